This is an optimization exercise on Yosys and OpenROAD, whose aim is small area, a short achievable clock period and few clock cycles, not a production implementation.
At most, simulation tests tie the RTL to the original design; equivalence was not proved.
The runs stand in the order in which they began. Some may have run side by side, so a run need not build on the results above it, and the first need not be the original design.
Some runs may be left out. An edit can pass the tests and still lose a function that they never use.
For runs 2 to 4, only the layout was checked, not whether the RTL still works.
No activity file was given, so power comes from the tool's default toggle rates.

### flow/design.v
module mulDiv(clk, rst_n, valid, ready, mode, in_A, in_B, out);
    input         clk, rst_n;
    input         valid, mode;  
    output        ready;
    input  [31:0] in_A, in_B;
    output [63:0] out;
    parameter IDLE = 2'b00;
    parameter MUL  = 2'b01;
    parameter DIV  = 2'b10;
    parameter OUT  = 2'b11;
    reg  [ 1:0] state, state_nxt;
    reg  [ 4:0] counter, counter_nxt;
    reg  [63:0] shreg, shreg_nxt;
    reg  [31:0] alu_in, alu_in_nxt;
    reg  [32:0] alu_out;
    assign  ready = (state==OUT);
    assign  out = shreg;
    always @(*) begin
        case(state)
            IDLE: begin
                if (valid)
                    state_nxt = (mode==1) ? DIV : MUL;
                else
                    state_nxt = IDLE;
            end
            MUL : state_nxt = (counter==5'b11111) ? OUT : MUL;
            DIV : state_nxt = (counter==5'b11111) ? OUT : DIV;
            OUT : state_nxt = IDLE;       
        endcase
    end
    always @(*) begin
        case(state)
            MUL : counter_nxt = counter + 1'b1;
            DIV : counter_nxt = counter + 1'b1;
            default : counter_nxt = 0;
        endcase
    end
    always @(*) begin
        case(state)
            IDLE: begin
                if (valid) alu_in_nxt = in_B;
                else       alu_in_nxt = 0;
            end
            OUT : alu_in_nxt = 0;
            default: alu_in_nxt = alu_in;
        endcase
    end
    always @(*) begin
        case(state)
            MUL: begin 
                if (shreg[0]==1'b1) alu_out = shreg[63:32] + alu_in;
                else                alu_out = shreg[63:32];
            end
            DIV:begin
                if (shreg[62:31] >= alu_in) alu_out = shreg[62:31] - alu_in;
                else                        alu_out = shreg[62:31];
            end
            default: alu_out = 0;
        endcase
    end
    always @( *) begin
        case(state)
            IDLE: begin
                if (valid)begin
                    shreg_nxt[63:32] = 32'b0;
                    shreg_nxt[31:0] = in_A[31:0];
                end                  
                else
                    shreg_nxt = 0;
            end
            MUL: begin
                shreg_nxt[63:31] = alu_out[32:0];
                shreg_nxt[30:0] = shreg[31:1];
            end
            DIV: begin
                if (shreg[62:31] >= alu_in)begin
                    shreg_nxt[63:32] = alu_out[31:0];
                    shreg_nxt[31:1] = shreg[30:0];
                    shreg_nxt[0] = 1;
                end 
                else begin
                    shreg_nxt[63:32] = alu_out[31:0];
                    shreg_nxt[31:1] = shreg[30:0];
                    shreg_nxt[0] = 0;
                end                        
            end
            default: shreg_nxt = shreg;
        endcase
    end
    always @(posedge clk or negedge rst_n) begin
        if (!rst_n) begin
            state <= IDLE;
            counter <= 0;
            shreg <= 0;
            alu_in <= 0;
        end
        else begin
            state <= state_nxt;
            counter <= counter_nxt;
            shreg <= shreg_nxt;
            alu_in <= alu_in_nxt;
        end
    end
endmodule
### flow/run.sh
#!/bin/bash
# synth_recipe.tcl (not shown) runs the flow's synth.tcl, then flattens the netlist and writes it again
# the make line also repeats each setting of config.mk as NAME=value (left out here)
make -C /OpenROAD-flow-scripts/flow DESIGN_CONFIG=/design/flow/config.mk WORK_HOME=/design/flow/orfs CLKGATE_MAP_FILE= SYNTH_SCRIPT=/design/flow/synth_recipe.tcl finish
### flow/config.mk
export PLATFORM = sky130hd
export DESIGN_NAME = mulDiv
export DESIGN_NICKNAME = mulDiv
export VERILOG_FILES = /design/flow/design.v
export SDC_FILE = /design/flow/constraint.sdc
export NUM_CORES = 8
export LEC_CHECK = 0
export CAP_MARGIN = 20
export CORE_MARGIN = 2
export CORE_UTILIZATION = 40
export PLACE_DENSITY = 0.6
export SLEW_MARGIN = 20
### flow/constraint.sdc
create_clock -name core_clock -period 5.0 [get_ports {clk}]
set_input_delay 1.0000 -clock core_clock [delete_from_list [all_inputs] [get_ports {clk}]]
set_output_delay 1.0000 -clock core_clock [all_outputs]
set_load 0.01 [all_outputs]
==> reports/summary.json, run 1 <==
{
  "run_status": {"value": "finished clean"},
  "maximum_number_of_pins_on_one_net_before_global_route_repair": {"value": 102},
  "worstHoldPathType": {"value": "reg -> reg"},
  "globalRoute.totalOverflow": {"value": 0},
  "ctsHoldBuffers": {"value": 0},
  "clock_latency_on_the_worst_skew_pair": {"value": 0.37, "unit": "ns"},
  "chipWidth": {"value": 154.2, "unit": "microns"},
  "report.final.setup_viol": {"value": 0},
  "synth-edff-count": {"value": 0},
  "post_cts.resized_instances": {"value": 0},
  "worst_slew_margin_relative_to_its_limit": {"value": 25.84, "unit": "%"},
  "std_cell_rows": {"value": 54},
  "syn_area_per_cell": {"value": 8.640, "unit": "sq um"},
  "layout_worst_path_cycle_share": {"value": 74.99, "unit": "%"},
  "hpwl": {"value": 19.37, "unit": "mm"},
  "syn_nets": {"value": 1186},
  "fillers": {"value": 2090},
  "diodes": {"value": 0},
  "yosysUniqueCellTypes": {"value": 76},
  "synth_cells": {"value": 1045},
  "dr_total_vias": {"value": 8356},
  "unrepaired_setup_endpoints_after_global_routing": {"value": "false"},
  "critical_path.max_fanout": {"value": 7},
  "cts_root_buf": {"value": "sky130_fd_sc_hd__clkbuf_16"},
  "pin_count": {"value": 133},
  "design.core.area": {"value": 21960, "unit": "sq um"},
  "drive_gt1_share": {"value": 6.063, "unit": "%"},
  "timing_max_transition_violations_final": {"value": 0},
  "num-nets-final": {"value": 1274},
  "yosysTopAreaCell": {"value": "sky130_fd_sc_hd__dfrtp_1"},
  "required": {"value": 5.27, "unit": "ns"},
  "power_leakage": {"value": 0.004691, "unit": "uW"},
  "initial_antenna_violation_count": {"value": 0},
  "globalplace.congestion": {"value": 0.8940},
  "grtUsageTotal": {"value": 22.86, "unit": "%"},
  "syn_to_final_growth": {"value": 20.05, "unit": "%"},
  "ir_drop": {"value": 166.0, "unit": "uV"},
  "first_iter_violations": {"value": 588},
  "drt_wl_total": {"value": 26.95, "unit": "mm"},
  "placed_area": {"value": 10520, "unit": "sq um"},
  "floorplan_die_area": {"value": 23790, "unit": "sq um"},
  "port_buffers": {"value": 132},
  "transition_time_of_the_tightest_slew_check_pin": {"value": 1.110, "unit": "ns"},
  "synth_warnings": {"value": 1},
  "antenna_left": {"value": 0},
  "via_per_instance_ratio": {"value": 5.893},
  "ys_dominant_reg_cell": {"value": "sky130_fd_sc_hd__dfrtp_1"},
  "synth-seq-cells": {"value": 103},
  "cp-end-kind": {"value": "register"},
  "skew": {"value": 0.007882, "unit": "ns"},
  "hold_viol_final": {"value": 0},
  "synthArstFlopShare": {"value": 100.0, "unit": "%"},
  "initial_core_util": {"value": 41.12, "unit": "%"},
  "synth_seq_area_share": {"value": 28.55, "unit": "%"},
  "critPathKind": {"value": "reg -> reg"},
  "drt-wirelength-per-cell": {"value": 19.01, "unit": "microns"},
  "netlist_top_cells_area": {"value": "sky130_fd_sc_hd__dfrtp_1 29%, sky130_fd_sc_hd__ha_1 9.8%, sky130_fd_sc_hd__a22o_1 6.0%, sky130_fd_sc_hd__a21oi_1 5.3%, sky130_fd_sc_hd__o21ai_0 4.1%"},
  "numClockSinks": {"value": 103},
  "final_design_area_no_fill": {"value": 10840, "unit": "sq um"},
  "drcViolationCount": {"value": 0},
  "critical_path.max_stage_delay": {"value": 0.59, "unit": "ns"},
  "first_global_vias": {"value": 8072},
  "post-cts-setup-buffers": {"value": 0},
  "cts.clk_slew.worst_paths": {"value": 0.08, "unit": "ns"},
  "startpoint_type": {"value": "register"},
  "critical_path.cell_chain": {"value": "ha_1 -> a211oi_1 -> o211ai_1 -> a32oi_1 -> buf_4 -> o31a_1 -> o21ai_1 -> a31o_2 -> o41a_1 -> xor2_1 -> a21oi_1 -> o31ai_1"},
  "syn-cell-area": {"value": 9029, "unit": "sq um"},
  "final_core_util": {"value": 49.36, "unit": "%"},
  "floorplan.die.height": {"value": 154.2, "unit": "microns"},
  "drt_first_pass_iters": {"value": 5},
  "maxClockFrequency": {"value": 266.7, "unit": "MHz"},
  "crit_slowest_cell": {"value": "sky130_fd_sc_hd__a211oi_1"},
  "cts_htree_levels": {"value": 3},
  "layout_min_cycle_time": {"value": 3.750, "unit": "ns"},
  "synth_top_cell_area_share": {"value": 28.55, "unit": "%"},
  "power_density": {"value": 473.9, "unit": "nW/um^2"},
  "cts_buf_count": {"value": 9},
  "cts_tree": {"value": "yes"},
  "clk_path_buf_depth": {"value": 2},
  "global_route_wire_length_before_repair": {"value": 44.19, "unit": "mm"},
  "worst_ep_arrival_time": {"value": 4.02, "unit": "ns"},
  "timing.max_cap.violations": {"value": 0},
  "setup_tns": {"value": 0, "unit": "ns"}
}
## cell families (layout without fill, tap and decap cells)
kind of cell | count (synthesis) | in the layout | synth area share [%]
xor gates and xnor gates | 59 | 59 | 5.723
DFF | 103 | 103 | 28.55
muxes | 50 | 50 | 5.876
adders and majority gates | 73 | 73 | 10.28
AOI/OAI and AO/OA | 422 | 422 | 32.73
buffers and inverters | 121 | 214 | 5.474
and+or+nand+nor | 217 | 217 | 11.36
## cell usage after synthesis (16+ instances only)
master                     number
sky130_fd_sc_hd__o21ai_0       74
sky130_fd_sc_hd__a21o_1        33
sky130_fd_sc_hd__a22o_1        62
sky130_fd_sc_hd__nor2_1        36
sky130_fd_sc_hd__xor2_1        18
sky130_fd_sc_hd__inv_1         54
sky130_fd_sc_hd__dfrtp_1      103
sky130_fd_sc_hd__a22oi_1       32
sky130_fd_sc_hd__clkbuf_1      57
sky130_fd_sc_hd__ha_1          71
sky130_fd_sc_hd__nand2_1       94
sky130_fd_sc_hd__mux2i_1       32
sky130_fd_sc_hd__nor2b_1       16
sky130_fd_sc_hd__xnor2_1       41
sky130_fd_sc_hd__a21oi_1       95
sky130_fd_sc_hd__nand3_1       18
sky130_fd_sc_hd__a211oi_1      19
## path summary, 6_finish.rpt
| path | start | end | slack, ns | cells past startpoint |
|---|---|---|---|---|
| worst max-delay path | shreg[33]$_DFFE_PN0P_ | shreg[62]$_DFFE_PN0P_ | 1.25 | 12 |
| worst min register to register | counter[0]$_DFF_PN0_ | counter[0]$_DFF_PN0_ | 0.47 | 1 |
| min in group asynchronous | rst_n | alu_in[18]$_DFFE_PN0P_ | 0.74 | 1 |
| max in group asynchronous | rst_n | shreg[14]$_DFFE_PN0P_ | 3.17 | 2 |
| worst min-delay path | counter[0]$_DFF_PN0_ | counter[0]$_DFF_PN0_ | 0.47 | 1 |
| worst max register to register | shreg[33]$_DFFE_PN0P_ | shreg[62]$_DFFE_PN0P_ | 1.25 | 12 |
## state kept, by name (all words and copies together) (netlist names)
name and flops:
alu_in 32, shreg 64, counter 5, state 2
## where the power goes
part	switching, uW	internal (uW)	total (uW)
Combinational	1750	1290	3040
Clock	360	442	802
Sequential	253	1040	1290
## through the flow
stage | worst slack [ns] | hold WS (ns) | total power, uW | std cells
2_1_floorplan | 1.843 | 0.4317 | 3469 | 1045
3_3_place_gp | 1.327 | 0.4558 | 4325 | 1402
3_5_place_dp | 1.348 | 0.4560 | 4335 | 1402
4_1_cts | 1.297 | 0.4687 | 5155 | 1418
5_1_grt | 1.137 | 0.4945 | 5536 | 1418
6_report | 1.250 | 0.4655 | 5136 | 1418
## layer usage
layer  share of wire [%]  track usage [%]  up-vias  routed length, microns
met4                 1.0            5.029        0                     276
met5                   0                0        -                       0
met1                  48            32.58     4041                   13000
met2                  46            37.07      214                   12430
met3                 4.6            3.026       16                    1245
li1                    -                -     4085                       -
## worst max-delay path, delay by kind of cell, from the launching register on
| kind | cells | cell delay (ns) |
|---|---|---|
| adders and majority gates | 1 | 0.35 |
| xor gates and xnor gates | 1 | 0.22 |
| DFF | 1 | 0.48 |
| buffers and inverters | 1 | 0.17 |
| AOI/OAI and AO/OA | 9 | 2.45 |
## layout by cell type, fill, tap and decap left out, types with 7 or more instances in the layout
| master | instances |
|---|---|
| sky130_fd_sc_hd__a211oi_1 | 19 |
| sky130_fd_sc_hd__a21o_1 | 33 |
| sky130_fd_sc_hd__a21oi_1 | 95 |
| sky130_fd_sc_hd__a221o_1 | 7 |
| sky130_fd_sc_hd__a22o_1 | 62 |
| sky130_fd_sc_hd__a22oi_1 | 32 |
| sky130_fd_sc_hd__and2_1 | 13 |
| sky130_fd_sc_hd__buf_4 | 12 |
| sky130_fd_sc_hd__clkbuf_16 | 9 |
| sky130_fd_sc_hd__clkdlybuf4s50_1 | 131 |
| sky130_fd_sc_hd__dfrtp_1 | 102 |
| sky130_fd_sc_hd__ha_1 | 67 |
| sky130_fd_sc_hd__inv_1 | 54 |
| sky130_fd_sc_hd__mux2_2 | 15 |
| sky130_fd_sc_hd__mux2i_1 | 32 |
| sky130_fd_sc_hd__nand2_1 | 94 |
| sky130_fd_sc_hd__nand2b_1 | 7 |
| sky130_fd_sc_hd__nand3_1 | 18 |
| sky130_fd_sc_hd__nand4_1 | 9 |
| sky130_fd_sc_hd__nor2_1 | 36 |
| sky130_fd_sc_hd__nor2b_1 | 14 |
| sky130_fd_sc_hd__nor3_1 | 7 |
| sky130_fd_sc_hd__o211ai_1 | 9 |
| sky130_fd_sc_hd__o21a_1 | 13 |
| sky130_fd_sc_hd__o21ai_0 | 74 |
| sky130_fd_sc_hd__o221ai_1 | 15 |
| sky130_fd_sc_hd__xnor2_1 | 41 |
| sky130_fd_sc_hd__xor2_1 | 18 |
## area by class of cell
type	count	area [sq um]	share of cell area, %
Clock buffer	9	225.2	2.078
Clock inverter	7	95.09	0.8773
Inverter	55	206.4	1.905
Multi-Input combinational cell	821	5982	55.19
Sequential cell	103	2579	23.79
Tap cell	280	350.3	3.232
Timing Repair Buffer	143	1401	12.93
Testbench counts, summed over its fixed seeds: cycles 54,400.
==> run 2: changes to the inputs <==
==> flow/design.v (replaced) <==
module mulDiv(clk, rst_n, valid, ready, mode, in_A, in_B, out);
    input         clk, rst_n;
    input         valid, mode;  
    output        ready;
    input  [31:0] in_A, in_B;
    output [63:0] out;
    function [4:0] lzc32;
        input [31:0] x;
        reg   [15:0] x16;
        reg   [7:0]  x8;
        reg   [3:0]  x4;
        reg   [1:0]  x2;
        begin
            lzc32[4] = ~|x[31:16];
            x16      = lzc32[4] ? x[15:0]  : x[31:16];
            lzc32[3] = ~|x16[15:8];
            x8       = lzc32[3] ? x16[7:0] : x16[15:8];
            lzc32[2] = ~|x8[7:4];
            x4       = lzc32[2] ? x8[3:0]  : x8[7:4];
            lzc32[1] = ~|x4[3:2];
            x2       = lzc32[1] ? x4[1:0]  : x4[3:2];
            lzc32[0] = ~x2[1];
        end
    endfunction
    reg         s_norm, s_iter, rdy;
    reg         md;
    reg  [4:0]  cnt;
    reg  [4:0]  lza, lzb;
    reg         za, zb;
    reg  [31:0] X, Y, Z;
    assign ready = rdy;
    assign out   = {X, Y};
    wire        a_short = (lza >= lzb);           
    wire [4:0]  lzm     = a_short ? lza : lzb;
    wire [31:0] mop     = a_short ? X : Z;        
    wire [31:0] nop     = a_short ? Z : X;        
    wire [4:0]  dsh     = lzb - lza;              
    wire [31:0] sh_in   = md ? Z : mop;
    wire [4:0]  sh_amt  = md ? dsh : lzm;
    wire [31:0] sh_out  = sh_in << sh_amt;
    wire        mul_triv = za | zb | (lzm == 5'd31);
    wire        div_triv = zb | (lza > lzb);
    wire [31:0] add_a = md ? X : {Y[30:0], 1'b0};
    wire [31:0] add_b = md ? ~Z : (X[31] ? Z : 32'd0);
    wire [32:0] sum   = {1'b0, add_a} + {1'b0, add_b} + {32'd0, md};
    wire        cy    = sum[32];
    wire [31:0] xinc  = {X[30:0], Y[31]} + {31'd0, cy};
    always @(posedge clk or negedge rst_n) begin
        if (!rst_n) begin
            s_norm <= 1'b0;
            s_iter <= 1'b0;
            rdy    <= 1'b0;
        end else begin
            rdy    <= 1'b0;
            s_norm <= 1'b0;
            if (valid) begin
                s_norm <= 1'b1;
            end
            if (s_norm) begin
                if (md ? div_triv : mul_triv) rdy <= 1'b1;
                else                          s_iter <= 1'b1;
            end
            if (s_iter && cnt == 5'd0) begin
                s_iter <= 1'b0;
                rdy    <= 1'b1;
            end
        end
    end
    always @(posedge clk) begin
        if (valid) begin
            md  <= mode;
            X   <= in_A;
            Z   <= in_B;
            lza <= lzc32(in_A);
            lzb <= lzc32(in_B);
            za  <= ~|in_A;
            zb  <= ~|in_B;
        end
        if (s_norm) begin
            if (md) begin
                cnt <= dsh;
                if (zb) Y <= 32'hFFFFFFFF;
                else    Y <= 32'd0;
                Z <= sh_out;
            end else begin
                cnt <= 5'd30 - lzm;
                if (za | zb) begin
                    X <= 32'd0;
                    Y <= 32'd0;
                end else begin
                    X <= {sh_out[30:0], 1'b0};
                    Y <= nop;
                end
                Z <= nop;
            end
        end
        if (s_iter) begin
            cnt <= cnt - 5'd1;
            if (md) begin
                if (cy) X <= sum[31:0];
                Y <= {Y[30:0], cy};
                Z <= {1'b0, Z[31:1]};
            end else begin
                Y <= sum[31:0];
                X <= xinc;
            end
        end
    end
endmodule
==> run 2 against run 1 <==
Compared with the run above:
- sequential power increased by 86%
- maximum frequency down 21%
- synthesized area up 58%
- synthesized cell count grew 84%
- total power is 130% higher
- non-clock buffer count increased by 115
- global-route usage up 17 points
- die area increased by 56%
- design area is 59% higher
- critical endpoint is now X[23]$_DFF_P_
- largest cell class unchanged
==> reports/summary.json, run 2 <==
{
  "run_status": {"value": "finished clean"},
  "multiInputGateArea": {"value": 10680, "unit": "sq um", "change": "+79%"},
  "layout.cells.most_common": {"value": "sky130_fd_sc_hd__nand2_1"},
  "drt_wl_total": {"value": 75.05, "unit": "mm", "change": "+180%"},
  "ir_drop": {"value": 393.1, "unit": "uV", "change": "+140%"},
  "netlist_top_cells_area": {"value": "sky130_fd_sc_hd__edfxtp_1 11%, sky130_fd_sc_hd__mux2i_1 9.6%, sky130_fd_sc_hd__dfxtp_1 9.0%, sky130_fd_sc_hd__nand2_1 6.1%, sky130_fd_sc_hd__mux2_2 6.0%"},
  "syn-cell-area": {"value": 14240, "unit": "sq um", "change": "+58%"},
  "setup_tns": {"value": 0, "unit": "ns", "change": "unchanged"},
  "first_iter_violations": {"value": 2696, "change": "+360%"},
  "p_sw_share": {"value": 52.53, "unit": "%", "change": "+6.6 points"},
  "cts_buf_count": {"value": 17, "change": "+8"},
  "timing.critical_path.mode_cell": {"value": "sky130_fd_sc_hd__and3_1"},
  "startpoint_type": {"value": "register"},
  "pin_count": {"value": 133, "change": "unchanged"},
  "netlist_top_cells_count": {"value": "233 x sky130_fd_sc_hd__nand2_1, 168 x sky130_fd_sc_hd__a21oi_1, 166 x sky130_fd_sc_hd__nor2_1"},
  "final.setup.worst_slack": {"value": 0.2743, "unit": "ns", "change": "-0.9762 ns"},
  "synthArstFlopShare": {"value": 2.564, "unit": "%", "change": "-97 points"},
  "yosysUniqueCellTypes": {"value": 91, "change": "+20%"},
  "drive_gt1_share": {"value": 14.92, "unit": "%", "change": "+8.9 points"},
  "seq_area": {"value": 2863, "unit": "sq um", "change": "+11%"},
  "place.detailed.instances": {"value": 2461, "change": "+76%"},
  "place_worst_setup_slack": {"value": 0.2528, "unit": "ns", "change": "-1.096 ns"},
  "drt_first_pass_iters": {"value": 6, "change": "+1"},
  "via_per_instance_ratio": {"value": 6.805, "change": "+15%"},
  "required": {"value": 5.30, "unit": "ns", "change": "+0.03 ns"},
  "cts_htree_levels": {"value": 4, "change": "+1"},
  "hpwl": {"value": 56.21, "unit": "mm", "change": "+190%"},
  "power.net_switching": {"value": 6176, "unit": "uW", "change": "+160%"},
  "critPathTopFamily": {"value": "compound AO/OA/AOI/OAI gates"},
  "combPwrFrac": {"value": 68.3, "unit": "%", "change": "+9.1 points"},
  "std_cell_rows": {"value": 69, "change": "+28%"},
  "share_clk_of_total_power": {"value": 11.3, "unit": "%", "change": "-4.3 points"},
  "dr_total_vias": {"value": 17013, "change": "+100%"},
  "clk_path_buf_depth": {"value": 2, "change": "unchanged"},
  "initial_antenna_violation_count": {"value": 0, "change": "unchanged"},
  "first_global_vias": {"value": 15686, "change": "+94%"},
  "report.final.setup_viol": {"value": 0, "change": "unchanged"},
  "hold_viol_final": {"value": 0, "change": "unchanged"},
  "critPathKind": {"value": "reg -> reg"},
  "worst_slew_margin_relative_to_its_limit": {"value": 38.31, "unit": "%", "change": "+12 points"},
  "synth-edff-count": {"value": 50, "change": "+50"},
  "cp.buffers_inverters": {"value": 2, "change": "+1"},
  "drcViolationCount": {"value": 0, "change": "unchanged"},
  "critical_path.max_fanout": {"value": 34, "change": "+27"},
  "design.core.area": {"value": 35310, "unit": "sq um", "change": "+61%"},
  "floorplan.die.height": {"value": 192.7, "unit": "microns", "change": "+25%"},
  "p_int": {"value": 5582, "unit": "uW", "change": "+100%"},
  "syn_to_final_growth": {"value": 20.76, "unit": "%"},
  "power_density": {"value": 683.7, "unit": "nW/um^2", "change": "+44%"},
  "biggestRegsByFlops": {"value": "X: 32 flops, Y: 32 flops, Z: 32 flops"},
  "cts.clk_slew.worst_paths": {"value": 0.06, "unit": "ns", "change": "-0.02 ns"},
  "power_leakage": {"value": 0.006920, "unit": "uW", "change": "+47%"},
  "drt-wirelength-per-cell": {"value": 30.02, "unit": "microns", "change": "+58%"},
  "num-nets-final": {"value": 2138, "change": "+68%"},
  "layoutNonFillerInstCount": {"value": 2500, "change": "+76%"},
  "cts_root_buf": {"value": "sky130_fd_sc_hd__clkbuf_16"},
  "cts_tree": {"value": "yes"},
  "post-synth-top-count-cell": {"value": "sky130_fd_sc_hd__nand2_1"},
  "layout_worst_path_cycle_share": {"value": 94.51, "unit": "%", "change": "+20 points"},
  "numClockSinks": {"value": 117, "change": "+14%"},
  "antenna_left": {"value": 0, "change": "unchanged"},
  "cp-end-kind": {"value": "register"},
  "ys_dominant_reg_cell": {"value": "sky130_fd_sc_hd__dfxtp_1"},
  "syn_area_per_cell": {"value": 7.409, "unit": "sq um", "change": "-14%"},
  "initial_core_util": {"value": 40.33, "unit": "%", "change": "-0.79 points"},
  "floorplan_die_area": {"value": 37130, "unit": "sq um", "change": "+56%"},
  "syn_nets": {"value": 2035, "change": "+72%"},
  "globalRoute.totalOverflow": {"value": 0, "change": "unchanged"},
  "yosysTopAreaCell": {"value": "sky130_fd_sc_hd__edfxtp_1"},
  "clock_latency_on_the_worst_skew_pair": {"value": 0.47, "unit": "ns", "change": "+0.10 ns"},
  "p_seq_share": {"value": 20.4, "unit": "%", "change": "-4.8 points"},
  "synth-seq-cells": {"value": 117, "change": "+14%"},
  "final_core_util": {"value": 48.70, "unit": "%", "change": "-0.66 points"},
  "worst_ep_arrival_time": {"value": 5.02, "unit": "ns", "change": "+1.00 ns"},
  "transition_time_of_the_tightest_slew_check_pin": {"value": 0.9231, "unit": "ns", "change": "-0.1866 ns"},
  "final.hold.worst_slack": {"value": 0.6167, "unit": "ns", "change": "+0.1511 ns"},
  "port_buffers": {"value": 132, "change": "unchanged"},
  "global_route_wire_length_before_repair": {"value": 107.1, "unit": "mm", "change": "+140%"},
  "crit_slowest_cell": {"value": "sky130_fd_sc_hd__edfxtp_1"},
  "worstHoldPathType": {"value": "reg -> reg"},
  "layout.cells.most_common_list": {"value": "230 x sky130_fd_sc_hd__nand2_1, 168 x sky130_fd_sc_hd__a21oi_1, 163 x sky130_fd_sc_hd__nor2_1"},
  "timing_max_transition_violations_final": {"value": 0, "change": "unchanged"},
  "grtUsageTotal": {"value": 39.65, "unit": "%", "change": "+17 points"},
  "skew": {"value": 0.01525, "unit": "ns", "change": "+0.007363 ns"},
  "maxClockFrequency": {"value": 211.6, "unit": "MHz", "change": "-21%"},
  "critical_path.cell_chain": {"value": "clkbuf_16 -> mux2_2 -> ha_1 -> o21ai_0 -> a21oi_1 -> nand3_2 -> a211oi_2 -> o21ai_1 -> a21bo_2 -> clkinv_4 -> ha_4 -> and3_1 -> and2_4 -> nand2_4 -> nor3_1 -> and3_1 -> xnor2_1 -> nor2_1 -> a31oi_1 -> o221ai_1"},
  "maximum_number_of_pins_on_one_net_before_global_route_repair": {"value": 100, "change": "-2.0%"},
  "globalplace.congestion": {"value": 1.033, "change": "+16%"},
  "fillers": {"value": 3529, "change": "+69%"},
  "critical_path.max_stage_delay": {"value": 0.45, "unit": "ns", "change": "-0.14 ns"},
  "synth_cells": {"value": 1922, "change": "+84%"},
  "chipWidth": {"value": 192.7, "unit": "microns", "change": "+25%"},
  "synth_seq_area_share": {"value": 20.07, "unit": "%", "change": "-8.5 points"},
  "synth_top_cell_area_share": {"value": 10.54, "unit": "%", "change": "-18 points"},
  "timing.max_cap.violations": {"value": 0, "change": "unchanged"},
  "synth_warnings": {"value": 1, "change": "unchanged"},
  "layout_min_cycle_time": {"value": 4.726, "unit": "ns", "change": "+0.9762 ns"}
}
[run 2: through the flow]
| stage | total power (uW) | cell area, sq um |
|---|---|---|
| final | 11760 | 17200 |
| after global routing | 12340 | 17190 |
| after global placement | 9986 | 16510 |
| after floorplan | 6955 | 14530 |
| after CTS | 11400 | 17110 |
| after detailed placement | 10030 | 16510 |
[run 2: power groups by stage]
stage | logic, uW | registers, uW | clock network (uW)
final | 8030 | 2400 | 1330
after global placement | 7660 | 2330 | 0
after global routing | 8560 | 2410 | 1360
after floorplan | 5010 | 1950 | 0
after CTS | 7750 | 2320 | 1330
after detailed placement | 7700 | 2330 | 0
[run 2: metal layers]
metal / track usage [%] / vias up / share of wire (%)
met4: 19.91 / 0 / 5.2
met2: 57.80 / 1258 / 42
met5: 0 / - / 0
met3: 8.947 / 211 / 12
li1: - / 7398 / -
met1: 54.46 / 8146 / 40
[run 2: kinds of logic after synthesis]
logic type	count (synthesis)	synth area share, %
xor gates and xnor gates	59	3.629
buffers and inverters	206	6.124
adders and majority gates	45	4.112
AOI/OAI and AO/OA	620	28.89
DFF	117	20.07
muxes	217	16.17
and+or+nand+nor	658	21.01
[run 2: final timing paths]
path | startpoint | end | slack [ns] | depth (start not counted)
max reg2reg | md$_DFFE_PP_ | X[23]$_DFF_P_ | 0.27 | 20
min in group asynchronous | rst_n | rdy$_DFF_PN0_ | 0.72 | 1
min reg2reg | cnt[4]$_DFFE_PP_ | rdy$_DFF_PN0_ | 0.62 | 1
min | cnt[4]$_DFFE_PP_ | rdy$_DFF_PN0_ | 0.62 | 1
max in group asynchronous | rst_n | s_norm$_DFF_PN0_ | 4.11 | 1
max | md$_DFFE_PP_ | X[23]$_DFF_P_ | 0.27 | 20
[run 2: cell type report]
type / instances / area share, %
clock inverters: 10 / 0.5166
clock buffers: 22 / 2.947
inverters: 32 / 0.7421
well taps: 461 / 3.354
multi-input cells: 1599 / 62.12
diodes: 1 / 0.01455
repair buffers: 258 / 13.66
flip-flops and latches: 117 / 16.65
[run 2: what timing repair did]
action | CTS | global route
endpoints found under the setup margin | 0 | 5
resized for setup | 0 | 3
hold buffers | 0 | 0
setup buffers | 0 | 4
==> run 3: changes to the inputs <==
--- a/flow/config.mk
+++ b/flow/config.mk
@@ -9,4 +9,5 @@
 export CORE_MARGIN = 2
 export CORE_UTILIZATION = 40
 export PLACE_DENSITY = 0.6
+export SETUP_SLACK_MARGIN = 1.5
 export SLEW_MARGIN = 20
==> run 3 against run 2 <==
Compared with the run above:
- synthesized cell count did not move
- hold slack worse by 0.066 ns
- critical path type unchanged
- highest routed layer is now met5
- combinational power grew 24%
- clock skew shrank 0.0013 ns
- routed wire length rose by 5.0%
- first-iteration DRC count shrank 14%
- design area increased by 19%
- via count increased by 6.2%
- setup slack better by 0.14 ns
- non-clock buffer count increased by 181
==> reports/summary.json, run 3 <==
{
  "synth_cells": {"value": 1922, "change": "unchanged"},
  "depth_of_the_worst_register_to_register_path": {"value": 24, "change": "+20%"},
  "multiInputGateArea": {"value": 12040, "unit": "sq um", "change": "+13%"},
  "syn_area_per_cell": {"value": 7.409, "unit": "sq um", "change": "unchanged"},
  "initial_antenna_violation_count": {"value": 1, "change": "+1"},
  "cts_tree": {"value": "yes"},
  "worstHoldStart": {"value": "cnt[4]$_DFFE_PP_"},
  "syn_to_final_growth": {"value": 43.82, "unit": "%"},
  "via_per_instance_ratio": {"value": 6.740, "change": "-0.96%"},
  "worst-r2r-setup-slack": {"value": 0.41, "unit": "ns", "change": "+0.14 ns"},
  "cts_buf_count": {"value": 17, "change": "unchanged"},
  "cts.clk_slew.worst_paths": {"value": 0.07, "unit": "ns", "change": "about the same"},
  "place_worst_setup_slack": {"value": 0.1252, "unit": "ns", "change": "-0.1276 ns"},
  "diodes": {"value": 0, "change": "-1"},
  "critical_path.max_fanout": {"value": 15, "change": "-56%"},
  "first_global_vias": {"value": 16327, "change": "+4.1%"},
  "whs_endpoint": {"value": "rdy$_DFF_PN0_"},
  "pin_count": {"value": 133, "change": "unchanged"},
  "netlist_top_cells_area": {"value": "sky130_fd_sc_hd__edfxtp_1 11%, sky130_fd_sc_hd__mux2i_1 9.6%, sky130_fd_sc_hd__dfxtp_1 9.0%, sky130_fd_sc_hd__nand2_1 6.1%, sky130_fd_sc_hd__mux2_2 6.0%"},
  "synthArstFlopShare": {"value": 2.564, "unit": "%", "change": "unchanged"},
  "worstHoldPathType": {"value": "reg -> reg"},
  "yosysUniqueCellTypes": {"value": 91, "change": "unchanged"},
  "floorplan_die_area": {"value": 37130, "unit": "sq um", "change": "unchanged"},
  "layout_min_cycle_time": {"value": 4.585, "unit": "ns", "change": "-0.1406 ns"},
  "worst_slew_margin_relative_to_its_limit": {"value": 34.37, "unit": "%", "change": "-3.9 points"},
  "final.setup.worst_slack": {"value": 0.4149, "unit": "ns", "change": "+0.1406 ns"},
  "min_delay_path_depth": {"value": 1, "change": "unchanged"},
  "layout.cells.most_common_list": {"value": "225 x sky130_fd_sc_hd__buf_4, 223 x sky130_fd_sc_hd__nand2_1, 150 x sky130_fd_sc_hd__a21oi_1, 150 x sky130_fd_sc_hd__nor2_1, 131 x sky130_fd_sc_hd__clkdlybuf4s50_1"},
  "maximum_number_of_pins_on_one_net_before_global_route_repair": {"value": 68, "change": "-32%"},
  "chipWidth": {"value": 192.7, "unit": "microns", "change": "unchanged"},
  "design.core.area": {"value": 35310, "unit": "sq um", "change": "unchanged"},
  "num-nets-final": {"value": 2321, "change": "+8.6%"},
  "antenna_left": {"value": 0, "change": "unchanged"},
  "cts_root_buf": {"value": "sky130_fd_sc_hd__clkbuf_16"},
  "hold_viol_final": {"value": 0, "change": "unchanged"},
  "power_leakage": {"value": 0.008273, "unit": "uW", "change": "+20%"},
  "port_buffers": {"value": 132, "change": "unchanged"},
  "power_density": {"value": 664.7, "unit": "nW/um^2", "change": "-2.8%"},
  "final.hold.worst_slack": {"value": 0.5505, "unit": "ns", "change": "-0.06620 ns"},
  "hpwl": {"value": 55.78, "unit": "mm", "change": "-0.76%"},
  "dr_total_vias": {"value": 18070, "change": "+6.2%"},
  "run_status": {"value": "finished clean"},
  "layout_worst_path_cycle_share": {"value": 91.70, "unit": "%", "change": "-2.8 points"},
  "design_power_total": {"value": 13610, "unit": "uW", "change": "+16%"},
  "netlist_top_cells_count": {"value": "233 x sky130_fd_sc_hd__nand2_1, 168 x sky130_fd_sc_hd__a21oi_1, 166 x sky130_fd_sc_hd__nor2_1"},
  "timing_max_transition_violations_final": {"value": 0, "change": "unchanged"},
  "transition_time_of_the_tightest_slew_check_pin": {"value": 0.9821, "unit": "ns", "change": "+0.05904 ns"},
  "synth_seq_area_share": {"value": 20.07, "unit": "%", "change": "unchanged"},
  "drt-wirelength-per-cell": {"value": 29.40, "unit": "microns", "change": "-2.1%"},
  "timing.max_cap.violations": {"value": 0, "change": "unchanged"},
  "syn-cell-area": {"value": 14240, "unit": "sq um", "change": "unchanged"},
  "ys_dominant_reg_cell": {"value": "sky130_fd_sc_hd__dfxtp_1"},
  "drive_gt1_share": {"value": 29.32, "unit": "%", "change": "+14 points"},
  "clock_latency_on_the_worst_skew_pair": {"value": 0.47, "unit": "ns", "change": "about the same"},
  "global_route_wire_length_before_repair": {"value": 109.0, "unit": "mm", "change": "+1.8%"},
  "syn_nets": {"value": 2035, "change": "unchanged"},
  "drt_wl_total": {"value": 78.82, "unit": "mm", "change": "+5.0%"},
  "synth_warnings": {"value": 1, "change": "unchanged"},
  "synth-seq-cells": {"value": 117, "change": "unchanged"},
  "ir_drop": {"value": 432.8, "unit": "uV", "change": "+10%"},
  "report.final.setup_viol": {"value": 0, "change": "unchanged"},
  "cts_htree_levels": {"value": 4, "change": "unchanged"},
  "globalRoute.totalOverflow": {"value": 0, "change": "unchanged"},
  "drt_first_pass_iters": {"value": 6, "change": "unchanged"},
  "fillers": {"value": 3239, "change": "-8.2%"},
  "numClockSinks": {"value": 117, "change": "unchanged"},
  "globalplace.congestion": {"value": 1.025, "change": "-0.83%"},
  "post-synth-top-count-cell": {"value": "sky130_fd_sc_hd__nand2_1"},
  "synth-edff-count": {"value": 50, "change": "unchanged"},
  "seq_area": {"value": 2863, "unit": "sq um", "change": "unchanged"},
  "layout.cells.most_common": {"value": "sky130_fd_sc_hd__buf_4"},
  "floorplan.die.height": {"value": 192.7, "unit": "microns", "change": "unchanged"},
  "critPathKind": {"value": "reg -> reg"},
  "required": {"value": 5.36, "unit": "ns", "change": "+0.06 ns"},
  "reg2reg_to": {"value": "X[14]$_DFF_P_"},
  "worst_ep_arrival_time": {"value": 4.94, "unit": "ns", "change": "-0.08 ns"},
  "std_cell_rows": {"value": 69, "change": "unchanged"},
  "clk_path_buf_depth": {"value": 2, "change": "unchanged"},
  "setup_tns": {"value": 0, "unit": "ns", "change": "unchanged"},
  "unrepaired_setup_endpoints_after_global_routing": {"value": "true"},
  "startpoint_type": {"value": "register"},
  "worst_r2r_startpoint": {"value": "md$_DFFE_PP_"},
  "first_iter_violations": {"value": 2330, "change": "-14%"},
  "drcViolationCount": {"value": 0, "change": "unchanged"},
  "synth_top_cell_area_share": {"value": 10.54, "unit": "%", "change": "unchanged"},
  "skew": {"value": 0.01390, "unit": "ns", "change": "-0.001345 ns"},
  "cp-end-kind": {"value": "register"},
  "initial_core_util": {"value": 40.33, "unit": "%", "change": "unchanged"},
  "yosysTopAreaCell": {"value": "sky130_fd_sc_hd__edfxtp_1"},
  "grtUsageTotal": {"value": 40.46, "unit": "%", "change": "+0.81 points"},
  "maxClockFrequency": {"value": 218.1, "unit": "MHz", "change": "+3.1%"},
  "biggestRegsByFlops": {"value": "X: 32 flops, Y: 32 flops, Z: 32 flops"}
}
run 3: cell counts after synthesis:
Identical to the previous run, type by type.
run 3: repair_timing:
action | 4_1_cts | 5_1_grt
cloned | 5 | 6
endpoints found under the hold margin | 0 | 0
hold buffers | 0 | 0
gates resized for setup | 156 | 191
endpoints found under the setup margin | 84 | 89
pin swaps | 58 | 74
setup buffers | 82 | 86
run 3: stage by stage:
stage | cells | cell area (sq um) | utilization (%)
3_3_place_gp | 2470 | 16640 | 47.12
2_1_floorplan | 1922 | 14600 | -
6_report | 2681 | 20480 | 58.00
4_1_cts | 2588 | 18760 | 53.14
5_1_grt | 2681 | 20480 | 58.00
3_5_place_dp | 2470 | 16640 | 47.12
run 3: worst max path at each step:
stage                             from       endpoint  slack (ns)  depth (start not counted)
after floorplan           md$_DFFE_PP_  X[31]$_DFF_P_       -0.02                         29
after global placement    md$_DFFE_PP_  X[31]$_DFF_P_        0.17                         23
after detailed placement  md$_DFFE_PP_  X[31]$_DFF_P_        0.13                         23
after CTS                 md$_DFFE_PP_  X[30]$_DFF_P_        0.44                         23
after global routing      md$_DFFE_PP_  X[30]$_DFF_P_        0.27                         22
final                     md$_DFFE_PP_  X[14]$_DFF_P_        0.41                         24
run 3: cells by family after synthesis:
logic type | synth area share [%]
simple gates | 21.01
mux | 16.17
flops | 20.07
xor+xnor | 3.629
buf+inv | 6.124
fa+ha+maj | 4.112
compound gates | 28.89
run 3: report_power, final:
| group | total (uW) | internal (uW) | switching (uW) |
|---|---|---|---|
| Sequential | 2350 | 1530 | 822 |
| Combinational | 9940 | 4400 | 5530 |
| Clock | 1320 | 785 | 535 |
| Total | 13600 | 6720 | 6890 |
run 3: layout make-up:
| type | instances | share of cell area [%] |
|---|---|---|
| tap | 461 | 2.816 |
| inverter | 32 | 0.6476 |
| clock inverter | 5 | 0.1588 |
| multi-input combinational | 1601 | 58.77 |
| sequential | 117 | 13.98 |
| clock buffer | 26 | 2.798 |
| timing repair buffer | 439 | 20.83 |
run 3: metal layers:
metal | up-vias | wire [microns] | track usage [%]
met3 | 287 | 9232 | 10.20
met1 | 8665 | 31440 | 54.42
met2 | 1342 | 32900 | 58.44
met5 | - | 13 | 0
met4 | 2 | 5237 | 22.84
li1 | 7774 | - | -
run 3: worst max-delay path: stages (launching register included):
cell and delay, ns:
sky130_fd_sc_hd__edfxtp_1 0.42, sky130_fd_sc_hd__buf_6 0.16, sky130_fd_sc_hd__buf_12 0.16, sky130_fd_sc_hd__mux2_2 0.35, sky130_fd_sc_hd__ha_1 0.32, sky130_fd_sc_hd__a2111oi_4 0.41, sky130_fd_sc_hd__o21ai_2 0.15, sky130_fd_sc_hd__nand3_4 0.13
sky130_fd_sc_hd__a211oi_4 0.09, sky130_fd_sc_hd__o21ai_2 0.19, sky130_fd_sc_hd__a21bo_2 0.23, sky130_fd_sc_hd__clkinv_4 0.09, sky130_fd_sc_hd__ha_4 0.16, sky130_fd_sc_hd__and3_4 0.14, sky130_fd_sc_hd__buf_4 0.13, sky130_fd_sc_hd__buf_6 0.10
sky130_fd_sc_hd__buf_6 0.10, sky130_fd_sc_hd__buf_6 0.10, sky130_fd_sc_hd__buf_6 0.11, sky130_fd_sc_hd__buf_6 0.10, sky130_fd_sc_hd__and3_4 0.17, sky130_fd_sc_hd__and3_4 0.17, sky130_fd_sc_hd__xnor2_2 0.15, sky130_fd_sc_hd__a221oi_2 0.08
sky130_fd_sc_hd__a31o_2 0.25
==> run 4: changes to the inputs <==
--- a/flow/config.mk
+++ b/flow/config.mk
@@ -5,9 +5,9 @@
 export SDC_FILE = /design/flow/constraint.sdc
 export NUM_CORES = 8
 export LEC_CHECK = 0
+export ABC_CLOCK_PERIOD_IN_PS = 2000
 export CAP_MARGIN = 20
 export CORE_MARGIN = 2
 export CORE_UTILIZATION = 40
 export PLACE_DENSITY = 0.6
-export SETUP_SLACK_MARGIN = 1.5
 export SLEW_MARGIN = 20
==> run 4 against run 3 <==
Compared with the run above:
- still clean
- total power shrank 14%
- synthesized area is the same
- clock skew is 0.0013 ns higher
- critical path type unchanged
- critical endpoint is now X[23]$_DFF_P_
- largest power group unchanged
==> reports/summary.json, run 4 <==
{
  "startpoint_type": {"value": "register"},
  "skew": {"value": 0.01525, "unit": "ns", "change": "+0.001345 ns"},
  "maxClockFrequency": {"value": 211.6, "unit": "MHz", "change": "-3.0%"},
  "design.core.area": {"value": 35310, "unit": "sq um", "change": "unchanged"},
  "dr_total_vias": {"value": 17013, "change": "-5.8%"},
  "synth-edff-count": {"value": 50, "change": "unchanged"},
  "p_seq_share": {"value": 20.4, "unit": "%", "change": "+3.1 points"},
  "clk_path_buf_depth": {"value": 2, "change": "unchanged"},
  "power_leakage": {"value": 0.006920, "unit": "uW", "change": "-16%"},
  "ir_drop": {"value": 393.1, "unit": "uV", "change": "-9.2%"},
  "netlist_top_cells_area": {"value": "sky130_fd_sc_hd__edfxtp_1 11%, sky130_fd_sc_hd__mux2i_1 9.6%, sky130_fd_sc_hd__dfxtp_1 9.0%, sky130_fd_sc_hd__nand2_1 6.1%, sky130_fd_sc_hd__mux2_2 6.0%"},
  "ys_dominant_reg_cell": {"value": "sky130_fd_sc_hd__dfxtp_1"},
  "drt-wirelength-per-cell": {"value": 30.02, "unit": "microns", "change": "+2.1%"},
  "initial_antenna_violation_count": {"value": 0, "change": "-1"},
  "globalRouteMet2Util": {"value": 57.80, "unit": "%", "change": "-0.63 points"},
  "synth_warnings": {"value": 1, "change": "unchanged"},
  "placed_area": {"value": 16510, "unit": "sq um", "change": "-0.77%"},
  "antenna_left": {"value": 0, "change": "unchanged"},
  "std_cell_rows": {"value": 69, "change": "unchanged"},
  "numClockSinks": {"value": 117, "change": "unchanged"},
  "timing_max_transition_violations_final": {"value": 0, "change": "unchanged"},
  "post-synth-top-count-cell": {"value": "sky130_fd_sc_hd__nand2_1"},
  "p_int": {"value": 5582, "unit": "uW", "change": "-17%"},
  "hold_viol_final": {"value": 0, "change": "unchanged"},
  "grt.met3_usage": {"value": 8.947, "unit": "%", "change": "-1.3 points"},
  "synth_seq_area_share": {"value": 20.07, "unit": "%", "change": "unchanged"},
  "cts.clk_slew.worst_paths": {"value": 0.06, "unit": "ns", "change": "about the same"},
  "share_clk_of_total_power": {"value": 11.3, "unit": "%", "change": "+1.6 points"},
  "cts_buf_count": {"value": 17, "change": "unchanged"},
  "design_power_total": {"value": 11760, "unit": "uW", "change": "-14%"},
  "biggestRegsByFlops": {"value": "X: 32 flops, Y: 32 flops, Z: 32 flops"},
  "num-nets-final": {"value": 2138, "change": "-7.9%"},
  "globalRoute.totalOverflow": {"value": 0, "change": "unchanged"},
  "timing.max_cap.violations": {"value": 0, "change": "unchanged"},
  "yosysUniqueCellTypes": {"value": 91, "change": "unchanged"},
  "pin_count": {"value": 133, "change": "unchanged"},
  "timing.critical_path.mode_cell": {"value": "sky130_fd_sc_hd__and3_1"},
  "globalplace.congestion": {"value": 1.033, "change": "+0.84%"},
  "crit_slowest_cell": {"value": "sky130_fd_sc_hd__edfxtp_1"},
  "netlist_top_cells_count": {"value": "233 x sky130_fd_sc_hd__nand2_1, 168 x sky130_fd_sc_hd__a21oi_1, 166 x sky130_fd_sc_hd__nor2_1"},
  "syn_nets": {"value": 2035, "change": "unchanged"},
  "layout_min_cycle_time": {"value": 4.726, "unit": "ns", "change": "+0.1406 ns"},
  "cts_tree": {"value": "yes"},
  "fillers": {"value": 3529, "change": "+9.0%"},
  "drive_gt1_share": {"value": 14.92, "unit": "%", "change": "-14 points"},
  "synth-seq-cells": {"value": 117, "change": "unchanged"},
  "syn_area_per_cell": {"value": 7.409, "unit": "sq um", "change": "unchanged"},
  "clock_latency_on_the_worst_skew_pair": {"value": 0.47, "unit": "ns", "change": "about the same"},
  "initial_core_util": {"value": 40.33, "unit": "%", "change": "unchanged"},
  "layout_worst_path_cycle_share": {"value": 94.51, "unit": "%", "change": "+2.8 points"},
  "layout.cells.most_common": {"value": "sky130_fd_sc_hd__nand2_1"},
  "final_core_util": {"value": 48.70, "unit": "%", "change": "-9.3 points"},
  "hpwl": {"value": 56.21, "unit": "mm", "change": "+0.76%"},
  "cts_root_buf": {"value": "sky130_fd_sc_hd__clkbuf_16"},
  "synthArstFlopShare": {"value": 2.564, "unit": "%", "change": "unchanged"},
  "cp-end-kind": {"value": "register"},
  "report.final.setup_viol": {"value": 0, "change": "unchanged"},
  "maximum_number_of_pins_on_one_net_before_global_route_repair": {"value": 100, "change": "+47%"},
  "drt_wl_total": {"value": 75.05, "unit": "mm", "change": "-4.8%"},
  "final_design_area_no_fill": {"value": 17200, "unit": "sq um", "change": "-16%"},
  "cts_htree_levels": {"value": 4, "change": "unchanged"},
  "run_status": {"value": "finished clean"},
  "combPwrFrac": {"value": 68.3, "unit": "%", "change": "-4.7 points"},
  "worst_ep_arrival_time": {"value": 5.02, "unit": "ns", "change": "+0.08 ns"},
  "drcViolationCount": {"value": 0, "change": "unchanged"},
  "critical_path.max_fanout": {"value": 34, "change": "+19"},
  "critical_path.cell_chain": {"value": "clkbuf_16 -> mux2_2 -> ha_1 -> o21ai_0 -> a21oi_1 -> nand3_2 -> a211oi_2 -> o21ai_1 -> a21bo_2 -> clkinv_4 -> ha_4 -> and3_1 -> and2_4 -> nand2_4 -> nor3_1 -> and3_1 -> xnor2_1 -> nor2_1 -> a31oi_1 -> o221ai_1"},
  "synth_top_cell_area_share": {"value": 10.54, "unit": "%", "change": "unchanged"},
  "global_route_wire_length_before_repair": {"value": 107.1, "unit": "mm", "change": "-1.7%"},
  "setup_tns": {"value": 0, "unit": "ns", "change": "unchanged"},
  "worstHoldPathType": {"value": "reg -> reg"},
  "first_global_vias": {"value": 15686, "change": "-3.9%"},
  "floorplan.die.height": {"value": 192.7, "unit": "microns", "change": "unchanged"},
  "yosysTopAreaCell": {"value": "sky130_fd_sc_hd__edfxtp_1"},
  "p_sw_share": {"value": 52.53, "unit": "%", "change": "+1.9 points"},
  "cp.buffers_inverters": {"value": 2, "change": "-7"},
  "via_per_instance_ratio": {"value": 6.805, "change": "+0.97%"},
  "floorplan_die_area": {"value": 37130, "unit": "sq um", "change": "unchanged"},
  "first_iter_violations": {"value": 2696, "change": "+16%"},
  "layout.cells.most_common_list": {"value": "230 x sky130_fd_sc_hd__nand2_1, 168 x sky130_fd_sc_hd__a21oi_1, 163 x sky130_fd_sc_hd__nor2_1"},
  "synth_cells": {"value": 1922, "change": "unchanged"},
  "port_buffers": {"value": 132, "change": "unchanged"},
  "globalRoute.busiestLayer": {"value": "met2"},
  "power_density": {"value": 683.7, "unit": "nW/um^2", "change": "+2.9%"},
  "required": {"value": 5.30, "unit": "ns", "change": "-0.06 ns"},
  "drt_first_pass_iters": {"value": 6, "change": "unchanged"},
  "transition_time_of_the_tightest_slew_check_pin": {"value": 0.9231, "unit": "ns", "change": "-0.05904 ns"},
  "grtUsageTotal": {"value": 39.65, "unit": "%", "change": "-0.81 points"},
  "chipWidth": {"value": 192.7, "unit": "microns", "change": "unchanged"},
  "critPathKind": {"value": "reg -> reg"},
  "met1_usage": {"value": 54.46, "unit": "%", "change": "about the same"},
  "critPathTopFamily": {"value": "compound AO/OA/AOI/OAI gates"},
  "syn_to_final_growth": {"value": 20.76, "unit": "%"},
  "syn-cell-area": {"value": 14240, "unit": "sq um", "change": "unchanged"},
  "critical_path.max_stage_delay": {"value": 0.45, "unit": "ns", "change": "+0.03 ns"},
  "worst_slew_margin_relative_to_its_limit": {"value": 38.31, "unit": "%", "change": "+3.9 points"},
  "power.net_switching": {"value": 6176, "unit": "uW", "change": "-10%"}
}
[run 4: cell count changes in the layout (fill, tap and decap cells not counted), moves of 11 or more]
cell,delta
sky130_fd_sc_hd__buf_4,-104
sky130_fd_sc_hd__buf_6,-49
sky130_fd_sc_hd__o21ai_0,+27
sky130_fd_sc_hd__o21ai_1,-20
sky130_fd_sc_hd__a21oi_1,+18
sky130_fd_sc_hd__buf_12,-16
sky130_fd_sc_hd__a21oi_2,-13
sky130_fd_sc_hd__nor2_1,+13
sky130_fd_sc_hd__nand3_1,+11
[run 4: logic make-up (layout without fill, tap and decap cells)]
| group | Yosys count | in the layout | share of synthesized area, % |
|---|---|---|---|
| simple gates | 658 | 658 | 21.01 |
| buf+inv | 206 | 322 | 6.124 |
| compound gates | 620 | 620 | 28.89 |
| xor+xnor | 59 | 59 | 3.629 |
| fa+ha+maj | 45 | 45 | 4.112 |
| flops | 117 | 117 | 20.07 |
| other cells | 0 | 1 | 0 |
| mux | 217 | 217 | 16.17 |
[run 4: layout make-up]
cell class | instances | area, sq um | share of cell area, %
Antenna cell | 1 | 2.502 | 0.01455
Clock buffer | 22 | 506.7 | 2.947
Clock inverter | 10 | 88.84 | 0.5166
Inverter | 32 | 127.6 | 0.7421
Multi-Input combinational cell | 1599 | 10680 | 62.12
Sequential cell | 117 | 2863 | 16.65
Tap cell | 461 | 576.8 | 3.354
Timing Repair Buffer | 258 | 2349 | 13.66
[run 4: worst register-to-register path, stage by stage (launching register included)]
cell                        delay [ns]
sky130_fd_sc_hd__edfxtp_1         0.45
sky130_fd_sc_hd__clkbuf_16        0.29
sky130_fd_sc_hd__mux2_2           0.40
sky130_fd_sc_hd__ha_1             0.39
sky130_fd_sc_hd__o21ai_0          0.12
sky130_fd_sc_hd__a21oi_1          0.30
sky130_fd_sc_hd__nand3_2          0.17
sky130_fd_sc_hd__a211oi_2         0.27
sky130_fd_sc_hd__o21ai_1          0.14
sky130_fd_sc_hd__a21bo_2          0.26
sky130_fd_sc_hd__clkinv_4         0.07
sky130_fd_sc_hd__ha_4             0.13
sky130_fd_sc_hd__and3_1           0.16
sky130_fd_sc_hd__and2_4           0.17
sky130_fd_sc_hd__nand2_4          0.08
sky130_fd_sc_hd__nor3_1           0.43
sky130_fd_sc_hd__and3_1           0.25
sky130_fd_sc_hd__xnor2_1          0.12
sky130_fd_sc_hd__nor2_1           0.05
sky130_fd_sc_hd__a31oi_1          0.18
sky130_fd_sc_hd__o221ai_1         0.15
[run 4: metal layers]
metal  routed length, microns  share of wire (%)
met1                    30170                 40
met4                     3886                5.2
met5                        0                  0
met2                    31770                 42
met3                     9222                 12
[run 4: path summary, 6_finish.rpt]
check | start | end | slack (ns) | depth (start not counted)
min in group asynchronous | rst_n | rdy$_DFF_PN0_ | 0.72 | 1
max reg2reg | md$_DFFE_PP_ | X[23]$_DFF_P_ | 0.27 | 20
max | md$_DFFE_PP_ | X[23]$_DFF_P_ | 0.27 | 20
min | cnt[4]$_DFFE_PP_ | rdy$_DFF_PN0_ | 0.62 | 1
max in group asynchronous | rst_n | s_norm$_DFF_PN0_ | 4.11 | 1
min reg2reg | cnt[4]$_DFFE_PP_ | rdy$_DFF_PN0_ | 0.62 | 1
[run 4: power by group through the flow]
stage | combinational [uW] | sequential, uW | clock [uW]
6_report | 8030 | 2400 | 1330
5_1_grt | 8560 | 2410 | 1360
4_1_cts | 7750 | 2320 | 1330
3_5_place_dp | 7700 | 2330 | 0
3_3_place_gp | 7660 | 2330 | 0
2_1_floorplan | 5010 | 1950 | 0
[run 4: through the flow]
step | instances | worst slack [ns] | hold slack (ns)
after floorplan | 1922 | -0.01950 | 0.4913
after CTS | 2493 | 0.2360 | 0.6152
after detailed placement | 2461 | 0.2528 | 0.5915
after global routing | 2499 | -0.0009357 | 0.6342
after global placement | 2461 | 0.2826 | 0.5944
final | 2500 | 0.2743 | 0.6167
[run 4: what timing repair did]
| item | 4_1_cts | 5_1_grt |
|---|---|---|
| hold buffers | 0 | 0 |
| buffers inserted | 0 | 4 |
| resized for setup | 0 | 3 |
| endpoints found under the setup margin | 0 | 5 |
| endpoints found under the hold margin | 0 | 0 |
==> run 5: changes to the inputs <==
==> flow/design.v (replaced) <==
module mulDiv(clk, rst_n, valid, ready, mode, in_A, in_B, out);
    input         clk, rst_n;
    input         valid, mode;  
    output        ready;
    input  [31:0] in_A, in_B;
    output [63:0] out;
    function [4:0] lzc32;
        input [31:0] x;
        reg   [15:0] v1;           
        reg   [15:0] p1;           
        reg   [7:0]  v2;
        reg   [15:0] p2;           
        reg   [3:0]  v3;
        reg   [11:0] p3;           
        reg   [1:0]  v4;
        reg   [7:0]  p4;           
        integer i;
        begin
            for (i = 0; i < 16; i = i + 1) begin
                v1[i] = x[2*i+1] | x[2*i];
                p1[i] = ~x[2*i+1];
            end
            for (i = 0; i < 8; i = i + 1) begin
                v2[i] = v1[2*i+1] | v1[2*i];
                p2[2*i+1]   = ~v1[2*i+1];
                p2[2*i]     = v1[2*i+1] ? p1[2*i+1] : p1[2*i];
            end
            for (i = 0; i < 4; i = i + 1) begin
                v3[i] = v2[2*i+1] | v2[2*i];
                p3[3*i+2]   = ~v2[2*i+1];
                p3[3*i+:2]  = v2[2*i+1] ? p2[2*(2*i+1)+:2] : p2[2*(2*i)+:2];
            end
            for (i = 0; i < 2; i = i + 1) begin
                v4[i] = v3[2*i+1] | v3[2*i];
                p4[4*i+3]   = ~v3[2*i+1];
                p4[4*i+:3]  = v3[2*i+1] ? p3[3*(2*i+1)+:3] : p3[3*(2*i)+:3];
            end
            lzc32[4]   = ~v4[1];
            lzc32[3:0] = v4[1] ? p4[7:4] : p4[3:0];
        end
    endfunction
    function [31:0] below_msb;
        input [31:0] x;
        integer i;
        begin
            below_msb[31] = x[31];
            for (i = 30; i >= 0; i = i - 1)
                below_msb[i] = below_msb[i+1] | x[i];
        end
    endfunction
    function [30:0] inc31;
        input [30:0] x;
        input        ci;
        reg   [30:0] p;
        integer i, l;
        begin
            p = x;
            for (l = 0; l < 5; l = l + 1)
                for (i = 30; i >= 0; i = i - 1)
                    if (i >= (1 << l)) p[i] = p[i] & p[i - (1 << l)];
            inc31[0] = x[0] ^ ci;
            for (i = 1; i < 31; i = i + 1)
                inc31[i] = x[i] ^ (ci & p[i-1]);
        end
    endfunction
    reg         s_norm, s_iter, s_fin, s_fix, rdy;
    reg         md;
    reg  [4:0]  cnt;
    reg         last;      
    reg  [4:0]  lza, lzb;
    reg         zb;
    reg         a_short;   
    reg         en, inv;   
    reg  [31:0] X, Y, Z;
    reg         e;       
    reg         xm;      
    assign ready = rdy;
    assign out   = {X, Y};
    wire [31:0] ma_in  = below_msb(in_A);
    wire [31:0] mb_in  = below_msb(in_B);
    wire        a_lt_b = |(in_B & ~ma_in);    
    wire        a_gt_b = |(in_A & ~mb_in);    
    wire        triv   = mode ? a_lt_b : ~ma_in[0];
    wire [4:0]  lzm     = a_short ? lza : lzb;
    wire [31:0] nop     = a_short ? Z : X;        
    wire [31:0] mop     = a_short ? X : Z;        
    wire [4:0]  dsh     = lzb - lza;
    wire [31:0] sh_in   = md ? Z : mop;
    wire [4:0]  sh_amt  = md ? dsh : lzm;
    wire [31:0] sh_out  = sh_in << sh_amt;
    wire        one     = (lzm == 5'd31);         
    wire [31:0] b    = (Z & {32{en}}) ^ {32{inv}};
    wire [33:0] t    = {1'b0, Y, 1'b1} + {1'b0, b, inv};
    wire [31:0] s    = t[32:1];
    wire        c    = t[33];
    wire        sgn  = e ^ inv ^ c;               
    wire        inc_lo = s_fix ? ~X[0] : X[0];
    wire [30:0] inc_hi = inc31(X[31:1], s_fix ? X[0] : (e & ~md));
    wire [31:0] inc    = {inc_hi, inc_lo};
    wire n_norm = valid & ~triv;
    wire n_iter = (s_norm & ~(md & zb)) | (s_iter & ~last);
    wire n_fin  = (s_norm & md & zb) | (s_iter & last & md);
    wire n_fix  = s_iter & last & ~md & c;
    wire n_rdy  = (valid & triv) | s_fin | s_fix | (s_iter & last & ~md & ~c);
    wire [4:0] n_cnt = s_norm ? (md ? dsh : (one ? 5'd0 : 5'd30 - lzm)) : cnt - 5'd1;
    always @(posedge clk or negedge rst_n) begin
        if (!rst_n) begin
            s_norm <= 1'b0;
            s_iter <= 1'b0;
            s_fin  <= 1'b0;
            s_fix  <= 1'b0;
            rdy    <= 1'b0;
        end else begin
            s_norm <= n_norm;
            s_iter <= n_iter;
            s_fin  <= n_fin;
            s_fix  <= n_fix;
            rdy    <= n_rdy;
        end
    end
    always @(posedge clk) begin
        lza     <= lzc32(in_A);
        lzb     <= lzc32(in_B);
        zb      <= ~mb_in[0];
        a_short <= ~a_gt_b;
        cnt     <= n_cnt;
        last    <= (n_cnt == 5'd0);
        if (valid) md <= mode;
        if (md) begin
            en  <= n_iter | (n_fin & sgn);
            inv <= n_iter & ~(s_iter & sgn);
        end else begin
            en  <= n_iter & (s_norm ? (one ? sh_out[31] : sh_out[30]) : X[31]);
            inv <= 1'b0;
        end
        if (s_norm)      e <= 1'b0;
        else if (md)     e <= sgn;
        else             e <= c;
        xm <= s_norm ? (one ? sh_out[31] : sh_out[30]) : X[31];
        if (valid)
            X <= in_A;
        else if (s_norm)
            X <= md ? {32{zb}} : {sh_out[29:0], 1'b0, nop[31] & ~one};
        else if (s_fin)
            X <= s;
        else if (s_fix | (last & ~md))
            X <= inc;
        else
            X <= {inc[30:0], md ? ~sgn : s[31]};
        if (valid)
            Y <= 32'd0;
        else if (s_norm)
            Y <= md ? X : {nop[30:0] & {31{~one}}, 1'b0};
        else if (s_fin)
            Y <= X;
        else if (md | last | s_fix)
            Y <= s;
        else
            Y <= {s[30:0], 1'b0};
        if (valid)
            Z <= in_B;
        else if (s_norm) begin
            if (md)            Z <= sh_out;
            else if (!a_short) Z <= X;
        end else if (s_iter & md & ~last)
            Z <= {1'b0, Z[31:1]};
    end
endmodule
--- a/flow/config.mk
+++ b/flow/config.mk
@@ -5,9 +5,9 @@
 export SDC_FILE = /design/flow/constraint.sdc
 export NUM_CORES = 8
 export LEC_CHECK = 0
-export ABC_CLOCK_PERIOD_IN_PS = 2000
 export CAP_MARGIN = 20
 export CORE_MARGIN = 2
 export CORE_UTILIZATION = 40
 export PLACE_DENSITY = 0.6
+export SETUP_SLACK_MARGIN = 1.5
 export SLEW_MARGIN = 20
==> run 5 against run 4 <==
Compared with the run above:
- clock power about the same
- die area is 0.51% lower
- sequential power is 29% lower
- count of clock-buffer cells in the layout fell by 2
- design area up 1.7%
- synthesized cell count up 1.6%
- sequential cell count increased by 6
- global-route usage down 2.1 points
- largest power group unchanged
- highest routed layer unchanged
==> reports/summary.json, run 5 <==
{
  "clock_latency_on_the_worst_skew_pair": {"value": 0.44, "unit": "ns", "change": "-0.03 ns"},
  "post-synth-top-count-cell": {"value": "sky130_fd_sc_hd__nand2_1"},
  "hold_viol_final": {"value": 0, "change": "unchanged"},
  "drt-wirelength-per-cell": {"value": 28.28, "unit": "microns", "change": "-5.8%"},
  "ys_dominant_reg_cell": {"value": "sky130_fd_sc_hd__dfxtp_1"},
  "crit_slowest_cell": {"value": "sky130_fd_sc_hd__edfxtp_1"},
  "critical_path.cell_chain": {"value": "buf_12 -> nand2b_1 -> o21ai_0 -> mux2i_1 -> mux2_2 -> mux2_2 -> mux2i_4 -> mux2i_1 -> a221o_1"},
  "layout_worst_path_cycle_share": {"value": 70.10, "unit": "%", "change": "-24 points"},
  "layout.cells.most_common": {"value": "sky130_fd_sc_hd__nand2_1"},
  "chipWidth": {"value": 192.2, "unit": "microns", "change": "-0.25%"},
  "place_worst_setup_slack": {"value": 0.8416, "unit": "ns", "change": "+0.5889 ns"},
  "critical_path.max_fanout": {"value": 30, "change": "-12%"},
  "first_global_vias": {"value": 15312, "change": "-2.4%"},
  "critPathTopFamily": {"value": "multiplexers"},
  "worst_ep_arrival_time": {"value": 3.69, "unit": "ns", "change": "-1.33 ns"},
  "syn_area_per_cell": {"value": 7.257, "unit": "sq um", "change": "-2.0%"},
  "biggestRegsByFlops": {"value": "X: 32 flops, Y: 32 flops, Z: 32 flops"},
  "run_status": {"value": "finished clean"},
  "skew": {"value": 0.01402, "unit": "ns", "change": "-0.001229 ns"},
  "multiInputGateArea": {"value": 10930, "unit": "sq um", "change": "+2.3%"},
  "place.detailed.instances": {"value": 2431, "change": "-1.2%"},
  "cp.buffers_inverters": {"value": 1, "change": "-1"},
  "final_design_area_no_fill": {"value": 17480, "unit": "sq um", "change": "+1.7%"},
  "fillers": {"value": 3443, "change": "-2.4%"},
  "unrepaired_setup_endpoints_after_global_routing": {"value": "true"},
  "grtUsageTotal": {"value": 37.55, "unit": "%", "change": "-2.1 points"},
  "synth-seq-cells": {"value": 123, "change": "+5.1%"},
  "yosysTopAreaCell": {"value": "sky130_fd_sc_hd__dfxtp_1"},
  "cts.clk_slew.worst_paths": {"value": 0.07, "unit": "ns", "change": "about the same"},
  "cts_buf_count": {"value": 17, "change": "unchanged"},
  "clk_path_buf_depth": {"value": 2, "change": "unchanged"},
  "worstHoldPathType": {"value": "reg -> reg"},
  "ctsHoldBuffers": {"value": 0, "change": "unchanged"},
  "synth-edff-count": {"value": 33, "change": "-34%"},
  "first_iter_violations": {"value": 2449, "change": "-9.2%"},
  "antenna_left": {"value": 0, "change": "unchanged"},
  "layout_min_cycle_time": {"value": 3.505, "unit": "ns", "change": "-1.221 ns"},
  "report.final.setup_viol": {"value": 0, "change": "unchanged"},
  "timing.max_cap.violations": {"value": 0, "change": "unchanged"},
  "drcViolationCount": {"value": 0, "change": "unchanged"},
  "syn_nets": {"value": 2060, "change": "+1.2%"},
  "netlist_top_cells_count": {"value": "211 x sky130_fd_sc_hd__nand2_1, 190 x sky130_fd_sc_hd__a21oi_1, 172 x sky130_fd_sc_hd__nor2_1"},
  "drt_first_pass_iters": {"value": 6, "change": "unchanged"},
  "drive_gt1_share": {"value": 13.68, "unit": "%", "change": "-1.2 points"},
  "timing_max_transition_violations_final": {"value": 0, "change": "unchanged"},
  "worst-r2r-setup-slack": {"value": 1.49, "unit": "ns", "change": "+1.22 ns"},
  "yosysUniqueCellTypes": {"value": 89, "change": "-2.2%"},
  "maxClockFrequency": {"value": 285.3, "unit": "MHz", "change": "+35%"},
  "globalplace.congestion": {"value": 1.037, "change": "+0.36%"},
  "syn_to_final_growth": {"value": 23.41, "unit": "%"},
  "startpoint_type": {"value": "register"},
  "global_route_wire_length_before_repair": {"value": 102.5, "unit": "mm", "change": "-4.3%"},
  "globalRoute.totalOverflow": {"value": 0, "change": "unchanged"},
  "worst_slew_margin_relative_to_its_limit": {"value": 40.68, "unit": "%", "change": "+2.4 points"},
  "critical_path.max_stage_delay": {"value": 0.54, "unit": "ns", "change": "+0.09 ns"},
  "via_per_instance_ratio": {"value": 6.724, "change": "-1.2%"},
  "initial_core_util": {"value": 40.81, "unit": "%", "change": "+0.48 points"},
  "floorplan.die.height": {"value": 192.2, "unit": "microns", "change": "-0.25%"},
  "layout.cells.most_common_list": {"value": "209 x sky130_fd_sc_hd__nand2_1, 175 x sky130_fd_sc_hd__a21oi_1, 168 x sky130_fd_sc_hd__nor2_1"},
  "drt_wl_total": {"value": 71.17, "unit": "mm", "change": "-5.2%"},
  "cts_htree_levels": {"value": 4, "change": "unchanged"},
  "design.core.area": {"value": 34710, "unit": "sq um", "change": "-1.7%"},
  "num-nets-final": {"value": 2157, "change": "+0.89%"},
  "synthArstFlopShare": {"value": 4.065, "unit": "%", "change": "+1.5 points"},
  "port_buffers": {"value": 132, "change": "unchanged"},
  "cp-end-kind": {"value": "register"},
  "power_leakage": {"value": 0.006948, "unit": "uW", "change": "+0.42%"},
  "final.setup.worst_slack": {"value": 1.495, "unit": "ns", "change": "+1.221 ns"},
  "synth_cells": {"value": 1952, "change": "+1.6%"},
  "dr_total_vias": {"value": 16924, "change": "-0.52%"},
  "initial_antenna_violation_count": {"value": 0, "change": "unchanged"},
  "final.hold.worst_slack": {"value": 0.4946, "unit": "ns", "change": "-0.1221 ns"},
  "std_cell_rows": {"value": 68, "change": "-1.4%"},
  "maximum_number_of_pins_on_one_net_before_global_route_repair": {"value": 77, "change": "-23%"},
  "seq_area": {"value": 2834, "unit": "sq um", "change": "-1.0%"},
  "ir_drop": {"value": 452.7, "unit": "uV", "change": "+15%"},
  "cts_root_buf": {"value": "sky130_fd_sc_hd__clkbuf_16"},
  "floorplan_die_area": {"value": 36940, "unit": "sq um", "change": "-0.51%"},
  "transition_time_of_the_tightest_slew_check_pin": {"value": 0.8898, "unit": "ns", "change": "-0.03325 ns"},
  "netlist_top_cells_area": {"value": "sky130_fd_sc_hd__dfxtp_1 12%, sky130_fd_sc_hd__mux2i_1 8.6%, sky130_fd_sc_hd__edfxtp_1 7.0%, sky130_fd_sc_hd__a21oi_1 6.7%, sky130_fd_sc_hd__o21ai_0 5.9%"},
  "synth_top_cell_area_share": {"value": 12.01, "unit": "%", "change": "+1.5 points"},
  "hpwl": {"value": 52.25, "unit": "mm", "change": "-7.0%"},
  "syn-cell-area": {"value": 14170, "unit": "sq um", "change": "-0.52%"},
  "numClockSinks": {"value": 123, "change": "+5.1%"},
  "synth_warnings": {"value": 1, "change": "unchanged"},
  "critPathKind": {"value": "reg -> reg"},
  "synth_seq_area_share": {"value": 19.89, "unit": "%", "change": "-0.18 points"},
  "setup_tns": {"value": 0, "unit": "ns", "change": "unchanged"},
  "pin_count": {"value": 133, "change": "unchanged"},
  "power_density": {"value": 547.6, "unit": "nW/um^2", "change": "-20%"},
  "cts_tree": {"value": "yes"},
  "placed_area": {"value": 15800, "unit": "sq um", "change": "-4.3%"},
  "required": {"value": 5.18, "unit": "ns", "change": "-0.12 ns"},
  "layoutNonFillerInstCount": {"value": 2517, "change": "+0.68%"},
  "diodes": {"value": 0, "change": "-1"}
}
-- run 5: cell types whose count changed after synthesis, moves of 22 or more --
cell	before	now
sky130_fd_sc_hd__nand3_1	98	40
sky130_fd_sc_hd__mux2_2	76	31
sky130_fd_sc_hd__inv_1	30	71
sky130_fd_sc_hd__o21ai_0	130	168
sky130_fd_sc_hd__xnor2_1	33	67
sky130_fd_sc_hd__a21oi_1	168	190
sky130_fd_sc_hd__nand2_1	233	211
-- run 5: area by class of cell --
cell class / instances / area share [%]
Clock inverter: 12 / 0.8231
Tap cell: 455 / 3.257
Timing Repair Buffer: 234 / 12.93
Clock buffer: 20 / 2.677
Inverter: 73 / 1.582
Sequential cell: 123 / 16.21
Multi-Input combinational cell: 1600 / 62.53
-- run 5: worst reg2reg max path, cell delays in order (launching register included) --
cell and delay, ns:
sky130_fd_sc_hd__edfxtp_1 0.54, sky130_fd_sc_hd__buf_12 0.25, sky130_fd_sc_hd__nand2b_1 0.42, sky130_fd_sc_hd__o21ai_0 0.55
sky130_fd_sc_hd__mux2i_1 0.19, sky130_fd_sc_hd__mux2_2 0.32, sky130_fd_sc_hd__mux2_2 0.29, sky130_fd_sc_hd__mux2i_4 0.23
sky130_fd_sc_hd__mux2i_1 0.12, sky130_fd_sc_hd__a221o_1 0.33
-- run 5: path summary, 6_finish.rpt --
path                                    end  depth (start not counted)      startpoint
max                         Z[25]$_DFFE_PP_                          9    md$_DFFE_PP_
min                          cnt[0]$_DFF_P_                          1  cnt[0]$_DFF_P_
max reg2reg                 Z[25]$_DFFE_PP_                          9    md$_DFFE_PP_
min reg2reg                  cnt[0]$_DFF_P_                          1  cnt[0]$_DFF_P_
max in group asynchronous  s_norm$_DFF_PN0_                          1           rst_n
min in group asynchronous   s_fix$_DFF_PN0_                          1           rst_n
-- run 5: cell families (layout without fill, tap and decap cells) --
kind of cell / Yosys count / in the layout / share of synthesized area, %
adder cells (fa/ha/maj): 40 / 40 / 3.586
flip-flops: 123 / 123 / 19.89
multiplexers: 162 / 162 / 12.37
buffers and inverters: 229 / 339 / 6.659
XOR/XNOR: 89 / 89 / 5.503
AND/OR/NAND/NOR: 615 / 615 / 20.39
AO/OA/AOI/OAI: 694 / 694 / 31.60
-- run 5: where the power goes --
part | switching [uW] | leakage, uW | internal (uW) | total, uW
Clock | 529 | 0.000292 | 822 | 1350
Combinational | 3850 | 0.00554 | 2670 | 6520
Sequential | 419 | 0.00112 | 1280 | 1700
Total | 4790 | 0.00695 | 4780 | 9570
-- run 5: through the flow --
stage	util, %	power (uW)
global placement	45.51	7213
finish	50.36	9573
global route	50.36	10030
detailed placement	45.52	7233
CTS	48.29	8809
floorplan	-	5311
-- run 5: repair_timing --
item | CTS | global route
gates cloned | 3 | 2
endpoints found under the setup margin | 62 | 59
gates resized for setup | 37 | 79
setup buffers | 11 | 38
pin swaps | 3 | 20
-- run 5: metal layers --
layer  routed length (microns)  vias to the layer above  track usage (%)
met5                         0                        -                0
met4                      3670                        0            16.76
met3                      8340                      194            8.825
met2                     30760                     1172            57.21
met1                     28410                     8124            50.26
li1                          -                     7434                -
Testbench counts for the RTL of run 5, summed over its fixed seeds: cycles 16,045.
==> run 6: changes to the inputs <==
--- a/flow/design.v
+++ b/flow/design.v
@@ -48,32 +48,37 @@
                 below_msb[i] = below_msb[i+1] | x[i];
         end
     endfunction
-    function [30:0] inc31;
-        input [30:0] x;
+    function [31:0] inc32;
+        input [31:0] x;
         input        ci;
-        reg   [30:0] p;
+        input [1:0]  k;
+        reg   [31:0] q;            
+        reg   [31:0] pa;           
+        reg   [31:0] cy;
         integer i, l;
         begin
-            p = x;
+            for (i = 0; i < 32; i = i + 1)
+                q[i] = x[i] | (i < k);
+            pa = q;
             for (l = 0; l < 5; l = l + 1)
-                for (i = 30; i >= 0; i = i - 1)
-                    if (i >= (1 << l)) p[i] = p[i] & p[i - (1 << l)];
-            inc31[0] = x[0] ^ ci;
-            for (i = 1; i < 31; i = i + 1)
-                inc31[i] = x[i] ^ (ci & p[i-1]);
+                for (i = 31; i >= 0; i = i - 1)
+                    if (i >= (1 << l)) pa[i] = pa[i] & pa[i - (1 << l)];
+            cy[0] = ci & (k == 2'd0);
+            for (i = 1; i < 32; i = i + 1)
+                cy[i] = ci & (i >= k) & pa[i-1];
+            inc32 = x ^ cy;
         end
     endfunction
     reg         s_norm, s_iter, s_fin, s_fix, rdy;
     reg         md;
-    reg  [4:0]  cnt;
-    reg         last;      
+    reg  [4:0]  r1;        
     reg  [4:0]  lza, lzb;
     reg         zb;
     reg         a_short;   
     reg         en, inv;   
     reg  [31:0] X, Y, Z;
-    reg         e;       
-    reg         xm;      
+    reg         e;         
+    reg  [1:0]  kp;        
     assign ready = rdy;
     assign out   = {X, Y};
     wire [31:0] ma_in  = below_msb(in_A);
@@ -89,20 +94,39 @@
     wire [4:0]  sh_amt  = md ? dsh : lzm;
     wire [31:0] sh_out  = sh_in << sh_amt;
     wire        one     = (lzm == 5'd31);         
+    reg  [1:0]  zc;        
+    reg  [1:0]  k;         
+    reg         last;      
+    wire [4:0]  r1n  = s_norm ? (md ? dsh : (one ? 5'd0 : 5'd30 - lzm))
+                              : r1 - 5'd1 - {3'd0, zc};
+    reg         xn31, xn30;
+    always @(*) begin
+        if (s_norm) begin
+            xn31 = sh_out[29];
+            xn30 = sh_out[28];
+        end else
+            case (k)
+                2'd1:    begin xn31 = X[30]; xn30 = X[29]; end
+                2'd2:    begin xn31 = X[29]; xn30 = X[28]; end
+                default: begin xn31 = X[28]; xn30 = X[27]; end
+            endcase
+    end
+    wire        z1n   = ~md & (r1n != 5'd0) & ~xn31;
+    wire        z2n   = z1n & (r1n != 5'd1) & ~xn30;
+    wire [1:0]  zcn   = {z2n, z1n & ~z2n};
+    wire        lastn = (r1n == {3'd0, zcn});
+    wire [1:0]  kn    = md ? 2'd1 : (lastn ? zcn : zcn + 2'd1);
     wire [31:0] b    = (Z & {32{en}}) ^ {32{inv}};
     wire [33:0] t    = {1'b0, Y, 1'b1} + {1'b0, b, inv};
     wire [31:0] s    = t[32:1];
     wire        c    = t[33];
     wire        sgn  = e ^ inv ^ c;               
-    wire        inc_lo = s_fix ? ~X[0] : X[0];
-    wire [30:0] inc_hi = inc31(X[31:1], s_fix ? X[0] : (e & ~md));
-    wire [31:0] inc    = {inc_hi, inc_lo};
+    wire [31:0] inc  = inc32(X, e & ~md, kp);
     wire n_norm = valid & ~triv;
     wire n_iter = (s_norm & ~(md & zb)) | (s_iter & ~last);
     wire n_fin  = (s_norm & md & zb) | (s_iter & last & md);
     wire n_fix  = s_iter & last & ~md & c;
     wire n_rdy  = (valid & triv) | s_fin | s_fix | (s_iter & last & ~md & ~c);
-    wire [4:0] n_cnt = s_norm ? (md ? dsh : (one ? 5'd0 : 5'd30 - lzm)) : cnt - 5'd1;
     always @(posedge clk or negedge rst_n) begin
         if (!rst_n) begin
             s_norm <= 1'b0;
@@ -123,40 +147,59 @@
         lzb     <= lzc32(in_B);
         zb      <= ~mb_in[0];
         a_short <= ~a_gt_b;
-        cnt     <= n_cnt;
-        last    <= (n_cnt == 5'd0);
         if (valid) md <= mode;
+        r1   <= r1n;
+        zc   <= zcn;
+        k    <= kn;
+        last <= lastn;
         if (md) begin
             en  <= n_iter | (n_fin & sgn);
             inv <= n_iter & ~(s_iter & sgn);
         end else begin
-            en  <= n_iter & (s_norm ? (one ? sh_out[31] : sh_out[30]) : X[31]);
+            if (s_norm)
+                en <= one ? sh_out[31] : sh_out[30];
+            else
+                case (k)
+                    2'd1:    en <= X[31] & ~last;
+                    2'd2:    en <= X[30] & ~last;
+                    default: en <= X[29] & ~last;
+                endcase
             inv <= 1'b0;
         end
         if (s_norm)      e <= 1'b0;
         else if (md)     e <= sgn;
         else             e <= c;
-        xm <= s_norm ? (one ? sh_out[31] : sh_out[30]) : X[31];
+        kp <= s_norm ? 2'd0 : k;
         if (valid)
             X <= in_A;
         else if (s_norm)
             X <= md ? {32{zb}} : {sh_out[29:0], 1'b0, nop[31] & ~one};
         else if (s_fin)
             X <= s;
-        else if (s_fix | (last & ~md))
+        else if (s_fix)
             X <= inc;
         else
-            X <= {inc[30:0], md ? ~sgn : s[31]};
+            case (k)
+                2'd0: X <= inc;
+                2'd1: X <= {inc[30:0], md ? ~sgn : s[31]};
+                2'd2: X <= {inc[29:0], s[31:30]};
+                2'd3: X <= {inc[28:0], s[31:29]};
+            endcase
         if (valid)
             Y <= 32'd0;
         else if (s_norm)
             Y <= md ? X : {nop[30:0] & {31{~one}}, 1'b0};
         else if (s_fin)
             Y <= X;
-        else if (md | last | s_fix)
+        else if (md | s_fix)
             Y <= s;
         else
-            Y <= {s[30:0], 1'b0};
+            case (k)
+                2'd0: Y <= s;
+                2'd1: Y <= {s[30:0], 1'b0};
+                2'd2: Y <= {s[29:0], 2'b0};
+                2'd3: Y <= {s[28:0], 3'b0};
+            endcase
         if (valid)
             Z <= in_B;
         else if (s_norm) begin
==> run 6 against run 5 <==
Compared with the run above:
- register-to-register slack hardly changed
- utilization shrank 0.60 points
- combinational power increased by about 40%
- die area is 7.5% higher
- clock skew decreased by 0.0057 ns
- total power up 32%
- still clean
- first-iteration DRC count up 13%
- clock power increased by 4%
==> reports/summary.json, run 6 <==
{
  "timing_max_transition_violations_final": {"value": 0, "change": "unchanged"},
  "drt-wirelength-per-cell": {"value": 29.34, "unit": "microns", "change": "+3.8%"},
  "synth_cells": {"value": 2058, "change": "+5.4%"},
  "startpoint": {"value": "lzb[0]$_DFF_P_"},
  "synth-seq-cells": {"value": 129, "change": "+4.9%"},
  "syn-cell-area": {"value": 15250, "unit": "sq um", "change": "+7.7%"},
  "layout.cells.most_common": {"value": "sky130_fd_sc_hd__nand2_1"},
  "worstSetupEndpoint": {"value": "X[29]$_DFF_P_"},
  "transition_time_of_the_tightest_slew_check_pin": {"value": 1.238, "unit": "ns", "change": "+0.3483 ns"},
  "first_global_vias": {"value": 16999, "change": "+11%"},
  "synth_top_cell_area_share": {"value": 11.94, "unit": "%", "change": "-0.069 points"},
  "worst-r2r-setup-slack": {"value": 1.49, "unit": "ns", "change": "about the same"},
  "synthArstFlopShare": {"value": 3.876, "unit": "%", "change": "-0.19 points"},
  "drt_wl_total": {"value": 78.63, "unit": "mm", "change": "+10%"},
  "cts_buf_count": {"value": 17, "change": "unchanged"},
  "clock_latency_on_the_worst_skew_pair": {"value": 0.45, "unit": "ns", "change": "about the same"},
  "ys_dominant_reg_cell": {"value": "sky130_fd_sc_hd__dfxtp_1"},
  "grtUsageTotal": {"value": 38.53, "unit": "%", "change": "+0.97 points"},
  "power_density": {"value": 673.8, "unit": "nW/um^2", "change": "+23%"},
  "synth_seq_area_share": {"value": 19.26, "unit": "%", "change": "-0.63 points"},
  "worstHoldPathType": {"value": "reg -> reg"},
  "antenna_left": {"value": 0, "change": "unchanged"},
  "design.core.area": {"value": 37580, "unit": "sq um", "change": "+8.3%"},
  "startpoint_type": {"value": "register"},
  "via_per_instance_ratio": {"value": 6.944, "change": "+3.3%"},
  "post-synth-top-count-cell": {"value": "sky130_fd_sc_hd__nand2_1"},
  "floorplan_die_area": {"value": 39710, "unit": "sq um", "change": "+7.5%"},
  "layout_worst_path_cycle_share": {"value": 70.11, "unit": "%", "change": "about the same"},
  "initial_core_util": {"value": 40.59, "unit": "%", "change": "-0.22 points"},
  "ir_drop": {"value": 383.1, "unit": "uV", "change": "-15%"},
  "unrepaired_setup_endpoints_after_global_routing": {"value": "true"},
  "reg2reg_to": {"value": "X[29]$_DFF_P_"},
  "num-nets-final": {"value": 2268, "change": "+5.1%"},
  "worst_ep_arrival_time": {"value": 3.89, "unit": "ns", "change": "+0.20 ns"},
  "numClockSinks": {"value": 129, "change": "+4.9%"},
  "worstHoldStart": {"value": "s_iter$_DFF_PN0_"},
  "cts.clk_slew.worst_paths": {"value": 0.07, "unit": "ns", "change": "about the same"},
  "worst_slew_margin_relative_to_its_limit": {"value": 17.15, "unit": "%", "change": "-24 points"},
  "port_buffers": {"value": 132, "change": "unchanged"},
  "chipWidth": {"value": 199.3, "unit": "microns", "change": "+3.7%"},
  "hold_viol_final": {"value": 0, "change": "unchanged"},
  "drt_first_pass_iters": {"value": 9, "change": "+3"},
  "maxClockFrequency": {"value": 285.3, "unit": "MHz", "change": "about the same"},
  "initial_antenna_violation_count": {"value": 4, "change": "+4"},
  "drive_gt1_share": {"value": 13.93, "unit": "%", "change": "+0.25 points"},
  "global_route_wire_length_before_repair": {"value": 112.4, "unit": "mm", "change": "+9.7%"},
  "first_iter_violations": {"value": 2760, "change": "+13%"},
  "worst_r2r_startpoint": {"value": "lzb[0]$_DFF_P_"},
  "yosysTopAreaCell": {"value": "sky130_fd_sc_hd__dfxtp_1"},
  "maximum_number_of_pins_on_one_net_before_global_route_repair": {"value": 67, "change": "-13%"},
  "cts_tree": {"value": "yes"},
  "biggestRegsByFlops": {"value": "X: 32 flops, Y: 32 flops, Z: 32 flops"},
  "hpwl": {"value": 57.92, "unit": "mm", "change": "+11%"},
  "std_cell_rows": {"value": 71, "change": "+4.4%"},
  "synth-edff-count": {"value": 33, "change": "unchanged"},
  "timing.max_cap.violations": {"value": 0, "change": "unchanged"},
  "drcViolationCount": {"value": 0, "change": "unchanged"},
  "layout_min_cycle_time": {"value": 3.505, "unit": "ns", "change": "+0.0004000 ns"},
  "critical_path.max_fanout": {"value": 12, "change": "-60%"},
  "netlist_top_cells_area": {"value": "sky130_fd_sc_hd__dfxtp_1 12%, sky130_fd_sc_hd__mux2i_1 9.6%, sky130_fd_sc_hd__edfxtp_1 6.5%, sky130_fd_sc_hd__a21oi_1 6.3%, sky130_fd_sc_hd__o21ai_0 5.2%"},
  "setup_tns": {"value": 0, "unit": "ns", "change": "unchanged"},
  "depth_of_the_worst_register_to_register_path": {"value": 12, "change": "+3"},
  "netlist_top_cells_count": {"value": "209 x sky130_fd_sc_hd__nand2_1, 192 x sky130_fd_sc_hd__a21oi_1, 163 x sky130_fd_sc_hd__nor2_1"},
  "final.hold.worst_slack": {"value": 0.4921, "unit": "ns", "change": "-0.002508 ns"},
  "critPathKind": {"value": "reg -> reg"},
  "synth_warnings": {"value": 1, "change": "unchanged"},
  "clk_path_buf_depth": {"value": 2, "change": "unchanged"},
  "dr_total_vias": {"value": 18611, "change": "+10%"},
  "globalplace.congestion": {"value": 1.035, "change": "-0.14%"},
  "skew": {"value": 0.008363, "unit": "ns", "change": "-0.005653 ns"},
  "floorplan.die.height": {"value": 199.3, "unit": "microns", "change": "+3.7%"},
  "cp-end-kind": {"value": "register"},
  "run_status": {"value": "finished clean"},
  "required": {"value": 5.39, "unit": "ns", "change": "+0.21 ns"},
  "pin_count": {"value": 133, "change": "unchanged"},
  "cts_htree_levels": {"value": 4, "change": "unchanged"},
  "report.final.setup_viol": {"value": 0, "change": "unchanged"},
  "globalRoute.totalOverflow": {"value": 0, "change": "unchanged"},
  "cts_root_buf": {"value": "sky130_fd_sc_hd__clkbuf_16"},
  "syn_area_per_cell": {"value": 7.412, "unit": "sq um", "change": "+2.1%"},
  "fillers": {"value": 3724, "change": "+8.2%"},
  "yosysUniqueCellTypes": {"value": 88, "change": "-1.1%"},
  "power_leakage": {"value": 0.007365, "unit": "uW", "change": "+6.0%"},
  "syn_to_final_growth": {"value": 22.60, "unit": "%"},
  "syn_nets": {"value": 2171, "change": "+5.4%"},
  "layout.cells.most_common_list": {"value": "207 x sky130_fd_sc_hd__nand2_1, 184 x sky130_fd_sc_hd__a21oi_1, 161 x sky130_fd_sc_hd__nor2_1"}
}
run 6: timing repair:
item	CTS	global route
setup buffers	28	40
resized for setup	48	74
pin swaps	5	24
hold buffers	0	0
endpoints found under the setup margin	84	69
gates cloned	3	1
run 6: worst min-delay path by stage:
stage | endpoint | slack (ns) | cells after the start
floorplan | inv$_SDFF_PN0_ | 0.44 | 1
global placement | inv$_SDFF_PN0_ | 0.47 | 1
detailed placement | inv$_SDFF_PN0_ | 0.47 | 1
CTS | inv$_SDFF_PN0_ | 0.48 | 1
global route | inv$_SDFF_PN0_ | 0.51 | 1
finish | inv$_SDFF_PN0_ | 0.49 | 1
run 6: power by group:
| part | switching, uW | leakage, uW | internal [uW] |
|---|---|---|---|
| Combinational | 5390 | 0.00590 | 3710 |
| Sequential | 696 | 0.00117 | 1410 |
| Clock | 554 | 0.000299 | 844 |
| Total | 6640 | 0.00737 | 5960 |
run 6: cells by family after synthesis:
family,after synthesis,synth area share (%)
AOI/OAI and AO/OA,780,34.64
buffers and inverters,245,6.759
adders and majority gates,45,3.790
xor gates and xnor gates,101,5.849
muxes,180,12.54
DFF,129,19.26
and+or+nand+nor,578,17.16
run 6: metal layers:
| layer | share of wire [%] | GRT usage [%] |
|---|---|---|
| met5 | 0.014 | 0 |
| met4 | 6.7 | 23.38 |
| met3 | 13 | 9.823 |
| met2 | 42 | 56.68 |
| met1 | 39 | 50.40 |
run 6: stage by stage:
stage | cells | utilization, % | worst slack [ns] | instance area (sq um) | power, uW
global placement | 2575 | 44.94 | 0.7820 | 16890 | 9682
detailed placement | 2575 | 44.95 | 0.7577 | 16890 | 9713
global route | 2679 | 49.76 | 1.364 | 18700 | 13180
floorplan | 2058 | - | 1.521 | 15270 | 7129
CTS | 2638 | 47.89 | 1.505 | 17990 | 11510
finish | 2680 | 49.77 | 1.495 | 18700 | 12600
run 6: final cells by class:
class | count | area (sq um) | share of cell area [%]
diodes | 1 | 2.502 | 0.01338
clock buffers | 21 | 450.4 | 2.409
clock inverters | 11 | 160.2 | 0.8564
inverters | 68 | 257.7 | 1.378
multi-input cells | 1687 | 11910 | 63.71
flip-flops and latches | 129 | 2952 | 15.78
well taps | 511 | 639.4 | 3.419
repair buffers | 252 | 2325 | 12.43
run 6: critical path, cell delays in order (launching register included):
cell and delay [ns]:
sky130_fd_sc_hd__dfxtp_2 0.31, sky130_fd_sc_hd__inv_1 0.11, sky130_fd_sc_hd__ha_4 0.15, sky130_fd_sc_hd__inv_1 0.05, sky130_fd_sc_hd__fa_2 0.69, sky130_fd_sc_hd__mux2_4 0.34, sky130_fd_sc_hd__nand3_1 0.13, sky130_fd_sc_hd__a21oi_2 0.31
sky130_fd_sc_hd__inv_1 0.19, sky130_fd_sc_hd__mux2_2 0.34, sky130_fd_sc_hd__and2_1 0.20, sky130_fd_sc_hd__o31ai_2 0.36, sky130_fd_sc_hd__o2111a_1 0.25
Testbench counts for the RTL of run 6, summed over its fixed seeds: cycles 13,418.
==> run 7: changes to the inputs <==
--- a/flow/design.v
+++ b/flow/design.v
@@ -61,8 +61,8 @@
                 q[i] = x[i] | (i < k);
             pa = q;
             for (l = 0; l < 5; l = l + 1)
-                for (i = 31; i >= 0; i = i - 1)
-                    if (i >= (1 << l)) pa[i] = pa[i] & pa[i - (1 << l)];
+                for (i = 0; i < 32; i = i + 1)
+                    if ((i >> l) & 1) pa[i] = pa[i] & pa[((i >> l) << l) - 1];
             cy[0] = ci & (k == 2'd0);
             for (i = 1; i < 32; i = i + 1)
                 cy[i] = ci & (i >= k) & pa[i-1];
==> flow/flow/run.sh (new file) <==
#!/bin/bash
# Own layout flow: the standard ORFS flow (standard.sh, unchanged synthesis
# and steps), except that the input and output ports are buffered with the
# smallest buffer cell (sky130_fd_sc_hd__buf_1) instead of the cell
# buffer_ports picks by default.  Every step's full output goes to a log file
# of its own in this folder (make.log) and in orfs/logs/.
set -euo pipefail
export BUFFER_PORTS_ARGS="-buffer_cell sky130_fd_sc_hd__buf_1"
bash standard.sh > make.log 2>&1
==> flow/standard.sh (new file) <==
#!/bin/bash
# synth_recipe.tcl (not shown) runs the flow's synth.tcl, then flattens the netlist and writes it again
# the make line also repeats each setting of config.mk as NAME=value (left out here)
make -C /OpenROAD-flow-scripts/flow DESIGN_CONFIG=/design/flow/config.mk WORK_HOME=/design/flow/orfs CLKGATE_MAP_FILE= SYNTH_SCRIPT=/design/flow/synth_recipe.tcl "${@:-finish}"
--- a/flow/config.mk
+++ b/flow/config.mk
@@ -7,7 +7,7 @@
 export LEC_CHECK = 0
 export CAP_MARGIN = 20
 export CORE_MARGIN = 2
-export CORE_UTILIZATION = 40
-export PLACE_DENSITY = 0.6
-export SETUP_SLACK_MARGIN = 1.5
+export CORE_UTILIZATION = 60
+export PLACE_DENSITY = 0.75
+export SETUP_SLACK_MARGIN = 1.7
 export SLEW_MARGIN = 20
removed: flow/run.sh
==> run 7 against run 6 <==
Compared with the run above:
- maximum frequency is 1.3% lower
- synthesized cell count shrank 8.4%
- still clean on timing, DRC and antenna
- global-route usage increased by 8.8 points
==> reports/summary.json, run 7 <==
{
  "cts_buf_count": {"value": 17, "change": "unchanged"},
  "clk_path_buf_depth": {"value": 2, "change": "unchanged"},
  "yosysTopAreaCell": {"value": "sky130_fd_sc_hd__dfxtp_1"},
  "yosysUniqueCellTypes": {"value": 80, "change": "-9.1%"},
  "first_global_vias": {"value": 15055, "change": "-11%"},
  "post-synth-top-count-cell": {"value": "sky130_fd_sc_hd__a21oi_1"},
  "unrepaired_setup_endpoints_after_global_routing": {"value": "true"},
  "critical_path.max_fanout": {"value": 5, "change": "-7"},
  "share_clk_of_total_power": {"value": 10.7, "unit": "%", "change": "-0.4 points"},
  "num-nets-final": {"value": 2130, "change": "-6.1%"},
  "cts.clk_slew.worst_paths": {"value": 0.07, "unit": "ns", "change": "about the same"},
  "cts_root_buf": {"value": "sky130_fd_sc_hd__clkbuf_16"},
  "depth_of_the_worst_register_to_register_path": {"value": 14, "change": "+2"},
  "synth-seq-cells": {"value": 129, "change": "unchanged"},
  "cp-end-kind": {"value": "register"},
  "dr_total_vias": {"value": 17295, "change": "-7.1%"},
  "required": {"value": 5.31, "unit": "ns", "change": "-0.08 ns"},
  "port_buffers": {"value": 132, "change": "unchanged"},
  "run_status": {"value": "finished clean"},
  "drcViolationCount": {"value": 0, "change": "unchanged"},
  "synthArstFlopShare": {"value": 3.876, "unit": "%", "change": "unchanged"},
  "syn_nets": {"value": 1998, "change": "-8.0%"},
  "cts_tree": {"value": "yes"},
  "skew": {"value": 0.02200, "unit": "ns", "change": "+0.01364 ns"},
  "synth_warnings": {"value": 1, "change": "unchanged"},
  "p_sw_share": {"value": 52.03, "unit": "%", "change": "-0.70 points"},
  "syn_to_final_growth": {"value": 24.10, "unit": "%"},
  "via_per_instance_ratio": {"value": 7.363, "change": "+6.0%"},
  "layout_min_cycle_time": {"value": 3.552, "unit": "ns", "change": "+0.04638 ns"},
  "setup_tns": {"value": 0, "unit": "ns", "change": "unchanged"},
  "met1_usage": {"value": 60.94, "unit": "%", "change": "+11 points"},
  "globalRouteMet2Util": {"value": 71.12, "unit": "%", "change": "+14 points"},
  "maxClockFrequency": {"value": 281.5, "unit": "MHz", "change": "-1.3%"},
  "globalplace.congestion": {"value": 1.030, "change": "-0.54%"},
  "worst-r2r-setup-slack": {"value": 1.45, "unit": "ns", "change": "-0.05 ns"},
  "initial_antenna_violation_count": {"value": 0, "change": "-4"},
  "floorplan.die.height": {"value": 157.5, "unit": "microns", "change": "-21%"},
  "combPwrFrac": {"value": 73.5, "unit": "%", "change": "+1.3 points"},
  "critPathKind": {"value": "reg -> reg"},
  "diodes": {"value": 0, "change": "-1"},
  "ys_dominant_reg_cell": {"value": "sky130_fd_sc_hd__dfxtp_1"},
  "layout_worst_path_cycle_share": {"value": 71.04, "unit": "%", "change": "+0.93 points"},
  "power.net_switching": {"value": 6490, "unit": "uW", "change": "-2.3%"},
  "synth_seq_area_share": {"value": 20.78, "unit": "%", "change": "+1.5 points"},
  "p_seq_share": {"value": 15.8, "unit": "%", "change": "-0.9 points"},
  "design.core.area": {"value": 23330, "unit": "sq um", "change": "-38%"},
  "syn_area_per_cell": {"value": 7.501, "unit": "sq um", "change": "+1.2%"},
  "place_worst_setup_slack": {"value": 0.8533, "unit": "ns", "change": "+0.09555 ns"},
  "p_int": {"value": 5985, "unit": "uW", "change": "+0.48%"},
  "worstHoldPathType": {"value": "in -> async"},
  "drt_first_pass_iters": {"value": 8, "change": "-1"},
  "chipWidth": {"value": 157.5, "unit": "microns", "change": "-21%"},
  "maximum_number_of_pins_on_one_net_before_global_route_repair": {"value": 65, "change": "-3.0%"},
  "antenna_left": {"value": 0, "change": "unchanged"},
  "worst_ep_arrival_time": {"value": 3.86, "unit": "ns", "change": "-0.03 ns"},
  "hpwl": {"value": 43.44, "unit": "mm", "change": "-25%"},
  "synth-edff-count": {"value": 33, "change": "unchanged"},
  "clock_latency_on_the_worst_skew_pair": {"value": 0.45, "unit": "ns", "change": "about the same"},
  "layout.cells.most_common": {"value": "sky130_fd_sc_hd__a21oi_1"},
  "final.setup.worst_slack": {"value": 1.448, "unit": "ns", "change": "-0.04638 ns"},
  "pin_count": {"value": 133, "change": "unchanged"},
  "initial_core_util": {"value": 60.60, "unit": "%", "change": "+20 points"},
  "globalRoute.totalOverflow": {"value": 0, "change": "unchanged"},
  "std_cell_rows": {"value": 56, "change": "-21%"},
  "synth_top_cell_area_share": {"value": 12.88, "unit": "%", "change": "+0.94 points"},
  "drive_gt1_share": {"value": 19.90, "unit": "%", "change": "+6.0 points"},
  "report.final.setup_viol": {"value": 0, "change": "unchanged"},
  "reg2reg_to": {"value": "X[1]$_DFF_P_"},
  "power_density": {"value": 710.9, "unit": "nW/um^2", "change": "+5.5%"},
  "hold_viol_final": {"value": 0, "change": "unchanged"},
  "cts_htree_levels": {"value": 4, "change": "unchanged"},
  "numClockSinks": {"value": 129, "change": "unchanged"},
  "ir_drop": {"value": 600.6, "unit": "uV", "change": "+57%"},
  "timing.max_cap.violations": {"value": 0, "change": "unchanged"},
  "drt_wl_total": {"value": 63.27, "unit": "mm", "change": "-20%"},
  "grtUsageTotal": {"value": 47.31, "unit": "%", "change": "+8.8 points"},
  "syn-cell-area": {"value": 14140, "unit": "sq um", "change": "-7.3%"},
  "worst_r2r_startpoint": {"value": "Z[5]$_DFFE_PP_"},
  "drt-wirelength-per-cell": {"value": 26.94, "unit": "microns", "change": "-8.2%"},
  "layout.cells.most_common_list": {"value": "181 x sky130_fd_sc_hd__a21oi_1, 178 x sky130_fd_sc_hd__nand2_1, 169 x sky130_fd_sc_hd__nor2_1"},
  "startpoint_type": {"value": "register"},
  "netlist_top_cells_count": {"value": "204 x sky130_fd_sc_hd__a21oi_1, 183 x sky130_fd_sc_hd__nand2_1, 173 x sky130_fd_sc_hd__nor2_1"},
  "biggestRegsByFlops": {"value": "X: 32 flops, Y: 32 flops, Z: 32 flops"},
  "first_iter_violations": {"value": 3033, "change": "+9.9%"},
  "power_leakage": {"value": 0.006938, "unit": "uW", "change": "-5.8%"},
  "global_route_wire_length_before_repair": {"value": 89.13, "unit": "mm", "change": "-21%"},
  "synth_cells": {"value": 1885, "change": "-8.4%"},
  "transition_time_of_the_tightest_slew_check_pin": {"value": 1.214, "unit": "ns", "change": "-0.02398 ns"},
  "grt.met3_usage": {"value": 8.756, "unit": "%", "change": "-1.1 points"},
  "timing_max_transition_violations_final": {"value": 0, "change": "unchanged"},
  "worst_slew_margin_relative_to_its_limit": {"value": 18.62, "unit": "%", "change": "+1.5 points"},
  "globalRoute.busiestLayer": {"value": "met2"},
  "netlist_top_cells_area": {"value": "sky130_fd_sc_hd__dfxtp_1 13%, sky130_fd_sc_hd__mux2i_1 11%, sky130_fd_sc_hd__a21oi_1 7.2%, sky130_fd_sc_hd__edfxtp_1 7.0%, sky130_fd_sc_hd__xnor2_1 5.0%"},
  "floorplan_die_area": {"value": 24810, "unit": "sq um", "change": "-38%"}
}
==> run 7: cell types whose count changed in the layout (fill, tap and decap cells not counted), moves of 17 or more <==
cell,previous run,this run
sky130_fd_sc_hd__mux2i_4,7,24
sky130_fd_sc_hd__a22oi_1,51,25
sky130_fd_sc_hd__o21ai_0,149,121
sky130_fd_sc_hd__clkdlybuf4s50_1,131,0
sky130_fd_sc_hd__buf_1,0,131
sky130_fd_sc_hd__mux2i_2,1,30
sky130_fd_sc_hd__nand2_1,207,178
sky130_fd_sc_hd__inv_1,66,46
sky130_fd_sc_hd__a221oi_1,47,29
sky130_fd_sc_hd__o22ai_1,27,10
sky130_fd_sc_hd__mux2i_1,144,108
sky130_fd_sc_hd__nand3_1,55,34
==> run 7: critical path, cell delays in order, from the launching register on <==
cell and delay, ns:
sky130_fd_sc_hd__edfxtp_1 0.56, sky130_fd_sc_hd__nand2_1 0.12, sky130_fd_sc_hd__xnor2_1 0.14, sky130_fd_sc_hd__ha_1 0.29, sky130_fd_sc_hd__a21o_1 0.20, sky130_fd_sc_hd__a31o_1 0.19
sky130_fd_sc_hd__a21o_1 0.22, sky130_fd_sc_hd__o211ai_1 0.34, sky130_fd_sc_hd__a31oi_2 0.18, sky130_fd_sc_hd__a311oi_2 0.36, sky130_fd_sc_hd__buf_4 0.20, sky130_fd_sc_hd__xnor2_4 0.11
sky130_fd_sc_hd__a221o_1 0.32, sky130_fd_sc_hd__a21oi_1 0.12, sky130_fd_sc_hd__o21ai_1 0.07
==> run 7: kinds of logic (layout without fill, tap and decap cells) <==
group                    Yosys count  count (layout)  synth area share, %
adder cells (fa/ha/maj)           45              45                4.088
XOR/XNOR                         101             101                6.256
multiplexers                     192             192                14.19
buffers and inverters            202             346                5.725
AO/OA/AOI/OAI                    679             680                31.74
flip-flops                       129             129                20.78
AND/OR/NAND/NOR                  537             537                17.22
==> run 7: worst max-delay path by stage <==
| stage | start | end | slack, ns | depth (start not counted) |
|---|---|---|---|---|
| after detailed placement | en$_DFF_P_ | X[24]$_DFF_P_ | 0.85 | 13 |
| after global placement | en$_DFF_P_ | X[24]$_DFF_P_ | 0.93 | 13 |
| after floorplan | en$_DFF_P_ | Y[22]$_SDFF_PP0_ | 1.70 | 15 |
| final | Z[5]$_DFFE_PP_ | X[1]$_DFF_P_ | 1.45 | 14 |
| after global routing | Z[15]$_DFFE_PP_ | Y[31]$_SDFF_PP0_ | 1.30 | 14 |
| after CTS | Z[7]$_DFFE_PP_ | Y[25]$_SDFF_PP0_ | 1.58 | 14 |
==> run 7: metal layers <==
metal  part of all wire [%]  vias to the layer above
met4                    9.1                        0
met2                     43                     1567
li1                       -                     7362
met1                     36                     7954
met3                     12                      412
met5                      0                        -
==> run 7: layout make-up <==
cell class	instances	area (sq um)
clock buffer	20	479.2
clock inverter	12	118.9
fill	1809	5786
inverter	51	207.7
multi-input combinational	1555	11710
sequential	129	2957
tap	319	399.1
timing repair buffer	262	1650
timing repair inverter	1	30.03
==> run 7: what timing repair did <==
action	4_1_cts	5_1_grt
setup buffers	50	40
hold buffers	0	0
endpoints found under the setup margin	88	79
gates cloned	2	0
pin swaps	48	66
gates resized for setup	88	204
hold endpoints to repair	0	0
==> run 7: stage by stage <==
step	cells	hold slack (ns)	cell area [sq um]	total power [uW]	utilization, %
after CTS	2309	0.4628	16210	10690	69.46
after global placement	2225	0.5118	14770	8481	63.30
final	2349	0.4618	17550	12470	75.20
after global routing	2349	0.4769	17550	12960	75.20
after floorplan	1885	0.4339	14160	6717	-
after detailed placement	2225	0.5105	14770	8587	63.30
==> run 7: power by group through the flow <==
stage               combinational [uW]  sequential (uW)  clock [uW]
floorplan                         5000             1720           0
global placement                  6540             1940           0
detailed placement                6640             1950           0
CTS                               7470             1910        1310
global route                      9650             1970        1350
finish                            9170             1970        1340
Testbench counts for the RTL of run 7, summed over its fixed seeds: cycles 13,418.
==> run 8: changes to the inputs <==
--- a/flow/config.mk
+++ b/flow/config.mk
@@ -7,7 +7,7 @@
 export LEC_CHECK = 0
 export CAP_MARGIN = 20
 export CORE_MARGIN = 2
-export CORE_UTILIZATION = 60
-export PLACE_DENSITY = 0.75
+export CORE_UTILIZATION = 50
+export PLACE_DENSITY = 0.7
 export SETUP_SLACK_MARGIN = 1.7
 export SLEW_MARGIN = 20
==> run 8 against run 7 <==
Compared with the run above:
- still clean
- sequential power is essentially flat
- synthesized area is the same
- die area grew 19%
- via count shrank 2.5%
- sequential cell count is the same
- total power grew 1.3%
- design area grew 1.1%
- hold slack gained 0.024 ns
==> reports/summary.json, run 8 <==
{
  "global_route_wire_length_before_repair": {"value": 92.40, "unit": "mm", "change": "+3.7%"},
  "cts_htree_levels": {"value": 4, "change": "unchanged"},
  "globalplace.congestion": {"value": 1.003, "change": "-2.6%"},
  "pin_count": {"value": 133, "change": "unchanged"},
  "syn_nets": {"value": 1998, "change": "unchanged"},
  "clock_latency_on_the_worst_skew_pair": {"value": 0.45, "unit": "ns", "change": "about the same"},
  "cts.clk_slew.worst_paths": {"value": 0.07, "unit": "ns", "change": "about the same"},
  "unrepaired_setup_endpoints_after_global_routing": {"value": "true"},
  "timing_max_transition_violations_final": {"value": 0, "change": "unchanged"},
  "antenna_left": {"value": 0, "change": "unchanged"},
  "first_iter_violations": {"value": 2363, "change": "-22%"},
  "critPathKind": {"value": "reg -> reg"},
  "layout.cells.most_common_list": {"value": "177 x sky130_fd_sc_hd__nand2_1, 177 x sky130_fd_sc_hd__a21oi_1, 168 x sky130_fd_sc_hd__nor2_1"},
  "cp-end-kind": {"value": "register"},
  "setup_tns": {"value": 0, "unit": "ns", "change": "unchanged"},
  "synth_top_cell_area_share": {"value": 12.88, "unit": "%", "change": "unchanged"},
  "synth_warnings": {"value": 1, "change": "unchanged"},
  "worstHoldPathType": {"value": "in -> async"},
  "cts_buf_count": {"value": 17, "change": "unchanged"},
  "syn_area_per_cell": {"value": 7.501, "unit": "sq um", "change": "unchanged"},
  "yosysTopAreaCell": {"value": "sky130_fd_sc_hd__dfxtp_1"},
  "clk_path_buf_depth": {"value": 2, "change": "unchanged"},
  "cts_root_buf": {"value": "sky130_fd_sc_hd__clkbuf_16"},
  "port_buffers": {"value": 132, "change": "unchanged"},
  "globalRoute.totalOverflow": {"value": 0, "change": "unchanged"},
  "crit_slowest_cell": {"value": "sky130_fd_sc_hd__fa_2"},
  "initial_antenna_violation_count": {"value": 0, "change": "unchanged"},
  "final_core_util": {"value": 63.87, "unit": "%", "change": "-11 points"},
  "diodes": {"value": 0, "change": "unchanged"},
  "floorplan_die_area": {"value": 29640, "unit": "sq um", "change": "+19%"},
  "critical_path.max_fanout": {"value": 6, "change": "+1"},
  "timing.max_cap.violations": {"value": 0, "change": "unchanged"},
  "cp.buffers_inverters": {"value": 5, "change": "+4"},
  "ys_dominant_reg_cell": {"value": "sky130_fd_sc_hd__dfxtp_1"},
  "first_global_vias": {"value": 15234, "change": "+1.2%"},
  "grtUsageTotal": {"value": 41.35, "unit": "%", "change": "-6.0 points"},
  "drt_wl_total": {"value": 63.38, "unit": "mm", "change": "+0.16%"},
  "drcViolationCount": {"value": 0, "change": "unchanged"},
  "power_density": {"value": 712.4, "unit": "nW/um^2", "change": "+0.21%"},
  "power_leakage": {"value": 0.007038, "unit": "uW", "change": "+1.4%"},
  "timing.critical_path.mode_cell": {"value": "sky130_fd_sc_hd__mux2i_1"},
  "drt_first_pass_iters": {"value": 14, "change": "+6"},
  "yosysUniqueCellTypes": {"value": 80, "change": "unchanged"},
  "layout_min_cycle_time": {"value": 3.507, "unit": "ns", "change": "-0.04497 ns"},
  "netlist_top_cells_count": {"value": "204 x sky130_fd_sc_hd__a21oi_1, 183 x sky130_fd_sc_hd__nand2_1, 173 x sky130_fd_sc_hd__nor2_1"},
  "syn-cell-area": {"value": 14140, "unit": "sq um", "change": "unchanged"},
  "critical_path.cell_chain": {"value": "inv_2 -> ha_4 -> inv_2 -> fa_2 -> xnor2_4 -> mux2i_4 -> buf_12 -> clkinv_16 -> buf_4 -> mux2i_4 -> mux2i_1 -> mux2i_1 -> mux2_2 -> mux2i_1 -> a211oi_2 -> a21oi_1"},
  "initial_core_util": {"value": 50.90, "unit": "%", "change": "-9.7 points"},
  "num-nets-final": {"value": 2143, "change": "+0.61%"},
  "maxClockFrequency": {"value": 285.2, "unit": "MHz", "change": "+1.3%"},
  "chipWidth": {"value": 172.2, "unit": "microns", "change": "+9.3%"},
  "synth_cells": {"value": 1885, "change": "unchanged"},
  "run_status": {"value": "finished clean"},
  "worst_ep_arrival_time": {"value": 3.83, "unit": "ns", "change": "-0.03 ns"},
  "dr_total_vias": {"value": 16860, "change": "-2.5%"},
  "synth-seq-cells": {"value": 129, "change": "unchanged"},
  "synth_seq_area_share": {"value": 20.78, "unit": "%", "change": "unchanged"},
  "layout_worst_path_cycle_share": {"value": 70.14, "unit": "%", "change": "-0.90 points"},
  "post-synth-top-count-cell": {"value": "sky130_fd_sc_hd__a21oi_1"},
  "std_cell_rows": {"value": 61, "change": "+8.9%"},
  "critical_path.max_stage_delay": {"value": 0.44, "unit": "ns", "change": "-0.12 ns"},
  "via_per_instance_ratio": {"value": 6.964, "change": "-5.4%"},
  "drive_gt1_share": {"value": 20.22, "unit": "%", "change": "+0.31 points"},
  "required": {"value": 5.33, "unit": "ns", "change": "+0.02 ns"},
  "startpoint_type": {"value": "register"},
  "transition_time_of_the_tightest_slew_check_pin": {"value": 1.093, "unit": "ns", "change": "-0.1214 ns"},
  "worst-r2r-setup-slack": {"value": 1.49, "unit": "ns", "change": "+0.04 ns"},
  "ir_drop": {"value": 421.8, "unit": "uV", "change": "-30%"},
  "syn_to_final_growth": {"value": 25.49, "unit": "%"},
  "cts_tree": {"value": "yes"},
  "synth-edff-count": {"value": 33, "change": "unchanged"},
  "design_power_total": {"value": 12640, "unit": "uW", "change": "+1.3%"},
  "report.final.setup_viol": {"value": 0, "change": "unchanged"},
  "hold_viol_final": {"value": 0, "change": "unchanged"},
  "drt-wirelength-per-cell": {"value": 26.18, "unit": "microns", "change": "-2.8%"},
  "biggestRegsByFlops": {"value": "X: 32 flops, Y: 32 flops, Z: 32 flops"},
  "worst_slew_margin_relative_to_its_limit": {"value": 26.88, "unit": "%", "change": "+8.3 points"},
  "design.core.area": {"value": 27780, "unit": "sq um", "change": "+19%"},
  "numClockSinks": {"value": 129, "change": "unchanged"},
  "synthArstFlopShare": {"value": 3.876, "unit": "%", "change": "unchanged"},
  "maximum_number_of_pins_on_one_net_before_global_route_repair": {"value": 57, "change": "-12%"},
  "floorplan.die.height": {"value": 172.2, "unit": "microns", "change": "+9.3%"},
  "netlist_top_cells_area": {"value": "sky130_fd_sc_hd__dfxtp_1 13%, sky130_fd_sc_hd__mux2i_1 11%, sky130_fd_sc_hd__a21oi_1 7.2%, sky130_fd_sc_hd__edfxtp_1 7.0%, sky130_fd_sc_hd__xnor2_1 5.0%"},
  "skew": {"value": 0.01767, "unit": "ns", "change": "-0.004331 ns"},
  "hpwl": {"value": 44.65, "unit": "mm", "change": "+2.8%"},
  "critPathTopFamily": {"value": "multiplexers"}
}
-- run 8: layout make-up --
class,count,area [sq um]
repair buffers,274,1762
clock buffers,19,475.5
multi-input cells,1555,11670
flip-flops and latches,129,2952
clock inverters,13,162.7
inverters,51,220.2
fillers,2481,10040
well taps,378,473.0
repair inverters,2,31.28
-- run 8: per-layer routing --
layer  share of wire (%)  global-route usage, %  wire length [microns]
met1                  38                  54.25                  24030
met4                 7.6                  26.05                   4832
met2                  43                  63.68                  27560
met3                  11                  6.294                   6950
met5                   0                      0                      0
-- run 8: power by group --
group          switching [uW]  internal, uW
clock                     603           814
sequential                535          1400
combinational            5390          3890
total                    6530          6110
-- run 8: metrics by stage --
| step | area [sq um] | std cells | hold slack [ns] | setup slack, ns |
|---|---|---|---|---|
| after floorplan | 14160 | 1885 | 0.4339 | 1.701 |
| after global routing | 17740 | 2421 | 0.4597 | 1.382 |
| after detailed placement | 14850 | 2285 | 0.5037 | 0.8559 |
| after CTS | 16570 | 2372 | 0.4666 | 1.582 |
| final | 17740 | 2421 | 0.4860 | 1.493 |
| after global placement | 14850 | 2285 | 0.5111 | 0.9207 |
-- run 8: repair_timing --
action | in CTS | in global routing
pin swaps | 49 | 69
resized for setup | 122 | 168
hold buffers | 0 | 0
setup buffers | 53 | 48
gates cloned | 2 | 1
endpoints found under the setup margin | 93 | 80
-- run 8: worst paths after layout --
kind,cells past startpoint,endpoint,startpoint
min reg2reg,1,inv$_SDFF_PN0_,s_iter$_DFF_PN0_
max in group asynchronous,1,s_fin$_DFF_PN0_,rst_n
min in group core_clock,1,inv$_SDFF_PN0_,s_iter$_DFF_PN0_
max,16,en$_DFF_P_,lzb[0]$_DFF_P_
min,1,s_norm$_DFF_PN0_,rst_n
max reg2reg,16,en$_DFF_P_,lzb[0]$_DFF_P_
-- run 8: kinds of logic (layout without fill, tap and decap cells) --
group | count (synthesis) | after routing | synth area share (%)
XOR/XNOR | 101 | 101 | 6.256
AND/OR/NAND/NOR | 537 | 537 | 17.22
buffers and inverters | 202 | 359 | 5.725
AO/OA/AOI/OAI | 679 | 680 | 31.74
adder cells (fa/ha/maj) | 45 | 45 | 4.088
flip-flops | 129 | 129 | 20.78
multiplexers | 192 | 192 | 14.19
==> run 9: changes to the inputs <==
--- a/flow/config.mk
+++ b/flow/config.mk
@@ -5,6 +5,7 @@
 export SDC_FILE = /design/flow/constraint.sdc
 export NUM_CORES = 8
 export LEC_CHECK = 0
+export ABC_AREA = 1
 export CAP_MARGIN = 20
 export CORE_MARGIN = 2
 export CORE_UTILIZATION = 50
==> run 9 against run 8 <==
Compared with the run above:
- highest routed layer unchanged
- sequential cell count is the same
- total power fell by 2.9%
- combinational power down 3.2%
- clock power decreased by 4%
- count of clock-buffer cells in the layout increased by 1
- routed wire length rose by 25%
- design area grew 1.4%
- synthesized area up 13%
- hold slack got worse by 0.0017 ns
- first-iteration DRC count grew 62%
==> reports/summary.json, run 9 <==
{
  "run_status": {"value": "finished clean"},
  "layout_min_cycle_time": {"value": 3.269, "unit": "ns", "change": "-0.2379 ns"},
  "critPathTopFamily": {"value": "simple AND/OR/NAND/NOR gates"},
  "critPathKind": {"value": "reg -> reg"},
  "cts_tree": {"value": "yes"},
  "timing_max_transition_violations_final": {"value": 0, "change": "unchanged"},
  "globalplace.congestion": {"value": 1.103, "change": "+10%"},
  "cp.buffers_inverters": {"value": 2, "change": "-3"},
  "drt_first_pass_iters": {"value": 10, "change": "-4"},
  "worst_ep_arrival_time": {"value": 3.61, "unit": "ns", "change": "-0.22 ns"},
  "globalRoute.totalOverflow": {"value": 0, "change": "unchanged"},
  "synthArstFlopShare": {"value": 3.876, "unit": "%", "change": "unchanged"},
  "critical_path.max_fanout": {"value": 4, "change": "-2"},
  "ys_dominant_reg_cell": {"value": "sky130_fd_sc_hd__dfxtp_1"},
  "grtUsageTotal": {"value": 45.74, "unit": "%", "change": "+4.4 points"},
  "worstHoldPathType": {"value": "in -> async"},
  "num-nets-final": {"value": 3016, "change": "+41%"},
  "hpwl": {"value": 61.11, "unit": "mm", "change": "+37%"},
  "timing.critical_path.mode_cell": {"value": "sky130_fd_sc_hd__nand2_1"},
  "worst_slew_margin_relative_to_its_limit": {"value": 29.18, "unit": "%", "change": "+2.3 points"},
  "std_cell_rows": {"value": 65, "change": "+6.6%"},
  "antenna_left": {"value": 0, "change": "unchanged"},
  "maxClockFrequency": {"value": 305.9, "unit": "MHz", "change": "+7.3%"},
  "drcViolationCount": {"value": 0, "change": "unchanged"},
  "fillers": {"value": 3262, "change": "+31%"},
  "first_global_vias": {"value": 19537, "change": "+28%"},
  "cts_htree_levels": {"value": 4, "change": "unchanged"},
  "critical_path.cell_chain": {"value": "nand2_2 -> xor2_2 -> inv_1 -> ha_4 -> nand2_1 -> nor2_2 -> inv_1 -> nor3_4 -> nand2_1 -> nand2_2 -> nand3_2 -> nand2_1 -> nand2_1 -> nand2_2 -> o21ai_1 -> nor2_1 -> nand2_1 -> nand2_1 -> nand2_1 -> nand2_1 -> nand2_1"},
  "cts.clk_slew.worst_paths": {"value": 0.07, "unit": "ns", "change": "about the same"},
  "design_power_total": {"value": 12280, "unit": "uW", "change": "-2.9%"},
  "cts_buf_count": {"value": 17, "change": "unchanged"},
  "syn_area_per_cell": {"value": 5.617, "unit": "sq um", "change": "-25%"},
  "required": {"value": 5.34, "unit": "ns", "change": "about the same"},
  "final_design_area_no_fill": {"value": 18000, "unit": "sq um", "change": "+1.4%"},
  "drt_wl_total": {"value": 79.32, "unit": "mm", "change": "+25%"},
  "synth-seq-cells": {"value": 129, "change": "unchanged"},
  "layout_worst_path_cycle_share": {"value": 65.38, "unit": "%", "change": "-4.8 points"},
  "maximum_number_of_pins_on_one_net_before_global_route_repair": {"value": 73, "change": "+28%"},
  "critical_path.max_stage_delay": {"value": 0.56, "unit": "ns", "change": "+0.12 ns"},
  "design.core.area": {"value": 31470, "unit": "sq um", "change": "+13%"},
  "yosysTopAreaCell": {"value": "sky130_fd_sc_hd__nand2_1"},
  "post-synth-top-count-cell": {"value": "sky130_fd_sc_hd__nand2_1"},
  "timing.max_cap.violations": {"value": 0, "change": "unchanged"},
  "cp-end-kind": {"value": "register"},
  "skew": {"value": 0.01701, "unit": "ns", "change": "-0.0006611 ns"},
  "transition_time_of_the_tightest_slew_check_pin": {"value": 1.056, "unit": "ns", "change": "-0.03687 ns"},
  "floorplan_die_area": {"value": 33390, "unit": "sq um", "change": "+13%"},
  "first_iter_violations": {"value": 3829, "change": "+62%"},
  "syn_to_final_growth": {"value": 12.68, "unit": "%"},
  "final.hold.worst_slack": {"value": 0.4843, "unit": "ns", "change": "-0.001669 ns"},
  "chipWidth": {"value": 182.7, "unit": "microns", "change": "+6.1%"},
  "initial_core_util": {"value": 50.75, "unit": "%", "change": "-0.14 points"},
  "netlist_top_cells_area": {"value": "sky130_fd_sc_hd__nand2_1 18%, sky130_fd_sc_hd__dfxtp_1 11%, sky130_fd_sc_hd__nand3_1 11%, sky130_fd_sc_hd__o21ai_0 7.8%, sky130_fd_sc_hd__inv_1 7.3%"},
  "power_leakage": {"value": 0.008267, "unit": "uW", "change": "+17%"},
  "clock_latency_on_the_worst_skew_pair": {"value": 0.45, "unit": "ns", "change": "about the same"},
  "port_buffers": {"value": 132, "change": "unchanged"},
  "hold_viol_final": {"value": 0, "change": "unchanged"},
  "numClockSinks": {"value": 129, "change": "unchanged"},
  "netlist_top_cells_count": {"value": "761 x sky130_fd_sc_hd__nand2_1, 356 x sky130_fd_sc_hd__nand3_1, 312 x sky130_fd_sc_hd__inv_1"},
  "layout.cells.most_common_list": {"value": "741 x sky130_fd_sc_hd__nand2_1, 347 x sky130_fd_sc_hd__nand3_1, 308 x sky130_fd_sc_hd__inv_1"},
  "crit_slowest_cell": {"value": "sky130_fd_sc_hd__edfxtp_1"},
  "initial_antenna_violation_count": {"value": 0, "change": "unchanged"},
  "placed_area": {"value": 16560, "unit": "sq um", "change": "+12%"},
  "biggestRegsByFlops": {"value": "X: 32 flops, Y: 32 flops, Z: 32 flops"},
  "floorplan.die.height": {"value": 182.7, "unit": "microns", "change": "+6.1%"},
  "synth-edff-count": {"value": 33, "change": "unchanged"},
  "diodes": {"value": 0, "change": "unchanged"},
  "drt-wirelength-per-cell": {"value": 23.91, "unit": "microns", "change": "-8.7%"},
  "synth_warnings": {"value": 1, "change": "unchanged"},
  "setup_tns": {"value": 0, "unit": "ns", "change": "unchanged"},
  "layout.cells.most_common": {"value": "sky130_fd_sc_hd__nand2_1"},
  "pin_count": {"value": 133, "change": "unchanged"},
  "global_route_wire_length_before_repair": {"value": 116.1, "unit": "mm", "change": "+26%"},
  "synth_top_cell_area_share": {"value": 17.88, "unit": "%", "change": "+5.0 points"},
  "startpoint_type": {"value": "register"},
  "syn-cell-area": {"value": 15970, "unit": "sq um", "change": "+13%"},
  "cts_root_buf": {"value": "sky130_fd_sc_hd__clkbuf_16"},
  "report.final.setup_viol": {"value": 0, "change": "unchanged"},
  "syn_nets": {"value": 2957, "change": "+48%"},
  "clk_path_buf_depth": {"value": 2, "change": "unchanged"},
  "yosysUniqueCellTypes": {"value": 63, "change": "-21%"},
  "ctsHoldBuffers": {"value": 0, "change": "unchanged"},
  "power_density": {"value": 682.0, "unit": "nW/um^2", "change": "-4.3%"},
  "drive_gt1_share": {"value": 8.196, "unit": "%", "change": "-12 points"},
  "synth_cells": {"value": 2844, "change": "+51%"},
  "via_per_instance_ratio": {"value": 6.548, "change": "-6.0%"},
  "ir_drop": {"value": 352.3, "unit": "uV", "change": "-16%"},
  "dr_total_vias": {"value": 21726, "change": "+29%"},
  "unrepaired_setup_endpoints_after_global_routing": {"value": "true"},
  "synth_seq_area_share": {"value": 18.39, "unit": "%", "change": "-2.4 points"}
}
[run 9: cell types whose count changed in the layout (fill, tap and decap cells not counted), moves of 24 or more]
| cell | change |
|---|---|
| sky130_fd_sc_hd__xnor2_1 | -64 |
| sky130_fd_sc_hd__mux2i_1 | -122 |
| sky130_fd_sc_hd__inv_1 | +262 |
| sky130_fd_sc_hd__nand3_1 | +315 |
| sky130_fd_sc_hd__nand4_1 | +41 |
| sky130_fd_sc_hd__a21o_1 | -35 |
| sky130_fd_sc_hd__nand2_1 | +564 |
| sky130_fd_sc_hd__a211oi_1 | -26 |
| sky130_fd_sc_hd__xor2_1 | +30 |
| sky130_fd_sc_hd__buf_4 | -59 |
| sky130_fd_sc_hd__a21oi_1 | +45 |
| sky130_fd_sc_hd__o21ai_0 | +114 |
| sky130_fd_sc_hd__a221oi_1 | -24 |
[run 9: final timing paths]
path                                       from               to  slack [ns]  cells past startpoint
worst max-delay path            Z[10]$_DFFE_PP_     X[0]$_DFF_P_        1.73                     21
worst min-delay path                      rst_n    rdy$_DFF_PN0_        0.48                      1
worst max register to register  Z[10]$_DFFE_PP_     X[0]$_DFF_P_        1.73                     21
worst min register to register    r1[4]$_DFF_P_    r1[4]$_DFF_P_        0.61                      3
max in group asynchronous                 rst_n  s_fin$_DFF_PN0_        4.14                      1
min in group core_clock           r1[4]$_DFF_P_    r1[4]$_DFF_P_        0.61                      3
[run 9: layer usage]
metal	vias up	wire length [microns]	global-route usage (%)
met3	355	11010	12.57
li1	9716	-	-
met2	1858	34090	71.00
met1	9797	28600	56.61
met5	-	0	0
met4	0	5622	27.52
[run 9: cell type report]
class / count / area (sq um) / share of cell area (%)
Clock inverter: 12 / 131.4 / 0.7299
Multi-Input combinational cell: 2237 / 11650 / 64.74
Inverter: 322 / 1251 / 6.951
Sequential cell: 129 / 2949 / 16.38
Clock buffer: 20 / 467.9 / 2.600
Tap cell: 402 / 503.0 / 2.794
Timing Repair inverter: 1 / 5.005 / 0.02780
Timing Repair Buffer: 195 / 1039 / 5.770
[run 9: timing repair]
action	in CTS	in global routing
resized for setup	39	113
setup buffers	8	19
gates cloned	1	1
pin swaps	0	17
endpoints found under the setup margin	85	70
[run 9: kinds of logic after synthesis]
kind of cell | share of synthesized area [%]
DFF | 18.39
buffers and inverters | 11.96
and+or+nand+nor | 40.09
AOI/OAI and AO/OA | 23.03
adders and majority gates | 3.619
xor gates and xnor gates | 2.851
muxes | 0.06266
[run 9: through the flow]
stage / instances / worst slack (ns) / utilization [%]
finish: 3318 / 1.731 / 57.19
global placement: 3257 / 0.8899 / 52.61
detailed placement: 3257 / 0.8650 / 52.61
CTS: 3298 / 1.615 / 55.21
floorplan: 2844 / 1.933 / -
global route: 3318 / 1.518 / 57.19
[run 9: worst reg2reg max path, cell delays in order, from the launching register on]
cell and delay [ns]:
sky130_fd_sc_hd__edfxtp_1 0.56, sky130_fd_sc_hd__nand2_2 0.16, sky130_fd_sc_hd__xor2_2 0.14, sky130_fd_sc_hd__inv_1 0.09
sky130_fd_sc_hd__ha_4 0.30, sky130_fd_sc_hd__nand2_1 0.12, sky130_fd_sc_hd__nor2_2 0.16, sky130_fd_sc_hd__inv_1 0.11
sky130_fd_sc_hd__nor3_4 0.14, sky130_fd_sc_hd__nand2_1 0.10, sky130_fd_sc_hd__nand2_2 0.13, sky130_fd_sc_hd__nand3_2 0.15
sky130_fd_sc_hd__nand2_1 0.13, sky130_fd_sc_hd__nand2_1 0.12, sky130_fd_sc_hd__nand2_2 0.10, sky130_fd_sc_hd__o21ai_1 0.10
sky130_fd_sc_hd__nor2_1 0.17, sky130_fd_sc_hd__nand2_1 0.08, sky130_fd_sc_hd__nand2_1 0.08, sky130_fd_sc_hd__nand2_1 0.10
sky130_fd_sc_hd__nand2_1 0.08, sky130_fd_sc_hd__nand2_1 0.05
[run 9: power breakdown]
part           total (uW)  leakage (uW)  switching (uW)  internal [uW]
Sequential           1940       0.00116             510           1430
Clock                1360      0.000282             577            779
Combinational        8980       0.00683            6160           2820
==> run 10: changes to the inputs <==
==> flow/flow/run.sh (replaced) <==
#!/bin/bash
# Own layout flow: the standard ORFS flow (standard.sh: unchanged
# synthesis, floorplan, placement, CTS, routing and finishing steps) with two
# changes:
#  - the input and output ports are buffered with sky130_fd_sc_hd__buf_1
#    instead of the cell buffer_ports picks by default;
#  - the setup-slack margin that timing repair aims for is 1.7 ns up to and
#    including CTS, and 1.2 ns for the repair after global routing, so that
#    the post-route repair only fixes what global-route parasitics break
#    instead of upsizing many paths for a few ps.
# Each make run's full output goes to its own log file in this folder
# (make_cts.log, make_finish.log); ORFS keeps each step's log in orfs/logs/.
set -euo pipefail
export BUFFER_PORTS_ARGS="-buffer_cell sky130_fd_sc_hd__buf_1"
SETUP_SLACK_MARGIN=1.7 bash standard.sh cts > make_cts.log 2>&1
SETUP_SLACK_MARGIN=1.2 bash standard.sh > make_finish.log 2>&1
--- a/flow/config.mk
+++ b/flow/config.mk
@@ -5,10 +5,8 @@
 export SDC_FILE = /design/flow/constraint.sdc
 export NUM_CORES = 8
 export LEC_CHECK = 0
-export ABC_AREA = 1
 export CAP_MARGIN = 20
 export CORE_MARGIN = 2
 export CORE_UTILIZATION = 50
 export PLACE_DENSITY = 0.7
-export SETUP_SLACK_MARGIN = 1.7
 export SLEW_MARGIN = 20
==> run 10 against run 9 <==
Compared with the run above:
- sequential cell count unchanged
- non-clock buffer count increased by 31
- hold slack improved by 0.011 ns
- cell count fell by 29%
==> reports/summary.json, run 10 <==
{
  "required": {"value": 5.33, "unit": "ns", "change": "about the same"},
  "diodes": {"value": 0, "change": "unchanged"},
  "power_leakage": {"value": 0.006660, "unit": "uW", "change": "-19%"},
  "synth_seq_area_share": {"value": 20.78, "unit": "%", "change": "+2.4 points"},
  "p_seq_share": {"value": 16.8, "unit": "%", "change": "+1.0 points"},
  "synthArstFlopShare": {"value": 3.876, "unit": "%", "change": "unchanged"},
  "timing.max_cap.violations": {"value": 0, "change": "unchanged"},
  "skew": {"value": 0.01942, "unit": "ns", "change": "+0.002407 ns"},
  "biggestRegsByFlops": {"value": "X: 32 flops, Y: 32 flops, Z: 32 flops"},
  "critical_path.max_stage_delay": {"value": 0.53, "unit": "ns", "change": "-0.03 ns"},
  "run_status": {"value": "finished clean"},
  "numClockSinks": {"value": 129, "change": "unchanged"},
  "layout_worst_path_cycle_share": {"value": 69.91, "unit": "%", "change": "+4.5 points"},
  "layout.cells.most_common": {"value": "sky130_fd_sc_hd__a21oi_1"},
  "floorplan_die_area": {"value": 29640, "unit": "sq um", "change": "-11%"},
  "cp-end-kind": {"value": "register"},
  "final_core_util": {"value": 59.63, "unit": "%", "change": "+2.4 points"},
  "placed_area": {"value": 14850, "unit": "sq um", "change": "-10%"},
  "syn-cell-area": {"value": 14140, "unit": "sq um", "change": "-11%"},
  "first_global_vias": {"value": 15234, "change": "-22%"},
  "syn_area_per_cell": {"value": 7.501, "unit": "sq um", "change": "+34%"},
  "std_cell_rows": {"value": 61, "change": "-6.2%"},
  "maxClockFrequency": {"value": 286.1, "unit": "MHz", "change": "-6.5%"},
  "clock_latency_on_the_worst_skew_pair": {"value": 0.45, "unit": "ns", "change": "about the same"},
  "critical_path.max_fanout": {"value": 5, "change": "+1"},
  "drt_wl_total": {"value": 61.10, "unit": "mm", "change": "-23%"},
  "critical_path.cell_chain": {"value": "nand2_1 -> xnor2_1 -> ha_1 -> a21o_1 -> a31o_1 -> a21o_1 -> o41a_1 -> a211o_1 -> nand2_4 -> o21bai_4 -> xor2_2 -> buf_6 -> a221oi_2 -> a21oi_1"},
  "depth_of_the_worst_register_to_register_path": {"value": 14, "change": "-33%"},
  "power.net_switching": {"value": 6025, "unit": "uW", "change": "-17%"},
  "syn_nets": {"value": 1998, "change": "-32%"},
  "final.hold.worst_slack": {"value": 0.4958, "unit": "ns", "change": "+0.01145 ns"},
  "syn_to_final_growth": {"value": 17.17, "unit": "%"},
  "port_buffers": {"value": 132, "change": "unchanged"},
  "clk_path_buf_depth": {"value": 2, "change": "unchanged"},
  "synth-edff-count": {"value": 33, "change": "unchanged"},
  "power_density": {"value": 694.6, "unit": "nW/um^2", "change": "+1.9%"},
  "post-synth-top-count-cell": {"value": "sky130_fd_sc_hd__a21oi_1"},
  "final_design_area_no_fill": {"value": 16570, "unit": "sq um", "change": "-8.0%"},
  "drive_gt1_share": {"value": 13.24, "unit": "%", "change": "+5.0 points"},
  "cts_tree": {"value": "yes"},
  "antenna_left": {"value": 0, "change": "unchanged"},
  "crit_cells": {"value": 14, "change": "-33%"},
  "layout.cells.most_common_list": {"value": "193 x sky130_fd_sc_hd__a21oi_1, 181 x sky130_fd_sc_hd__nand2_1, 170 x sky130_fd_sc_hd__nor2_1"},
  "synth-seq-cells": {"value": 129, "change": "unchanged"},
  "netlist_top_cells_area": {"value": "sky130_fd_sc_hd__dfxtp_1 13%, sky130_fd_sc_hd__mux2i_1 11%, sky130_fd_sc_hd__a21oi_1 7.2%, sky130_fd_sc_hd__edfxtp_1 7.0%, sky130_fd_sc_hd__xnor2_1 5.0%"},
  "ys_dominant_reg_cell": {"value": "sky130_fd_sc_hd__dfxtp_1"},
  "crit_slowest_cell": {"value": "sky130_fd_sc_hd__edfxtp_1"},
  "layout_min_cycle_time": {"value": 3.495, "unit": "ns", "change": "+0.2265 ns"},
  "cts_buf_count": {"value": 17, "change": "unchanged"},
  "startpoint_type": {"value": "register"},
  "hold_viol_final": {"value": 0, "change": "unchanged"},
  "synth_warnings": {"value": 1, "change": "unchanged"},
  "globalplace.congestion": {"value": 1.003, "change": "-9.1%"},
  "synth_top_cell_area_share": {"value": 12.88, "unit": "%", "change": "-5.0 points"},
  "via_per_instance_ratio": {"value": 6.883, "change": "+5.1%"},
  "hpwl": {"value": 44.65, "unit": "mm", "change": "-27%"},
  "yosysTopAreaCell": {"value": "sky130_fd_sc_hd__dfxtp_1"},
  "pin_count": {"value": 133, "change": "unchanged"},
  "critPathTopFamily": {"value": "compound AO/OA/AOI/OAI gates"},
  "floorplan.die.height": {"value": 172.2, "unit": "microns", "change": "-5.8%"},
  "first_iter_violations": {"value": 2308, "change": "-40%"},
  "critPathKind": {"value": "reg -> reg"},
  "cts_root_buf": {"value": "sky130_fd_sc_hd__clkbuf_16"},
  "setup_tns": {"value": 0, "unit": "ns", "change": "unchanged"},
  "worst_slew_margin_relative_to_its_limit": {"value": 25.74, "unit": "%", "change": "-3.4 points"},
  "worstHoldPathType": {"value": "in -> async"},
  "design.core.area": {"value": 27780, "unit": "sq um", "change": "-12%"},
  "dr_total_vias": {"value": 16326, "change": "-25%"},
  "initial_antenna_violation_count": {"value": 1, "change": "+1"},
  "cp.buffers_inverters": {"value": 1, "change": "-1"},
  "p_sw_share": {"value": 52.36, "unit": "%", "change": "-6.7 points"},
  "transition_time_of_the_tightest_slew_check_pin": {"value": 1.110, "unit": "ns", "change": "+0.05399 ns"},
  "globalRoute.totalOverflow": {"value": 0, "change": "unchanged"},
  "cts_htree_levels": {"value": 4, "change": "unchanged"},
  "grtUsageTotal": {"value": 41.35, "unit": "%", "change": "-4.4 points"},
  "fillers": {"value": 2597, "change": "-20%"},
  "maximum_number_of_pins_on_one_net_before_global_route_repair": {"value": 57, "change": "-22%"},
  "drt_first_pass_iters": {"value": 8, "change": "-2"},
  "global_route_wire_length_before_repair": {"value": 92.40, "unit": "mm", "change": "-20%"},
  "drt-wirelength-per-cell": {"value": 25.76, "unit": "microns", "change": "+7.8%"},
  "share_clk_of_total_power": {"value": 12.2, "unit": "%", "change": "+1.2 points"},
  "num-nets-final": {"value": 2094, "change": "-31%"},
  "timing_max_transition_violations_final": {"value": 0, "change": "unchanged"},
  "chipWidth": {"value": 172.2, "unit": "microns", "change": "-5.8%"},
  "timing.critical_path.mode_cell": {"value": "sky130_fd_sc_hd__a21o_1"},
  "unrepaired_setup_endpoints_after_global_routing": {"value": "false"},
  "drcViolationCount": {"value": 0, "change": "unchanged"},
  "initial_core_util": {"value": 50.90, "unit": "%", "change": "+0.14 points"},
  "synth_cells": {"value": 1885, "change": "-34%"},
  "p_int": {"value": 5483, "unit": "uW", "change": "+9.1%"},
  "cts.clk_slew.worst_paths": {"value": 0.07, "unit": "ns", "change": "about the same"},
  "report.final.setup_viol": {"value": 0, "change": "unchanged"},
  "netlist_top_cells_count": {"value": "204 x sky130_fd_sc_hd__a21oi_1, 183 x sky130_fd_sc_hd__nand2_1, 173 x sky130_fd_sc_hd__nor2_1"},
  "yosysUniqueCellTypes": {"value": 80, "change": "+27%"},
  "combPwrFrac": {"value": 70.9, "unit": "%", "change": "-2.3 points"},
  "ir_drop": {"value": 453.2, "unit": "uV", "change": "+29%"},
  "worst_ep_arrival_time": {"value": 3.82, "unit": "ns", "change": "+0.21 ns"}
}
run 10: cell count changes in the layout (fill, tap and decap cells not counted), sizes merged, moves of 29 or more:
cell	delta
nand2	-589
nand3	-324
inv	-257
mux2i	+161
o21ai	-128
xnor2	+76
nand4	-41
a21o	+37
nor2	-36
a211oi	+35
a221oi	+33
buf	+32
a21oi	-29
run 10: logic make-up (layout without fill, tap and decap cells):
group           after synthesis  count (layout)  share of synthesized area [%]
mux                         192             192                          14.19
compound gates              679             680                          31.74
fa+ha+maj                    45              45                          4.088
buf+inv                     202             310                          5.725
flops                       129             129                          20.78
xor+xnor                    101             101                          6.256
simple gates                537             537                          17.22
run 10: what timing repair did:
item                                    in CTS  in global routing
pin swaps                                   49                  0
endpoints found under the setup margin      93                  1
hold buffers                                 0                  0
resized for setup                          122                  1
setup buffers                               53                  0
gates cloned                                 2                  0
run 10: power groups by stage:
| stage | clock [uW] | sequential (uW) | combinational, uW |
|---|---|---|---|
| floorplan | 0 | 1720 | 5000 |
| global placement | 0 | 1960 | 6630 |
| detailed placement | 0 | 1960 | 6710 |
| CTS | 1400 | 1910 | 7860 |
| global route | 1450 | 1950 | 8730 |
| finish | 1410 | 1940 | 8160 |
run 10: path summary, 6_finish.rpt:
path                             startpoint          endpoint  slack (ns)
setup / recovery             Z[5]$_DFFE_PP_  Y[25]$_SDFF_PP0_        1.50
hold / removal                        rst_n  s_norm$_DFF_PN0_        0.50
setup reg to reg             Z[5]$_DFFE_PP_  Y[25]$_SDFF_PP0_        1.50
hold reg to reg            s_iter$_DFF_PN0_    inv$_SDFF_PN0_        0.53
max in group asynchronous             rst_n   s_fin$_DFF_PN0_        4.12
min in group core_clock    s_iter$_DFF_PN0_    inv$_SDFF_PN0_        0.53
run 10: cell type report:
class | instances | area, sq um | area share, %
Clock buffer | 19 | 475.5 | 2.870
Clock inverter | 13 | 162.7 | 0.9818
Inverter | 51 | 206.4 | 1.246
Multi-Input combinational cell | 1555 | 10950 | 66.11
Sequential cell | 129 | 2950 | 17.81
Tap cell | 378 | 473.0 | 2.855
Timing Repair Buffer | 226 | 1339 | 8.081
Timing Repair inverter | 1 | 8.758 | 0.05287
run 10: layer usage:
| layer | part of all wire, % | track usage, % | wire length (microns) |
|---|---|---|---|
| met1 | 39 | 54.25 | 24120 |
| met2 | 43 | 63.68 | 26460 |
| met5 | 0 | 0 | 0 |
| met4 | 7.2 | 26.05 | 4393 |
| met3 | 10 | 6.294 | 6130 |
run 10: through the flow:
step / std cells / setup slack, ns / total power [uW]
6_report: 2372 / 1.505 / 11510
3_3_place_gp: 2285 / 0.9207 / 8592
4_1_cts: 2372 / 1.582 / 11170
2_1_floorplan: 1885 / 1.701 / 6717
5_1_grt: 2372 / 1.307 / 12140
3_5_place_dp: 2285 / 0.8559 / 8674
==> run 11: changes to the inputs <==
==> flow/flow/run.sh (replaced) <==
#!/bin/bash
# Own layout flow: the standard ORFS flow (standard.sh: unchanged
# synthesis, floorplan, placement, CTS, routing and finishing steps) with two
# changes:
#  - the input and output ports are buffered with sky130_fd_sc_hd__buf_1
#    instead of the cell buffer_ports picks by default;
#  - the setup-slack margin that timing repair aims for is 1.8 ns up to and
#    including CTS, and 1.2 ns for the repair after global routing, so that
#    the post-route repair only fixes what global-route parasitics break
#    instead of upsizing many paths for a few ps.
# Each make run's full output goes to its own log file in this folder
# (make_cts.log, make_finish.log); ORFS keeps each step's log in orfs/logs/.
set -euo pipefail
export BUFFER_PORTS_ARGS="-buffer_cell sky130_fd_sc_hd__buf_1"
SETUP_SLACK_MARGIN=1.8 bash standard.sh cts > make_cts.log 2>&1
SETUP_SLACK_MARGIN=1.2 bash standard.sh > make_finish.log 2>&1
==> run 11 against run 10 <==
Compared with the run above:
- combinational power is essentially flat
- first-iteration DRC count up 11%
- clock power hardly changed
- synthesized area unchanged
- clock skew rose by 0.0029 ns
- via count is 1.8% higher
- maximum frequency shrank 4.2%
- die area stayed put
- sequential power hardly changed
- routed wire length rose by 2.4%
- hold slack worse by 0.073 ns
==> reports/summary.json, run 11 <==
{
  "multiInputGateArea": {"value": 11080, "unit": "sq um", "change": "+1.1%"},
  "drcViolationCount": {"value": 0, "change": "unchanged"},
  "timing.max_cap.violations": {"value": 0, "change": "unchanged"},
  "yosysUniqueCellTypes": {"value": 80, "change": "unchanged"},
  "first_iter_violations": {"value": 2559, "change": "+11%"},
  "ctsHoldBuffers": {"value": 0, "change": "unchanged"},
  "cts_tree": {"value": "yes"},
  "crit_cells": {"value": 13, "change": "-1"},
  "num-nets-final": {"value": 2110, "change": "+0.76%"},
  "syn_area_per_cell": {"value": 7.501, "unit": "sq um", "change": "unchanged"},
  "drive_gt1_share": {"value": 14.68, "unit": "%", "change": "+1.4 points"},
  "hold_viol_final": {"value": 0, "change": "unchanged"},
  "power_density": {"value": 687.8, "unit": "nW/um^2", "change": "-0.98%"},
  "layout.cells.most_common": {"value": "sky130_fd_sc_hd__a21oi_1"},
  "grtUsageTotal": {"value": 42.12, "unit": "%", "change": "+0.77 points"},
  "globalplace.congestion": {"value": 1.006, "change": "+0.24%"},
  "required": {"value": 5.32, "unit": "ns", "change": "about the same"},
  "ir_drop": {"value": 512.3, "unit": "uV", "change": "+13%"},
  "final_core_util": {"value": 60.39, "unit": "%", "change": "+0.76 points"},
  "depth_of_the_worst_register_to_register_path": {"value": 13, "change": "-1"},
  "globalRoute.totalOverflow": {"value": 0, "change": "unchanged"},
  "final_design_area_no_fill": {"value": 16780, "unit": "sq um", "change": "+1.3%"},
  "floorplan_die_area": {"value": 29640, "unit": "sq um", "change": "unchanged"},
  "worst_ep_arrival_time": {"value": 3.97, "unit": "ns", "change": "+0.15 ns"},
  "initial_core_util": {"value": 50.90, "unit": "%", "change": "unchanged"},
  "synth_seq_area_share": {"value": 20.78, "unit": "%", "change": "unchanged"},
  "drt_wl_total": {"value": 62.55, "unit": "mm", "change": "+2.4%"},
  "critPathTopFamily": {"value": "compound AO/OA/AOI/OAI gates"},
  "pin_count": {"value": 133, "change": "unchanged"},
  "power_leakage": {"value": 0.006748, "unit": "uW", "change": "+1.3%"},
  "report.final.setup_viol": {"value": 0, "change": "unchanged"},
  "startpoint_type": {"value": "register"},
  "netlist_top_cells_count": {"value": "204 x sky130_fd_sc_hd__a21oi_1, 183 x sky130_fd_sc_hd__nand2_1, 173 x sky130_fd_sc_hd__nor2_1"},
  "setup_tns": {"value": 0, "unit": "ns", "change": "unchanged"},
  "timing.critical_path.mode_cell": {"value": "sky130_fd_sc_hd__a21o_1"},
  "cts.clk_slew.worst_paths": {"value": 0.07, "unit": "ns", "change": "about the same"},
  "cp.buffers_inverters": {"value": 0, "change": "-1"},
  "dr_total_vias": {"value": 16626, "change": "+1.8%"},
  "timing_max_transition_violations_final": {"value": 0, "change": "unchanged"},
  "first_global_vias": {"value": 15471, "change": "+1.6%"},
  "cts_root_buf": {"value": "sky130_fd_sc_hd__clkbuf_16"},
  "clock_latency_on_the_worst_skew_pair": {"value": 0.46, "unit": "ns", "change": "about the same"},
  "hpwl": {"value": 44.85, "unit": "mm", "change": "+0.45%"},
  "netlist_top_cells_area": {"value": "sky130_fd_sc_hd__dfxtp_1 13%, sky130_fd_sc_hd__mux2i_1 11%, sky130_fd_sc_hd__a21oi_1 7.2%, sky130_fd_sc_hd__edfxtp_1 7.0%, sky130_fd_sc_hd__xnor2_1 5.0%"},
  "drt_first_pass_iters": {"value": 8, "change": "unchanged"},
  "yosysTopAreaCell": {"value": "sky130_fd_sc_hd__dfxtp_1"},
  "critPathKind": {"value": "reg -> reg"},
  "cts_buf_count": {"value": 17, "change": "unchanged"},
  "crit_slowest_cell": {"value": "sky130_fd_sc_hd__edfxtp_1"},
  "synth_warnings": {"value": 1, "change": "unchanged"},
  "unrepaired_setup_endpoints_after_global_routing": {"value": "false"},
  "cp-end-kind": {"value": "register"},
  "synth-seq-cells": {"value": 129, "change": "unchanged"},
  "layout_min_cycle_time": {"value": 3.648, "unit": "ns", "change": "+0.1525 ns"},
  "synth_cells": {"value": 1885, "change": "unchanged"},
  "biggestRegsByFlops": {"value": "X: 32 flops, Y: 32 flops, Z: 32 flops"},
  "synth_top_cell_area_share": {"value": 12.88, "unit": "%", "change": "unchanged"},
  "critical_path.max_stage_delay": {"value": 0.68, "unit": "ns", "change": "+0.15 ns"},
  "maximum_number_of_pins_on_one_net_before_global_route_repair": {"value": 73, "change": "+28%"},
  "critical_path.cell_chain": {"value": "nand2_2 -> xnor2_1 -> ha_1 -> a21o_1 -> a31o_1 -> a21o_1 -> o41a_1 -> a21o_1 -> a21oi_2 -> xnor2_2 -> a221o_1 -> a21oi_2 -> o22ai_1"},
  "worst_slew_margin_relative_to_its_limit": {"value": 22.99, "unit": "%", "change": "-2.7 points"},
  "via_per_instance_ratio": {"value": 6.962, "change": "+1.2%"},
  "antenna_left": {"value": 0, "change": "unchanged"},
  "placed_area": {"value": 14920, "unit": "sq um", "change": "+0.47%"},
  "cts_htree_levels": {"value": 4, "change": "unchanged"},
  "layout.cells.most_common_list": {"value": "191 x sky130_fd_sc_hd__a21oi_1, 180 x sky130_fd_sc_hd__nand2_1, 171 x sky130_fd_sc_hd__nor2_1"},
  "worstHoldPathType": {"value": "in -> async"},
  "floorplan.die.height": {"value": 172.2, "unit": "microns", "change": "unchanged"},
  "numClockSinks": {"value": 129, "change": "unchanged"},
  "syn_nets": {"value": 1998, "change": "unchanged"},
  "seq_area": {"value": 2949, "unit": "sq um", "change": "about the same"},
  "syn-cell-area": {"value": 14140, "unit": "sq um", "change": "unchanged"},
  "global_route_wire_length_before_repair": {"value": 93.87, "unit": "mm", "change": "+1.6%"},
  "ys_dominant_reg_cell": {"value": "sky130_fd_sc_hd__dfxtp_1"},
  "initial_antenna_violation_count": {"value": 1, "change": "unchanged"},
  "maxClockFrequency": {"value": 274.1, "unit": "MHz", "change": "-4.2%"},
  "design.core.area": {"value": 27780, "unit": "sq um", "change": "unchanged"},
  "skew": {"value": 0.02234, "unit": "ns", "change": "+0.002926 ns"},
  "synth-edff-count": {"value": 33, "change": "unchanged"},
  "clk_path_buf_depth": {"value": 2, "change": "unchanged"},
  "synthArstFlopShare": {"value": 3.876, "unit": "%", "change": "unchanged"},
  "chipWidth": {"value": 172.2, "unit": "microns", "change": "unchanged"},
  "layout_worst_path_cycle_share": {"value": 72.96, "unit": "%", "change": "+3.0 points"},
  "syn_to_final_growth": {"value": 18.65, "unit": "%"},
  "drt-wirelength-per-cell": {"value": 26.19, "unit": "microns", "change": "+1.7%"},
  "run_status": {"value": "finished clean"},
  "post-synth-top-count-cell": {"value": "sky130_fd_sc_hd__a21oi_1"},
  "std_cell_rows": {"value": 61, "change": "unchanged"},
  "diodes": {"value": 0, "change": "unchanged"},
  "port_buffers": {"value": 132, "change": "unchanged"},
  "critical_path.max_fanout": {"value": 4, "change": "-1"},
  "transition_time_of_the_tightest_slew_check_pin": {"value": 1.151, "unit": "ns", "change": "+0.04104 ns"},
  "fillers": {"value": 2600, "change": "+0.12%"}
}
## run 11: path summary, 6_finish.rpt
| kind | endpoint | startpoint | slack (ns) |
|---|---|---|---|
| worst max-delay path | Y[21]$_SDFF_PP0_ | Z[5]$_DFFE_PP_ | 1.35 |
| worst min-delay path | s_fix$_DFF_PN0_ | rst_n | 0.42 |
| worst max register to register | Y[21]$_SDFF_PP0_ | Z[5]$_DFFE_PP_ | 1.35 |
| worst min register to register | inv$_SDFF_PN0_ | s_iter$_DFF_PN0_ | 0.56 |
| max in group asynchronous | s_fin$_DFF_PN0_ | rst_n | 4.30 |
| min in group core_clock | inv$_SDFF_PN0_ | s_iter$_DFF_PN0_ | 0.56 |
## run 11: kinds of logic after synthesis
family	after synthesis	share of synthesized area, %
AO/OA/AOI/OAI	679	31.74
XOR/XNOR	101	6.256
adder cells (fa/ha/maj)	45	4.088
buffers and inverters	202	5.725
flip-flops	129	20.78
multiplexers	192	14.19
AND/OR/NAND/NOR	537	17.22
## run 11: through the flow
step,cells,setup WS [ns],hold WS (ns),power [uW]
3_3_place_gp,2289,0.9631,0.5395,8626
3_5_place_dp,2289,0.9383,0.5259,8699
6_report,2388,1.352,0.4226,11540
4_1_cts,2388,1.647,0.4234,11170
5_1_grt,2388,1.215,0.4301,12130
2_1_floorplan,1885,1.766,0.4339,6786
## run 11: power breakdown
group          switching [uW]  internal, uW  total [uW]
combinational            4910          3280        8190
sequential                524          1400        1930
clock                     610           811        1420
## run 11: final cells by class
type / count / share of cell area (%)
clock inverters: 13 / 0.9248
well taps: 378 / 2.819
flip-flops and latches: 129 / 17.58
clock buffers: 19 / 2.834
inverters: 51 / 1.253
repair buffers: 240 / 8.457
repair inverters: 2 / 0.1193
multi-input cells: 1556 / 66.02
## run 11: repair_timing
action                                  CTS  global route
endpoints found under the setup margin  100             0
resized for setup                       137             0
endpoints found under the hold margin     0             0
buffers inserted                         63             0
## run 11: metal layers
| layer | wire, microns | GRT usage (%) | up-vias |
|---|---|---|---|
| li1 | - | - | 7327 |
| met1 | 24100 | 54.04 | 7793 |
| met2 | 27120 | 64.19 | 1236 |
| met3 | 6572 | 7.713 | 270 |
| met4 | 4760 | 28.97 | 0 |
| met5 | 0 | 0 | - |
==> run 12: changes to the inputs <==
==> flow/flow/run.sh (replaced) <==
#!/bin/bash
# Own layout flow: the standard ORFS flow (standard.sh: unchanged
# synthesis, floorplan, placement, CTS, routing and finishing steps) with two
# changes:
#  - the input and output ports are buffered with sky130_fd_sc_hd__buf_1
#    instead of the cell buffer_ports picks by default;
#  - the setup-slack margin that timing repair aims for is 1.6 ns up to and
#    including CTS, and 1.1 ns for the repair after global routing, so that
#    the post-route repair only fixes what global-route parasitics break
#    instead of upsizing many paths for a few ps.
# Each make run's full output goes to its own log file in this folder
# (make_cts.log, make_finish.log); ORFS keeps each step's log in orfs/logs/.
set -euo pipefail
export BUFFER_PORTS_ARGS="-buffer_cell sky130_fd_sc_hd__buf_1"
SETUP_SLACK_MARGIN=1.6 bash standard.sh cts > make_cts.log 2>&1
SETUP_SLACK_MARGIN=1.1 bash standard.sh > make_finish.log 2>&1
==> run 12 against run 11 <==
Compared with the run above:
- largest cell class unchanged
- via count shrank 1.8%
- largest power group unchanged
- utilization shrank 2.7 points
- critical endpoint is now Y[24]$_SDFF_PP0_
- clock power shrank 6%
- still clean on timing, DRC and antenna
- cell count shrank 1.2%
- global-route usage shrank 1.4 points
==> reports/summary.json, run 12 <==
{
  "run_status": {"value": "finished clean"},
  "design.core.area": {"value": 27780, "unit": "sq um", "change": "unchanged"},
  "initial_antenna_violation_count": {"value": 0, "change": "-1"},
  "reg2reg_to": {"value": "Y[24]$_SDFF_PP0_"},
  "first_global_vias": {"value": 14869, "change": "-3.9%"},
  "drt-wirelength-per-cell": {"value": 25.78, "unit": "microns", "change": "-1.6%"},
  "layout_worst_path_cycle_share": {"value": 71.68, "unit": "%", "change": "-1.3 points"},
  "ir_drop": {"value": 487.1, "unit": "uV", "change": "-4.9%"},
  "startpoint_type": {"value": "register"},
  "synthArstFlopShare": {"value": 3.876, "unit": "%", "change": "unchanged"},
  "hpwl": {"value": 44.59, "unit": "mm", "change": "-0.58%"},
  "critPathKind": {"value": "reg -> reg"},
  "fillers": {"value": 2682, "change": "+3.2%"},
  "pin_count": {"value": 133, "change": "unchanged"},
  "final_core_util": {"value": 57.68, "unit": "%", "change": "-2.7 points"},
  "synth-edff-count": {"value": 33, "change": "unchanged"},
  "synth_top_cell_area_share": {"value": 12.88, "unit": "%", "change": "unchanged"},
  "yosysUniqueCellTypes": {"value": 80, "change": "unchanged"},
  "layoutNonFillerInstCount": {"value": 2359, "change": "-1.2%"},
  "first_iter_violations": {"value": 2238, "change": "-13%"},
  "syn_area_per_cell": {"value": 7.501, "unit": "sq um", "change": "unchanged"},
  "drt_wl_total": {"value": 60.82, "unit": "mm", "change": "-2.8%"},
  "design_power_total": {"value": 10780, "unit": "uW", "change": "-6.6%"},
  "synth_warnings": {"value": 1, "change": "unchanged"},
  "cts_root_buf": {"value": "sky130_fd_sc_hd__clkbuf_16"},
  "setup_tns": {"value": 0, "unit": "ns", "change": "unchanged"},
  "std_cell_rows": {"value": 61, "change": "unchanged"},
  "numClockSinks": {"value": 129, "change": "unchanged"},
  "cp-end-kind": {"value": "register"},
  "syn-cell-area": {"value": 14140, "unit": "sq um", "change": "unchanged"},
  "skew": {"value": 0.01247, "unit": "ns", "change": "-0.009873 ns"},
  "drive_gt1_share": {"value": 10.55, "unit": "%", "change": "-4.1 points"},
  "clock_latency_on_the_worst_skew_pair": {"value": 0.46, "unit": "ns", "change": "about the same"},
  "port_buffers": {"value": 132, "change": "unchanged"},
  "netlist_top_cells_area": {"value": "sky130_fd_sc_hd__dfxtp_1 13%, sky130_fd_sc_hd__mux2i_1 11%, sky130_fd_sc_hd__a21oi_1 7.2%, sky130_fd_sc_hd__edfxtp_1 7.0%, sky130_fd_sc_hd__xnor2_1 5.0%"},
  "chipWidth": {"value": 172.2, "unit": "microns", "change": "unchanged"},
  "cts_htree_levels": {"value": 4, "change": "unchanged"},
  "timing.max_cap.violations": {"value": 0, "change": "unchanged"},
  "share_clk_of_total_power": {"value": 12.3, "unit": "%", "change": "about the same"},
  "required": {"value": 5.35, "unit": "ns", "change": "+0.03 ns"},
  "global_route_wire_length_before_repair": {"value": 90.82, "unit": "mm", "change": "-3.2%"},
  "worstHoldPathType": {"value": "in -> async"},
  "drcViolationCount": {"value": 0, "change": "unchanged"},
  "syn_to_final_growth": {"value": 13.33, "unit": "%"},
  "transition_time_of_the_tightest_slew_check_pin": {"value": 1.043, "unit": "ns", "change": "-0.1076 ns"},
  "ys_dominant_reg_cell": {"value": "sky130_fd_sc_hd__dfxtp_1"},
  "synth-seq-cells": {"value": 129, "change": "unchanged"},
  "globalRoute.totalOverflow": {"value": 0, "change": "unchanged"},
  "via_per_instance_ratio": {"value": 6.924, "change": "-0.55%"},
  "num-nets-final": {"value": 2081, "change": "-1.4%"},
  "floorplan_die_area": {"value": 29640, "unit": "sq um", "change": "unchanged"},
  "maximum_number_of_pins_on_one_net_before_global_route_repair": {"value": 54, "change": "-26%"},
  "p_int": {"value": 5026, "unit": "uW", "change": "-8.5%"},
  "cts_buf_count": {"value": 17, "change": "unchanged"},
  "worstSetupEndpoint": {"value": "Y[24]$_SDFF_PP0_"},
  "layout.cells.most_common": {"value": "sky130_fd_sc_hd__a21oi_1"},
  "post-synth-top-count-cell": {"value": "sky130_fd_sc_hd__a21oi_1"},
  "combPwrFrac": {"value": 69.5, "unit": "%", "change": "-1.5 points"},
  "power.net_switching": {"value": 5753, "unit": "uW", "change": "-4.9%"},
  "unrepaired_setup_endpoints_after_global_routing": {"value": "false"},
  "cts_tree": {"value": "yes"},
  "p_seq_share": {"value": 18.2, "unit": "%", "change": "+1.5 points"},
  "hold_viol_final": {"value": 0, "change": "unchanged"},
  "p_sw_share": {"value": 53.37, "unit": "%", "change": "+0.97 points"},
  "worst_ep_arrival_time": {"value": 3.93, "unit": "ns", "change": "-0.04 ns"},
  "timing_max_transition_violations_final": {"value": 0, "change": "unchanged"},
  "clk_path_buf_depth": {"value": 2, "change": "unchanged"},
  "syn_nets": {"value": 1998, "change": "unchanged"},
  "depth_of_the_worst_register_to_register_path": {"value": 13, "change": "unchanged"},
  "yosysTopAreaCell": {"value": "sky130_fd_sc_hd__dfxtp_1"},
  "worst_r2r_startpoint": {"value": "Z[5]$_DFFE_PP_"},
  "antenna_left": {"value": 0, "change": "unchanged"},
  "netlist_top_cells_count": {"value": "204 x sky130_fd_sc_hd__a21oi_1, 183 x sky130_fd_sc_hd__nand2_1, 173 x sky130_fd_sc_hd__nor2_1"},
  "worst_slew_margin_relative_to_its_limit": {"value": 30.45, "unit": "%", "change": "+7.5 points"},
  "dr_total_vias": {"value": 16333, "change": "-1.8%"},
  "power_density": {"value": 672.7, "unit": "nW/um^2", "change": "-2.2%"},
  "cts.clk_slew.worst_paths": {"value": 0.07, "unit": "ns", "change": "about the same"},
  "layout_min_cycle_time": {"value": 3.584, "unit": "ns", "change": "-0.06408 ns"},
  "synth_seq_area_share": {"value": 20.78, "unit": "%", "change": "unchanged"},
  "power_leakage": {"value": 0.006517, "unit": "uW", "change": "-3.4%"},
  "layout.cells.most_common_list": {"value": "200 x sky130_fd_sc_hd__a21oi_1, 182 x sky130_fd_sc_hd__nand2_1, 171 x sky130_fd_sc_hd__nor2_1"},
  "report.final.setup_viol": {"value": 0, "change": "unchanged"},
  "drt_first_pass_iters": {"value": 9, "change": "+1"},
  "critical_path.max_fanout": {"value": 5, "change": "+1"},
  "grtUsageTotal": {"value": 40.67, "unit": "%", "change": "-1.4 points"},
  "worst-r2r-setup-slack": {"value": 1.42, "unit": "ns", "change": "+0.06 ns"},
  "synth_cells": {"value": 1885, "change": "unchanged"},
  "maxClockFrequency": {"value": 279.0, "unit": "MHz", "change": "+1.8%"},
  "biggestRegsByFlops": {"value": "X: 32 flops, Y: 32 flops, Z: 32 flops"},
  "globalplace.congestion": {"value": 0.9839, "change": "-2.2%"},
  "initial_core_util": {"value": 50.90, "unit": "%", "change": "unchanged"},
  "startpoint": {"value": "Z[5]$_DFFE_PP_"},
  "place.detailed.instances": {"value": 2289, "change": "unchanged"},
  "diodes": {"value": 0, "change": "unchanged"},
  "floorplan.die.height": {"value": 172.2, "unit": "microns", "change": "unchanged"}
}
run 12: area by class of cell:
cell class,instances,area (sq um),share of cell area (%)
timing repair buffer,213,1167,7.285
inverter,51,201.4,1.257
timing repair inverter,1,6.256,0.03904
clock buffer,17,425.4,2.655
clock inverter,15,160.2,0.9995
sequential,129,2949,18.40
multi-input combinational,1555,10640,66.41
tap,378,473.0,2.952
run 12: layer usage:
| layer | wire length [microns] | GRT usage [%] | share of wire (%) |
|---|---|---|---|
| met1 | 24210 | 53.49 | 40 |
| met5 | 0 | 0 | 0 |
| met2 | 26820 | 63.70 | 44 |
| met4 | 3938 | 23.79 | 6.5 |
| met3 | 5859 | 5.699 | 9.6 |
run 12: cells by family (layout without fill, tap and decap cells):
family                   Yosys count  in the layout  synth area share [%]
AO/OA/AOI/OAI                    679            680                 31.74
AND/OR/NAND/NOR                  537            537                 17.22
buffers and inverters            202            297                 5.725
multiplexers                     192            192                 14.19
flip-flops                       129            129                 20.78
XOR/XNOR                         101            101                 6.256
adder cells (fa/ha/maj)           45             45                 4.088
run 12: timing repair:
action	CTS	global route
setup buffers	36	0
endpoints found under the setup margin	89	0
hold buffers	0	0
resized for setup	59	0
run 12: metrics by stage:
stage | hold slack (ns) | instance area (sq um) | setup WS, ns
global route | 0.4733 | 16020 | 1.211
finish | 0.4730 | 16020 | 1.416
detailed placement | 0.5545 | 14870 | 0.9596
floorplan | 0.4339 | 14140 | 1.588
global placement | 0.5484 | 14870 | 1.013
CTS | 0.4559 | 16020 | 1.552
run 12: power groups by stage:
stage                     clock (uW)  combinational [uW]  sequential (uW)
after global routing            1360                8040             1970
after floorplan                    0                4990             1720
after CTS                       1320                7250             1930
after detailed placement           0                6700             1960
after global placement             0                6620             1960
final                           1330                7490             1960
run 12: worst min path at each step:
stage / depth (start not counted) / slack [ns] / endpoint
after floorplan: 1 / 0.43 / inv$_SDFF_PN0_
after global placement: 2 / 0.55 / kp[0]$_SDFF_PP0_
after detailed placement: 2 / 0.55 / kp[0]$_SDFF_PP0_
after CTS: 1 / 0.46 / s_norm$_DFF_PN0_
after global routing: 1 / 0.47 / s_norm$_DFF_PN0_
final: 1 / 0.47 / s_norm$_DFF_PN0_
run 12: critical path, stage by stage (launching register included):
cell	delay, ns
sky130_fd_sc_hd__edfxtp_1	0.53
sky130_fd_sc_hd__nand2_1	0.12
sky130_fd_sc_hd__xnor2_1	0.14
sky130_fd_sc_hd__ha_1	0.32
sky130_fd_sc_hd__a21o_1	0.20
sky130_fd_sc_hd__a31o_1	0.19
sky130_fd_sc_hd__a21o_1	0.20
sky130_fd_sc_hd__o41a_1	0.50
sky130_fd_sc_hd__a211o_1	0.32
sky130_fd_sc_hd__nand2_2	0.12
sky130_fd_sc_hd__xnor2_1	0.20
sky130_fd_sc_hd__a221o_1	0.41
sky130_fd_sc_hd__a21oi_1	0.14
sky130_fd_sc_hd__a21oi_1	0.07
==> run 13: changes to the inputs <==
==> flow/flow/run.sh (replaced) <==
#!/bin/bash
# Own layout flow: the standard ORFS flow (standard.sh: unchanged
# synthesis, floorplan, placement, CTS, routing and finishing steps) with two
# changes:
#  - the input and output ports are buffered with sky130_fd_sc_hd__buf_1
#    instead of the cell buffer_ports picks by default;
#  - the setup-slack margin that timing repair aims for is 1.7 ns up to and
#    including CTS, and 1.2 ns for the repair after global routing, so that
#    the post-route repair only fixes what global-route parasitics break
#    instead of upsizing many paths for a few ps.
# Each make run's full output goes to its own log file in this folder
# (make_cts.log, make_finish.log); ORFS keeps each step's log in orfs/logs/.
set -euo pipefail
export BUFFER_PORTS_ARGS="-buffer_cell sky130_fd_sc_hd__buf_1"
SETUP_SLACK_MARGIN=1.7 bash standard.sh cts > make_cts.log 2>&1
SETUP_SLACK_MARGIN=1.2 bash standard.sh > make_finish.log 2>&1
--- a/flow/config.mk
+++ b/flow/config.mk
@@ -5,8 +5,8 @@
 export SDC_FILE = /design/flow/constraint.sdc
 export NUM_CORES = 8
 export LEC_CHECK = 0
-export CAP_MARGIN = 20
+export CAP_MARGIN = 10
 export CORE_MARGIN = 2
 export CORE_UTILIZATION = 50
 export PLACE_DENSITY = 0.7
-export SLEW_MARGIN = 20
+export SLEW_MARGIN = 10
==> run 13 against run 12 <==
Compared with the run above:
- still clean
- utilization rose by 2.0 points
- via count barely moved
- synthesized cell count did not move
- global-route usage up 0.67 points
- highest routed layer unchanged
==> reports/summary.json, run 13 <==
{
  "cts.clk_slew.worst_paths": {"value": 0.07, "unit": "ns", "change": "about the same"},
  "cp.buffers_inverters": {"value": 1, "change": "+1"},
  "critPathKind": {"value": "reg -> reg"},
  "global_route_wire_length_before_repair": {"value": 92.40, "unit": "mm", "change": "+1.7%"},
  "timing.max_cap.violations": {"value": 0, "change": "unchanged"},
  "report.final.setup_viol": {"value": 0, "change": "unchanged"},
  "antenna_left": {"value": 0, "change": "unchanged"},
  "maximum_number_of_pins_on_one_net_before_global_route_repair": {"value": 57, "change": "+5.6%"},
  "clock_latency_on_the_worst_skew_pair": {"value": 0.45, "unit": "ns", "change": "about the same"},
  "hpwl": {"value": 44.65, "unit": "mm", "change": "+0.14%"},
  "final_core_util": {"value": 59.63, "unit": "%", "change": "+2.0 points"},
  "via_per_instance_ratio": {"value": 6.883, "change": "-0.59%"},
  "drcViolationCount": {"value": 0, "change": "unchanged"},
  "worst_r2r_startpoint": {"value": "Z[5]$_DFFE_PP_"},
  "clk_path_buf_depth": {"value": 2, "change": "unchanged"},
  "crit_slowest_cell": {"value": "sky130_fd_sc_hd__edfxtp_1"},
  "floorplan_die_area": {"value": 29640, "unit": "sq um", "change": "unchanged"},
  "reg2reg_to": {"value": "Y[25]$_SDFF_PP0_"},
  "netlist_top_cells_count": {"value": "204 x sky130_fd_sc_hd__a21oi_1, 183 x sky130_fd_sc_hd__nand2_1, 173 x sky130_fd_sc_hd__nor2_1"},
  "port_buffers": {"value": 132, "change": "unchanged"},
  "synth-seq-cells": {"value": 129, "change": "unchanged"},
  "place_worst_setup_slack": {"value": 0.8559, "unit": "ns", "change": "-0.1037 ns"},
  "cts_buf_count": {"value": 17, "change": "unchanged"},
  "post-synth-top-count-cell": {"value": "sky130_fd_sc_hd__a21oi_1"},
  "chipWidth": {"value": 172.2, "unit": "microns", "change": "unchanged"},
  "drt-wirelength-per-cell": {"value": 25.76, "unit": "microns", "change": "about the same"},
  "power_density": {"value": 694.6, "unit": "nW/um^2", "change": "+3.3%"},
  "critPathTopFamily": {"value": "compound AO/OA/AOI/OAI gates"},
  "layoutNonFillerInstCount": {"value": 2372, "change": "+0.55%"},
  "grtUsageTotal": {"value": 41.35, "unit": "%", "change": "+0.67 points"},
  "syn_nets": {"value": 1998, "change": "unchanged"},
  "timing_max_transition_violations_final": {"value": 0, "change": "unchanged"},
  "globalRoute.totalOverflow": {"value": 0, "change": "unchanged"},
  "drt_wl_total": {"value": 61.10, "unit": "mm", "change": "+0.46%"},
  "required": {"value": 5.33, "unit": "ns", "change": "-0.02 ns"},
  "drt_first_pass_iters": {"value": 8, "change": "-1"},
  "setup_tns": {"value": 0, "unit": "ns", "change": "unchanged"},
  "depth_of_the_worst_register_to_register_path": {"value": 14, "change": "+1"},
  "synth_warnings": {"value": 1, "change": "unchanged"},
  "yosysUniqueCellTypes": {"value": 80, "change": "unchanged"},
  "cp-end-kind": {"value": "register"},
  "place.detailed.instances": {"value": 2285, "change": "-0.17%"},
  "floorplan.die.height": {"value": 172.2, "unit": "microns", "change": "unchanged"},
  "yosysTopAreaCell": {"value": "sky130_fd_sc_hd__dfxtp_1"},
  "netlist_top_cells_area": {"value": "sky130_fd_sc_hd__dfxtp_1 13%, sky130_fd_sc_hd__mux2i_1 11%, sky130_fd_sc_hd__a21oi_1 7.2%, sky130_fd_sc_hd__edfxtp_1 7.0%, sky130_fd_sc_hd__xnor2_1 5.0%"},
  "power_leakage": {"value": 0.006660, "unit": "uW", "change": "+2.2%"},
  "synth_seq_area_share": {"value": 20.78, "unit": "%", "change": "unchanged"},
  "worst_ep_arrival_time": {"value": 3.82, "unit": "ns", "change": "-0.11 ns"},
  "std_cell_rows": {"value": 61, "change": "unchanged"},
  "biggestRegsByFlops": {"value": "X: 32 flops, Y: 32 flops, Z: 32 flops"},
  "initial_antenna_violation_count": {"value": 1, "change": "+1"},
  "critical_path.max_fanout": {"value": 5, "change": "unchanged"},
  "drive_gt1_share": {"value": 13.24, "unit": "%", "change": "+2.7 points"},
  "synthArstFlopShare": {"value": 3.876, "unit": "%", "change": "unchanged"},
  "syn-cell-area": {"value": 14140, "unit": "sq um", "change": "unchanged"},
  "synth_cells": {"value": 1885, "change": "unchanged"},
  "numClockSinks": {"value": 129, "change": "unchanged"},
  "synth_top_cell_area_share": {"value": 12.88, "unit": "%", "change": "unchanged"},
  "synth-edff-count": {"value": 33, "change": "unchanged"},
  "unrepaired_setup_endpoints_after_global_routing": {"value": "false"},
  "startpoint_type": {"value": "register"},
  "diodes": {"value": 0, "change": "unchanged"},
  "skew": {"value": 0.01942, "unit": "ns", "change": "+0.006947 ns"},
  "first_global_vias": {"value": 15234, "change": "+2.5%"},
  "transition_time_of_the_tightest_slew_check_pin": {"value": 1.110, "unit": "ns", "change": "+0.06653 ns"},
  "num-nets-final": {"value": 2094, "change": "+0.62%"},
  "ir_drop": {"value": 453.2, "unit": "uV", "change": "-7.0%"},
  "run_status": {"value": "finished clean"},
  "syn_area_per_cell": {"value": 7.501, "unit": "sq um", "change": "unchanged"},
  "final_design_area_no_fill": {"value": 16570, "unit": "sq um", "change": "+3.4%"},
  "hold_viol_final": {"value": 0, "change": "unchanged"},
  "cts_htree_levels": {"value": 4, "change": "unchanged"},
  "placed_area": {"value": 14850, "unit": "sq um", "change": "-0.17%"},
  "cts_tree": {"value": "yes"},
  "critical_path.cell_chain": {"value": "nand2_1 -> xnor2_1 -> ha_1 -> a21o_1 -> a31o_1 -> a21o_1 -> o41a_1 -> a211o_1 -> nand2_4 -> o21bai_4 -> xor2_2 -> buf_6 -> a221oi_2 -> a21oi_1"},
  "cts_root_buf": {"value": "sky130_fd_sc_hd__clkbuf_16"},
  "maxClockFrequency": {"value": 286.1, "unit": "MHz", "change": "+2.5%"},
  "dr_total_vias": {"value": 16326, "change": "-0.043%"},
  "initial_core_util": {"value": 50.90, "unit": "%", "change": "unchanged"},
  "worstHoldPathType": {"value": "in -> async"},
  "design.core.area": {"value": 27780, "unit": "sq um", "change": "unchanged"},
  "pin_count": {"value": 133, "change": "unchanged"},
  "timing.critical_path.mode_cell": {"value": "sky130_fd_sc_hd__a21o_1"},
  "worst_slew_margin_relative_to_its_limit": {"value": 25.74, "unit": "%", "change": "-4.7 points"},
  "ys_dominant_reg_cell": {"value": "sky130_fd_sc_hd__dfxtp_1"},
  "globalplace.congestion": {"value": 1.003, "change": "+2.0%"},
  "worst-r2r-setup-slack": {"value": 1.50, "unit": "ns", "change": "+0.09 ns"},
  "layout_worst_path_cycle_share": {"value": 69.91, "unit": "%", "change": "-1.8 points"},
  "layout_min_cycle_time": {"value": 3.495, "unit": "ns", "change": "-0.08839 ns"},
  "first_iter_violations": {"value": 2308, "change": "+3.1%"},
  "critical_path.max_stage_delay": {"value": 0.53, "unit": "ns", "change": "about the same"},
  "final.setup.worst_slack": {"value": 1.505, "unit": "ns", "change": "+0.08839 ns"},
  "layout.cells.most_common": {"value": "sky130_fd_sc_hd__a21oi_1"},
  "layout.cells.most_common_list": {"value": "193 x sky130_fd_sc_hd__a21oi_1, 181 x sky130_fd_sc_hd__nand2_1, 170 x sky130_fd_sc_hd__nor2_1"},
  "syn_to_final_growth": {"value": 17.17, "unit": "%"}
}
==> run 13: changes by cell type in the layout (fill, tap and decap cells not counted), sizes merged <==
cell and delta:
clkbuf +2, clkinv +2, inv -4, bufinv +1
buf +13, clkinvlp -1
==> run 13: logic make-up after synthesis <==
group                    synth area share [%]
flip-flops                              20.78
buffers and inverters                   5.725
adder cells (fa/ha/maj)                 4.088
AND/OR/NAND/NOR                         17.22
multiplexers                            14.19
XOR/XNOR                                6.256
AO/OA/AOI/OAI                           31.74
==> run 13: how the worst max path moves through the flow <==
stage,start,cells past startpoint,end
after floorplan,en$_DFF_P_,15,Y[22]$_SDFF_PP0_
after CTS,Z[7]$_DFFE_PP_,14,Y[25]$_SDFF_PP0_
final,Z[5]$_DFFE_PP_,14,Y[25]$_SDFF_PP0_
after detailed placement,en$_DFF_P_,13,X[24]$_DFF_P_
after global routing,Z[6]$_DFFE_PP_,13,Y[23]$_SDFF_PP0_
after global placement,en$_DFF_P_,13,X[24]$_DFF_P_
==> run 13: area by class of cell <==
cell class	instances	area [sq um]
repair inverters	1	8.758
multi-input cells	1555	10950
inverters	51	206.4
fillers	2597	11210
well taps	378	473.0
clock inverters	13	162.7
clock buffers	19	475.5
flip-flops and latches	129	2950
repair buffers	226	1339
==> run 13: where the power goes <==
group / leakage [uW] / internal [uW] / switching (uW)
Clock: 0.000311 / 814 / 593
Sequential: 0.00117 / 1400 / 533
Combinational: 0.00518 / 3260 / 4900
==> run 13: per-layer routing <==
metal  track usage, %  up-vias  share of wire (%)
li1                 -     7266                  -
met1            54.25     7696                 39
met2            63.68     1134                 43
met3            6.294      230                 10
met4            26.05        0                7.2
met5                0        -                  0
==> run 13: worst register-to-register path: cells and delay by family (launching register included) <==
| kind | cells | cell delay (ns) |
|---|---|---|
| xor+xnor | 2 | 0.32 |
| compound gates | 8 | 1.86 |
| buf+inv | 1 | 0.15 |
| flops | 1 | 0.53 |
| simple gates | 2 | 0.23 |
| fa+ha+maj | 1 | 0.29 |
==> run 13: what timing repair did <==
action	4_1_cts	5_1_grt
pin swaps	49	0
endpoints found under the setup margin	93	1
hold buffers	0	0
gates cloned	2	0
setup buffers	53	0
resized for setup	122	1
==> run 13: per-stage QoR <==
stage / hold slack (ns) / power (uW)
after CTS: 0.4666 / 11170
after detailed placement: 0.5037 / 8674
final: 0.4958 / 11510
after global placement: 0.5111 / 8592
after global routing: 0.4597 / 12140
after floorplan: 0.4339 / 6717
==> run 14: changes to the inputs <==
==> flow/config.mk (replaced) <==
export PLATFORM = sky130hd
export DESIGN_NAME = mulDiv
export DESIGN_NICKNAME = mulDiv
export VERILOG_FILES = /design/flow/design.v
export SDC_FILE = /design/flow/constraint.sdc
export NUM_CORES = 8
export LEC_CHECK = 0
export CAP_MARGIN = 20
export CORE_MARGIN = 2
export CORE_UTILIZATION = 50
export PLACE_DENSITY = 0.8
export SLEW_MARGIN = 20
==> run 14 against run 13 <==
Compared with the run above:
- hold slack improved by 0.0043 ns
- setup slack got worse by 0.082 ns
- clock power fell by 4%
- routed wire length barely moved
- sequential share of layout area rose by 0.36 points
- synthesized cell count did not move
- cell count fell by 0.21%
- critical path type unchanged
- largest cell class unchanged
- highest routed layer unchanged
==> reports/summary.json, run 14 <==
{
  "run_status": {"value": "finished clean"},
  "yosysUniqueCellTypes": {"value": 80, "change": "unchanged"},
  "drive_gt1_share": {"value": 11.71, "unit": "%", "change": "-1.5 points"},
  "port_buffers": {"value": 132, "change": "unchanged"},
  "drt_wl_total": {"value": 61.15, "unit": "mm", "change": "about the same"},
  "std_cell_rows": {"value": 61, "change": "unchanged"},
  "worst_ep_arrival_time": {"value": 3.90, "unit": "ns", "change": "+0.08 ns"},
  "pin_count": {"value": 133, "change": "unchanged"},
  "final.hold.worst_slack": {"value": 0.5001, "unit": "ns", "change": "+0.004293 ns"},
  "syn-cell-area": {"value": 14140, "unit": "sq um", "change": "unchanged"},
  "hpwl": {"value": 44.06, "unit": "mm", "change": "-1.3%"},
  "ir_drop": {"value": 439.1, "unit": "uV", "change": "-3.1%"},
  "cts_root_buf": {"value": "sky130_fd_sc_hd__clkbuf_16"},
  "design.core.area": {"value": 27780, "unit": "sq um", "change": "unchanged"},
  "worst_r2r_startpoint": {"value": "md$_DFFE_PP_"},
  "place.detailed.instances": {"value": 2285, "change": "unchanged"},
  "synth_warnings": {"value": 1, "change": "unchanged"},
  "syn_area_per_cell": {"value": 7.501, "unit": "sq um", "change": "unchanged"},
  "timing_max_transition_violations_final": {"value": 0, "change": "unchanged"},
  "globalRoute.totalOverflow": {"value": 0, "change": "unchanged"},
  "numClockSinks": {"value": 129, "change": "unchanged"},
  "layout.cells.most_common": {"value": "sky130_fd_sc_hd__a21oi_1"},
  "unrepaired_setup_endpoints_after_global_routing": {"value": "false"},
  "first_global_vias": {"value": 15430, "change": "+1.3%"},
  "layoutNonFillerInstCount": {"value": 2367, "change": "-0.21%"},
  "required": {"value": 5.33, "unit": "ns", "change": "about the same"},
  "floorplan.die.height": {"value": 172.2, "unit": "microns", "change": "unchanged"},
  "layout_worst_path_cycle_share": {"value": 71.56, "unit": "%", "change": "+1.6 points"},
  "diodes": {"value": 0, "change": "unchanged"},
  "syn_nets": {"value": 1998, "change": "unchanged"},
  "report.final.setup_viol": {"value": 0, "change": "unchanged"},
  "dr_total_vias": {"value": 16721, "change": "+2.4%"},
  "initial_core_util": {"value": 50.90, "unit": "%", "change": "unchanged"},
  "drcViolationCount": {"value": 0, "change": "unchanged"},
  "clk_path_buf_depth": {"value": 2, "change": "unchanged"},
  "cts_buf_count": {"value": 17, "change": "unchanged"},
  "worst_slew_margin_relative_to_its_limit": {"value": 23.99, "unit": "%", "change": "-1.7 points"},
  "synthArstFlopShare": {"value": 3.876, "unit": "%", "change": "unchanged"},
  "antenna_left": {"value": 0, "change": "unchanged"},
  "final_design_area_no_fill": {"value": 16230, "unit": "sq um", "change": "-2.0%"},
  "maximum_number_of_pins_on_one_net_before_global_route_repair": {"value": 58, "change": "+1.8%"},
  "initial_antenna_violation_count": {"value": 1, "change": "unchanged"},
  "netlist_top_cells_area": {"value": "sky130_fd_sc_hd__dfxtp_1 13%, sky130_fd_sc_hd__mux2i_1 11%, sky130_fd_sc_hd__a21oi_1 7.2%, sky130_fd_sc_hd__edfxtp_1 7.0%, sky130_fd_sc_hd__xnor2_1 5.0%"},
  "transition_time_of_the_tightest_slew_check_pin": {"value": 1.136, "unit": "ns", "change": "+0.02609 ns"},
  "chipWidth": {"value": 172.2, "unit": "microns", "change": "unchanged"},
  "startpoint": {"value": "md$_DFFE_PP_"},
  "cts_tree": {"value": "yes"},
  "power_leakage": {"value": 0.006593, "unit": "uW", "change": "-1.0%"},
  "syn_to_final_growth": {"value": 14.80, "unit": "%"},
  "maxClockFrequency": {"value": 279.5, "unit": "MHz", "change": "-2.3%"},
  "synth_top_cell_area_share": {"value": 12.88, "unit": "%", "change": "unchanged"},
  "num-nets-final": {"value": 2089, "change": "-0.24%"},
  "critPathKind": {"value": "reg -> reg"},
  "worst-r2r-setup-slack": {"value": 1.42, "unit": "ns", "change": "-0.08 ns"},
  "skew": {"value": 0.01555, "unit": "ns", "change": "-0.003872 ns"},
  "synth_cells": {"value": 1885, "change": "unchanged"},
  "yosysTopAreaCell": {"value": "sky130_fd_sc_hd__dfxtp_1"},
  "synth-edff-count": {"value": 33, "change": "unchanged"},
  "layout.cells.most_common_list": {"value": "198 x sky130_fd_sc_hd__a21oi_1, 181 x sky130_fd_sc_hd__nand2_1, 171 x sky130_fd_sc_hd__nor2_1"},
  "global_route_wire_length_before_repair": {"value": 92.54, "unit": "mm", "change": "+0.15%"},
  "layout_min_cycle_time": {"value": 3.578, "unit": "ns", "change": "+0.08231 ns"},
  "synth_seq_area_share": {"value": 20.78, "unit": "%", "change": "unchanged"},
  "cts.clk_slew.worst_paths": {"value": 0.07, "unit": "ns", "change": "about the same"},
  "drt-wirelength-per-cell": {"value": 25.83, "unit": "microns", "change": "+0.28%"},
  "cp-end-kind": {"value": "register"},
  "ys_dominant_reg_cell": {"value": "sky130_fd_sc_hd__dfxtp_1"},
  "clock_latency_on_the_worst_skew_pair": {"value": 0.45, "unit": "ns", "change": "about the same"},
  "first_iter_violations": {"value": 2931, "change": "+27%"},
  "via_per_instance_ratio": {"value": 7.064, "change": "+2.6%"},
  "worstHoldPathType": {"value": "in -> async"},
  "startpoint_type": {"value": "register"},
  "setup_tns": {"value": 0, "unit": "ns", "change": "unchanged"},
  "critical_path.max_fanout": {"value": 12, "change": "+7"},
  "drt_first_pass_iters": {"value": 11, "change": "+3"},
  "synth-seq-cells": {"value": 129, "change": "unchanged"},
  "cts_htree_levels": {"value": 4, "change": "unchanged"},
  "netlist_top_cells_count": {"value": "204 x sky130_fd_sc_hd__a21oi_1, 183 x sky130_fd_sc_hd__nand2_1, 173 x sky130_fd_sc_hd__nor2_1"},
  "post-synth-top-count-cell": {"value": "sky130_fd_sc_hd__a21oi_1"},
  "timing.max_cap.violations": {"value": 0, "change": "unchanged"},
  "grtUsageTotal": {"value": 41.06, "unit": "%", "change": "-0.29 points"},
  "biggestRegsByFlops": {"value": "X: 32 flops, Y: 32 flops, Z: 32 flops"},
  "globalplace.congestion": {"value": 1.057, "change": "+5.3%"},
  "hold_viol_final": {"value": 0, "change": "unchanged"},
  "floorplan_die_area": {"value": 29640, "unit": "sq um", "change": "unchanged"},
  "placed_area": {"value": 14850, "unit": "sq um", "change": "unchanged"},
  "fillers": {"value": 2622, "change": "+0.96%"},
  "power_density": {"value": 678.0, "unit": "nW/um^2", "change": "-2.4%"}
}
run 14: cell counts after synthesis:
Identical to the previous run, type by type.
run 14: layout make-up:
type,instances,area (sq um),share of cell area (%)
Clock buffer,17,425.4,2.621
Clock inverter,15,170.2,1.048
Inverter,51,198.9,1.226
Multi-Input combinational cell,1555,10760,66.30
Sequential cell,129,2949,18.17
Tap cell,378,473.0,2.914
Timing Repair Buffer,220,1241,7.646
Timing Repair inverter,2,12.51,0.07708
run 14: timing repair:
item	4_1_cts	5_1_grt
gates resized for setup	75	1
cloned	3	0
hold endpoints to repair	0	0
buffers inserted	47	0
hold buffers	0	0
pin swaps	28	0
setup endpoints to repair	90	1
run 14: metal layers:
metal	part of all wire, %	GRT usage [%]	vias to the layer above
li1	-	-	7285
met1	37	52.78	7813
met2	43	62.74	1315
met3	12	8.080	308
met4	7.8	26.74	0
met5	0	0	-
run 14: worst paths after layout:
path                                          to  depth (start not counted)
worst max register to register        en$_DFF_P_                         12
worst max-delay path                  en$_DFF_P_                         12
worst min-delay path             s_fix$_DFF_PN0_                          1
max in group asynchronous       s_norm$_DFF_PN0_                          1
worst min register to register    inv$_SDFF_PN0_                          1
min in group core_clock           inv$_SDFF_PN0_                          1
run 14: cell families after synthesis:
logic type | Yosys count | share of synthesized area [%]
DFF | 129 | 20.78
adders and majority gates | 45 | 4.088
buffers and inverters | 202 | 5.725
and+or+nand+nor | 537 | 17.22
xor gates and xnor gates | 101 | 6.256
AOI/OAI and AO/OA | 679 | 31.74
muxes | 192 | 14.19
run 14: stage by stage:
stage,setup slack [ns],utilization (%),total power [uW]
final,1.422,58.43,11010
after global routing,1.275,58.43,11570
after CTS,1.591,58.42,10610
after detailed placement,0.9583,53.45,8617
after global placement,1.003,53.45,8476
after floorplan,1.701,-,6717
run 14: critical path, stage by stage, from the launching register on:
cell	delay, ns
sky130_fd_sc_hd__edfxtp_1	0.50
sky130_fd_sc_hd__inv_2	0.15
sky130_fd_sc_hd__mux2i_4	0.29
sky130_fd_sc_hd__buf_12	0.19
sky130_fd_sc_hd__buf_4	0.14
sky130_fd_sc_hd__mux2i_1	0.41
sky130_fd_sc_hd__mux2i_1	0.18
sky130_fd_sc_hd__mux2i_1	0.39
sky130_fd_sc_hd__mux2i_1	0.20
sky130_fd_sc_hd__mux2_2	0.32
sky130_fd_sc_hd__mux2i_1	0.25
sky130_fd_sc_hd__a211oi_2	0.14
sky130_fd_sc_hd__a21oi_1	0.28
run 14: power by group:
group	switching, uW	internal (uW)	leakage, uW	total, uW
Clock	597	751	0.000296	1350
Sequential	551	1400	0.00117	1960
Combinational	4730	2970	0.00513	7700
Total	5880	5130	0.00659	11000
==> run 15: changes to the inputs <==
--- a/flow/flow/run.sh
+++ b/flow/flow/run.sh
@@ -5,7 +5,7 @@
 #  - the input and output ports are buffered with sky130_fd_sc_hd__buf_1
 #    instead of the cell buffer_ports picks by default;
 #  - the setup-slack margin that timing repair aims for is 1.7 ns up to and
-#    including CTS, and 1.2 ns for the repair after global routing, so that
+#    including CTS, and 1.4 ns for the repair after global routing, so that
 #    the post-route repair only fixes what global-route parasitics break
 #    instead of upsizing many paths for a few ps.
 # Each make run's full output goes to its own log file in this folder
@@ -13,4 +13,4 @@
 set -euo pipefail
 export BUFFER_PORTS_ARGS="-buffer_cell sky130_fd_sc_hd__buf_1"
 SETUP_SLACK_MARGIN=1.7 bash standard.sh cts > make_cts.log 2>&1
-SETUP_SLACK_MARGIN=1.2 bash standard.sh > make_finish.log 2>&1
+SETUP_SLACK_MARGIN=1.4 bash standard.sh > make_finish.log 2>&1
--- a/flow/config.mk
+++ b/flow/config.mk
@@ -8,5 +8,5 @@
 export CAP_MARGIN = 20
 export CORE_MARGIN = 2
 export CORE_UTILIZATION = 50
-export PLACE_DENSITY = 0.8
+export PLACE_DENSITY = 0.7
 export SLEW_MARGIN = 20
==> run 15 against run 14 <==
Compared with the run above:
- still clean on timing, DRC and antenna
- sequential share of layout area decreased by 0.38 points
- sequential cell count unchanged
- non-clock buffer count increased by 7
- synthesized cell count unchanged
- setup slack improved by 0.11 ns
- clock skew increased by 0.0012 ns
- hold slack got worse by 0.013 ns
- die area unchanged
- utilization increased by 1.3 points
- global-route usage increased by 0.29 points
- critical endpoint is now Z[26]$_DFFE_PP_
==> reports/summary.json, run 15 <==
{
  "run_status": {"value": "finished clean"},
  "design.core.area": {"value": 27780, "unit": "sq um", "change": "unchanged"},
  "first_iter_violations": {"value": 2325, "change": "-21%"},
  "num-nets-final": {"value": 2095, "change": "+0.29%"},
  "transition_time_of_the_tightest_slew_check_pin": {"value": 1.105, "unit": "ns", "change": "-0.03119 ns"},
  "synth_top_cell_area_share": {"value": 12.88, "unit": "%", "change": "unchanged"},
  "skew": {"value": 0.01675, "unit": "ns", "change": "+0.001206 ns"},
  "startpoint": {"value": "lzb[0]$_DFF_P_"},
  "pin_count": {"value": 133, "change": "unchanged"},
  "unrepaired_setup_endpoints_after_global_routing": {"value": "true"},
  "post-synth-top-count-cell": {"value": "sky130_fd_sc_hd__a21oi_1"},
  "initial_antenna_violation_count": {"value": 1, "change": "unchanged"},
  "synth_cells": {"value": 1885, "change": "unchanged"},
  "share_clk_of_total_power": {"value": 12.2, "unit": "%", "change": "about the same"},
  "drive_gt1_share": {"value": 13.43, "unit": "%", "change": "+1.7 points"},
  "port_buffers": {"value": 132, "change": "unchanged"},
  "design_power_total": {"value": 11550, "unit": "uW", "change": "+4.9%"},
  "synth_warnings": {"value": 1, "change": "unchanged"},
  "worstHoldPathType": {"value": "in -> async"},
  "worstSetupEndpoint": {"value": "Z[26]$_DFFE_PP_"},
  "power_density": {"value": 696.1, "unit": "nW/um^2", "change": "+2.7%"},
  "hold_viol_final": {"value": 0, "change": "unchanged"},
  "synth_seq_area_share": {"value": 20.78, "unit": "%", "change": "unchanged"},
  "startpoint_type": {"value": "register"},
  "cts.clk_slew.worst_paths": {"value": 0.07, "unit": "ns", "change": "about the same"},
  "layout.cells.most_common_list": {"value": "193 x sky130_fd_sc_hd__a21oi_1, 180 x sky130_fd_sc_hd__nand2_1, 170 x sky130_fd_sc_hd__nor2_1"},
  "worst-r2r-setup-slack": {"value": 1.53, "unit": "ns", "change": "+0.11 ns"},
  "layout.cells.most_common": {"value": "sky130_fd_sc_hd__a21oi_1"},
  "timing.max_cap.violations": {"value": 0, "change": "unchanged"},
  "syn-cell-area": {"value": 14140, "unit": "sq um", "change": "unchanged"},
  "combPwrFrac": {"value": 71.0, "unit": "%", "change": "+1.0 points"},
  "power_leakage": {"value": 0.006674, "unit": "uW", "change": "+1.2%"},
  "timing_max_transition_violations_final": {"value": 0, "change": "unchanged"},
  "netlist_top_cells_area": {"value": "sky130_fd_sc_hd__dfxtp_1 13%, sky130_fd_sc_hd__mux2i_1 11%, sky130_fd_sc_hd__a21oi_1 7.2%, sky130_fd_sc_hd__edfxtp_1 7.0%, sky130_fd_sc_hd__xnor2_1 5.0%"},
  "drt-wirelength-per-cell": {"value": 25.76, "unit": "microns", "change": "-0.30%"},
  "report.final.setup_viol": {"value": 0, "change": "unchanged"},
  "critPathKind": {"value": "reg -> reg"},
  "timing.critical_path.mode_cell": {"value": "sky130_fd_sc_hd__mux2i_2"},
  "floorplan_die_area": {"value": 29640, "unit": "sq um", "change": "unchanged"},
  "critical_path.max_stage_delay": {"value": 0.37, "unit": "ns", "change": "-0.13 ns"},
  "setup_tns": {"value": 0, "unit": "ns", "change": "unchanged"},
  "floorplan.die.height": {"value": 172.2, "unit": "microns", "change": "unchanged"},
  "p_int": {"value": 5510, "unit": "uW", "change": "+7.4%"},
  "globalRoute.totalOverflow": {"value": 0, "change": "unchanged"},
  "cp-end-kind": {"value": "register"},
  "diodes": {"value": 0, "change": "unchanged"},
  "clk_path_buf_depth": {"value": 2, "change": "unchanged"},
  "required": {"value": 5.18, "unit": "ns", "change": "-0.15 ns"},
  "worst_slew_margin_relative_to_its_limit": {"value": 26.17, "unit": "%", "change": "+2.2 points"},
  "ctsHoldBuffers": {"value": 0, "change": "unchanged"},
  "reg2reg_to": {"value": "Z[26]$_DFFE_PP_"},
  "crit_slowest_cell": {"value": "sky130_fd_sc_hd__fa_2"},
  "netlist_top_cells_count": {"value": "204 x sky130_fd_sc_hd__a21oi_1, 183 x sky130_fd_sc_hd__nand2_1, 173 x sky130_fd_sc_hd__nor2_1"},
  "cts_htree_levels": {"value": 4, "change": "unchanged"},
  "layout_worst_path_cycle_share": {"value": 69.40, "unit": "%", "change": "-2.2 points"},
  "drt_wl_total": {"value": 61.12, "unit": "mm", "change": "about the same"},
  "dr_total_vias": {"value": 16364, "change": "-2.1%"},
  "p_seq_share": {"value": 16.8, "unit": "%", "change": "-1.0 points"},
  "numClockSinks": {"value": 129, "change": "unchanged"},
  "biggestRegsByFlops": {"value": "X: 32 flops, Y: 32 flops, Z: 32 flops"},
  "antenna_left": {"value": 0, "change": "unchanged"},
  "worst_ep_arrival_time": {"value": 3.65, "unit": "ns", "change": "-0.25 ns"},
  "synthArstFlopShare": {"value": 3.876, "unit": "%", "change": "unchanged"},
  "yosysTopAreaCell": {"value": "sky130_fd_sc_hd__dfxtp_1"},
  "cts_buf_count": {"value": 17, "change": "unchanged"},
  "via_per_instance_ratio": {"value": 6.896, "change": "-2.4%"},
  "initial_core_util": {"value": 50.90, "unit": "%", "change": "unchanged"},
  "syn_nets": {"value": 1998, "change": "unchanged"},
  "yosysUniqueCellTypes": {"value": 80, "change": "unchanged"},
  "worst_r2r_startpoint": {"value": "lzb[0]$_DFF_P_"},
  "depth_of_the_worst_register_to_register_path": {"value": 15, "change": "+3"},
  "grtUsageTotal": {"value": 41.35, "unit": "%", "change": "+0.29 points"},
  "syn_area_per_cell": {"value": 7.501, "unit": "sq um", "change": "unchanged"},
  "cts_tree": {"value": "yes"},
  "syn_to_final_growth": {"value": 17.33, "unit": "%"},
  "cts_root_buf": {"value": "sky130_fd_sc_hd__clkbuf_16"},
  "layout_min_cycle_time": {"value": 3.470, "unit": "ns", "change": "-0.1077 ns"},
  "ys_dominant_reg_cell": {"value": "sky130_fd_sc_hd__dfxtp_1"},
  "maximum_number_of_pins_on_one_net_before_global_route_repair": {"value": 57, "change": "-1.7%"},
  "drt_first_pass_iters": {"value": 12, "change": "+1"},
  "synth-seq-cells": {"value": 129, "change": "unchanged"},
  "clock_latency_on_the_worst_skew_pair": {"value": 0.45, "unit": "ns", "change": "about the same"},
  "hpwl": {"value": 44.65, "unit": "mm", "change": "+1.3%"},
  "maxClockFrequency": {"value": 288.2, "unit": "MHz", "change": "+3.1%"},
  "ir_drop": {"value": 450.5, "unit": "uV", "change": "+2.6%"},
  "first_global_vias": {"value": 15234, "change": "-1.3%"},
  "final_core_util": {"value": 59.72, "unit": "%", "change": "+1.3 points"},
  "p_sw_share": {"value": 52.29, "unit": "%", "change": "-1.1 points"},
  "globalplace.congestion": {"value": 1.003, "change": "-5.0%"},
  "synth-edff-count": {"value": 33, "change": "unchanged"},
  "drcViolationCount": {"value": 0, "change": "unchanged"},
  "power.net_switching": {"value": 6039, "unit": "uW", "change": "+2.8%"},
  "critical_path.max_fanout": {"value": 11, "change": "-1"},
  "std_cell_rows": {"value": 61, "change": "unchanged"},
  "critical_path.cell_chain": {"value": "inv_1 -> ha_1 -> inv_1 -> fa_2 -> xnor2_2 -> mux2i_4 -> buf_12 -> inv_12 -> mux2i_2 -> mux2i_2 -> a21o_1 -> mux2i_2 -> nor2_1 -> a2111oi_1 -> a21oi_1"},
  "global_route_wire_length_before_repair": {"value": 92.40, "unit": "mm", "change": "-0.15%"},
  "chipWidth": {"value": 172.2, "unit": "microns", "change": "unchanged"}
}
run 15: what timing repair did:
action,in CTS,in global routing
setup endpoints to repair,93,14
cloned,2,0
buffers inserted,53,1
gates resized for setup,122,4
pin swaps,49,1
run 15: cell families (layout without fill, tap and decap cells):
| family | after synthesis | in the layout | synth area share [%] |
|---|---|---|---|
| compound gates | 679 | 680 | 31.74 |
| simple gates | 537 | 537 | 17.22 |
| buf+inv | 202 | 311 | 5.725 |
| mux | 192 | 192 | 14.19 |
| flops | 129 | 129 | 20.78 |
| xor+xnor | 101 | 101 | 6.256 |
| fa+ha+maj | 45 | 45 | 4.088 |
run 15: worst min path at each step:
stage                           from                to  slack (ns)  cells after the start
floorplan           s_iter$_DFF_PN0_    inv$_SDFF_PN0_        0.43                      1
global placement    s_iter$_DFF_PN0_    inv$_SDFF_PN0_        0.51                      1
detailed placement  s_iter$_DFF_PN0_    inv$_SDFF_PN0_        0.50                      1
CTS                            rst_n  s_norm$_DFF_PN0_        0.47                      1
global route                   rst_n  s_norm$_DFF_PN0_        0.46                      1
finish                         rst_n  s_norm$_DFF_PN0_        0.49                      1
run 15: per-stage QoR:
stage | cells | hold WS [ns] | setup WS, ns | cell area (sq um)
finish | 2373 | 0.4875 | 1.530 | 16590
global route | 2373 | 0.4597 | 1.321 | 16590
CTS | 2372 | 0.4666 | 1.582 | 16570
detailed placement | 2285 | 0.5037 | 0.8559 | 14850
global placement | 2285 | 0.5111 | 0.9207 | 14850
floorplan | 1885 | 0.4339 | 1.701 | 14160
run 15: cell type report:
cell class / instances / area [sq um]
repair buffers: 227 / 1346
flip-flops and latches: 129 / 2950
inverters: 51 / 206.4
repair inverters: 1 / 8.758
well taps: 378 / 473.0
clock inverters: 13 / 162.7
fillers: 2595 / 11190
multi-input cells: 1555 / 10970
clock buffers: 19 / 475.5
run 15: critical path: cells and delay by family (launching register included):
kind,cells,cell delay (ns)
flip-flops,1,0.31
AO/OA/AOI/OAI,3,0.70
buffers and inverters,4,0.41
AND/OR/NAND/NOR,1,0.07
adder cells (fa/ha/maj),2,0.55
XOR/XNOR,1,0.24
multiplexers,4,0.89
run 15: power groups by stage:
stage          clock network, uW  logic, uW  registers (uW)
6_report                    1410       8200            1940
5_1_grt                     1450       8780            1950
3_5_place_dp                   0       6710            1960
3_3_place_gp                   0       6630            1960
2_1_floorplan                  0       5000            1720
4_1_cts                     1400       7860            1910
run 15: per-layer routing:
layer	up-vias	global-route usage (%)	part of all wire [%]
met1	7634	54.25	39
met5	-	0	0
li1	7274	-	-
met4	0	26.05	7.2
met2	1216	63.68	43
met3	240	6.294	11
==> run 16: changes to the inputs <==
==> flow/flow/run.sh (replaced) <==
#!/bin/bash
# Own layout flow: the standard ORFS flow (standard.sh: unchanged
# synthesis, floorplan, placement, CTS, routing and finishing steps) with two
# changes:
#  - the input and output ports are buffered with sky130_fd_sc_hd__buf_1
#    instead of the cell buffer_ports picks by default;
#  - the setup-slack margin that timing repair aims for is 1.65 ns up to and
#    including CTS, and 1.2 ns for the repair after global routing, so that
#    the post-route repair only fixes what global-route parasitics break
#    instead of upsizing many paths for a few ps.
# Each make run's full output goes to its own log file in this folder
# (make_cts.log, make_finish.log); ORFS keeps each step's log in orfs/logs/.
set -euo pipefail
export BUFFER_PORTS_ARGS="-buffer_cell sky130_fd_sc_hd__buf_1"
SETUP_SLACK_MARGIN=1.65 bash standard.sh cts > make_cts.log 2>&1
SETUP_SLACK_MARGIN=1.2 bash standard.sh > make_finish.log 2>&1
==> run 16 against run 15 <==
Compared with the run above:
- clock skew fell by 0.0021 ns
- count of clock-buffer cells in the layout fell by 2
- global-route usage fell by 0.70 points
- synthesized cell count did not move
- maximum frequency fell by 2.8%
- first-iteration DRC count fell by 9.1%
- non-clock buffer count fell by 12
- highest routed layer unchanged
- total power fell by 6.3%
- utilization fell by 1.8 points
- register-to-register slack got worse by 0.10 ns
- clock power fell by 6%
==> reports/summary.json, run 16 <==
{
  "synth-seq-cells": {"value": 129, "change": "unchanged"},
  "layout.cells.most_common": {"value": "sky130_fd_sc_hd__a21oi_1"},
  "post-synth-top-count-cell": {"value": "sky130_fd_sc_hd__a21oi_1"},
  "cts_htree_levels": {"value": 4, "change": "unchanged"},
  "pin_count": {"value": 133, "change": "unchanged"},
  "dr_total_vias": {"value": 16257, "change": "-0.65%"},
  "drcViolationCount": {"value": 0, "change": "unchanged"},
  "critical_path.max_fanout": {"value": 6, "change": "-5"},
  "synth_top_cell_area_share": {"value": 12.88, "unit": "%", "change": "unchanged"},
  "worst_r2r_startpoint": {"value": "en$_DFF_P_"},
  "antenna_left": {"value": 0, "change": "unchanged"},
  "skew": {"value": 0.01469, "unit": "ns", "change": "-0.002060 ns"},
  "drt_first_pass_iters": {"value": 9, "change": "-3"},
  "cts_root_buf": {"value": "sky130_fd_sc_hd__clkbuf_16"},
  "syn_nets": {"value": 1998, "change": "unchanged"},
  "num-nets-final": {"value": 2084, "change": "-0.53%"},
  "clk_path_buf_depth": {"value": 2, "change": "unchanged"},
  "floorplan.die.height": {"value": 172.2, "unit": "microns", "change": "unchanged"},
  "required": {"value": 5.38, "unit": "ns", "change": "+0.20 ns"},
  "power_density": {"value": 672.4, "unit": "nW/um^2", "change": "-3.4%"},
  "layout_min_cycle_time": {"value": 3.571, "unit": "ns", "change": "+0.1011 ns"},
  "grtUsageTotal": {"value": 40.65, "unit": "%", "change": "-0.70 points"},
  "design.core.area": {"value": 27780, "unit": "sq um", "change": "unchanged"},
  "syn-cell-area": {"value": 14140, "unit": "sq um", "change": "unchanged"},
  "numClockSinks": {"value": 129, "change": "unchanged"},
  "fillers": {"value": 2672, "change": "+3.0%"},
  "worst-r2r-setup-slack": {"value": 1.43, "unit": "ns", "change": "-0.10 ns"},
  "synth-simple-area-share": {"value": 17.22, "unit": "%", "change": "unchanged"},
  "depth_of_the_worst_register_to_register_path": {"value": 15, "change": "unchanged"},
  "worstHoldPathType": {"value": "in -> async"},
  "synth-edff-count": {"value": 33, "change": "unchanged"},
  "port_buffers": {"value": 132, "change": "unchanged"},
  "layout.cells.most_common_list": {"value": "198 x sky130_fd_sc_hd__a21oi_1, 181 x sky130_fd_sc_hd__nand2_1, 171 x sky130_fd_sc_hd__nor2_1"},
  "syn_to_final_growth": {"value": 13.79, "unit": "%"},
  "hpwl": {"value": 44.59, "unit": "mm", "change": "-0.14%"},
  "drive_gt1_share": {"value": 11.04, "unit": "%", "change": "-2.4 points"},
  "ir_drop": {"value": 482.9, "unit": "uV", "change": "+7.2%"},
  "initial_core_util": {"value": 50.90, "unit": "%", "change": "unchanged"},
  "synth_fa_ha_area_share": {"value": 4.088, "unit": "%", "change": "unchanged"},
  "first_iter_violations": {"value": 2114, "change": "-9.1%"},
  "synthMuxAreaShare": {"value": 14.19, "unit": "%", "change": "unchanged"},
  "place.detailed.instances": {"value": 2289, "change": "+0.18%"},
  "drt-wirelength-per-cell": {"value": 25.76, "unit": "microns", "change": "about the same"},
  "worst_ep_arrival_time": {"value": 3.95, "unit": "ns", "change": "+0.30 ns"},
  "syn_area_per_cell": {"value": 7.501, "unit": "sq um", "change": "unchanged"},
  "diodes": {"value": 0, "change": "unchanged"},
  "layout_worst_path_cycle_share": {"value": 71.42, "unit": "%", "change": "+2.0 points"},
  "multiInputGateArea": {"value": 10690, "unit": "sq um", "change": "-2.5%"},
  "via_per_instance_ratio": {"value": 6.883, "change": "-0.19%"},
  "ys_dominant_reg_cell": {"value": "sky130_fd_sc_hd__dfxtp_1"},
  "cts_buf_count": {"value": 17, "change": "unchanged"},
  "synth_cells": {"value": 1885, "change": "unchanged"},
  "ctsHoldBuffers": {"value": 0, "change": "unchanged"},
  "power_leakage": {"value": 0.006543, "unit": "uW", "change": "-2.0%"},
  "initial_antenna_violation_count": {"value": 0, "change": "-1"},
  "run_status": {"value": "finished clean"},
  "timing_max_transition_violations_final": {"value": 0, "change": "unchanged"},
  "global_route_wire_length_before_repair": {"value": 90.77, "unit": "mm", "change": "-1.8%"},
  "startpoint_type": {"value": "register"},
  "transition_time_of_the_tightest_slew_check_pin": {"value": 1.027, "unit": "ns", "change": "-0.07759 ns"},
  "seq_area": {"value": 2949, "unit": "sq um", "change": "about the same"},
  "netlist_top_cells_area": {"value": "sky130_fd_sc_hd__dfxtp_1 13%, sky130_fd_sc_hd__mux2i_1 11%, sky130_fd_sc_hd__a21oi_1 7.2%, sky130_fd_sc_hd__edfxtp_1 7.0%, sky130_fd_sc_hd__xnor2_1 5.0%"},
  "globalRoute.totalOverflow": {"value": 0, "change": "unchanged"},
  "synth_seq_area_share": {"value": 20.78, "unit": "%", "change": "unchanged"},
  "reg2reg_to": {"value": "X[0]$_DFF_P_"},
  "hold_viol_final": {"value": 0, "change": "unchanged"},
  "cts_tree": {"value": "yes"},
  "synth_warnings": {"value": 1, "change": "unchanged"},
  "critPathKind": {"value": "reg -> reg"},
  "drt_wl_total": {"value": 60.85, "unit": "mm", "change": "-0.45%"},
  "cp-end-kind": {"value": "register"},
  "timing.max_cap.violations": {"value": 0, "change": "unchanged"},
  "yosys.area_share.xor_xnor": {"value": 6.256, "unit": "%", "change": "unchanged"},
  "yosysTopAreaCell": {"value": "sky130_fd_sc_hd__dfxtp_1"},
  "yosysUniqueCellTypes": {"value": 80, "change": "unchanged"},
  "unrepaired_setup_endpoints_after_global_routing": {"value": "false"},
  "chipWidth": {"value": 172.2, "unit": "microns", "change": "unchanged"},
  "maxClockFrequency": {"value": 280.0, "unit": "MHz", "change": "-2.8%"},
  "layoutNonFillerInstCount": {"value": 2362, "change": "-0.46%"},
  "report.final.setup_viol": {"value": 0, "change": "unchanged"},
  "maximum_number_of_pins_on_one_net_before_global_route_repair": {"value": 54, "change": "-5.3%"},
  "std_cell_rows": {"value": 61, "change": "unchanged"},
  "floorplan_die_area": {"value": 29640, "unit": "sq um", "change": "unchanged"},
  "globalplace.congestion": {"value": 0.9839, "change": "-1.9%"},
  "clock_latency_on_the_worst_skew_pair": {"value": 0.46, "unit": "ns", "change": "about the same"},
  "synth_compound_area_share": {"value": 31.74, "unit": "%", "change": "unchanged"},
  "setup_tns": {"value": 0, "unit": "ns", "change": "unchanged"},
  "cts.clk_slew.worst_paths": {"value": 0.08, "unit": "ns", "change": "about the same"},
  "synthArstFlopShare": {"value": 3.876, "unit": "%", "change": "unchanged"},
  "first_global_vias": {"value": 14925, "change": "-2.0%"},
  "netlist_top_cells_count": {"value": "204 x sky130_fd_sc_hd__a21oi_1, 183 x sky130_fd_sc_hd__nand2_1, 173 x sky130_fd_sc_hd__nor2_1"},
  "biggestRegsByFlops": {"value": "X: 32 flops, Y: 32 flops, Z: 32 flops"},
  "largest_family_of_logic_cells_by_synthesized_area": {"value": "compound AO/OA/AOI/OAI gates"},
  "worst_slew_margin_relative_to_its_limit": {"value": 31.52, "unit": "%", "change": "+5.4 points"}
}
run 16: cells by family after synthesis:
group,Yosys count
adder cells (fa/ha/maj),45
XOR/XNOR,101
buffers and inverters,202
AND/OR/NAND/NOR,537
AO/OA/AOI/OAI,679
flip-flops,129
multiplexers,192
run 16: report_power, final:
part	switching, uW	internal (uW)
Sequential	551	1400
Clock	620	709
Combinational	4600	2930
run 16: worst max-delay path by stage:
| stage | from | slack (ns) | cells past startpoint | to |
|---|---|---|---|---|
| detailed placement | en$_DFF_P_ | 0.96 | 14 | X[0]$_DFF_P_ |
| CTS | en$_DFF_P_ | 1.57 | 16 | X[0]$_DFF_P_ |
| finish | en$_DFF_P_ | 1.43 | 15 | X[0]$_DFF_P_ |
| floorplan | en$_DFF_P_ | 1.59 | 15 | Y[22]$_SDFF_PP0_ |
| global placement | en$_DFF_P_ | 1.01 | 14 | X[1]$_DFF_P_ |
| global route | md$_DFFE_PP_ | 1.25 | 12 | X[26]$_DFF_P_ |
run 16: worst max-delay path, cell delays in order, from the launching register on:
cell,delay [ns]
sky130_fd_sc_hd__dfxtp_4,0.42
sky130_fd_sc_hd__buf_6,0.16
sky130_fd_sc_hd__nand2_1,0.07
sky130_fd_sc_hd__xnor2_1,0.13
sky130_fd_sc_hd__ha_1,0.37
sky130_fd_sc_hd__a2111oi_0,0.42
sky130_fd_sc_hd__o21ai_0,0.16
sky130_fd_sc_hd__o21ai_0,0.18
sky130_fd_sc_hd__a221o_1,0.27
sky130_fd_sc_hd__a31oi_2,0.14
sky130_fd_sc_hd__a311oi_2,0.22
sky130_fd_sc_hd__buf_4,0.18
sky130_fd_sc_hd__o21a_2,0.19
sky130_fd_sc_hd__xnor2_1,0.11
sky130_fd_sc_hd__or3_1,0.36
sky130_fd_sc_hd__o211ai_1,0.09
run 16: metal layers:
metal	GRT usage (%)	vias up	share of wire (%)
li1	-	7260	-
met1	52.82	7639	39
met2	63.37	1134	44
met3	6.638	224	10
met4	24.55	0	6.6
met5	0	-	0
run 16: layout make-up:
class	instances	area share, %
Multi-Input combinational cell	1556	66.45
Sequential cell	129	18.33
Timing Repair Buffer	215	7.349
Tap cell	378	2.940
Timing Repair inverter	1	0.03888
Inverter	51	1.252
Clock inverter	15	0.9954
Clock buffer	17	2.644
run 16: what timing repair did:
action,CTS,global route
setup buffers,38,0
gates resized for setup,69,0
setup endpoints to repair,89,0
run 16: through the flow:
stage / hold WS (ns) / cell area (sq um) / setup slack (ns) / utilization (%) / power (uW)
global placement: 0.5484 / 14870 / 1.013 / 53.54 / 8580
global route: 0.4690 / 16090 / 1.247 / 57.91 / 11410
detailed placement: 0.5545 / 14870 / 0.9596 / 53.54 / 8660
CTS: 0.4559 / 16090 / 1.566 / 57.91 / 10540
finish: 0.4579 / 16090 / 1.429 / 57.91 / 10820
floorplan: 0.4339 / 14140 / 1.588 / - / 6703
==> run 17: changes to the inputs <==
==> flow/flow/run.sh (replaced) <==
#!/bin/bash
# Own layout flow: the standard ORFS flow (standard.sh: unchanged
# synthesis, floorplan, placement, CTS, routing and finishing steps) with
# three changes:
#  - the input and output ports are buffered with sky130_fd_sc_hd__buf_1
#    instead of the cell buffer_ports picks by default;
#  - clock tree synthesis runs with ORFS's default arguments plus
#    -dont_use_dummy_load (no dummy load cells on the clock tree);
#  - the setup-slack margin that timing repair aims for is 1.7 ns up to and
#    including CTS, and 1.2 ns for the repair after global routing, so that
#    the post-route repair only fixes what global-route parasitics break
#    instead of upsizing many paths for a few ps.
# Each make run's full output goes to its own log file in this folder
# (make_cts.log, make_finish.log); ORFS keeps each step's log in orfs/logs/.
set -euo pipefail
export BUFFER_PORTS_ARGS="-buffer_cell sky130_fd_sc_hd__buf_1"
export CTS_ARGS="-sink_clustering_enable -repair_clock_nets -dont_use_dummy_load"
SETUP_SLACK_MARGIN=1.7 bash standard.sh cts > make_cts.log 2>&1
SETUP_SLACK_MARGIN=1.2 bash standard.sh > make_finish.log 2>&1
==> run 17 against run 16 <==
Compared with the run above:
- total power grew 3.1%
- setup slack gained 0.028 ns
- die area is the same
- design area grew 1.5%
- synthesized area is the same
- register-to-register slack gained 0.03 ns
- via count grew 1.2%
- first-iteration DRC count grew 15%
- sequential power is essentially flat
- count of clock-buffer cells in the layout is the same
- combinational power grew 8.4%
- clock skew grew 0.014 ns
- critical endpoint is now en$_DFF_P_
- largest cell class unchanged
- highest routed layer unchanged
==> reports/summary.json, run 17 <==
{
  "run_status": {"value": "finished clean"},
  "synthArstFlopShare": {"value": 3.876, "unit": "%", "change": "unchanged"},
  "setup_tns": {"value": 0, "unit": "ns", "change": "unchanged"},
  "multiInputGateArea": {"value": 10940, "unit": "sq um", "change": "+2.3%"},
  "globalRoute.totalOverflow": {"value": 0, "change": "unchanged"},
  "yosysTopAreaCell": {"value": "sky130_fd_sc_hd__dfxtp_1"},
  "cts_root_buf": {"value": "sky130_fd_sc_hd__clkbuf_16"},
  "initial_antenna_violation_count": {"value": 0, "change": "unchanged"},
  "yosysUniqueCellTypes": {"value": 80, "change": "unchanged"},
  "syn-cell-area": {"value": 14140, "unit": "sq um", "change": "unchanged"},
  "globalRoute.busiestLayer": {"value": "met2"},
  "chipWidth": {"value": 172.2, "unit": "microns", "change": "unchanged"},
  "synth_seq_area_share": {"value": 20.78, "unit": "%", "change": "unchanged"},
  "syn_nets": {"value": 1998, "change": "unchanged"},
  "syn_area_per_cell": {"value": 7.501, "unit": "sq um", "change": "unchanged"},
  "timing.max_cap.violations": {"value": 0, "change": "unchanged"},
  "layout.cells.most_common": {"value": "sky130_fd_sc_hd__a21oi_1"},
  "maximum_number_of_pins_on_one_net_before_global_route_repair": {"value": 57, "change": "+5.6%"},
  "critical_path.max_fanout": {"value": 13, "change": "+7"},
  "floorplan.die.height": {"value": 172.2, "unit": "microns", "change": "unchanged"},
  "fillers": {"value": 2630, "change": "-1.6%"},
  "synth_cells": {"value": 1885, "change": "unchanged"},
  "cts_htree_levels": {"value": 4, "change": "unchanged"},
  "grtUsageTotal": {"value": 41.05, "unit": "%", "change": "+0.40 points"},
  "hold_viol_final": {"value": 0, "change": "unchanged"},
  "design_power_total": {"value": 11160, "unit": "uW", "change": "+3.1%"},
  "synth_warnings": {"value": 1, "change": "unchanged"},
  "netlist_top_cells_area": {"value": "sky130_fd_sc_hd__dfxtp_1 13%, sky130_fd_sc_hd__mux2i_1 11%, sky130_fd_sc_hd__a21oi_1 7.2%, sky130_fd_sc_hd__edfxtp_1 7.0%, sky130_fd_sc_hd__xnor2_1 5.0%"},
  "layout_worst_path_cycle_share": {"value": 70.86, "unit": "%", "change": "-0.56 points"},
  "synth-seq-cells": {"value": 129, "change": "unchanged"},
  "clk_path_buf_depth": {"value": 2, "change": "unchanged"},
  "drt_first_pass_iters": {"value": 16, "change": "+7"},
  "startpoint_type": {"value": "register"},
  "grt.met3_usage": {"value": 5.470, "unit": "%", "change": "-1.2 points"},
  "worstHoldPathType": {"value": "in -> async"},
  "dr_total_vias": {"value": 16446, "change": "+1.2%"},
  "globalplace.congestion": {"value": 1.003, "change": "+2.0%"},
  "cts_buf_count": {"value": 17, "change": "unchanged"},
  "floorplan_die_area": {"value": 29640, "unit": "sq um", "change": "unchanged"},
  "required": {"value": 5.31, "unit": "ns", "change": "-0.07 ns"},
  "layout_min_cycle_time": {"value": 3.543, "unit": "ns", "change": "-0.02819 ns"},
  "drt-wirelength-per-cell": {"value": 25.84, "unit": "microns", "change": "+0.31%"},
  "hpwl": {"value": 44.65, "unit": "mm", "change": "+0.14%"},
  "drt_wl_total": {"value": 60.98, "unit": "mm", "change": "+0.22%"},
  "drive_gt1_share": {"value": 12.66, "unit": "%", "change": "+1.6 points"},
  "ys_dominant_reg_cell": {"value": "sky130_fd_sc_hd__dfxtp_1"},
  "pin_count": {"value": 133, "change": "unchanged"},
  "netlist_top_cells_count": {"value": "204 x sky130_fd_sc_hd__a21oi_1, 183 x sky130_fd_sc_hd__nand2_1, 173 x sky130_fd_sc_hd__nor2_1"},
  "cts_tree": {"value": "yes"},
  "first_global_vias": {"value": 15186, "change": "+1.7%"},
  "cts.clk_slew.worst_paths": {"value": 0.07, "unit": "ns", "change": "about the same"},
  "global_route_wire_length_before_repair": {"value": 91.73, "unit": "mm", "change": "+1.1%"},
  "std_cell_rows": {"value": 61, "change": "unchanged"},
  "final.hold.worst_slack": {"value": 0.4955, "unit": "ns", "change": "+0.03756 ns"},
  "synth-edff-count": {"value": 33, "change": "unchanged"},
  "critPathKind": {"value": "reg -> reg"},
  "port_buffers": {"value": 132, "change": "unchanged"},
  "post-synth-top-count-cell": {"value": "sky130_fd_sc_hd__a21oi_1"},
  "layout.cells.most_common_list": {"value": "193 x sky130_fd_sc_hd__a21oi_1, 180 x sky130_fd_sc_hd__nand2_1, 170 x sky130_fd_sc_hd__nor2_1"},
  "maxClockFrequency": {"value": 282.2, "unit": "MHz", "change": "+0.80%"},
  "drcViolationCount": {"value": 0, "change": "unchanged"},
  "worst_slew_margin_relative_to_its_limit": {"value": 26.65, "unit": "%", "change": "-4.9 points"},
  "design.core.area": {"value": 27780, "unit": "sq um", "change": "unchanged"},
  "ctsHoldBuffers": {"value": 0, "change": "unchanged"},
  "antenna_left": {"value": 0, "change": "unchanged"},
  "syn_to_final_growth": {"value": 15.52, "unit": "%"},
  "met1_usage": {"value": 54.40, "unit": "%", "change": "+1.6 points"},
  "num-nets-final": {"value": 2097, "change": "+0.62%"},
  "worst_ep_arrival_time": {"value": 3.85, "unit": "ns", "change": "-0.10 ns"},
  "initial_core_util": {"value": 50.90, "unit": "%", "change": "unchanged"},
  "diodes": {"value": 0, "change": "unchanged"},
  "seq_area": {"value": 2949, "unit": "sq um", "change": "unchanged"},
  "timing_max_transition_violations_final": {"value": 0, "change": "unchanged"},
  "power_leakage": {"value": 0.006575, "unit": "uW", "change": "+0.49%"},
  "globalRouteMet2Util": {"value": 63.80, "unit": "%", "change": "+0.44 points"},
  "ir_drop": {"value": 359.2, "unit": "uV", "change": "-26%"},
  "via_per_instance_ratio": {"value": 6.969, "change": "+1.2%"},
  "synth_top_cell_area_share": {"value": 12.88, "unit": "%", "change": "unchanged"},
  "biggestRegsByFlops": {"value": "X: 32 flops, Y: 32 flops, Z: 32 flops"},
  "transition_time_of_the_tightest_slew_check_pin": {"value": 1.098, "unit": "ns", "change": "+0.07041 ns"},
  "cp-end-kind": {"value": "register"},
  "first_iter_violations": {"value": 2428, "change": "+15%"},
  "clock_latency_on_the_worst_skew_pair": {"value": 0.44, "unit": "ns", "change": "-0.02 ns"},
  "report.final.setup_viol": {"value": 0, "change": "unchanged"},
  "skew": {"value": 0.02832, "unit": "ns", "change": "+0.01363 ns"},
  "power_density": {"value": 683.0, "unit": "nW/um^2", "change": "+1.6%"},
  "unrepaired_setup_endpoints_after_global_routing": {"value": "false"},
  "numClockSinks": {"value": 129, "change": "unchanged"}
}
## run 17: where the power goes
part           internal [uW]  switching, uW  leakage, uW
registers               1410            534      0.00117
logic                   3270           4890      0.00520
clock network            590            470     0.000209
## run 17: layout make-up
class	instances	share of cell area, %
multi-input combinational	1555	66.99
sequential	129	18.05
timing repair buffer	229	8.158
tap	378	2.895
clock buffer	17	2.604
inverter	51	1.249
timing repair inverter	1	0.05362
## run 17: routing by layer
metal	vias up	wire length (microns)
li1	7257	-
met1	7771	23980
met2	1181	26570
met3	237	6235
met4	0	4189
met5	-	0
## run 17: repair_timing
item | in CTS | in global routing
resized for setup | 119 | 0
endpoints found under the setup margin | 93 | 0
setup buffers | 56 | 0
## run 17: critical path, cell delays in order (launching register included)
cell and delay, ns:
sky130_fd_sc_hd__edfxtp_1 0.41, sky130_fd_sc_hd__inv_2 0.35, sky130_fd_sc_hd__mux2i_4 0.32, sky130_fd_sc_hd__buf_12 0.17
sky130_fd_sc_hd__buf_4 0.21, sky130_fd_sc_hd__mux2i_1 0.32, sky130_fd_sc_hd__mux2i_4 0.13, sky130_fd_sc_hd__mux2i_2 0.41
sky130_fd_sc_hd__mux2i_1 0.18, sky130_fd_sc_hd__mux2_2 0.30, sky130_fd_sc_hd__mux2i_1 0.20, sky130_fd_sc_hd__a211oi_2 0.12
sky130_fd_sc_hd__a21oi_1 0.27
## run 17: kinds of logic (layout without fill, tap and decap cells)
logic type | Yosys count | after routing | synth area share [%]
mux | 192 | 192 | 14.19
buf+inv | 202 | 298 | 5.725
compound gates | 679 | 680 | 31.74
simple gates | 537 | 537 | 17.22
xor+xnor | 101 | 101 | 6.256
fa+ha+maj | 45 | 45 | 4.088
flops | 129 | 129 | 20.78
## run 17: worst paths after layout
path,startpoint,end,slack [ns],cells after the start
worst min-delay path,rst_n,s_norm$_DFF_PN0_,0.50,1
worst max-delay path,md$_DFFE_PP_,en$_DFF_P_,1.46,12
min in group core_clock,s_iter$_DFF_PN0_,inv$_SDFF_PN0_,0.52,1
worst max register to register,md$_DFFE_PP_,en$_DFF_P_,1.46,12
max in group asynchronous,rst_n,s_fin$_DFF_PN0_,4.12,1
worst min register to register,s_iter$_DFF_PN0_,inv$_SDFF_PN0_,0.52,1
## run 17: through the flow
| step | cells | area, sq um | worst slack [ns] | util (%) |
|---|---|---|---|---|
| 5_1_grt | 2360 | 16330 | 1.214 | 58.80 |
| 2_1_floorplan | 1885 | 14160 | 1.701 | - |
| 4_1_cts | 2360 | 16330 | 1.569 | 58.80 |
| 3_3_place_gp | 2285 | 14850 | 0.9207 | 53.45 |
| 3_5_place_dp | 2285 | 14850 | 0.8559 | 53.45 |
| 6_report | 2360 | 16330 | 1.457 | 58.80 |
==> run 18: changes to the inputs <==
==> flow/flow/run.sh (replaced) <==
#!/bin/bash
# Own layout flow: the standard ORFS flow (standard.sh: unchanged
# synthesis, floorplan, placement, CTS, routing and finishing steps) with
# three changes:
#  - the input and output ports are buffered with sky130_fd_sc_hd__buf_1
#    instead of the cell buffer_ports picks by default;
#  - clock tree synthesis runs with ORFS's default arguments plus
#    -dont_use_dummy_load (no dummy load cells on the clock tree);
#  - the setup-slack margin that timing repair aims for is 1.9 ns up to and
#    including CTS, and 1.5 ns for the repair after global routing, so that
#    the post-route repair only fixes what global-route parasitics break
#    instead of upsizing many paths for a few ps.
# Each make run's full output goes to its own log file in this folder
# (make_cts.log, make_finish.log); ORFS keeps each step's log in orfs/logs/.
set -euo pipefail
export BUFFER_PORTS_ARGS="-buffer_cell sky130_fd_sc_hd__buf_1"
export CTS_ARGS="-sink_clustering_enable -repair_clock_nets -dont_use_dummy_load"
SETUP_SLACK_MARGIN=1.9 bash standard.sh cts > make_cts.log 2>&1
SETUP_SLACK_MARGIN=1.5 bash standard.sh > make_finish.log 2>&1
--- a/flow/config.mk
+++ b/flow/config.mk
@@ -5,6 +5,7 @@
 export SDC_FILE = /design/flow/constraint.sdc
 export NUM_CORES = 8
 export LEC_CHECK = 0
+export ABC_AREA = 1
 export CAP_MARGIN = 20
 export CORE_MARGIN = 2
 export CORE_UTILIZATION = 50
==> run 18 against run 17 <==
Compared with the run above:
- sequential share of layout area is 1.2 points lower
- critical path depth is 5 higher
- register-to-register slack better by 0.26 ns
- combinational power is 6.7% higher
- die area is 13% higher
- largest cell class unchanged
==> reports/summary.json, run 18 <==
{
  "hold_viol_final": {"value": 0, "change": "unchanged"},
  "run_status": {"value": "finished clean"},
  "place.detailed.instances": {"value": 3257, "change": "+43%"},
  "critical_path.max_fanout": {"value": 56, "change": "+43"},
  "design.core.area": {"value": 31470, "unit": "sq um", "change": "+13%"},
  "cts_htree_levels": {"value": 4, "change": "unchanged"},
  "worstHoldPathType": {"value": "in -> async"},
  "antenna_left": {"value": 0, "change": "unchanged"},
  "floorplan_die_area": {"value": 33390, "unit": "sq um", "change": "+13%"},
  "clock_latency_on_the_worst_skew_pair": {"value": 0.44, "unit": "ns", "change": "about the same"},
  "synth_cells": {"value": 2844, "change": "+51%"},
  "cts_root_buf": {"value": "sky130_fd_sc_hd__clkbuf_16"},
  "first_global_vias": {"value": 19668, "change": "+30%"},
  "synth-edff-count": {"value": 33, "change": "unchanged"},
  "synth_top_cell_area_share": {"value": 17.88, "unit": "%", "change": "+5.0 points"},
  "timing_max_transition_violations_final": {"value": 0, "change": "unchanged"},
  "setup_tns": {"value": 0, "unit": "ns", "change": "unchanged"},
  "syn_area_per_cell": {"value": 5.617, "unit": "sq um", "change": "-25%"},
  "globalRoute.totalOverflow": {"value": 0, "change": "unchanged"},
  "drive_gt1_share": {"value": 6.161, "unit": "%", "change": "-6.5 points"},
  "unrepaired_setup_endpoints_after_global_routing": {"value": "false"},
  "share_clk_of_total_power": {"value": 9.2, "unit": "%", "change": "-0.3 points"},
  "cp-end-kind": {"value": "register"},
  "skew": {"value": 0.01852, "unit": "ns", "change": "-0.009807 ns"},
  "critPathTopFamily": {"value": "simple AND/OR/NAND/NOR gates"},
  "std_cell_rows": {"value": 65, "change": "+6.6%"},
  "ctsHoldBuffers": {"value": 0, "change": "unchanged"},
  "layout_worst_path_cycle_share": {"value": 65.66, "unit": "%", "change": "-5.2 points"},
  "netlist_top_cells_area": {"value": "sky130_fd_sc_hd__nand2_1 18%, sky130_fd_sc_hd__dfxtp_1 11%, sky130_fd_sc_hd__nand3_1 11%, sky130_fd_sc_hd__o21ai_0 7.8%, sky130_fd_sc_hd__inv_1 7.3%"},
  "drcViolationCount": {"value": 0, "change": "unchanged"},
  "diodes": {"value": 0, "change": "unchanged"},
  "layout_min_cycle_time": {"value": 3.283, "unit": "ns", "change": "-0.2599 ns"},
  "critical_path.max_stage_delay": {"value": 0.49, "unit": "ns", "change": "+0.08 ns"},
  "yosysUniqueCellTypes": {"value": 63, "change": "-21%"},
  "ir_drop": {"value": 343.2, "unit": "uV", "change": "-4.4%"},
  "syn_nets": {"value": 2957, "change": "+48%"},
  "post-synth-top-count-cell": {"value": "sky130_fd_sc_hd__nand2_1"},
  "synth_warnings": {"value": 1, "change": "unchanged"},
  "final.setup.worst_slack": {"value": 1.717, "unit": "ns", "change": "+0.2599 ns"},
  "required": {"value": 5.32, "unit": "ns", "change": "about the same"},
  "startpoint": {"value": "md$_DFFE_PP_"},
  "p_int": {"value": 4705, "unit": "uW", "change": "-11%"},
  "p_sw_share": {"value": 59.88, "unit": "%", "change": "+7.0 points"},
  "place_worst_setup_slack": {"value": 0.8650, "unit": "ns", "change": "+0.009103 ns"},
  "power.net_switching": {"value": 7023, "unit": "uW", "change": "+19%"},
  "power_density": {"value": 668.6, "unit": "nW/um^2", "change": "-2.1%"},
  "grtUsageTotal": {"value": 46.00, "unit": "%", "change": "+4.9 points"},
  "netlist_top_cells_count": {"value": "761 x sky130_fd_sc_hd__nand2_1, 356 x sky130_fd_sc_hd__nand3_1, 312 x sky130_fd_sc_hd__inv_1"},
  "floorplan.die.height": {"value": 182.7, "unit": "microns", "change": "+6.1%"},
  "global_route_wire_length_before_repair": {"value": 116.5, "unit": "mm", "change": "+27%"},
  "synth-seq-cells": {"value": 129, "change": "unchanged"},
  "yosysTopAreaCell": {"value": "sky130_fd_sc_hd__nand2_1"},
  "first_iter_violations": {"value": 3563, "change": "+47%"},
  "report.final.setup_viol": {"value": 0, "change": "unchanged"},
  "timing.critical_path.mode_cell": {"value": "sky130_fd_sc_hd__nand2_1"},
  "transition_time_of_the_tightest_slew_check_pin": {"value": 1.034, "unit": "ns", "change": "-0.06315 ns"},
  "num-nets-final": {"value": 3004, "change": "+43%"},
  "synthArstFlopShare": {"value": 3.876, "unit": "%", "change": "unchanged"},
  "initial_antenna_violation_count": {"value": 1, "change": "+1"},
  "numClockSinks": {"value": 129, "change": "unchanged"},
  "critical_path.cell_chain": {"value": "bufinv_8 -> nand2_1 -> buf_4 -> o21ai_0 -> nand2_1 -> nor2_1 -> nand2_1 -> nand3_1 -> nand3_1 -> nand2_2 -> nand2_2 -> nand2_2 -> nand2_2 -> inv_2 -> o21ai_1 -> nand2_1 -> nand2_1"},
  "maximum_number_of_pins_on_one_net_before_global_route_repair": {"value": 73, "change": "+28%"},
  "cp.buffers_inverters": {"value": 3, "change": "unchanged"},
  "maxClockFrequency": {"value": 304.6, "unit": "MHz", "change": "+7.9%"},
  "ys_dominant_reg_cell": {"value": "sky130_fd_sc_hd__dfxtp_1"},
  "crit_slowest_cell": {"value": "sky130_fd_sc_hd__o21ai_0"},
  "globalplace.congestion": {"value": 1.103, "change": "+10%"},
  "port_buffers": {"value": 132, "change": "unchanged"},
  "crit_cells": {"value": 17, "change": "+5"},
  "biggestRegsByFlops": {"value": "X: 32 flops, Y: 32 flops, Z: 32 flops"},
  "dr_total_vias": {"value": 21545, "change": "+31%"},
  "hpwl": {"value": 61.11, "unit": "mm", "change": "+37%"},
  "cts_buf_count": {"value": 17, "change": "unchanged"},
  "drt-wirelength-per-cell": {"value": 23.99, "unit": "microns", "change": "-7.2%"},
  "reg2reg_to": {"value": "k[0]$_SDFF_PP1_"},
  "worst_ep_arrival_time": {"value": 3.60, "unit": "ns", "change": "-0.25 ns"},
  "depth_of_the_worst_register_to_register_path": {"value": 17, "change": "+5"},
  "p_seq_share": {"value": 16.5, "unit": "%", "change": "-0.9 points"},
  "startpoint_type": {"value": "register"},
  "worst-r2r-setup-slack": {"value": 1.72, "unit": "ns", "change": "+0.26 ns"},
  "timing.max_cap.violations": {"value": 0, "change": "unchanged"},
  "layout.cells.most_common_list": {"value": "755 x sky130_fd_sc_hd__nand2_1, 348 x sky130_fd_sc_hd__nand3_1, 307 x sky130_fd_sc_hd__inv_1"},
  "layout.cells.most_common": {"value": "sky130_fd_sc_hd__nand2_1"},
  "pin_count": {"value": 133, "change": "unchanged"},
  "chipWidth": {"value": 182.7, "unit": "microns", "change": "+6.1%"},
  "drt_wl_total": {"value": 78.94, "unit": "mm", "change": "+29%"},
  "combPwrFrac": {"value": 74.2, "unit": "%", "change": "+1.1 points"},
  "power_leakage": {"value": 0.008117, "unit": "uW", "change": "+23%"},
  "layoutNonFillerInstCount": {"value": 3291, "change": "+39%"},
  "syn-cell-area": {"value": 15970, "unit": "sq um", "change": "+13%"},
  "syn_to_final_growth": {"value": 9.807, "unit": "%"},
  "via_per_instance_ratio": {"value": 6.547, "change": "-6.1%"},
  "critPathKind": {"value": "reg -> reg"},
  "cts_tree": {"value": "yes"},
  "worst_r2r_startpoint": {"value": "md$_DFFE_PP_"},
  "cts.clk_slew.worst_paths": {"value": 0.06, "unit": "ns", "change": "about the same"},
  "synth_seq_area_share": {"value": 18.39, "unit": "%", "change": "-2.4 points"},
  "clk_path_buf_depth": {"value": 2, "change": "unchanged"},
  "drt_first_pass_iters": {"value": 10, "change": "-6"},
  "worst_slew_margin_relative_to_its_limit": {"value": 30.61, "unit": "%", "change": "+4.0 points"},
  "initial_core_util": {"value": 50.75, "unit": "%", "change": "-0.14 points"}
}
==> run 18: cell types whose count changed in the layout (fill, tap and decap cells not counted), sizes merged, moves of 33 or more <==
| cell | previous run | this run |
|---|---|---|
| a211oi | 36 | 1 |
| nand4 | 14 | 55 |
| mux2i | 162 | 1 |
| nand2 | 183 | 772 |
| inv | 51 | 314 |
| buf | 228 | 181 |
| a21o | 38 | 1 |
| xnor2 | 81 | 5 |
| o21ai | 139 | 267 |
| nand3 | 34 | 358 |
| a221oi | 37 | 4 |
| nor2 | 173 | 209 |
==> run 18: power by group through the flow <==
stage	clock, uW	sequential (uW)	combinational (uW)
6_report	1080	1940	8710
3_3_place_gp	0	1920	7760
4_1_cts	1060	1880	8360
5_1_grt	1100	1940	9460
2_1_floorplan	0	1760	5580
3_5_place_dp	0	1930	7860
==> run 18: logic make-up after synthesis <==
group / count (synthesis) / synth area share [%]
simple gates: 1485 / 40.09
compound gates: 654 / 23.03
buf+inv: 478 / 11.96
flops: 129 / 18.39
xor+xnor: 52 / 2.851
fa+ha+maj: 45 / 3.619
mux: 1 / 0.06266
==> run 18: stage by stage <==
stage	hold WS, ns	power, uW	instance area (sq um)	util, %
finish	0.5010	11730	17540	55.73
global route	0.4850	12500	17540	55.73
CTS	0.4756	11310	17530	55.70
detailed placement	0.5825	9787	16560	52.61
global placement	0.5730	9689	16560	52.61
floorplan	0.4595	7337	15970	-
==> run 18: timing repair <==
action / in CTS / in global routing
pin swaps: 8 / 0
buffers inserted: 15 / 0
endpoints found under the setup margin: 101 / 2
cloned: 2 / 0
gates resized for setup: 99 / 2
==> run 18: worst max-delay path by stage <==
stage                     slack [ns]          endpoint
after floorplan                 1.93  Y[16]$_SDFF_PP0_
after global placement          0.89      X[0]$_DFF_P_
after detailed placement        0.87      X[0]$_DFF_P_
after CTS                       1.84      X[0]$_DFF_P_
after global routing            1.51  Y[29]$_SDFF_PP0_
final                           1.72   k[0]$_SDFF_PP1_
==> run 18: per-layer routing <==
metal	routed length [microns]	GRT usage, %
met1	28350	56.28
met2	33730	71.27
met3	11110	13.44
met4	5755	28.35
met5	0	0
==> run 18: cell type report <==
cell class	count	area, sq um
tap	402	503.0
inverter	322	1246
sequential	129	2949
multi-input combinational	2237	11460
timing repair buffer	183	952.2
clock buffer	17	425.4
timing repair inverter	1	5.005
fill	3324	13930
==> run 19: changes to the inputs <==
==> flow/flow/run.sh (replaced) <==
#!/bin/bash
# Own layout flow: the standard ORFS flow (standard.sh: unchanged
# synthesis, floorplan, placement, CTS, routing and finishing steps) with
# three changes:
#  - the input and output ports are buffered with sky130_fd_sc_hd__buf_1
#    instead of the cell buffer_ports picks by default;
#  - clock tree synthesis runs with ORFS's default arguments plus
#    -dont_use_dummy_load (no dummy load cells on the clock tree);
#  - the setup-slack margin that timing repair aims for is 1.8 ns up to and
#    including CTS, and 1.4 ns for the repair after global routing, so that
#    the post-route repair only fixes what global-route parasitics break
#    instead of upsizing many paths for a few ps.
# Each make run's full output goes to its own log file in this folder
# (make_cts.log, make_finish.log); ORFS keeps each step's log in orfs/logs/.
set -euo pipefail
export BUFFER_PORTS_ARGS="-buffer_cell sky130_fd_sc_hd__buf_1"
export CTS_ARGS="-sink_clustering_enable -repair_clock_nets -dont_use_dummy_load"
SETUP_SLACK_MARGIN=1.8 bash standard.sh cts > make_cts.log 2>&1
SETUP_SLACK_MARGIN=1.4 bash standard.sh > make_finish.log 2>&1
==> run 19 against run 18 <==
Compared with the run above:
- register-to-register slack lost 0.07 ns
- first-iteration DRC count grew 0.93%
- maximum frequency shrank 2.2%
- via count shrank 0.17%
- largest cell class unchanged
==> reports/summary.json, run 19 <==
{
  "drt-wirelength-per-cell": {"value": 23.87, "unit": "microns", "change": "-0.48%"},
  "diodes": {"value": 0, "change": "unchanged"},
  "drt_wl_total": {"value": 78.47, "unit": "mm", "change": "-0.60%"},
  "global_route_wire_length_before_repair": {"value": 116.0, "unit": "mm", "change": "-0.48%"},
  "required": {"value": 5.34, "unit": "ns", "change": "+0.02 ns"},
  "clock_latency_on_the_worst_skew_pair": {"value": 0.45, "unit": "ns", "change": "about the same"},
  "worst_slew_margin_relative_to_its_limit": {"value": 31.69, "unit": "%", "change": "+1.1 points"},
  "power_density": {"value": 663.6, "unit": "nW/um^2", "change": "-0.75%"},
  "drt_first_pass_iters": {"value": 13, "change": "+3"},
  "dr_total_vias": {"value": 21509, "change": "-0.17%"},
  "layout_min_cycle_time": {"value": 3.357, "unit": "ns", "change": "+0.07375 ns"},
  "synth_cells": {"value": 2844, "change": "unchanged"},
  "ir_drop": {"value": 349.0, "unit": "uV", "change": "+1.7%"},
  "synth-edff-count": {"value": 33, "change": "unchanged"},
  "yosysTopAreaCell": {"value": "sky130_fd_sc_hd__nand2_1"},
  "maxClockFrequency": {"value": 297.9, "unit": "MHz", "change": "-2.2%"},
  "transition_time_of_the_tightest_slew_check_pin": {"value": 1.018, "unit": "ns", "change": "-0.01607 ns"},
  "cts_tree": {"value": "yes"},
  "numClockSinks": {"value": 129, "change": "unchanged"},
  "startpoint_type": {"value": "register"},
  "synth_seq_area_share": {"value": 18.39, "unit": "%", "change": "unchanged"},
  "hold_viol_final": {"value": 0, "change": "unchanged"},
  "std_cell_rows": {"value": 65, "change": "unchanged"},
  "crit_slowest_cell": {"value": "sky130_fd_sc_hd__dfxtp_4"},
  "worstHoldPathType": {"value": "in -> async"},
  "globalplace.congestion": {"value": 1.103, "change": "unchanged"},
  "drive_gt1_share": {"value": 5.130, "unit": "%", "change": "-1.0 points"},
  "cts_htree_levels": {"value": 4, "change": "unchanged"},
  "first_global_vias": {"value": 19491, "change": "-0.90%"},
  "critical_path.cell_chain": {"value": "buf_6 -> nand2_1 -> xor2_1 -> inv_1 -> ha_1 -> nand2_1 -> nor2_1 -> nand2_1 -> nand2_1 -> nand2_1 -> nand2_1 -> nand3_2 -> nand2_1 -> nand2_1 -> nand3_1 -> o21ai_1 -> nor2_1 -> nand2_1 -> nand2_1 -> nand2_1 -> nand2_1 -> nand2_1"},
  "critPathKind": {"value": "reg -> reg"},
  "synth-seq-cells": {"value": 129, "change": "unchanged"},
  "synthArstFlopShare": {"value": 3.876, "unit": "%", "change": "unchanged"},
  "report.final.setup_viol": {"value": 0, "change": "unchanged"},
  "layoutNonFillerInstCount": {"value": 3287, "change": "-0.12%"},
  "initial_core_util": {"value": 50.75, "unit": "%", "change": "unchanged"},
  "syn_nets": {"value": 2957, "change": "unchanged"},
  "hpwl": {"value": 61.11, "unit": "mm", "change": "unchanged"},
  "unrepaired_setup_endpoints_after_global_routing": {"value": "false"},
  "syn_area_per_cell": {"value": 5.617, "unit": "sq um", "change": "unchanged"},
  "drcViolationCount": {"value": 0, "change": "unchanged"},
  "grtUsageTotal": {"value": 45.81, "unit": "%", "change": "-0.19 points"},
  "layout_worst_path_cycle_share": {"value": 67.14, "unit": "%", "change": "+1.5 points"},
  "setup_tns": {"value": 0, "unit": "ns", "change": "unchanged"},
  "cts.clk_slew.worst_paths": {"value": 0.06, "unit": "ns", "change": "about the same"},
  "floorplan.die.height": {"value": 182.7, "unit": "microns", "change": "unchanged"},
  "initial_antenna_violation_count": {"value": 0, "change": "-1"},
  "ys_dominant_reg_cell": {"value": "sky130_fd_sc_hd__dfxtp_1"},
  "via_per_instance_ratio": {"value": 6.544, "change": "about the same"},
  "globalRoute.totalOverflow": {"value": 0, "change": "unchanged"},
  "clk_path_buf_depth": {"value": 2, "change": "unchanged"},
  "timing.max_cap.violations": {"value": 0, "change": "unchanged"},
  "critical_path.max_stage_delay": {"value": 0.41, "unit": "ns", "change": "-0.08 ns"},
  "place.detailed.instances": {"value": 3257, "change": "unchanged"},
  "netlist_top_cells_count": {"value": "761 x sky130_fd_sc_hd__nand2_1, 356 x sky130_fd_sc_hd__nand3_1, 312 x sky130_fd_sc_hd__inv_1"},
  "timing_max_transition_violations_final": {"value": 0, "change": "unchanged"},
  "pin_count": {"value": 133, "change": "unchanged"},
  "syn_to_final_growth": {"value": 8.451, "unit": "%"},
  "design.core.area": {"value": 31470, "unit": "sq um", "change": "unchanged"},
  "power_leakage": {"value": 0.008063, "unit": "uW", "change": "-0.66%"},
  "first_iter_violations": {"value": 3596, "change": "+0.93%"},
  "antenna_left": {"value": 0, "change": "unchanged"},
  "cp-end-kind": {"value": "register"},
  "fillers": {"value": 3352, "change": "+0.84%"},
  "synth_warnings": {"value": 1, "change": "unchanged"},
  "post-synth-top-count-cell": {"value": "sky130_fd_sc_hd__nand2_1"},
  "yosysUniqueCellTypes": {"value": 63, "change": "unchanged"},
  "critical_path.max_fanout": {"value": 14, "change": "-75%"},
  "timing.critical_path.mode_cell": {"value": "sky130_fd_sc_hd__nand2_1"},
  "biggestRegsByFlops": {"value": "X: 32 flops, Y: 32 flops, Z: 32 flops"},
  "port_buffers": {"value": 132, "change": "unchanged"},
  "syn-cell-area": {"value": 15970, "unit": "sq um", "change": "unchanged"},
  "design_power_total": {"value": 11500, "unit": "uW", "change": "-2.0%"},
  "critPathTopFamily": {"value": "simple AND/OR/NAND/NOR gates"},
  "num-nets-final": {"value": 3000, "change": "-0.13%"},
  "cp.buffers_inverters": {"value": 2, "change": "-1"},
  "synth_top_cell_area_share": {"value": 17.88, "unit": "%", "change": "unchanged"},
  "run_status": {"value": "finished clean"},
  "worst_ep_arrival_time": {"value": 3.70, "unit": "ns", "change": "+0.10 ns"},
  "cts_root_buf": {"value": "sky130_fd_sc_hd__clkbuf_16"},
  "netlist_top_cells_area": {"value": "sky130_fd_sc_hd__nand2_1 18%, sky130_fd_sc_hd__dfxtp_1 11%, sky130_fd_sc_hd__nand3_1 11%, sky130_fd_sc_hd__o21ai_0 7.8%, sky130_fd_sc_hd__inv_1 7.3%"},
  "floorplan_die_area": {"value": 33390, "unit": "sq um", "change": "unchanged"},
  "cts_buf_count": {"value": 17, "change": "unchanged"},
  "layout.cells.most_common": {"value": "sky130_fd_sc_hd__nand2_1"},
  "final_core_util": {"value": 55.04, "unit": "%", "change": "-0.69 points"},
  "skew": {"value": 0.01776, "unit": "ns", "change": "-0.0007521 ns"},
  "layout.cells.most_common_list": {"value": "759 x sky130_fd_sc_hd__nand2_1, 350 x sky130_fd_sc_hd__nand3_1, 310 x sky130_fd_sc_hd__inv_1"},
  "chipWidth": {"value": 182.7, "unit": "microns", "change": "unchanged"},
  "maximum_number_of_pins_on_one_net_before_global_route_repair": {"value": 73, "change": "unchanged"}
}
## run 19: cell counts after synthesis
No cell type changed its count.
## run 19: area by class of cell
| cell class | count | area (sq um) | share of cell area, % |
|---|---|---|---|
| inverter | 322 | 1229 | 7.092 |
| sequential | 129 | 2948 | 17.02 |
| timing repair inverter | 1 | 5.005 | 0.02889 |
| tap | 402 | 503.0 | 2.903 |
| multi-input combinational | 2237 | 11300 | 65.21 |
| timing repair buffer | 179 | 917.1 | 5.294 |
| clock buffer | 17 | 425.4 | 2.456 |
## run 19: logic make-up (layout without fill, tap and decap cells)
group	count (synthesis)	after routing	share of synthesized area (%)
DFF	129	129	18.39
buffers and inverters	478	519	11.96
xor gates and xnor gates	52	52	2.851
AOI/OAI and AO/OA	654	654	23.03
adders and majority gates	45	45	3.619
muxes	1	1	0.06266
and+or+nand+nor	1485	1485	40.09
## run 19: worst paths after layout
kind                                from              end  slack [ns]  cells past startpoint
setup / recovery              en$_DFF_P_     X[0]$_DFF_P_        1.64                     22
max in group asynchronous          rst_n  s_fin$_DFF_PN0_        4.12                      1
min in group core_clock    r1[4]$_DFF_P_    r1[4]$_DFF_P_        0.61                      3
hold reg to reg            r1[4]$_DFF_P_    r1[4]$_DFF_P_        0.61                      3
setup reg to reg              en$_DFF_P_     X[0]$_DFF_P_        1.64                     22
hold / removal                     rst_n    rdy$_DFF_PN0_        0.50                      1
## run 19: report_power, final
group	switching (uW)	internal, uW	leakage (uW)
Clock	494	589	0.000209
Combinational	5920	2570	0.00669
Sequential	497	1430	0.00116
## run 19: stage by stage
stage	area [sq um]	hold WS, ns	setup slack (ns)
2_1_floorplan	15970	0.4595	1.933
3_3_place_gp	16560	0.5730	0.8899
3_5_place_dp	16560	0.5825	0.8650
4_1_cts	17320	0.4756	1.746
5_1_grt	17320	0.4840	1.430
6_report	17320	0.4992	1.643
## run 19: worst reg2reg max path: stages (launching register included)
cell and delay, ns:
sky130_fd_sc_hd__dfxtp_4 0.41, sky130_fd_sc_hd__buf_6 0.17, sky130_fd_sc_hd__nand2_1 0.08, sky130_fd_sc_hd__xor2_1 0.22
sky130_fd_sc_hd__inv_1 0.07, sky130_fd_sc_hd__ha_1 0.38, sky130_fd_sc_hd__nand2_1 0.15, sky130_fd_sc_hd__nor2_1 0.13
sky130_fd_sc_hd__nand2_1 0.09, sky130_fd_sc_hd__nand2_1 0.17, sky130_fd_sc_hd__nand2_1 0.09, sky130_fd_sc_hd__nand2_1 0.15
sky130_fd_sc_hd__nand3_2 0.17, sky130_fd_sc_hd__nand2_1 0.13, sky130_fd_sc_hd__nand2_1 0.09, sky130_fd_sc_hd__nand3_1 0.08
sky130_fd_sc_hd__o21ai_1 0.11, sky130_fd_sc_hd__nor2_1 0.17, sky130_fd_sc_hd__nand2_1 0.07, sky130_fd_sc_hd__nand2_1 0.08
sky130_fd_sc_hd__nand2_1 0.11, sky130_fd_sc_hd__nand2_1 0.08, sky130_fd_sc_hd__nand2_1 0.05
## run 19: metal layers
layer,up-vias,track usage (%),routed length (microns)
li1,9656,-,-
met1,9711,56.87,28450
met2,1783,70.72,33500
met3,359,12.71,10790
met4,0,27.74,5725
met5,-,0,0
## run 19: repair_timing
action	CTS	global route
gates cloned	2	0
setup buffers	11	0
setup endpoints to repair	98	1
pin swaps	4	0
resized for setup	59	2
hold buffers	0	0
endpoints found under the hold margin	0	0
==> run 20: changes to the inputs <==
==> flow/flow/run.sh (replaced) <==
#!/bin/bash
# Own layout flow: the standard ORFS flow (standard.sh: unchanged
# synthesis, floorplan, placement, CTS, routing and finishing steps) with two
# changes:
#  - the input and output ports are buffered with sky130_fd_sc_hd__buf_1
#    instead of the cell buffer_ports picks by default;
#  - the setup-slack margin that timing repair aims for is 1.7 ns up to and
#    including CTS, and 1.2 ns for the repair after global routing, so that
#    the post-route repair only fixes what global-route parasitics break
#    instead of upsizing many paths for a few ps.
# Each make run's full output goes to its own log file in this folder
# (make_cts.log, make_finish.log); ORFS keeps each step's log in orfs/logs/.
set -euo pipefail
export BUFFER_PORTS_ARGS="-buffer_cell sky130_fd_sc_hd__buf_1"
SETUP_SLACK_MARGIN=1.7 bash standard.sh cts > make_cts.log 2>&1
SETUP_SLACK_MARGIN=1.2 bash standard.sh > make_finish.log 2>&1
--- a/flow/config.mk
+++ b/flow/config.mk
@@ -5,9 +5,9 @@
 export SDC_FILE = /design/flow/constraint.sdc
 export NUM_CORES = 8
 export LEC_CHECK = 0
-export ABC_AREA = 1
 export CAP_MARGIN = 20
 export CORE_MARGIN = 2
 export CORE_UTILIZATION = 50
+export GPL_ROUTABILITY_DRIVEN = 0
 export PLACE_DENSITY = 0.7
 export SLEW_MARGIN = 20
==> run 20 against run 19 <==
Compared with the run above:
- utilization grew 4.6 points
- first-iteration DRC count shrank 14%
- sequential cell count is the same
- design area shrank 4.3%
- hold slack lost 0.042 ns
==> reports/summary.json, run 20 <==
{
  "run_status": {"value": "finished clean"},
  "grtUsageTotal": {"value": 39.83, "unit": "%", "change": "-6.0 points"},
  "ys_dominant_reg_cell": {"value": "sky130_fd_sc_hd__dfxtp_1"},
  "first_iter_violations": {"value": 3090, "change": "-14%"},
  "cts_htree_levels": {"value": 4, "change": "unchanged"},
  "startpoint_type": {"value": "register"},
  "layout.cells.most_common": {"value": "sky130_fd_sc_hd__a21oi_1"},
  "netlist_top_cells_area": {"value": "sky130_fd_sc_hd__dfxtp_1 13%, sky130_fd_sc_hd__mux2i_1 11%, sky130_fd_sc_hd__a21oi_1 7.2%, sky130_fd_sc_hd__edfxtp_1 7.0%, sky130_fd_sc_hd__xnor2_1 5.0%"},
  "critPathTopFamily": {"value": "multiplexers"},
  "drt_wl_total": {"value": 60.10, "unit": "mm", "change": "-23%"},
  "maxClockFrequency": {"value": 274.6, "unit": "MHz", "change": "-7.8%"},
  "syn_nets": {"value": 1998, "change": "-32%"},
  "drt_first_pass_iters": {"value": 9, "change": "-4"},
  "hold_viol_final": {"value": 0, "change": "unchanged"},
  "synth_seq_area_share": {"value": 20.78, "unit": "%", "change": "+2.4 points"},
  "place.detailed.instances": {"value": 2280, "change": "-30%"},
  "setup_tns": {"value": 0, "unit": "ns", "change": "unchanged"},
  "initial_core_util": {"value": 50.90, "unit": "%", "change": "+0.14 points"},
  "biggestRegsByFlops": {"value": "X: 32 flops, Y: 32 flops, Z: 32 flops"},
  "timing.critical_path.mode_cell": {"value": "sky130_fd_sc_hd__mux2i_1"},
  "floorplan_die_area": {"value": 29640, "unit": "sq um", "change": "-11%"},
  "critical_path.cell_chain": {"value": "inv_4 -> mux2i_4 -> buf_4 -> buf_4 -> mux2i_1 -> mux2i_4 -> mux2i_1 -> mux2i_1 -> mux2_2 -> mux2i_1 -> a211oi_1 -> a21oi_1"},
  "cts.clk_slew.worst_paths": {"value": 0.07, "unit": "ns", "change": "about the same"},
  "global_route_wire_length_before_repair": {"value": 90.22, "unit": "mm", "change": "-22%"},
  "num-nets-final": {"value": 2102, "change": "-30%"},
  "critical_path.max_stage_delay": {"value": 0.53, "unit": "ns", "change": "+0.12 ns"},
  "chipWidth": {"value": 172.2, "unit": "microns", "change": "-5.8%"},
  "timing_max_transition_violations_final": {"value": 0, "change": "unchanged"},
  "std_cell_rows": {"value": 61, "change": "-6.2%"},
  "cts_root_buf": {"value": "sky130_fd_sc_hd__clkbuf_16"},
  "required": {"value": 5.32, "unit": "ns", "change": "-0.02 ns"},
  "first_global_vias": {"value": 15465, "change": "-21%"},
  "design.core.area": {"value": 27780, "unit": "sq um", "change": "-12%"},
  "hpwl": {"value": 42.72, "unit": "mm", "change": "-30%"},
  "syn_to_final_growth": {"value": 17.20, "unit": "%"},
  "diodes": {"value": 0, "change": "unchanged"},
  "crit_slowest_cell": {"value": "sky130_fd_sc_hd__edfxtp_1"},
  "antenna_left": {"value": 0, "change": "unchanged"},
  "maximum_number_of_pins_on_one_net_before_global_route_repair": {"value": 82, "change": "+12%"},
  "unrepaired_setup_endpoints_after_global_routing": {"value": "false"},
  "syn-cell-area": {"value": 14140, "unit": "sq um", "change": "-11%"},
  "cts_tree": {"value": "yes"},
  "worst_slew_margin_relative_to_its_limit": {"value": 23.92, "unit": "%", "change": "-7.8 points"},
  "clock_latency_on_the_worst_skew_pair": {"value": 0.45, "unit": "ns", "change": "about the same"},
  "yosysUniqueCellTypes": {"value": 80, "change": "+27%"},
  "layout.cells.most_common_list": {"value": "191 x sky130_fd_sc_hd__a21oi_1, 180 x sky130_fd_sc_hd__nand2_1, 170 x sky130_fd_sc_hd__nor2_1"},
  "fillers": {"value": 2528, "change": "-25%"},
  "initial_antenna_violation_count": {"value": 2, "change": "+2"},
  "layout_worst_path_cycle_share": {"value": 72.83, "unit": "%", "change": "+5.7 points"},
  "netlist_top_cells_count": {"value": "204 x sky130_fd_sc_hd__a21oi_1, 183 x sky130_fd_sc_hd__nand2_1, 173 x sky130_fd_sc_hd__nor2_1"},
  "worst_ep_arrival_time": {"value": 3.96, "unit": "ns", "change": "+0.26 ns"},
  "report.final.setup_viol": {"value": 0, "change": "unchanged"},
  "synth_cells": {"value": 1885, "change": "-34%"},
  "ir_drop": {"value": 680.0, "unit": "uV", "change": "+95%"},
  "synth_warnings": {"value": 1, "change": "unchanged"},
  "worst_r2r_startpoint": {"value": "md$_DFFE_PP_"},
  "globalRoute.totalOverflow": {"value": 0, "change": "unchanged"},
  "power_density": {"value": 697.8, "unit": "nW/um^2", "change": "+5.1%"},
  "cp.buffers_inverters": {"value": 3, "change": "+1"},
  "transition_time_of_the_tightest_slew_check_pin": {"value": 1.137, "unit": "ns", "change": "+0.1186 ns"},
  "synth_top_cell_area_share": {"value": 12.88, "unit": "%", "change": "-5.0 points"},
  "cts_buf_count": {"value": 17, "change": "unchanged"},
  "via_per_instance_ratio": {"value": 7.042, "change": "+7.6%"},
  "worst-r2r-setup-slack": {"value": 1.36, "unit": "ns", "change": "-0.28 ns"},
  "port_buffers": {"value": 132, "change": "unchanged"},
  "post-synth-top-count-cell": {"value": "sky130_fd_sc_hd__a21oi_1"},
  "numClockSinks": {"value": 129, "change": "unchanged"},
  "clk_path_buf_depth": {"value": 2, "change": "unchanged"},
  "design_power_total": {"value": 11560, "unit": "uW", "change": "+0.58%"},
  "syn_area_per_cell": {"value": 7.501, "unit": "sq um", "change": "+34%"},
  "layoutNonFillerInstCount": {"value": 2380, "change": "-28%"},
  "critPathKind": {"value": "reg -> reg"},
  "worstHoldPathType": {"value": "in -> async"},
  "floorplan.die.height": {"value": 172.2, "unit": "microns", "change": "-5.8%"},
  "dr_total_vias": {"value": 16759, "change": "-22%"},
  "final_core_util": {"value": 59.65, "unit": "%", "change": "+4.6 points"},
  "synth-seq-cells": {"value": 129, "change": "unchanged"},
  "power_leakage": {"value": 0.006692, "unit": "uW", "change": "-17%"},
  "synthArstFlopShare": {"value": 3.876, "unit": "%", "change": "unchanged"},
  "pin_count": {"value": 133, "change": "unchanged"},
  "layout_min_cycle_time": {"value": 3.642, "unit": "ns", "change": "+0.2848 ns"},
  "reg2reg_to": {"value": "en$_DFF_P_"},
  "skew": {"value": 0.01576, "unit": "ns", "change": "-0.002003 ns"},
  "drt-wirelength-per-cell": {"value": 25.25, "unit": "microns", "change": "+5.8%"},
  "critical_path.max_fanout": {"value": 9, "change": "-5"},
  "depth_of_the_worst_register_to_register_path": {"value": 12, "change": "-45%"},
  "timing.max_cap.violations": {"value": 0, "change": "unchanged"},
  "cp-end-kind": {"value": "register"},
  "yosysTopAreaCell": {"value": "sky130_fd_sc_hd__dfxtp_1"},
  "drive_gt1_share": {"value": 13.44, "unit": "%", "change": "+8.3 points"},
  "synth-edff-count": {"value": 33, "change": "unchanged"},
  "drcViolationCount": {"value": 0, "change": "unchanged"}
}
[run 20: cell types whose count changed after synthesis, sizes merged, moves of 35 or more]
cell    before  now
nand4       55   14
nand2      772  183
nor2       209  173
a21o         1   38
nand3      358   34
xnor2        5   81
o21ai      267  139
inv        317   50
a211oi       1   36
mux2i        1  162
[run 20: what timing repair did]
item	4_1_cts	5_1_grt
endpoints found under the setup margin	87	0
buffers inserted	64	0
hold buffers	0	0
endpoints found under the hold margin	0	0
resized for setup	122	0
[run 20: metal layers]
metal / part of all wire (%) / global-route usage [%]
met5: 0 / 0.6957
met4: 8.4 / 27.37
met3: 13 / 10.23
met2: 43 / 60.43
met1: 36 / 49.47
[run 20: logic make-up (layout without fill, tap and decap cells)]
family | after synthesis | in the layout | synth area share, %
XOR/XNOR | 101 | 101 | 6.256
AND/OR/NAND/NOR | 537 | 537 | 17.22
AO/OA/AOI/OAI | 679 | 680 | 31.74
multiplexers | 192 | 192 | 14.19
flip-flops | 129 | 129 | 20.78
adder cells (fa/ha/maj) | 45 | 45 | 4.088
buffers and inverters | 202 | 318 | 5.725
[run 20: cell type report]
cell class              count  area (sq um)  share of cell area (%)
clock buffers              19         454.2                   2.741
clock inverters            13         162.7                  0.9815
inverters                  51         201.4                   1.216
multi-input cells        1555         10920                   65.91
flip-flops and latches    129          2949                   17.80
well taps                 378         473.0                   2.854
repair buffers            234          1398                   8.433
repair inverters            1         11.26                 0.06795
[run 20: worst max-delay path by stage]
stage | from | endpoint | slack, ns | cells past startpoint
2_1_floorplan | en$_DFF_P_ | Y[22]$_SDFF_PP0_ | 1.70 | 15
3_3_place_gp | en$_DFF_P_ | X[24]$_DFF_P_ | 1.05 | 14
3_5_place_dp | en$_DFF_P_ | X[24]$_DFF_P_ | 0.95 | 14
4_1_cts | Z[5]$_DFFE_PP_ | Y[26]$_SDFF_PP0_ | 1.62 | 14
5_1_grt | en$_DFF_P_ | Y[7]$_SDFF_PP0_ | 1.21 | 14
6_report | md$_DFFE_PP_ | en$_DFF_P_ | 1.36 | 12
[run 20: through the flow]
step / worst slack (ns) / instance area, sq um / hold WS (ns)
final: 1.358 / 16570 / 0.4569
after floorplan: 1.701 / 14160 / 0.4339
after global routing: 1.210 / 16570 / 0.4510
after detailed placement: 0.9489 / 14810 / 0.5656
after global placement: 1.046 / 14810 / 0.5736
after CTS: 1.623 / 16560 / 0.4398
[run 20: where the power goes]
group	leakage (uW)	internal (uW)	switching, uW	total (uW)
sequential	0.00117	1410	564	1970
clock	0.000300	784	582	1370
combinational	0.00522	3340	4890	8230
[run 20: worst reg2reg max path, delay by kind of cell, from the launching register on]
family,cells,cell delay [ns]
AOI/OAI and AO/OA,2,0.44
DFF,1,0.53
buffers and inverters,3,0.68
muxes,7,1.88
==> run 21: changes to the inputs <==
--- a/flow/config.mk
+++ b/flow/config.mk
@@ -7,7 +7,6 @@
 export LEC_CHECK = 0
 export CAP_MARGIN = 20
 export CORE_MARGIN = 2
-export CORE_UTILIZATION = 50
-export GPL_ROUTABILITY_DRIVEN = 0
-export PLACE_DENSITY = 0.7
+export CORE_UTILIZATION = 55
+export PLACE_DENSITY = 0.75
 export SLEW_MARGIN = 20
==> run 21 against run 20 <==
Compared with the run above:
- still clean
- total power decreased by 2.1%
- first-iteration DRC count is 15% lower
- die area down 8.9%
- count of clock-buffer cells in the layout rose by 1
- register-to-register slack better by 0.09 ns
- cell count shrank 2.3%
- critical path type unchanged
==> reports/summary.json, run 21 <==
{
  "run_status": {"value": "finished clean"},
  "antenna_left": {"value": 0, "change": "unchanged"},
  "synth_cells": {"value": 1885, "change": "unchanged"},
  "drt-wirelength-per-cell": {"value": 26.89, "unit": "microns", "change": "+6.5%"},
  "crit_cells": {"value": 14, "change": "+2"},
  "drcViolationCount": {"value": 0, "change": "unchanged"},
  "floorplan.die.height": {"value": 164.3, "unit": "microns", "change": "-4.5%"},
  "layout.cells.most_common": {"value": "sky130_fd_sc_hd__a21oi_1"},
  "startpoint_type": {"value": "register"},
  "worst_slew_margin_relative_to_its_limit": {"value": 22.72, "unit": "%", "change": "-1.2 points"},
  "initial_antenna_violation_count": {"value": 0, "change": "-2"},
  "critPathKind": {"value": "reg -> reg"},
  "global_route_wire_length_before_repair": {"value": 92.81, "unit": "mm", "change": "+2.9%"},
  "yosysTopAreaCell": {"value": "sky130_fd_sc_hd__dfxtp_1"},
  "synth_top_cell_area_share": {"value": 12.88, "unit": "%", "change": "unchanged"},
  "pin_count": {"value": 133, "change": "unchanged"},
  "via_per_instance_ratio": {"value": 7.169, "change": "+1.8%"},
  "synth_warnings": {"value": 1, "change": "unchanged"},
  "cp-end-kind": {"value": "register"},
  "worst-r2r-setup-slack": {"value": 1.45, "unit": "ns", "change": "+0.09 ns"},
  "synth_fa_ha_area_share": {"value": 4.088, "unit": "%", "change": "unchanged"},
  "unrepaired_setup_endpoints_after_global_routing": {"value": "false"},
  "synthMuxAreaShare": {"value": 14.19, "unit": "%", "change": "unchanged"},
  "layout.cells.most_common_list": {"value": "194 x sky130_fd_sc_hd__a21oi_1, 181 x sky130_fd_sc_hd__nand2_1, 171 x sky130_fd_sc_hd__nor2_1"},
  "dr_total_vias": {"value": 16675, "change": "-0.50%"},
  "critical_path.max_fanout": {"value": 4, "change": "-5"},
  "ir_drop": {"value": 866.2, "unit": "uV", "change": "+27%"},
  "first_iter_violations": {"value": 2621, "change": "-15%"},
  "timing.critical_path.mode_cell": {"value": "sky130_fd_sc_hd__a21o_1"},
  "cts_tree": {"value": "yes"},
  "maximum_number_of_pins_on_one_net_before_global_route_repair": {"value": 65, "change": "-21%"},
  "power_leakage": {"value": 0.006617, "unit": "uW", "change": "-1.1%"},
  "synth_compound_area_share": {"value": 31.74, "unit": "%", "change": "unchanged"},
  "cp.buffers_inverters": {"value": 1, "change": "-2"},
  "synth_seq_area_share": {"value": 20.78, "unit": "%", "change": "unchanged"},
  "ctsHoldBuffers": {"value": 0, "change": "unchanged"},
  "synth-simple-area-share": {"value": 17.22, "unit": "%", "change": "unchanged"},
  "layoutNonFillerInstCount": {"value": 2326, "change": "-2.3%"},
  "critPathTopFamily": {"value": "compound AO/OA/AOI/OAI gates"},
  "depth_of_the_worst_register_to_register_path": {"value": 14, "change": "+2"},
  "cts_buf_count": {"value": 17, "change": "unchanged"},
  "std_cell_rows": {"value": 58, "change": "-4.9%"},
  "port_buffers": {"value": 132, "change": "unchanged"},
  "synth-seq-cells": {"value": 129, "change": "unchanged"},
  "critical_path.max_stage_delay": {"value": 0.50, "unit": "ns", "change": "-0.03 ns"},
  "crit_slowest_cell": {"value": "sky130_fd_sc_hd__edfxtp_1"},
  "power_density": {"value": 694.6, "unit": "nW/um^2", "change": "-0.45%"},
  "biggestRegsByFlops": {"value": "X: 32 flops, Y: 32 flops, Z: 32 flops"},
  "required": {"value": 5.31, "unit": "ns", "change": "about the same"},
  "cts.clk_slew.worst_paths": {"value": 0.07, "unit": "ns", "change": "about the same"},
  "transition_time_of_the_tightest_slew_check_pin": {"value": 1.155, "unit": "ns", "change": "+0.01804 ns"},
  "clock_latency_on_the_worst_skew_pair": {"value": 0.45, "unit": "ns", "change": "about the same"},
  "chipWidth": {"value": 164.3, "unit": "microns", "change": "-4.5%"},
  "timing_max_transition_violations_final": {"value": 0, "change": "unchanged"},
  "initial_core_util": {"value": 56.15, "unit": "%", "change": "+5.3 points"},
  "synth-edff-count": {"value": 33, "change": "unchanged"},
  "post-synth-top-count-cell": {"value": "sky130_fd_sc_hd__a21oi_1"},
  "fillers": {"value": 2286, "change": "-9.6%"},
  "timing.max_cap.violations": {"value": 0, "change": "unchanged"},
  "layout_worst_path_cycle_share": {"value": 71.01, "unit": "%", "change": "-1.8 points"},
  "num-nets-final": {"value": 2096, "change": "-0.29%"},
  "globalplace.congestion": {"value": 1.032},
  "maxClockFrequency": {"value": 281.6, "unit": "MHz", "change": "+2.6%"},
  "design.core.area": {"value": 25180, "unit": "sq um", "change": "-9.4%"},
  "final.hold.worst_slack": {"value": 0.4532, "unit": "ns", "change": "-0.003687 ns"},
  "report.final.setup_viol": {"value": 0, "change": "unchanged"},
  "worstHoldPathType": {"value": "in -> async"},
  "hpwl": {"value": 45.23, "unit": "mm", "change": "+5.9%"},
  "first_global_vias": {"value": 15277, "change": "-1.2%"},
  "grtUsageTotal": {"value": 45.66, "unit": "%", "change": "+5.8 points"},
  "syn-cell-area": {"value": 14140, "unit": "sq um", "change": "unchanged"},
  "syn_nets": {"value": 1998, "change": "unchanged"},
  "globalRoute.totalOverflow": {"value": 0, "change": "unchanged"},
  "cts_root_buf": {"value": "sky130_fd_sc_hd__clkbuf_16"},
  "cts_htree_levels": {"value": 4, "change": "unchanged"},
  "layout_min_cycle_time": {"value": 3.551, "unit": "ns", "change": "-0.09100 ns"},
  "synthArstFlopShare": {"value": 3.876, "unit": "%", "change": "unchanged"},
  "largest_family_of_logic_cells_by_synthesized_area": {"value": "compound AO/OA/AOI/OAI gates"},
  "netlist_top_cells_count": {"value": "204 x sky130_fd_sc_hd__a21oi_1, 183 x sky130_fd_sc_hd__nand2_1, 173 x sky130_fd_sc_hd__nor2_1"},
  "drive_gt1_share": {"value": 12.73, "unit": "%", "change": "-0.71 points"},
  "diodes": {"value": 0, "change": "unchanged"},
  "numClockSinks": {"value": 129, "change": "unchanged"},
  "place.detailed.instances": {"value": 2241, "change": "-1.7%"},
  "ys_dominant_reg_cell": {"value": "sky130_fd_sc_hd__dfxtp_1"},
  "clk_path_buf_depth": {"value": 2, "change": "unchanged"},
  "skew": {"value": 0.01540, "unit": "ns", "change": "-0.0003620 ns"},
  "drt_wl_total": {"value": 62.56, "unit": "mm", "change": "+4.1%"},
  "critical_path.cell_chain": {"value": "nand2_1 -> xnor2_1 -> ha_1 -> a21o_1 -> a31o_1 -> a21o_1 -> o41a_1 -> buf_6 -> xor2_4 -> a221o_1 -> a21oi_2 -> a2111oi_2 -> a221oi_1 -> nor2_1"},
  "syn_to_final_growth": {"value": 15.31, "unit": "%"},
  "yosys.area_share.xor_xnor": {"value": 6.256, "unit": "%", "change": "unchanged"},
  "floorplan_die_area": {"value": 27010, "unit": "sq um", "change": "-8.9%"},
  "netlist_top_cells_area": {"value": "sky130_fd_sc_hd__dfxtp_1 13%, sky130_fd_sc_hd__mux2i_1 11%, sky130_fd_sc_hd__a21oi_1 7.2%, sky130_fd_sc_hd__edfxtp_1 7.0%, sky130_fd_sc_hd__xnor2_1 5.0%"},
  "drt_first_pass_iters": {"value": 9, "change": "unchanged"},
  "setup_tns": {"value": 0, "unit": "ns", "change": "unchanged"},
  "yosysUniqueCellTypes": {"value": 80, "change": "unchanged"},
  "syn_area_per_cell": {"value": 7.501, "unit": "sq um", "change": "unchanged"},
  "worst_ep_arrival_time": {"value": 3.86, "unit": "ns", "change": "-0.10 ns"},
  "hold_viol_final": {"value": 0, "change": "unchanged"}
}
## run 21: changes by cell type in the layout (fill, tap and decap cells not counted), moves of 3 or more
cell                       previous run  this run
sky130_fd_sc_hd__buf_12               6         3
sky130_fd_sc_hd__a221oi_1            32        35
sky130_fd_sc_hd__inv_8                5         0
sky130_fd_sc_hd__a31oi_2              0         3
sky130_fd_sc_hd__buf_6                6         2
sky130_fd_sc_hd__buf_4               87        90
sky130_fd_sc_hd__a21oi_1            191       194
sky130_fd_sc_hd__a21oi_2             13         9
sky130_fd_sc_hd__a221oi_2             5         2
## run 21: worst register-to-register path, cell delays in order (launching register included)
cell                        delay (ns)
sky130_fd_sc_hd__edfxtp_1         0.50
sky130_fd_sc_hd__nand2_1          0.12
sky130_fd_sc_hd__xnor2_1          0.20
sky130_fd_sc_hd__ha_1             0.29
sky130_fd_sc_hd__a21o_1           0.22
sky130_fd_sc_hd__a31o_1           0.19
sky130_fd_sc_hd__a21o_1           0.21
sky130_fd_sc_hd__o41a_1           0.50
sky130_fd_sc_hd__buf_6            0.16
sky130_fd_sc_hd__xor2_4           0.15
sky130_fd_sc_hd__a221o_1          0.33
sky130_fd_sc_hd__a21oi_2          0.13
sky130_fd_sc_hd__a2111oi_2        0.05
sky130_fd_sc_hd__a221oi_1         0.28
sky130_fd_sc_hd__nor2_1           0.09
## run 21: final cells by class
| cell class | count | area (sq um) | share of cell area (%) |
|---|---|---|---|
| inverter | 51 | 209.0 | 1.282 |
| clock inverter | 12 | 152.6 | 0.9362 |
| multi-input combinational | 1555 | 10850 | 66.53 |
| sequential | 129 | 2949 | 18.09 |
| clock buffer | 20 | 446.7 | 2.740 |
| timing repair buffer | 229 | 1287 | 7.897 |
| tap | 330 | 412.9 | 2.532 |
## run 21: worst paths after layout
kind,from,endpoint
worst max-delay path,Z[5]$_DFFE_PP_,Y[15]$_SDFF_PP0_
worst min-delay path,rst_n,s_fin$_DFF_PN0_
worst max register to register,Z[5]$_DFFE_PP_,Y[15]$_SDFF_PP0_
worst min register to register,s_iter$_DFF_PN0_,inv$_SDFF_PN0_
max in group asynchronous,rst_n,s_norm$_DFF_PN0_
min in group core_clock,s_iter$_DFF_PN0_,inv$_SDFF_PN0_
## run 21: metal layers
metal  GRT usage, %  wire length, microns  up-vias
li1               -                     -     7291
met1          59.41                 24080     7828
met2          68.87                 26950     1260
met3          8.864                  6749      296
met4          29.59                  4778        0
met5              0                     0        -
## run 21: through the flow
stage	power [uW]	cell area, sq um	worst slack [ns]	utilization [%]
finish	11330	16300	1.449	64.75
global route	11910	16300	1.291	64.75
CTS	10940	16300	1.605	64.75
detailed placement	8668	14820	0.9781	58.83
global placement	8596	14820	1.090	58.83
floorplan	6717	14160	1.701	-
## run 21: what timing repair did
item / CTS / global route
endpoints found under the hold margin: 0 / 0
buffers inserted: 52 / 0
gates resized for setup: 106 / 0
endpoints found under the setup margin: 92 / 0
## run 21: kinds of logic (layout without fill, tap and decap cells)
logic type	Yosys count	in the layout
xor+xnor	101	101
buf+inv	202	312
mux	192	192
simple gates	537	537
flops	129	129
compound gates	679	680
fa+ha+maj	45	45
## run 21: where the power goes
group | total [uW] | switching [uW] | internal, uW
Clock | 1370 | 567 | 801
Sequential | 1940 | 531 | 1400
Combinational | 8020 | 4850 | 3180
Total | 11300 | 5940 | 5380
==> run 22: changes to the inputs <==
==> flow/run.sh (new file) <==
#!/bin/bash
# synth_recipe.tcl (not shown) runs the flow's synth.tcl, then flattens the netlist and writes it again
# the make line also repeats each setting of config.mk as NAME=value (left out here)
make -C /OpenROAD-flow-scripts/flow DESIGN_CONFIG=/design/flow/config.mk WORK_HOME=/design/flow/orfs CLKGATE_MAP_FILE= SYNTH_SCRIPT=/design/flow/synth_recipe.tcl finish
--- a/flow/config.mk
+++ b/flow/config.mk
@@ -5,8 +5,10 @@
 export SDC_FILE = /design/flow/constraint.sdc
 export NUM_CORES = 8
 export LEC_CHECK = 0
+export ABC_AREA = 1
 export CAP_MARGIN = 20
 export CORE_MARGIN = 2
-export CORE_UTILIZATION = 55
-export PLACE_DENSITY = 0.75
+export CORE_UTILIZATION = 50
+export PLACE_DENSITY = 0.7
+export SETUP_SLACK_MARGIN = 1.7
 export SLEW_MARGIN = 20
removed: flow/flow/run.sh
removed: flow/standard.sh
==> run 22 against run 21 <==
Compared with the run above:
- utilization shrank 4.9 points
- cell count increased by 43%
- routed wire length is 26% higher
- first-iteration DRC count is 54% higher
- via count up 31%
- synthesized area rose by 13%
- sequential power barely moved
- clock power down 3%
- maximum frequency increased by 7.8%
- count of clock-buffer cells in the layout is 1 higher
- critical endpoint is now X[26]$_DFF_P_
==> reports/summary.json, run 22 <==
{
  "run_status": {"value": "finished clean"},
  "globalRouteMet2Util": {"value": 71.80, "unit": "%", "change": "+2.9 points"},
  "yosysTopAreaCell": {"value": "sky130_fd_sc_hd__nand2_1"},
  "cts.clk_slew.worst_paths": {"value": 0.06, "unit": "ns", "change": "about the same"},
  "cts_tree": {"value": "yes"},
  "hold_viol_final": {"value": 0, "change": "unchanged"},
  "drcViolationCount": {"value": 0, "change": "unchanged"},
  "initial_core_util": {"value": 50.75, "unit": "%", "change": "-5.4 points"},
  "first_iter_violations": {"value": 4028, "change": "+54%"},
  "cts_buf_count": {"value": 17, "change": "unchanged"},
  "startpoint": {"value": "lzb[0]$_DFF_P_"},
  "worst_r2r_startpoint": {"value": "lzb[0]$_DFF_P_"},
  "dr_total_vias": {"value": 21831, "change": "+31%"},
  "hpwl": {"value": 60.22, "unit": "mm", "change": "+33%"},
  "diodes": {"value": 0, "change": "unchanged"},
  "critical_path.cell_chain": {"value": "inv_1 -> ha_1 -> inv_1 -> fa_1 -> nand3_1 -> nand3_1 -> nand2_1 -> nand2_1 -> nand2_4 -> clkinvlp_4 -> buf_4 -> nand3_1 -> nand3_1 -> nand2_1 -> nand2_1 -> o21ai_0"},
  "worstHoldPathType": {"value": "reg -> reg"},
  "ys_dominant_reg_cell": {"value": "sky130_fd_sc_hd__dfxtp_1"},
  "synth_cells": {"value": 2844, "change": "+51%"},
  "grt.met3_usage": {"value": 11.56, "unit": "%", "change": "+2.7 points"},
  "layout.cells.most_common_list": {"value": "742 x sky130_fd_sc_hd__nand2_1, 344 x sky130_fd_sc_hd__nand3_1, 308 x sky130_fd_sc_hd__inv_1"},
  "numClockSinks": {"value": 129, "change": "unchanged"},
  "skew": {"value": 0.01124, "unit": "ns", "change": "-0.004162 ns"},
  "place.detailed.instances": {"value": 3262, "change": "+46%"},
  "floorplan_die_area": {"value": 33390, "unit": "sq um", "change": "+24%"},
  "layout_min_cycle_time": {"value": 3.294, "unit": "ns", "change": "-0.2568 ns"},
  "syn_to_final_growth": {"value": 17.98, "unit": "%"},
  "grtUsageTotal": {"value": 45.26, "unit": "%", "change": "-0.41 points"},
  "transition_time_of_the_tightest_slew_check_pin": {"value": 1.016, "unit": "ns", "change": "-0.1390 ns"},
  "yosysUniqueCellTypes": {"value": 63, "change": "-21%"},
  "power_leakage": {"value": 0.008608, "unit": "uW", "change": "+30%"},
  "netlist_top_cells_count": {"value": "761 x sky130_fd_sc_hd__nand2_1, 356 x sky130_fd_sc_hd__nand3_1, 312 x sky130_fd_sc_hd__inv_1"},
  "pin_count": {"value": 133, "change": "unchanged"},
  "num-nets-final": {"value": 3022, "change": "+44%"},
  "clock_latency_on_the_worst_skew_pair": {"value": 0.44, "unit": "ns", "change": "about the same"},
  "met1_usage": {"value": 56.37, "unit": "%", "change": "-3.0 points"},
  "design.core.area": {"value": 31470, "unit": "sq um", "change": "+25%"},
  "floorplan.die.height": {"value": 182.7, "unit": "microns", "change": "+11%"},
  "globalplace.congestion": {"value": 1.114, "change": "+8.0%"},
  "timing_max_transition_violations_final": {"value": 0, "change": "unchanged"},
  "antenna_left": {"value": 0, "change": "unchanged"},
  "maximum_number_of_pins_on_one_net_before_global_route_repair": {"value": 69, "change": "+6.2%"},
  "syn_nets": {"value": 2957, "change": "+48%"},
  "globalRoute.totalOverflow": {"value": 0, "change": "unchanged"},
  "depth_of_the_worst_register_to_register_path": {"value": 16, "change": "+2"},
  "critPathKind": {"value": "reg -> reg"},
  "cts_root_buf": {"value": "sky130_fd_sc_hd__clkbuf_16"},
  "critical_path.max_stage_delay": {"value": 0.43, "unit": "ns", "change": "-0.07 ns"},
  "worstHoldStart": {"value": "r1[4]$_DFF_P_"},
  "post-synth-top-count-cell": {"value": "sky130_fd_sc_hd__nand2_1"},
  "chipWidth": {"value": 182.7, "unit": "microns", "change": "+11%"},
  "reg2reg_to": {"value": "X[26]$_DFF_P_"},
  "synth-seq-cells": {"value": 129, "change": "unchanged"},
  "setup_tns": {"value": 0, "unit": "ns", "change": "unchanged"},
  "startpoint_type": {"value": "register"},
  "std_cell_rows": {"value": 65, "change": "+12%"},
  "layoutNonFillerInstCount": {"value": 3324, "change": "+43%"},
  "global_route_wire_length_before_repair": {"value": 115.4, "unit": "mm", "change": "+24%"},
  "clk_path_buf_depth": {"value": 2, "change": "unchanged"},
  "initial_antenna_violation_count": {"value": 3, "change": "+3"},
  "unrepaired_setup_endpoints_after_global_routing": {"value": "true"},
  "maxClockFrequency": {"value": 303.6, "unit": "MHz", "change": "+7.8%"},
  "required": {"value": 5.33, "unit": "ns", "change": "+0.02 ns"},
  "syn-cell-area": {"value": 15970, "unit": "sq um", "change": "+13%"},
  "synth-edff-count": {"value": 33, "change": "unchanged"},
  "ir_drop": {"value": 320.4, "unit": "uV", "change": "-63%"},
  "synth_top_cell_area_share": {"value": 17.88, "unit": "%", "change": "+5.0 points"},
  "syn_area_per_cell": {"value": 5.617, "unit": "sq um", "change": "-25%"},
  "final.hold.worst_slack": {"value": 0.6013, "unit": "ns", "change": "+0.1480 ns"},
  "min_delay_path_depth": {"value": 3},
  "layout.cells.most_common": {"value": "sky130_fd_sc_hd__nand2_1"},
  "timing.max_cap.violations": {"value": 0, "change": "unchanged"},
  "power_density": {"value": 663.1, "unit": "nW/um^2", "change": "-4.5%"},
  "via_per_instance_ratio": {"value": 6.568, "change": "-8.4%"},
  "cts_htree_levels": {"value": 4, "change": "unchanged"},
  "layout_worst_path_cycle_share": {"value": 65.88, "unit": "%", "change": "-5.1 points"},
  "netlist_top_cells_area": {"value": "sky130_fd_sc_hd__nand2_1 18%, sky130_fd_sc_hd__dfxtp_1 11%, sky130_fd_sc_hd__nand3_1 11%, sky130_fd_sc_hd__o21ai_0 7.8%, sky130_fd_sc_hd__inv_1 7.3%"},
  "synth_warnings": {"value": 1, "change": "unchanged"},
  "synthArstFlopShare": {"value": 3.876, "unit": "%", "change": "unchanged"},
  "first_global_vias": {"value": 19863, "change": "+30%"},
  "synth_seq_area_share": {"value": 18.39, "unit": "%", "change": "-2.4 points"},
  "worst_slew_margin_relative_to_its_limit": {"value": 31.55, "unit": "%", "change": "+8.8 points"},
  "worst-r2r-setup-slack": {"value": 1.71, "unit": "ns", "change": "+0.26 ns"},
  "biggestRegsByFlops": {"value": "X: 32 flops, Y: 32 flops, Z: 32 flops"},
  "drt_first_pass_iters": {"value": 13, "change": "+4"},
  "report.final.setup_viol": {"value": 0, "change": "unchanged"},
  "drive_gt1_share": {"value": 8.282, "unit": "%", "change": "-4.4 points"},
  "critical_path.max_fanout": {"value": 19, "change": "+15"},
  "worst_ep_arrival_time": {"value": 3.63, "unit": "ns", "change": "-0.23 ns"},
  "globalRoute.busiestLayer": {"value": "met2"},
  "port_buffers": {"value": 132, "change": "unchanged"},
  "cp-end-kind": {"value": "register"},
  "whs_endpoint": {"value": "r1[4]$_DFF_P_"},
  "crit_slowest_cell": {"value": "sky130_fd_sc_hd__fa_1"},
  "drt-wirelength-per-cell": {"value": 23.80, "unit": "microns", "change": "-12%"},
  "drt_wl_total": {"value": 79.10, "unit": "mm", "change": "+26%"}
}
## run 22: cell count changes after synthesis, sizes merged, moves of 28 or more
cell    delta
a221oi    -33
o21ai    +128
a21oi     +29
nand2    +589
inv      +267
nand4     +41
mux2i    -161
mux2      -28
a21o      -37
xnor2     -76
nor2      +36
a211oi    -35
nand3    +324
## run 22: what timing repair did
| item | 4_1_cts | 5_1_grt |
|---|---|---|
| gates resized for setup | 26 | 123 |
| hold buffers | 0 | 0 |
| pin swaps | 1 | 14 |
| cloned | 0 | 2 |
| endpoints found under the setup margin | 82 | 78 |
| setup buffers | 6 | 22 |
## run 22: where the power goes
part	internal (uW)	total, uW	switching (uW)
Clock	780	1330	551
Combinational	3070	9220	6150
Sequential	1430	1940	516
Total	5280	12500	7220
## run 22: layout make-up
class | instances | area [sq um]
Sequential cell | 129 | 2952
Tap cell | 402 | 503.0
Timing Repair inverter | 1 | 5.005
Clock buffer | 21 | 471.7
Multi-Input combinational cell | 2237 | 11630
Inverter | 322 | 1241
Timing Repair Buffer | 201 | 1916
Clock inverter | 11 | 125.1
Fill cell | 3118 | 12630
## run 22: kinds of logic after synthesis
logic type                 after synthesis  share of synthesized area, %
adders and majority gates               45                         3.619
xor gates and xnor gates                52                         2.851
AOI/OAI and AO/OA                      654                         23.03
muxes                                    1                       0.06266
and+or+nand+nor                       1485                         40.09
DFF                                    129                         18.39
buffers and inverters                  478                         11.96
## run 22: worst max-delay path by stage
stage	to	slack (ns)	cells past startpoint
2_1_floorplan	Y[16]$_SDFF_PP0_	1.93	20
4_1_cts	X[0]$_DFF_P_	1.70	22
6_report	X[26]$_DFF_P_	1.71	16
5_1_grt	k[0]$_SDFF_PP1_	1.59	20
3_5_place_dp	Y[24]$_SDFF_PP0_	1.28	16
3_3_place_gp	Y[24]$_SDFF_PP0_	1.27	16
## run 22: metal layers
| metal | routed length, microns | up-vias |
|---|---|---|
| met2 | 34260 | 1932 |
| li1 | - | 9725 |
| met1 | 28100 | 9775 |
| met4 | 5369 | 4 |
| met3 | 11340 | 395 |
| met5 | 23 | - |
## run 22: critical path, delay by kind of cell, from the launching register on
kind	cells	cell delay (ns)
buffers and inverters	4	0.61
AND/OR/NAND/NOR	9	1.38
flip-flops	1	0.30
adder cells (fa/ha/maj)	2	0.60
AO/OA/AOI/OAI	1	0.29
## run 22: metrics by stage
step,setup slack (ns),area (sq um),power (uW),utilization [%]
floorplan,1.933,15970,7337,-
global placement,1.268,17410,9955,55.33
detailed placement,1.276,17410,10070,55.33
CTS,1.703,18150,11490,57.65
global route,1.588,18850,13290,59.88
finish,1.706,18850,12500,59.88

port drivers added, routing unchanged:
In the flow no input, the clock included, has a driving cell. The finished layouts below were timed again as built, in two steps.
Step 1 assumes that a clkbuf_16 drives the clock port and a buf_2 every other input.
Step 2 times the ports against the registers' clock, not the clock port: input delays grow and output delays shrink by t, the midpoint of the rising clock arrivals with the driver on.
Slacks: no drivers / after step 1 / after step 2; pairs: no drivers / after step 1.
run	t (ns)	setup WS [ns]	worst hold slack (ns)	worst slew at a driven data input, ns
run 1	0.411	1.250 / 1.250 / 1.250	0.466 / 0.466 / 0.466	0.07
run 2	0.519	0.274 / 0.274 / 0.274	0.617 / 0.617 / 0.617	0.04
run 3	0.513	0.415 / 0.415 / 0.415	0.550 / 0.550 / 0.550	0.06
run 4	0.519	0.274 / 0.274 / 0.274	0.617 / 0.617 / 0.617	0.04
run 5	0.485	1.495 / 1.495 / 1.228	0.495 / 0.495 / 0.495	0.05
run 6	0.501	1.495 / 1.495 / 1.201	0.492 / 0.492 / 0.492	0.04
run 7	0.494	1.448 / 1.448 / 1.308	0.462 / 0.433 / 0.525	0.04
run 8	0.490	1.493 / 1.493 / 1.369	0.486 / 0.455 / 0.523	0.04
run 9	0.495	1.731 / 1.731 / 1.558	0.484 / 0.452 / 0.613	0.07
run 10	0.488	1.505 / 1.505 / 1.239	0.496 / 0.465 / 0.528	0.04
run 11	0.498	1.352 / 1.352 / 1.352	0.423 / 0.394 / 0.561	0.04
run 12	0.496	1.416 / 1.416 / 1.416	0.473 / 0.458 / 0.572	0.04
run 13	0.488	1.505 / 1.505 / 1.239	0.496 / 0.465 / 0.528	0.04
run 14	0.490	1.422 / 1.422 / 1.411	0.500 / 0.485 / 0.505	0.04
run 15	0.488	1.530 / 1.530 / 1.317	0.488 / 0.457 / 0.522	0.04
run 16	0.500	1.429 / 1.429 / 1.411	0.458 / 0.441 / 0.571	0.04
run 17	0.473	1.457 / 1.457 / 1.262	0.495 / 0.466 / 0.522	0.04
run 18	0.491	1.717 / 1.717 / 1.539	0.501 / 0.468 / 0.625	0.07
run 19	0.492	1.643 / 1.643 / 1.574	0.499 / 0.468 / 0.614	0.07
run 20	0.497	1.358 / 1.358 / 1.171	0.457 / 0.426 / 0.602	0.04
run 21	0.496	1.449 / 1.449 / 1.270	0.453 / 0.425 / 0.511	0.04
run 22	0.498	1.706 / 1.706 / 1.294	0.601 / 0.601 / 0.601	0.07
After both steps setup and hold are still met in every run listed. For run 22, which loses most, drivers alone change the setup slack by 0.000 ns; drivers and shift together by -0.412 ns.
